From an optimization exercise on the open Yosys and OpenROAD flow, aimed at small area; shortcuts taken in it are not production practice. At most, simulation tests tie the RTL to the original design; equivalence was not proved. Runs are listed by start time; runs that overlapped did not see each other's results, and the first one shown may already differ from the original design. Not every run is shown, and edits may drop behaviour that the tests do not exercise. Function not checked in runs 2 to 10, 12 to 14, 17, 18, 20, 22, 24, 35 and 41: the RTL went through the layout flow alone. Power and IR drop assume default switching activity.

==> design/flow/design.v <==
module mid_3x3(
	input			clk,
	input			reset_n,
	input			i_line_vaild,
	output			o_data_valid,
	input	[23:0]	i_line3_1,
	input	[23:0]	i_line3_2,
	input	[23:0]	i_line3_3,
	output	[7:0]	o_mid_data
);
reg		data_vaild;
always @(posedge clk or negedge reset_n)
	if(~reset_n)
		data_vaild	<=	1'b0;
	else
		data_vaild	<=	i_line_vaild;
reg		[7:0]	r1_1_d,r1_2_d,r1_3_d;
reg		[7:0]	r2_1_d,r2_2_d,r2_3_d;
reg		[7:0]	r3_1_d,r3_2_d,r3_3_d;
always @(*) begin
	{r1_1_d,r1_2_d,r1_3_d}		=i_line3_1;
	{r2_1_d,r2_2_d,r2_3_d}		=i_line3_2;
	{r3_1_d,r3_2_d,r3_3_d}		=i_line3_3;
end
reg		[7:0]	r1_1,r1_2,r1_3;
reg		[7:0]	r2_1,r2_2,r2_3;
reg		[7:0]	r3_1,r3_2,r3_3;
reg		[7:0]	r1_max,r1_mid,r1_min;
reg		[7:0]	r2_max,r2_mid,r2_min;
reg		[7:0]	r3_max,r3_mid,r3_min;
always @(posedge clk)
	{r1_1,r1_2,r1_3	}	<=	{i_line3_1};
always @(posedge clk)
	{r2_1,r2_2,r2_3	}	<=	{i_line3_2};
always @(posedge clk)
	{r3_1,r3_2,r3_3	}	<=	{i_line3_3};
wire	a_cmp1_12,a_cmp1_13,a_cmp1_23;
wire	a_cmp2_12,a_cmp2_13,a_cmp2_23;
wire	a_cmp3_12,a_cmp3_13,a_cmp3_23;
assign	a_cmp1_12	=	~(r1_1_d	>r1_2_d);
assign	a_cmp1_13	=	~(r1_1_d	>r1_3_d);
assign	a_cmp1_23	=	~(r1_2_d	>r1_3_d);
assign	a_cmp2_12	=	~(r2_1_d	>r2_2_d);
assign	a_cmp2_13	=	~(r2_1_d	>r2_3_d);
assign	a_cmp2_23	=	~(r2_2_d	>r2_3_d);
assign	a_cmp3_12	=	~(r3_1_d	>r3_2_d);
assign	a_cmp3_13	=	~(r3_1_d	>r3_3_d);
assign	a_cmp3_23	=	~(r3_2_d	>r3_3_d);
always @(posedge clk) begin
		case({a_cmp1_12,a_cmp1_13,a_cmp1_23})
			3'b000:	{r1_max,r1_mid,r1_min}	<=	{r1_1_d,r1_2_d,r1_3_d};
			3'b001:	{r1_max,r1_mid,r1_min}	<=	{r1_1_d,r1_3_d,r1_2_d};
			3'b011:	{r1_max,r1_mid,r1_min}	<=	{r1_3_d,r1_1_d,r1_2_d};
			3'b100:	{r1_max,r1_mid,r1_min}	<=	{r1_2_d,r1_1_d,r1_3_d};
			3'b110:	{r1_max,r1_mid,r1_min}	<=	{r1_2_d,r1_3_d,r1_1_d};
			3'b111:	{r1_max,r1_mid,r1_min}	<=	{r1_3_d,r1_2_d,r1_1_d};
			default:
					{r1_max,r1_mid,r1_min}	<=	0	;
		endcase
		case({a_cmp2_12,a_cmp2_13,a_cmp2_23})
			3'b000:	{r2_max,r2_mid,r2_min}	<=	{r2_1_d,r2_2_d,r2_3_d};
			3'b001:	{r2_max,r2_mid,r2_min}	<=	{r2_1_d,r2_3_d,r2_2_d};
			3'b011:	{r2_max,r2_mid,r2_min}	<=	{r2_3_d,r2_1_d,r2_2_d};
			3'b100:	{r2_max,r2_mid,r2_min}	<=	{r2_2_d,r2_1_d,r2_3_d};
			3'b110:	{r2_max,r2_mid,r2_min}	<=	{r2_2_d,r2_3_d,r2_1_d};
			3'b111:	{r2_max,r2_mid,r2_min}	<=	{r2_3_d,r2_2_d,r2_1_d};
			default:
					{r2_max,r2_mid,r2_min}	<=	0	;
		endcase
		case({a_cmp3_12,a_cmp3_13,a_cmp3_23})
			3'b000:	{r3_max,r3_mid,r3_min}	<=	{r3_1_d,r3_2_d,r3_3_d};
			3'b001:	{r3_max,r3_mid,r3_min}	<=	{r3_1_d,r3_3_d,r3_2_d};
			3'b011:	{r3_max,r3_mid,r3_min}	<=	{r3_3_d,r3_1_d,r3_2_d};
			3'b100:	{r3_max,r3_mid,r3_min}	<=	{r3_2_d,r3_1_d,r3_3_d};
			3'b110:	{r3_max,r3_mid,r3_min}	<=	{r3_2_d,r3_3_d,r3_1_d};
			3'b111:	{r3_max,r3_mid,r3_min}	<=	{r3_3_d,r3_2_d,r3_1_d};
			default:
					{r3_max,r3_mid,r3_min}	<=	0	;
		endcase
	end
reg		[7:0]	b1_max,b1_mid,b1_min;
reg		[7:0]	b2_max,b2_mid,b2_min;
reg		[7:0]	b3_max,b3_mid,b3_min;
wire	b_cmp1_12,b_cmp1_13,b_cmp1_23;
wire	b_cmp2_12,b_cmp2_13,b_cmp2_23;
wire	b_cmp3_12,b_cmp3_13,b_cmp3_23;
assign	b_cmp1_12	=	~(r1_max	>r2_max);
assign	b_cmp1_13	=	~(r1_max	>r3_max);
assign	b_cmp1_23	=	~(r2_max	>r3_max);
assign	b_cmp2_12	=	~(r1_mid	>r2_mid);
assign	b_cmp2_13	=	~(r1_mid	>r3_mid);
assign	b_cmp2_23	=	~(r2_mid	>r3_mid);
assign	b_cmp3_12	=	~(r1_min	>r2_min);
assign	b_cmp3_13	=	~(r1_min	>r3_min);
assign	b_cmp3_23	=	~(r2_min	>r3_min);
always @(posedge clk) begin
		case({b_cmp1_12,b_cmp1_13,b_cmp1_23})
			3'b000:	{b1_max,b1_mid,b1_min}	<=	{r1_max,r2_max,r3_max};
			3'b001:	{b1_max,b1_mid,b1_min}	<=	{r1_max,r3_max,r2_max};
			3'b011:	{b1_max,b1_mid,b1_min}	<=	{r3_max,r1_max,r2_max};
			3'b100:	{b1_max,b1_mid,b1_min}	<=	{r2_max,r1_max,r3_max};
			3'b110:	{b1_max,b1_mid,b1_min}	<=	{r2_max,r3_max,r1_max};
			3'b111:	{b1_max,b1_mid,b1_min}	<=	{r3_max,r2_max,r1_max};
			default:
					{b1_max,b1_mid,b1_min}	<=	0	;
		endcase
		case({b_cmp2_12,b_cmp2_13,b_cmp2_23})
			3'b000:	{b2_max,b2_mid,b2_min}	<=	{r1_mid,r2_mid,r3_mid};
			3'b001:	{b2_max,b2_mid,b2_min}	<=	{r1_mid,r3_mid,r2_mid};
			3'b011:	{b2_max,b2_mid,b2_min}	<=	{r3_mid,r1_mid,r2_mid};
			3'b100:	{b2_max,b2_mid,b2_min}	<=	{r2_mid,r1_mid,r3_mid};
			3'b110:	{b2_max,b2_mid,b2_min}	<=	{r2_mid,r3_mid,r1_mid};
			3'b111:	{b2_max,b2_mid,b2_min}	<=	{r3_mid,r2_mid,r1_mid};
			default:
					{b2_max,b2_mid,b2_min}	<=	0	;
		endcase
		case({b_cmp3_12,b_cmp3_13,b_cmp3_23})
			3'b000:	{b3_max,b3_mid,b3_min}	<=	{r1_min,r2_min,r3_min};
			3'b001:	{b3_max,b3_mid,b3_min}	<=	{r1_min,r3_min,r2_min};
			3'b011:	{b3_max,b3_mid,b3_min}	<=	{r3_min,r1_min,r2_min};
			3'b100:	{b3_max,b3_mid,b3_min}	<=	{r2_min,r1_min,r3_min};
			3'b110:	{b3_max,b3_mid,b3_min}	<=	{r2_min,r3_min,r1_min};
			3'b111:	{b3_max,b3_mid,b3_min}	<=	{r3_min,r2_min,r1_min};
			default:
					{b3_max,b3_mid,b3_min}	<=	0	;
		endcase
	end
reg		[7:0]	c1_max,c1_mid,c1_min;
wire	c_cmp1_12,c_cmp1_13,c_cmp1_23;
assign	c_cmp1_12	=	~(b1_min	>b2_mid);
assign	c_cmp1_13	=	~(b1_min	>b3_max);
assign	c_cmp1_23	=	~(b2_mid	>b3_max);
always @(posedge clk) begin
		case({c_cmp1_12,c_cmp1_13,c_cmp1_23})
			3'b000:	{c1_max,c1_mid,c1_min}	<=	{b1_min,b2_mid,b3_max};
			3'b001:	{c1_max,c1_mid,c1_min}	<=	{b1_min,b3_max,b2_mid};
			3'b011:	{c1_max,c1_mid,c1_min}	<=	{b3_max,b1_min,b2_mid};
			3'b100:	{c1_max,c1_mid,c1_min}	<=	{b2_mid,b1_min,b3_max};
			3'b110:	{c1_max,c1_mid,c1_min}	<=	{b2_mid,b3_max,b1_min};
			3'b111:	{c1_max,c1_mid,c1_min}	<=	{b3_max,b2_mid,b1_min};
			default:
					{c1_max,c1_mid,c1_min}	<=	0	;
		endcase
end
reg	[2:0]	data_vaild_r;
always @(posedge clk or negedge reset_n)
	if(~reset_n)
		data_vaild_r	<=	3'b000;
	else
		data_vaild_r	<=	{data_vaild_r[1:0],i_line_vaild};
assign	o_mid_data	=	c1_mid										;
assign	o_data_valid=	data_vaild_r[2]								;
endmodule
module	delta_3x3(
	input			clk,
	input			reset_n,
	input			i_line_vaild,
	output			o_line_valid,
	input	[23:0]	i_line3_1,
	input	[23:0]	i_line3_2,
	input	[23:0]	i_line3_3,
	output	[26:0]	o_line3_1,
	output	[26:0]	o_line3_2,
	output	[26:0]	o_line3_3
);
reg		[7:0]	r1_1,r1_2,r1_3;
reg		[7:0]	r2_1,r2_2,r2_3;
reg		[7:0]	r3_1,r3_2,r3_3;
reg		data_vaild;
always @(posedge clk or negedge reset_n)
	if(~reset_n)
		data_vaild	<=	1'b0;
	else
		data_vaild	<=	i_line_vaild;
always @(posedge clk)
	{r1_1,r1_2,r1_3	}	<=	{i_line3_1};
always @(posedge clk)
	{r2_1,r2_2,r2_3	}	<=	{i_line3_2};
always @(posedge clk)
	{r3_1,r3_2,r3_3	}	<=	{i_line3_3};
reg		[7:0]	r2_2_1,r2_2_2,r2_2_3;
always @(posedge clk)
	{r2_2_1,r2_2_2,r2_2_3}	<=	{3{i_line3_2[15:8]}	};
reg signed	[8:0]	o_dat1,o_dat2,o_dat3,o_dat4,o_dat5,o_dat6,o_dat7,o_dat8,o_dat9;
reg signed	[8:0]	o_dat1_r1,o_dat2_r1,o_dat3_r1,o_dat4_r1,o_dat5_r1,o_dat6_r1,o_dat7_r1,o_dat8_r1,o_dat9_r1;
always @(posedge clk)
	if(data_vaild) begin
		o_dat1	<=	r2_2	-	r1_1;
		o_dat2	<=	r2_2	-	r1_2;
		o_dat3	<=	r2_2_1	-	r1_3;
		o_dat4	<=	r2_2_1	-	r2_1;
		o_dat6	<=	r2_2_2	-	r2_3;
		o_dat7	<=	r2_2_2	-	r3_1;
		o_dat8	<=	r2_2_3	-	r3_2;
		o_dat9	<=	r2_2_3	-	r3_3;
	end
always @(posedge clk)
	{o_dat1_r1,o_dat2_r1,o_dat3_r1,o_dat4_r1,o_dat6_r1,o_dat7_r1,o_dat8_r1,o_dat9_r1}	<=	
	{o_dat1,o_dat2,o_dat3,o_dat4,o_dat6,o_dat7,o_dat8,o_dat9							};
reg	[2:0]	data_vaild_r;
always @(posedge clk or negedge reset_n)
	if(~reset_n)
		data_vaild_r	<=	3'b000;
	else
		data_vaild_r	<=	{data_vaild_r[1:0],i_line_vaild};
reg	[7:0]	r2_2_q0;
reg	[7:0]	r2_2_q1;
reg	[7:0]	r2_2_q2;
always @(posedge clk) begin
	r2_2_q0	<=	r2_2;
	r2_2_q1	<=	r2_2_q0;
	r2_2_q2	<=	r2_2_q1;
end
assign	o_line3_1	=	{o_dat1_r1,	o_dat2_r1,			o_dat3_r1}	;
assign	o_line3_2	=	{o_dat4_r1,	{1'b0,r2_2_q2},		o_dat6_r1}	;
assign	o_line3_3	=	{o_dat7_r1,	o_dat8_r1,			o_dat9_r1}	;
assign	o_line_valid=	data_vaild_r[2]								;
endmodule
module dpc_judge(
	input				clk,
	input				reset_n,
	input	[7:0]		i_dpc_threshold,
	input				i_line_vaild,
	input	[26:0]		i_line3_1,
	input	[26:0]		i_line3_2,
	input	[26:0]		i_line3_3,
	input	[7:0]		i_mid_num,
	output	[7:0]		o_judge_data,
	output				o_judge_vaild
);
reg			[8:0]		r1_0,r2_0,r3_0,r4_0,r5_0,r6_0,r7_0,r8_0,r9_0;
reg			[7:0]		thr1r0;
wire		[7:0]		sig_bit;
wire		comp_en;
always @(posedge clk )
	{r1_0,r2_0,r3_0,r4_0,r5_0,r6_0,r7_0,r8_0,r9_0	}	<=	{i_line3_1,i_line3_2,i_line3_3	};
always @(posedge clk or negedge reset_n)
	if(~reset_n)
		thr1r0	<=	0;
	else
		thr1r0	<=	i_dpc_threshold;
assign	sig_bit	=	{	r1_0[8],r2_0[8],r3_0[8],r4_0[8],
						r6_0[8],r7_0[8],r8_0[8],r9_0[8]	};
assign	comp_en	=	sig_bit	==4'h0 | sig_bit ==4'hf;
reg		comp_en_q;	
reg			[7:0]		r1_1,r2_1,r3_1,r4_1			,r6_1,r7_1,r8_1,r9_1;
reg			[7:0]		thrlr1,thr2r1,thr3r1,thr4r1,	thr6r1,thr7r1,thr8r1,thr9r1;
always @(posedge clk) begin
		{thrlr1,thr2r1,thr3r1,thr4r1,	thr6r1,thr7r1,thr8r1,thr9r1}	<=	{8{	thr1r0}};
		comp_en_q			<=	comp_en;
	end
always @(posedge clk)
	if(	r1_0[8])
		r1_1	<=	~r1_0[7:0]	;
	else
		r1_1	<=	r1_0[7:0]	;
always @(posedge clk)
	if(	r2_0[8])
		r2_1	<=	~r2_0[7:0]	;
	else
		r2_1	<=	r2_0[7:0]	;
always @(posedge clk)
	if(	r3_0[8])
		r3_1	<=	~r3_0[7:0]	;
	else
		r3_1	<=	r3_0[7:0]	;
always @(posedge clk)
	if(	r4_0[8])
		r4_1	<=	~r4_0[7:0]	;
	else
		r4_1	<=	r4_0[7:0]	;
always @(posedge clk)
	if(	r6_0[8])
		r6_1	<=	~r6_0[7:0]	;
	else
		r6_1	<=	r6_0[7:0]	;
always @(posedge clk)
	if(	r7_0[8])
		r7_1	<=	~r7_0[7:0]	;
	else
		r7_1	<=	r7_0[7:0]	;
always @(posedge clk)
	if(	r8_0[8])
		r8_1	<=	~r8_0[7:0]	;
	else
		r8_1	<=	r8_0[7:0]	;
always @(posedge clk)
	if(	r9_0[8])
		r9_1	<=	~r9_0[7:0]	;
	else
		r9_1	<=	r9_0[7:0]	;
wire	[7:0]	flg;
assign			flg[0]		=	r1_1	>	thrlr1;
assign			flg[1]		=	r2_1	>	thr2r1;
assign			flg[2]		=	r3_1	>	thr3r1;
assign			flg[3]		=	r4_1	>	thr4r1;
assign			flg[4]		=	r6_1	>	thr6r1;
assign			flg[5]		=	r7_1	>	thr7r1;
assign			flg[6]		=	r8_1	>	thr8r1;
assign			flg[7]		=	r9_1	>	thr9r1;
reg		[7:0]	new_data;
reg		[7:0]	r5_1;
reg		[7:0]	midr0,midr1	;
reg		[2:0]	vaild_r;
wire	judge_flag;
always @(posedge clk)
	r5_1			<=	r5_0;
always @(posedge clk)
	{midr1,midr0}	<=	{midr0,i_mid_num};
always @(posedge clk)
	vaild_r			<=	{vaild_r[1:0],i_line_vaild};
always @(posedge clk)
	if(judge_flag	==1'b1)
		new_data	<=	midr1;
	else
		new_data	<=	r5_1;
assign	judge_flag		=comp_en_q &(flg ==8'hff);
assign	o_judge_data	=new_data;
assign	o_judge_vaild	=vaild_r[2];
endmodule
module	dpc_5x5(
	input			clk,
	input			reset_n,
	input			bayer_format,
	input	[7:0]	i_dpc_threshold,
	input	[2:0]	i_video_syn,
	input	[7:0]	i_data_r0,
	input	[7:0]	i_data_r1,
	input	[7:0]	i_data_r2,
	input	[7:0]	i_data_r3,
	input	[7:0]	i_data_r4,
	output	[2:0]	o_video_sync,
	output	[7:0]	o_data
);
reg		[7:0]		r1_1,r1_2,r1_3,r1_4,r1_5;
reg		[7:0]		r2_1,r2_2,r2_3,r2_4,r2_5;
reg		[7:0]		r3_1,r3_2,r3_3,r3_4,r3_5;
reg		[7:0]		r4_1,r4_2,r4_3,r4_4,r4_5;
reg		[7:0]		r5_1,r5_2,r5_3,r5_4,r5_5;
always @(posedge clk or negedge reset_n)
	if(~reset_n)
		{r1_1,r1_2,r1_3,r1_4,r1_5	}	<=	0;
	else
		{r1_1,r1_2,r1_3,r1_4,r1_5	}	<=	{r1_2,r1_3,r1_4,r1_5,i_data_r0	};
always @(posedge clk or negedge reset_n)
	if(~reset_n)
		{r2_1,r2_2,r2_3,r2_4,r2_5	}	<=	0;
	else
		{r2_1,r2_2,r2_3,r2_4,r2_5	}	<=	{r2_2,r2_3,r2_4,r2_5,i_data_r1	};
always @(posedge clk or negedge reset_n)
	if(~reset_n)
		{r3_1,r3_2,r3_3,r3_4,r3_5	}	<=	0;
	else
		{r3_1,r3_2,r3_3,r3_4,r3_5	}	<=	{r3_2,r3_3,r3_4,r3_5,i_data_r2	};
always @(posedge clk or negedge reset_n)
	if(~reset_n)
		{r4_1,r4_2,r4_3,r4_4,r4_5	}	<=	0;
	else
		{r4_1,r4_2,r4_3,r4_4,r4_5	}	<=	{r4_2,r4_3,r4_4,r4_5,i_data_r3	};
always @(posedge clk or negedge reset_n)
	if(~reset_n)
		{r5_1,r5_2,r5_3,r5_4,r5_5	}	<=	0;
	else
		{r5_1,r5_2,r5_3,r5_4,r5_5	}	<=	{r5_2,r5_3,r5_4,r5_5,i_data_r4	};
reg		[11:0]		syn_v,syn_h,syn_d;
always @(posedge clk or negedge reset_n)
	if(~reset_n) begin
		syn_v	<=	0;
		syn_h	<=	0;
		syn_d	<=	0;
	end else begin
		syn_v	<=	{syn_v[10:0],	i_video_syn[2]};
		syn_d	<=	{syn_d[10:0],	i_video_syn[1]};
		syn_h	<=	{syn_h[10:0],	i_video_syn[0]};
	end
wire	syn_d_pos	=	(syn_d[4:3]	==	2'b01);
wire	syn_v_neg	=	(syn_v[4:3]	==	2'b10);
reg					odd_pixel,odd_line;
reg		[7:0]		r1_1r0,r1_3r0,r1_5r0;
reg		[7:0]		r3_1r0,r3_3r0,r3_5r0;
reg		[7:0]		r5_1r0,r5_3r0,r5_5r0;
always @(posedge clk or negedge reset_n)
	if(~reset_n)
		odd_pixel	<=	1'b0;
	else if(syn_d_pos)
		odd_pixel	<=	~bayer_format;
	else if(syn_d[4])
		odd_pixel	<=	~odd_pixel;
always @(posedge clk or negedge reset_n)
	if(~reset_n)
		odd_line	<=	1'b0;
	else if(syn_v_neg)
		odd_line	<=	1'b0;
	else if(syn_d_pos)
		odd_line	<=	~odd_line;
always @(posedge clk)
	if(odd_pixel	==	odd_line) begin
		{r1_1r0,r1_3r0,r1_5r0}	<=	{r1_1,r1_3,r1_5};
		{r3_1r0,r3_3r0,r3_5r0}	<=	{r3_1,r3_3,r3_5};
		{r5_1r0,r5_3r0,r5_5r0}	<=	{r5_1,r5_3,r5_5};
	end else begin
		{r1_3r0}				<=	{r1_3};
		{r1_1r0,r1_5r0}			<=	{r2_2,r2_4};
		{r3_1r0,r3_3r0,r3_5r0}	<=	{r3_1,r3_3,r3_5};
		{r5_1r0,r5_5r0}			<=	{r4_2,r4_4};
		{r5_3r0}				<=	{r5_3};
	end
wire	signed 	[8:0]		dlt1,dlt2,dlt3,dlt4,dlt5,dlt6,dlt7,dlt8,dlt9	;
wire			[7:0]		mid_num;
delta_3x3 u_delta_3x3(
	.clk				(clk					),
	.reset_n			(reset_n				),
	.i_line_vaild		(syn_d[5]				),
	.i_line3_1			({r1_1r0,r1_3r0,r1_5r0}	),
	.i_line3_2			({r3_1r0,r3_3r0,r3_5r0}	),
	.i_line3_3			({r5_1r0,r5_3r0,r5_5r0}	),
	.o_line3_1			({dlt1,dlt2,dlt3}		),
	.o_line3_2			({dlt4,dlt5,dlt6}		),
	.o_line3_3			({dlt7,dlt8,dlt9}		)
);
mid_3x3	u_mid_3x3(
	.clk				(clk					),
	.reset_n			(reset_n				),
	.i_line_vaild		(syn_d[5]				),
	.i_line3_1			({r1_1r0,r1_3r0,r1_5r0}	),
	.i_line3_2			({r3_1r0,r3_3r0,r3_5r0}	),
	.i_line3_3			({r5_1r0,r5_3r0,r5_5r0}	),
	.o_mid_data			(mid_num				)
);
dpc_judge	u_dpc_judge(
	.clk				(clk					),
	.reset_n			(reset_n				),
	.i_dpc_threshold	(i_dpc_threshold		),
	.i_line_vaild		(syn_d[8]				),
	.i_line3_1			({dlt1,dlt2,dlt3}		),
	.i_line3_2			({dlt4,dlt5,dlt6}		),
	.i_line3_3			({dlt7,dlt8,dlt9}		),
	.i_mid_num			(mid_num				),
	.o_judge_data		(o_data					),
	.o_judge_vaild		(						)
);
assign		o_video_sync	=	{syn_v[11],		syn_d[11],		syn_h[11]};
endmodule
==> design/flow/run.sh <==
#!/bin/bash
# synth_recipe.tcl (not shown) runs the flow's synth.tcl, then flattens the netlist and writes it again
# the make line also repeats each setting of config.mk as NAME=value (left out here)
make -C /OpenROAD-flow-scripts/flow DESIGN_CONFIG=/design/flow/config.mk WORK_HOME=/design/flow/orfs CLKGATE_MAP_FILE= SYNTH_SCRIPT=/design/flow/synth_recipe.tcl finish
==> design/flow/config.mk <==
export PLATFORM = sky130hd
export DESIGN_NAME = dpc_5x5
export DESIGN_NICKNAME = dpc_5x5
export VERILOG_FILES = /design/flow/design.v
export SDC_FILE = /design/flow/constraint.sdc
export NUM_CORES = 4
export LEC_CHECK = 0
export CAP_MARGIN = 20
export CORE_MARGIN = 2
export CORE_UTILIZATION = 40
export SLEW_MARGIN = 20
==> design/flow/constraint.sdc <==
create_clock -name core_clock -period 3.5 [get_ports {clk}]
set_input_delay 0.7000 -clock core_clock [delete_from_list [all_inputs] [get_ports {clk}]]
set_output_delay 0.7000 -clock core_clock [all_outputs]
set_load 0.01 [all_outputs]
==> results of run 1 <==
logic make-up after synthesis:
family	count (synthesis)
flops	831
compound gates	434
mux	49
buf+inv	292
simple gates	269
xor+xnor	107
fa+ha+maj	304
cells in the mapped netlist (all sizes together), types with 8 or more instances:
| cell type | count |
|---|---|
| and2 | 21 |
| dfrtp | 230 |
| a21o | 37 |
| nand3 | 29 |
| inv | 266 |
| nand2b | 23 |
| a21boi | 23 |
| xnor2 | 19 |
| ha | 296 |
| a221o | 57 |
| dfxtp | 529 |
| o211ai | 16 |
| xor2 | 88 |
| mux2 | 47 |
| clkbuf | 18 |
| nor2 | 38 |
| nor2b | 40 |
| edfxtp | 72 |
| o21ai | 75 |
| a21oi | 142 |
| nand4 | 44 |
| buf | 8 |
| fa | 8 |
| a222oi | 48 |
| nand2 | 51 |
placed cells by master, fill, tap and decap left out, drive strengths merged, types with 21 or more instances in the layout:
cell type      count
dfxtp            529
ha               296
inv              274
dfrtp            230
a21oi            142
clkbuf           119
xor2              88
o21ai             75
edfxtp            72
clkdlybuf4s50     63
a221o             57
nand2             51
a222oi            48
mux2              47
nand4             44
nor2b             40
nor2              38
a21o              37
nand3             29
nand2b            23
a21boi            23
and2              21
cell type report:
class                      count  share of cell area
clock inverter                34             0.00944
tap                          959              0.0352
timing repair buffer          72              0.0215
multi-input combinational   1163               0.289
sequential                   831               0.544
clock buffer                 119              0.0717
inverter                     266              0.0293
metrics by stage:
step / setup WS (ns) / power (mW) / instances / hold WS (ns)
finish: 0.691 / 28.2 / 3444 / 0.0438
global route: 0.544 / 30.0 / 3444 / 0.0861
CTS: 0.700 / 28.5 / 3444 / 0.0675
detailed placement: 0.731 / 19.6 / 3291 / 0.312
global placement: 0.764 / 19.4 / 3291 / 0.312
floorplan: 1.26 / 17.3 / 2286 / 0.310
worst register-to-register path: stages, from the launching register on:
cell,delay (ns)
dfxtp_1,0.53
inv_1,0.13
ha_1,0.32
nor2b_1,0.14
o211ai_1,0.17
a21oi_1,0.12
o21bai_1,0.38
nor2_1,0.25
a222oi_1,0.49
inv_1,0.13
worst paths after layout:
path                                    endpoint                startpoint  cells after the start
max                          u_mid_3x3.r2_max[5]                 r3_5r0[1]                      9
min                                      r1_5[3]                   reset_n                      1
max reg2reg                  u_mid_3x3.r2_max[5]                 r3_5r0[1]                      9
min reg2reg                  u_dpc_judge.r9_0[6]  u_delta_3x3.o_dat9_r1[6]                      0
max in group asynchronous  u_dpc_judge.thr1r0[0]                   reset_n                      2
min in group core_clock      u_dpc_judge.r9_0[6]  u_delta_3x3.o_dat9_r1[6]                      0
power groups by stage:
stage / combinational, mW / clock [mW] / sequential, mW
2_1_floorplan: 5.09 / 0 / 12.2
3_3_place_gp: 6.41 / 0 / 13.0
3_5_place_dp: 6.67 / 0 / 13.0
4_1_cts: 6.71 / 9.00 / 12.8
5_1_grt: 7.65 / 9.43 / 12.9
6_report: 6.70 / 8.73 / 12.7
layer usage:
layer / routed length (um) / vias up / track usage
li1: - / 8274 / -
met1: 26200 / 8013 / 0.209
met2: 29200 / 482 / 0.277
met3: 3350 / 124 / 0.0319
met4: 2050 / 0 / 0.0656
met5: 0 / - / 0
==> notes.md, run 1 <==
* Crit path top cell by count: inv_1
* Post-synth EDFFs at just over 70
* PortBufs at between 60 and 70
* Initial core utilization at 0.404
* CP Buf/Inv Count at 2
* Synth Area in Simple Gates at 0.0493
* Pre-antenna DRT Iters at 9
* Clock latency (worst-skew pair) at roughly 0.63 ns
* Post-cts resize count at 0
* Post-CTS Setup Bufs at 0
* P per Cell Area at between 800 and 900 mW/mm2
* Critical path's top delay family: compound AO/OA/AOI/OAI gates
* Clock power share at 0.310
* Core area at ~0.073 mm2
* Crit Path Category: reg -> reg
* Mapped Nets at ~2.6k
* Worst-Margin Slew at between 0.6 and 0.7 ns
* CTS H-tree lvls at 3
* CTS Root Buffer Type: clkbuf_16
* P&R area growth vs syn at 15.5%
* Rel. slew slack at 0.534
* CP Data Arrival Time at about 3.3 ns
* Clock skew at 0.0240 ns
* Max Fanout on Critical Path at 8
* Post-route cell area at ~0.034 mm2
* Largest regs: syn_d x12, syn_h x12, syn_v x12
* Mux contribution to synthesized area at 0.0188
* Reg clk slew, reported paths at 0.06 ns
* Via density at 4.91
* Max-cap violations at 0
* CP Launch Type: register
* Worst stage delay on the critical path at 0.53 ns
* Dpl cell area at approximately 0.031 mm2
* Placer Congestion at between 0.8 and 0.9
* Switching Power at between 8 and 9 mW
* Setup slack, reg-to-reg at just under 0.7 ns
* Bufs on Longest Clock Path at 3
* First-pass GRT wire length at around 96 mm
* Worst min-delay path class: in -> async
* Fmax achieved at roughly 360 MHz
* FF+latch area at about 0.019 mm2
* Leak pwr at 15.4 nW
* Final net count at around 2.8k
* FP Rows at 99
* Distinct cell type count after synthesis at 66
* DRC at 0
* Post-synth top flop: dfxtp_1
* Fin crit share at 0.803
* Total grt overflow at 0
* Crit-path slowest cell: dfxtp_1
* Routed Antenna Nets at 0
* Diode count at 0
* Mean cell area of the mapped netlist at between 10 and 15 um2
* Status: timing/DRC/antenna clean
* Synth top area cells: dfxtp_1 36%, dfrtp_1 20%, ha_1 13%
* Seq/Total Area, Yosys at 0.628
* Top cell type's share of synthesized area at 0.359
* DIE AREA at between 0.07 and 0.08 mm2
* Vias in the first global route at 17.8k
* Post-detail-place hpwl at 45.8 mm
* Post-route setup TNS at 0 ns
* Die X at 275 um
* RSZ-0062 raised after global routing: no
* Area fraction in compound gates after synthesis at 0.103
* Final Setup Violations at 0
* GRT Util Overall at 0.165
* P_int at 19.5 mW
* Top Ports at 65
* Antenna violations before repair at 0
* Synth area leader: dfxtp_1
* Power share of the combinational group at 0.238
* CTS tree: built
* Synth Area in Adders at 0.131
* Wirelength per Cell at around 18 um
* Sw Ratio at 0.307
* Die height at about 280 um
* Util after Layout at 0.467
* Minimum clock period at around 2.8 ns
* Share of cells above drive strength 1 at 0.0833
* DRT iter0 DRCs at 1210
* Vias at about 17k
* CTS Buf Count at between 80 and 90
* Number of max-slew violations in the final report at 0
* Synth Register Bits at 831
* CTS sink count at just over 800
* Largest net degree at the start of global routing at 86
* Post-Synth XOR/XNOR Area at 0.0318
* Cell Area, Synth at between 0.02 and 0.03 mm2
* Final hold vios at 0
* Cells after Synth at approximately 2.3k
* Critical Path Sink Type: register
* Multi-input logic area at approximately 0.0098 mm2
* Required time worst endpoint at between 3 and 4 ns
* Max IR drop VDD at 0.440 mV
* Seq pwr share at 0.452
* Ys async rst share at 0.277
* Hold_buf cts at 0
* Routed wire length at 60.8 mm
* Worst path cell trace: inv_1 -> ha_1 -> nor2b_1 -> o211ai_1 -> a21oi_1 -> o21bai_1 -> nor2_1 -> a222oi_1 -> inv_1
* Synthesis warning total at 4
* # fillers at 6350
* Largest family of logic cells by synthesized area: adder cells
==> run 2: changes to the inputs <==
==> design/flow/design.v (replaced) <==
module dpc_5x5(
	input			clk,
	input			reset_n,
	input			bayer_format,
	input	[7:0]	i_dpc_threshold,
	input	[2:0]	i_video_syn,
	input	[7:0]	i_data_r0,
	input	[7:0]	i_data_r1,
	input	[7:0]	i_data_r2,
	input	[7:0]	i_data_r3,
	input	[7:0]	i_data_r4,
	output	[2:0]	o_video_sync,
	output	[7:0]	o_data
);
reg		[11:0]	syn_v, syn_h, syn_d;
always @(posedge clk or negedge reset_n)
	if (~reset_n) begin
		syn_v <= 0;
		syn_h <= 0;
		syn_d <= 0;
	end else begin
		syn_v <= {syn_v[10:0], i_video_syn[2]};
		syn_d <= {syn_d[10:0], i_video_syn[1]};
		syn_h <= {syn_h[10:0], i_video_syn[0]};
	end
assign o_video_sync = {syn_v[11], syn_d[11], syn_h[11]};
wire	de_rise = syn_d[2] & ~syn_d[3];
wire	vs_fall = syn_v[3] & ~syn_v[2];
reg		odd_pixel;
reg		odd_line;
always @(posedge clk)
	if (de_rise)
		odd_pixel <= ~bayer_format;
	else if (syn_d[3])
		odd_pixel <= ~odd_pixel;
always @(posedge clk or negedge reset_n)
	if (~reset_n)
		odd_line <= 1'b0;
	else if (vs_fall)
		odd_line <= 1'b0;
	else if (de_rise)
		odd_line <= ~odd_line;
wire	g1 = odd_pixel ^ odd_line;		 
reg		[39:0]	s1, s2, s3, s4, s5, s6;
wire	[39:0]	s0 = {i_data_r4, i_data_r3, i_data_r2, i_data_r1, i_data_r0};
always @(posedge clk) begin
	s1 <= s0;
	s2 <= s1;
	s3 <= s2;
	s4 <= s3;
	s5 <= s4;
	s6 <= s5;
end
function [63:0] nbrs;		 
	input			g;
	input	[39:0]	c1, c2, c3, c4, c5;
	reg		[7:0]	n1, n2, n3, n4, n6, n7, n8, n9;
	begin
		n1 = g ? c2[8*(1) +: 8] : c1[8*(0) +: 8];
		n2 = c3[8*(0) +: 8];
		n3 = g ? c4[8*(1) +: 8] : c5[8*(0) +: 8];
		n4 = c1[8*(2) +: 8];
		n6 = c5[8*(2) +: 8];
		n7 = g ? c2[8*(3) +: 8] : c1[8*(4) +: 8];
		n8 = c3[8*(4) +: 8];
		n9 = g ? c4[8*(3) +: 8] : c5[8*(4) +: 8];
		nbrs = {n9, n8, n7, n6, n4, n3, n2, n1};
	end
endfunction
wire	[63:0]	w1 = nbrs(g1, s4, s3, s2, s1, s0);
wire	[7:0]	c_1 = s2[8*(2) +: 8];
wire	[7:0]	thr = i_dpc_threshold;
wire	[8:0]	u = {1'b0, c_1} - {1'b0, thr};			 
wire	[8:0]	v = {1'b0, c_1} + {1'b0, thr} + 9'd1;	 
reg		[7:0]	pos;		 
reg		[3:0]	neg;		 
integer	i;
always @(*) begin
	for (i = 0; i < 8; i = i + 1)
		pos[i] = ~u[8] & (u[7:0] > w1[8*i +: 8]);
	for (i = 0; i < 4; i = i + 1)
		neg[i] = ~v[8] & (w1[8*(i+4) +: 8] > v[7:0]);
end
wire	dec_a = &pos;
wire	dec_b = (&pos[3:0]) & (&neg);
function [16:0] mstep;		 
	input	[7:0]	t;
	input	[7:0]	a;
	input	[7:0]	x;
	reg		[7:0]	e;
	reg				m;
	integer			k;
	reg		[3:0]	cnt;
	begin
		e = (t & x) | (~t & a);
		cnt = 0;
		for (k = 0; k < 8; k = k + 1)
			cnt = cnt + e[k];
		m = (cnt >= 4);
		mstep = {m, t & ~(x ^ {8{m}}), e};
	end
endfunction
function [7:0] bitcol;
	input	[63:0]	w;
	input	integer	b;
	integer			k;
	begin
		for (k = 0; k < 8; k = k + 1)
			bitcol[k] = w[8*k + b];
	end
endfunction
reg		[7:0]	t1, a1;
reg		[7:6]	m1;
reg				a_1, b_1, g2;
reg		[16:0]	st7, st6;
always @(*) begin
	st7 = mstep(8'hff, 8'h00, bitcol(w1, 7));
	st6 = mstep(st7[15:8], st7[7:0], bitcol(w1, 6));
end
always @(posedge clk) begin
	t1  <= st6[15:8];
	a1  <= st6[7:0];
	m1  <= {st7[16], st6[16]};
	a_1 <= dec_a;
	b_1 <= dec_b;
	g2  <= g1;
end
wire	[63:0]	w2 = nbrs(g2, s5, s4, s3, s2, s1);
reg		[7:0]	t2, a2;
reg		[7:3]	m2;
reg				a_2, b_2, g3;
reg		[16:0]	st5, st4, st3;
always @(*) begin
	st5 = mstep(t1, a1, bitcol(w2, 5));
	st4 = mstep(st5[15:8], st5[7:0], bitcol(w2, 4));
	st3 = mstep(st4[15:8], st4[7:0], bitcol(w2, 3));
end
always @(posedge clk) begin
	t2  <= st3[15:8];
	a2  <= st3[7:0];
	m2  <= {m1, st5[16], st4[16], st3[16]};
	a_2 <= a_1;
	b_2 <= b_1;
	g3  <= g2;
end
wire	[63:0]	w3 = nbrs(g3, s6, s5, s4, s3, s2);
wire	[7:0]	c_3 = s4[8*(2) +: 8];		 
wire	[7:0]	p_3 = s5[8*(2) +: 8];		 
reg		[16:0]	st2, st1, st0;
always @(*) begin
	st2 = mstep(t2, a2, bitcol(w3, 2));
	st1 = mstep(st2[15:8], st2[7:0], bitcol(w3, 1));
	st0 = mstep(st1[15:8], st1[7:0], bitcol(w3, 0));
end
wire	[7:0]	med = {m2, st2[16], st1[16], st0[16]};
reg		[7:0]	d0, d1, d2, d3, d4, d5;
always @(posedge clk) begin
	d0 <= a_2 ? med : (b_2 ? c_3 : p_3);
	d1 <= d0;
	d2 <= d1;
	d3 <= d2;
	d4 <= d3;
	d5 <= d4;
end
assign o_data = d5;
endmodule
==> run 2 against run 1 <==
Effect of this change:
- the layout now fails its checks (setup timing)
- register-to-register slack lost 5.4 ns
- via count is 43% lower
- clock-buffer cell count is 76 lower
- cell count fell by 41%
- sequential share of layout area decreased by 19 points
- core utilization increased by 11 points
- critical path type unchanged
==> notes.md, run 2 <==
* Post-synth EDFFs at 1
* Post-detail-place hpwl at between 20 and 30 mm
* Synthesis warning total at 1
* Required time worst endpoint at roughly 4 ns
* Worst hold path endpoint: d2[7]
* Hold_sp: d1[7]
* DRC at 0
* Top cell type's share of synthesized area at 0.429
* CTS sink count at ~320
* CTS H-tree lvls at 2
* Mean cell area of the mapped netlist at roughly 11 um2
* Routed Antenna Nets at 0
* Hold Path Stages at 0
* Vias in the first global route at between 10k and 15k
* Setup slack after layout at -4.71 ns
* Placer Congestion at between 0.8 and 0.9
* Wirelength per Cell at between 15 and 20 um
* CP Launch Type: register
* CTS Root Buffer Type: clkbuf_16
* P&R area growth vs syn at 42.5%
* Top Ports at 65
* Rel. slew slack at 0.406
* Hold slack at around 0.32 ns
* Crit Path Category: reg -> reg
* Synth Register Bits at about 320
* Final hold vios at 0
* Distinct cell type count after synthesis at 80
* Core area at ~0.033 mm2
* Crit-path slowest cell: fa_1
* Minimum clock period at 8.21 ns
* CTS tree: built
* Post-synth top flop: dfxtp_1
* Hold_buf cts at 0
* Synth top cells by count: 284 x dfxtp_1, 128 x ha_1, 105 x inv_1, 60 x a21oi_1, 51 x mux2i_1
* Crit path top cell by count: fa_1
* Cell Area, Synth at 0.0132 mm2
* Capturing point of the worst reg2reg path: t2[5]
* Synth top area cells: dfxtp_1 43%, ha_1 12%, dfrtp_1 7.0%
* DRT iter0 DRCs at around 400
* Worst stage delay on the critical path at around 0.56 ns
* Max Fanout on Critical Path at 5
* Vias at 9669
* Most frequent cell after synthesis: dfxtp_1
* Status: finished with violations
* CP Data Arrival Time at about 8.6 ns
* Clock skew at between 0.015 and 0.02 ns
* Worst-Margin Slew at ~0.9 ns
* Fmax achieved at around 120 MHz
* First-pass GRT wire length at roughly 54 mm
* Most frequent cells in the layout: 279 x dfxtp_1, 277 x buf_4, 103 x ha_1
* Pre-antenna DRT Iters at 7
* Synth area leader: dfxtp_1
* Total grt overflow at 0
* Worst min-delay path class: reg -> reg
* Seq/Total Area, Yosys at 0.502
* Share of cells above drive strength 1 at 0.351
* GRT Util Overall at 0.204
* FP Rows at 66
* Setup slack, reg-to-reg at -4.71 ns
* Reg clk slew, reported paths at around 0.060 ns
* Via density at 4.78
* Final Setup Violations at 31
* Mapped Nets at roughly 1.4k
* Post-route insts no fill at ~2.0k
* Reg2reg start: g2
* Largest regs: s1 x40, s2 x40, s3 x40
* PortBufs at between 60 and 70
* Cells after Synth at roughly 1.2k
* Commonest non-fill, non-tap cell in the layout: dfxtp_1
* Initial core utilization at 0.407
* SO Viols: setup timing
* Max-cap violations at 0
* Fin crit share at 2.35
* Clock latency (worst-skew pair) at 0.52 ns
* CTS Buf Count at 35
* Number of max-slew violations in the final report at 0
* Antenna violations before repair at 2
* Largest net degree at the start of global routing at 38
* Die height at roughly 190 um
* Placed cells at 1927
* R2R cell count at 33
* Bufs on Longest Clock Path at 3
* Critical Path Sink Type: register
* Ys async rst share at 0.115
* RSZ-0062 raised after global routing: yes
* Routed wire length at around 34 mm
* DIE AREA at 0.0346 mm2
* Final net count at around 1.8k
* Die X at approximately 190 um
[run 2: stage by stage]
stage	setup slack (ns)	util	area [um2]	setup TNS (ns)
global route	-5.06	0.580	18900	-96.41
finish	-4.71	0.580	18900	-88.02
floorplan	-5.00	-	13600	-90.99
detailed placement	-4.89	0.510	16600	-104.64
CTS	-4.73	0.570	18500	-89.75
global placement	-4.67	0.510	16600	-100.98
[run 2: what timing repair did]
action / 4_1_cts / 5_1_grt
endpoints found under the setup margin: 33 / 31
buffers inserted: 27 / 11
pin swaps: 76 / 42
resized for setup: 115 / 54
cloned: 1 / 0
[run 2: metal layers]
layer	global-route usage	up-vias	wire, um
met1	0.262	4577	15300
met2	0.344	168	16200
met4	0.0800	0	1210
met5	0	-	0
met3	0.0321	61	1160
li1	-	4863	-
[run 2: layout make-up]
class / instances / area (um2)
antenna: 1 / 2.50
clock buffer: 43 / 967
clock inverter: 19 / 270
fill: 2835 / 13700
inverter: 107 / 420
multi-input combinational: 728 / 7010
sequential: 322 / 6650
tap: 442 / 553
timing repair buffer: 361 / 3000
[run 2: worst max path at each step]
stage,from,end,slack [ns],cells after the start
6_report,g2,t2[5],-4.71,33
5_1_grt,g2,t2[5],-5.06,33
4_1_cts,g2,t2[4],-4.73,35
3_5_place_dp,g2,t2[3],-4.89,34
3_3_place_gp,g2,t2[3],-4.67,34
2_1_floorplan,g2,t2[3],-5.00,38
[run 2: cells by family (layout without fill, tap and decap cells)]
family | after synthesis | in the layout | share of synthesized area
AO/OA/AOI/OAI | 220 | 221 | 0.113
XOR/XNOR | 46 | 46 | 0.0310
adder cells (fa/ha/maj) | 162 | 162 | 0.167
buffers and inverters | 131 | 530 | 0.0412
flip-flops | 322 | 322 | 0.502
multiplexers | 73 | 73 | 0.0580
other | 0 | 1 | 0
AND/OR/NAND/NOR | 226 | 226 | 0.0882
[run 2: worst max-delay path: cells and delay by family (launching register included)]
| kind | cells | cell delay [ns] |
|---|---|---|
| fa+ha+maj | 11 | 4.64 |
| simple gates | 9 | 1.25 |
| compound gates | 7 | 1.01 |
| mux | 2 | 0.47 |
| flops | 1 | 0.36 |
| buf+inv | 3 | 0.21 |
| xor+xnor | 1 | 0.18 |
Power of run 2 is left out: the tool's default activity adds up to more than one toggle a clock period on the data nets, which glitch-free logic cannot reach.
==> run 3: changes to the inputs <==
--- a/design/flow/design.v
+++ b/design/flow/design.v
@@ -85,17 +85,24 @@
 wire	dec_b = (&pos[3:0]) & (&neg);
+function [3:0] sort4;		 
+	input	[3:0]	x;
+	begin
+		sort4[0] = |x;
+		sort4[3] = &x;
+		sort4[1] = (x[0] & x[1]) | (x[2] & x[3]) | ((x[0] | x[1]) & (x[2] | x[3]));
+		sort4[2] = (x[0] & x[1] & (x[2] | x[3])) | (x[2] & x[3] & (x[0] | x[1]));
+	end
+endfunction
 function [16:0] mstep;		 
-	input	[7:0]	t;
-	input	[7:0]	a;
+	input	[7:0]	hi;
+	input	[7:0]	lo;
 	input	[7:0]	x;
 	reg		[7:0]	e;
+	reg		[3:0]	p, q;
 	reg				m;
-	integer			k;
-	reg		[3:0]	cnt;
 	begin
-		e = (t & x) | (~t & a);
-		cnt = 0;
-		for (k = 0; k < 8; k = k + 1)
-			cnt = cnt + e[k];
-		m = (cnt >= 4);
-		mstep = {m, t & ~(x ^ {8{m}}), e};
+		e = hi | (x & ~lo);
+		p = sort4(e[3:0]);
+		q = sort4(e[7:4]);
+		m = p[3] | q[3] | (p[0] & q[2]) | (p[1] & q[1]) | (p[2] & q[0]);
+		mstep = {m, hi | (e & {8{~m}}), lo | (~e & {8{m}})};
 	end
@@ -114,5 +121,6 @@
 reg				a_1, b_1, g2;
+reg		[5:0]	n1_2, n7_2;		 
 reg		[16:0]	st7, st6;
 always @(*) begin
-	st7 = mstep(8'hff, 8'h00, bitcol(w1, 7));
+	st7 = mstep(8'h00, 8'h00, bitcol(w1, 7));
 	st6 = mstep(st7[15:8], st7[7:0], bitcol(w1, 6));
@@ -126,4 +134,7 @@
 	g2  <= g1;
+	n1_2 <= w1[5:0];
+	n7_2 <= w1[45:40];
 end
-wire	[63:0]	w2 = nbrs(g2, s5, s4, s3, s2, s1);
+wire	[63:0]	w2x = nbrs(g2, s5, s4, s3, s2, s1);
+wire	[63:0]	w2 = {w2x[63:48], 2'b0, n7_2, w2x[39:8], 2'b0, n1_2};
 reg		[7:0]	t2, a2;
@@ -131,2 +142,3 @@
 reg				a_2, b_2, g3;
+reg		[2:0]	n1_3, n7_3;
 reg		[16:0]	st5, st4, st3;
@@ -144,4 +156,7 @@
 	g3  <= g2;
+	n1_3 <= n1_2[2:0];
+	n7_3 <= n7_2[2:0];
 end
-wire	[63:0]	w3 = nbrs(g3, s6, s5, s4, s3, s2);
+wire	[63:0]	w3x = nbrs(g3, s6, s5, s4, s3, s2);
+wire	[63:0]	w3 = {w3x[63:48], 5'b0, n7_3, w3x[39:8], 5'b0, n1_3};
 wire	[7:0]	c_3 = s4[8*(2) +: 8];		 
--- a/design/flow/config.mk
+++ b/design/flow/config.mk
@@ -7,2 +7,3 @@
 export LEC_CHECK = 0
+export ABC_AREA = 1
 export CAP_MARGIN = 20
==> run 3 against run 2 <==
Effect of this change:
- now clean on timing, DRC and antenna
- routed wire length grew 0.93%
- synthesized area down 4.9%
- core utilization down 1.7 points
- synthesized cell count rose by 23%
- first-iteration DRC count grew 23%
- via count rose by 7.3%
- worst setup slack better by 4.8 ns
- maximum frequency is 140% higher
- critical endpoint unchanged
==> notes.md, run 3 <==
* Status: timing/DRC/antenna clean
* Pre-antenna DRT Iters at 5
* Crit-path slowest cell: dfxtp_4
* Placer Congestion at between 0.9 and 1
* Synth area leader: dfxtp_1
* Critical Path Sink Type: register
* Routed Antenna Nets at 0
* Post-detail-place hpwl at roughly 26 mm
* Cell Area, Synth at 0.0126 mm2
* Synth Register Bits at between 300 and 400
* Final hold vios at 0
* Required time worst endpoint at 3.87 ns
* Antenna violations before repair at 3
* Core area at between 0.03 and 0.04 mm2
* Crit path top cell by count: nand2_2
* CP Data Arrival Time at ~3.8 ns
* Commonest non-fill, non-tap cell in the layout: dfxtp_1
* Util after Layout at 0.563
* CTS tree: built
* Worst min-delay path class: reg -> reg
* Max Fanout on Critical Path at 6
* R2R cell count at 31
* Number of max-slew violations in the final report at 0
* Clock skew at roughly 0.033 ns
* Worst-Margin Slew at around 0.82 ns
* Routed wire length at roughly 34 mm
* Setup slack after layout at slightly below 0.1 ns
* Ys async rst share at 0.122
* DRC at 0
* Setup slack, reg-to-reg at around 0.097 ns
* DIE AREA at between 0.03 and 0.04 mm2
* P&R area growth vs syn at 37.9%
* Final Setup Violations at 0
* Die height at about 180 um
* Mean cell area of the mapped netlist at between 8 and 9 um2
* Synth top area cells: dfxtp_1 42%, ha_1 11%, nand2_1 9.1%
* Distinct cell type count after synthesis at 54
* Vias in the first global route at roughly 9.9k
* Reg clk slew, reported paths at 0.06 ns
* Mapped Nets at approximately 1.6k
* Seq/Total Area, Yosys at 0.499
* Synth top cells by count: 304 x nand2_1, 266 x dfxtp_1, 220 x inv_1, 112 x ha_1, 90 x a21oi_1
* Hold_sp: s3[6]
* Fin crit share at 0.972
* Wirelength per Cell at approximately 16 um
* Largest regs: s1 x40, s2 x40, s3 x40
* Final net count at roughly 1.9k
* Initial core utilization at 0.409
* CTS H-tree lvls at 2
* Top Ports at between 60 and 70
* CTS Buf Count at 34
* Post-route insts no fill at between 2k and 2.5k
* CTS sink count at 304
* Largest net degree at the start of global routing at 32
* Synthesis warning total at 1
* Reg2reg start: g2
* Max-cap violations at 0
* Fmax achieved at between 200 and 300 MHz
* Share of cells above drive strength 1 at 0.302
* Worst hold path endpoint: s4[6]
* Placed cells at 2037
* Pre-CTS WS at -0.675 ns
* Clock latency (worst-skew pair) at between 0.5 and 0.6 ns
* Post-synth top flop: dfxtp_1
* DRT iter0 DRCs at 501
* Minimum clock period at about 3.4 ns
* Crit Path Category: reg -> reg
* Post-synth EDFFs at 1
* Vias at just over 10k
* Most frequent cells in the layout: 257 x dfxtp_1, 239 x nand2_1, 195 x inv_1
* Worst stage delay on the critical path at between 0.4 and 0.5 ns
* FP Rows at 64
* Bufs on Longest Clock Path at 3
* RSZ-0062 raised after global routing: yes
* Cells after Synth at between 1k and 1.5k
* Die X at 181 um
* CTS Root Buffer Type: clkbuf_16
* Total grt overflow at 0
* CP Buf/Inv Count at 5
* Via density at roughly 4.8
* Critical path's top delay family: simple AND/OR/NAND/NOR gates
* GRT Util Overall at 0.199
* Hold Path Stages at 0
* CP Launch Type: register
* Top cell type's share of synthesized area at 0.423
* Capturing point of the worst reg2reg path: t2[5]
* Most frequent cell after synthesis: nand2_1
* PortBufs at 64
* Rel. slew slack at 0.451
* First-pass GRT wire length at a little over 50 mm
run 3: cell count changes after synthesis, moves of 30 or more:
cell | previous run | this run
nand3_1 | 19 | 59
inv_1 | 105 | 220
nand2_1 | 47 | 304
mux2i_1 | 51 | 7
o21ai_0 | 42 | 72
a21oi_1 | 60 | 90
xnor2_1 | 38 | 1
run 3: stage by stage:
step | hold WS, ns | area (um2) | setup TNS [ns]
2_1_floorplan | 0.310 | 12600 | 0
3_3_place_gp | 0.310 | 14700 | -2.85
3_5_place_dp | 0.312 | 14700 | -4.59
4_1_cts | 0.323 | 16000 | 0
5_1_grt | 0.326 | 17400 | -1.84
6_report | 0.319 | 17400 | 0
run 3: logic make-up (layout without fill, tap and decap cells):
family                     Yosys count  in the layout  synth area share
AOI/OAI and AO/OA                  247            247             0.113
xor gates and xnor gates            12             12           0.00834
adders and majority gates          114            114             0.114
buffers and inverters              247            543            0.0760
DFF                                304            304             0.499
muxes                                7              7           0.00556
other                                0              1                 0
and+or+nand+nor                    516            523             0.184
run 3: how the worst max path moves through the flow:
stage | depth (start not counted) | end | from
2_1_floorplan | 19 | a_1 | i_dpc_threshold[2]
3_3_place_gp | 18 | b_1 | i_dpc_threshold[2]
3_5_place_dp | 20 | a_1 | i_dpc_threshold[2]
4_1_cts | 27 | t2[5] | g2
5_1_grt | 31 | t2[7] | a1[1]
6_report | 31 | t2[5] | g2
run 3: repair_timing:
item / 4_1_cts / 5_1_grt
resized for setup: 24 / 280
hold endpoints to repair: 0 / 0
buffers inserted: 4 / 37
setup endpoints to repair: 22 / 37
pin swaps: 11 / 101
hold buffers: 0 / 0
cloned: 0 / 8
run 3: final cells by class:
class	instances	area (um2)
Multi-Input combinational cell	903	6400
Clock buffer	42	932
Antenna cell	1	2.50
Fill cell	2698	13500
Sequential cell	304	6300
Inverter	233	902
Clock inverter	19	239
Timing Repair Buffer	249	2090
Tap cell	396	495
run 3: metal layers:
metal,share of wire,wire [um],GRT usage
met5,0,0,0
met4,0.031,1080,0.0663
met3,0.047,1610,0.0293
met2,0.48,16500,0.347
met1,0.44,15000,0.253
run 3: worst register-to-register path, delay by kind of cell (launching register included):
kind / cells / cell delay, ns
and+or+nand+nor: 25 / 2.28
AOI/OAI and AO/OA: 1 / 0.18
DFF: 1 / 0.42
buffers and inverters: 5 / 0.36
Power of run 3 is not shown: the default activity estimate is doubtful for this run.
==> run 4: changes to the inputs <==
--- a/design/flow/config.mk
+++ b/design/flow/config.mk
@@ -7,3 +7,2 @@
 export LEC_CHECK = 0
-export ABC_AREA = 1
 export CAP_MARGIN = 20
==> run 4 against run 3 <==
Effect of this change:
- the layout now fails its checks (setup timing)
- core utilization grew 2.3 points
- worst hold slack lost 0.068 ns
- design area grew 12%
- critical path depth shrank 10
- synthesized area grew 6.7%
- flip-flop and latch count is the same
- highest routed layer unchanged
- first-iteration DRC count grew 28%
- non-clock buffer count grew 151
- cell count grew 3.5%
- die area grew 6.6%
==> notes.md, run 4 <==
* Status: finished with violations
* SO Viols: setup timing
* Setup slack, reg-to-reg at -1.06 ns
* Crit path capture: a2[4]
* Minimum clock period at 4.56 ns
* Cells after Synth at 1340
* Vias in the first global route at 11.6k
* Synthesis warning total at 1
* Worst-Margin Slew at between 0.9 and 1 ns
* Initial core utilization at 0.404
* Worst path cell trace: mux2_4 -> a21oi_4 -> maj3_2 -> a2bb2oi_2 -> o221ai_4 -> buf_6 -> nor2_4 -> inv_2 -> o31a_1 -> maj3_2 -> a2bb2oi_2 -> o221ai_2 -> buf_12 -> o31a_1 -> nor4b_4 -> a221oi_2 -> nor3_4 -> o21ai_4 -> buf_6 -> o211ai_1 -> nand2b_1
* Crit Path Category: reg -> reg
* Worst Setup SP: g2
* CTS H-tree lvls at 2
* Synth Register Bits at roughly 300
* Ys async rst share at 0.122
* Final net count at about 1.9k
* Mean cell area of the mapped netlist at between 10 and 15 um2
* DRC at 0
* Capturing point of the worst reg2reg path: a2[4]
* Commonest non-fill, non-tap cell in the layout: buf_4
* Cell Area, Synth at between 0.01 and 0.015 mm2
* Routed wire length at between 40 and 50 mm
* Routed wire length on met2 at 19.9 mm
* Total grt overflow at 0
* DR top layer: met4
* Post-synth top flop: dfxtp_1
* Synth area leader: dfxtp_1
* FP Rows at 67
* Worst min-delay path class: in -> async
* Required time worst endpoint at 3.90 ns
* CTS sink count at approximately 300
* Critical path's top delay family: compound AO/OA/AOI/OAI gates
* Reg2reg start: g2
* Synth top area cells: dfxtp_1 40%, ha_1 10%, dfrtp_1 6.9%
* Vias at around 12k
* First-pass GRT wire length at between 60 and 70 mm
* Reg clk slew, reported paths at ~0.06 ns
* RSZ-0062 raised after global routing: yes
* CTS Root Buffer Type: clkbuf_16
* Mapped Nets at 1508
* Routed Antenna Nets at 0
* CP Data Arrival Time at ~5.0 ns
* CP Launch Type: register
* Wirelength per Cell at approximately 18 um
* Max-cap violations at 0
* Largest net degree at the start of global routing at 38
* Core area at around 0.033 mm2
* R2R cell count at 21
* Critical Path Sink Type: register
* Rel. slew slack at 0.386
* Post-synth EDFFs at 1
* Placer Congestion at between 0.8 and 0.9
* Fin crit share at 1.30
* Via density at 5.23
* Largest regs: s1 x40, s2 x40, s3 x40
* P&R area growth vs syn at 45.1%
* Most frequent cells in the layout: 310 x buf_4, 260 x dfxtp_1, 105 x ha_1
* Antenna violations before repair at 0
* Clock skew at 0.0146 ns
* Die height at between 150 and 200 um
* Crit-path slowest cell: maj3_2
* Number of max-slew violations in the final report at 0
* Post-detail-place hpwl at slightly above 30 mm
* Fmax achieved at 219 MHz
* Share of cells above drive strength 1 at 0.346
* CTS tree: built
* Most frequent cell after synthesis: dfxtp_1
* Seq/Total Area, Yosys at 0.467
* Met3 routed WL at 1.81 mm
* Distinct cell type count after synthesis at 100
* GRT Util Overall at 0.228
* Final Setup Violations at 37
* Bufs on Longest Clock Path at 3
* Pre-antenna DRT Iters at 5
* Clock latency (worst-skew pair) at around 0.52 ns
* Top cell type's share of synthesized area at 0.396
* Diode count at 0
* Final hold vios at 0
* Synth top cells by count: 266 x dfxtp_1, 112 x ha_1, 101 x nor2_1, 91 x inv_1, 90 x a21oi_1
* DRT iter0 DRCs at 643
* Worst path depth at 21
* CP Buf/Inv Count at 4
* Post-route setup TNS at -26.30 ns
* DIE AREA at around 0.035 mm2
* Max Fanout on Critical Path at 12
* Worst stage delay on the critical path at about 0.35 ns
* PortBufs at 64
* Setup slack after layout at -1.06 ns
* Met1 wire length at approximately 18 mm
* Top Ports at 65
* CTS Buf Count at 34
* Die X at around 190 um
run 4: cell count changes in the layout (fill, tap and decap cells not counted), sizes merged, moves of 17 or more:
cell    previous run  this run
maj3               0        24
nor2b              0        34
buf              184       337
nand3             63        20
nor2              76       104
nor3               5        26
a21o               2        21
mux2i              7        44
nand2            330        73
or2               25         5
inv              234        96
nand2b             0        25
a31oi              0        17
run 4: cells by family (layout without fill, tap and decap cells):
logic type	after synthesis	count (layout)	synth area share
mux	52	52	0.0400
compound gates	363	365	0.188
fa+ha+maj	138	138	0.125
xor+xnor	14	14	0.00968
buf+inv	126	558	0.0398
flops	304	304	0.467
simple gates	343	344	0.130
run 4: worst min-delay path by stage:
stage	start	end	slack, ns	cells past startpoint
after floorplan	a_1	a_2	0.31	0
after global placement	d1[2]	d2[2]	0.31	0
after detailed placement	s1[2]	s2[2]	0.31	0
after CTS	reset_n	syn_v[0]	0.26	1
after global routing	reset_n	syn_d[0]	0.32	1
final	reset_n	syn_h[0]	0.25	1
run 4: final cells by class:
cell class | instances | area (um2)
Sequential cell | 304 | 6290
Tap cell | 448 | 561
Timing Repair Buffer | 400 | 3290
Inverter | 97 | 375
Fill cell | 2869 | 13800
Multi-Input combinational cell | 913 | 7770
Clock buffer | 47 | 983
Clock inverter | 14 | 235
run 4: routing by layer:
| layer | up-vias | GRT usage |
|---|---|---|
| met5 | - | 0 |
| met4 | 0 | 0.0815 |
| met3 | 76 | 0.0356 |
| met2 | 288 | 0.401 |
| met1 | 5581 | 0.282 |
| li1 | 5679 | - |
run 4: stage by stage:
step	util	setup slack, ns	instance area [um2]	hold slack (ns)	instances
finish	0.586	-1.06	19500	0.251	2223
global route	0.586	-1.28	19500	0.325	2223
CTS	0.568	-0.989	18900	0.264	2211
detailed placement	0.508	-1.30	16900	0.312	2115
global placement	0.508	-1.20	16900	0.310	2115
floorplan	-	-0.715	13700	0.310	1340
run 4: repair_timing:
item                       4_1_cts  5_1_grt
setup endpoints to repair       39       39
buffers inserted                35       13
pin swaps                       79       54
hold buffers                     0        0
resized for setup              113      103
cloned                           3        0
Power of run 4 is not shown: the default activity estimate is doubtful for this run.
==> run 5: changes to the inputs <==
==> design/flow/design.v (replaced) <==
module dpc_5x5(
	input			clk,
	input			reset_n,
	input			bayer_format,
	input	[7:0]	i_dpc_threshold,
	input	[2:0]	i_video_syn,
	input	[7:0]	i_data_r0,
	input	[7:0]	i_data_r1,
	input	[7:0]	i_data_r2,
	input	[7:0]	i_data_r3,
	input	[7:0]	i_data_r4,
	output	[2:0]	o_video_sync,
	output	[7:0]	o_data
);
reg		[11:0]	syn_v, syn_h, syn_d;
always @(posedge clk or negedge reset_n)
	if (~reset_n) begin
		syn_v <= 0;
		syn_h <= 0;
		syn_d <= 0;
	end else begin
		syn_v <= {syn_v[10:0], i_video_syn[2]};
		syn_d <= {syn_d[10:0], i_video_syn[1]};
		syn_h <= {syn_h[10:0], i_video_syn[0]};
	end
assign o_video_sync = {syn_v[11], syn_d[11], syn_h[11]};
wire	de_rise = syn_d[2] & ~syn_d[3];
wire	vs_fall = syn_v[3] & ~syn_v[2];
reg		odd_pixel;
reg		odd_line;
always @(posedge clk)
	if (de_rise)
		odd_pixel <= ~bayer_format;
	else if (syn_d[3])
		odd_pixel <= ~odd_pixel;
always @(posedge clk or negedge reset_n)
	if (~reset_n)
		odd_line <= 1'b0;
	else if (vs_fall)
		odd_line <= 1'b0;
	else if (de_rise)
		odd_line <= ~odd_line;
wire	g1 = odd_pixel ^ odd_line;		 
wire	[39:0]	s0 = {i_data_r4, i_data_r3, i_data_r2, i_data_r1, i_data_r0};
reg		[39:0]	s1, s2, s3, s4, s5, s6;
always @(posedge clk) begin
	s1 <= s0;
	s2 <= s1;
	s3 <= s2;
	s4 <= s3;
	s5 <= s4;
	s6 <= s5;
end
function [63:0] nbrs;
	input			g;
	input	[39:0]	c1, c2, c3, c4, c5;
	reg		[7:0]	n1, n2, n3, n4, n6, n7, n8, n9;
	begin
		n1 = g ? c2[8*(1) +: 8] : c1[8*(0) +: 8];
		n2 = c3[8*(0) +: 8];
		n3 = g ? c4[8*(1) +: 8] : c5[8*(0) +: 8];
		n4 = c1[8*(2) +: 8];
		n6 = c5[8*(2) +: 8];
		n7 = g ? c2[8*(3) +: 8] : c1[8*(4) +: 8];
		n8 = c3[8*(4) +: 8];
		n9 = g ? c4[8*(3) +: 8] : c5[8*(4) +: 8];
		nbrs = {n9, n8, n7, n6, n4, n3, n2, n1};
	end
endfunction
function [7:0] bitcol;
	input	[63:0]	x;
	input	integer	b;
	integer			k;
	begin
		for (k = 0; k < 8; k = k + 1)
			bitcol[k] = x[8*k + b];
	end
endfunction
function gt8;
	input	[7:0]	a;
	input	[7:0]	b;
	integer			k;
	begin
		gt8 = 1'b0;
		for (k = 0; k < 8; k = k + 1)
			gt8 = (a[k] & ~b[k]) | ((a[k] | ~b[k]) & gt8);
	end
endfunction
function [8:0] add8;
	input	[7:0]	a;
	input	[7:0]	b;
	input			ci;
	integer			k;
	reg				cy;
	begin
		cy = ci;
		for (k = 0; k < 8; k = k + 1) begin
			add8[k] = a[k] ^ b[k] ^ cy;
			cy = (a[k] & b[k]) | (a[k] & cy) | (b[k] & cy);
		end
		add8[8] = cy;
	end
endfunction
function [3:0] sort4;		 
	input	[3:0]	x;
	begin
		sort4[0] = |x;
		sort4[3] = &x;
		sort4[1] = (x[0] & x[1]) | (x[2] & x[3]) | ((x[0] | x[1]) & (x[2] | x[3]));
		sort4[2] = (x[0] & x[1] & (x[2] | x[3])) | (x[2] & x[3] & (x[0] | x[1]));
	end
endfunction
function th4;				 
	input	[7:0]	e;
	reg		[3:0]	p, q;
	begin
		p = sort4(e[3:0]);
		q = sort4(e[7:4]);
		th4 = p[3] | q[3] | (p[0] & q[2]) | (p[1] & q[1]) | (p[2] & q[0]);
	end
endfunction
function [16:0] mstep;		 
	input	[7:0]	hi;
	input	[7:0]	lo;
	input	[7:0]	x;
	reg		[7:0]	e;
	reg				m;
	begin
		e = hi | (x & ~lo);
		m = th4(e);
		mstep = {m, hi | (e & {8{~m}}), lo | (~e & {8{m}})};
	end
endfunction
function [17:0] mstep2;	 
	input	[7:0]	hi;
	input	[7:0]	lo;
	input	[7:0]	x1;
	input	[7:0]	x0;
	reg		[7:0]	e, e0, e1, hia, loa;
	reg				m, ma, mb, mn;
	begin
		e = hi | (x1 & ~lo);
		m = th4(e);
		e0 = e | (x0 & ~lo);
		e1 = hi | (x0 & e);
		ma = th4(e0);
		mb = th4(e1);
		mn = m ? mb : ma;
		hia = hi | (e & {8{~m}});
		loa = lo | (~e & {8{m}});
		e = m ? e1 : e0;
		mstep2 = {m, mn, hia | (e & {8{~mn}}), loa | (~e & {8{mn}})};
	end
endfunction
wire	[63:0]	w1 = nbrs(g1, s4, s3, s2, s1, s0);
wire	[7:0]	c_1 = s2[8*(2) +: 8];
wire	[7:0]	thr = i_dpc_threshold;
wire	[8:0]	u_c = add8(c_1, ~thr, 1'b1);	 
wire	[8:0]	v = add8(c_1, thr, 1'b1);		 
reg		[7:0]	pos;		 
reg		[3:0]	neg;		 
integer	i;
always @(*) begin
	for (i = 0; i < 8; i = i + 1)
		pos[i] = u_c[8] & gt8(u_c[7:0], w1[8*i +: 8]);
	for (i = 0; i < 4; i = i + 1)
		neg[i] = ~v[8] & gt8(w1[8*(i+4) +: 8], v[7:0]);
end
wire	dec_a = &pos;
wire	dec_b = (&pos[3:0]) & (&neg);
wire	[16:0]	q1_7 = mstep(8'h00, 8'h00, bitcol(w1, 7));
wire	[16:0]	q1_6 = mstep(q1_7[15:8], q1_7[7:0], bitcol(w1, 6));
reg		[7:0]	hi2, lo2;
reg		[7:6]	m2;
reg				a_2, b_2, g2;
reg		[5:0]	n1_2, n7_2;
always @(posedge clk) begin
	hi2 <= q1_6[15:8];
	lo2 <= q1_6[7:0];
	m2 <= {q1_7[16], q1_6[16]};
	a_2 <= dec_a;
	b_2 <= dec_b;
	g2 <= g1;
	n1_2 <= w1[5:0];
	n7_2 <= w1[45:40];
end
wire	[63:0]	w2x = nbrs(g2, s5, s4, s3, s2, s1);
wire	[63:0]	w2 = {w2x[63:48], 2'b0, n7_2, w2x[39:8], 2'b0, n1_2};
wire	[16:0]	q2_5 = mstep(hi2, lo2, bitcol(w2, 5));
wire	[16:0]	q2_4 = mstep(q2_5[15:8], q2_5[7:0], bitcol(w2, 4));
wire	[16:0]	q2_3 = mstep(q2_4[15:8], q2_4[7:0], bitcol(w2, 3));
reg		[7:0]	hi3, lo3;
reg		[7:3]	m3;
reg				a_3, b_3, g3;
reg		[2:0]	n1_3, n7_3;
always @(posedge clk) begin
	hi3 <= q2_3[15:8];
	lo3 <= q2_3[7:0];
	m3 <= {m2, q2_5[16], q2_4[16], q2_3[16]};
	a_3 <= a_2;
	b_3 <= b_2;
	g3 <= g2;
	n1_3 <= n1_2[2:0];
	n7_3 <= n7_2[2:0];
end
wire	[63:0]	w3x = nbrs(g3, s6, s5, s4, s3, s2);
wire	[63:0]	w3 = {w3x[63:48], 5'b0, n7_3, w3x[39:8], 5'b0, n1_3};
wire	[16:0]	q3_2 = mstep(hi3, lo3, bitcol(w3, 2));
wire	[16:0]	q3_1 = mstep(q3_2[15:8], q3_2[7:0], bitcol(w3, 1));
wire	[16:0]	q3_0 = mstep(q3_1[15:8], q3_1[7:0], bitcol(w3, 0));
wire	[7:0]	med = {m3, q3_2[16], q3_1[16], q3_0[16]};
wire	[7:0]	c_f = s4[8*(2) +: 8];		 
wire	[7:0]	p_f = s5[8*(2) +: 8];		 
reg		[7:0]	d0, d1, d2, d3, d4, d5;
always @(posedge clk) begin
	d0 <= a_3 ? med : (b_3 ? c_f : p_f);
	d1 <= d0;
	d2 <= d1;
	d3 <= d2;
	d4 <= d3;
	d5 <= d4;
end
assign o_data = d5;
endmodule
--- a/design/flow/config.mk
+++ b/design/flow/config.mk
@@ -7,2 +7,3 @@
 export LEC_CHECK = 0
+export ABC_AREA = 1
 export CAP_MARGIN = 20
==> run 5 against run 4 <==
Effect of this change:
- clock skew grew 0.0085 ns
- worst hold slack improved by 0.071 ns
- largest cell class is now registers
- synthesized cell count fell by 3.0%
- via count down 23%
- worst setup slack gained 0.41 ns
- the layout still fails its checks (setup timing)
- global-route usage shrank 4.5 points
- critical path type unchanged
==> notes.md, run 5 <==
* Most frequent cell after synthesis: nand2_1
* Most frequent cells in the layout: 259 x nand2_1, 256 x dfxtp_1, 167 x inv_1
* Post-synth EDFFs at 1
* Antenna violations before repair at 1
* Post-Synth XOR/XNOR Area at 0
* Final hold vios at 0
* Post-detail-place hpwl at ~21 mm
* Total grt overflow at 0
* Seq/Total Area, Yosys at 0.552
* Largest family of logic cells by synthesized area: simple AND/OR/NAND/NOR gates
* Minimum clock period at roughly 4.2 ns
* Die X at around 170 um
* DRT iter0 DRCs at around 630
* DR top layer: met4
* CP Data Arrival Time at around 4.6 ns
* Final Setup Violations at 2
* Initial core utilization at 0.408
* CTS Buf Count at 31
* Routed Antenna Nets at 0
* Core area at 0.0279 mm2
* GRT Util Overall at 0.183
* Rel. slew slack at 0.601
* CTS H-tree lvls at 1
* Die height at 173 um
* Bufs on Longest Clock Path at 3
* RSZ-0062 raised after global routing: yes
* Crit Path Category: reg -> reg
* SO Viols: setup timing
* Top cell type's share of synthesized area at 0.468
* Fin crit share at 1.19
* Routed wire length on met2 at between 10 and 15 mm
* Final net count at approximately 1.6k
* Vias at roughly 9.0k
* First-pass GRT wire length at 43.9 mm
* Cell Area, Synth at 0.0114 mm2
* Hold_buf cts at 0
* Synth Area in Simple Gates at 0.197
* CTS tree: built
* Wirelength per Cell at 14.9 um
* Synthesis warning total at 1
* DRC at 0
* Mapped Nets at between 1k and 1.5k
* Mean cell area of the mapped netlist at approximately 8.7 um2
* Met1 wire length at around 14 mm
* Critical Path Sink Type: register
* Synth area leader: dfxtp_1
* R2R cell count at 16
* Worst Setup SP: s2[16]
* Fmax achieved at between 200 and 250 MHz
* Max-cap violations at 0
* Post-route cell area at 0.0149 mm2
* PortBufs at between 60 and 70
* Area fraction in compound gates after synthesis at 0.136
* Hold_sp: d2[0]
* Status: finished with violations
* Clock latency (worst-skew pair) at about 0.57 ns
* Distinct cell type count after synthesis at 46
* DIE AREA at between 0.02 and 0.03 mm2
* Via density at 4.75
* Worst-Margin Slew at about 0.58 ns
* Synth top cells by count: 296 x nand2_1, 266 x dfxtp_1, 184 x inv_1, 84 x o21ai_0, 71 x nor2_1
* Dpl cell area at 0.0131 mm2
* Share of cells above drive strength 1 at 0.263
* Required time worst endpoint at between 3 and 4 ns
* Max Fanout on Critical Path at 5
* Cells after Synth at between 1k and 1.5k
* CTS sink count at approximately 300
* Commonest non-fill, non-tap cell in the layout: nand2_1
* Largest regs: s1 x40, s2 x40, s3 x40
* Met3 routed WL at between 1 and 1.5 mm
* Worst min-delay path class: reg -> reg
* Util after Layout at 0.536
* Routed wire length at approximately 28 mm
* Vias in the first global route at between 8k and 9k
* Synth top area cells: dfxtp_1 47%, nand2_1 9.8%, dfrtp_1 8.1%
* FP Rows at 61
* Pre-antenna DRT Iters at 5
* Setup slack after layout at -0.652 ns
* CP Launch Type: register
* Post-synth top flop: dfxtp_1
* Clock skew at around 0.023 ns
* Synth Register Bits at a little over 300
* P&R area growth vs syn at 31.4%
* Mux contribution to synthesized area at 0.00440
* # fillers at 2557
* Reg clk slew, reported paths at approximately 0.060 ns
* Ys async rst share at 0.122
* Reg2reg start: s2[16]
* Hold Path Stages at 0
* Synth Area in Adders at 0.0321
* Top Ports at 65
* Post-route setup TNS at -1.28 ns
* CTS Root Buffer Type: clkbuf_16
* Placer Congestion at between 0.9 and 1
* Largest net degree at the start of global routing at 38
* Diode count at 0
* Number of max-slew violations in the final report at 0
[run 5: cell families after synthesis]
kind of cell | count (synthesis)
flip-flops | 304
AO/OA/AOI/OAI | 247
multiplexers | 5
AND/OR/NAND/NOR | 495
buffers and inverters | 227
adder cells (fa/ha/maj) | 22
[run 5: repair_timing]
action / in CTS / in global routing
endpoints found under the setup margin: 13 / 37
pin swaps: 2 / 43
cloned: 0 / 6
resized for setup: 12 / 156
buffers inserted: 4 / 13
[run 5: final timing paths]
kind	to	slack, ns
max reg2reg	a_2	-0.65
min	d3[0]	0.32
min in group asynchronous	syn_d[0]	0.53
max	a_2	-0.65
min reg2reg	d3[0]	0.32
max in group asynchronous	syn_v[7]	2.66
[run 5: final cells by class]
cell class	count	area (um2)	share of cell area
Multi-Input combinational cell	775	4800	0.321
Sequential cell	304	6300	0.421
Clock inverter	20	244	0.0163
Inverter	210	803	0.0538
Clock buffer	38	875	0.0585
Tap cell	378	473	0.0317
Timing Repair Buffer	167	1450	0.0971
[run 5: routing by layer]
metal,track usage,vias up
met5,0,-
met4,0.0427,0
met3,0.0244,44
met2,0.299,187
met1,0.259,4199
li1,-,4550
[run 5: critical path, cell delays in order (launching register included)]
cell     delay, ns
dfxtp_2       0.32
inv_2         0.07
ha_4          0.13
inv_2         0.03
fa_2          0.34
fa_2          0.36
fa_2          0.36
fa_2          0.36
fa_2          0.36
fa_2          0.35
fa_2          0.57
inv_4         0.05
o21ai_2       0.10
nand4_1       0.10
a21oi_1       0.11
o21ai_1       0.10
nor4_1        0.32
[run 5: through the flow]
stage	worst slack [ns]	hold slack [ns]	cells
finish	-0.652	0.322	1892
global placement	-1.48	0.310	1811
global route	-0.794	0.320	1892
CTS	-0.664	0.324	1873
floorplan	-0.690	0.310	1300
detailed placement	-1.51	0.312	1811
Power of run 5 is not shown: the default activity estimate is doubtful for this run.
==> run 6: changes to the inputs <==
--- a/design/flow/design.v
+++ b/design/flow/design.v
@@ -170,4 +170,3 @@
 wire	dec_b = (&pos[3:0]) & (&neg);
-wire	[16:0]	q1_7 = mstep(8'h00, 8'h00, bitcol(w1, 7));
-wire	[16:0]	q1_6 = mstep(q1_7[15:8], q1_7[7:0], bitcol(w1, 6));
+wire	[17:0]	q1_7 = mstep2(8'h00, 8'h00, bitcol(w1, 7), bitcol(w1, 6));
 reg		[7:0]	hi2, lo2;
@@ -177,5 +176,5 @@
 always @(posedge clk) begin
-	hi2 <= q1_6[15:8];
-	lo2 <= q1_6[7:0];
-	m2 <= {q1_7[16], q1_6[16]};
+	hi2 <= q1_7[15:8];
+	lo2 <= q1_7[7:0];
+	m2 <= {q1_7[17], q1_7[16]};
 	a_2 <= dec_a;
@@ -188,9 +187,8 @@
 wire	[63:0]	w2 = {w2x[63:48], 2'b0, n7_2, w2x[39:8], 2'b0, n1_2};
-wire	[16:0]	q2_5 = mstep(hi2, lo2, bitcol(w2, 5));
-wire	[16:0]	q2_4 = mstep(q2_5[15:8], q2_5[7:0], bitcol(w2, 4));
-wire	[16:0]	q2_3 = mstep(q2_4[15:8], q2_4[7:0], bitcol(w2, 3));
+wire	[17:0]	q2_5 = mstep2(hi2, lo2, bitcol(w2, 5), bitcol(w2, 4));
+wire	[17:0]	q2_3 = mstep2(q2_5[15:8], q2_5[7:0], bitcol(w2, 3), bitcol(w2, 2));
 reg		[7:0]	hi3, lo3;
-reg		[7:3]	m3;
+reg		[7:2]	m3;
 reg				a_3, b_3, g3;
-reg		[2:0]	n1_3, n7_3;
+reg		[1:0]	n1_3, n7_3;
 always @(posedge clk) begin
@@ -198,3 +196,3 @@
 	lo3 <= q2_3[7:0];
-	m3 <= {m2, q2_5[16], q2_4[16], q2_3[16]};
+	m3 <= {m2, q2_5[17], q2_5[16], q2_3[17], q2_3[16]};
 	a_3 <= a_2;
@@ -202,11 +200,9 @@
 	g3 <= g2;
-	n1_3 <= n1_2[2:0];
-	n7_3 <= n7_2[2:0];
+	n1_3 <= n1_2[1:0];
+	n7_3 <= n7_2[1:0];
 end
 wire	[63:0]	w3x = nbrs(g3, s6, s5, s4, s3, s2);
-wire	[63:0]	w3 = {w3x[63:48], 5'b0, n7_3, w3x[39:8], 5'b0, n1_3};
-wire	[16:0]	q3_2 = mstep(hi3, lo3, bitcol(w3, 2));
-wire	[16:0]	q3_1 = mstep(q3_2[15:8], q3_2[7:0], bitcol(w3, 1));
-wire	[16:0]	q3_0 = mstep(q3_1[15:8], q3_1[7:0], bitcol(w3, 0));
-wire	[7:0]	med = {m3, q3_2[16], q3_1[16], q3_0[16]};
+wire	[63:0]	w3 = {w3x[63:48], 6'b0, n7_3, w3x[39:8], 6'b0, n1_3};
+wire	[17:0]	q3_1 = mstep2(hi3, lo3, bitcol(w3, 1), bitcol(w3, 0));
+wire	[7:0]	med = {m3, q3_1[17], q3_1[16]};
 wire	[7:0]	c_f = s4[8*(2) +: 8];		 
==> run 6 against run 5 <==
Effect of this change:
- the layout still fails its checks (setup timing)
- die area is 5.8% higher
- worst hold slack got worse by 0.094 ns
- largest cell class unchanged
- clock skew fell by 0.011 ns
- design area is 0.18% higher
- core utilization shrank 3.1 points
- critical endpoint unchanged
- cell count increased by 8.2%
- register-to-register slack better by 0.21 ns
==> notes.md, run 6 <==
* CP Buf/Inv Count at 5
* Die X at 178 um
* Seq/Total Area, Yosys at 0.518
* DR top layer: met4
* Total grt overflow at 0
* Crit path top cell by count: fa_2
* Fmax achieved at approximately 250 MHz
* Synth area leader: dfxtp_1
* Vias in the first global route at ~9.5k
* Hold_buf cts at 0
* Setup slack after layout at -0.449 ns
* Top Ports at 65
* Final Setup Violations at 2
* Cells after Synth at around 1.5k
* Top cell type's share of synthesized area at 0.439
* CTS Root Buffer Type: clkbuf_16
* Vias at a little over 10k
* Number of max-slew violations in the final report at 0
* CTS tree: built
* SO Viols: setup timing
* CTS sink count at around 300
* Routed wire length on met2 at around 15 mm
* Cell Area, Synth at ~0.012 mm2
* Met3 routed WL at about 1.6 mm
* Post-route cell area at around 0.015 mm2
* CP Data Arrival Time at 4.45 ns
* GRT Util Overall at 0.209
* Worst path cell trace: clkdlybuf4s15_2 -> ha_4 -> inv_2 -> fa_2 -> fa_2 -> fa_2 -> fa_2 -> inv_2 -> fa_2 -> inv_2 -> fa_2 -> fa_2 -> clkinv_4 -> o22ai_2 -> o2111ai_2 -> nor2_1 -> nand2_1 -> nor2_1
* Share of cells above drive strength 1 at 0.162
* Ys async rst share at 0.123
* Post-synth top flop: dfxtp_1
* CP Launch Type: input port
* Worst min-delay path class: in -> async
* Diode count at 0
* Wirelength per Cell at 16.1 um
* Largest regs: s1 x40, s2 x40, s3 x40
* Core area at around 0.030 mm2
* CTS H-tree lvls at 1
* Bufs on Longest Clock Path at 3
* Mean cell area of the mapped netlist at a little over 8 um2
* Worst stage delay on the critical path at a little over 0.6 ns
* Post-route insts no fill at a little over 2k
* Status: finished with violations
* Final net count at ~1.7k
* Synth top area cells: dfxtp_1 44%, nand2_1 11%, dfrtp_1 7.7%
* Hold slack at ~0.23 ns
* Die height at between 150 and 200 um
* Antenna violations before repair at 0
* Critical Path Sink Type: register
* Most frequent cell after synthesis: nand2_1
* Synth top cells by count: 343 x nand2_1, 264 x dfxtp_1, 218 x inv_1, 95 x o21ai_0
* CTS Buf Count at 30
* Synth Register Bits at 302
* Crit-path slowest cell: fa_2
* Distinct cell type count after synthesis at slightly above 50
* Routed wire length at 32.9 mm
* Post-detail-place hpwl at approximately 26 mm
* Fin crit share at 1.13
* Initial core utilization at 0.406
* Required time worst endpoint at around 4.0 ns
* Rel. slew slack at 0.480
* Setup slack, reg-to-reg at -0.44 ns
* Post-synth EDFFs at 1
* Crit path capture: a_2
* Largest net degree at the start of global routing at 38
* Max-cap violations at 0
* FP Rows at 63
* P&R area growth vs syn at 24.3%
* Met1 wire length at 14.9 mm
* Reg2reg start: s2[16]
* Commonest non-fill, non-tap cell in the layout: nand2_1
* Pre-antenna DRT Iters at 5
* Max Fanout on Critical Path at 5
* Worst-Margin Slew at approximately 0.8 ns
* DIE AREA at 0.0315 mm2
* Worst Setup SP: i_dpc_threshold[0]
* DRC at 0
* Reg clk slew, reported paths at approximately 0.060 ns
* Mapped Nets at between 1.5k and 2k
* Dpl cell area at 0.0138 mm2
* Crit Path Category: in -> reg
* Placer Congestion at 0.916
* Final hold vios at 0
* DRT iter0 DRCs at roughly 760
* Minimum clock period at a little under 4 ns
* Placed cells at ~2k
* RSZ-0062 raised after global routing: yes
* Clock skew at 0.0123 ns
* First-pass GRT wire length at around 50 mm
* Synthesis warning total at 1
* Routed Antenna Nets at 0
* R2R cell count at 18
* # fillers at ~2.9k
* Capturing point of the worst reg2reg path: a_2
* Critical path's top delay family: adder cells
* Clock latency (worst-skew pair) at about 0.56 ns
* Worst path depth at 18
* Most frequent cells in the layout: 340 x nand2_1, 261 x dfxtp_1, 212 x inv_1
* PortBufs at 64
* Via density at around 5
* Pre-CTS WS at -1.49 ns
run 6: how the worst min path moves through the flow:
stage	from	end	cells past startpoint
after floorplan	a_2	a_3	0
final	reset_n	syn_h[0]	1
after CTS	reset_n	syn_h[0]	1
after detailed placement	d0[4]	d1[4]	0
after global routing	reset_n	syn_h[1]	1
after global placement	s3[21]	s4[21]	0
run 6: cell type report:
type	instances	area (um2)	area share
inverters	229	872	0.0583
clock buffers	42	847	0.0566
flip-flops and latches	302	6240	0.417
multi-input cells	909	4990	0.333
repair buffers	163	1400	0.0938
repair inverters	1	5.00	0.000334
well taps	390	488	0.0326
clock inverters	12	123	0.00819
run 6: timing repair:
action | CTS | global route
setup endpoints to repair | 4 | 23
gates resized for setup | 13 | 32
cloned | 1 | 3
buffers inserted | 2 | 3
pin swaps | 6 | 7
run 6: kinds of logic (layout without fill, tap and decap cells):
kind of cell	Yosys count	after routing	share of synthesized area
AO/OA/AOI/OAI	296	296	0.154
adder cells (fa/ha/maj)	19	19	0.0278
flip-flops	302	302	0.518
multiplexers	5	5	0.00415
AND/OR/NAND/NOR	586	589	0.214
buffers and inverters	249	447	0.0813
run 6: through the flow:
| step | setup TNS (ns) | util |
|---|---|---|
| after floorplan | -1.22 | - |
| after global placement | -2.84 | 0.466 |
| after detailed placement | -2.91 | 0.466 |
| after CTS | -0.854 | 0.501 |
| after global routing | -1.23 | 0.505 |
| final | -0.895 | 0.505 |
run 6: metal layers:
layer  vias up  GRT usage
met1      4566      0.280
met3        73     0.0274
li1       5118          -
met2       300      0.348
met5         -          0
met4         0     0.0707
Power of run 6 is not shown: the default activity estimate is doubtful for this run.
==> run 7: changes to the inputs <==
--- a/design/flow/design.v
+++ b/design/flow/design.v
@@ -156,3 +156,5 @@
 wire	[7:0]	c_1 = s2[8*(2) +: 8];
-wire	[7:0]	thr = i_dpc_threshold;
+reg		[7:0]	thr;
+always @(posedge clk)
+	thr <= i_dpc_threshold;
 wire	[8:0]	u_c = add8(c_1, ~thr, 1'b1);	 
==> run 7 against run 6 <==
Effect of this change:
- still fails the layout checks on setup timing
- critical path depth up 2
- die area up 2.7%
- first-iteration DRC count up 2.7%
- critical endpoint unchanged
- highest routed layer unchanged
==> notes.md, run 7 <==
* Status: finished with violations
* SO Viols: setup timing
* Vias at between 10k and 15k
* First-pass GRT wire length at roughly 52 mm
* Distinct cell type count after synthesis at between 40 and 50
* Max Fanout on Critical Path at 9
* Wirelength per Cell at ~16 um
* DRC at 0
* Cell Area, Synth at between 0.01 and 0.015 mm2
* Top Ports at between 60 and 70
* Share of cells above drive strength 1 at 0.146
* Largest net degree at the start of global routing at 38
* P&R area growth vs syn at 21.2%
* PortBufs at 64
* Synth Register Bits at just over 300
* DRT iter0 DRCs at about 790
* Reg clk slew, reported paths at around 0.070 ns
* Most frequent cells in the layout: 337 x nand2_1, 267 x dfxtp_1, 213 x inv_1
* CTS Buf Count at 31
* Clock latency (worst-skew pair) at 0.57 ns
* Top cell type's share of synthesized area at 0.440
* Largest regs: s1 x40, s2 x40, s3 x40
* Bufs on Longest Clock Path at 3
* Worst min-delay path class: in -> async
* Final hold vios at 0
* DIE AREA at 0.0324 mm2
* Diode count at 0
* Post-route setup TNS at -0.642 ns
* Synthesis warning total at 1
* Post-Synth XOR/XNOR Area at 0
* Synth Area in Simple Gates at 0.219
* CTS H-tree lvls at 1
* Post-synth EDFFs at 1
* CP Data Arrival Time at approximately 4.3 ns
* RSZ-0062 raised after global routing: yes
* Max-cap violations at 0
* Required time worst endpoint at around 4.0 ns
* Via density at about 5
* CTS tree: built
* Placer Congestion at slightly above 0.9
* Die height at around 180 um
* Ys async rst share at 0.119
* Vias in the first global route at a little under 10k
* Setup slack after layout at -0.331 ns
* Post-route cell area at between 0.015 and 0.02 mm2
* Antenna violations before repair at 0
* Commonest non-fill, non-tap cell in the layout: nand2_1
* GRT Util Overall at 0.202
* Synth Area in Adders at 0.0279
* Worst-Margin Slew at around 0.87 ns
* Synth top cells by count: 339 x nand2_1, 272 x dfxtp_1, 217 x inv_1, 108 x o21ai_0, 89 x nor2_1
* Clock skew at 0.0209 ns
* Mapped Nets at roughly 1.6k
* Seq/Total Area, Yosys at 0.517
* CTS sink count at 310
* Most frequent cell after synthesis: nand2_1
* Rel. slew slack at 0.420
* Pre-CTS WS at -0.413 ns
* Die X at roughly 180 um
* Routed Antenna Nets at 0
* Area fraction in compound gates after synthesis at 0.150
* Routed wire length at ~33 mm
* Mux contribution to synthesized area at 0.00323
* Post-detail-place hpwl at 25.8 mm
* CTS Root Buffer Type: clkbuf_16
* Final net count at 1672
* Core area at 0.0305 mm2
* Post-CTS Setup Bufs at 0
* Fin crit share at 1.09
* Dpl cell area at between 0.01 and 0.015 mm2
* Mean cell area of the mapped netlist at around 8.3 um2
* Synth area leader: dfxtp_1
* Fmax achieved at about 260 MHz
* Crit Path Category: reg -> reg
* Synth top area cells: dfxtp_1 44%, nand2_1 10%, dfrtp_1 7.5%
* CP Launch Type: register
* Minimum clock period at about 3.8 ns
* Post-synth top flop: dfxtp_1
* FP Rows at 64
* Largest family of logic cells by synthesized area: simple AND/OR/NAND/NOR gates
* Critical Path Sink Type: register
* Initial core utilization at 0.406
* Number of max-slew violations in the final report at 0
* Cells after Synth at 1487
* Final Setup Violations at 2
* Pre-antenna DRT Iters at 6
* Total grt overflow at 0
==> run 7: area by class of cell <==
class | instances | area (um2)
clock buffers | 43 | 871
clock inverters | 13 | 279
fillers | 2860 | 15500
inverters | 235 | 890
multi-input cells | 922 | 5110
flip-flops and latches | 310 | 6410
well taps | 396 | 495
repair buffers | 102 | 950
==> run 7: path summary, 6_finish.rpt <==
| kind | from | to | slack (ns) | cells after the start |
|---|---|---|---|---|
| max reg2reg | s2[16] | a_2 | -0.33 | 20 |
| min | reset_n | syn_v[0] | 0.25 | 1 |
| max | s2[16] | a_2 | -0.33 | 20 |
| max in group asynchronous | reset_n | syn_d[9] | 2.70 | 1 |
| min in group core_clock | s3[20] | s4[20] | 0.32 | 0 |
| min reg2reg | s3[20] | s4[20] | 0.32 | 0 |
==> run 7: timing repair <==
| action | 4_1_cts | 5_1_grt |
|---|---|---|
| endpoints found under the setup margin | 2 | 31 |
| gates cloned | 0 | 2 |
| pin swaps | 4 | 3 |
| hold buffers | 0 | 0 |
| resized for setup | 6 | 30 |
==> run 7: cell families after synthesis <==
family | after synthesis
flip-flops | 310
buffers and inverters | 257
AND/OR/NAND/NOR | 596
multiplexers | 4
AO/OA/AOI/OAI | 300
adder cells (fa/ha/maj) | 20
==> run 7: per-layer routing <==
metal	vias to the layer above	global-route usage	part of all wire
li1	5054	-	-
met1	4635	0.254	0.44
met2	299	0.353	0.48
met3	71	0.0310	0.052
met4	0	0.0654	0.033
met5	-	0	0
==> run 7: critical path, cell delays in order (launching register included) <==
cell	delay, ns
dfxtp_2	0.32
inv_2	0.06
ha_1	0.15
inv_1	0.05
fa_2	0.34
fa_2	0.37
fa_2	0.34
fa_2	0.35
inv_2	0.06
fa_1	0.16
inv_1	0.05
fa_2	0.33
fa_1	0.53
inv_2	0.10
nand2_1	0.07
o211ai_1	0.08
inv_1	0.07
nand4_1	0.09
nor2_1	0.12
nand2_1	0.06
nor2_1	0.07
==> run 7: through the flow <==
stage	hold slack, ns	util	instances
after floorplan	0.310	-	1487
after global placement	0.310	0.450	1963
after detailed placement	0.312	0.450	1963
after CTS	0.266	0.488	2019
after global routing	0.319	0.492	2021
final	0.249	0.492	2021
Power of run 7 is not shown: the default activity estimate is doubtful for this run.
==> run 8: changes to the inputs <==
--- a/design/flow/design.v
+++ b/design/flow/design.v
@@ -172,3 +172,4 @@
 wire	dec_b = (&pos[3:0]) & (&neg);
-wire	[17:0]	q1_7 = mstep2(8'h00, 8'h00, bitcol(w1, 7), bitcol(w1, 6));
+wire	[16:0]	q1_7 = mstep(8'h00, 8'h00, bitcol(w1, 7));
+wire	[16:0]	q1_6 = mstep(q1_7[15:8], q1_7[7:0], bitcol(w1, 6));
 reg		[7:0]	hi2, lo2;
@@ -178,5 +179,5 @@
 always @(posedge clk) begin
-	hi2 <= q1_7[15:8];
-	lo2 <= q1_7[7:0];
-	m2 <= {q1_7[17], q1_7[16]};
+	hi2 <= q1_6[15:8];
+	lo2 <= q1_6[7:0];
+	m2 <= {q1_7[16], q1_6[16]};
 	a_2 <= dec_a;
@@ -189,8 +190,9 @@
 wire	[63:0]	w2 = {w2x[63:48], 2'b0, n7_2, w2x[39:8], 2'b0, n1_2};
-wire	[17:0]	q2_5 = mstep2(hi2, lo2, bitcol(w2, 5), bitcol(w2, 4));
-wire	[17:0]	q2_3 = mstep2(q2_5[15:8], q2_5[7:0], bitcol(w2, 3), bitcol(w2, 2));
+wire	[16:0]	q2_5 = mstep(hi2, lo2, bitcol(w2, 5));
+wire	[16:0]	q2_4 = mstep(q2_5[15:8], q2_5[7:0], bitcol(w2, 4));
+wire	[16:0]	q2_3 = mstep(q2_4[15:8], q2_4[7:0], bitcol(w2, 3));
 reg		[7:0]	hi3, lo3;
-reg		[7:2]	m3;
+reg		[7:3]	m3;
 reg				a_3, b_3, g3;
-reg		[1:0]	n1_3, n7_3;
+reg		[2:0]	n1_3, n7_3;
 always @(posedge clk) begin
@@ -198,3 +200,3 @@
 	lo3 <= q2_3[7:0];
-	m3 <= {m2, q2_5[17], q2_5[16], q2_3[17], q2_3[16]};
+	m3 <= {m2, q2_5[16], q2_4[16], q2_3[16]};
 	a_3 <= a_2;
@@ -202,9 +204,11 @@
 	g3 <= g2;
-	n1_3 <= n1_2[1:0];
-	n7_3 <= n7_2[1:0];
+	n1_3 <= n1_2[2:0];
+	n7_3 <= n7_2[2:0];
 end
 wire	[63:0]	w3x = nbrs(g3, s6, s5, s4, s3, s2);
-wire	[63:0]	w3 = {w3x[63:48], 6'b0, n7_3, w3x[39:8], 6'b0, n1_3};
-wire	[17:0]	q3_1 = mstep2(hi3, lo3, bitcol(w3, 1), bitcol(w3, 0));
-wire	[7:0]	med = {m3, q3_1[17], q3_1[16]};
+wire	[63:0]	w3 = {w3x[63:48], 5'b0, n7_3, w3x[39:8], 5'b0, n1_3};
+wire	[16:0]	q3_2 = mstep(hi3, lo3, bitcol(w3, 2));
+wire	[16:0]	q3_1 = mstep(q3_2[15:8], q3_2[7:0], bitcol(w3, 1));
+wire	[16:0]	q3_0 = mstep(q3_1[15:8], q3_1[7:0], bitcol(w3, 0));
+wire	[7:0]	med = {m3, q3_2[16], q3_1[16], q3_0[16]};
 wire	[7:0]	c_f = s4[8*(2) +: 8];		 
==> run 8 against run 7 <==
Effect of this change:
- still fails the layout checks on setup timing
- routed wire length decreased by 18%
- via count fell by 11%
- clock skew fell by 0.0064 ns
- clock-buffer cell count grew 5
- worst setup slack lost 0.24 ns
- first-iteration DRC count decreased by 19%
- worst hold slack got worse by 0.026 ns
- flip-flop and latch count grew 2
- critical endpoint unchanged
- largest cell class unchanged
- highest routed layer unchanged
==> notes.md, run 8 <==
* Initial core utilization at 0.404
* CTS tree: built
* DIE AREA at a little over 0.03 mm2
* Cell Area, Synth at approximately 0.012 mm2
* Bufs on Longest Clock Path at 3
* DR top layer: met4
* Placer Congestion at just under 0.9
* Commonest non-fill, non-tap cell in the layout: dfxtp_1
* Post-synth top flop: dfxtp_1
* Distinct cell type count after synthesis at 46
* Ys async rst share at 0.119
* Number of max-slew violations in the final report at 0
* Synth top cells by count: 296 x nand2_1, 274 x dfxtp_1, 184 x inv_1, 84 x o21ai_0, 71 x nor2_1
* Fmax achieved at 246 MHz
* Share of cells above drive strength 1 at 0.239
* Synthesis warning total at 1
* PortBufs at 64
* Critical Path Sink Type: register
* Post-synth EDFFs at 1
* Worst stage delay on the critical path at approximately 0.58 ns
* Minimum clock period at 4.07 ns
* Required time worst endpoint at 3.96 ns
* CTS Root Buffer Type: clkbuf_16
* Util after Layout at 0.521
* CTS Buf Count at 30
* Synth area leader: dfxtp_1
* Vias at a little under 9k
* Met3 routed WL at around 1.1 mm
* Worst path cell trace: inv_2 -> ha_2 -> inv_1 -> fa_2 -> fa_2 -> fa_2 -> fa_2 -> fa_2 -> fa_2 -> fa_2 -> inv_4 -> o21ai_2 -> nand4_1 -> a21oi_2 -> o21ai_2 -> nor4_1
* First-pass GRT wire length at roughly 42 mm
* Diode count at 0
* Post-detail-place hpwl at about 20 mm
* RSZ-0062 raised after global routing: yes
* # fillers at about 2.7k
* CP Launch Type: register
* Largest regs: s1 x40, s2 x40, s3 x40
* Worst Setup SP: s2[16]
* Rel. slew slack at 0.490
* Max-cap violations at 0
* Routed wire length at roughly 27 mm
* Crit path top cell by count: fa_2
* FP Rows at 62
* Die height at 174 um
* Top cell type's share of synthesized area at 0.476
* Die X at between 150 and 200 um
* Most frequent cells in the layout: 268 x dfxtp_1, 263 x nand2_1, 175 x inv_1
* Clock latency (worst-skew pair) at approximately 0.56 ns
* Setup slack after layout at -0.567 ns
* Pre-CTS WS at -0.606 ns
* Most frequent cell after synthesis: nand2_1
* Routed wire length on met2 at about 12 mm
* CP Data Arrival Time at approximately 4.5 ns
* CTS H-tree lvls at 1
* Top Ports at 65
* Final hold vios at 0
* Hold_buf cts at 0
* Post-route insts no fill at 1884
* Pre-antenna DRT Iters at 5
* GRT Util Overall at 0.172
* Worst min-delay path class: in -> async
* Placed cells at 1806
* Reg2reg start: s2[16]
* Hold slack at 0.224 ns
* Seq/Total Area, Yosys at 0.558
* CTS sink count at between 300 and 400
* Via density at 4.74
* Final Setup Violations at 2
* Routed Antenna Nets at 0
* Crit Path Category: reg -> reg
* CP Buf/Inv Count at 3
* Met1 wire length at about 14 mm
* Vias in the first global route at roughly 8.3k
* Critical path's top delay family: adder cells
* Cells after Synth at ~1.3k
* Final net count at 1546
* Fin crit share at 1.16
* Mean cell area of the mapped netlist at around 8.8 um2
* Wirelength per Cell at 14.5 um
* Largest net degree at the start of global routing at 38
* DRC at 0
* Core area at around 0.029 mm2
* Mapped Nets at around 1.4k
* Synth Register Bits at 312
* P&R area growth vs syn at 28.9%
* Synth top area cells: dfxtp_1 48%, nand2_1 9.6%, dfrtp_1 8.0%
* Antenna violations before repair at 0
* Total grt overflow at 0
* Max Fanout on Critical Path at 5
* SO Viols: setup timing
* DRT iter0 DRCs at roughly 630
* Crit-path slowest cell: fa_2
* Clock skew at 0.0145 ns
* Worst-Margin Slew at about 0.77 ns
* Status: finished with violations
* Reg clk slew, reported paths at 0.06 ns
run 8: kinds of logic (layout without fill, tap and decap cells):
group	after synthesis	in the layout	synth area share
multiplexers	5	5	0.00434
AND/OR/NAND/NOR	495	502	0.194
flip-flops	312	312	0.558
adder cells (fa/ha/maj)	22	22	0.0317
AO/OA/AOI/OAI	247	247	0.134
buffers and inverters	227	412	0.0770
run 8: final timing paths:
kind | endpoint | slack [ns] | cells past startpoint
max in group asynchronous | syn_d[7] | 2.79 | 1
hold reg to reg | s2[1] | 0.32 | 0
hold / removal | syn_v[0] | 0.22 | 1
min in group core_clock | s2[1] | 0.32 | 0
setup / recovery | a_2 | -0.57 | 16
setup reg to reg | a_2 | -0.57 | 16
run 8: cell type report:
| type | instances | area (um2) | share of cell area |
|---|---|---|---|
| clock inverters | 8 | 126 | 0.00850 |
| repair buffers | 146 | 1280 | 0.0859 |
| flip-flops and latches | 312 | 6450 | 0.434 |
| multi-input cells | 776 | 4790 | 0.322 |
| inverters | 210 | 796 | 0.0535 |
| well taps | 384 | 480 | 0.0323 |
| clock buffers | 48 | 940 | 0.0632 |
run 8: per-stage QoR:
stage,cell area [um2],setup TNS (ns)
2_1_floorplan,11600,-0.688
3_3_place_gp,13100,-3.74
3_5_place_dp,13100,-4.33
4_1_cts,14200,-1.05
5_1_grt,14900,-4.95
6_report,14900,-1.06
run 8: what timing repair did:
action | in CTS | in global routing
buffers inserted | 0 | 14
gates resized for setup | 2 | 141
pin swaps | 1 | 51
endpoints found under the setup margin | 2 | 37
endpoints found under the hold margin | 0 | 0
gates cloned | 0 | 8
run 8: per-layer routing:
metal / up-vias / track usage
li1: 4538 / -
met1: 4157 / 0.245
met4: 0 / 0.0424
met2: 200 / 0.277
met5: - / 0
met3: 43 / 0.0243
Power of run 8 is not shown: the default activity estimate is doubtful for this run.
==> run 9: changes to the inputs <==
--- a/design/flow/design.v
+++ b/design/flow/design.v
@@ -155,3 +155,2 @@
 wire	[63:0]	w1 = nbrs(g1, s4, s3, s2, s1, s0);
-wire	[7:0]	c_1 = s2[8*(2) +: 8];
 reg		[7:0]	thr;
@@ -159,4 +158,7 @@
 	thr <= i_dpc_threshold;
-wire	[8:0]	u_c = add8(c_1, ~thr, 1'b1);	 
-wire	[8:0]	v = add8(c_1, thr, 1'b1);		 
+reg		[8:0]	u_c, v;
+always @(posedge clk) begin
+	u_c <= add8(s1[8*(2) +: 8], ~thr, 1'b1);
+	v   <= add8(s1[8*(2) +: 8], thr, 1'b1);
+end
 reg		[7:0]	pos;		 
--- a/design/flow/config.mk
+++ b/design/flow/config.mk
@@ -11,2 +11,4 @@
 export CORE_UTILIZATION = 40
+export CTS_BUF_LIST = sky130_fd_sc_hd__clkbuf_8
+export GPL_TIMING_DRIVEN = 0
 export SLEW_MARGIN = 20
==> run 9 against run 8 <==
Effect of this change:
- still fails the layout checks on setup timing
- cell count is 1.6% higher
- synthesized area is 1.7% higher
- worst setup slack better by 0.53 ns
- critical path depth is 16 higher
- critical path type unchanged
- clock skew is 0.018 ns higher
- worst hold slack worse by 0.21 ns
- global-route usage is 0.27 points higher
==> notes.md, run 9 <==
* Pre-CTS WS at -0.784 ns
* Core area at 0.0288 mm2
* Hold_buf cts at 0
* RSZ-0062 raised after global routing: yes
* Multi-input logic area at around 0.0047 mm2
* Fin crit share at 1.01
* Setup slack after layout at -0.0333 ns
* Ys async rst share at 0.112
* Cell Area, Synth at approximately 0.012 mm2
* Util after Layout at 0.528
* Synthesis warning total at 1
* Top cell type's share of synthesized area at 0.498
* Seq/Total Area, Yosys at 0.580
* Vias at 9198
* FF+latch area at ~0.007 mm2
* CTS H-tree lvls at 2
* DRT iter0 DRCs at around 610
* Mean cell area of the mapped netlist at 8.89 um2
* Crit path top cell by count: nand2_1
* Post-synth top flop: dfxtp_1
* Final Setup Violations at 9
* Share of cells above drive strength 1 at 0.239
* Via density at 4.81
* Largest regs: s1 x40, s2 x40, s3 x40
* Final hold vios at 0
* Synth area leader: dfxtp_1
* P&R area growth vs syn at 29.6%
* Crit Path Category: reg -> reg
* CP Data Arrival Time at 3.97 ns
* CTS sink count at 330
* CTS tree: built
* Bufs on Longest Clock Path at 3
* Dpl cell area at roughly 0.013 mm2
* Routed Antenna Nets at 0
* Synth top cells by count: 314 x nand2_1, 292 x dfxtp_1, 188 x inv_1, 71 x o21ai_0, 70 x nor2_1
* Max Fanout on Critical Path at 7
* Pre-antenna DRT Iters at 5
* Clock latency (worst-skew pair) at 0.59 ns
* DIE AREA at between 0.03 and 0.04 mm2
* Post-detail-place hpwl at ~20 mm
* Worst-Margin Slew at ~0.74 ns
* Synth Area in Adders at 0.0303
* Mapped Nets at around 1.4k
* First-pass GRT wire length at 42.6 mm
* Area fraction in compound gates after synthesis at 0.126
* Clock skew at 0.0326 ns
* Worst min-delay path class: in -> async
* Max-cap violations at 0
* CP Launch Type: register
* Total grt overflow at 0
* Minimum clock period at roughly 3.5 ns
* # fillers at between 2k and 3k
* Critical Path Sink Type: register
* Required time worst endpoint at 3.94 ns
* SO Viols: setup timing
* Most frequent cells in the layout: 290 x dfxtp_1, 259 x nand2_1, 187 x inv_1
* Most frequent cell after synthesis: nand2_1
* Fmax achieved at 283 MHz
* Vias in the first global route at about 8.5k
* Post-route cell area at between 0.015 and 0.02 mm2
* Diode count at 0
* Worst stage delay on the critical path at 0.39 ns
* Top Ports at 65
* Crit-path slowest cell: dfxtp_4
* Largest net degree at the start of global routing at 24
* Die X at approximately 180 um
* DRC at 0
* Status: finished with violations
* Rel. slew slack at 0.502
* Largest family of logic cells by synthesized area: simple AND/OR/NAND/NOR gates
* Antenna violations before repair at 0
* Placer Congestion at 0.923
* PortBufs at 64
* CTS Root Buffer Type: clkbuf_8
* GRT Util Overall at 0.175
* FP Rows at 62
* Mux contribution to synthesized area at 0.00693
* Final net count at 1556
* Post-synth EDFFs at 1
* Synth Register Bits at 330
* Commonest non-fill, non-tap cell in the layout: dfxtp_1
* Die height at around 180 um
* Synth top area cells: dfxtp_1 50%, nand2_1 10%, dfrtp_1 7.9%
* Distinct cell type count after synthesis at 47
* Cells after Synth at ~1.3k
* Post-Synth XOR/XNOR Area at 0
* Routed wire length at approximately 28 mm
* Synth Area in Simple Gates at 0.183
* Initial core utilization at 0.408
* Wirelength per Cell at 14.6 um
* Number of max-slew violations in the final report at 0
* CTS Buf Count at 53
* Reg clk slew, reported paths at roughly 0.06 ns
## run 9: final timing paths
kind | from | endpoint | slack, ns | depth (start not counted)
min | reset_n | syn_h[5] | 0.01 | 1
min reg2reg | d0[3] | d1[3] | 0.30 | 0
max | s1[21] | hi3[1] | -0.03 | 32
max in group asynchronous | reset_n | odd_line | 3.05 | 2
min in group core_clock | d0[3] | d1[3] | 0.30 | 0
max reg2reg | s1[21] | hi3[1] | -0.03 | 32
## run 9: area by class of cell
class | count | area share
repair buffers | 101 | 0.0637
clock inverters | 30 | 0.0222
well taps | 384 | 0.0316
inverters | 208 | 0.0526
flip-flops and latches | 330 | 0.448
clock buffers | 69 | 0.0624
plain buffers | 17 | 0.00773
multi-input cells | 775 | 0.312
## run 9: metrics by stage
stage               setup TNS, ns  cells  hold slack [ns]
floorplan                       0   1320            0.310
global placement            -7.86   1768            0.310
detailed placement          -9.09   1769            0.312
CTS                             0   1875         0.000816
global route                -4.80   1914          0.00357
finish                     -0.147   1914           0.0113
## run 9: timing repair
item,CTS,global route
resized for setup,38,189
pin swaps,6,65
endpoints found under the setup margin,39,39
gates cloned,3,8
setup buffers,4,31
## run 9: critical path, delay by kind of cell, from the launching register on
kind	cells	cell delay (ns)
AO/OA/AOI/OAI	2	0.37
flip-flops	1	0.39
buffers and inverters	6	0.52
AND/OR/NAND/NOR	24	2.09
## run 9: kinds of logic after synthesis
family,Yosys count
adder cells (fa/ha/maj),21
multiplexers,8
flip-flops,330
buffers and inverters,225
AO/OA/AOI/OAI,245
AND/OR/NAND/NOR,491
## run 9: routing by layer
| layer | GRT usage | share of wire | up-vias | wire [um] |
|---|---|---|---|---|
| li1 | - | - | 4587 | - |
| met1 | 0.251 | 0.48 | 4298 | 13400 |
| met2 | 0.268 | 0.44 | 267 | 12300 |
| met3 | 0.0340 | 0.062 | 46 | 1740 |
| met4 | 0.0500 | 0.017 | 0 | 465 |
| met5 | 0 | 0 | - | 0 |
Power of run 9 is not shown: the default activity estimate is doubtful for this run.
==> run 10: changes to the inputs <==
--- a/design/flow/design.v
+++ b/design/flow/design.v
@@ -44,3 +44,3 @@
 wire	[39:0]	s0 = {i_data_r4, i_data_r3, i_data_r2, i_data_r1, i_data_r0};
-reg		[39:0]	s1, s2, s3, s4, s5, s6;
+reg		[39:0]	s1, s2, s3, s4, s5, s6, s7;
 always @(posedge clk) begin
@@ -52,2 +52,3 @@
 	s6 <= s5;
+	s7 <= s6;
 end
@@ -194,11 +195,10 @@
 wire	[16:0]	q2_4 = mstep(q2_5[15:8], q2_5[7:0], bitcol(w2, 4));
-wire	[16:0]	q2_3 = mstep(q2_4[15:8], q2_4[7:0], bitcol(w2, 3));
 reg		[7:0]	hi3, lo3;
-reg		[7:3]	m3;
+reg		[7:4]	m3;
 reg				a_3, b_3, g3;
-reg		[2:0]	n1_3, n7_3;
-always @(posedge clk) begin
-	hi3 <= q2_3[15:8];
-	lo3 <= q2_3[7:0];
-	m3 <= {m2, q2_5[16], q2_4[16], q2_3[16]};
+reg		[3:0]	n1_3, n7_3;
+always @(posedge clk) begin
+	hi3 <= q2_4[15:8];
+	lo3 <= q2_4[7:0];
+	m3 <= {m2, q2_5[16], q2_4[16]};
 	a_3 <= a_2;
@@ -206,16 +206,33 @@
 	g3 <= g2;
-	n1_3 <= n1_2[2:0];
-	n7_3 <= n7_2[2:0];
+	n1_3 <= n1_2[3:0];
+	n7_3 <= n7_2[3:0];
 end
 wire	[63:0]	w3x = nbrs(g3, s6, s5, s4, s3, s2);
-wire	[63:0]	w3 = {w3x[63:48], 5'b0, n7_3, w3x[39:8], 5'b0, n1_3};
-wire	[16:0]	q3_2 = mstep(hi3, lo3, bitcol(w3, 2));
-wire	[16:0]	q3_1 = mstep(q3_2[15:8], q3_2[7:0], bitcol(w3, 1));
-wire	[16:0]	q3_0 = mstep(q3_1[15:8], q3_1[7:0], bitcol(w3, 0));
-wire	[7:0]	med = {m3, q3_2[16], q3_1[16], q3_0[16]};
-wire	[7:0]	c_f = s4[8*(2) +: 8];		 
-wire	[7:0]	p_f = s5[8*(2) +: 8];		 
-reg		[7:0]	d0, d1, d2, d3, d4, d5;
-always @(posedge clk) begin
-	d0 <= a_3 ? med : (b_3 ? c_f : p_f);
+wire	[63:0]	w3 = {w3x[63:48], 4'b0, n7_3, w3x[39:8], 4'b0, n1_3};
+wire	[16:0]	q3_3 = mstep(hi3, lo3, bitcol(w3, 3));
+wire	[16:0]	q3_2 = mstep(q3_3[15:8], q3_3[7:0], bitcol(w3, 2));
+reg		[7:0]	hi4, lo4;
+reg		[7:2]	m4;
+reg				a_4, b_4, g4;
+reg		[1:0]	n1_4, n7_4;
+always @(posedge clk) begin
+	hi4 <= q3_2[15:8];
+	lo4 <= q3_2[7:0];
+	m4 <= {m3, q3_3[16], q3_2[16]};
+	a_4 <= a_3;
+	b_4 <= b_3;
+	g4 <= g3;
+	n1_4 <= n1_3[1:0];
+	n7_4 <= n7_3[1:0];
+end
+wire	[63:0]	w4x = nbrs(g4, s7, s6, s5, s4, s3);
+wire	[63:0]	w4 = {w4x[63:48], 6'b0, n7_4, w4x[39:8], 6'b0, n1_4};
+wire	[16:0]	q4_1 = mstep(hi4, lo4, bitcol(w4, 1));
+wire	[16:0]	q4_0 = mstep(q4_1[15:8], q4_1[7:0], bitcol(w4, 0));
+wire	[7:0]	med = {m4, q4_1[16], q4_0[16]};
+wire	[7:0]	c_f = s5[8*(2) +: 8];		 
+wire	[7:0]	p_f = s6[8*(2) +: 8];		 
+reg		[7:0]	d0, d1, d2, d3, d4;
+always @(posedge clk) begin
+	d0 <= a_4 ? med : (b_4 ? c_f : p_f);
 	d1 <= d0;
@@ -224,5 +241,4 @@
 	d4 <= d3;
-	d5 <= d4;
-end
-assign o_data = d5;
+end
+assign o_data = d4;
 endmodule
--- a/design/flow/config.mk
+++ b/design/flow/config.mk
@@ -11,4 +11,2 @@
 export CORE_UTILIZATION = 40
-export CTS_BUF_LIST = sky130_fd_sc_hd__clkbuf_8
-export GPL_TIMING_DRIVEN = 0
 export SLEW_MARGIN = 20
==> run 10 against run 9 <==
Effect of this change:
- the run now finishes clean
- synthesized cell count rose by 12%
- sequential share of layout area rose by 4.8 points
- routed wire length up 3.5%
- synthesized area increased by 8.7%
- critical path depth down 22
- cell count is 4.9% higher
- worst setup slack improved by 0.15 ns
- global-route usage increased by 0.23 points
- critical endpoint is now u_c[7]
- largest cell class unchanged
- highest routed layer unchanged
==> notes.md, run 10 <==
* Seq/Total Area, Yosys at 0.591
* Util after Layout at 0.483
* Diode count at 0
* Antenna violations before repair at 0
* Top Ports at 65
* Sw Ratio at 0.371
* Bufs on Longest Clock Path at 3
* Leak pwr at between 7 and 8 nW
* Commonest non-fill, non-tap cell in the layout: nand2_1
* Synth Register Bits at approximately 370
* Worst path cell trace: inv_1 -> ha_1 -> fa_1 -> fa_2 -> fa_2 -> fa_2 -> fa_2 -> fa_1 -> inv_1 -> fa_1
* P per Cell Area at between 900 and 1000 mW/mm2
* Ys async rst share at 0.101
* CTS sink count at 367
* Worst stage delay on the critical path at approximately 0.40 ns
* Largest regs: s1 x40, s2 x40, s3 x40
* Worst-Margin Slew at slightly below 0.8 ns
* Max-cap violations at 0
* Critical Path Sink Type: register
* Pre-CTS WS at -0.0803 ns
* Most frequent cells in the layout: 437 x nand2_1, 329 x dfxtp_1, 213 x inv_1
* Share of cells above drive strength 1 at 0.0897
* Rel. slew slack at 0.470
* Post-detail-place hpwl at about 22 mm
* FP Rows at 65
* Final Setup Violations at 0
* Total Power at ~14 mW
* DRT iter0 DRCs at 553
* Synth top area cells: dfxtp_1 52%, nand2_1 13%, dfrtp_1 7.3%
* Synth top cells by count: 437 x nand2_1, 329 x dfxtp_1, 213 x inv_1, 79 x o21ai_0, 74 x a21oi_1
* Setup slack after layout at ~0.11 ns
* Reg clk slew, reported paths at around 0.060 ns
* DRC at 0
* CTS Buf Count at 39
* Crit Path Category: reg -> reg
* Post-Synth XOR/XNOR Area at 0
* CP Launch Type: register
* First-pass GRT wire length at between 40 and 50 mm
* Status: timing/DRC/antenna clean
* RSZ-0062 raised after global routing: no
* Hold slack at approximately 0.31 ns
* Clock latency (worst-skew pair) at around 0.53 ns
* CTS Root Buffer Type: clkbuf_16
* Critical path's top delay family: adder cells
* Die X at approximately 180 um
* Largest net degree at the start of global routing at 38
* Area fraction in compound gates after synthesis at 0.105
* Cell Area, Synth at 0.0128 mm2
* P_int at ~8.7 mW
* CP Data Arrival Time at around 3.8 ns
* P&R area growth vs syn at 19.3%
* Routed Antenna Nets at 0
* Post-synth top flop: dfxtp_1
* Die height at approximately 180 um
* Final net count at 1646
* Vias in the first global route at around 9k
* Worst min-delay path class: reg -> reg
* Max Fanout on Critical Path at 2
* Crit-path slowest cell: fa_1
* GRT Util Overall at 0.177
* Cells after Synth at about 1.5k
* Clock power share at 0.302
* Post-synth EDFFs at 1
* Mux contribution to synthesized area at 0.00314
* DIE AREA at approximately 0.033 mm2
* Power share of the combinational group at 0.327
* Max IR drop VDD at between 0.5 and 0.6 mV
* Top cell type's share of synthesized area at 0.516
* CTS tree: built
* Routed wire length at roughly 29 mm
* Fin crit share at 0.967
* Total grt overflow at 0
* Largest family of logic cells by synthesized area: simple AND/OR/NAND/NOR gates
* Initial core utilization at 0.405
* Mean cell area of the mapped netlist at 8.61 um2
* Synth area leader: dfxtp_1
* Final hold vios at 0
* CP Buf/Inv Count at 2
* Wirelength per Cell at 14.4 um
* PortBufs at 64
* Synth Area in Simple Gates at 0.200
* Minimum clock period at 3.39 ns
* CTS H-tree lvls at 2
* Fmax achieved at ~300 MHz
* Placer Congestion at between 0.8 and 0.9
* Most frequent cell after synthesis: nand2_1
* Mapped Nets at roughly 1.6k
* Distinct cell type count after synthesis at 42
* Seq pwr share at 0.371
* Required time worst endpoint at slightly below 4 ns
* Pre-antenna DRT Iters at 5
* Clock skew at 0.0265 ns
* Via density at 4.65
* Crit path top cell by count: fa_2
* Synthesis warning total at 1
* Core area at ~0.031 mm2
* Switching Power at a little over 5 mW
* Vias at roughly 9.3k
* Post-route setup TNS at 0 ns
* Number of max-slew violations in the final report at 0
* Synth Area in Adders at 0.0255
run 10: timing repair:
item                                    in CTS  in global routing
setup buffers                                0                  0
pin swaps                                    0                  0
hold buffers                                 0                  0
gates resized for setup                      5                  4
endpoints found under the setup margin       2                  2
run 10: layout make-up:
class | count | area [um2]
flip-flops and latches | 367 | 7540
clock inverters | 19 | 228
inverters | 230 | 863
clock buffers | 52 | 1100
fillers | 2907 | 16300
multi-input cells | 866 | 4270
repair buffers | 72 | 701
well taps | 402 | 503
run 10: power groups by stage:
stage | sequential (mW) | clock, mW | combinational, mW
final | 5.10 | 4.15 | 4.50
after global routing | 5.16 | 4.43 | 5.23
after CTS | 5.11 | 4.24 | 4.49
after detailed placement | 5.19 | 0 | 4.48
after global placement | 5.19 | 0 | 4.41
after floorplan | 5.03 | 0 | 3.45
run 10: per-stage QoR:
step | instances | cell area (um2)
final | 2008 | 15200
after global routing | 2008 | 15200
after CTS | 2008 | 15200
after detailed placement | 1937 | 13900
after global placement | 1937 | 13900
after floorplan | 1481 | 12800
run 10: path summary, 6_finish.rpt:
check / from / to / slack (ns) / cells past startpoint
max reg2reg: s1[16] / u_c[7] / 0.11 / 10
max in group asynchronous: reset_n / syn_h[10] / 2.62 / 2
min in group asynchronous: reset_n / syn_v[2] / 0.57 / 2
max: s1[16] / u_c[7] / 0.11 / 10
min: d3[4] / d4[4] / 0.31 / 0
min reg2reg: d3[4] / d4[4] / 0.31 / 0
run 10: worst reg2reg max path, stage by stage, from the launching register on:
cell and delay (ns):
dfxtp_1 0.33, inv_1 0.07, ha_1 0.21, fa_1 0.39, fa_2 0.36, fa_2 0.36
fa_2 0.35, fa_2 0.35, fa_1 0.38, inv_1 0.08, fa_1 0.40
run 10: logic make-up (layout without fill, tap and decap cells):
kind of cell | after synthesis | after routing
AO/OA/AOI/OAI | 234 | 234
multiplexers | 4 | 4
AND/OR/NAND/NOR | 610 | 610
buffers and inverters | 248 | 373
adder cells (fa/ha/maj) | 18 | 18
flip-flops | 367 | 367
run 10: routing by layer:
layer,GRT usage,wire length (um),vias up
li1,-,-,4847
met1,0.242,13700,4246
met4,0.0390,449,0
met3,0.0315,1430,37
met5,0,0,-
met2,0.294,13200,213
==> run 11: changes to the inputs <==
--- a/design/flow/design.v
+++ b/design/flow/design.v
@@ -44,3 +44,3 @@
 wire	[39:0]	s0 = {i_data_r4, i_data_r3, i_data_r2, i_data_r1, i_data_r0};
-reg		[39:0]	s1, s2, s3, s4, s5, s6, s7;
+reg		[39:0]	s1, s2, s3, s4, s5, s6;
 always @(posedge clk) begin
@@ -52,3 +52,2 @@
 	s6 <= s5;
-	s7 <= s6;
 end
@@ -175,4 +174,3 @@
 wire	dec_b = (&pos[3:0]) & (&neg);
-wire	[16:0]	q1_7 = mstep(8'h00, 8'h00, bitcol(w1, 7));
-wire	[16:0]	q1_6 = mstep(q1_7[15:8], q1_7[7:0], bitcol(w1, 6));
+wire	[17:0]	q1_7 = mstep2(8'h00, 8'h00, bitcol(w1, 7), bitcol(w1, 6));
 reg		[7:0]	hi2, lo2;
@@ -182,5 +180,5 @@
 always @(posedge clk) begin
-	hi2 <= q1_6[15:8];
-	lo2 <= q1_6[7:0];
-	m2 <= {q1_7[16], q1_6[16]};
+	hi2 <= q1_7[15:8];
+	lo2 <= q1_7[7:0];
+	m2 <= {q1_7[17], q1_7[16]};
 	a_2 <= dec_a;
@@ -193,12 +191,12 @@
 wire	[63:0]	w2 = {w2x[63:48], 2'b0, n7_2, w2x[39:8], 2'b0, n1_2};
-wire	[16:0]	q2_5 = mstep(hi2, lo2, bitcol(w2, 5));
-wire	[16:0]	q2_4 = mstep(q2_5[15:8], q2_5[7:0], bitcol(w2, 4));
+wire	[17:0]	q2_5 = mstep2(hi2, lo2, bitcol(w2, 5), bitcol(w2, 4));
+wire	[17:0]	q2_3 = mstep2(q2_5[15:8], q2_5[7:0], bitcol(w2, 3), bitcol(w2, 2));
 reg		[7:0]	hi3, lo3;
-reg		[7:4]	m3;
+reg		[7:2]	m3;
 reg				a_3, b_3, g3;
-reg		[3:0]	n1_3, n7_3;
-always @(posedge clk) begin
-	hi3 <= q2_4[15:8];
-	lo3 <= q2_4[7:0];
-	m3 <= {m2, q2_5[16], q2_4[16]};
+reg		[1:0]	n1_3, n7_3;
+always @(posedge clk) begin
+	hi3 <= q2_3[15:8];
+	lo3 <= q2_3[7:0];
+	m3 <= {m2, q2_5[17], q2_5[16], q2_3[17], q2_3[16]};
 	a_3 <= a_2;
@@ -206,33 +204,14 @@
 	g3 <= g2;
-	n1_3 <= n1_2[3:0];
-	n7_3 <= n7_2[3:0];
+	n1_3 <= n1_2[1:0];
+	n7_3 <= n7_2[1:0];
 end
 wire	[63:0]	w3x = nbrs(g3, s6, s5, s4, s3, s2);
-wire	[63:0]	w3 = {w3x[63:48], 4'b0, n7_3, w3x[39:8], 4'b0, n1_3};
-wire	[16:0]	q3_3 = mstep(hi3, lo3, bitcol(w3, 3));
-wire	[16:0]	q3_2 = mstep(q3_3[15:8], q3_3[7:0], bitcol(w3, 2));
-reg		[7:0]	hi4, lo4;
-reg		[7:2]	m4;
-reg				a_4, b_4, g4;
-reg		[1:0]	n1_4, n7_4;
-always @(posedge clk) begin
-	hi4 <= q3_2[15:8];
-	lo4 <= q3_2[7:0];
-	m4 <= {m3, q3_3[16], q3_2[16]};
-	a_4 <= a_3;
-	b_4 <= b_3;
-	g4 <= g3;
-	n1_4 <= n1_3[1:0];
-	n7_4 <= n7_3[1:0];
-end
-wire	[63:0]	w4x = nbrs(g4, s7, s6, s5, s4, s3);
-wire	[63:0]	w4 = {w4x[63:48], 6'b0, n7_4, w4x[39:8], 6'b0, n1_4};
-wire	[16:0]	q4_1 = mstep(hi4, lo4, bitcol(w4, 1));
-wire	[16:0]	q4_0 = mstep(q4_1[15:8], q4_1[7:0], bitcol(w4, 0));
-wire	[7:0]	med = {m4, q4_1[16], q4_0[16]};
-wire	[7:0]	c_f = s5[8*(2) +: 8];		 
-wire	[7:0]	p_f = s6[8*(2) +: 8];		 
-reg		[7:0]	d0, d1, d2, d3, d4;
-always @(posedge clk) begin
-	d0 <= a_4 ? med : (b_4 ? c_f : p_f);
+wire	[63:0]	w3 = {w3x[63:48], 6'b0, n7_3, w3x[39:8], 6'b0, n1_3};
+wire	[17:0]	q3_1 = mstep2(hi3, lo3, bitcol(w3, 1), bitcol(w3, 0));
+wire	[7:0]	med = {m3, q3_1[17], q3_1[16]};
+wire	[7:0]	c_f = s4[8*(2) +: 8];		 
+wire	[7:0]	p_f = s5[8*(2) +: 8];		 
+reg		[7:0]	d0, d1, d2, d3, d4, d5;
+always @(posedge clk) begin
+	d0 <= a_3 ? med : (b_3 ? c_f : p_f);
 	d1 <= d0;
@@ -241,4 +220,5 @@
 	d4 <= d3;
-end
-assign o_data = d4;
+	d5 <= d4;
+end
+assign o_data = d5;
 endmodule
==> run 11 against run 10 <==
Effect of this change:
- sequential share of layout area fell by 4.8 points
- critical endpoint is now v[7]
- synthesized cell count rose by 1.6%
- critical path depth rose by 2
- register-to-register slack improved by 0.07 ns
- synthesized area fell by 1.4%
- still clean
- cell count rose by 1.3%
- routed wire length rose by 11%
- highest routed layer unchanged
==> notes.md, run 11 <==
* Die X at 181 um
* Worst stage delay on the critical path at approximately 0.4 ns
* Post-route setup TNS at 0 ns
* Initial core utilization at 0.409
* Post-synth top flop: dfxtp_1
* Vias in the first global route at between 9k and 10k
* Worst min-delay path class: in -> async
* Worst path cell trace: inv_1 -> ha_1 -> inv_1 -> fa_2 -> fa_2 -> fa_2 -> fa_2 -> fa_2 -> fa_2 -> inv_1 -> fa_1 -> inv_1
* Synth top cells by count: 360 x nand2_1, 290 x dfxtp_1, 218 x inv_1, 104 x o21ai_0, 88 x nor2_1
* Routed wire length at between 30 and 40 mm
* Synth Register Bits at 328
* Synth top area cells: dfxtp_1 46%, nand2_1 11%, dfrtp_1 7.4%
* CTS Buf Count at 35
* CP Launch Type: register
* Critical Path Sink Type: register
* PortBufs at 64
* CP Data Arrival Time at ~3.8 ns
* Synthesis warning total at 1
* GRT Util Overall at 0.190
* Distinct cell type count after synthesis at just under 60
* Bufs on Longest Clock Path at 3
* First-pass GRT wire length at slightly below 50 mm
* Minimum clock period at 3.32 ns
* Ys async rst share at 0.113
* Commonest non-fill, non-tap cell in the layout: nand2_1
* Final Setup Violations at 0
* Cell Area, Synth at approximately 0.013 mm2
* Max Fanout on Critical Path at 2
* Clock latency (worst-skew pair) at 0.52 ns
* P&R area growth vs syn at 20.4%
* Total grt overflow at 0
* DRT iter0 DRCs at slightly below 800
* Largest net degree at the start of global routing at 38
* Vias at about 10k
* Most frequent cell after synthesis: nand2_1
* Diode count at 0
* Required time worst endpoint at ~4 ns
* Largest regs: s1 x40, s2 x40, s3 x40
* Fmax achieved at ~300 MHz
* Reg clk slew, reported paths at ~0.06 ns
* Top Ports at 65
* Via density at between 4 and 5
* Wirelength per Cell at approximately 16 um
* Fin crit share at 0.949
* CTS tree: built
* Placer Congestion at between 0.9 and 1
* CTS sink count at roughly 330
* CTS H-tree lvls at 2
* Antenna violations before repair at 0
* Crit-path slowest cell: fa_2
* Mapped Nets at 1574
* Max-cap violations at 0
* Final net count at between 1.5k and 2k
* Crit Path Category: reg -> reg
* Most frequent cells in the layout: 356 x nand2_1, 285 x dfxtp_1, 216 x inv_1
* Top cell type's share of synthesized area at 0.462
* Cells after Synth at roughly 1.5k
* Number of max-slew violations in the final report at 0
* Share of cells above drive strength 1 at 0.126
* Status: timing/DRC/antenna clean
* Mean cell area of the mapped netlist at 8.36 um2
* Pre-antenna DRT Iters at 5
* Rel. slew slack at 0.337
* Clock skew at around 0.023 ns
* DRC at 0
* Seq/Total Area, Yosys at 0.538
* Crit path top cell by count: fa_2
* DIE AREA at roughly 0.033 mm2
* Worst-Margin Slew at a little under 1 ns
* CTS Root Buffer Type: clkbuf_16
* Post-detail-place hpwl at around 24 mm
* Post-synth EDFFs at 1
* Synth area leader: dfxtp_1
* Routed Antenna Nets at 0
* Die height at about 180 um
* Final hold vios at 0
* FP Rows at 64
* Core area at 0.0307 mm2
[run 11: worst paths after layout]
path                              start  endpoint  slack, ns  depth (start not counted)
worst min register to register    m2[6]     m3[6]       0.32                          0
worst min-delay path            reset_n  syn_v[0]       0.25                          1
worst max-delay path             s1[16]      v[7]       0.18                         12
max in group asynchronous       reset_n  syn_h[2]       2.76                          1
min in group core_clock           m2[6]     m3[6]       0.32                          0
worst max register to register   s1[16]      v[7]       0.18                         12
[run 11: critical path: cells and delay by family (launching register included)]
family | cells | cell delay, ns
flops | 1 | 0.31
fa+ha+maj | 8 | 2.71
buf+inv | 4 | 0.25
[run 11: final cells by class]
type	instances	area (um2)
Sequential cell	328	6770
Timing Repair Buffer	95	901
Tap cell	396	495
Fill cell	3002	15600
Inverter	230	878
Clock inverter	13	138
Multi-Input combinational cell	924	4960
Clock buffer	48	996
Timing Repair inverter	1	5.00
[run 11: kinds of logic after synthesis]
group | synth area share
muxes | 0.00478
adders and majority gates | 0.0251
and+or+nand+nor | 0.208
DFF | 0.538
buffers and inverters | 0.0805
AOI/OAI and AO/OA | 0.144
[run 11: per-layer routing]
metal / part of all wire / global-route usage / wire [um] / vias to the layer above
met5: 0 / 0 / 0 / -
met4: 0.027 / 0.0595 / 872 / 0
met3: 0.059 / 0.0306 / 1900 / 60
met2: 0.44 / 0.301 / 14100 / 308
met1: 0.47 / 0.265 / 15100 / 4691
li1: - / - / - / 5109
[run 11: per-stage QoR]
stage	hold slack (ns)	cells	worst slack (ns)	cell area (um2)	utilization
CTS	0.265	2023	0.0305	14900	0.484
floorplan	0.310	1504	0.131	12600	-
global route	0.304	2035	-0.0201	15100	0.492
detailed placement	0.312	1962	-0.0681	13700	0.447
finish	0.246	2035	0.180	15100	0.492
global placement	0.310	1962	-0.0510	13700	0.447
[run 11: timing repair]
item                       4_1_cts  5_1_grt
setup endpoints to repair        2       36
cloned                           0        3
buffers inserted                 0        9
gates resized for setup          4       54
hold buffers                     0        0
pin swaps                        0        9
Power of run 11 is not shown: the default activity estimate is doubtful for this run.
==> run 12: changes to the inputs <==
--- a/design/flow/design.v
+++ b/design/flow/design.v
@@ -174,3 +174,4 @@
 wire	dec_b = (&pos[3:0]) & (&neg);
-wire	[17:0]	q1_7 = mstep2(8'h00, 8'h00, bitcol(w1, 7), bitcol(w1, 6));
+wire	[16:0]	q1_7 = mstep(8'h00, 8'h00, bitcol(w1, 7));
+wire	[16:0]	q1_6 = mstep(q1_7[15:8], q1_7[7:0], bitcol(w1, 6));
 reg		[7:0]	hi2, lo2;
@@ -180,5 +181,5 @@
 always @(posedge clk) begin
-	hi2 <= q1_7[15:8];
-	lo2 <= q1_7[7:0];
-	m2 <= {q1_7[17], q1_7[16]};
+	hi2 <= q1_6[15:8];
+	lo2 <= q1_6[7:0];
+	m2 <= {q1_7[16], q1_6[16]};
 	a_2 <= dec_a;
@@ -191,8 +192,9 @@
 wire	[63:0]	w2 = {w2x[63:48], 2'b0, n7_2, w2x[39:8], 2'b0, n1_2};
-wire	[17:0]	q2_5 = mstep2(hi2, lo2, bitcol(w2, 5), bitcol(w2, 4));
-wire	[17:0]	q2_3 = mstep2(q2_5[15:8], q2_5[7:0], bitcol(w2, 3), bitcol(w2, 2));
+wire	[16:0]	q2_5 = mstep(hi2, lo2, bitcol(w2, 5));
+wire	[16:0]	q2_4 = mstep(q2_5[15:8], q2_5[7:0], bitcol(w2, 4));
+wire	[16:0]	q2_3 = mstep(q2_4[15:8], q2_4[7:0], bitcol(w2, 3));
 reg		[7:0]	hi3, lo3;
-reg		[7:2]	m3;
+reg		[7:3]	m3;
 reg				a_3, b_3, g3;
-reg		[1:0]	n1_3, n7_3;
+reg		[2:0]	n1_3, n7_3;
 always @(posedge clk) begin
@@ -200,3 +202,3 @@
 	lo3 <= q2_3[7:0];
-	m3 <= {m2, q2_5[17], q2_5[16], q2_3[17], q2_3[16]};
+	m3 <= {m2, q2_5[16], q2_4[16], q2_3[16]};
 	a_3 <= a_2;
@@ -204,9 +206,11 @@
 	g3 <= g2;
-	n1_3 <= n1_2[1:0];
-	n7_3 <= n7_2[1:0];
+	n1_3 <= n1_2[2:0];
+	n7_3 <= n7_2[2:0];
 end
 wire	[63:0]	w3x = nbrs(g3, s6, s5, s4, s3, s2);
-wire	[63:0]	w3 = {w3x[63:48], 6'b0, n7_3, w3x[39:8], 6'b0, n1_3};
-wire	[17:0]	q3_1 = mstep2(hi3, lo3, bitcol(w3, 1), bitcol(w3, 0));
-wire	[7:0]	med = {m3, q3_1[17], q3_1[16]};
+wire	[63:0]	w3 = {w3x[63:48], 5'b0, n7_3, w3x[39:8], 5'b0, n1_3};
+wire	[16:0]	q3_2 = mstep(hi3, lo3, bitcol(w3, 2));
+wire	[16:0]	q3_1 = mstep(q3_2[15:8], q3_2[7:0], bitcol(w3, 1));
+wire	[16:0]	q3_0 = mstep(q3_1[15:8], q3_1[7:0], bitcol(w3, 0));
+wire	[7:0]	med = {m3, q3_2[16], q3_1[16], q3_0[16]};
 wire	[7:0]	c_f = s4[8*(2) +: 8];		 
==> design/flow/flow/run.sh (new file) <==
#!/bin/bash
# Layout flow: the standard synthesis, then the combinational logic of
# the synthesised netlist is mapped again for area (ABC amap); registers are
# left exactly as the standard synthesis made them. The rest is the standard
# layout (floorplan to finish). Each tool writes its own log here.
set -euo pipefail
R=orfs/results/${FLOW_PLATFORM}/dpc_5x5/base

# 1. standard synthesis
bash standard.sh synth > log_synth.txt 2>&1

# 2. map the combinational logic again
cp "$R/1_2_yosys.v" log_1_2_yosys_standard.v
yosys -c flow/remap.tcl > log_remap.txt 2>&1
cp remap_out.v "$R/1_2_yosys.v"
rm -f "$R/1_synth.odb" "$R/1_synth.sdc"

# 3. the rest of the standard layout
bash standard.sh > log_layout.txt 2>&1
==> design/flow/flow/amap.abc (new file) <==
strash
dch -f
amap
topo
==> design/flow/flow/remap.tcl (new file) <==
# Map the combinational part of the standard synthesis netlist again with an
# area-oriented ABC script. Flip-flops are kept as cells (same names and
# types); only the logic between them is replaced.
yosys -import
set lib $::env(FLOW_HOME)/platforms/$::env(FLOW_PLATFORM)/lib/sky130_fd_sc_hd__tt_025C_1v80.lib
set top $::env(FLOW_TOP)
set net orfs/results/$::env(FLOW_PLATFORM)/dpc_5x5/base/1_2_yosys.v

read_liberty -ignore_miss_func $lib
read_verilog $net
hierarchy -top $top
# keep every sequential cell as it is
setattr -mod -set keep_hierarchy 1 sky130_fd_sc_hd__df* sky130_fd_sc_hd__edf* sky130_fd_sc_hd__sdf* sky130_fd_sc_hd__dl* sky130_fd_sc_hd__sdl*
flatten
opt_clean
stat -liberty $lib

set dont_use {}
foreach c {probe_p_8 probec_p_8 lpflow_*} { lappend dont_use -dont_use sky130_fd_sc_hd__$c }
abc -script flow/amap.abc -liberty $lib {*}$dont_use
opt_clean -purge
stat -liberty $lib
select $top
write_verilog -noattr -noexpr -nohex -nodec -selected remap_out.v
==> design/flow/standard.sh (new file) <==
#!/bin/bash
# synth_recipe.tcl (not shown) runs the flow's synth.tcl, then flattens the netlist and writes it again
# the make line also repeats each setting of config.mk as NAME=value (left out here)
make -C /OpenROAD-flow-scripts/flow DESIGN_CONFIG=/design/flow/config.mk WORK_HOME=/design/flow/orfs CLKGATE_MAP_FILE= SYNTH_SCRIPT=/design/flow/synth_recipe.tcl "${@:-finish}"
removed: design/flow/run.sh
==> run 12 against run 11 <==
Effect of this change:
- now fails the layout checks on setup timing
- first-iteration DRC count down 34%
- clock skew is 0.0031 ns higher
- synthesized cell count decreased by 28%
- worst setup slack worse by 1.4 ns
- clock-buffer cell count up 4
- register-to-register slack got worse by 1.4 ns
- non-clock buffer count up 249
- flip-flop and latch count up 2
- sequential share of layout area shrank 2.7 points
- global-route usage increased by 2.4 points
- cell count shrank 10%
- routed wire length shrank 5.2%
- critical path type unchanged
==> notes.md, run 12 <==
* CTS Root Buffer Type: clkbuf_16
* Rel. slew slack at 0.661
* Routed Antenna Nets at 0
* Critical Path Sink Type: register
* Post-detail-place hpwl at between 20 and 25 mm
* Wirelength per Cell at 16.6 um
* DRT iter0 DRCs at around 510
* Reg clk slew, reported paths at 0.06 ns
* PortBufs at 64
* CP Data Arrival Time at between 5 and 6 ns
* RSZ-0062 raised after global routing: yes
* Synthesis warning total at 1
* Die height at approximately 170 um
* Final hold vios at 0
* Diode count at 0
* Cell Area, Synth at 0.0107 mm2
* Crit Path Category: reg -> reg
* Top Ports at 65
* Setup slack after layout at -1.20 ns
* Clock skew at about 0.026 ns
* Share of cells above drive strength 1 at 0.357
* Die X at 168 um
* Final net count at ~1.5k
* Minimum clock period at around 4.7 ns
* Cells after Synth at between 1k and 1.5k
* DRC at 0
* Largest net degree at the start of global routing at 38
* Core area at between 0.02 and 0.03 mm2
* P&R area growth vs syn at 51.1%
* Via density at ~5
* Status: finished with violations
* Pre-CTS WS at -1.57 ns
* DIE AREA at approximately 0.028 mm2
* First-pass GRT wire length at approximately 47 mm
* Vias at between 9k and 10k
* Util after Layout at 0.618
* Worst stage delay on the critical path at ~0.38 ns
* Largest regs: s1 x40, s2 x40, s3 x40
* Most frequent cells in the layout: 290 x dfxtp_1, 262 x buf_4, 113 x clkinv_1
* CTS Buf Count at 35
* Commonest non-fill, non-tap cell in the layout: dfxtp_1
* Clock latency (worst-skew pair) at 0.52 ns
* Pre-antenna DRT Iters at 5
* Antenna violations before repair at 0
* GRT Util Overall at 0.214
* Routed wire length at ~30 mm
* Total grt overflow at 0
* Worst-Margin Slew at slightly above 0.5 ns
* Number of max-slew violations in the final report at 0
* CP Launch Type: register
* Mean cell area of the mapped netlist at 9.85 um2
* Crit-path slowest cell: nor4_4
* Hold slack at 0.320 ns
* CTS sink count at 330
* Fin crit share at 1.34
* CTS H-tree lvls at 2
* Worst Setup SP: lo2[4]
* Fmax achieved at 213 MHz
* Bufs on Longest Clock Path at 3
* Placer Congestion at 0.932
* SO Viols: setup timing
* FP Rows at between 50 and 60
* Worst min-delay path class: reg -> reg
* Reg2reg start: lo2[4]
* Mapped Nets at ~1.1k
* CTS tree: built
* Initial core utilization at 0.409
* Hold_sp: s2[20]
* Max-cap violations at 0
* Required time worst endpoint at around 4 ns
* Final Setup Violations at 35
* Vias in the first global route at slightly above 9k
* Max Fanout on Critical Path at 8
==> run 12: critical path: cells and delay by family, from the launching register on <==
family / cells / cell delay [ns]
flip-flops: 1 / 0.32
AND/OR/NAND/NOR: 8 / 1.42
buffers and inverters: 11 / 1.50
AO/OA/AOI/OAI: 10 / 1.35
==> run 12: worst paths after layout <==
check	end	slack [ns]	cells after the start
hold reg to reg	s3[20]	0.32	0
min in group asynchronous	syn_h[0]	0.60	2
max in group asynchronous	syn_v[11]	2.58	2
setup reg to reg	hi3[6]	-1.20	29
setup / recovery	hi3[6]	-1.20	29
hold / removal	s3[20]	0.32	0
==> run 12: cell type report <==
type                            count  area (um2)
Clock buffer                       52        1020
Sequential cell                   330        6810
Inverter                          148         621
Timing Repair Buffer              344        2840
Multi-Input combinational cell    610        4390
Clock inverter                     11         101
Fill cell                        2190       10000
Tap cell                          335         419
==> run 12: layer usage <==
metal / GRT usage / part of all wire / vias up
met5: 0 / 0 / -
met3: 0.0378 / 0.050 / 38
li1: - / - / 4603
met2: 0.355 / 0.48 / 219
met1: 0.287 / 0.45 / 4491
met4: 0.0631 / 0.019 / 0
==> run 12: through the flow <==
step	cell area [um2]	instances	TNS (ns)
2_1_floorplan	11000	1088	-24.57
3_3_place_gp	13700	1696	-35.15
3_5_place_dp	13700	1696	-36.98
4_1_cts	15800	1820	-19.41
5_1_grt	16200	1830	-31.18
6_report	16200	1830	-24.10
==> run 12: repair_timing <==
action,CTS,global route
endpoints found under the setup margin,38,40
hold buffers,0,0
setup buffers,60,15
endpoints found under the hold margin,0,0
resized for setup,171,72
cloned,1,0
pin swaps,57,25
Power of run 12 is not shown: the default activity estimate is doubtful for this run.
==> run 13: changes to the inputs <==
==> design/flow/flow/abc.constr (new file) <==
set_driving_cell sky130_fd_sc_hd__buf_1
set_load 5
==> design/flow/flow/amap.abc (replaced) <==
strash
dch -f
amap
topo
stime -c
buffer -c
upsize -c
dnsize -c
--- a/design/flow/flow/remap.tcl
+++ b/design/flow/flow/remap.tcl
@@ -19,3 +19,3 @@
 foreach c {probe_p_8 probec_p_8 lpflow_*} { lappend dont_use -dont_use sky130_fd_sc_hd__$c }
-abc -script flow/amap.abc -liberty $lib {*}$dont_use
+abc -script flow/amap.abc -liberty $lib {*}$dont_use -constr flow/abc.constr -D [expr {int($::env(FLOW_PERIOD_NS) * 1000)}]
 opt_clean -purge
--- a/design/flow/config.mk
+++ b/design/flow/config.mk
@@ -7,3 +7,2 @@
 export LEC_CHECK = 0
-export ABC_AREA = 1
 export CAP_MARGIN = 20
==> run 13 against run 12 <==
Effect of this change:
- synthesized cell count is 15% higher
- flip-flop and latch count stayed put
- register-to-register slack worse by 0.43 ns
- global-route usage is 0.53 points higher
- maximum frequency is 8.3% lower
- design area is 11% higher
- die area is 8.7% higher
- worst setup slack worse by 0.43 ns
- the layout still fails its checks (setup timing)
==> notes.md, run 13 <==
* Crit path top cell by count: buf_4
* Worst stage delay on the critical path at 0.37 ns
* Reg clk slew, reported paths at 0.06 ns
* Dpl cell area at 0.0151 mm2
* CTS Root Buffer Type: clkbuf_16
* Synthesis warning total at 1
* SO Viols: setup timing
* Final Setup Violations at 36
* Rel. slew slack at 0.476
* Wirelength per Cell at around 17 um
* Die height at roughly 170 um
* Vias at 10.9k
* Final hold vios at 0
* Bufs on Longest Clock Path at 3
* Hold Path Stages at 0
* Fmax achieved at 195 MHz
* Core area at roughly 0.029 mm2
* Most frequent cells in the layout: 327 x buf_4, 288 x dfxtp_1, 142 x inv_1
* Status: finished with violations
* Fin crit share at 1.46
* Post-detail-place hpwl at between 20 and 25 mm
* Required time worst endpoint at a little under 4 ns
* Met3 usage at 0.0292
* FP Rows at 62
* CP Data Arrival Time at around 5.5 ns
* Met1 Usage GRT at 0.297
* DIE AREA at around 0.031 mm2
* Final net count at 1739
* DRC at 0
* RSZ-0062 raised after global routing: yes
* Antenna violations before repair at 1
* Share of cells above drive strength 1 at 0.375
* Clock latency (worst-skew pair) at between 0.5 and 0.6 ns
* Pre-antenna DRT Iters at 5
* Post-route setup TNS at -35.16 ns
* R2R cell count at 32
* CP Launch Type: register
* Largest regs: s1 x40, s2 x40, s3 x40
* Initial core utilization at 0.407
* Commonest non-fill, non-tap cell in the layout: buf_4
* GRT Util Overall at 0.219
* CTS Buf Count at 35
* Cell Area, Synth at between 0.01 and 0.015 mm2
* Worst min-delay path class: reg -> reg
* Routed Antenna Nets at 0
* Worst-Margin Slew at about 0.78 ns
* CTS sink count at between 300 and 400
* Number of max-slew violations in the final report at 0
* Total grt overflow at 0
* CTS H-tree lvls at 2
* Max-cap violations at 0
* Post-route cell area at approximately 0.018 mm2
* First-pass GRT wire length at between 50 and 60 mm
* Cells after Synth at between 1k and 1.5k
* CTS tree: built
* Diode count at 0
* Routing usage on met2 at 0.373
* Placer Congestion at just under 0.9
* Via density at around 5.2
* PortBufs at 64
* Clock skew at roughly 0.031 ns
* Minimum clock period at 5.13 ns
* Critical Path Sink Type: register
* P&R area growth vs syn at 53.5%
* Largest net degree at the start of global routing at 27
* Mapped Nets at about 1.3k
* Routed wire length at 34.9 mm
* GR peak layer: met2
* DRT iter0 DRCs at about 820
* Vias in the first global route at ~11k
* Max Fanout on Critical Path at 8
* Crit Path Category: reg -> reg
* Hold_buf cts at 0
* Top Ports at 65
* Post-route insts no fill at 2094
* Setup slack after layout at -1.63 ns
* Mean cell area of the mapped netlist at around 9.3 um2
* Die X at roughly 170 um
* Placed cells at 1948
* Crit-path slowest cell: dfxtp_4
==> run 13: final timing paths <==
| kind | startpoint | end | slack [ns] |
|---|---|---|---|
| worst max-delay path | g2 | hi3[5] | -1.63 |
| worst min-delay path | n1_2[0] | n1_3[0] | 0.31 |
| worst max register to register | g2 | hi3[5] | -1.63 |
| worst min register to register | n1_2[0] | n1_3[0] | 0.31 |
| max in group asynchronous | reset_n | syn_h[11] | 2.21 |
| min in group asynchronous | reset_n | syn_v[0] | 0.63 |
==> run 13: repair_timing <==
| item | CTS | global route |
|---|---|---|
| setup buffers | 50 | 41 |
| cloned | 1 | 0 |
| setup endpoints to repair | 39 | 40 |
| pin swaps | 30 | 86 |
| resized for setup | 126 | 142 |
| endpoints found under the hold margin | 0 | 0 |
==> run 13: worst max-delay path, delay by kind of cell, from the launching register on <==
| kind | cells | cell delay, ns |
|---|---|---|
| compound gates | 13 | 2.13 |
| buf+inv | 12 | 1.34 |
| flops | 1 | 0.37 |
| simple gates | 7 | 1.17 |
==> run 13: metal layers <==
metal / share of wire / wire length (um)
met4: 0.018 / 646
met1: 0.45 / 15700
met5: 0 / 0
met2: 0.48 / 16700
met3: 0.053 / 1850
==> run 13: area by class of cell <==
cell class,count,area (um2)
timing repair inverter,1,7.51
clock buffer,50,1010
inverter,164,633
clock inverter,12,143
tap,384,480
multi-input combinational,729,5310
fill,2345,10800
timing repair buffer,424,3510
sequential,330,6810
==> run 13: through the flow <==
| step | worst slack, ns | hold slack (ns) | utilization |
|---|---|---|---|
| CTS | -1.49 | 0.321 | 0.596 |
| finish | -1.63 | 0.315 | 0.624 |
| global placement | -1.54 | 0.310 | 0.525 |
| global route | -1.82 | 0.326 | 0.624 |
| detailed placement | -1.72 | 0.312 | 0.525 |
| floorplan | -1.33 | 0.310 | - |
Power of run 13 is not shown: the default activity estimate is doubtful for this run.
==> run 14: changes to the inputs <==
--- a/design/flow/design.v
+++ b/design/flow/design.v
@@ -174,4 +174,3 @@
 wire	dec_b = (&pos[3:0]) & (&neg);
-wire	[16:0]	q1_7 = mstep(8'h00, 8'h00, bitcol(w1, 7));
-wire	[16:0]	q1_6 = mstep(q1_7[15:8], q1_7[7:0], bitcol(w1, 6));
+wire	[17:0]	q1_7 = mstep2(8'h00, 8'h00, bitcol(w1, 7), bitcol(w1, 6));
 reg		[7:0]	hi2, lo2;
@@ -181,5 +180,5 @@
 always @(posedge clk) begin
-	hi2 <= q1_6[15:8];
-	lo2 <= q1_6[7:0];
-	m2 <= {q1_7[16], q1_6[16]};
+	hi2 <= q1_7[15:8];
+	lo2 <= q1_7[7:0];
+	m2 <= {q1_7[17], q1_7[16]};
 	a_2 <= dec_a;
@@ -192,13 +191,11 @@
 wire	[63:0]	w2 = {w2x[63:48], 2'b0, n7_2, w2x[39:8], 2'b0, n1_2};
-wire	[16:0]	q2_5 = mstep(hi2, lo2, bitcol(w2, 5));
-wire	[16:0]	q2_4 = mstep(q2_5[15:8], q2_5[7:0], bitcol(w2, 4));
-wire	[16:0]	q2_3 = mstep(q2_4[15:8], q2_4[7:0], bitcol(w2, 3));
+wire	[17:0]	q2_5 = mstep2(hi2, lo2, bitcol(w2, 5), bitcol(w2, 4));
 reg		[7:0]	hi3, lo3;
-reg		[7:3]	m3;
+reg		[7:4]	m3;
 reg				a_3, b_3, g3;
-reg		[2:0]	n1_3, n7_3;
-always @(posedge clk) begin
-	hi3 <= q2_3[15:8];
-	lo3 <= q2_3[7:0];
-	m3 <= {m2, q2_5[16], q2_4[16], q2_3[16]};
+reg		[3:0]	n1_3, n7_3;
+always @(posedge clk) begin
+	hi3 <= q2_5[15:8];
+	lo3 <= q2_5[7:0];
+	m3 <= {m2, q2_5[17], q2_5[16]};
 	a_3 <= a_2;
@@ -206,11 +203,10 @@
 	g3 <= g2;
-	n1_3 <= n1_2[2:0];
-	n7_3 <= n7_2[2:0];
+	n1_3 <= n1_2[3:0];
+	n7_3 <= n7_2[3:0];
 end
 wire	[63:0]	w3x = nbrs(g3, s6, s5, s4, s3, s2);
-wire	[63:0]	w3 = {w3x[63:48], 5'b0, n7_3, w3x[39:8], 5'b0, n1_3};
-wire	[16:0]	q3_2 = mstep(hi3, lo3, bitcol(w3, 2));
-wire	[16:0]	q3_1 = mstep(q3_2[15:8], q3_2[7:0], bitcol(w3, 1));
-wire	[16:0]	q3_0 = mstep(q3_1[15:8], q3_1[7:0], bitcol(w3, 0));
-wire	[7:0]	med = {m3, q3_2[16], q3_1[16], q3_0[16]};
+wire	[63:0]	w3 = {w3x[63:48], 4'b0, n7_3, w3x[39:8], 4'b0, n1_3};
+wire	[17:0]	q3_3 = mstep2(hi3, lo3, bitcol(w3, 3), bitcol(w3, 2));
+wire	[17:0]	q3_1 = mstep2(q3_3[15:8], q3_3[7:0], bitcol(w3, 1), bitcol(w3, 0));
+wire	[7:0]	med = {m3, q3_3[17], q3_3[16], q3_1[17], q3_1[16]};
 wire	[7:0]	c_f = s4[8*(2) +: 8];		 
==> run 14 against run 13 <==
Effect of this change:
- still fails the layout checks on setup timing
- core utilization decreased by 8.4 points
- first-iteration DRC count increased by 11%
- cell count decreased by 2.5%
- non-clock buffer count is 166 lower
- global-route usage rose by 0.18 points
- critical path depth decreased by 12
- flip-flop and latch count up 2
- routed wire length up 0.82%
- sequential share of layout area is 3.8 points higher
- worst hold slack better by 0.0070 ns
- highest routed layer unchanged
==> notes.md, run 14 <==
* Cells after Synth at between 1k and 1.5k
* Mapped Nets at between 1k and 1.5k
* Wirelength per Cell at between 15 and 20 um
* Final net count at approximately 1.7k
* Via density at ~5.2
* Worst-Margin Slew at just over 0.6 ns
* Clock skew at roughly 0.02 ns
* CP Launch Type: register
* Synthesis warning total at 1
* Bufs on Longest Clock Path at 3
* DIE AREA at 0.0320 mm2
* Fmax achieved at about 250 MHz
* Initial core utilization at 0.403
* Max Fanout on Critical Path at 8
* Core area at roughly 0.03 mm2
* CTS tree: built
* Placed cells at between 1.5k and 2k
* First-pass GRT wire length at approximately 54 mm
* Post-route cell area at roughly 0.016 mm2
* Share of cells above drive strength 1 at 0.237
* Pre-antenna DRT Iters at 9
* Total Power at roughly 18 mW
* P&R area growth vs syn at 34.0%
* Routed wire length at ~35 mm
* P per Cell Area at between 1000 and 1500 mW/mm2
* Largest regs: s1 x40, s2 x40, s3 x40
* Critical Path Sink Type: register
* Required time worst endpoint at a little under 4 ns
* Hold slack at around 0.32 ns
* PortBufs at 64
* Reg clk slew, reported paths at 0.06 ns
* Rel. slew slack at 0.598
* CP Data Arrival Time at roughly 4.4 ns
* Clock latency (worst-skew pair) at between 0.5 and 0.6 ns
* Vias at 10.6k
* CTS sink count at approximately 330
* Number of max-slew violations in the final report at 0
* Largest net degree at the start of global routing at 38
* Dpl cell area at 0.0146 mm2
* Minimum clock period at about 3.9 ns
* SO Viols: setup timing
* DRC at 0
* Vias in the first global route at roughly 10k
* GRT Util Overall at 0.221
* Worst min-delay path class: reg -> reg
* Hold_buf cts at 0
* Status: finished with violations
* Max IR drop VDD at around 0.64 mV
* CTS Buf Count at 34
* FP Rows at 64
* Post-route setup TNS at -0.797 ns
* Total grt overflow at 0
* Most frequent cells in the layout: 289 x dfxtp_1, 187 x buf_4, 165 x nor2_1
* Max-cap violations at 0
* RSZ-0062 raised after global routing: yes
* Routed Antenna Nets at 0
* Post-detail-place hpwl at 26.6 mm
* Mean cell area of the mapped netlist at ~9 um2
* Final hold vios at 0
* Fin crit share at 1.13
* Setup slack after layout at -0.450 ns
* Crit Path Category: reg -> reg
* Die height at 179 um
* DRT iter0 DRCs at around 910
* Cell Area, Synth at 0.0122 mm2
* Post-route insts no fill at ~2k
* CTS Root Buffer Type: clkbuf_16
* Die X at ~180 um
* Antenna violations before repair at 0
* CTS H-tree lvls at 2
* Leak pwr at 7.03 nW
* Placer Congestion at ~1
* Top Ports at 65
* Commonest non-fill, non-tap cell in the layout: dfxtp_1
* Final Setup Violations at 2
==> run 14: critical path, stage by stage, from the launching register on <==
cell and delay (ns):
dfxtp_1 0.32, inv_2 0.05, a21oi_4 0.20, nor2_2 0.10, o21a_1 0.24, buf_4 0.15, o21a_1 0.20, a311oi_2 0.30
nor2b_4 0.32, inv_4 0.11, a21oi_4 0.19, nor2_2 0.07, or4b_4 0.49, o21a_1 0.24, nand2_2 0.10, nor2_1 0.06
o21a_1 0.18, a221oi_2 0.23, nor3_1 0.09, o22a_1 0.17, nand2b_1 0.06
==> run 14: path summary, 6_finish.rpt <==
check                        start        to  slack, ns  depth (start not counted)
setup / recovery            lo3[4]     d0[0]      -0.45                         20
hold / removal               d0[3]     d1[3]       0.32                          0
setup reg to reg            lo3[4]     d0[0]      -0.45                         20
hold reg to reg              d0[3]     d1[3]       0.32                          0
max in group asynchronous  reset_n  syn_h[8]       2.58                          2
min in group asynchronous  reset_n  syn_v[2]       0.58                          2
==> run 14: layout make-up <==
| class | count | area, um2 |
|---|---|---|
| antenna | 1 | 2.50 |
| clock buffer | 50 | 992 |
| clock inverter | 10 | 101 |
| fill | 2694 | 14000 |
| inverter | 175 | 672 |
| multi-input combinational | 819 | 5150 |
| sequential | 332 | 6850 |
| tap | 396 | 495 |
| timing repair buffer | 258 | 2120 |
==> run 14: through the flow <==
step / setup WS (ns) / utilization
2_1_floorplan: -0.0411 / -
3_3_place_gp: -0.447 / 0.480
3_5_place_dp: -0.603 / 0.480
4_1_cts: -0.292 / 0.528
5_1_grt: -0.636 / 0.540
6_report: -0.450 / 0.540
==> run 14: power breakdown <==
group	internal [mW]	leakage, nW	switching [mW]
clock	2.06	0.541	1.44
sequential	4.22	2.92	0.298
combinational	4.33	3.57	5.34
==> run 14: repair_timing <==
item / CTS / global route
setup endpoints to repair: 11 / 31
resized for setup: 50 / 74
pin swaps: 19 / 23
buffers inserted: 13 / 13
cloned: 1 / 0
==> run 14: metal layers <==
layer	global-route usage	up-vias	wire [um]
met2	0.350	338	15800
li1	-	5299	-
met5	0	-	0
met1	0.306	4932	16500
met3	0.0382	68	2060
met4	0.0722	0	922
==> run 15: changes to the inputs <==
--- a/design/flow/design.v
+++ b/design/flow/design.v
@@ -192,10 +192,11 @@
 wire	[17:0]	q2_5 = mstep2(hi2, lo2, bitcol(w2, 5), bitcol(w2, 4));
+wire	[17:0]	q2_3 = mstep2(q2_5[15:8], q2_5[7:0], bitcol(w2, 3), bitcol(w2, 2));
 reg		[7:0]	hi3, lo3;
-reg		[7:4]	m3;
+reg		[7:2]	m3;
 reg				a_3, b_3, g3;
-reg		[3:0]	n1_3, n7_3;
-always @(posedge clk) begin
-	hi3 <= q2_5[15:8];
-	lo3 <= q2_5[7:0];
-	m3 <= {m2, q2_5[17], q2_5[16]};
+reg		[1:0]	n1_3, n7_3;
+always @(posedge clk) begin
+	hi3 <= q2_3[15:8];
+	lo3 <= q2_3[7:0];
+	m3 <= {m2, q2_5[17], q2_5[16], q2_3[17], q2_3[16]};
 	a_3 <= a_2;
@@ -203,10 +204,9 @@
 	g3 <= g2;
-	n1_3 <= n1_2[3:0];
-	n7_3 <= n7_2[3:0];
+	n1_3 <= n1_2[1:0];
+	n7_3 <= n7_2[1:0];
 end
 wire	[63:0]	w3x = nbrs(g3, s6, s5, s4, s3, s2);
-wire	[63:0]	w3 = {w3x[63:48], 4'b0, n7_3, w3x[39:8], 4'b0, n1_3};
-wire	[17:0]	q3_3 = mstep2(hi3, lo3, bitcol(w3, 3), bitcol(w3, 2));
-wire	[17:0]	q3_1 = mstep2(q3_3[15:8], q3_3[7:0], bitcol(w3, 1), bitcol(w3, 0));
-wire	[7:0]	med = {m3, q3_3[17], q3_3[16], q3_1[17], q3_1[16]};
+wire	[63:0]	w3 = {w3x[63:48], 6'b0, n7_3, w3x[39:8], 6'b0, n1_3};
+wire	[17:0]	q3_1 = mstep2(hi3, lo3, bitcol(w3, 1), bitcol(w3, 0));
+wire	[7:0]	med = {m3, q3_1[17], q3_1[16]};
 wire	[7:0]	c_f = s4[8*(2) +: 8];		 
==> design/flow/run.sh (new file) <==
#!/bin/bash
# synth_recipe.tcl (not shown) runs the flow's synth.tcl, then flattens the netlist and writes it again
# the make line also repeats each setting of config.mk as NAME=value (left out here)
make -C /OpenROAD-flow-scripts/flow DESIGN_CONFIG=/design/flow/config.mk WORK_HOME=/design/flow/orfs CLKGATE_MAP_FILE= SYNTH_SCRIPT=/design/flow/synth_recipe.tcl finish
--- a/design/flow/config.mk
+++ b/design/flow/config.mk
@@ -7,2 +7,3 @@
 export LEC_CHECK = 0
+export ABC_AREA = 1
 export CAP_MARGIN = 20
@@ -10,2 +11,4 @@
 export CORE_UTILIZATION = 40
+export CTS_CLUSTER_DIAMETER = 100
+export CTS_CLUSTER_SIZE = 30
 export SLEW_MARGIN = 20
removed: design/flow/flow/run.sh
removed: design/flow/flow/abc.constr
removed: design/flow/flow/amap.abc
removed: design/flow/flow/remap.tcl
removed: design/flow/standard.sh
==> run 15 against run 14 <==
Effect of this change:
- the run now finishes clean
- cell count is 2.1% lower
- register-to-register slack better by 0.62 ns
- critical path depth is 8 lower
- design area is 12% lower
- first-iteration DRC count is 16% lower
- clock skew is 0.0045 ns higher
- global-route usage is 3.6 points lower
- critical path type unchanged
==> notes.md, run 15 <==
* Largest regs: s1 x40, s2 x40, s3 x40
* Synth top cells by count: 360 x nand2_1, 290 x dfxtp_1, 218 x inv_1, 104 x o21ai_0, 88 x nor2_1
* CTS tree: built
* Fmax achieved at about 300 MHz
* # fillers at 3066
* Worst-Margin Slew at between 0.9 and 1 ns
* DR top layer: met4
* Fin crit share at 0.951
* Synth area leader: dfxtp_1
* Crit path top cell by count: fa_2
* DRC at 0
* Rel. slew slack at 0.355
* Die X at 181 um
* Max-cap violations at 0
* Placer Congestion at about 0.9
* Commonest non-fill, non-tap cell in the layout: nand2_1
* Worst min-delay path class: in -> async
* Core area at between 0.03 and 0.04 mm2
* Post-route setup TNS at 0 ns
* Antenna violations before repair at 0
* Placed cells at slightly below 2k
* CP Launch Type: register
* Mapped Nets at about 1.6k
* Synthesis warning total at 1
* Routed wire length at around 32 mm
* Reg clk slew, reported paths at approximately 0.11 ns
* Initial core utilization at 0.409
* Cells after Synth at between 1.5k and 2k
* Diode count at 0
* Status: timing/DRC/antenna clean
* Number of max-slew violations in the final report at 0
* Largest net degree at the start of global routing at 38
* PortBufs at between 60 and 70
* Required time worst endpoint at between 3 and 4 ns
* Ys async rst share at 0.113
* P&R area growth vs syn at 14.8%
* Synth Register Bits at around 330
* Minimum clock period at 3.33 ns
* Die height at 181 um
* CTS H-tree lvls at 1
* Clock latency (worst-skew pair) at roughly 0.52 ns
* Critical path's top delay family: adder cells
* Crit Path Category: reg -> reg
* Met3 routed WL at around 1.4 mm
* Distinct cell type count after synthesis at 58
* Top cell type's share of synthesized area at 0.462
* Final net count at between 1.5k and 2k
* Worst path cell trace: inv_1 -> ha_1 -> inv_1 -> fa_2 -> fa_2 -> fa_2 -> fa_2 -> fa_2 -> fa_2 -> inv_1 -> fa_1 -> inv_1
* CP Buf/Inv Count at 4
* Hold_buf cts at 0
* Final Setup Violations at 0
* Vias in the first global route at a little over 9k
* Dpl cell area at approximately 0.014 mm2
* Seq/Total Area, Yosys at 0.538
* Wirelength per Cell at between 15 and 20 um
* Synth top area cells: dfxtp_1 46%, nand2_1 11%, dfrtp_1 7.4%
* First-pass GRT wire length at around 48 mm
* DRT iter0 DRCs at around 760
* DIE AREA at around 0.033 mm2
* GRT Util Overall at 0.185
* Vias at around 10k
* Final hold vios at 0
* CP Data Arrival Time at 3.80 ns
* Post-synth EDFFs at 1
* Routed wire length on met2 at 13.8 mm
* Most frequent cell after synthesis: nand2_1
* Top Ports at 65
* Routed Antenna Nets at 0
* CTS sink count at approximately 330
* Post-route cell area at around 0.014 mm2
* Pre-antenna DRT Iters at 6
* Via density at 5.04
* Post-detail-place hpwl at ~24 mm
* Post-route insts no fill at 1998
* Total grt overflow at 0
* Share of cells above drive strength 1 at 0.107
* Critical Path Sink Type: register
* Reg2reg start: s1[16]
* Cell Area, Synth at about 0.013 mm2
* Clock skew at 0.0246 ns
* Capturing point of the worst reg2reg path: v[7]
* Mean cell area of the mapped netlist at 8.36 um2
* Post-synth top flop: dfxtp_1
* CTS Root Buffer Type: clkbuf_16
* Worst stage delay on the critical path at 0.40 ns
* Setup slack, reg-to-reg at between 0.15 and 0.2 ns
* Most frequent cells in the layout: 357 x nand2_1, 281 x dfxtp_1, 217 x inv_1
* FP Rows at between 60 and 70
* Hold slack at approximately 0.23 ns
* Max Fanout on Critical Path at 2
* Met1 wire length at 15.6 mm
* R2R cell count at 12
* Bufs on Longest Clock Path at 3
* CTS Buf Count at 15
* Crit-path slowest cell: fa_1
-- run 15: area by class of cell --
type / count / area (um2) / share of cell area
Timing Repair Buffer: 95 / 901 / 0.0624
Sequential cell: 328 / 6780 / 0.469
Timing Repair inverter: 1 / 5.00 / 0.000347
Inverter: 230 / 878 / 0.0608
Clock buffer: 19 / 390 / 0.0270
Multi-Input combinational cell: 925 / 4940 / 0.342
Clock inverter: 4 / 50.0 / 0.00347
Tap cell: 396 / 495 / 0.0343
-- run 15: how the worst max path moves through the flow --
stage	start	depth (start not counted)	end	slack, ns
after floorplan	s1[16]	10	u_c[7]	0.13
after global placement	s1[16]	10	u_c[7]	-0.05
after detailed placement	s1[16]	10	u_c[7]	-0.07
after CTS	s1[16]	10	u_c[7]	0.01
after global routing	lo2[6]	27	lo3[5]	-0.02
final	s1[16]	12	v[7]	0.17
-- run 15: metrics by stage --
stage | util | setup WS, ns
6_report | 0.470 | 0.170
5_1_grt | 0.470 | -0.0219
4_1_cts | 0.462 | 0.0123
3_5_place_dp | 0.447 | -0.0681
3_3_place_gp | 0.447 | -0.0510
2_1_floorplan | - | 0.131
-- run 15: layer usage --
layer	vias to the layer above	track usage
met2	257	0.293
met1	4708	0.268
li1	5053	-
met3	44	0.0196
met5	-	0
met4	0	0.0494
-- run 15: cell families after synthesis --
logic type | Yosys count | share of synthesized area
mux | 6 | 0.00478
compound gates | 302 | 0.144
fa+ha+maj | 17 | 0.0251
flops | 328 | 0.538
simple gates | 597 | 0.208
buf+inv | 254 | 0.0805
-- run 15: what timing repair did --
action | CTS | global route
setup buffers | 0 | 9
resized for setup | 4 | 52
cloned | 0 | 4
setup endpoints to repair | 2 | 36
pin swaps | 0 | 10
hold endpoints to repair | 0 | 0
Power of run 15 is not shown: the default activity estimate is doubtful for this run.
==> run 16: changes to the inputs <==
--- a/design/flow/config.mk
+++ b/design/flow/config.mk
@@ -13,2 +13,3 @@
 export CTS_CLUSTER_SIZE = 30
+export GPL_TIMING_DRIVEN = 0
 export SLEW_MARGIN = 20
==> run 16 against run 15 <==
Effect of this change:
- via count rose by 0.12%
- core utilization up 1.4 points
- sequential share of layout area decreased by 1.4 points
- flip-flop and latch count unchanged
==> notes.md, run 16 <==
* CTS tree: built
* P&R area growth vs syn at 18.2%
* Mapped Nets at approximately 1.6k
* Commonest non-fill, non-tap cell in the layout: nand2_1
* Max Fanout on Critical Path at 2
* DRC at 0
* CP Data Arrival Time at 3.83 ns
* Die height at 181 um
* Fmax achieved at 292 MHz
* Final net count at about 1.7k
* Top cell type's share of synthesized area at 0.462
* Max-cap violations at 0
* # fillers at ~3.0k
* R2R cell count at 10
* GR peak layer: met2
* Fin crit share at 0.978
* Met1 Usage GRT at 0.277
* Post-route cell area at 0.0149 mm2
* FP Rows at 64
* Hold_sp: s2[18]
* Worst-Margin Slew at approximately 0.90 ns
* Largest net degree at the start of global routing at 35
* Synth area leader: dfxtp_1
* Ys async rst share at 0.113
* Synth Register Bits at approximately 330
* Rel. slew slack at 0.387
* Critical Path Sink Type: register
* Routed Antenna Nets at 0
* Core area at 0.0307 mm2
* CP Buf/Inv Count at 2
* Hold Path Stages at 0
* Reg2reg start: s1[16]
* Wirelength per Cell at 16.0 um
* Top Ports at 65
* Met3 usage at 0.0298
* Post-detail-place hpwl at ~24 mm
* Required time worst endpoint at 3.91 ns
* Dpl cell area at ~0.014 mm2
* Crit path top cell by count: fa_2
* CTS sink count at 328
* Clock latency (worst-skew pair) at ~0.53 ns
* Largest regs: s1 x40, s2 x40, s3 x40
* RSZ-0062 raised after global routing: yes
* Synthesis warning total at 1
* PortBufs at 64
* Share of cells above drive strength 1 at 0.138
* Cells after Synth at roughly 1.5k
* Critical path's top delay family: adder cells
* Placer Congestion at around 0.9
* Most frequent cells in the layout: 348 x nand2_1, 280 x dfxtp_1, 214 x inv_1
* Distinct cell type count after synthesis at 58
* Antenna violations before repair at 1
* Most frequent cell after synthesis: nand2_1
* Post-synth EDFFs at 1
* CTS H-tree lvls at 1
* Pre-antenna DRT Iters at 6
* Die X at 181 um
* Post-synth top flop: dfxtp_1
* Total grt overflow at 0
* Setup slack, reg-to-reg at approximately 0.076 ns
* Clock skew at 0.0315 ns
* Util after Layout at 0.483
* Worst min-delay path class: reg -> reg
* Cell Area, Synth at ~0.013 mm2
* Final hold vios at 0
* Crit Path Category: reg -> reg
* Minimum clock period at 3.42 ns
* Worst hold path endpoint: s3[18]
* Bufs on Longest Clock Path at 3
* GRT Util Overall at 0.193
* Synth top area cells: dfxtp_1 46%, nand2_1 11%, dfrtp_1 7.4%
* CTS Root Buffer Type: clkbuf_16
* Worst path cell trace: inv_1 -> ha_1 -> fa_2 -> fa_2 -> fa_2 -> fa_2 -> fa_2 -> fa_2 -> inv_2 -> fa_1
* DIE AREA at 0.0329 mm2
* Reg clk slew, reported paths at between 0.1 and 0.15 ns
* Crit-path slowest cell: fa_2
* Capturing point of the worst reg2reg path: u_c[7]
* First-pass GRT wire length at roughly 50 mm
* Routed wire length at ~32 mm
* Initial core utilization at 0.409
* CP Launch Type: register
* CTS Buf Count at 15
* Number of max-slew violations in the final report at 0
* Worst stage delay on the critical path at approximately 0.43 ns
* DRT iter0 DRCs at 846
* Status: timing/DRC/antenna clean
* Synth top cells by count: 360 x nand2_1, 290 x dfxtp_1, 218 x inv_1, 104 x o21ai_0, 88 x nor2_1
* Routing usage on met2 at 0.303
* Mean cell area of the mapped netlist at 8.36 um2
* Vias at between 10k and 15k
* Via density at between 5 and 6
* Vias in the first global route at between 9k and 10k
* Final Setup Violations at 0
* Seq/Total Area, Yosys at 0.538
-- run 16: cell counts after synthesis --
Identical to the previous run, type by type.
-- run 16: kinds of logic (layout without fill, tap and decap cells) --
| logic type | Yosys count | in the layout | share of synthesized area |
|---|---|---|---|
| and+or+nand+nor | 597 | 600 | 0.208 |
| DFF | 328 | 328 | 0.538 |
| AOI/OAI and AO/OA | 302 | 302 | 0.144 |
| buffers and inverters | 254 | 364 | 0.0805 |
| adders and majority gates | 17 | 17 | 0.0251 |
| muxes | 6 | 6 | 0.00478 |
| other | 0 | 1 | 0 |
-- run 16: timing repair --
item	CTS	global route
endpoints found under the setup margin	37	39
pin swaps	5	25
endpoints found under the hold margin	3	0
hold buffers	1	0
gates resized for setup	29	121
setup buffers	3	18
cloned	0	5
-- run 16: worst max-delay path by stage --
stage                     startpoint      to  slack (ns)  depth (start not counted)
after floorplan               s1[16]  u_c[7]        0.13                         10
after CTS                   odd_line  lo2[6]       0.008                         21
after global placement     odd_pixel     a_2       -0.48                         15
after global routing              g2  hi3[0]       -0.03                         26
final                         s1[16]  u_c[7]        0.08                         10
after detailed placement    odd_line     a_2       -0.45                         15
-- run 16: layout make-up --
class / count / area [um2] / area share
tap: 396 / 495 / 0.0333
clock buffer: 17 / 383 / 0.0258
inverter: 230 / 871 / 0.0586
antenna: 1 / 2.50 / 0.000168
timing repair buffer: 89 / 843 / 0.0567
sequential: 328 / 6780 / 0.456
buffer: 24 / 174 / 0.0117
clock inverter: 4 / 67.6 / 0.00454
multi-input combinational: 925 / 5250 / 0.353
-- run 16: metal layers --
layer,up-vias,wire [um],share of wire
met5,-,0,0
met4,0,782,0.024
met2,260,14100,0.44
li1,5081,-,-
met1,4698,15500,0.48
met3,35,1840,0.057
-- run 16: stage by stage --
stage                     setup WS [ns]  instances  hold WS [ns]  setup TNS (ns)
final                            0.0762       2014         0.331               0
after global routing            -0.0303       2013         0.334         -0.0774
after CTS                       0.00787       1990         0.318               0
after detailed placement         -0.445       1965         0.312           -6.05
after global placement           -0.475       1964         0.310           -6.03
after floorplan                   0.131       1504         0.310               0
-- run 16: worst register-to-register path, delay by kind of cell (launching register included) --
family | cells | cell delay, ns
flip-flops | 1 | 0.34
adder cells (fa/ha/maj) | 8 | 2.85
buffers and inverters | 2 | 0.11
Power of run 16 is not shown: the default activity estimate is doubtful for this run.
==> run 17: changes to the inputs <==
--- a/design/flow/design.v
+++ b/design/flow/design.v
@@ -158,7 +158,4 @@
 	thr <= i_dpc_threshold;
-reg		[8:0]	u_c, v;
-always @(posedge clk) begin
-	u_c <= add8(s1[8*(2) +: 8], ~thr, 1'b1);
-	v   <= add8(s1[8*(2) +: 8], thr, 1'b1);
-end
+wire	[8:0]	u_c = {1'b0, s2[8*(2) +: 8]} + {1'b0, ~thr} + 9'd1;
+wire	[8:0]	v = {1'b0, s2[8*(2) +: 8]} + {1'b0, thr} + 9'd1;
 reg		[7:0]	pos;		 
@@ -174,3 +171,4 @@
 wire	dec_b = (&pos[3:0]) & (&neg);
-wire	[17:0]	q1_7 = mstep2(8'h00, 8'h00, bitcol(w1, 7), bitcol(w1, 6));
+wire	[16:0]	q1_7 = mstep(8'h00, 8'h00, bitcol(w1, 7));
+wire	[16:0]	q1_6 = mstep(q1_7[15:8], q1_7[7:0], bitcol(w1, 6));
 reg		[7:0]	hi2, lo2;
@@ -180,5 +178,5 @@
 always @(posedge clk) begin
-	hi2 <= q1_7[15:8];
-	lo2 <= q1_7[7:0];
-	m2 <= {q1_7[17], q1_7[16]};
+	hi2 <= q1_6[15:8];
+	lo2 <= q1_6[7:0];
+	m2 <= {q1_7[16], q1_6[16]};
 	a_2 <= dec_a;
@@ -191,8 +189,9 @@
 wire	[63:0]	w2 = {w2x[63:48], 2'b0, n7_2, w2x[39:8], 2'b0, n1_2};
-wire	[17:0]	q2_5 = mstep2(hi2, lo2, bitcol(w2, 5), bitcol(w2, 4));
-wire	[17:0]	q2_3 = mstep2(q2_5[15:8], q2_5[7:0], bitcol(w2, 3), bitcol(w2, 2));
+wire	[16:0]	q2_5 = mstep(hi2, lo2, bitcol(w2, 5));
+wire	[16:0]	q2_4 = mstep(q2_5[15:8], q2_5[7:0], bitcol(w2, 4));
+wire	[16:0]	q2_3 = mstep(q2_4[15:8], q2_4[7:0], bitcol(w2, 3));
 reg		[7:0]	hi3, lo3;
-reg		[7:2]	m3;
+reg		[7:3]	m3;
 reg				a_3, b_3, g3;
-reg		[1:0]	n1_3, n7_3;
+reg		[2:0]	n1_3, n7_3;
 always @(posedge clk) begin
@@ -200,3 +199,3 @@
 	lo3 <= q2_3[7:0];
-	m3 <= {m2, q2_5[17], q2_5[16], q2_3[17], q2_3[16]};
+	m3 <= {m2, q2_5[16], q2_4[16], q2_3[16]};
 	a_3 <= a_2;
@@ -204,9 +203,11 @@
 	g3 <= g2;
-	n1_3 <= n1_2[1:0];
-	n7_3 <= n7_2[1:0];
+	n1_3 <= n1_2[2:0];
+	n7_3 <= n7_2[2:0];
 end
 wire	[63:0]	w3x = nbrs(g3, s6, s5, s4, s3, s2);
-wire	[63:0]	w3 = {w3x[63:48], 6'b0, n7_3, w3x[39:8], 6'b0, n1_3};
-wire	[17:0]	q3_1 = mstep2(hi3, lo3, bitcol(w3, 1), bitcol(w3, 0));
-wire	[7:0]	med = {m3, q3_1[17], q3_1[16]};
+wire	[63:0]	w3 = {w3x[63:48], 5'b0, n7_3, w3x[39:8], 5'b0, n1_3};
+wire	[16:0]	q3_2 = mstep(hi3, lo3, bitcol(w3, 2));
+wire	[16:0]	q3_1 = mstep(q3_2[15:8], q3_2[7:0], bitcol(w3, 1));
+wire	[16:0]	q3_0 = mstep(q3_1[15:8], q3_1[7:0], bitcol(w3, 0));
+wire	[7:0]	med = {m3, q3_2[16], q3_1[16], q3_0[16]};
 wire	[7:0]	c_f = s4[8*(2) +: 8];		 
--- a/design/flow/config.mk
+++ b/design/flow/config.mk
@@ -13,3 +13,2 @@
 export CTS_CLUSTER_SIZE = 30
-export GPL_TIMING_DRIVEN = 0
 export SLEW_MARGIN = 20
==> run 17 against run 16 <==
Effect of this change:
- sequential share of layout area down 1.8 points
- critical path depth up 19
- cell count down 3.4%
- clock-buffer cell count up 2
- worst hold slack worse by 0.0087 ns
- clock skew down 0.0013 ns
- worst setup slack better by 0.064 ns
- design area down 0.74%
- first-iteration DRC count down 36%
- largest cell class unchanged
==> notes.md, run 17 <==
* Status: timing/DRC/antenna clean
* Total grt overflow at 0
* Post-route setup TNS at 0 ns
* Hold slack at between 0.3 and 0.4 ns
* Vias at around 9.3k
* Via density at between 4 and 5
* Worst stage delay on the critical path at just under 0.4 ns
* Antenna violations before repair at 1
* Wirelength per Cell at approximately 15 um
* Hold_buf cts at 0
* CP Launch Type: register
* Post-route cell area at 0.0148 mm2
* DRT iter0 DRCs at 538
* Largest net degree at the start of global routing at 38
* DIE AREA at slightly above 0.03 mm2
* Fin crit share at 0.960
* Crit path top cell by count: nand2_2
* Synth top area cells: dfxtp_1 47%, nand2_1 12%, dfrtp_1 7.9%
* Die height at 175 um
* Bufs on Longest Clock Path at 3
* Pre-CTS WS at -0.213 ns
* Diode count at 0
* Post-synth EDFFs at 1
* Share of cells above drive strength 1 at 0.242
* Most frequent cells in the layout: 302 x nand2_1, 261 x dfxtp_1, 160 x inv_1
* Crit-path slowest cell: dfxtp_4
* R2R cell count at 29
* Pre-antenna DRT Iters at 5
* Core area at 0.0287 mm2
* Minimum clock period at roughly 3.4 ns
* # fillers at roughly 2.7k
* Mapped Nets at around 1.5k
* Dpl cell area at 0.0133 mm2
* Crit Path Category: reg -> reg
* Setup slack, reg-to-reg at roughly 0.14 ns
* Synthesis warning total at 1
* Worst-Margin Slew at roughly 0.64 ns
* Initial core utilization at 0.407
* Hold_sp: d0[2]
* Routed wire length at a little under 30 mm
* Final hold vios at 0
* P&R area growth vs syn at 26.4%
* Max-cap violations at 0
* Multi-input logic area at a little over 0.005 mm2
* Most frequent cell after synthesis: nand2_1
* Largest regs: s1 x40, s2 x40, s3 x40
* Die X at 175 um
* CP Data Arrival Time at 3.76 ns
* CTS sink count at 312
* Final net count at ~1.6k
* Final Setup Violations at 0
* Rel. slew slack at 0.570
* Synth Register Bits at about 310
* Required time worst endpoint at between 3 and 4 ns
* Commonest non-fill, non-tap cell in the layout: nand2_1
* Synth top cells by count: 365 x nand2_1, 274 x dfxtp_1, 180 x inv_1, 97 x o21ai_0, 76 x nor2_1
* Placer Congestion at about 0.92
* Number of max-slew violations in the final report at 0
* Reg clk slew, reported paths at ~0.11 ns
* CTS Buf Count at 14
* Mean cell area of the mapped netlist at between 8 and 9 um2
* FF+latch area at around 0.0065 mm2
* Seq/Total Area, Yosys at 0.552
* Reg2reg start: g2
* Vias in the first global route at 8562
* CTS tree: built
* PortBufs at 64
* Max Fanout on Critical Path at 8
* Cell Area, Synth at about 0.012 mm2
* CTS Root Buffer Type: clkbuf_16
* RSZ-0062 raised after global routing: yes
* Capturing point of the worst reg2reg path: hi3[1]
* Fmax achieved at a little under 300 MHz
* Synth area leader: dfxtp_1
* Clock skew at between 0.03 and 0.04 ns
* Distinct cell type count after synthesis at between 50 and 60
* Hold Path Stages at 0
* Clock latency (worst-skew pair) at slightly above 0.5 ns
* Worst hold path endpoint: d1[2]
* GRT Util Overall at 0.181
* DRC at 0
* Critical Path Sink Type: register
* Ys async rst share at 0.119
* Top cell type's share of synthesized area at 0.470
* Setup slack after layout at between 0.1 and 0.15 ns
* Worst min-delay path class: reg -> reg
* Top Ports at 65
* First-pass GRT wire length at 43.8 mm
* Post-synth top flop: dfxtp_1
* CTS H-tree lvls at 1
* Post-detail-place hpwl at 21.7 mm
* FP Rows at 62
* Routed Antenna Nets at 0
* Cells after Synth at approximately 1.4k
## run 17: logic make-up after synthesis
logic type      synth area share
simple gates               0.215
buf+inv                   0.0730
fa+ha+maj                 0.0257
compound gates             0.130
flops                      0.552
xor+xnor                 0.00150
mux                      0.00343
## run 17: cell type report
class,instances,share of cell area
multi-input combinational,868,0.352
clock inverter,2,0.00136
timing repair buffer,159,0.0968
tap,384,0.0326
inverter,202,0.0519
clock buffer,19,0.0271
sequential,312,0.438
## run 17: how the worst max path moves through the flow
stage / startpoint / to / slack, ns / depth (start not counted)
after CTS: lo2[0] / hi3[1] / 0.005 / 28
after detailed placement: i_data_r4[7] / lo2[5] / -0.21 / 20
after floorplan: i_data_r4[7] / hi2[4] / 0.51 / 18
final: g2 / hi3[1] / 0.14 / 29
after global placement: i_data_r4[7] / lo2[0] / -0.13 / 20
after global routing: g2 / hi3[1] / -0.10 / 31
## run 17: per-stage QoR
step	utilization	instances
2_1_floorplan	-	1390
3_3_place_gp	0.462	1892
3_5_place_dp	0.462	1892
4_1_cts	0.477	1914
5_1_grt	0.514	1946
6_report	0.514	1946
## run 17: timing repair
item	in CTS	in global routing
setup buffers	0	23
pin swaps	1	67
gates cloned	1	9
endpoints found under the setup margin	10	37
gates resized for setup	5	244
## run 17: metal layers
metal / GRT usage / vias up / wire length [um]
met2: 0.290 / 174 / 13000
met3: 0.0211 / 36 / 1230
li1: - / 4790 / -
met5: 0 / - / 0
met4: 0.0382 / 0 / 487
met1: 0.263 / 4308 / 14300
## run 17: worst max-delay path, delay by kind of cell (launching register included)
family,cells,cell delay (ns)
compound gates,1,0.17
buf+inv,3,0.23
simple gates,25,2.46
flops,1,0.39
Power of run 17 is not shown: the default activity estimate is doubtful for this run.
==> run 18: changes to the inputs <==
==> design/flow/flow/run.sh (new file) <==
#!/bin/bash
# Layout flow: the standard synthesis, then the combinational logic of
# the synthesised netlist is mapped again; registers are
# left exactly as the standard synthesis made them. The rest is the standard
# layout (floorplan to finish). Each tool writes its own log here.
set -euo pipefail
R=orfs/results/${FLOW_PLATFORM}/dpc_5x5/base

# 1. standard synthesis
bash standard.sh synth > log_synth.txt 2>&1

# 2. map the combinational logic again
cp "$R/1_2_yosys.v" log_1_2_yosys_standard.v
yosys -c flow/remap.tcl > log_remap.txt 2>&1
cp remap_out.v "$R/1_2_yosys.v"
rm -f "$R/1_synth.odb" "$R/1_synth.sdc"

# 3. the rest of the standard layout
bash standard.sh > log_layout.txt 2>&1
==> design/flow/flow/abc.constr (new file) <==
set_driving_cell sky130_fd_sc_hd__buf_1
set_load 5
==> design/flow/flow/remap.abc (new file) <==
strash
dch
map -B 0.9
topo
stime -c
buffer -c
upsize -c
dnsize -c
==> design/flow/flow/remap.tcl (new file) <==
# Map the combinational part of the standard synthesis netlist again: the
# adder cells that synthesis extracted are dissolved into plain logic and
# ABC maps all logic between the registers again, with the same ABC script,
# delay target and constraints as the standard synthesis. Flip-flops are
# kept as cells (same names and types); only the logic between them changes.
yosys -import
set lib $::env(FLOW_HOME)/platforms/$::env(FLOW_PLATFORM)/lib/sky130_fd_sc_hd__tt_025C_1v80.lib
set top $::env(FLOW_TOP)
set net orfs/results/$::env(FLOW_PLATFORM)/dpc_5x5/base/1_2_yosys.v

read_liberty -ignore_miss_func $lib
read_verilog $net
hierarchy -top $top
# keep every sequential cell as it is
setattr -mod -set keep_hierarchy 1 sky130_fd_sc_hd__df* sky130_fd_sc_hd__edf* sky130_fd_sc_hd__sdf* sky130_fd_sc_hd__dl* sky130_fd_sc_hd__sdl*
flatten
opt_clean
stat -liberty $lib

set dont_use {}
foreach c {probe_p_8 probec_p_8 lpflow_*} { lappend dont_use -dont_use sky130_fd_sc_hd__$c }
abc -script flow/remap.abc -liberty $lib {*}$dont_use -constr flow/abc.constr -D [expr {int($::env(FLOW_PERIOD_NS) * 1000)}]
opt_clean -purge
stat -liberty $lib
select $top
write_verilog -noattr -noexpr -nohex -nodec -selected remap_out.v
==> design/flow/standard.sh (new file) <==
#!/bin/bash
# synth_recipe.tcl (not shown) runs the flow's synth.tcl, then flattens the netlist and writes it again
# the make line also repeats each setting of config.mk as NAME=value (left out here)
make -C /OpenROAD-flow-scripts/flow DESIGN_CONFIG=/design/flow/config.mk WORK_HOME=/design/flow/orfs CLKGATE_MAP_FILE= SYNTH_SCRIPT=/design/flow/synth_recipe.tcl "${@:-finish}"
removed: design/flow/run.sh
==> run 18 against run 17 <==
Effect of this change:
- die area shrank 2.5%
- clock-buffer cell count shrank 1
- critical path depth is the same
- core utilization shrank 1.3 points
- clock skew shrank 0.0058 ns
- flip-flop and latch count is the same
- register-to-register slack gained 0.03 ns
- highest routed layer unchanged
==> notes.md, run 18 <==
* Critical Path Sink Type: register
* Share of cells above drive strength 1 at 0.173
* First-pass GRT wire length at around 42 mm
* Reg clk slew, reported paths at 0.11 ns
* RSZ-0062 raised after global routing: yes
* Diode count at 0
* Vias in the first global route at roughly 8.3k
* Post-route insts no fill at ~1.9k
* Final hold vios at 0
* CTS tree: built
* Routed wire length at around 28 mm
* GRT Util Overall at 0.175
* CTS sink count at 312
* Commonest non-fill, non-tap cell in the layout: nand2_1
* Fmax achieved at 300 MHz
* Placed cells at 1868
* CTS Buf Count at 15
* Cell Area, Synth at roughly 0.011 mm2
* P&R area growth vs syn at 22.7%
* Crit path capture: hi3[2]
* Pre-antenna DRT Iters at 6
* Post-detail-place hpwl at roughly 21 mm
* Mean cell area of the mapped netlist at between 8 and 9 um2
* Mapped Nets at about 1.4k
* DRC at 0
* Crit Path Category: reg -> reg
* CTS Root Buffer Type: clkbuf_16
* Antenna violations before repair at 0
* Top Ports at 65
* Max Fanout on Critical Path at 6
* Minimum clock period at ~3.3 ns
* Worst stage delay on the critical path at 0.35 ns
* Number of max-slew violations in the final report at 0
* CP Launch Type: register
* Crit path top cell by count: nand2_2
* Required time worst endpoint at about 4 ns
* Clock skew at 0.0244 ns
* Cells after Synth at roughly 1.4k
* Synthesis warning total at 1
* Largest net degree at the start of global routing at 41
* DRT iter0 DRCs at 677
* Total grt overflow at 0
* R2R cell count at 29
* Capturing point of the worst reg2reg path: hi3[2]
* Max-cap violations at 0
* Setup slack, reg-to-reg at roughly 0.17 ns
* Reg2reg start: lo2[4]
* Worst Setup SP: lo2[4]
* Largest regs: s1 x40, s2 x40, s3 x40
* Crit-path slowest cell: dfxtp_2
* Initial core utilization at 0.408
* Worst min-delay path class: in -> async
* Placer Congestion at 0.939
* Bufs on Longest Clock Path at 3
* Final Setup Violations at 0
* Wirelength per Cell at 14.5 um
* CP Data Arrival Time at 3.80 ns
* Worst-Margin Slew at between 0.8 and 0.9 ns
* Status: timing/DRC/antenna clean
* Routed Antenna Nets at 0
* Clock latency (worst-skew pair) at around 0.52 ns
* Most frequent cells in the layout: 335 x nand2_1, 269 x dfxtp_1, 185 x inv_1
* FP Rows at between 60 and 70
* Vias at 9214
* Die height at approximately 170 um
* PortBufs at 64
* Core area at 0.0279 mm2
* Die X at 173 um
* CTS H-tree lvls at 1
* DIE AREA at 0.0298 mm2
* Rel. slew slack at 0.429
* Via density at between 4 and 5
* Fin crit share at 0.952
* Final net count at about 1.6k
* Hold_buf cts at 0
## run 18: routing by layer
layer  up-vias  part of all wire  track usage
met5         -                 0            0
met4         0             0.016       0.0410
met3        28             0.055       0.0233
met2       217              0.45        0.279
met1      4261              0.48        0.254
li1       4708                 -            -
## run 18: what timing repair did
| item | in CTS | in global routing |
|---|---|---|
| gates cloned | 0 | 4 |
| setup buffers | 0 | 17 |
| gates resized for setup | 4 | 156 |
| setup endpoints to repair | 17 | 37 |
| pin swaps | 0 | 44 |
## run 18: stage by stage
stage | TNS, ns | area (um2) | setup slack (ns) | hold slack (ns) | util
finish | 0 | 14000 | 0.168 | 0.274 | 0.501
global route | -0.491 | 14000 | -0.0513 | 0.320 | 0.501
CTS | 0 | 13300 | 0.00587 | 0.289 | 0.479
detailed placement | -1.87 | 12900 | -0.152 | 0.312 | 0.461
global placement | 0 | 12900 | 0.0130 | 0.310 | 0.461
floorplan | 0 | 11400 | 0.542 | 0.310 | -
## run 18: layout make-up
cell class	instances	area [um2]
Clock inverter	5	83.8
Tap cell	378	473
Fill cell	2667	13900
Inverter	206	779
Multi-Input combinational cell	851	4510
Clock buffer	18	397
Sequential cell	312	6450
Timing Repair Buffer	142	1260
## run 18: critical path, delay by kind of cell, from the launching register on
kind | cells | cell delay (ns)
simple gates | 24 | 2.41
compound gates | 1 | 0.22
flops | 1 | 0.35
buf+inv | 4 | 0.30
## run 18: how the worst min path moves through the flow
stage,depth (start not counted),slack [ns],start,endpoint
6_report,1,0.27,reset_n,syn_h[10]
5_1_grt,0,0.32,d3[0],d4[0]
4_1_cts,1,0.29,reset_n,syn_h[8]
3_5_place_dp,0,0.31,d3[6],d4[6]
3_3_place_gp,0,0.31,s2[31],s3[31]
2_1_floorplan,0,0.31,a_2,a_3
Power of run 18 is not shown: the default activity estimate is doubtful for this run.
==> run 19: changes to the inputs <==
--- a/design/flow/design.v
+++ b/design/flow/design.v
@@ -171,4 +171,3 @@
 wire	dec_b = (&pos[3:0]) & (&neg);
-wire	[16:0]	q1_7 = mstep(8'h00, 8'h00, bitcol(w1, 7));
-wire	[16:0]	q1_6 = mstep(q1_7[15:8], q1_7[7:0], bitcol(w1, 6));
+wire	[17:0]	q1_7 = mstep2(8'h00, 8'h00, bitcol(w1, 7), bitcol(w1, 6));
 reg		[7:0]	hi2, lo2;
@@ -178,5 +177,5 @@
 always @(posedge clk) begin
-	hi2 <= q1_6[15:8];
-	lo2 <= q1_6[7:0];
-	m2 <= {q1_7[16], q1_6[16]};
+	hi2 <= q1_7[15:8];
+	lo2 <= q1_7[7:0];
+	m2 <= {q1_7[17], q1_7[16]};
 	a_2 <= dec_a;
@@ -189,9 +188,8 @@
 wire	[63:0]	w2 = {w2x[63:48], 2'b0, n7_2, w2x[39:8], 2'b0, n1_2};
-wire	[16:0]	q2_5 = mstep(hi2, lo2, bitcol(w2, 5));
-wire	[16:0]	q2_4 = mstep(q2_5[15:8], q2_5[7:0], bitcol(w2, 4));
-wire	[16:0]	q2_3 = mstep(q2_4[15:8], q2_4[7:0], bitcol(w2, 3));
+wire	[17:0]	q2_5 = mstep2(hi2, lo2, bitcol(w2, 5), bitcol(w2, 4));
+wire	[17:0]	q2_3 = mstep2(q2_5[15:8], q2_5[7:0], bitcol(w2, 3), bitcol(w2, 2));
 reg		[7:0]	hi3, lo3;
-reg		[7:3]	m3;
+reg		[7:2]	m3;
 reg				a_3, b_3, g3;
-reg		[2:0]	n1_3, n7_3;
+reg		[1:0]	n1_3, n7_3;
 always @(posedge clk) begin
@@ -199,3 +197,3 @@
 	lo3 <= q2_3[7:0];
-	m3 <= {m2, q2_5[16], q2_4[16], q2_3[16]};
+	m3 <= {m2, q2_5[17], q2_5[16], q2_3[17], q2_3[16]};
 	a_3 <= a_2;
@@ -203,11 +201,9 @@
 	g3 <= g2;
-	n1_3 <= n1_2[2:0];
-	n7_3 <= n7_2[2:0];
+	n1_3 <= n1_2[1:0];
+	n7_3 <= n7_2[1:0];
 end
 wire	[63:0]	w3x = nbrs(g3, s6, s5, s4, s3, s2);
-wire	[63:0]	w3 = {w3x[63:48], 5'b0, n7_3, w3x[39:8], 5'b0, n1_3};
-wire	[16:0]	q3_2 = mstep(hi3, lo3, bitcol(w3, 2));
-wire	[16:0]	q3_1 = mstep(q3_2[15:8], q3_2[7:0], bitcol(w3, 1));
-wire	[16:0]	q3_0 = mstep(q3_1[15:8], q3_1[7:0], bitcol(w3, 0));
-wire	[7:0]	med = {m3, q3_2[16], q3_1[16], q3_0[16]};
+wire	[63:0]	w3 = {w3x[63:48], 6'b0, n7_3, w3x[39:8], 6'b0, n1_3};
+wire	[17:0]	q3_1 = mstep2(hi3, lo3, bitcol(w3, 1), bitcol(w3, 0));
+wire	[7:0]	med = {m3, q3_1[17], q3_1[16]};
 wire	[7:0]	c_f = s4[8*(2) +: 8];		 
==> run 19 against run 18 <==
Effect of this change:
- largest cell class unchanged
- global-route usage is 2.6 points higher
- core utilization is 3.6 points lower
- die area increased by 8.0%
- critical path depth down 5
- routed wire length rose by 15%
- non-clock buffer count is 53 lower
- critical path type unchanged
- flip-flop and latch count decreased by 2
- critical endpoint is now hi3[0]
- sequential share of layout area is 0.90 points lower
- register-to-register slack improved by 0.06 ns
- synthesized area rose by 8.2%
- worst hold slack gained 0.044 ns
==> notes.md, run 19 <==
* Clock skew at around 0.024 ns
* Total grt overflow at 0
* Worst-Margin Slew at between 0.7 and 0.8 ns
* Rel. slew slack at 0.470
* Required time worst endpoint at about 4 ns
* Met1 wire length at about 16 mm
* Antenna violations before repair at 0
* Wirelength per Cell at around 16 um
* Vias at 10.1k
* Post-detail-place hpwl at 25.1 mm
* Worst path cell trace: inv_2 -> nand2_1 -> nand2_1 -> inv_1 -> nand2_1 -> or2_1 -> nand2_2 -> nand2_4 -> inv_4 -> nand2_4 -> a21oi_2 -> nand3_1 -> nand2_2 -> nand2_1 -> nand2_2 -> inv_2 -> nand2_1 -> nand2_2 -> nand2_4 -> nor2_8 -> buf_8 -> o21ai_0 -> nand2_1 -> nand2_1
* Top Ports at 65
* Multi-input logic area at 0.00508 mm2
* R2R cell count at 24
* Post-route setup TNS at 0 ns
* CTS Buf Count at 15
* Pre-CTS WS at -0.0652 ns
* Hold Path Stages at 0
* CP Data Arrival Time at 3.73 ns
* Crit path top cell by count: nand2_1
* Final hold vios at 0
* GRT Util Overall at 0.202
* Cell Area, Synth at ~0.012 mm2
* PortBufs at 64
* Clock latency (worst-skew pair) at 0.52 ns
* Hold_sp: d3[4]
* CP Launch Type: register
* CTS Root Buffer Type: clkbuf_16
* Fmax achieved at approximately 310 MHz
* Met3 routed WL at between 1 and 1.5 mm
* Die X at 179 um
* Routed wire length at 32.0 mm
* Largest regs: s1 x40, s2 x40, s3 x40
* Die height at between 150 and 200 um
* Number of max-slew violations in the final report at 0
* Mapped Nets at about 1.6k
* Mean cell area of the mapped netlist at 7.87 um2
* DRT iter0 DRCs at approximately 780
* Diode count at 0
* Largest net degree at the start of global routing at 38
* Final Setup Violations at 0
* Bufs on Longest Clock Path at 3
* CTS H-tree lvls at 1
* Reg clk slew, reported paths at approximately 0.11 ns
* Hold slack at approximately 0.32 ns
* Worst stage delay on the critical path at between 0.3 and 0.4 ns
* First-pass GRT wire length at a little over 50 mm
* Worst hold path endpoint: d4[4]
* Routed Antenna Nets at 0
* FF+latch area at around 0.0064 mm2
* Pre-antenna DRT Iters at 5
* Placer Congestion at about 0.92
* Reg2reg start: lo2[0]
* Routed wire length on met2 at 14.3 mm
* Via density at approximately 5
* Max Fanout on Critical Path at 22
* Max-cap violations at 0
* Vias in the first global route at approximately 9.4k
* Setup slack, reg-to-reg at 0.23 ns
* Initial core utilization at 0.404
* DRC at 0
* # fillers at slightly above 3k
* Crit Path Category: reg -> reg
* FP Rows at between 60 and 70
* Cells after Synth at between 1.5k and 2k
* CTS sink count at 310
* Capturing point of the worst reg2reg path: hi3[0]
* Share of cells above drive strength 1 at 0.106
* Synthesis warning total at 1
* Hold_buf cts at 0
* Core area at between 0.03 and 0.04 mm2
* Fin crit share at 0.934
* Final net count at 1705
* CTS tree: built
* Critical Path Sink Type: register
* P&R area growth vs syn at 14.9%
* Minimum clock period at 3.27 ns
* Setup slack after layout at roughly 0.23 ns
* Crit-path slowest cell: dfxtp_2
* Most frequent cells in the layout: 419 x nand2_1, 269 x dfxtp_1, 202 x inv_1
* Commonest non-fill, non-tap cell in the layout: nand2_1
* DIE AREA at 0.0322 mm2
* Worst min-delay path class: reg -> reg
* DR top layer: met4
* Status: timing/DRC/antenna clean
[run 19: worst max-delay path by stage]
stage | from | end | cells past startpoint | slack [ns]
2_1_floorplan | g2 | lo3[4] | 25 | 0.75
3_3_place_gp | g2 | hi3[0] | 24 | -0.08
3_5_place_dp | g2 | hi3[0] | 26 | -0.07
4_1_cts | lo2[1] | hi3[0] | 25 | 0.002
5_1_grt | lo2[5] | hi3[0] | 25 | -0.02
6_report | lo2[0] | hi3[0] | 24 | 0.23
[run 19: metrics by stage]
stage	util	instances	cell area, um2
2_1_floorplan	-	1563	12300
3_3_place_gp	0.443	2024	13500
3_5_place_dp	0.443	2024	13500
4_1_cts	0.458	2047	13900
5_1_grt	0.465	2053	14100
6_report	0.465	2053	14100
[run 19: final cells by class]
class                           instances  share of cell area
Multi-Input combinational cell       1008               0.360
Clock buffer                           17              0.0271
Clock inverter                          6             0.00460
Inverter                              227              0.0612
Tap cell                              396              0.0351
Timing Repair Buffer                   89              0.0591
Sequential cell                       310               0.453
[run 19: repair_timing]
action                     4_1_cts  5_1_grt
buffers inserted                 0        4
pin swaps                        0        4
cloned                           0        2
setup endpoints to repair       15       19
gates resized for setup          2       41
[run 19: critical path, delay by kind of cell (launching register included)]
kind	cells	cell delay, ns
buffers and inverters	5	0.45
and+or+nand+nor	17	1.75
AOI/OAI and AO/OA	2	0.62
DFF	1	0.36
[run 19: routing by layer]
layer  GRT usage  vias up
met3      0.0205       31
met5           0        -
met2       0.325      227
met4      0.0370        0
li1            -     5186
met1       0.296     4665
Power of run 19 is not shown: the default activity estimate is doubtful for this run.
==> run 20: changes to the inputs <==
--- a/design/flow/design.v
+++ b/design/flow/design.v
@@ -171,3 +171,4 @@
 wire	dec_b = (&pos[3:0]) & (&neg);
-wire	[17:0]	q1_7 = mstep2(8'h00, 8'h00, bitcol(w1, 7), bitcol(w1, 6));
+wire	[16:0]	q1_7 = mstep(8'h00, 8'h00, bitcol(w1, 7));
+wire	[16:0]	q1_6 = mstep(q1_7[15:8], q1_7[7:0], bitcol(w1, 6));
 reg		[7:0]	hi2, lo2;
@@ -177,5 +178,5 @@
 always @(posedge clk) begin
-	hi2 <= q1_7[15:8];
-	lo2 <= q1_7[7:0];
-	m2 <= {q1_7[17], q1_7[16]};
+	hi2 <= q1_6[15:8];
+	lo2 <= q1_6[7:0];
+	m2 <= {q1_7[16], q1_6[16]};
 	a_2 <= dec_a;
@@ -188,8 +189,9 @@
 wire	[63:0]	w2 = {w2x[63:48], 2'b0, n7_2, w2x[39:8], 2'b0, n1_2};
-wire	[17:0]	q2_5 = mstep2(hi2, lo2, bitcol(w2, 5), bitcol(w2, 4));
-wire	[17:0]	q2_3 = mstep2(q2_5[15:8], q2_5[7:0], bitcol(w2, 3), bitcol(w2, 2));
+wire	[16:0]	q2_5 = mstep(hi2, lo2, bitcol(w2, 5));
+wire	[16:0]	q2_4 = mstep(q2_5[15:8], q2_5[7:0], bitcol(w2, 4));
+wire	[16:0]	q2_3 = mstep(q2_4[15:8], q2_4[7:0], bitcol(w2, 3));
 reg		[7:0]	hi3, lo3;
-reg		[7:2]	m3;
+reg		[7:3]	m3;
 reg				a_3, b_3, g3;
-reg		[1:0]	n1_3, n7_3;
+reg		[2:0]	n1_3, n7_3;
 always @(posedge clk) begin
@@ -197,3 +199,3 @@
 	lo3 <= q2_3[7:0];
-	m3 <= {m2, q2_5[17], q2_5[16], q2_3[17], q2_3[16]};
+	m3 <= {m2, q2_5[16], q2_4[16], q2_3[16]};
 	a_3 <= a_2;
@@ -201,9 +203,11 @@
 	g3 <= g2;
-	n1_3 <= n1_2[1:0];
-	n7_3 <= n7_2[1:0];
+	n1_3 <= n1_2[2:0];
+	n7_3 <= n7_2[2:0];
 end
 wire	[63:0]	w3x = nbrs(g3, s6, s5, s4, s3, s2);
-wire	[63:0]	w3 = {w3x[63:48], 6'b0, n7_3, w3x[39:8], 6'b0, n1_3};
-wire	[17:0]	q3_1 = mstep2(hi3, lo3, bitcol(w3, 1), bitcol(w3, 0));
-wire	[7:0]	med = {m3, q3_1[17], q3_1[16]};
+wire	[63:0]	w3 = {w3x[63:48], 5'b0, n7_3, w3x[39:8], 5'b0, n1_3};
+wire	[16:0]	q3_2 = mstep(hi3, lo3, bitcol(w3, 2));
+wire	[16:0]	q3_1 = mstep(q3_2[15:8], q3_2[7:0], bitcol(w3, 1));
+wire	[16:0]	q3_0 = mstep(q3_1[15:8], q3_1[7:0], bitcol(w3, 0));
+wire	[7:0]	med = {m3, q3_2[16], q3_1[16], q3_0[16]};
 wire	[7:0]	c_f = s4[8*(2) +: 8];		 
==> design/flow/flow/remap.abc (replaced) <==
strash
dch
map -D 2400
topo
stime -c
buffer -c
upsize -c
dnsize -c
--- a/design/flow/flow/remap.tcl
+++ b/design/flow/flow/remap.tcl
@@ -2,4 +2,4 @@
 # adder cells that synthesis extracted are dissolved into plain logic and
-# ABC maps all logic between the registers again, with the same ABC script,
-# delay target and constraints as the standard synthesis. Flip-flops are
+# ABC maps all logic between the registers again, with an ABC script that maps for area under a required time,
+# and the constraints of the standard synthesis. Flip-flops are
 # kept as cells (same names and types); only the logic between them changes.
==> run 20 against run 19 <==
Effect of this change:
- sequential share of layout area fell by 2.4 points
- synthesized area down 11%
- worst hold slack better by 0.0051 ns
- now fails the layout checks on setup timing
- critical path type unchanged
==> notes.md, run 20 <==
* Setup slack after layout at -0.334 ns
* Post-detail-place hpwl at roughly 21 mm
* CTS H-tree lvls at 1
* Crit Path Category: reg -> reg
* Core area at roughly 0.027 mm2
* Die X at 170 um
* Final Setup Violations at 18
* Worst-Margin Slew at between 0.8 and 0.9 ns
* Max Fanout on Critical Path at 6
* Mapped Nets at 1274
* Cell Area, Synth at around 0.011 mm2
* Synthesis warning total at 1
* CP Buf/Inv Count at 4
* Die height at ~170 um
* Mean cell area of the mapped netlist at about 9.0 um2
* Routed wire length on met2 at roughly 13 mm
* Wirelength per Cell at 15.5 um
* Minimum clock period at between 3 and 4 ns
* Pre-antenna DRT Iters at 5
* Antenna violations before repair at 0
* CTS sink count at 312
* CP Launch Type: register
* Status: finished with violations
* Initial core utilization at 0.407
* RSZ-0062 raised after global routing: yes
* Vias in the first global route at between 8k and 9k
* Reg clk slew, reported paths at between 0.1 and 0.15 ns
* DRT iter0 DRCs at ~570
* Final hold vios at 0
* DRC at 0
* GRT Util Overall at 0.194
* Met3 routed WL at between 800 and 900 um
* Max-cap violations at 0
* CTS Buf Count at 14
* Worst stage delay on the critical path at 0.41 ns
* Clock latency (worst-skew pair) at 0.51 ns
* Required time worst endpoint at 3.90 ns
* Worst min-delay path class: reg -> reg
* Hold slack at approximately 0.32 ns
* Largest regs: s1 x40, s2 x40, s3 x40
* Met1 wire length at 14.1 mm
* Cells after Synth at between 1k and 1.5k
* FP Rows at 60
* Fin crit share at 1.10
* DIE AREA at about 0.029 mm2
* Commonest non-fill, non-tap cell in the layout: dfxtp_1
* Fmax achieved at approximately 260 MHz
* Largest net degree at the start of global routing at 38
* Placer Congestion at between 0.8 and 0.9
* Crit-path slowest cell: dfxtp_4
* Hold_buf cts at 0
* Bufs on Longest Clock Path at 3
* Rel. slew slack at 0.429
* Clock skew at approximately 0.032 ns
* Most frequent cells in the layout: 268 x dfxtp_1, 191 x buf_4, 169 x nand2_1
* CP Data Arrival Time at between 4 and 5 ns
* Routed wire length at approximately 29 mm
* Total grt overflow at 0
* SO Viols: setup timing
* CTS tree: built
* CTS Root Buffer Type: clkbuf_16
* Critical Path Sink Type: register
* Share of cells above drive strength 1 at 0.322
* P&R area growth vs syn at 37.0%
* Number of max-slew violations in the final report at 0
* Vias at 9106
* Via density at 4.95
* DR top layer: met4
* First-pass GRT wire length at 44.0 mm
* Routed Antenna Nets at 0
* Crit path top cell by count: nand2_2
* Final net count at about 1.5k
* Critical path's top delay family: compound AO/OA/AOI/OAI gates
* Top Ports at 65
* PortBufs at between 60 and 70
## run 20: final cells by class
| class | count | area (um2) |
|---|---|---|
| Clock inverter | 3 | 37.5 |
| Timing Repair Buffer | 278 | 2350 |
| Sequential cell | 312 | 6450 |
| Multi-Input combinational cell | 728 | 4790 |
| Fill cell | 2326 | 11900 |
| Antenna cell | 1 | 2.50 |
| Clock buffer | 18 | 365 |
| Tap cell | 341 | 427 |
| Inverter | 158 | 609 |
## run 20: per-stage QoR
stage	setup slack (ns)	instance area [um2]	setup TNS, ns	std cells	utilization
finish	-0.334	15000	-5.12	1839	0.558
CTS	-0.263	14300	-3.79	1820	0.529
floorplan	0.0537	11000	0	1220	-
global route	-0.552	15000	-10.96	1838	0.558
global placement	-0.443	13300	-12.49	1783	0.494
detailed placement	-0.582	13300	-16.06	1783	0.494
## run 20: timing repair
item	CTS	global route
setup endpoints to repair	35	37
cloned	2	0
setup buffers	14	19
resized for setup	123	180
pin swaps	32	57
## run 20: worst register-to-register path: cells and delay by family, from the launching register on
family,cells,cell delay (ns)
simple gates,12,1.23
buf+inv,4,0.60
flops,1,0.41
compound gates,9,1.49
## run 20: per-layer routing
metal / vias up / GRT usage
li1: 4633 / -
met1: 4285 / 0.284
met2: 159 / 0.312
met3: 29 / 0.0212
met4: 0 / 0.0383
met5: - / 0
## run 20: path summary, 6_finish.rpt
check | from | cells past startpoint | slack [ns] | end
hold reg to reg | d2[1] | 0 | 0.32 | d3[1]
hold / removal | d2[1] | 0 | 0.32 | d3[1]
setup / recovery | g2 | 25 | -0.33 | lo3[0]
max in group asynchronous | reset_n | 2 | 2.61 | syn_h[10]
min in group asynchronous | reset_n | 2 | 0.59 | syn_d[3]
setup reg to reg | g2 | 25 | -0.33 | lo3[0]
Power of run 20 is not shown: the default activity estimate is doubtful for this run.
==> run 21: changes to the inputs <==
--- a/design/flow/design.v
+++ b/design/flow/design.v
@@ -171,4 +171,3 @@
 wire	dec_b = (&pos[3:0]) & (&neg);
-wire	[16:0]	q1_7 = mstep(8'h00, 8'h00, bitcol(w1, 7));
-wire	[16:0]	q1_6 = mstep(q1_7[15:8], q1_7[7:0], bitcol(w1, 6));
+wire	[17:0]	q1_7 = mstep2(8'h00, 8'h00, bitcol(w1, 7), bitcol(w1, 6));
 reg		[7:0]	hi2, lo2;
@@ -178,5 +177,5 @@
 always @(posedge clk) begin
-	hi2 <= q1_6[15:8];
-	lo2 <= q1_6[7:0];
-	m2 <= {q1_7[16], q1_6[16]};
+	hi2 <= q1_7[15:8];
+	lo2 <= q1_7[7:0];
+	m2 <= {q1_7[17], q1_7[16]};
 	a_2 <= dec_a;
@@ -189,9 +188,8 @@
 wire	[63:0]	w2 = {w2x[63:48], 2'b0, n7_2, w2x[39:8], 2'b0, n1_2};
-wire	[16:0]	q2_5 = mstep(hi2, lo2, bitcol(w2, 5));
-wire	[16:0]	q2_4 = mstep(q2_5[15:8], q2_5[7:0], bitcol(w2, 4));
-wire	[16:0]	q2_3 = mstep(q2_4[15:8], q2_4[7:0], bitcol(w2, 3));
+wire	[17:0]	q2_5 = mstep2(hi2, lo2, bitcol(w2, 5), bitcol(w2, 4));
+wire	[17:0]	q2_3 = mstep2(q2_5[15:8], q2_5[7:0], bitcol(w2, 3), bitcol(w2, 2));
 reg		[7:0]	hi3, lo3;
-reg		[7:3]	m3;
+reg		[7:2]	m3;
 reg				a_3, b_3, g3;
-reg		[2:0]	n1_3, n7_3;
+reg		[1:0]	n1_3, n7_3;
 always @(posedge clk) begin
@@ -199,3 +197,3 @@
 	lo3 <= q2_3[7:0];
-	m3 <= {m2, q2_5[16], q2_4[16], q2_3[16]};
+	m3 <= {m2, q2_5[17], q2_5[16], q2_3[17], q2_3[16]};
 	a_3 <= a_2;
@@ -203,11 +201,9 @@
 	g3 <= g2;
-	n1_3 <= n1_2[2:0];
-	n7_3 <= n7_2[2:0];
+	n1_3 <= n1_2[1:0];
+	n7_3 <= n7_2[1:0];
 end
 wire	[63:0]	w3x = nbrs(g3, s6, s5, s4, s3, s2);
-wire	[63:0]	w3 = {w3x[63:48], 5'b0, n7_3, w3x[39:8], 5'b0, n1_3};
-wire	[16:0]	q3_2 = mstep(hi3, lo3, bitcol(w3, 2));
-wire	[16:0]	q3_1 = mstep(q3_2[15:8], q3_2[7:0], bitcol(w3, 1));
-wire	[16:0]	q3_0 = mstep(q3_1[15:8], q3_1[7:0], bitcol(w3, 0));
-wire	[7:0]	med = {m3, q3_2[16], q3_1[16], q3_0[16]};
+wire	[63:0]	w3 = {w3x[63:48], 6'b0, n7_3, w3x[39:8], 6'b0, n1_3};
+wire	[17:0]	q3_1 = mstep2(hi3, lo3, bitcol(w3, 1), bitcol(w3, 0));
+wire	[7:0]	med = {m3, q3_1[17], q3_1[16]};
 wire	[7:0]	c_f = s4[8*(2) +: 8];		 
==> design/flow/flow/remap.abc (replaced) <==
strash
dch
map -D 3000
topo
stime -c
buffer -c
upsize -c
dnsize -c
==> run 21 against run 20 <==
Effect of this change:
- the layout still fails its checks (setup timing)
- routed wire length increased by 7.1%
- cell count increased by 2.9%
- critical path depth decreased by 1
- maximum frequency increased by 3.8%
- largest cell class unchanged
- sequential share of layout area increased by 1.5 points
- worst setup slack improved by 0.14 ns
- die area increased by 3.2%
- via count increased by 4.9%
- register-to-register slack improved by 0.14 ns
- clock-buffer cell count unchanged
==> notes.md, run 21 <==
* Status: finished with violations
* SO Viols: setup timing
* Mean cell area of the mapped netlist at between 8 and 9 um2
* Setup slack after layout at -0.193 ns
* Worst path cell trace: inv_1 -> nand2_1 -> nand2_1 -> nor2_1 -> nand3_1 -> a31oi_2 -> nand3_2 -> buf_6 -> nand4_4 -> nand2_4 -> buf_6 -> o221ai_4 -> inv_2 -> nand2_2 -> nand2_2 -> inv_2 -> nor2_4 -> nor2_4 -> a22oi_2 -> a221oi_2 -> nand3_4 -> nand2_1 -> o21ai_4 -> a221o_1
* Largest regs: s1 x40, s2 x40, s3 x40
* CTS Buf Count at 14
* Final hold vios at 0
* Fmax achieved at around 270 MHz
* Post-detail-place hpwl at approximately 24 mm
* Post-route setup TNS at -2.07 ns
* Fin crit share at 1.06
* Max-cap violations at 0
* Commonest non-fill, non-tap cell in the layout: dfxtp_1
* Routed Antenna Nets at 0
* Worst min-delay path class: reg -> reg
* CP Data Arrival Time at approximately 4 ns
* Clock latency (worst-skew pair) at between 0.5 and 0.6 ns
* First-pass GRT wire length at about 47 mm
* Vias at roughly 9.6k
* Die X at 172 um
* Required time worst endpoint at approximately 3.9 ns
* Antenna violations before repair at 1
* Multi-input logic area at about 0.0046 mm2
* PortBufs at between 60 and 70
* Cells after Synth at approximately 1.3k
* Core area at around 0.028 mm2
* Diode count at 0
* Share of cells above drive strength 1 at 0.204
* RSZ-0062 raised after global routing: yes
* Synthesis warning total at 1
* Wirelength per Cell at around 16 um
* FP Rows at 61
* Crit-path slowest cell: dfxtp_1
* Final Setup Violations at 17
* Max Fanout on Critical Path at 8
* Routed wire length at 30.6 mm
* CTS H-tree lvls at 1
* Worst stage delay on the critical path at between 0.3 and 0.4 ns
* CTS Root Buffer Type: clkbuf_16
* Crit path top cell by count: nand2_1
* DRC at 0
* Worst-Margin Slew at 0.792 ns
* Reg clk slew, reported paths at 0.11 ns
* Crit Path Category: reg -> reg
* Pre-antenna DRT Iters at 5
* Most frequent cells in the layout: 271 x dfxtp_1, 198 x nand2_1, 166 x inv_1
* Largest net degree at the start of global routing at 38
* CTS sink count at 310
* Die height at 172 um
* Final net count at around 1.6k
* Top Ports at 65
* CP Launch Type: register
* Setup slack, reg-to-reg at -0.19 ns
* Initial core utilization at 0.407
* DRT iter0 DRCs at ~660
* Critical Path Sink Type: register
* Mapped Nets at between 1k and 1.5k
* Total grt overflow at 0
* P&R area growth vs syn at 27.3%
* Via density at ~5.0
* DIE AREA at between 0.02 and 0.03 mm2
* Bufs on Longest Clock Path at 3
* Minimum clock period at roughly 3.7 ns
* # fillers at ~2.6k
* Clock skew at approximately 0.016 ns
* Placer Congestion at about 0.9
* CTS tree: built
* Cell Area, Synth at 0.0113 mm2
* Vias in the first global route at a little over 9k
* Number of max-slew violations in the final report at 0
* FF+latch area at between 0.006 and 0.007 mm2
* Rel. slew slack at 0.466
* GRT Util Overall at 0.204
-- run 21: cell count changes in the layout (fill, tap and decap cells not counted), moves of 10 or more --
cell,delta
buf_4,-66
nor2_1,+42
a21oi_1,+32
inv_1,+30
nand2_1,+29
o22ai_1,+22
o21ai_2,-21
nand2_2,-16
nor2_2,-16
a31oi_1,+11
o21ai_1,-10
-- run 21: final timing paths --
path,depth (start not counted),endpoint,startpoint
setup / recovery,24,hi3[5],lo2[1]
hold / removal,0,d5[3],d4[3]
setup reg to reg,24,hi3[5],lo2[1]
hold reg to reg,0,d5[3],d4[3]
max in group asynchronous,2,syn_h[11],reset_n
min in group asynchronous,2,syn_v[0],reset_n
-- run 21: repair_timing --
item,4_1_cts,5_1_grt
endpoints found under the setup margin,17,21
pin swaps,10,22
buffers inserted,9,8
gates cloned,4,1
gates resized for setup,60,98
hold buffers,0,0
-- run 21: worst max-delay path: cells and delay by family, from the launching register on --
| family | cells | cell delay (ns) |
|---|---|---|
| AO/OA/AOI/OAI | 6 | 1.09 |
| AND/OR/NAND/NOR | 13 | 1.65 |
| flip-flops | 1 | 0.33 |
| buffers and inverters | 5 | 0.54 |
-- run 21: metal layers --
metal  routed length, um  global-route usage  vias up
met3                1600              0.0266       45
met4                 657              0.0537        0
met1               14400               0.281     4492
met2               13900               0.340      227
li1                    -                   -     4786
met5                   0                   0        -
-- run 21: final cells by class --
cell class	instances	area share
multi-input combinational	790	0.322
tap	378	0.0328
sequential	310	0.444
clock inverter	2	0.00321
timing repair buffer	204	0.121
timing repair inverter	2	0.000954
clock buffer	18	0.0268
inverter	189	0.0501
-- run 21: per-stage QoR --
step / worst slack (ns) / utilization / hold WS, ns / area [um2] / cells
final: -0.193 / 0.518 / 0.332 / 14400 / 1893
after global routing: -0.459 / 0.518 / 0.330 / 14400 / 1893
after CTS: -0.0393 / 0.503 / 0.335 / 14000 / 1884
after detailed placement: -0.342 / 0.475 / 0.312 / 13200 / 1851
after global placement: -0.239 / 0.475 / 0.310 / 13200 / 1851
after floorplan: 0.235 / - / 0.310 / 11300 / 1308
Power of run 21 is not shown: the default activity estimate is doubtful for this run.
==> run 22: changes to the inputs <==
--- a/design/flow/design.v
+++ b/design/flow/design.v
@@ -171,3 +171,4 @@
 wire	dec_b = (&pos[3:0]) & (&neg);
-wire	[17:0]	q1_7 = mstep2(8'h00, 8'h00, bitcol(w1, 7), bitcol(w1, 6));
+wire	[16:0]	q1_7 = mstep(8'h00, 8'h00, bitcol(w1, 7));
+wire	[16:0]	q1_6 = mstep(q1_7[15:8], q1_7[7:0], bitcol(w1, 6));
 reg		[7:0]	hi2, lo2;
@@ -177,5 +178,5 @@
 always @(posedge clk) begin
-	hi2 <= q1_7[15:8];
-	lo2 <= q1_7[7:0];
-	m2 <= {q1_7[17], q1_7[16]};
+	hi2 <= q1_6[15:8];
+	lo2 <= q1_6[7:0];
+	m2 <= {q1_7[16], q1_6[16]};
 	a_2 <= dec_a;
@@ -188,8 +189,9 @@
 wire	[63:0]	w2 = {w2x[63:48], 2'b0, n7_2, w2x[39:8], 2'b0, n1_2};
-wire	[17:0]	q2_5 = mstep2(hi2, lo2, bitcol(w2, 5), bitcol(w2, 4));
-wire	[17:0]	q2_3 = mstep2(q2_5[15:8], q2_5[7:0], bitcol(w2, 3), bitcol(w2, 2));
+wire	[16:0]	q2_5 = mstep(hi2, lo2, bitcol(w2, 5));
+wire	[16:0]	q2_4 = mstep(q2_5[15:8], q2_5[7:0], bitcol(w2, 4));
+wire	[16:0]	q2_3 = mstep(q2_4[15:8], q2_4[7:0], bitcol(w2, 3));
 reg		[7:0]	hi3, lo3;
-reg		[7:2]	m3;
+reg		[7:3]	m3;
 reg				a_3, b_3, g3;
-reg		[1:0]	n1_3, n7_3;
+reg		[2:0]	n1_3, n7_3;
 always @(posedge clk) begin
@@ -197,3 +199,3 @@
 	lo3 <= q2_3[7:0];
-	m3 <= {m2, q2_5[17], q2_5[16], q2_3[17], q2_3[16]};
+	m3 <= {m2, q2_5[16], q2_4[16], q2_3[16]};
 	a_3 <= a_2;
@@ -201,9 +203,11 @@
 	g3 <= g2;
-	n1_3 <= n1_2[1:0];
-	n7_3 <= n7_2[1:0];
+	n1_3 <= n1_2[2:0];
+	n7_3 <= n7_2[2:0];
 end
 wire	[63:0]	w3x = nbrs(g3, s6, s5, s4, s3, s2);
-wire	[63:0]	w3 = {w3x[63:48], 6'b0, n7_3, w3x[39:8], 6'b0, n1_3};
-wire	[17:0]	q3_1 = mstep2(hi3, lo3, bitcol(w3, 1), bitcol(w3, 0));
-wire	[7:0]	med = {m3, q3_1[17], q3_1[16]};
+wire	[63:0]	w3 = {w3x[63:48], 5'b0, n7_3, w3x[39:8], 5'b0, n1_3};
+wire	[16:0]	q3_2 = mstep(hi3, lo3, bitcol(w3, 2));
+wire	[16:0]	q3_1 = mstep(q3_2[15:8], q3_2[7:0], bitcol(w3, 1));
+wire	[16:0]	q3_0 = mstep(q3_1[15:8], q3_1[7:0], bitcol(w3, 0));
+wire	[7:0]	med = {m3, q3_2[16], q3_1[16], q3_0[16]};
 wire	[7:0]	c_f = s4[8*(2) +: 8];		 
--- a/design/flow/flow/run.sh
+++ b/design/flow/flow/run.sh
@@ -2,5 +2,6 @@
 # Layout flow: the standard synthesis, then the combinational logic of
-# the synthesised netlist is mapped again; registers are
+# the synthesised netlist is mapped again (see remap.tcl); registers are
 # left exactly as the standard synthesis made them. The rest is the standard
-# layout (floorplan to finish). Each tool writes its own log here.
+# layout (floorplan to finish), with the port buffers made of the smallest
+# buffer cell. Each tool writes its own log here.
 set -euo pipefail
@@ -18,2 +19,2 @@
 # 3. the rest of the standard layout
-bash standard.sh > log_layout.txt 2>&1
+bash standard.sh "BUFFER_PORTS_ARGS=-buffer_cell sky130_fd_sc_hd__buf_1" finish > log_layout.txt 2>&1
==> design/flow/flow/remap.abc (replaced) <==
strash
dch
map -B 0.9
topo
stime -c
buffer -c
upsize -c
dnsize -c
--- a/design/flow/flow/remap.tcl
+++ b/design/flow/flow/remap.tcl
@@ -2,4 +2,4 @@
 # adder cells that synthesis extracted are dissolved into plain logic and
-# ABC maps all logic between the registers again, with an ABC script that maps for area under a required time,
-# and the constraints of the standard synthesis. Flip-flops are
+# ABC maps all logic between the registers again, with the same ABC script,
+# delay target and constraints as the standard synthesis. Flip-flops are
 # kept as cells (same names and types); only the logic between them changes.
==> run 22 against run 21 <==
Effect of this change:
- the run now finishes clean
- global-route usage down 3.1 points
- via count down 4.4%
- critical path type unchanged
- clock skew up 0.014 ns
- cell count up 0.32%
==> notes.md, run 22 <==
* Final net count at ~1.6k
* Pre-antenna DRT Iters at 5
* CP Launch Type: register
* Routed wire length at between 20 and 30 mm
* Setup slack after layout at ~0.076 ns
* R2R cell count at 25
* Pre-CTS WS at -0.0214 ns
* Diode count at 0
* Hold_sp: i_data_r3[3]
* Status: timing/DRC/antenna clean
* # fillers at between 2k and 3k
* Mapped Nets at around 1.4k
* Top Ports at 65
* Share of cells above drive strength 1 at 0.183
* CP Buf/Inv Count at 3
* GRT Util Overall at 0.173
* Bufs on Longest Clock Path at 3
* Met3 usage at 0.0231
* Minimum clock period at 3.42 ns
* Crit Path Category: reg -> reg
* Final Setup Violations at 0
* Dpl cell area at between 0.01 and 0.015 mm2
* DRT iter0 DRCs at roughly 580
* GR peak layer: met2
* Clock skew at 0.0299 ns
* CTS sink count at around 310
* Post-detail-place hpwl at between 20 and 25 mm
* Final hold vios at 0
* Die height at around 170 um
* Placer Congestion at 0.927
* Cell Area, Synth at ~0.011 mm2
* Routing usage on met2 at 0.280
* Wirelength per Cell at approximately 15 um
* Vias at approximately 9.1k
* First-pass GRT wire length at just over 40 mm
* Hold Path Stages at 1
* Most frequent cells in the layout: 322 x nand2_1, 268 x dfxtp_1, 182 x inv_1
* Util after Layout at 0.491
* Max Fanout on Critical Path at 8
* DIE AREA at roughly 0.030 mm2
* Total grt overflow at 0
* CTS H-tree lvls at 1
* Number of max-slew violations in the final report at 0
* FP Rows at 61
* Setup slack, reg-to-reg at roughly 0.076 ns
* Crit-path slowest cell: dfxtp_2
* RSZ-0062 raised after global routing: yes
* CP Data Arrival Time at between 3 and 4 ns
* Required time worst endpoint at ~4 ns
* Mean cell area of the mapped netlist at about 8.2 um2
* Reg2reg start: lo2[0]
* CTS Buf Count at 15
* Met1 Usage GRT at 0.248
* Cells after Synth at roughly 1.4k
* Vias in the first global route at approximately 8.2k
* PortBufs at 64
* Post-route cell area at approximately 0.014 mm2
* Routed Antenna Nets at 0
* Synthesis warning total at 1
* Capturing point of the worst reg2reg path: hi3[2]
* Critical Path Sink Type: register
* Fmax achieved at 292 MHz
* Die X at between 150 and 200 um
* Via density at approximately 4.8
* DRC at 0
* Largest regs: s1 x40, s2 x40, s3 x40
* Worst-Margin Slew at between 0.8 and 0.9 ns
* Rel. slew slack at 0.430
* Commonest non-fill, non-tap cell in the layout: nand2_1
* Max-cap violations at 0
* Worst min-delay path class: in -> reg
* Post-route setup TNS at 0 ns
* Antenna violations before repair at 0
* P&R area growth vs syn at 20.3%
* Largest net degree at the start of global routing at 41
* Fin crit share at 0.978
* CTS tree: built
* Reg clk slew, reported paths at around 0.12 ns
* Core area at 0.0279 mm2
* CTS Root Buffer Type: clkbuf_16
* Worst hold path endpoint: s1[27]
* Worst stage delay on the critical path at 0.34 ns
* Clock latency (worst-skew pair) at 0.53 ns
* Initial core utilization at 0.408
* Critical path's top delay family: simple AND/OR/NAND/NOR gates
run 22: cell types whose count changed in the layout (fill, tap and decap cells not counted), moves of 26 or more:
cell / delta
buf_1: +63
o22ai_1: -27
buf_4: -65
o21ai_0: +28
nor2_1: -49
nand2_1: +124
clkdlybuf4s50_1: -64
nand3_1: +26
a21oi_1: -50
run 22: final cells by class:
class	instances	area, um2	share of cell area
Clock buffer	18	387	0.0283
Timing Repair Buffer	130	786	0.0574
Inverter	206	782	0.0572
Multi-Input combinational cell	851	4730	0.346
Sequential cell	312	6450	0.472
Tap cell	378	473	0.0346
Clock inverter	4	67.6	0.00494
run 22: stage by stage:
step | hold slack (ns) | cells
after floorplan | 0.310 | 1383
after global placement | 0.310 | 1842
after detailed placement | 0.312 | 1842
after CTS | 0.239 | 1864
after global routing | 0.245 | 1899
final | 0.253 | 1899
run 22: metal layers:
metal / part of all wire / vias to the layer above
li1: - / 4662
met1: 0.48 / 4239
met3: 0.048 / 37
met4: 0.016 / 0
met5: 0 / -
met2: 0.46 / 191
run 22: what timing repair did:
item	in CTS	in global routing
endpoints found under the setup margin	8	37
buffers inserted	0	31
cloned	0	4
hold buffers	0	0
gates resized for setup	1	212
pin swaps	0	64
run 22: worst reg2reg max path, cell delays in order (launching register included):
cell     delay, ns
dfxtp_2       0.34
inv_2         0.04
a21o_1        0.23
inv_2         0.08
nand2_1       0.06
or2_1         0.25
nand2_2       0.13
nand2_4       0.10
buf_12        0.15
o21ai_4       0.14
nand3_2       0.12
nand2_4       0.12
nor2_2        0.06
nor2_1        0.11
nand3_2       0.14
nand4_4       0.22
nand2_2       0.08
nand2_2       0.11
nand2_4       0.08
nor2_2        0.15
nand2_1       0.10
nand3_2       0.15
nand2_4       0.10
nor2_4        0.18
nand2_1       0.07
nand2_1       0.05
run 22: worst max-delay path by stage:
| stage | startpoint | end | cells after the start |
|---|---|---|---|
| floorplan | odd_pixel | lo2[5] | 22 |
| global placement | g2 | hi3[7] | 27 |
| detailed placement | g2 | hi3[2] | 29 |
| CTS | g3 | d0[0] | 26 |
| global route | odd_pixel | hi2[3] | 24 |
| finish | lo2[0] | hi3[2] | 25 |
Power of run 22 is not shown: the default activity estimate is doubtful for this run.
==> run 23: changes to the inputs <==
--- a/design/flow/design.v
+++ b/design/flow/design.v
@@ -171,4 +171,3 @@
 wire	dec_b = (&pos[3:0]) & (&neg);
-wire	[16:0]	q1_7 = mstep(8'h00, 8'h00, bitcol(w1, 7));
-wire	[16:0]	q1_6 = mstep(q1_7[15:8], q1_7[7:0], bitcol(w1, 6));
+wire	[17:0]	q1_7 = mstep2(8'h00, 8'h00, bitcol(w1, 7), bitcol(w1, 6));
 reg		[7:0]	hi2, lo2;
@@ -178,5 +177,5 @@
 always @(posedge clk) begin
-	hi2 <= q1_6[15:8];
-	lo2 <= q1_6[7:0];
-	m2 <= {q1_7[16], q1_6[16]};
+	hi2 <= q1_7[15:8];
+	lo2 <= q1_7[7:0];
+	m2 <= {q1_7[17], q1_7[16]};
 	a_2 <= dec_a;
@@ -189,9 +188,8 @@
 wire	[63:0]	w2 = {w2x[63:48], 2'b0, n7_2, w2x[39:8], 2'b0, n1_2};
-wire	[16:0]	q2_5 = mstep(hi2, lo2, bitcol(w2, 5));
-wire	[16:0]	q2_4 = mstep(q2_5[15:8], q2_5[7:0], bitcol(w2, 4));
-wire	[16:0]	q2_3 = mstep(q2_4[15:8], q2_4[7:0], bitcol(w2, 3));
+wire	[17:0]	q2_5 = mstep2(hi2, lo2, bitcol(w2, 5), bitcol(w2, 4));
+wire	[17:0]	q2_3 = mstep2(q2_5[15:8], q2_5[7:0], bitcol(w2, 3), bitcol(w2, 2));
 reg		[7:0]	hi3, lo3;
-reg		[7:3]	m3;
+reg		[7:2]	m3;
 reg				a_3, b_3, g3;
-reg		[2:0]	n1_3, n7_3;
+reg		[1:0]	n1_3, n7_3;
 always @(posedge clk) begin
@@ -199,3 +197,3 @@
 	lo3 <= q2_3[7:0];
-	m3 <= {m2, q2_5[16], q2_4[16], q2_3[16]};
+	m3 <= {m2, q2_5[17], q2_5[16], q2_3[17], q2_3[16]};
 	a_3 <= a_2;
@@ -203,11 +201,9 @@
 	g3 <= g2;
-	n1_3 <= n1_2[2:0];
-	n7_3 <= n7_2[2:0];
+	n1_3 <= n1_2[1:0];
+	n7_3 <= n7_2[1:0];
 end
 wire	[63:0]	w3x = nbrs(g3, s6, s5, s4, s3, s2);
-wire	[63:0]	w3 = {w3x[63:48], 5'b0, n7_3, w3x[39:8], 5'b0, n1_3};
-wire	[16:0]	q3_2 = mstep(hi3, lo3, bitcol(w3, 2));
-wire	[16:0]	q3_1 = mstep(q3_2[15:8], q3_2[7:0], bitcol(w3, 1));
-wire	[16:0]	q3_0 = mstep(q3_1[15:8], q3_1[7:0], bitcol(w3, 0));
-wire	[7:0]	med = {m3, q3_2[16], q3_1[16], q3_0[16]};
+wire	[63:0]	w3 = {w3x[63:48], 6'b0, n7_3, w3x[39:8], 6'b0, n1_3};
+wire	[17:0]	q3_1 = mstep2(hi3, lo3, bitcol(w3, 1), bitcol(w3, 0));
+wire	[7:0]	med = {m3, q3_1[17], q3_1[16]};
 wire	[7:0]	c_f = s4[8*(2) +: 8];		 
==> run 23 against run 22 <==
Effect of this change:
- via count increased by 10%
- die area increased by 8.0%
- synthesized area increased by 8.2%
- global-route usage increased by 2.5 points
- routed wire length increased by 14%
- design area increased by 0.55%
- worst setup slack improved by 0.19 ns
- largest cell class unchanged
- highest routed layer unchanged
==> notes.md, run 23 <==
* Status: timing/DRC/antenna clean
* Crit-path slowest cell: dfxtp_1
* Reg clk slew, reported paths at between 0.1 and 0.15 ns
* CTS H-tree lvls at 1
* DRT iter0 DRCs at 821
* Total grt overflow at 0
* PortBufs at 64
* Capturing point of the worst reg2reg path: hi3[1]
* Dpl cell area at 0.0131 mm2
* DRC at 0
* Fin crit share at 0.924
* Cells after Synth at about 1.6k
* Synthesis warning total at 1
* Minimum clock period at 3.23 ns
* Commonest non-fill, non-tap cell in the layout: nand2_1
* Top Ports at 65
* Die height at 179 um
* Post-route insts no fill at between 2k and 2.5k
* Final Setup Violations at 0
* Routed Antenna Nets at 0
* Hold_buf cts at 0
* GRT Util Overall at 0.198
* Crit Path Category: reg -> reg
* Share of cells above drive strength 1 at 0.107
* Final net count at approximately 1.7k
* Pre-antenna DRT Iters at 6
* Placer Congestion at approximately 0.9
* CTS tree: built
* Met1 Usage GRT at 0.276
* Routed wire length at approximately 31 mm
* Bufs on Longest Clock Path at 3
* Fmax achieved at about 310 MHz
* Vias in the first global route at approximately 9.4k
* Crit path capture: hi3[1]
* Vias at approximately 10k
* Mapped Nets at roughly 1.6k
* Routing usage on met2 at 0.323
* Worst-Margin Slew at ~0.85 ns
* Most frequent cells in the layout: 418 x nand2_1, 268 x dfxtp_1, 202 x inv_1
* Post-route cell area at 0.0138 mm2
* Final hold vios at 0
* Number of max-slew violations in the final report at 0
* Worst Setup SP: lo2[0]
* Max-cap violations at 0
* Wirelength per Cell at ~15 um
* Critical Path Sink Type: register
* Reg2reg start: lo2[0]
* CP Launch Type: register
* GR peak layer: met2
* DIE AREA at around 0.032 mm2
* P&R area growth vs syn at 11.8%
* Required time worst endpoint at between 3 and 4 ns
* Clock latency (worst-skew pair) at a little over 0.5 ns
* Hold slack at about 0.27 ns
* Placed cells at 2024
* Mean cell area of the mapped netlist at roughly 7.9 um2
* CTS sink count at a little over 300
* Setup slack, reg-to-reg at between 0.2 and 0.3 ns
* Antenna violations before repair at 0
* R2R cell count at 24
* # fillers at between 3k and 4k
* CTS Root Buffer Type: clkbuf_16
* Diode count at 0
* Largest net degree at the start of global routing at 38
* Worst path cell trace: inv_2 -> nand2_1 -> nand2_1 -> inv_1 -> nand2_1 -> or2_1 -> nand2_2 -> nand2_8 -> nor2_8 -> nand2_1 -> nand2_1 -> inv_1 -> a21oi_4 -> nand2_2 -> nor2_2 -> nand2_1 -> nand3_2 -> nand2_4 -> nor2_8 -> inv_6 -> nand2_8 -> nand2_4 -> nand2_1 -> nand2_1
* Rel. slew slack at 0.436
* Cell Area, Synth at around 0.012 mm2
* Die X at roughly 180 um
* First-pass GRT wire length at between 40 and 50 mm
* Via density at a little under 5
* Max Fanout on Critical Path at 18
* Clock skew at between 0.01 and 0.015 ns
* CP Data Arrival Time at roughly 3.7 ns
* Post-detail-place hpwl at 24.6 mm
* CTS Buf Count at 14
* Initial core utilization at 0.404
* Largest regs: s1 x40, s2 x40, s3 x40
* Crit path top cell by count: nand2_1
* FP Rows at between 60 and 70
* Met3 usage at 0.0293
* Worst stage delay on the critical path at 0.37 ns
* Worst min-delay path class: in -> reg
* Core area at ~0.03 mm2
==> run 23: cell types whose count changed in the layout (fill, tap and decap cells not counted), moves of 18 or more <==
cell / delta
o22ai_1: +21
buf_4: -35
nand3_1: +28
nor2_1: +48
o21ai_0: +25
nand2_1: +96
nand2_4: -18
inv_1: +20
==> run 23: per-layer routing <==
| metal | up-vias | wire length (um) | part of all wire |
|---|---|---|---|
| met4 | 0 | 731 | 0.023 |
| met2 | 272 | 14200 | 0.45 |
| met5 | - | 0 | 0 |
| met3 | 41 | 1740 | 0.055 |
| met1 | 4589 | 14800 | 0.47 |
| li1 | 5183 | - | - |
==> run 23: critical path: cells and delay by family, from the launching register on <==
family	cells	cell delay, ns
DFF	1	0.37
AOI/OAI and AO/OA	1	0.18
and+or+nand+nor	19	2.21
buffers and inverters	4	0.34
==> run 23: layout make-up <==
type	count	area [um2]	share of cell area
clock inverter	3	51.3	0.00373
multi-input combinational	1008	5080	0.369
clock buffer	18	387	0.0281
sequential	310	6410	0.466
timing repair buffer	91	460	0.0335
inverter	227	871	0.0633
tap	396	495	0.0360
==> run 23: how the worst min path moves through the flow <==
stage | start | endpoint | slack, ns | cells after the start
3_3_place_gp | s1[7] | s2[7] | 0.31 | 0
6_report | i_dpc_threshold[4] | thr[4] | 0.27 | 1
3_5_place_dp | d1[7] | d2[7] | 0.31 | 0
2_1_floorplan | a_2 | a_3 | 0.31 | 0
5_1_grt | i_data_r3[5] | s1[29] | 0.25 | 1
4_1_cts | i_data_r1[4] | s1[12] | 0.25 | 1
==> run 23: repair_timing <==
item | in CTS | in global routing
buffers inserted | 0 | 6
gates resized for setup | 0 | 46
endpoints found under the hold margin | 0 | 0
setup endpoints to repair | 0 | 27
==> run 23: through the flow <==
step           setup TNS, ns  setup WS, ns  utilization
3_3_place_gp               0        0.0696        0.429
2_1_floorplan              0         0.754            -
3_5_place_dp               0        0.0766        0.429
4_1_cts                    0        0.0170        0.444
5_1_grt              -0.0285       -0.0227        0.452
6_report                   0         0.266        0.452
Power of run 23 is not shown: the default activity estimate is doubtful for this run.
==> run 24: changes to the inputs <==
--- a/design/flow/design.v
+++ b/design/flow/design.v
@@ -171,3 +171,4 @@
 wire	dec_b = (&pos[3:0]) & (&neg);
-wire	[17:0]	q1_7 = mstep2(8'h00, 8'h00, bitcol(w1, 7), bitcol(w1, 6));
+wire	[16:0]	q1_7 = mstep(8'h00, 8'h00, bitcol(w1, 7));
+wire	[16:0]	q1_6 = mstep(q1_7[15:8], q1_7[7:0], bitcol(w1, 6));
 reg		[7:0]	hi2, lo2;
@@ -177,5 +178,5 @@
 always @(posedge clk) begin
-	hi2 <= q1_7[15:8];
-	lo2 <= q1_7[7:0];
-	m2 <= {q1_7[17], q1_7[16]};
+	hi2 <= q1_6[15:8];
+	lo2 <= q1_6[7:0];
+	m2 <= {q1_7[16], q1_6[16]};
 	a_2 <= dec_a;
@@ -188,8 +189,9 @@
 wire	[63:0]	w2 = {w2x[63:48], 2'b0, n7_2, w2x[39:8], 2'b0, n1_2};
-wire	[17:0]	q2_5 = mstep2(hi2, lo2, bitcol(w2, 5), bitcol(w2, 4));
-wire	[17:0]	q2_3 = mstep2(q2_5[15:8], q2_5[7:0], bitcol(w2, 3), bitcol(w2, 2));
+wire	[16:0]	q2_5 = mstep(hi2, lo2, bitcol(w2, 5));
+wire	[16:0]	q2_4 = mstep(q2_5[15:8], q2_5[7:0], bitcol(w2, 4));
+wire	[16:0]	q2_3 = mstep(q2_4[15:8], q2_4[7:0], bitcol(w2, 3));
 reg		[7:0]	hi3, lo3;
-reg		[7:2]	m3;
+reg		[7:3]	m3;
 reg				a_3, b_3, g3;
-reg		[1:0]	n1_3, n7_3;
+reg		[2:0]	n1_3, n7_3;
 always @(posedge clk) begin
@@ -197,3 +199,3 @@
 	lo3 <= q2_3[7:0];
-	m3 <= {m2, q2_5[17], q2_5[16], q2_3[17], q2_3[16]};
+	m3 <= {m2, q2_5[16], q2_4[16], q2_3[16]};
 	a_3 <= a_2;
@@ -201,9 +203,11 @@
 	g3 <= g2;
-	n1_3 <= n1_2[1:0];
-	n7_3 <= n7_2[1:0];
+	n1_3 <= n1_2[2:0];
+	n7_3 <= n7_2[2:0];
 end
 wire	[63:0]	w3x = nbrs(g3, s6, s5, s4, s3, s2);
-wire	[63:0]	w3 = {w3x[63:48], 6'b0, n7_3, w3x[39:8], 6'b0, n1_3};
-wire	[17:0]	q3_1 = mstep2(hi3, lo3, bitcol(w3, 1), bitcol(w3, 0));
-wire	[7:0]	med = {m3, q3_1[17], q3_1[16]};
+wire	[63:0]	w3 = {w3x[63:48], 5'b0, n7_3, w3x[39:8], 5'b0, n1_3};
+wire	[16:0]	q3_2 = mstep(hi3, lo3, bitcol(w3, 2));
+wire	[16:0]	q3_1 = mstep(q3_2[15:8], q3_2[7:0], bitcol(w3, 1));
+wire	[16:0]	q3_0 = mstep(q3_1[15:8], q3_1[7:0], bitcol(w3, 0));
+wire	[7:0]	med = {m3, q3_2[16], q3_1[16], q3_0[16]};
 wire	[7:0]	c_f = s4[8*(2) +: 8];		 
==> design/flow/flow/run.sh (replaced) <==
#!/bin/bash
# Layout flow: the standard synthesis, then the combinational logic of
# the synthesised netlist is mapped again (remap.tcl); registers are left
# exactly as the standard synthesis made them. The re-mapped netlist is used
# only if Yosys proves it equivalent to the standard one (check.tcl). The
# rest is the standard layout (floorplan to finish), with the port buffers
# made of the smallest buffer cell. Each tool writes its own log here.
set -euo pipefail
R=orfs/results/${FLOW_PLATFORM}/dpc_5x5/base

# 1. standard synthesis
bash standard.sh synth > log_synth.txt 2>&1

# 2. map the combinational logic again, keep it if proven equivalent
cp "$R/1_2_yosys.v" log_1_2_yosys_standard.v
if yosys -c flow/remap.tcl > log_remap.txt 2>&1 && yosys -c flow/check.tcl > log_check.txt 2>&1; then
	echo "re-mapped netlist proven equivalent; using it" > log_choice.txt
	cp remap_out.v "$R/1_2_yosys.v"
	rm -f "$R/1_synth.odb" "$R/1_synth.sdc"
else
	echo "re-mapped netlist not used; keeping the standard netlist" > log_choice.txt
fi

# 3. the rest of the standard layout
bash standard.sh "BUFFER_PORTS_ARGS=-buffer_cell sky130_fd_sc_hd__buf_1" finish > log_layout.txt 2>&1
==> design/flow/flow/check.tcl (new file) <==
# Prove that the re-mapped netlist (remap_out.v) does what the standard
# synthesis netlist does: registers and ports are paired by name, internal
# nets are not, and equiv_status fails if any pair is not proven.
yosys -import
set lib $::env(FLOW_HOME)/platforms/$::env(FLOW_PLATFORM)/lib/sky130_fd_sc_hd__tt_025C_1v80.lib
set top $::env(FLOW_TOP)

foreach {name file} [list gold log_1_2_yosys_standard.v gate remap_out.v] {
	design -reset
	read_liberty -ignore_miss_func $lib
	read_verilog $file
	hierarchy -top $top
	flatten
	async2sync
	yosys rename -hide w:_*
	opt_clean
	yosys rename $top $name
	design -stash $name
}
design -reset
design -copy-from gold -as gold gold
design -copy-from gate -as gate gate
equiv_make gold gate equiv
hierarchy -top equiv
equiv_simple -seq 2
equiv_induct -seq 2
equiv_status -assert
==> design/flow/flow/remap.abc (replaced) <==
strash
dc2
dch
map -B 0.9
topo
stime -c
buffer -c
upsize -c
dnsize -c
--- a/design/flow/flow/remap.tcl
+++ b/design/flow/flow/remap.tcl
@@ -2,4 +2,5 @@
 # adder cells that synthesis extracted are dissolved into plain logic and
-# ABC maps all logic between the registers again, with the same ABC script,
-# delay target and constraints as the standard synthesis. Flip-flops are
+# ABC maps all logic between the registers again (a dc2 rewrite, then the
+# same mapping script as the standard synthesis),
+# with its delay target and constraints. Flip-flops are
 # kept as cells (same names and types); only the logic between them changes.
==> run 24 against run 23 <==
Effect of this change:
- the layout now fails its checks (setup timing)
- worst setup slack lost 0.28 ns
- via count down 9.8%
- global-route usage shrank 1.1 points
- clock-buffer cell count is 2 lower
- cell count is 9.4% lower
- critical path type unchanged
- highest routed layer unchanged
==> notes.md, run 24 <==
* Status: finished with violations
* SO Viols: setup timing
* Commonest non-fill, non-tap cell in the layout: nand2_1
* Final net count at around 1.5k
* CTS Buf Count at 14
* Max-cap violations at 0
* CP Launch Type: register
* Post-detail-place hpwl at around 22 mm
* Fin crit share at 1.00
* Fmax achieved at roughly 280 MHz
* Worst hold path endpoint: s1[14]
* Util after Layout at 0.490
* Number of max-slew violations in the final report at 0
* Wirelength per Cell at ~15 um
* Routed Antenna Nets at 0
* Reg clk slew, reported paths at around 0.11 ns
* Largest regs: s1 x40, s2 x40, s3 x40
* Mapped Nets at 1394
* Largest net degree at the start of global routing at 38
* Rel. slew slack at 0.419
* Top Ports at between 60 and 70
* Share of cells above drive strength 1 at 0.208
* Final hold vios at 0
* CTS H-tree lvls at 1
* Die height at 172 um
* Total grt overflow at 0
* Mean cell area of the mapped netlist at 8.42 um2
* P&R area growth vs syn at 20.7%
* Via density at around 5
* Synthesis warning total at 1
* Setup slack, reg-to-reg at -0.02 ns
* Critical path's top delay family: simple AND/OR/NAND/NOR gates
* Worst stage delay on the critical path at approximately 0.34 ns
* Antenna violations before repair at 0
* Setup slack after layout at -0.0159 ns
* Worst-Margin Slew at around 0.87 ns
* Capturing point of the worst reg2reg path: hi3[0]
* CP Data Arrival Time at between 3 and 4 ns
* Critical Path Sink Type: register
* Pre-CTS WS at -0.132 ns
* Cells after Synth at around 1.3k
* CTS Root Buffer Type: clkbuf_16
* CTS tree: built
* Crit path top cell by count: nand2_4
* Most frequent cells in the layout: 285 x nand2_1, 261 x dfxtp_1, 169 x inv_1
* Vias at between 9k and 10k
* R2R cell count at 29
* DRT iter0 DRCs at ~500
* GRT Util Overall at 0.186
* # fillers at about 2.7k
* Max Fanout on Critical Path at 5
* Hold_sp: i_data_r1[6]
* Pre-antenna DRT Iters at 5
* Routed wire length at approximately 29 mm
* DRC at 0
* CP Buf/Inv Count at 5
* Vias in the first global route at around 8.5k
* Reg2reg start: lo2[3]
* Die X at between 150 and 200 um
* Worst min-delay path class: in -> reg
* RSZ-0062 raised after global routing: yes
* Final Setup Violations at 2
* Bufs on Longest Clock Path at 3
* CTS sink count at 312
* Initial core utilization at 0.406
* PortBufs at 64
* Placer Congestion at between 0.9 and 1
* Hold Path Stages at 1
* FP Rows at 61
* Crit-path slowest cell: dfxtp_2
* Required time worst endpoint at roughly 4.0 ns
* Diode count at 0
* Clock latency (worst-skew pair) at approximately 0.52 ns
* Clock skew at approximately 0.03 ns
* Minimum clock period at about 3.5 ns
* DIE AREA at between 0.02 and 0.03 mm2
* First-pass GRT wire length at between 40 and 50 mm
* Cell Area, Synth at between 0.01 and 0.015 mm2
* Crit Path Category: reg -> reg
* Core area at ~0.028 mm2
run 24: cell count changes in the layout (fill, tap and decap cells not counted), moves of 13 or more:
cell | previous run | this run
o221ai_1 | 17 | 33
inv_1 | 202 | 169
a21oi_2 | 16 | 3
nand3_1 | 74 | 44
nand2_2 | 24 | 50
o22ai_1 | 41 | 21
o21ai_2 | 1 | 14
o21ai_0 | 110 | 80
nand2_4 | 10 | 26
nand2_1 | 418 | 285
nor2_1 | 134 | 58
o21ai_1 | 9 | 24
buf_4 | 25 | 62
run 24: worst max-delay path by stage:
stage               from      to  cells after the start
2_1_floorplan  odd_pixel  hi2[6]                     25
3_3_place_gp          g2  hi3[4]                     27
3_5_place_dp          g2  hi3[4]                     27
4_1_cts               g2  hi3[3]                     27
5_1_grt           lo2[1]  lo3[4]                     29
6_report          lo2[3]  hi3[0]                     29
run 24: layout make-up:
type,instances,area (um2),share of cell area
repair buffers,134,817,0.0600
repair inverters,1,7.51,0.000551
clock inverters,3,62.6,0.00459
well taps,378,473,0.0347
flip-flops and latches,312,6460,0.474
inverters,195,742,0.0545
multi-input cells,822,4700,0.345
clock buffers,16,358,0.0263
run 24: repair_timing:
item	4_1_cts	5_1_grt
buffers inserted	0	43
gates resized for setup	3	221
pin swaps	0	50
cloned	0	6
hold buffers	0	0
setup endpoints to repair	17	37
run 24: worst reg2reg max path: cells and delay by family (launching register included):
kind                   cells  cell delay [ns]
and+or+nand+nor           22             2.32
buffers and inverters      5             0.61
DFF                        1             0.34
AOI/OAI and AO/OA          2             0.18
run 24: metal layers:
layer  vias to the layer above  global-route usage  share of wire
met3                        64              0.0227          0.037
li1                       4608                   -              -
met1                      4234               0.235           0.44
met5                         -                   0              0
met4                         0              0.0614          0.034
met2                       193               0.332           0.49
run 24: metrics by stage:
stage	instance area [um2]	TNS, ns	hold slack, ns	std cells
CTS	12600	0	0.250	1812
detailed placement	12100	-1.10	0.312	1793
global route	13600	-2.43	0.243	1861
global placement	12100	-0.980	0.310	1793
floorplan	11300	0	0.310	1340
finish	13600	-0.0233	0.266	1861
Power of run 24 is not shown: the default activity estimate is doubtful for this run.
==> run 25: changes to the inputs <==
--- a/design/flow/design.v
+++ b/design/flow/design.v
@@ -171,4 +171,3 @@
 wire	dec_b = (&pos[3:0]) & (&neg);
-wire	[16:0]	q1_7 = mstep(8'h00, 8'h00, bitcol(w1, 7));
-wire	[16:0]	q1_6 = mstep(q1_7[15:8], q1_7[7:0], bitcol(w1, 6));
+wire	[17:0]	q1_7 = mstep2(8'h00, 8'h00, bitcol(w1, 7), bitcol(w1, 6));
 reg		[7:0]	hi2, lo2;
@@ -178,5 +177,5 @@
 always @(posedge clk) begin
-	hi2 <= q1_6[15:8];
-	lo2 <= q1_6[7:0];
-	m2 <= {q1_7[16], q1_6[16]};
+	hi2 <= q1_7[15:8];
+	lo2 <= q1_7[7:0];
+	m2 <= {q1_7[17], q1_7[16]};
 	a_2 <= dec_a;
@@ -189,9 +188,8 @@
 wire	[63:0]	w2 = {w2x[63:48], 2'b0, n7_2, w2x[39:8], 2'b0, n1_2};
-wire	[16:0]	q2_5 = mstep(hi2, lo2, bitcol(w2, 5));
-wire	[16:0]	q2_4 = mstep(q2_5[15:8], q2_5[7:0], bitcol(w2, 4));
-wire	[16:0]	q2_3 = mstep(q2_4[15:8], q2_4[7:0], bitcol(w2, 3));
+wire	[17:0]	q2_5 = mstep2(hi2, lo2, bitcol(w2, 5), bitcol(w2, 4));
+wire	[17:0]	q2_3 = mstep2(q2_5[15:8], q2_5[7:0], bitcol(w2, 3), bitcol(w2, 2));
 reg		[7:0]	hi3, lo3;
-reg		[7:3]	m3;
+reg		[7:2]	m3;
 reg				a_3, b_3, g3;
-reg		[2:0]	n1_3, n7_3;
+reg		[1:0]	n1_3, n7_3;
 always @(posedge clk) begin
@@ -199,3 +197,3 @@
 	lo3 <= q2_3[7:0];
-	m3 <= {m2, q2_5[16], q2_4[16], q2_3[16]};
+	m3 <= {m2, q2_5[17], q2_5[16], q2_3[17], q2_3[16]};
 	a_3 <= a_2;
@@ -203,11 +201,9 @@
 	g3 <= g2;
-	n1_3 <= n1_2[2:0];
-	n7_3 <= n7_2[2:0];
+	n1_3 <= n1_2[1:0];
+	n7_3 <= n7_2[1:0];
 end
 wire	[63:0]	w3x = nbrs(g3, s6, s5, s4, s3, s2);
-wire	[63:0]	w3 = {w3x[63:48], 5'b0, n7_3, w3x[39:8], 5'b0, n1_3};
-wire	[16:0]	q3_2 = mstep(hi3, lo3, bitcol(w3, 2));
-wire	[16:0]	q3_1 = mstep(q3_2[15:8], q3_2[7:0], bitcol(w3, 1));
-wire	[16:0]	q3_0 = mstep(q3_1[15:8], q3_1[7:0], bitcol(w3, 0));
-wire	[7:0]	med = {m3, q3_2[16], q3_1[16], q3_0[16]};
+wire	[63:0]	w3 = {w3x[63:48], 6'b0, n7_3, w3x[39:8], 6'b0, n1_3};
+wire	[17:0]	q3_1 = mstep2(hi3, lo3, bitcol(w3, 1), bitcol(w3, 0));
+wire	[7:0]	med = {m3, q3_1[17], q3_1[16]};
 wire	[7:0]	c_f = s4[8*(2) +: 8];		 
==> run 25 against run 24 <==
Effect of this change:
- now clean on timing, DRC and antenna
- maximum frequency grew 10%
- non-clock buffer count shrank 49
- register-to-register slack gained 0.32 ns
- first-iteration DRC count grew 68%
- core utilization shrank 3.9 points
- sequential share of layout area shrank 0.58 points
- via count grew 10%
- synthesized cell count grew 17%
- flip-flop and latch count shrank 2
- synthesized area grew 8.6%
- critical endpoint is now hi3[3]
==> notes.md, run 25 <==
* DIE AREA at about 0.032 mm2
* Core area at between 0.03 and 0.04 mm2
* Synthesis warning total at 1
* Routed wire length at 31.1 mm
* Cell Area, Synth at about 0.012 mm2
* Crit Path Category: reg -> reg
* Cells after Synth at around 1.6k
* Largest net degree at the start of global routing at 38
* DRC at 0
* Fmax achieved at about 310 MHz
* Rel. slew slack at 0.425
* Max-cap violations at 0
* Crit-path slowest cell: dfxtp_4
* CTS Root Buffer Type: clkbuf_16
* Crit path top cell by count: nand2_1
* # fillers at between 3k and 4k
* Routed Antenna Nets at 0
* CTS sink count at 310
* Status: timing/DRC/antenna clean
* Wirelength per Cell at ~15 um
* Final hold vios at 0
* Final net count at approximately 1.7k
* Die X at ~180 um
* First-pass GRT wire length at 48.7 mm
* Met3 usage at 0.0244
* Post-detail-place hpwl at roughly 25 mm
* DRT iter0 DRCs at roughly 840
* CTS H-tree lvls at 1
* Diode count at 0
* Number of max-slew violations in the final report at 0
* Total grt overflow at 0
* CP Launch Type: register
* RSZ-0062 raised after global routing: yes
* Met1 Usage GRT at 0.259
* Hold_buf cts at 0
* Mapped Nets at roughly 1.6k
* Share of cells above drive strength 1 at 0.105
* Worst-Margin Slew at 0.863 ns
* P&R area growth vs syn at 11.7%
* Routing usage on met2 at 0.336
* GRT Util Overall at 0.196
* Top Ports at 65
* GR peak layer: met2
* CTS Buf Count at 14
* Reg clk slew, reported paths at roughly 0.11 ns
* CP Data Arrival Time at 3.59 ns
* Pre-antenna DRT Iters at 10
* Critical Path Sink Type: register
* Die height at around 180 um
* Largest regs: s1 x40, s2 x40, s3 x40
* Fin crit share at 0.913
* Bufs on Longest Clock Path at 3
* Worst stage delay on the critical path at between 0.4 and 0.5 ns
* FP Rows at 64
* Placer Congestion at about 0.97
* Via density at 4.90
* CTS tree: built
* Final Setup Violations at 0
* Setup slack, reg-to-reg at ~0.31 ns
* Vias in the first global route at slightly above 9k
* Most frequent cells in the layout: 423 x nand2_1, 265 x dfxtp_1, 213 x inv_1
* Hold slack at 0.279 ns
* Clock latency (worst-skew pair) at around 0.5 ns
* Initial core utilization at 0.404
* Mean cell area of the mapped netlist at 7.84 um2
* Worst path cell trace: inv_4 -> nand2_1 -> nand2_1 -> nand2_2 -> nand3_1 -> nand2_1 -> nand3_1 -> nand2_2 -> nand4_4 -> buf_6 -> a21oi_2 -> nand3_1 -> nand2_1 -> clkinv_1 -> nand2_1 -> nand2_1 -> nand2_1 -> nand2_2 -> nand4_4 -> buf_4 -> nand2_1 -> nand2_1 -> nand2_1
* PortBufs at 64
* Worst min-delay path class: in -> reg
* Required time worst endpoint at about 3.9 ns
* Antenna violations before repair at 0
* Minimum clock period at 3.19 ns
* Max Fanout on Critical Path at 11
* Commonest non-fill, non-tap cell in the layout: nand2_1
* Clock skew at roughly 0.017 ns
* Vias at ~10k
-- run 25: worst paths after layout --
kind,depth (start not counted),end,from
setup reg to reg,23,hi3[3],g2
setup / recovery,23,hi3[3],g2
hold / removal,1,s1[31],i_data_r3[7]
max in group asynchronous,1,syn_v[9],reset_n
min in group asynchronous,1,syn_h[0],reset_n
hold reg to reg,0,d1[6],d0[6]
-- run 25: layout make-up --
| cell class | instances | area (um2) | share of cell area |
|---|---|---|---|
| clock inverter | 1 | 20.0 | 0.00146 |
| tap | 396 | 495 | 0.0362 |
| multi-input combinational | 994 | 5060 | 0.370 |
| inverter | 241 | 907 | 0.0662 |
| timing repair buffer | 85 | 403 | 0.0294 |
| sequential | 310 | 6420 | 0.469 |
| clock buffer | 18 | 387 | 0.0282 |
-- run 25: critical path, delay by kind of cell, from the launching register on --
family	cells	cell delay (ns)
AND/OR/NAND/NOR	18	1.81
buffers and inverters	4	0.59
flip-flops	1	0.41
AO/OA/AOI/OAI	1	0.23
-- run 25: through the flow --
step	util	worst slack [ns]	cells	cell area, um2	setup TNS (ns)
floorplan	-	0.888	1563	12300	0
global placement	0.429	0.161	2017	13000	0
detailed placement	0.429	0.143	2017	13000	0
CTS	0.442	0.104	2036	13400	0
global route	0.451	-0.0146	2045	13700	-0.0146
finish	0.451	0.306	2045	13700	0
-- run 25: repair_timing --
action | CTS | global route
gates resized for setup | 0 | 59
setup endpoints to repair | 0 | 25
buffers inserted | 0 | 8
-- run 25: metal layers --
| layer | vias to the layer above | share of wire |
|---|---|---|
| met5 | - | 0 |
| met4 | 0 | 0.027 |
| met3 | 42 | 0.052 |
| met2 | 293 | 0.47 |
| met1 | 4505 | 0.45 |
| li1 | 5186 | - |
Power of run 25 is not shown: the default activity estimate is doubtful for this run.
==> run 26: changes to the inputs <==
--- a/design/flow/design.v
+++ b/design/flow/design.v
@@ -171,3 +171,4 @@
 wire	dec_b = (&pos[3:0]) & (&neg);
-wire	[17:0]	q1_7 = mstep2(8'h00, 8'h00, bitcol(w1, 7), bitcol(w1, 6));
+wire	[16:0]	q1_7 = mstep(8'h00, 8'h00, bitcol(w1, 7));
+wire	[16:0]	q1_6 = mstep(q1_7[15:8], q1_7[7:0], bitcol(w1, 6));
 reg		[7:0]	hi2, lo2;
@@ -177,5 +178,5 @@
 always @(posedge clk) begin
-	hi2 <= q1_7[15:8];
-	lo2 <= q1_7[7:0];
-	m2 <= {q1_7[17], q1_7[16]};
+	hi2 <= q1_6[15:8];
+	lo2 <= q1_6[7:0];
+	m2 <= {q1_7[16], q1_6[16]};
 	a_2 <= dec_a;
@@ -189,7 +190,7 @@
 wire	[17:0]	q2_5 = mstep2(hi2, lo2, bitcol(w2, 5), bitcol(w2, 4));
-wire	[17:0]	q2_3 = mstep2(q2_5[15:8], q2_5[7:0], bitcol(w2, 3), bitcol(w2, 2));
+wire	[16:0]	q2_3 = mstep(q2_5[15:8], q2_5[7:0], bitcol(w2, 3));
 reg		[7:0]	hi3, lo3;
-reg		[7:2]	m3;
+reg		[7:3]	m3;
 reg				a_3, b_3, g3;
-reg		[1:0]	n1_3, n7_3;
+reg		[2:0]	n1_3, n7_3;
 always @(posedge clk) begin
@@ -197,3 +198,3 @@
 	lo3 <= q2_3[7:0];
-	m3 <= {m2, q2_5[17], q2_5[16], q2_3[17], q2_3[16]};
+	m3 <= {m2, q2_5[17], q2_5[16], q2_3[16]};
 	a_3 <= a_2;
@@ -201,9 +202,11 @@
 	g3 <= g2;
-	n1_3 <= n1_2[1:0];
-	n7_3 <= n7_2[1:0];
+	n1_3 <= n1_2[2:0];
+	n7_3 <= n7_2[2:0];
 end
 wire	[63:0]	w3x = nbrs(g3, s6, s5, s4, s3, s2);
-wire	[63:0]	w3 = {w3x[63:48], 6'b0, n7_3, w3x[39:8], 6'b0, n1_3};
-wire	[17:0]	q3_1 = mstep2(hi3, lo3, bitcol(w3, 1), bitcol(w3, 0));
-wire	[7:0]	med = {m3, q3_1[17], q3_1[16]};
+wire	[63:0]	w3 = {w3x[63:48], 5'b0, n7_3, w3x[39:8], 5'b0, n1_3};
+wire	[16:0]	q3_2 = mstep(hi3, lo3, bitcol(w3, 2));
+wire	[16:0]	q3_1 = mstep(q3_2[15:8], q3_2[7:0], bitcol(w3, 1));
+wire	[16:0]	q3_0 = mstep(q3_1[15:8], q3_1[7:0], bitcol(w3, 0));
+wire	[7:0]	med = {m3, q3_2[16], q3_1[16], q3_0[16]};
 wire	[7:0]	c_f = s4[8*(2) +: 8];		 
==> run 26 against run 25 <==
Effect of this change:
- routed wire length shrank 11%
- register-to-register slack worse by 0.08 ns
- flip-flop and latch count grew 2
- worst hold slack worse by 0.013 ns
- clock-buffer cell count did not move
- cell count is 8.8% lower
- worst setup slack got worse by 0.078 ns
- critical path type unchanged
==> notes.md, run 26 <==
* PortBufs at 64
* Top Ports at between 60 and 70
* CTS tree: built
* CTS sink count at around 310
* Pre-antenna DRT Iters at 5
* Crit Path Category: reg -> reg
* CTS Buf Count at 15
* Bufs on Longest Clock Path at 3
* Clock latency (worst-skew pair) at about 0.52 ns
* Cells after Synth at 1385
* Reg clk slew, reported paths at roughly 0.11 ns
* Fmax achieved at 306 MHz
* Critical path's top delay family: simple AND/OR/NAND/NOR gates
* Met3 usage at 0.0228
* CP Data Arrival Time at 3.67 ns
* Mean cell area of the mapped netlist at about 8.3 um2
* Status: timing/DRC/antenna clean
* Routing usage on met2 at 0.292
* CTS Root Buffer Type: clkbuf_16
* Routed wire length at between 20 and 30 mm
* Share of cells above drive strength 1 at 0.0985
* CP Launch Type: register
* Vias at 8944
* Max-cap violations at 0
* Initial core utilization at 0.403
* CTS H-tree lvls at 1
* DRT iter0 DRCs at slightly below 600
* DIE AREA at ~0.03 mm2
* Placer Congestion at between 0.9 and 1
* Post-detail-place hpwl at 21.2 mm
* First-pass GRT wire length at ~43 mm
* Final net count at approximately 1.5k
* Wirelength per Cell at approximately 15 um
* FP Rows at just over 60
* GRT Util Overall at 0.181
* Final Setup Violations at 0
* Worst stage delay on the critical path at 0.40 ns
* Diode count at 0
* Vias in the first global route at 8297
* Met1 Usage GRT at 0.260
* Worst-Margin Slew at around 0.87 ns
* Minimum clock period at between 3 and 4 ns
* Number of max-slew violations in the final report at 0
* Clock skew at ~0.035 ns
* P&R area growth vs syn at 12.3%
* Worst min-delay path class: in -> reg
* Via density at 4.79
* CP Buf/Inv Count at 6
* Critical Path Sink Type: register
* Worst path cell trace: inv_1 -> nand2_1 -> nand2_2 -> buf_4 -> o21ai_0 -> buf_4 -> nor2_1 -> a21oi_1 -> nand2_1 -> o22ai_1 -> nand2_1 -> nor2_4 -> buf_4 -> buf_4 -> o21ai_1 -> nand2_1 -> nor2_1 -> nand2_1 -> nand3_1 -> o221ai_1 -> nor2_4 -> buf_4 -> o22ai_1
* Rel. slew slack at 0.419
* Die X at between 150 and 200 um
* Fin crit share at 0.935
* Core area at 0.0285 mm2
* DRC at 0
* Required time worst endpoint at approximately 4 ns
* Synthesis warning total at 1
* Commonest non-fill, non-tap cell in the layout: nand2_1
* Hold_buf cts at 0
* Die height at about 170 um
* Max Fanout on Critical Path at 8
* Crit-path slowest cell: edfxtp_1
* Mapped Nets at 1439
* Largest net degree at the start of global routing at 38
* GR peak layer: met2
* Pre-CTS WS at -0.0337 ns
* Antenna violations before repair at 0
* Cell Area, Synth at about 0.011 mm2
* Total grt overflow at 0
* Largest regs: s1 x40, s2 x40, s3 x40
* Most frequent cells in the layout: 350 x nand2_1, 267 x dfxtp_1, 189 x inv_1
* Final hold vios at 0
* Routed Antenna Nets at 0
* Setup slack after layout at between 0.2 and 0.25 ns
## run 26: changes by cell type in the layout (fill, tap and decap cells not counted), moves of 9 or more
cell / delta
a21oi_4: -9
inv_1: -24
inv_2: -13
nand2_1: -73
nand3_1: -28
nand3_2: -15
o21ai_0: -18
o21bai_1: +9
## run 26: final cells by class
type | count | area, um2
Clock inverter | 4 | 66.3
Fill cell | 2894 | 15600
Inverter | 202 | 763
Clock buffer | 18 | 387
Tap cell | 384 | 480
Sequential cell | 312 | 6450
Multi-Input combinational cell | 854 | 4280
Timing Repair Buffer | 92 | 452
## run 26: path summary, 6_finish.rpt
check / start / to / slack, ns / depth (start not counted)
worst min register to register: b_2 / b_3 / 0.31 / 0
worst max register to register: odd_pixel / lo2[6] / 0.23 / 23
min in group asynchronous: reset_n / syn_v[7] / 0.28 / 1
max in group asynchronous: reset_n / syn_v[0] / 2.68 / 1
worst min-delay path: i_data_r3[3] / s1[27] / 0.27 / 1
worst max-delay path: odd_pixel / lo2[6] / 0.23 / 23
## run 26: timing repair
action                     CTS  global route
gates resized for setup      2            50
setup buffers                0            20
setup endpoints to repair   15            37
pin swaps                    0            11
gates cloned                 0             2
## run 26: stage by stage
step | hold slack, ns | TNS, ns | cells | instance area (um2) | utilization
finish | 0.266 | 0 | 1866 | 12900 | 0.453
floorplan | 0.310 | 0 | 1385 | 11500 | -
global route | 0.246 | -0.0145 | 1866 | 12900 | 0.453
global placement | 0.310 | 0 | 1822 | 12200 | 0.427
CTS | 0.249 | 0 | 1844 | 12600 | 0.443
detailed placement | 0.312 | -0.182 | 1822 | 12200 | 0.427
## run 26: worst register-to-register path: cells and delay by family (launching register included)
| kind | cells | cell delay, ns |
|---|---|---|
| AND/OR/NAND/NOR | 11 | 1.27 |
| AO/OA/AOI/OAI | 6 | 0.61 |
| buffers and inverters | 6 | 0.91 |
| flip-flops | 1 | 0.40 |
## run 26: layer usage
metal | vias to the layer above | part of all wire
met4 | 0 | 0.015
met1 | 4125 | 0.49
li1 | 4626 | -
met3 | 27 | 0.040
met5 | - | 0
met2 | 166 | 0.45
Power of run 26 is not shown: the default activity estimate is doubtful for this run.
==> run 27: changes to the inputs <==
--- a/design/flow/design.v
+++ b/design/flow/design.v
@@ -155,5 +155,3 @@
 wire	[63:0]	w1 = nbrs(g1, s4, s3, s2, s1, s0);
-reg		[7:0]	thr;
-always @(posedge clk)
-	thr <= i_dpc_threshold;
+wire	[7:0]	thr = i_dpc_threshold;
 wire	[8:0]	u_c = {1'b0, s2[8*(2) +: 8]} + {1'b0, ~thr} + 9'd1;
==> run 27 against run 26 <==
Effect of this change:
- clock skew decreased by 0.0042 ns
- global-route usage grew 0.34 points
- highest routed layer unchanged
- synthesized cell count decreased by 5.8%
- maximum frequency up 1.7%
- via count decreased by 4.4%
- register-to-register slack better by 0.06 ns
- die area decreased by 2.6%
- routed wire length is 3.0% lower
- critical endpoint is now hi2[0]
- critical path depth unchanged
- cell count fell by 4.6%
==> notes.md, run 27 <==
* Required time worst endpoint at 3.88 ns
* Commonest non-fill, non-tap cell in the layout: nand2_1
* Largest net degree at the start of global routing at 38
* P&R area growth vs syn at 11.6%
* Critical Path Sink Type: register
* Cells after Synth at ~1.3k
* CTS tree: built
* Worst path cell trace: inv_1 -> nand2_1 -> nand2_2 -> inv_2 -> or2_1 -> o21ai_2 -> nand2_2 -> a21oi_1 -> o21ai_0 -> nand2_1 -> nand3_2 -> buf_4 -> nor2_2 -> nor2_1 -> a21oi_2 -> nor2_1 -> nor2_1 -> nand3_1 -> nand2_1 -> nor2_2 -> buf_4 -> inv_2 -> o21ai_0
* Clock power share at 0.160
* CTS H-tree lvls at 1
* Vias in the first global route at roughly 8k
* Worst-Margin Slew at between 0.8 and 0.9 ns
* Mapped Nets at between 1k and 1.5k
* Reg clk slew, reported paths at 0.11 ns
* Largest regs: s1 x40, s2 x40, s3 x40
* Leak pwr at roughly 5.8 nW
* Initial core utilization at 0.404
* Sw Ratio at 0.440
* Worst stage delay on the critical path at 0.40 ns
* Core area at between 0.02 and 0.03 mm2
* Bufs on Longest Clock Path at 3
* Wirelength per Cell at around 15 um
* Placed cells at about 1.8k
* Max IR drop VDD at about 0.51 mV
* Final Setup Violations at 0
* Worst min-delay path class: in -> reg
* RSZ-0062 raised after global routing: yes
* Rel. slew slack at 0.402
* Power share of the combinational group at 0.486
* DRC at 0
* P_int at around 6.4 mW
* Share of cells above drive strength 1 at 0.107
* GRT Util Overall at 0.184
* Post-route cell area at approximately 0.012 mm2
* DRT iter0 DRCs at 516
* Mean cell area of the mapped netlist at between 8 and 9 um2
* FP Rows at 61
* Routed Antenna Nets at 0
* CTS Buf Count at 14
* Routed wire length at roughly 27 mm
* Switching Power at 5.07 mW
* Fin crit share at 0.919
* Post-route insts no fill at ~1.8k
* CTS sink count at a little over 300
* Final net count at ~1.5k
* Util after Layout at 0.451
* First-pass GRT wire length at 42.0 mm
* Clock skew at slightly above 0.03 ns
* CTS Root Buffer Type: clkbuf_16
* Setup slack after layout at 0.284 ns
* P per Cell Area at 922 mW/mm2
* Pre-antenna DRT Iters at 6
* Minimum clock period at 3.22 ns
* PortBufs at between 60 and 70
* Final hold vios at 0
* Number of max-slew violations in the final report at 0
* # fillers at around 2.8k
* Seq pwr share at 0.354
* Hold slack at 0.269 ns
* Max Fanout on Critical Path at 6
* Die X at 171 um
* Antenna violations before repair at 0
* Dpl cell area at ~0.012 mm2
* Crit-path slowest cell: dfrtp_1
* Most frequent cells in the layout: 277 x nand2_1, 263 x dfxtp_1, 181 x inv_1
* Fmax achieved at 311 MHz
* Clock latency (worst-skew pair) at 0.51 ns
* DIE AREA at approximately 0.029 mm2
* Status: timing/DRC/antenna clean
* Synthesis warning total at 1
* Pre-CTS WS at ~0.019 ns
* Cell Area, Synth at between 0.01 and 0.015 mm2
* Vias at about 8.6k
* Max-cap violations at 0
* Post-detail-place hpwl at 21.4 mm
* Via density at approximately 4.8
* Total grt overflow at 0
* CP Launch Type: register
* Crit Path Category: reg -> reg
* Diode count at 0
* Top Ports at 65
* Placer Congestion at roughly 0.91
* CP Data Arrival Time at 3.60 ns
* Die height at 171 um
-- run 27: path summary, 6_finish.rpt --
kind | from | endpoint | slack, ns | cells after the start
max in group asynchronous | reset_n | syn_v[9] | 2.65 | 1
hold / removal | i_data_r3[3] | s1[27] | 0.27 | 1
min in group asynchronous | reset_n | syn_h[2] | 0.28 | 1
setup reg to reg | odd_line | hi2[0] | 0.28 | 23
hold reg to reg | d4[6] | d5[6] | 0.33 | 0
setup / recovery | odd_line | hi2[0] | 0.28 | 23
-- run 27: worst max-delay path: cells and delay by family, from the launching register on --
family	cells	cell delay, ns
AOI/OAI and AO/OA	5	0.68
buffers and inverters	5	0.61
DFF	1	0.40
and+or+nand+nor	13	1.40
-- run 27: area by class of cell --
cell class | instances | area (um2) | area share
clock buffer | 18 | 365 | 0.0293
inverter | 195 | 732 | 0.0587
timing repair buffer | 94 | 467 | 0.0374
tap | 378 | 473 | 0.0379
clock inverter | 4 | 51.3 | 0.00411
multi-input combinational | 787 | 4100 | 0.329
sequential | 304 | 6280 | 0.504
-- run 27: power by group through the flow --
stage | Combinational, mW | Sequential, mW | Clock, mW
global route | 6.26 | 4.12 | 2.04
floorplan | 4.23 | 4.07 | 0
finish | 5.59 | 4.07 | 1.84
global placement | 5.31 | 4.15 | 0
CTS | 5.40 | 4.08 | 1.92
detailed placement | 5.38 | 4.16 | 0
-- run 27: repair_timing --
item | 4_1_cts | 5_1_grt
hold buffers | 0 | 0
buffers inserted | 0 | 3
resized for setup | 0 | 22
setup endpoints to repair | 0 | 31
-- run 27: layer usage --
metal / vias to the layer above / global-route usage / share of wire
li1: 4438 / - / -
met1: 3937 / 0.244 / 0.46
met2: 144 / 0.319 / 0.48
met3: 35 / 0.0206 / 0.035
met4: 0 / 0.0497 / 0.024
met5: - / 0 / 0
-- run 27: metrics by stage --
step                setup TNS, ns  power [mW]
CTS                             0        11.4
detailed placement              0        9.54
global route              -0.0103        12.4
finish                          0        11.5
global placement                0        9.46
floorplan                       0        8.31
==> run 28: changes to the inputs <==
--- a/design/flow/config.mk
+++ b/design/flow/config.mk
@@ -11,2 +11,3 @@
 export CORE_UTILIZATION = 40
+export CTS_BUF_LIST = sky130_fd_sc_hd__clkbuf_8 sky130_fd_sc_hd__clkbuf_16
 export CTS_CLUSTER_DIAMETER = 100
==> run 28 against run 27 <==
Effect of this change:
- still clean
- design area unchanged
- worst setup slack improved by 0.0034 ns
- maximum frequency is 0.10% higher
- sequential share of layout area stayed put
- core utilization stayed put
- synthesized area unchanged
- flip-flop and latch count is the same
- register-to-register slack is essentially flat
- routed wire length barely moved
- total power down 0.15%
- critical path depth unchanged
- clock power barely moved
- largest cell class unchanged
==> notes.md, run 28 <==
* Largest net degree at the start of global routing at 38
* DRT iter0 DRCs at about 490
* R2R cell count at 23
* Wirelength per Cell at ~15 um
* Share of cells above drive strength 1 at 0.107
* Hold_buf cts at 0
* Cell Area, Synth at 0.0112 mm2
* Rel. slew slack at 0.405
* PortBufs at 64
* CTS tree: built
* Clock skew at around 0.03 ns
* DIE AREA at about 0.029 mm2
* Setup slack after layout at ~0.29 ns
* Commonest non-fill, non-tap cell in the layout: nand2_1
* Clock latency (worst-skew pair) at between 0.5 and 0.6 ns
* Via density at 4.83
* Top Ports at 65
* Leak pwr at 5.80 nW
* Die height at ~170 um
* CTS Root Buffer Type: clkbuf_16
* CP Data Arrival Time at around 3.6 ns
* Fmax achieved at between 300 and 400 MHz
* Fin crit share at 0.918
* Hold_sp: i_data_r3[3]
* Hold slack at ~0.27 ns
* Placer Congestion at between 0.9 and 1
* Vias at 8593
* Antenna violations before repair at 0
* Status: timing/DRC/antenna clean
* Capturing point of the worst reg2reg path: hi2[0]
* Pre-antenna DRT Iters at 6
* Die X at about 170 um
* Hold Path Stages at 1
* Total Power at between 10 and 15 mW
* Largest regs: s1 x40, s2 x40, s3 x40
* Final Setup Violations at 0
* Pre-CTS WS at between 0.015 and 0.02 ns
* Synthesis warning total at 1
* Most frequent cells in the layout: 277 x nand2_1, 263 x dfxtp_1, 185 x inv_1
* Final hold vios at 0
* Mapped Nets at ~1.4k
* Vias in the first global route at between 8k and 9k
* CTS sink count at 304
* Crit Path Category: reg -> reg
* Max Fanout on Critical Path at 6
* Post-route cell area at between 0.01 and 0.015 mm2
* Worst hold path endpoint: s1[27]
* Routed Antenna Nets at 0
* Routed wire length at around 27 mm
* CP Launch Type: register
* CTS H-tree lvls at 1
* Reg2reg start: odd_line
* Mean cell area of the mapped netlist at around 8.6 um2
* RSZ-0062 raised after global routing: yes
* Max IR drop VDD at about 0.5 mV
* Diode count at 0
* Core area at between 0.02 and 0.03 mm2
* Cells after Synth at 1305
* CTS Buf Count at 14
* Number of max-slew violations in the final report at 0
* Required time worst endpoint at ~3.9 ns
* Initial core utilization at 0.404
* Reg clk slew, reported paths at about 0.11 ns
* Post-route setup TNS at 0 ns
* Post-detail-place hpwl at ~21 mm
* Critical Path Sink Type: register
* Setup slack, reg-to-reg at around 0.29 ns
* P&R area growth vs syn at 11.6%
* Bufs on Longest Clock Path at 3
* P per Cell Area at between 900 and 1000 mW/mm2
* Minimum clock period at 3.21 ns
* Worst min-delay path class: in -> reg
* Worst-Margin Slew at 0.893 ns
* GRT Util Overall at 0.184
* First-pass GRT wire length at 42.1 mm
* Max-cap violations at 0
* Dpl cell area at about 0.012 mm2
* DRC at 0
* FP Rows at 61
* Total grt overflow at 0
* Final net count at roughly 1.5k
[run 28: critical path, cell delays in order (launching register included)]
cell and delay, ns:
dfrtp_1 0.40, inv_1 0.10, nand2_1 0.07, nand2_2 0.11
inv_2 0.08, or2_1 0.22, o21ai_2 0.14, nand2_2 0.13
a21oi_1 0.17, o21ai_0 0.10, nand2_1 0.09, nand3_2 0.15
buf_4 0.20, nor2_2 0.09, nor2_1 0.06, a21oi_2 0.18
nor2_1 0.08, nor2_1 0.15, nand3_1 0.09, nand2_1 0.10
nor2_2 0.05, buf_4 0.15, inv_2 0.08, o21ai_0 0.09
[run 28: how the worst max path moves through the flow]
stage / startpoint / endpoint / slack (ns) / cells past startpoint
after CTS: odd_pixel / hi2[0] / 0.24 / 23
final: odd_line / hi2[0] / 0.29 / 23
after global placement: i_dpc_threshold[0] / a_2 / 0.08 / 19
after global routing: g3 / d0[0] / -0.007 / 26
after detailed placement: i_dpc_threshold[0] / a_2 / 0.02 / 20
after floorplan: i_dpc_threshold[0] / a_2 / 0.71 / 18
[run 28: per-layer routing]
metal / wire (um) / global-route usage / share of wire
met5: 0 / 0 / 0
met4: 656 / 0.0497 / 0.024
met3: 1040 / 0.0206 / 0.039
met2: 12800 / 0.319 / 0.48
met1: 12300 / 0.244 / 0.46
[run 28: final cells by class]
cell class,count,area (um2)
Tap cell,378,473
Clock buffer,14,350
Multi-Input combinational cell,787,4100
Inverter,195,732
Clock inverter,8,66.3
Sequential cell,304,6280
Fill cell,2772,15200
Timing Repair Buffer,94,467
[run 28: timing repair]
item,in CTS,in global routing
resized for setup,0,22
endpoints found under the setup margin,0,31
setup buffers,0,3
[run 28: stage by stage]
step | std cells | utilization
after CTS | 1776 | 0.448
after global placement | 1754 | 0.433
final | 1780 | 0.451
after global routing | 1780 | 0.451
after detailed placement | 1754 | 0.433
after floorplan | 1305 | -
[run 28: report_power, final]
group / internal (mW) / leakage (nW) / switching, mW
Clock: 0.762 / 0.214 / 1.07
Combinational: 1.78 / 2.91 / 3.80
Sequential: 3.88 / 2.68 / 0.189
==> run 29: changes to the inputs <==
--- a/design/flow/config.mk
+++ b/design/flow/config.mk
@@ -10,4 +10,3 @@
 export CORE_MARGIN = 2
-export CORE_UTILIZATION = 40
-export CTS_BUF_LIST = sky130_fd_sc_hd__clkbuf_8 sky130_fd_sc_hd__clkbuf_16
+export CORE_UTILIZATION = 55
 export CTS_CLUSTER_DIAMETER = 100
==> run 29 against run 28 <==
Effect of this change:
- clock-buffer cell count grew 5
- non-clock buffer count fell by 4
- core utilization rose by 16 points
- first-iteration DRC count decreased by 9.1%
- total power shrank 0.91%
- worst setup slack improved by 0.0094 ns
- routed wire length decreased by 1.6%
- highest routed layer unchanged
- sequential share of layout area is 0.84 points higher
- clock power barely moved
- critical path type unchanged
- clock skew increased by 0.0047 ns
- register-to-register slack hardly changed
- worst hold slack better by 0.020 ns
- critical endpoint is now lo3[7]
==> notes.md, run 29 <==
* FP Rows at 52
* Multi-input logic area at 0.00406 mm2
* Share of cells above drive strength 1 at 0.0925
* DRC at 0
* GRT Util Overall at 0.243
* Cell Area, Synth at 0.0112 mm2
* Diode count at 0
* Hold slack at approximately 0.29 ns
* Max IR drop VDD at 0.748 mV
* Routed wire length at ~26 mm
* Max Fanout on Critical Path at 17
* PortBufs at 64
* Dpl cell area at ~0.012 mm2
* # fillers at 1801
* Largest net degree at the start of global routing at 38
* Required time worst endpoint at ~4 ns
* Initial core utilization at 0.556
* Final net count at between 1k and 1.5k
* Reg clk slew, reported paths at 0.11 ns
* Reg2reg start: s5[21]
* Bufs on Longest Clock Path at 3
* Cells after Synth at 1305
* Leak pwr at just under 6 nW
* Post-route cell area at 0.0123 mm2
* Setup slack after layout at 0.297 ns
* CP Launch Type: register
* Placed cells at roughly 1.6k
* Status: timing/DRC/antenna clean
* RSZ-0062 raised after global routing: no
* FF+latch area at between 0.006 and 0.007 mm2
* Post-route insts no fill at ~1.7k
* CP Data Arrival Time at approximately 3.6 ns
* P per Cell Area at slightly above 900 mW/mm2
* Mean cell area of the mapped netlist at ~8.6 um2
* Vias at ~8.6k
* Final hold vios at 0
* Fmax achieved at approximately 310 MHz
* Core area at 0.0201 mm2
* Minimum clock period at 3.20 ns
* Final Setup Violations at 0
* Wirelength per Cell at ~16 um
* CTS tree: built
* Die X at roughly 150 um
* Post-cts resize count at 0
* Pre-antenna DRT Iters at 5
* Synthesis warning total at 1
* CTS H-tree lvls at 1
* Routed Antenna Nets at 0
* Clock latency (worst-skew pair) at 0.50 ns
* Pre-CTS WS at -0.0240 ns
* DIE AREA at about 0.021 mm2
* Die height at about 150 um
* CTS Buf Count at 14
* Number of max-slew violations in the final report at 0
* P&R area growth vs syn at 9.79%
* Largest regs: s1 x40, s2 x40, s3 x40
* Clock skew at between 0.03 and 0.04 ns
* Placer Congestion at 0.940
* Post-CTS Setup Bufs at 0
* Max-cap violations at 0
* Worst min-delay path class: in -> async
* Hold_buf cts at 0
* Post-detail-place hpwl at ~21 mm
* Most frequent cells in the layout: 280 x nand2_1, 264 x dfxtp_1, 181 x inv_1
* Total grt overflow at 0
* Critical Path Sink Type: register
* Vias in the first global route at roughly 8.0k
* CTS Root Buffer Type: clkbuf_16
* Antenna violations before repair at 0
* Post-route setup TNS at 0 ns
* Mapped Nets at between 1k and 1.5k
* Setup slack, reg-to-reg at 0.30 ns
* CTS sink count at between 300 and 400
* R2R cell count at 22
* Rel. slew slack at 0.440
* Top Ports at 65
* Util after Layout at 0.610
* Commonest non-fill, non-tap cell in the layout: nand2_1
* Fin crit share at 0.915
* DRT iter0 DRCs at ~450
* Via density at around 5.1
* First-pass GRT wire length at just over 40 mm
* Crit Path Category: reg -> reg
* Capturing point of the worst reg2reg path: lo3[7]
* Worst-Margin Slew at between 0.8 and 0.9 ns
* Total Power at between 10 and 15 mW
-- run 29: worst max-delay path by stage --
stage                       start      to  slack, ns  cells after the start
2_1_floorplan  i_dpc_threshold[0]     a_2       0.71                     18
3_3_place_gp   i_dpc_threshold[0]     a_2      -0.03                     20
3_5_place_dp   i_dpc_threshold[0]     a_2      -0.02                     20
4_1_cts                        g2  lo3[7]       0.20                     23
5_1_grt                    s2[17]     b_2      0.006                     20
6_report                   s5[21]  lo3[7]       0.30                     22
-- run 29: report_power, final --
group / internal, mW / switching (mW)
sequential: 3.88 / 0.200
clock: 0.807 / 1.04
combinational: 1.70 / 3.75
total: 6.40 / 4.99
-- run 29: layout make-up --
class,instances,area share
clock buffers,19,0.0318
clock inverters,1,0.00245
well taps,270,0.0275
flip-flops and latches,304,0.512
repair buffers,90,0.0356
inverters,195,0.0597
multi-input cells,786,0.331
-- run 29: critical path: stages, from the launching register on --
cell      delay (ns)
dfxtp_1         0.43
nand2_1         0.11
nand2_1         0.15
inv_1           0.11
o21ai_0         0.14
inv_1           0.12
nand2_1         0.09
and2_1          0.16
nor2_1          0.05
nand2_1         0.05
nand2_1         0.04
nand4_1         0.11
nand2_4         0.16
o21ai_2         0.22
nor2_1          0.06
o21ai_0         0.11
nand2_1         0.16
nor2_1          0.17
nand2_1         0.08
nand3_1         0.16
nand2_2         0.11
nor2_8          0.22
o21bai_2        0.08
-- run 29: routing by layer --
layer / share of wire / track usage / vias up
met3: 0.035 / 0.0219 / 33
met2: 0.48 / 0.428 / 183
met4: 0.024 / 0.0587 / 0
met5: 0 / 0 / -
met1: 0.46 / 0.325 / 3918
li1: - / - / 4420
==> run 30: changes to the inputs <==
--- a/design/flow/flow/run.sh
+++ b/design/flow/flow/run.sh
@@ -6,3 +6,4 @@
 # rest is the standard layout (floorplan to finish), with the port buffers
-# made of the smallest buffer cell. Each tool writes its own log here.
+# made of the smallest buffer cell and a clock tree without dummy loads.
+# Each tool writes its own log here.
 set -euo pipefail
@@ -24,2 +25,2 @@
 # 3. the rest of the standard layout
-bash standard.sh "BUFFER_PORTS_ARGS=-buffer_cell sky130_fd_sc_hd__buf_1" finish > log_layout.txt 2>&1
+bash standard.sh "BUFFER_PORTS_ARGS=-buffer_cell sky130_fd_sc_hd__buf_1" "CTS_ARGS=-sink_clustering_enable -repair_clock_nets -sink_clustering_size 30 -sink_clustering_max_diameter 100 -dont_use_dummy_load" finish > log_layout.txt 2>&1
--- a/design/flow/config.mk
+++ b/design/flow/config.mk
@@ -10,3 +10,3 @@
 export CORE_MARGIN = 2
-export CORE_UTILIZATION = 55
+export CORE_UTILIZATION = 40
 export CTS_CLUSTER_DIAMETER = 100
==> run 30 against run 29 <==
Effect of this change:
- die area is 36% higher
- still clean on timing, DRC and antenna
- non-clock buffer count is 4 higher
- routed wire length is 1.5% higher
- highest routed layer unchanged
==> notes.md, run 30 <==
* Routed Antenna Nets at 0
* CTS tree: built
* Setup slack, reg-to-reg at approximately 0.25 ns
* Largest net degree at the start of global routing at 38
* PortBufs at 64
* Critical Path Sink Type: register
* Pre-antenna DRT Iters at 5
* P per Cell Area at 915 mW/mm2
* Minimum clock period at around 3.2 ns
* Capturing point of the worst reg2reg path: hi2[0]
* Die X at between 150 and 200 um
* Fin crit share at 0.927
* Critical path's top delay family: simple AND/OR/NAND/NOR gates
* CP Data Arrival Time at between 3 and 4 ns
* Initial core utilization at 0.404
* Largest regs: s1 x40, s2 x40, s3 x40
* Cells after Synth at 1305
* Worst path cell trace: inv_1 -> nand2_1 -> nand2_2 -> inv_2 -> or2_1 -> o21ai_2 -> nand2_2 -> a21oi_1 -> o21ai_0 -> nand2_1 -> nand3_2 -> buf_4 -> nor2_2 -> nor2_1 -> a21oi_2 -> nor2_1 -> nor2_1 -> nand3_1 -> nand2_1 -> nor2_2 -> buf_4 -> inv_2 -> o21ai_0
* Leak pwr at 5.76 nW
* Top Ports at 65
* Placer Congestion at 0.914
* Clock skew at approximately 0.066 ns
* DRC at 0
* Mapped Nets at between 1k and 1.5k
* Setup slack after layout at between 0.2 and 0.3 ns
* Antenna violations before repair at 0
* # fillers at roughly 2.8k
* Hold_sp: i_data_r3[0]
* GRT Util Overall at 0.184
* Routed wire length on met2 at 12.6 mm
* Rel. slew slack at 0.407
* Worst hold path endpoint: s1[24]
* Placed cells at 1754
* CP Buf/Inv Count at 5
* Synthesis warning total at 1
* CTS Buf Count at 14
* Core area at about 0.028 mm2
* Vias in the first global route at about 8.0k
* CTS H-tree lvls at 1
* Worst min-delay path class: in -> reg
* Worst-Margin Slew at between 0.8 and 0.9 ns
* DRT iter0 DRCs at roughly 520
* Vias at about 8.6k
* Reg clk slew, reported paths at approximately 0.10 ns
* R2R cell count at 23
* RSZ-0062 raised after global routing: yes
* Crit-path slowest cell: dfrtp_1
* Post-route insts no fill at 1772
* Via density at roughly 4.8
* Total grt overflow at 0
* Post-detail-place hpwl at ~21 mm
* Reg2reg start: odd_line
* Worst stage delay on the critical path at ~0.4 ns
* DR top layer: met4
* Number of max-slew violations in the final report at 0
* Cell Area, Synth at around 0.011 mm2
* Met3 routed WL at just over 1 mm
* Commonest non-fill, non-tap cell in the layout: nand2_1
* Bufs on Longest Clock Path at 3
* CTS Root Buffer Type: clkbuf_16
* Wirelength per Cell at approximately 15 um
* Die height at 171 um
* Dpl cell area at 0.0120 mm2
* Fmax achieved at around 310 MHz
* Status: timing/DRC/antenna clean
* Pre-CTS WS at 0.0189 ns
* Final Setup Violations at 0
* CTS sink count at approximately 300
* DIE AREA at roughly 0.029 mm2
* Max Fanout on Critical Path at 6
* Mean cell area of the mapped netlist at 8.56 um2
* Max-cap violations at 0
* FP Rows at 61
* Final net count at roughly 1.5k
* P&R area growth vs syn at 11.0%
* Diode count at 0
* Hold Path Stages at 1
* Post-route cell area at ~0.012 mm2
* FF+latch area at 0.00628 mm2
* Max IR drop VDD at ~0.50 mV
* Share of cells above drive strength 1 at 0.103
* Met1 wire length at approximately 12 mm
* Multi-input logic area at ~0.0041 mm2
* Most frequent cells in the layout: 277 x nand2_1, 263 x dfxtp_1, 181 x inv_1
* Clock latency (worst-skew pair) at roughly 0.51 ns
* First-pass GRT wire length at approximately 42 mm
* Routed wire length at between 20 and 30 mm
* CP Launch Type: register
* Required time worst endpoint at about 3.9 ns
* Final hold vios at 0
* Crit Path Category: reg -> reg
-- run 30: worst max path at each step --
stage / cells past startpoint / from / end
final: 23 / odd_line / hi2[0]
after global routing: 21 / g2 / hi3[7]
after global placement: 19 / i_dpc_threshold[0] / a_2
after detailed placement: 20 / i_dpc_threshold[0] / a_2
after floorplan: 18 / i_dpc_threshold[0] / a_2
after CTS: 23 / odd_pixel / hi2[0]
-- run 30: power by group --
group          leakage (nW)  internal [mW]  switching [mW]  total [mW]
Clock                 0.173          0.723           0.986        1.71
Combinational          2.91           1.77            3.79        5.56
Sequential             2.68           3.88           0.187        4.07
Total                  5.76           6.38            4.96        11.3
-- run 30: per-layer routing --
| layer | vias to the layer above | GRT usage |
|---|---|---|
| li1 | 4424 | - |
| met1 | 3938 | 0.243 |
| met2 | 158 | 0.319 |
| met3 | 40 | 0.0206 |
| met4 | 0 | 0.0508 |
| met5 | - | 0 |
-- run 30: worst reg2reg max path, delay by kind of cell, from the launching register on --
family,cells,cell delay (ns)
buf+inv,5,0.61
simple gates,13,1.40
flops,1,0.40
compound gates,5,0.68
-- run 30: repair_timing --
item	in CTS	in global routing
setup endpoints to repair	0	33
setup buffers	0	3
hold buffers	0	0
resized for setup	0	19
-- run 30: area by class of cell --
| type | count | share of cell area |
|---|---|---|
| clock buffer | 14 | 0.0283 |
| inverter | 195 | 0.0590 |
| multi-input combinational | 787 | 0.330 |
| sequential | 304 | 0.507 |
| tap | 378 | 0.0381 |
| timing repair buffer | 94 | 0.0376 |
-- run 30: stage by stage --
stage / setup TNS, ns / power, mW / hold slack [ns] / utilization
after detailed placement: 0 / 9.54 / 0.312 / 0.433
after floorplan: 0 / 8.31 / 0.310 / -
after global routing: -0.0144 / 12.3 / 0.255 / 0.449
final: 0 / 11.3 / 0.273 / 0.449
after global placement: 0 / 9.46 / 0.310 / 0.433
after CTS: 0 / 11.3 / 0.251 / 0.446
==> run 31: changes to the inputs <==
--- a/design/flow/design.v
+++ b/design/flow/design.v
@@ -187,12 +187,12 @@
 wire	[63:0]	w2 = {w2x[63:48], 2'b0, n7_2, w2x[39:8], 2'b0, n1_2};
-wire	[17:0]	q2_5 = mstep2(hi2, lo2, bitcol(w2, 5), bitcol(w2, 4));
-wire	[16:0]	q2_3 = mstep(q2_5[15:8], q2_5[7:0], bitcol(w2, 3));
+wire	[16:0]	q2_5 = mstep(hi2, lo2, bitcol(w2, 5));
+wire	[16:0]	q2_4 = mstep(q2_5[15:8], q2_5[7:0], bitcol(w2, 4));
 reg		[7:0]	hi3, lo3;
-reg		[7:3]	m3;
+reg		[7:4]	m3;
 reg				a_3, b_3, g3;
-reg		[2:0]	n1_3, n7_3;
-always @(posedge clk) begin
-	hi3 <= q2_3[15:8];
-	lo3 <= q2_3[7:0];
-	m3 <= {m2, q2_5[17], q2_5[16], q2_3[16]};
+reg		[3:0]	n1_3, n7_3;
+always @(posedge clk) begin
+	hi3 <= q2_4[15:8];
+	lo3 <= q2_4[7:0];
+	m3 <= {m2, q2_5[16], q2_4[16]};
 	a_3 <= a_2;
@@ -200,11 +200,10 @@
 	g3 <= g2;
-	n1_3 <= n1_2[2:0];
-	n7_3 <= n7_2[2:0];
+	n1_3 <= n1_2[3:0];
+	n7_3 <= n7_2[3:0];
 end
 wire	[63:0]	w3x = nbrs(g3, s6, s5, s4, s3, s2);
-wire	[63:0]	w3 = {w3x[63:48], 5'b0, n7_3, w3x[39:8], 5'b0, n1_3};
-wire	[16:0]	q3_2 = mstep(hi3, lo3, bitcol(w3, 2));
-wire	[16:0]	q3_1 = mstep(q3_2[15:8], q3_2[7:0], bitcol(w3, 1));
-wire	[16:0]	q3_0 = mstep(q3_1[15:8], q3_1[7:0], bitcol(w3, 0));
-wire	[7:0]	med = {m3, q3_2[16], q3_1[16], q3_0[16]};
+wire	[63:0]	w3 = {w3x[63:48], 4'b0, n7_3, w3x[39:8], 4'b0, n1_3};
+wire	[17:0]	q3_3 = mstep2(hi3, lo3, bitcol(w3, 3), bitcol(w3, 2));
+wire	[17:0]	q3_1 = mstep2(q3_3[15:8], q3_3[7:0], bitcol(w3, 1), bitcol(w3, 0));
+wire	[7:0]	med = {m3, q3_3[17], q3_3[16], q3_1[17], q3_1[16]};
 wire	[7:0]	c_f = s4[8*(2) +: 8];		 
==> design/flow/flow/remap.abc (replaced) <==
strash
dc2
dch
map -D 2100
topo
stime -c
buffer -c
upsize -c
dnsize -c
--- a/design/flow/flow/remap.tcl
+++ b/design/flow/flow/remap.tcl
@@ -2,4 +2,5 @@
 # adder cells that synthesis extracted are dissolved into plain logic and
-# ABC maps all logic between the registers again (a dc2 rewrite, then the
-# same mapping script as the standard synthesis),
+# ABC maps all logic between the registers again (a dc2 rewrite, then a
+# mapping for area under a 2.1 ns required time, then the sizing steps of
+# the standard synthesis script),
 # with its delay target and constraints. Flip-flops are
--- a/design/flow/config.mk
+++ b/design/flow/config.mk
@@ -10,3 +10,3 @@
 export CORE_MARGIN = 2
-export CORE_UTILIZATION = 40
+export CORE_UTILIZATION = 55
 export CTS_CLUSTER_DIAMETER = 100
==> run 31 against run 30 <==
Effect of this change:
- synthesized area decreased by 2.4%
- register-to-register slack got worse by 0.06 ns
- still clean
- critical path depth shrank 3
- sequential share of layout area increased by 1.6 points
- combinational power rose by about 10%
- global-route usage is 5.8 points higher
- worst hold slack got worse by 0.015 ns
- via count decreased by 1.8%
- largest power group unchanged
==> notes.md, run 31 <==
* Status: timing/DRC/antenna clean
* Post-route insts no fill at between 1.5k and 2k
* Placer Congestion at approximately 0.92
* Setup slack after layout at between 0.15 and 0.2 ns
* Required time worst endpoint at between 3 and 4 ns
* Mean cell area of the mapped netlist at 8.88 um2
* Vias at ~8.4k
* Max-cap violations at 0
* Diode count at 0
* PortBufs at between 60 and 70
* CTS H-tree lvls at 1
* Worst min-delay path class: in -> async
* CTS Buf Count at 14
* Synthesis warning total at 1
* Routed wire length at roughly 25 mm
* Final hold vios at 0
* Hold slack at ~0.26 ns
* GRT Util Overall at 0.242
* Antenna violations before repair at 0
* CTS Root Buffer Type: clkbuf_16
* Post-route cell area at ~0.012 mm2
* Crit Path Category: reg -> reg
* Wirelength per Cell at between 15 and 20 um
* Core area at a little under 0.02 mm2
* # fillers at roughly 1.7k
* Capturing point of the worst reg2reg path: d0[0]
* Dpl cell area at roughly 0.012 mm2
* Max IR drop VDD at ~0.55 mV
* Initial core utilization at 0.561
* Clock latency (worst-skew pair) at around 0.52 ns
* Fmax achieved at ~300 MHz
* Largest regs: s1 x40, s2 x40, s3 x40
* Fin crit share at 0.943
* Mapped Nets at approximately 1.3k
* Total grt overflow at 0
* CP Launch Type: register
* Largest net degree at the start of global routing at 38
* FF+latch area at 0.00632 mm2
* Final Setup Violations at 0
* First-pass GRT wire length at around 40 mm
* Worst-Margin Slew at between 0.8 and 0.9 ns
* Vias in the first global route at approximately 7.7k
* Die height at between 100 and 150 um
* Pre-CTS WS at approximately 0.010 ns
* Die X at roughly 140 um
* Bufs on Longest Clock Path at 3
* Setup slack, reg-to-reg at slightly below 0.2 ns
* Cells after Synth at between 1k and 1.5k
* CP Data Arrival Time at between 3 and 4 ns
* Critical Path Sink Type: register
* Minimum clock period at about 3.3 ns
* Multi-input logic area at 0.00401 mm2
* Via density at between 5 and 6
* CTS sink count at 306
* DRT iter0 DRCs at about 550
* Reg2reg start: g3
* Clock skew at around 0.064 ns
* R2R cell count at 20
* Cell Area, Synth at approximately 0.011 mm2
* P per Cell Area at between 900 and 1000 mW/mm2
* Commonest non-fill, non-tap cell in the layout: dfxtp_1
* CTS tree: built
* Share of cells above drive strength 1 at 0.0877
* DIE AREA at roughly 0.021 mm2
* FP Rows at 51
* Reg clk slew, reported paths at between 0.1 and 0.15 ns
* DRC at 0
* Placed cells at between 1.5k and 2k
* Most frequent cells in the layout: 266 x dfxtp_1, 213 x nand2_1, 140 x inv_1
* Leak pwr at 5.42 nW
* Post-detail-place hpwl at 19.9 mm
* Number of max-slew violations in the final report at 0
* Pre-antenna DRT Iters at 5
* Rel. slew slack at 0.420
* Top Ports at between 60 and 70
* P&R area growth vs syn at 10.8%
* Final net count at approximately 1.4k
* Routed Antenna Nets at 0
* Max Fanout on Critical Path at 8
run 31: timing repair:
| action | in CTS | in global routing |
|---|---|---|
| hold buffers | 0 | 0 |
| setup endpoints to repair | 0 | 32 |
| gates resized for setup | 0 | 28 |
| setup buffers | 0 | 4 |
run 31: power by group:
part           internal [mW]  switching, mW
Clock                  0.723          0.999
Combinational           2.25           3.88
Sequential              3.94          0.230
Total                   6.91           5.11
run 31: final cells by class:
type | instances | share of cell area
tap | 265 | 0.0274
inverter | 148 | 0.0462
clock buffer | 14 | 0.0290
multi-input combinational | 755 | 0.332
timing repair buffer | 100 | 0.0426
sequential | 306 | 0.523
run 31: worst max path at each step:
stage,start,end,slack [ns],cells after the start
floorplan,i_dpc_threshold[2],a_2,0.46,18
global placement,i_dpc_threshold[0],a_2,0.07,20
detailed placement,i_dpc_threshold[0],a_2,0.01,20
CTS,g3,d0[0],0.17,15
global route,g3,d0[0],-0.02,19
finish,g3,d0[0],0.20,20
run 31: metrics by stage:
step,power (mW),utilization,TNS (ns)
after floorplan,8.51,-,0
after global placement,9.91,0.597,0
after detailed placement,9.98,0.597,0
after CTS,11.7,0.615,0
after global routing,13.0,0.621,-0.0211
final,12.0,0.621,0
run 31: worst max-delay path, stage by stage (launching register included):
cell      delay, ns
dfxtp_2        0.38
o21ai_1        0.17
a21oi_2        0.08
or2_1          0.25
nand2_1        0.10
o22ai_1        0.07
a31oi_1        0.18
nand3_2        0.21
buf_4          0.20
inv_2          0.10
nand2_1        0.06
o21ai_1        0.10
nor2_1         0.08
a211oi_2       0.33
nand2_1        0.13
nor2_1         0.14
nor2_1         0.08
o22ai_1        0.11
nand4_1        0.10
a21oi_1        0.18
o22ai_2        0.10
run 31: metal layers:
metal	global-route usage	up-vias	wire length [um]
met3	0.0286	29	1090
met5	0	-	0
li1	-	4312	-
met1	0.355	3873	12500
met4	0.0485	0	473
met2	0.389	195	11400
==> run 32: changes to the inputs <==
--- a/design/flow/design.v
+++ b/design/flow/design.v
@@ -187,12 +187,12 @@
 wire	[63:0]	w2 = {w2x[63:48], 2'b0, n7_2, w2x[39:8], 2'b0, n1_2};
-wire	[16:0]	q2_5 = mstep(hi2, lo2, bitcol(w2, 5));
-wire	[16:0]	q2_4 = mstep(q2_5[15:8], q2_5[7:0], bitcol(w2, 4));
+wire	[17:0]	q2_5 = mstep2(hi2, lo2, bitcol(w2, 5), bitcol(w2, 4));
+wire	[16:0]	q2_3 = mstep(q2_5[15:8], q2_5[7:0], bitcol(w2, 3));
 reg		[7:0]	hi3, lo3;
-reg		[7:4]	m3;
+reg		[7:3]	m3;
 reg				a_3, b_3, g3;
-reg		[3:0]	n1_3, n7_3;
-always @(posedge clk) begin
-	hi3 <= q2_4[15:8];
-	lo3 <= q2_4[7:0];
-	m3 <= {m2, q2_5[16], q2_4[16]};
+reg		[2:0]	n1_3, n7_3;
+always @(posedge clk) begin
+	hi3 <= q2_3[15:8];
+	lo3 <= q2_3[7:0];
+	m3 <= {m2, q2_5[17], q2_5[16], q2_3[16]};
 	a_3 <= a_2;
@@ -200,10 +200,11 @@
 	g3 <= g2;
-	n1_3 <= n1_2[3:0];
-	n7_3 <= n7_2[3:0];
+	n1_3 <= n1_2[2:0];
+	n7_3 <= n7_2[2:0];
 end
 wire	[63:0]	w3x = nbrs(g3, s6, s5, s4, s3, s2);
-wire	[63:0]	w3 = {w3x[63:48], 4'b0, n7_3, w3x[39:8], 4'b0, n1_3};
-wire	[17:0]	q3_3 = mstep2(hi3, lo3, bitcol(w3, 3), bitcol(w3, 2));
-wire	[17:0]	q3_1 = mstep2(q3_3[15:8], q3_3[7:0], bitcol(w3, 1), bitcol(w3, 0));
-wire	[7:0]	med = {m3, q3_3[17], q3_3[16], q3_1[17], q3_1[16]};
+wire	[63:0]	w3 = {w3x[63:48], 5'b0, n7_3, w3x[39:8], 5'b0, n1_3};
+wire	[16:0]	q3_2 = mstep(hi3, lo3, bitcol(w3, 2));
+wire	[16:0]	q3_1 = mstep(q3_2[15:8], q3_2[7:0], bitcol(w3, 1));
+wire	[16:0]	q3_0 = mstep(q3_1[15:8], q3_1[7:0], bitcol(w3, 0));
+wire	[7:0]	med = {m3, q3_2[16], q3_1[16], q3_0[16]};
 wire	[7:0]	c_f = s4[8*(2) +: 8];		 
==> design/flow/flow/remap.abc (replaced) <==
strash
dc2
dch
map -B 0.9
topo
stime -c
buffer -c
upsize -c
dnsize -c
--- a/design/flow/flow/remap.tcl
+++ b/design/flow/flow/remap.tcl
@@ -2,5 +2,4 @@
 # adder cells that synthesis extracted are dissolved into plain logic and
-# ABC maps all logic between the registers again (a dc2 rewrite, then a
-# mapping for area under a 2.1 ns required time, then the sizing steps of
-# the standard synthesis script),
+# ABC maps all logic between the registers again (a dc2 rewrite, then the
+# same mapping script as the standard synthesis),
 # with its delay target and constraints. Flip-flops are
==> run 32 against run 31 <==
Effect of this change:
- still clean
- flip-flop and latch count is 2 lower
- global-route usage hardly changed
- cell count is 4.5% higher
- clock skew is 0.0086 ns higher
- non-clock buffer count is 10 lower
- routed wire length is 2.8% higher
- synthesized cell count is 6.3% higher
- clock-buffer cell count stayed put
- highest routed layer unchanged
==> notes.md, run 32 <==
* Bufs on Longest Clock Path at 3
* Initial core utilization at 0.556
* RSZ-0062 raised after global routing: no
* Dpl cell area at 0.0118 mm2
* Pre-CTS WS at -0.0240 ns
* Core area at slightly above 0.02 mm2
* Post-detail-place hpwl at about 21 mm
* Cells after Synth at ~1.3k
* Fin crit share at 0.912
* Critical path's top delay family: simple AND/OR/NAND/NOR gates
* Fmax achieved at around 310 MHz
* Worst stage delay on the critical path at around 0.43 ns
* Leak pwr at between 5 and 6 nW
* Reg clk slew, reported paths at about 0.11 ns
* R2R cell count at 22
* Largest net degree at the start of global routing at 38
* P per Cell Area at approximately 920 mW/mm2
* Status: timing/DRC/antenna clean
* CP Buf/Inv Count at 2
* Share of cells above drive strength 1 at 0.0922
* CTS Root Buffer Type: clkbuf_16
* Max IR drop VDD at between 0.7 and 0.8 mV
* Placer Congestion at around 0.94
* Routed wire length at 26.2 mm
* Largest regs: s1 x40, s2 x40, s3 x40
* P&R area growth vs syn at 9.18%
* Total grt overflow at 0
* Wirelength per Cell at approximately 16 um
* Post-CTS Setup Bufs at 0
* Mapped Nets at approximately 1.4k
* Worst min-delay path class: in -> reg
* Minimum clock period at roughly 3.2 ns
* PortBufs at 64
* Worst path cell trace: nand2_1 -> nand2_1 -> inv_1 -> o21ai_0 -> inv_1 -> nand2_1 -> and2_1 -> nor2_1 -> nand2_1 -> nand2_1 -> nand4_1 -> nand2_4 -> o21ai_2 -> nor2_1 -> o21ai_0 -> nand2_1 -> nor2_1 -> nand2_1 -> nand3_1 -> nand2_2 -> nor2_8 -> o21bai_2
* Diode count at 0
* Mean cell area of the mapped netlist at approximately 8.6 um2
* Routed Antenna Nets at 0
* Crit-path slowest cell: dfxtp_1
* Rel. slew slack at 0.436
* Die height at roughly 150 um
* Hold Path Stages at 1
* Max Fanout on Critical Path at 17
* Number of max-slew violations in the final report at 0
* Most frequent cells in the layout: 279 x nand2_1, 264 x dfxtp_1, 181 x inv_1
* DIE AREA at 0.0215 mm2
* Final hold vios at 0
* Commonest non-fill, non-tap cell in the layout: nand2_1
* Hold_sp: i_data_r1[2]
* Top Ports at 65
* Vias in the first global route at between 7k and 8k
* CTS H-tree lvls at 1
* Capturing point of the worst reg2reg path: lo3[7]
* Setup slack after layout at a little over 0.3 ns
* Setup slack, reg-to-reg at around 0.31 ns
* CTS sink count at just over 300
* Critical Path Sink Type: register
* DRT iter0 DRCs at roughly 470
* FP Rows at 52
* CP Data Arrival Time at about 3.6 ns
* Crit Path Category: reg -> reg
* Worst hold path endpoint: s1[10]
* Clock latency (worst-skew pair) at 0.49 ns
* Via density at 5.14
* Vias at between 8k and 9k
* Post-route cell area at 0.0122 mm2
* Required time worst endpoint at about 3.9 ns
* GRT Util Overall at 0.243
* Pre-antenna DRT Iters at 5
* DRC at 0
* Crit path top cell by count: nand2_1
* Die X at roughly 150 um
* Antenna violations before repair at 0
* Clock skew at roughly 0.072 ns
* Final Setup Violations at 0
* Worst-Margin Slew at 0.846 ns
* Final net count at between 1k and 1.5k
* Synthesis warning total at 1
* CP Launch Type: register
* Hold slack at around 0.29 ns
* CTS tree: built
* Reg2reg start: s5[21]
* First-pass GRT wire length at between 40 and 50 mm
* CTS Buf Count at 14
* Max-cap violations at 0
* Cell Area, Synth at 0.0112 mm2
run 32: cell types whose count changed in the layout (fill, tap and decap cells not counted), moves of 12 or more:
cell,previous run,this run
a21oi_1,72,45
o21ai_1,23,35
o221ai_1,21,47
nor2_1,106,87
nand2_1,213,279
o22ai_1,29,14
inv_1,140,181
run 32: where the power goes:
part	total [mW]	switching, mW	internal (mW)
registers	4.09	0.200	3.89
clock network	1.70	0.976	0.723
logic	5.44	3.74	1.70
run 32: layout make-up:
class                   count  area [um2]
fillers                  1805        7910
flip-flops and latches    304        6280
inverters                 195         732
well taps                 270         338
clock buffers              14         350
multi-input cells         786        4060
repair buffers             90         437
run 32: how the worst max path moves through the flow:
stage          slack, ns          startpoint  endpoint  cells past startpoint
2_1_floorplan       0.71  i_dpc_threshold[0]       a_2                     18
3_3_place_gp       -0.03  i_dpc_threshold[0]       a_2                     20
3_5_place_dp       -0.02  i_dpc_threshold[0]       a_2                     20
4_1_cts             0.21                  g2    lo3[7]                     23
5_1_grt            0.001            odd_line    hi2[3]                     21
6_report            0.31              s5[21]    lo3[7]                     22
run 32: timing repair:
action                     in CTS  in global routing
gates resized for setup         0                  7
hold buffers                    0                  0
setup endpoints to repair       0                 33
run 32: layer usage:
metal | vias up | wire length [um] | track usage
li1 | 4421 | - | -
met2 | 193 | 12500 | 0.425
met3 | 29 | 1080 | 0.0250
met1 | 3889 | 12000 | 0.325
met5 | - | 0 | 0
met4 | 0 | 618 | 0.0568
run 32: through the flow:
stage                     power [mW]  TNS (ns)  utilization  std cells
after detailed placement        9.55   -0.0240        0.588       1645
after CTS                       11.3         0        0.606       1659
after global placement          9.50   -0.0310        0.588       1645
final                           11.2         0        0.607       1659
after global routing            12.1         0        0.607       1659
after floorplan                 8.31         0            -       1305
run 32: worst register-to-register path, delay by kind of cell (launching register included):
kind | cells | cell delay [ns]
AO/OA/AOI/OAI | 4 | 0.55
AND/OR/NAND/NOR | 16 | 1.88
flip-flops | 1 | 0.43
buffers and inverters | 2 | 0.22
==> run 33: changes to the inputs <==
--- a/design/flow/design.v
+++ b/design/flow/design.v
@@ -187,12 +187,12 @@
 wire	[63:0]	w2 = {w2x[63:48], 2'b0, n7_2, w2x[39:8], 2'b0, n1_2};
-wire	[17:0]	q2_5 = mstep2(hi2, lo2, bitcol(w2, 5), bitcol(w2, 4));
-wire	[16:0]	q2_3 = mstep(q2_5[15:8], q2_5[7:0], bitcol(w2, 3));
+wire	[16:0]	q2_5 = mstep(hi2, lo2, bitcol(w2, 5));
+wire	[16:0]	q2_4 = mstep(q2_5[15:8], q2_5[7:0], bitcol(w2, 4));
 reg		[7:0]	hi3, lo3;
-reg		[7:3]	m3;
+reg		[7:4]	m3;
 reg				a_3, b_3, g3;
-reg		[2:0]	n1_3, n7_3;
-always @(posedge clk) begin
-	hi3 <= q2_3[15:8];
-	lo3 <= q2_3[7:0];
-	m3 <= {m2, q2_5[17], q2_5[16], q2_3[16]};
+reg		[3:0]	n1_3, n7_3;
+always @(posedge clk) begin
+	hi3 <= q2_4[15:8];
+	lo3 <= q2_4[7:0];
+	m3 <= {m2, q2_5[16], q2_4[16]};
 	a_3 <= a_2;
@@ -200,11 +200,10 @@
 	g3 <= g2;
-	n1_3 <= n1_2[2:0];
-	n7_3 <= n7_2[2:0];
+	n1_3 <= n1_2[3:0];
+	n7_3 <= n7_2[3:0];
 end
 wire	[63:0]	w3x = nbrs(g3, s6, s5, s4, s3, s2);
-wire	[63:0]	w3 = {w3x[63:48], 5'b0, n7_3, w3x[39:8], 5'b0, n1_3};
-wire	[16:0]	q3_2 = mstep(hi3, lo3, bitcol(w3, 2));
-wire	[16:0]	q3_1 = mstep(q3_2[15:8], q3_2[7:0], bitcol(w3, 1));
-wire	[16:0]	q3_0 = mstep(q3_1[15:8], q3_1[7:0], bitcol(w3, 0));
-wire	[7:0]	med = {m3, q3_2[16], q3_1[16], q3_0[16]};
+wire	[63:0]	w3 = {w3x[63:48], 4'b0, n7_3, w3x[39:8], 4'b0, n1_3};
+wire	[17:0]	q3_3 = mstep2(hi3, lo3, bitcol(w3, 3), bitcol(w3, 2));
+wire	[17:0]	q3_1 = mstep2(q3_3[15:8], q3_3[7:0], bitcol(w3, 1), bitcol(w3, 0));
+wire	[7:0]	med = {m3, q3_3[17], q3_3[16], q3_1[17], q3_1[16]};
 wire	[7:0]	c_f = s4[8*(2) +: 8];		 
==> design/flow/flow/remap.abc (replaced) <==
strash
dc2
dch
map -D 2100
topo
stime -c
buffer -c
upsize -c
dnsize -c
--- a/design/flow/flow/remap.tcl
+++ b/design/flow/flow/remap.tcl
@@ -2,4 +2,5 @@
 # adder cells that synthesis extracted are dissolved into plain logic and
-# ABC maps all logic between the registers again (a dc2 rewrite, then the
-# same mapping script as the standard synthesis),
+# ABC maps all logic between the registers again (a dc2 rewrite, then a
+# mapping for area under a 2.1 ns required time, then the sizing steps of
+# the standard synthesis script),
 # with its delay target and constraints. Flip-flops are
--- a/design/flow/config.mk
+++ b/design/flow/config.mk
@@ -10,3 +10,3 @@
 export CORE_MARGIN = 2
-export CORE_UTILIZATION = 55
+export CORE_UTILIZATION = 65
 export CTS_CLUSTER_DIAMETER = 100
==> run 33 against run 32 <==
Effect of this change:
- core utilization rose by 12 points
- largest cell class unchanged
- worst hold slack got worse by 0.0054 ns
- die area down 17%
- highest routed layer unchanged
- critical path depth shrank 4
- routed wire length fell by 0.77%
- still clean
- synthesized area fell by 2.4%
- cell count decreased by 7.4%
- non-clock buffer count up 2
- first-iteration DRC count rose by 93%
- flip-flop and latch count rose by 2
- register-to-register slack lost 0.20 ns
==> notes.md, run 33 <==
* Total grt overflow at 0
* Clock latency (worst-skew pair) at around 0.5 ns
* Synthesis warning total at 1
* Dpl cell area at ~0.011 mm2
* Pre-antenna DRT Iters at 5
* Post-detail-place hpwl at between 15 and 20 mm
* Vias at approximately 8.7k
* Worst-Margin Slew at 0.862 ns
* DIE AREA at between 0.015 and 0.02 mm2
* Mean cell area of the mapped netlist at ~8.9 um2
* Max Fanout on Critical Path at 7
* CP Data Arrival Time at 3.77 ns
* Hold slack at approximately 0.29 ns
* CTS Root Buffer Type: clkbuf_16
* Placed cells at between 1.5k and 2k
* CTS tree: built
* Most frequent cells in the layout: 266 x dfxtp_1, 215 x nand2_1, 138 x inv_1
* # fillers at 1278
* Routed Antenna Nets at 0
* Cell Area, Synth at between 0.01 and 0.015 mm2
* Core area at roughly 0.017 mm2
* Via density at 5.67
* CTS Buf Count at 14
* Cells after Synth at ~1.2k
* Initial core utilization at 0.660
* Clock skew at 0.0247 ns
* Post-route insts no fill at ~1.5k
* Die X at approximately 130 um
* Worst min-delay path class: in -> async
* Largest net degree at the start of global routing at 38
* Number of max-slew violations in the final report at 0
* Bufs on Longest Clock Path at 3
* CTS sink count at 306
* Fmax achieved at ~290 MHz
* DR top layer: met4
* PortBufs at 64
* Placer Congestion at roughly 0.92
* P&R area growth vs syn at 10.5%
* Largest regs: s1 x40, s2 x40, s3 x40
* Met1 wire length at between 10 and 15 mm
* Minimum clock period at about 3.4 ns
* Vias in the first global route at a little over 8k
* Met3 routed WL at 1.66 mm
* Post-route cell area at about 0.012 mm2
* Commonest non-fill, non-tap cell in the layout: dfxtp_1
* Antenna violations before repair at 0
* Share of cells above drive strength 1 at 0.0904
* Routed wire length on met2 at 11.9 mm
* DRT iter0 DRCs at ~900
* Setup slack after layout at 0.103 ns
* GRT Util Overall at 0.290
* Routed wire length at 26.0 mm
* Top Ports at 65
* Required time worst endpoint at a little under 4 ns
* Final hold vios at 0
* Rel. slew slack at 0.425
* Wirelength per Cell at around 17 um
* Reg clk slew, reported paths at around 0.1 ns
* CTS H-tree lvls at 1
* DRC at 0
* Hold_buf cts at 0
* Mapped Nets at between 1k and 1.5k
* Final net count at 1373
* Fin crit share at 0.971
* Pre-CTS WS at approximately 0.0085 ns
* Status: timing/DRC/antenna clean
* Critical Path Sink Type: register
* CP Launch Type: register
* Final Setup Violations at 0
* Die height at approximately 130 um
* Diode count at 0
* Crit Path Category: reg -> reg
* Max-cap violations at 0
* FP Rows at 47
* First-pass GRT wire length at around 41 mm
-- run 33: layer usage --
metal	up-vias	global-route usage
li1	4300	-
met1	4054	0.416
met2	308	0.464
met3	53	0.0384
met4	0	0.0833
met5	-	0
-- run 33: per-stage QoR --
| stage | setup TNS, ns | utilization |
|---|---|---|
| 5_1_grt | -0.178 | 0.729 |
| 3_5_place_dp | 0 | 0.696 |
| 3_3_place_gp | 0 | 0.696 |
| 4_1_cts | 0 | 0.717 |
| 2_1_floorplan | 0 | - |
| 6_report | 0 | 0.729 |
-- run 33: final cells by class --
class | instances | area [um2] | area share
flip-flops and latches | 306 | 6330 | 0.525
multi-input cells | 757 | 4080 | 0.339
well taps | 220 | 275 | 0.0228
clock buffers | 14 | 350 | 0.0291
repair buffers | 92 | 459 | 0.0381
inverters | 148 | 562 | 0.0466
-- run 33: timing repair --
item                       4_1_cts  5_1_grt
buffers inserted                 0        5
gates resized for setup          0       47
setup endpoints to repair        0       33
-- run 33: path summary, 6_finish.rpt --
kind                        endpoint  cells past startpoint    startpoint  slack (ns)
hold reg to reg               s2[18]                      0        s1[18]        0.31
setup reg to reg               d0[1]                     18        s2[19]        0.10
max in group asynchronous  syn_d[10]                      1       reset_n        2.64
hold / removal              syn_d[1]                      1       reset_n        0.29
min in group core_clock        s1[9]                      1  i_data_r1[1]        0.29
setup / recovery               d0[1]                     18        s2[19]        0.10
-- run 33: worst max-delay path, cell delays in order (launching register included) --
cell	delay (ns)
dfxtp_1	0.44
nand2_1	0.13
o21ai_0	0.34
nor2_1	0.12
a21oi_1	0.26
o41ai_2	0.12
a22o_1	0.19
nand4_1	0.17
and2_4	0.26
nor2_1	0.07
a211oi_2	0.20
buf_4	0.17
nand2_2	0.08
o22ai_4	0.14
nand3_1	0.12
a22oi_2	0.27
nand2_1	0.08
nand2_1	0.06
o21ai_1	0.06
Power of run 33 is not shown: the default activity estimate is doubtful for this run.
==> run 34: changes to the inputs <==
==> design/flow/flow/remap.abc (replaced) <==
strash
dc2
dch
map -D 1800
topo
stime -c
buffer -c
upsize -c
dnsize -c
--- a/design/flow/flow/remap.tcl
+++ b/design/flow/flow/remap.tcl
@@ -3,3 +3,3 @@
 # ABC maps all logic between the registers again (a dc2 rewrite, then a
-# mapping for area under a 2.1 ns required time, then the sizing steps of
+# mapping for area under a 1.8 ns required time, then the sizing steps of
 # the standard synthesis script),
--- a/design/flow/config.mk
+++ b/design/flow/config.mk
@@ -10,3 +10,3 @@
 export CORE_MARGIN = 2
-export CORE_UTILIZATION = 65
+export CORE_UTILIZATION = 55
 export CTS_CLUSTER_DIAMETER = 100
==> run 34 against run 33 <==
Effect of this change:
- non-clock buffer count shrank 6
- design area grew 2.6%
- via count grew 0.72%
- still clean on timing, DRC and antenna
- maximum frequency grew 1.6%
==> notes.md, run 34 <==
* Largest net degree at the start of global routing at 38
* Mapped Nets at 1314
* CTS tree: built
* Vias at a little under 9k
* Routing usage on met2 at 0.406
* CTS sink count at a little over 300
* Cells after Synth at approximately 1.3k
* Reg clk slew, reported paths at between 0.1 and 0.15 ns
* Vias in the first global route at ~8.4k
* Bufs on Longest Clock Path at 3
* Die height at between 100 and 150 um
* Share of cells above drive strength 1 at 0.0885
* Post-detail-place hpwl at about 21 mm
* Required time worst endpoint at between 3 and 4 ns
* Pre-antenna DRT Iters at 5
* Commonest non-fill, non-tap cell in the layout: dfxtp_1
* DRC at 0
* Fin crit share at 0.956
* Top Ports at 65
* Clock latency (worst-skew pair) at 0.52 ns
* Met3 usage at 0.0264
* Diode count at 0
* Routed Antenna Nets at 0
* Status: timing/DRC/antenna clean
* P&R area growth vs syn at 10.4%
* Dpl cell area at between 0.01 and 0.015 mm2
* Final Setup Violations at 0
* First-pass GRT wire length at between 40 and 50 mm
* Hold_buf cts at 0
* CP Data Arrival Time at about 3.6 ns
* Wirelength per Cell at roughly 17 um
* Worst min-delay path class: in -> reg
* Met1 Usage GRT at 0.351
* Worst-Margin Slew at 0.850 ns
* Routed wire length at between 20 and 30 mm
* Hold slack at between 0.2 and 0.3 ns
* Fmax achieved at between 200 and 300 MHz
* Final hold vios at 0
* Crit Path Category: reg -> reg
* Largest regs: s1 x40, s2 x40, s3 x40
* Max-cap violations at 0
* GR peak layer: met2
* Initial core utilization at 0.557
* Final net count at ~1.4k
* CTS Root Buffer Type: clkbuf_16
* Mean cell area of the mapped netlist at roughly 8.9 um2
* Crit-path slowest cell: dfxtp_1
* RSZ-0062 raised after global routing: yes
* Minimum clock period at roughly 3.3 ns
* GRT Util Overall at 0.247
* FF+latch area at approximately 0.0063 mm2
* Rel. slew slack at 0.433
* Worst stage delay on the critical path at between 0.4 and 0.5 ns
* Max Fanout on Critical Path at 9
* FP Rows at 52
* Cell Area, Synth at ~0.011 mm2
* Crit path top cell by count: nand2_1
* Post-route insts no fill at 1614
* DIE AREA at 0.0215 mm2
* Critical Path Sink Type: register
* Die X at between 100 and 150 um
* CTS H-tree lvls at 1
* Antenna violations before repair at 0
* DRT iter0 DRCs at between 500 and 600
* Post-route cell area at 0.0124 mm2
* Total grt overflow at 0
* Most frequent cells in the layout: 268 x dfxtp_1, 246 x nand2_1, 143 x inv_1
* Multi-input logic area at around 0.0044 mm2
* PortBufs at 64
* Via density at ~5.4
* Core area at a little over 0.02 mm2
* Post-route setup TNS at 0 ns
* Placed cells at 1592
* CP Launch Type: register
* Worst path cell trace: inv_2 -> o21bai_1 -> nand2_1 -> nor2_1 -> nor2_2 -> a31oi_4 -> nand3_4 -> nand4_4 -> nand2_8 -> a2bb2oi_2 -> nand2_1 -> o22ai_1 -> nand3_1 -> o21ai_1 -> nand4_1 -> a21oi_1 -> o22ai_2
* Number of max-slew violations in the final report at 0
* Placer Congestion at between 0.9 and 1
* # fillers at around 1.8k
* Synthesis warning total at 1
* Clock skew at 0.104 ns
* CTS Buf Count at 14
run 34: stage by stage:
| step | util | setup WS, ns |
|---|---|---|
| CTS | 0.605 | 0.0319 |
| global route | 0.615 | -0.116 |
| finish | 0.615 | 0.155 |
| floorplan | - | 0.737 |
| detailed placement | 0.586 | 0.0747 |
| global placement | 0.586 | 0.0353 |
run 34: critical path: cells and delay by family, from the launching register on:
| kind | cells | cell delay [ns] |
|---|---|---|
| flops | 1 | 0.43 |
| simple gates | 9 | 1.33 |
| compound gates | 7 | 1.23 |
| buf+inv | 1 | 0.10 |
run 34: metal layers:
metal  routed length [um]  share of wire
met3                 1070          0.040
met4                  722          0.027
met2                12100           0.45
met5                    0              0
met1                12900           0.48
run 34: layout make-up:
type / instances / area share
Clock buffer: 14 / 0.0283
Inverter: 148 / 0.0449
Multi-Input combinational cell: 790 / 0.354
Sequential cell: 306 / 0.511
Tap cell: 270 / 0.0273
Timing Repair Buffer: 86 / 0.0339
run 34: path summary, 6_finish.rpt:
check / startpoint / to / slack (ns) / cells after the start
min in group asynchronous: reset_n / syn_v[0] / 0.27 / 1
setup reg to reg: g3 / d0[0] / 0.16 / 17
hold reg to reg: d4[0] / d5[0] / 0.28 / 0
setup / recovery: g3 / d0[0] / 0.16 / 17
hold / removal: i_data_r1[5] / s1[13] / 0.26 / 1
max in group asynchronous: reset_n / syn_d[10] / 2.68 / 1
run 34: timing repair:
action	4_1_cts	5_1_grt
buffers inserted	0	6
setup endpoints to repair	2	25
cloned	1	1
pin swaps	1	5
resized for setup	1	27
Power of run 34 is not shown: the default activity estimate is doubtful for this run.
==> run 35: changes to the inputs <==
--- a/design/flow/design.v
+++ b/design/flow/design.v
@@ -155,3 +155,5 @@
 wire	[63:0]	w1 = nbrs(g1, s4, s3, s2, s1, s0);
-wire	[7:0]	thr = i_dpc_threshold;
+reg		[7:0]	thr;
+always @(posedge clk)
+	thr <= i_dpc_threshold;
 wire	[8:0]	u_c = {1'b0, s2[8*(2) +: 8]} + {1'b0, ~thr} + 9'd1;
==> design/flow/flow/remap.abc (replaced) <==
strash
dc2
dch
map -D 2700
topo
stime -c
buffer -c
upsize -c
dnsize -c
--- a/design/flow/flow/remap.tcl
+++ b/design/flow/flow/remap.tcl
@@ -3,3 +3,3 @@
 # ABC maps all logic between the registers again (a dc2 rewrite, then a
-# mapping for area under a 1.8 ns required time, then the sizing steps of
+# mapping for area under a 2.7 ns required time, then the sizing steps of
 # the standard synthesis script),
==> run 35 against run 34 <==
Effect of this change:
- sequential share of layout area shrank 0.51 points
- via count down 0.66%
- largest cell class unchanged
- worst hold slack improved by 0.017 ns
- clock skew shrank 0.070 ns
- routed wire length is 0.29% lower
- still clean on timing, DRC and antenna
- synthesized area decreased by 3.2%
- cell count up 0.31%
- non-clock buffer count rose by 63
- synthesized cell count down 4.0%
==> notes.md, run 35 <==
* Pre-CTS WS at -0.266 ns
* Crit Path Category: reg -> reg
* Hold Path Stages at 1
* Worst path depth at 18
* CTS sink count at around 310
* Routed Antenna Nets at 0
* Critical path's top delay family: compound AO/OA/AOI/OAI gates
* DRT iter0 DRCs at between 500 and 600
* Fin crit share at 0.978
* Top Ports at 65
* Placer Congestion at slightly above 0.9
* Commonest non-fill, non-tap cell in the layout: dfxtp_1
* Worst path cell trace: buf_6 -> a211oi_2 -> inv_1 -> or2_1 -> nand2_2 -> inv_2 -> o22ai_2 -> o311ai_1 -> nand4_1 -> o21a_4 -> nor2_1 -> a211oi_2 -> buf_4 -> nand2_1 -> or4_1 -> a31oi_1 -> o2111ai_2 -> o311ai_1
* PortBufs at 64
* Number of max-slew violations in the final report at 0
* Most frequent cells in the layout: 270 x dfxtp_1, 192 x nand2_1, 138 x inv_1
* Cell Area, Synth at 0.0108 mm2
* RSZ-0062 raised after global routing: yes
* Rel. slew slack at 0.414
* # fillers at between 1.5k and 2k
* GRT Util Overall at 0.251
* Leak pwr at between 5 and 6 nW
* CTS Root Buffer Type: clkbuf_16
* Worst min-delay path class: in -> reg
* First-pass GRT wire length at between 40 and 50 mm
* Crit-path slowest cell: or4_1
* Reg clk slew, reported paths at between 0.1 and 0.15 ns
* DIE AREA at about 0.021 mm2
* Critical Path Sink Type: register
* Post-route setup TNS at 0 ns
* Initial core utilization at 0.559
* Max-cap violations at 0
* Largest net degree at the start of global routing at 38
* Max IR drop VDD at about 0.55 mV
* Placed cells at approximately 1.6k
* Max Fanout on Critical Path at 6
* CP Buf/Inv Count at 4
* Final net count at 1410
* DRC at 0
* Core area at approximately 0.019 mm2
* Total grt overflow at 0
* Cells after Synth at between 1k and 1.5k
* Final Setup Violations at 0
* P per Cell Area at ~1000 mW/mm2
* Via density at about 5.4
* Vias in the first global route at approximately 7.9k
* Mean cell area of the mapped netlist at 8.96 um2
* Status: timing/DRC/antenna clean
* Die X at around 140 um
* P&R area growth vs syn at 18.3%
* Post-route insts no fill at 1619
* Pre-antenna DRT Iters at 5
* Antenna violations before repair at 0
* Clock latency (worst-skew pair) at between 0.5 and 0.6 ns
* Post-detail-place hpwl at around 20 mm
* Wirelength per Cell at approximately 16 um
* Fmax achieved at between 200 and 300 MHz
* Routed wire length at between 20 and 30 mm
* Minimum clock period at 3.42 ns
* CP Data Arrival Time at ~3.8 ns
* CTS H-tree lvls at 1
* CP Launch Type: register
* Mapped Nets at around 1.3k
* Setup slack after layout at between 0.07 and 0.08 ns
* Worst-Margin Slew at approximately 0.88 ns
* Share of cells above drive strength 1 at 0.176
* Required time worst endpoint at 3.90 ns
* Clock skew at 0.0342 ns
* Total Power at 12.8 mW
* FP Rows at 51
* R2R cell count at 18
* CTS Buf Count at 14
* Final hold vios at 0
* Bufs on Longest Clock Path at 3
* Vias at 8720
* Synthesis warning total at 1
* CTS tree: built
* Diode count at 0
* Largest regs: s1 x40, s2 x40, s3 x40
* Die height at around 140 um
* Worst stage delay on the critical path at approximately 0.43 ns
-- run 35: timing repair --
action                                  4_1_cts  5_1_grt
endpoints found under the setup margin        6       38
hold buffers                                  0        0
cloned                                        0        1
resized for setup                             7      145
pin swaps                                     0       27
setup buffers                                 0       11
-- run 35: per-stage QoR --
stage / hold slack (ns) / utilization / cell area [um2]
2_1_floorplan: 0.310 / - / 10800
3_3_place_gp: 0.310 / 0.614 / 11900
3_5_place_dp: 0.312 / 0.614 / 11900
4_1_cts: 0.272 / 0.633 / 12300
5_1_grt: 0.270 / 0.661 / 12800
6_report: 0.280 / 0.661 / 12800
-- run 35: final timing paths --
check,start,slack (ns),to
setup reg to reg,g3,0.08,d0[0]
setup / recovery,g3,0.08,d0[0]
max in group asynchronous,reset_n,2.64,syn_h[11]
hold reg to reg,s1[18],0.32,s2[18]
hold / removal,i_dpc_threshold[6],0.28,thr[6]
min in group asynchronous,reset_n,0.30,syn_d[1]
-- run 35: power by group --
group / leakage, nW / internal (mW) / switching (mW)
Combinational: 2.73 / 2.64 / 4.07
Clock: 0.173 / 0.725 / 1.03
Sequential: 2.77 / 4.03 / 0.276
Total: 5.67 / 7.40 / 5.38
-- run 35: layout make-up --
type,count,area [um2],area share
Clock buffer,14,350,0.0273
Inverter,146,552,0.0430
Multi-Input combinational cell,731,4150,0.323
Sequential cell,314,6490,0.506
Tap cell,265,332,0.0258
Timing Repair Buffer,149,953,0.0743
-- run 35: routing by layer --
layer,track usage,wire [um],vias up
li1,-,-,4351
met4,0.0634,718,0
met3,0.0262,1280,48
met1,0.361,12500,4060
met5,0,0,-
met2,0.409,12200,261
==> run 36: changes to the inputs <==
--- a/design/flow/design.v
+++ b/design/flow/design.v
@@ -155,5 +155,3 @@
 wire	[63:0]	w1 = nbrs(g1, s4, s3, s2, s1, s0);
-reg		[7:0]	thr;
-always @(posedge clk)
-	thr <= i_dpc_threshold;
+wire	[7:0]	thr = i_dpc_threshold;
 wire	[8:0]	u_c = {1'b0, s2[8*(2) +: 8]} + {1'b0, ~thr} + 9'd1;
--- a/design/flow/flow/run.sh
+++ b/design/flow/flow/run.sh
@@ -25,2 +25,2 @@
 # 3. the rest of the standard layout
-bash standard.sh "BUFFER_PORTS_ARGS=-buffer_cell sky130_fd_sc_hd__buf_1" "CTS_ARGS=-sink_clustering_enable -repair_clock_nets -sink_clustering_size 30 -sink_clustering_max_diameter 100 -dont_use_dummy_load" finish > log_layout.txt 2>&1
+bash standard.sh "BUFFER_PORTS_ARGS=-buffer_cell sky130_fd_sc_hd__buf_1" "CTS_ARGS=-sink_clustering_enable -repair_clock_nets -sink_clustering_size 18 -sink_clustering_max_diameter 80 -dont_use_dummy_load -buf_list sky130_fd_sc_hd__clkbuf_8" finish > log_layout.txt 2>&1
==> design/flow/flow/remap.abc (replaced) <==
strash
dc2
dch
map -D 2100
topo
stime -c
buffer -c
upsize -c
dnsize -c
--- a/design/flow/flow/remap.tcl
+++ b/design/flow/flow/remap.tcl
@@ -3,3 +3,3 @@
 # ABC maps all logic between the registers again (a dc2 rewrite, then a
-# mapping for area under a 2.7 ns required time, then the sizing steps of
+# mapping for area under a 2.1 ns required time, then the sizing steps of
 # the standard synthesis script),
==> run 36 against run 35 <==
Effect of this change:
- maximum frequency grew 3.2%
- design area shrank 6.6%
- die area grew 0.64%
- critical path depth shrank 3
- sequential power shrank 3%
==> notes.md, run 36 <==
* Reg2reg start: s2[19]
* Final hold vios at 0
* Capturing point of the worst reg2reg path: d0[0]
* Crit-path slowest cell: dfxtp_1
* Max-cap violations at 0
* FP Rows at 51
* Top Ports at 65
* Number of max-slew violations in the final report at 0
* Core area at around 0.019 mm2
* CP Launch Type: register
* PortBufs at 64
* Required time worst endpoint at ~4 ns
* Initial core utilization at 0.561
* Die height at approximately 140 um
* Worst stage delay on the critical path at between 0.4 and 0.5 ns
* First-pass GRT wire length at around 39 mm
* Mean cell area of the mapped netlist at ~8.9 um2
* Die X at between 100 and 150 um
* Reg clk slew, reported paths at 0.12 ns
* Wirelength per Cell at between 15 and 20 um
* Vias in the first global route at approximately 7.8k
* Final Setup Violations at 0
* Vias at ~8.5k
* CTS H-tree lvls at 1
* Cell Area, Synth at 0.0109 mm2
* DRT iter0 DRCs at ~580
* GRT Util Overall at 0.245
* Setup slack, reg-to-reg at 0.18 ns
* P&R area growth vs syn at 9.77%
* Bufs on Longest Clock Path at 3
* Worst Setup SP: s2[19]
* Fin crit share at 0.948
* P per Cell Area at between 900 and 1000 mW/mm2
* CTS Root Buffer Type: clkbuf_8
* Commonest non-fill, non-tap cell in the layout: dfxtp_1
* Largest regs: s1 x40, s2 x40, s3 x40
* Post-route insts no fill at approximately 1.6k
* Max IR drop VDD at 0.449 mV
* DIE AREA at approximately 0.021 mm2
* Synthesis warning total at 1
* Max Fanout on Critical Path at 14
* Largest net degree at the start of global routing at 38
* Worst min-delay path class: in -> async
* R2R cell count at 15
* CTS sink count at 306
* Critical path's top delay family: compound AO/OA/AOI/OAI gates
* CTS Buf Count at 20
* Worst path cell trace: nand2_1 -> o21ai_0 -> nor2_1 -> a21oi_1 -> o41ai_2 -> a22o_1 -> nand4_1 -> and2_4 -> o221a_2 -> o21ai_0 -> or2_1 -> o211ai_1 -> nand4_1 -> a21oi_1 -> o22ai_2
* Clock skew at 0.0207 ns
* Post-route setup TNS at 0 ns
* Minimum clock period at roughly 3.3 ns
* Post-detail-place hpwl at roughly 20 mm
* Clock latency (worst-skew pair) at 0.55 ns
* Mapped Nets at 1282
* Leak pwr at approximately 5.4 nW
* Total grt overflow at 0
* Most frequent cells in the layout: 266 x dfxtp_1, 213 x nand2_1, 140 x inv_1
* Status: timing/DRC/antenna clean
* Antenna violations before repair at 0
* Routed wire length at about 25 mm
* Cells after Synth at approximately 1.2k
* Placer Congestion at 0.921
* Rel. slew slack at 0.426
* Worst-Margin Slew at between 0.8 and 0.9 ns
* Pre-antenna DRT Iters at 5
* Final net count at 1384
* CP Data Arrival Time at between 3 and 4 ns
* Critical Path Sink Type: register
* Routed Antenna Nets at 0
* Hold slack at 0.237 ns
* Hold_buf cts at 0
* CTS tree: built
* Via density at approximately 5.3
* Share of cells above drive strength 1 at 0.0881
* Fmax achieved at around 300 MHz
* Placed cells at 1569
* CP Buf/Inv Count at 0
* DRC at 0
* Total Power at about 12 mW
* Crit Path Category: reg -> reg
* Diode count at 0
[run 36: layout make-up]
| type | instances | area (um2) |
|---|---|---|
| inverters | 148 | 558 |
| repair buffers | 100 | 515 |
| flip-flops and latches | 306 | 6320 |
| fillers | 1708 | 7490 |
| clock buffers | 20 | 275 |
| multi-input cells | 754 | 3970 |
| well taps | 265 | 332 |
[run 36: repair_timing]
| action | in CTS | in global routing |
|---|---|---|
| resized for setup | 0 | 19 |
| buffers inserted | 0 | 4 |
| endpoints found under the setup margin | 0 | 30 |
[run 36: layer usage]
metal	vias up	routed length, um	share of wire	track usage
met2	215	11400	0.45	0.391
li1	4325	-	-	-
met1	3882	12200	0.48	0.356
met5	-	0	0	0
met3	28	1350	0.053	0.0306
met4	0	493	0.019	0.0583
[run 36: power by group]
group	total (mW)	internal (mW)	switching [mW]
clock	1.51	0.518	0.989
sequential	4.16	3.93	0.229
combinational	5.97	2.17	3.80
[run 36: metrics by stage]
step	setup WS (ns)	utilization	area, um2
6_report	0.183	0.615	12000
5_1_grt	-0.0271	0.615	12000
4_1_cts	0.206	0.611	11900
3_5_place_dp	0.0101	0.597	11600
3_3_place_gp	0.0662	0.597	11600
2_1_floorplan	0.463	-	10900
[run 36: worst max path at each step]
| stage | to | slack (ns) | depth (start not counted) |
|---|---|---|---|
| after floorplan | a_2 | 0.46 | 18 |
| after global placement | a_2 | 0.07 | 20 |
| after detailed placement | a_2 | 0.01 | 20 |
| after CTS | d0[0] | 0.21 | 15 |
| after global routing | d0[1] | -0.03 | 18 |
| final | d0[0] | 0.18 | 15 |
==> run 37: changes to the inputs <==
--- a/design/flow/flow/run.sh
+++ b/design/flow/flow/run.sh
@@ -6,3 +6,4 @@
 # rest is the standard layout (floorplan to finish), with the port buffers
-# made of the smallest buffer cell and a clock tree without dummy loads.
+# made of the smallest buffer cell and a clock tree of clkbuf_8 cells in
+# clusters of up to 18 sinks, without dummy loads.
 # Each tool writes its own log here.
==> run 37 against run 36 <==
Effect of this change:
- combinational power is essentially flat
- sequential power is essentially flat
- cell count is the same
- global-route usage is the same
- synthesized area is the same
- synthesized cell count is the same
- first-iteration DRC count is the same
- clock power is essentially flat
- sequential share of layout area is the same
- design area is the same
- routed wire length is the same
- clock-buffer cell count is the same
==> notes.md, run 37 <==
* Status: timing/DRC/antenna clean
* Fin crit share at 0.948
* P per Cell Area at between 900 and 1000 mW/mm2
* Worst path cell trace: nand2_1 -> o21ai_0 -> nor2_1 -> a21oi_1 -> o41ai_2 -> a22o_1 -> nand4_1 -> and2_4 -> o221a_2 -> o21ai_0 -> or2_1 -> o211ai_1 -> nand4_1 -> a21oi_1 -> o22ai_2
* Minimum clock period at between 3 and 4 ns
* Via density at between 5 and 6
* CTS sink count at ~300
* Util after Layout at 0.615
* Total grt overflow at 0
* CP Buf/Inv Count at 0
* FP Rows at just over 50
* Vias at about 8.5k
* Final hold vios at 0
* Reg2reg start: s2[19]
* Max Fanout on Critical Path at 14
* Largest net degree at the start of global routing at 38
* Fmax achieved at between 300 and 400 MHz
* Largest regs: s1 x40, s2 x40, s3 x40
* Initial core utilization at 0.561
* GRT Util Overall at 0.245
* Placed cells at around 1.6k
* Reg clk slew, reported paths at 0.12 ns
* CP Launch Type: register
* Die height at about 140 um
* Setup slack, reg-to-reg at ~0.18 ns
* Worst min-delay path class: in -> async
* Post-route cell area at 0.0120 mm2
* Required time worst endpoint at 3.93 ns
* Worst-Margin Slew at roughly 0.86 ns
* P&R area growth vs syn at 9.77%
* Post-route setup TNS at 0 ns
* Leak pwr at ~5.4 nW
* Capturing point of the worst reg2reg path: d0[0]
* Commonest non-fill, non-tap cell in the layout: dfxtp_1
* Worst stage delay on the critical path at about 0.44 ns
* Share of cells above drive strength 1 at 0.0881
* Hold slack at roughly 0.24 ns
* Vias in the first global route at just under 8k
* Max-cap violations at 0
* Post-route insts no fill at about 1.6k
* Routed Antenna Nets at 0
* Crit Path Category: reg -> reg
* Max IR drop VDD at approximately 0.45 mV
* Core area at between 0.015 and 0.02 mm2
* Antenna violations before repair at 0
* Synthesis warning total at 1
* Post-detail-place hpwl at 19.9 mm
* Top Ports at 65
* Mapped Nets at approximately 1.3k
* Pre-antenna DRT Iters at 5
* CP Data Arrival Time at about 3.7 ns
* Critical Path Sink Type: register
* Setup slack after layout at approximately 0.18 ns
* Crit-path slowest cell: dfxtp_1
* First-pass GRT wire length at 39.4 mm
* CTS Buf Count at 20
* Diode count at 0
* Final Setup Violations at 0
* Number of max-slew violations in the final report at 0
* PortBufs at 64
* CTS Root Buffer Type: clkbuf_8
* DRC at 0
* Placer Congestion at just over 0.9
* Rel. slew slack at 0.426
* Clock skew at 0.0207 ns
* Cells after Synth at 1228
* Cell Area, Synth at 0.0109 mm2
* Dpl cell area at about 0.012 mm2
* Wirelength per Cell at ~16 um
* Die X at between 100 and 150 um
* DRT iter0 DRCs at a little under 600
* Pre-CTS WS at roughly 0.010 ns
* Routed wire length at ~25 mm
* R2R cell count at 15
* Bufs on Longest Clock Path at 3
* Most frequent cells in the layout: 266 x dfxtp_1, 213 x nand2_1, 140 x inv_1
* Total Power at approximately 12 mW
* Critical path's top delay family: compound AO/OA/AOI/OAI gates
* CTS H-tree lvls at 1
* Final net count at between 1k and 1.5k
* # fillers at ~1.7k
* CTS tree: built
* Clock latency (worst-skew pair) at between 0.5 and 0.6 ns
* Mean cell area of the mapped netlist at between 8 and 9 um2
* DIE AREA at 0.0210 mm2
-- run 37: how the worst max path moves through the flow --
| stage | start | to | slack (ns) | cells after the start |
|---|---|---|---|---|
| global route | g3 | d0[1] | -0.03 | 18 |
| CTS | g3 | d0[0] | 0.21 | 15 |
| detailed placement | i_dpc_threshold[0] | a_2 | 0.01 | 20 |
| global placement | i_dpc_threshold[0] | a_2 | 0.07 | 20 |
| finish | s2[19] | d0[0] | 0.18 | 15 |
| floorplan | i_dpc_threshold[2] | a_2 | 0.46 | 18 |
-- run 37: layout make-up --
cell class,instances,area (um2),area share
multi-input cells,754,3970,0.332
inverters,148,558,0.0466
clock buffers,20,275,0.0230
repair buffers,100,515,0.0430
flip-flops and latches,306,6320,0.528
well taps,265,332,0.0277
-- run 37: where the power goes --
group | internal (mW) | switching (mW) | leakage, nW
Combinational | 2.17 | 3.80 | 2.54
Sequential | 3.93 | 0.229 | 2.70
Clock | 0.518 | 0.989 | 0.144
-- run 37: per-layer routing --
layer	track usage	vias up	share of wire
met3	0.0306	28	0.053
met2	0.391	215	0.45
li1	-	4325	-
met1	0.356	3882	0.48
met5	0	-	0
met4	0.0583	0	0.019
-- run 37: what timing repair did --
action,in CTS,in global routing
hold buffers,0,0
setup buffers,0,4
setup endpoints to repair,0,30
resized for setup,0,19
==> run 38: changes to the inputs <==
--- a/design/flow/config.mk
+++ b/design/flow/config.mk
@@ -11,4 +11,3 @@
 export CORE_UTILIZATION = 55
-export CTS_CLUSTER_DIAMETER = 100
-export CTS_CLUSTER_SIZE = 30
+export GPL_TIMING_DRIVEN = 0
 export SLEW_MARGIN = 20
==> run 38 against run 37 <==
Effect of this change:
- routed wire length rose by 1.2%
- synthesized cell count did not move
- worst hold slack improved by 0.0012 ns
- non-clock buffer count fell by 9
- core utilization rose by 0.37 points
- critical endpoint is now d0[1]
- largest cell class unchanged
==> notes.md, run 38 <==
* Via density at 5.36
* Most frequent cells in the layout: 264 x dfxtp_1, 215 x nand2_1, 137 x inv_1
* Post-route insts no fill at roughly 1.6k
* Fmax achieved at around 300 MHz
* Bufs on Longest Clock Path at 3
* Max-cap violations at 0
* Initial core utilization at 0.561
* Number of max-slew violations in the final report at 0
* Reg2reg start: g3
* DIE AREA at 0.0210 mm2
* Total grt overflow at 0
* Final hold vios at 0
* Post-detail-place hpwl at 19.8 mm
* Multi-input logic area at around 0.0041 mm2
* FF+latch area at ~0.0063 mm2
* Worst min-delay path class: in -> reg
* RSZ-0062 raised after global routing: yes
* Crit Path Category: reg -> reg
* # fillers at approximately 1.7k
* Crit path capture: d0[1]
* Reg clk slew, reported paths at between 0.1 and 0.15 ns
* Post-route cell area at 0.0120 mm2
* FP Rows at 51
* Die height at between 100 and 150 um
* Die X at 145 um
* Largest regs: s1 x40, s2 x40, s3 x40
* Routed Antenna Nets at 0
* Final Setup Violations at 0
* Placed cells at between 1.5k and 2k
* CP Data Arrival Time at approximately 3.7 ns
* Status: timing/DRC/antenna clean
* Capturing point of the worst reg2reg path: d0[1]
* Commonest non-fill, non-tap cell in the layout: dfxtp_1
* Mapped Nets at ~1.3k
* Clock latency (worst-skew pair) at 0.55 ns
* Minimum clock period at 3.28 ns
* CP Launch Type: register
* Fin crit share at 0.937
* Top Ports at 65
* Setup slack after layout at between 0.2 and 0.25 ns
* Max Fanout on Critical Path at 10
* Synthesis warning total at 1
* Worst-Margin Slew at roughly 0.65 ns
* Pre-antenna DRT Iters at 5
* CTS sink count at approximately 300
* Critical Path Sink Type: register
* Final net count at roughly 1.4k
* PortBufs at 64
* Cells after Synth at approximately 1.2k
* Antenna violations before repair at 0
* P&R area growth vs syn at 10.4%
* Dpl cell area at around 0.012 mm2
* CTS Root Buffer Type: clkbuf_8
* DRT iter0 DRCs at just over 600
* Rel. slew slack at 0.570
* R2R cell count at 20
* Wirelength per Cell at approximately 16 um
* Mean cell area of the mapped netlist at ~8.9 um2
* Largest net degree at the start of global routing at 35
* Setup slack, reg-to-reg at about 0.22 ns
* Cell Area, Synth at 0.0109 mm2
* Core area at approximately 0.02 mm2
* CTS tree: built
* First-pass GRT wire length at 40.1 mm
* DRC at 0
* Required time worst endpoint at roughly 3.9 ns
* CTS H-tree lvls at 1
* Share of cells above drive strength 1 at 0.0963
* Vias at around 8.5k
* Diode count at 0
* Routed wire length at between 20 and 30 mm
* Clock skew at about 0.028 ns
* Placer Congestion at 0.979
* Pre-CTS WS at -0.482 ns
* CTS Buf Count at 20
* GRT Util Overall at 0.250
* Worst Setup SP: g3
* Vias in the first global route at between 7k and 8k
==> run 38: worst min path at each step <==
stage | startpoint | end | cells after the start
after floorplan | a_2 | a_3 | 0
after global placement | s3[21] | s4[21] | 0
after detailed placement | b_2 | b_3 | 0
after CTS | i_data_r3[7] | s1[31] | 1
after global routing | i_data_r1[6] | s1[14] | 1
final | i_data_r3[7] | s1[31] | 1
==> run 38: repair_timing <==
| item | CTS | global route |
|---|---|---|
| buffers inserted | 0 | 5 |
| hold endpoints to repair | 3 | 0 |
| gates resized for setup | 3 | 75 |
| hold buffers | 1 | 0 |
| setup endpoints to repair | 2 | 33 |
| pin swaps | 0 | 15 |
==> run 38: final cells by class <==
class | count | area share
Timing Repair Buffer | 71 | 0.0257
Sequential cell | 306 | 0.525
Inverter | 148 | 0.0461
Multi-Input combinational cell | 754 | 0.341
Tap cell | 265 | 0.0275
Clock buffer | 20 | 0.0228
Buffer | 20 | 0.0111
==> run 38: worst max-delay path: stages (launching register included) <==
cell      delay [ns]
dfxtp_4         0.41
o21ai_4         0.18
a21oi_4         0.06
or2_1           0.24
nand2_1         0.09
o22ai_1         0.07
a31oi_1         0.18
nand3_2         0.16
nand4_1         0.14
and2_4          0.20
buf_6           0.15
nor2_1          0.06
a211oi_2        0.29
buf_4           0.17
nand2_2         0.08
o22ai_4         0.12
nand3_1         0.11
a22oi_2         0.24
nand2_1         0.07
nand2_1         0.06
o21ai_1         0.06
==> run 38: stage by stage <==
| stage | TNS [ns] | hold WS, ns | utilization |
|---|---|---|---|
| finish | 0 | 0.238 | 0.619 |
| global route | -0.188 | 0.216 | 0.619 |
| CTS | 0 | 0.218 | 0.606 |
| detailed placement | -0.930 | 0.312 | 0.591 |
| global placement | -0.894 | 0.309 | 0.590 |
| floorplan | 0 | 0.310 | - |
==> run 38: layer usage <==
layer	part of all wire	track usage
met1	0.47	0.353
met2	0.44	0.399
met3	0.063	0.0428
met4	0.026	0.0639
met5	0	0
Power of run 38 is not shown: the default activity estimate is doubtful for this run.
==> run 39: changes to the inputs <==
--- a/design/flow/config.mk
+++ b/design/flow/config.mk
@@ -10,4 +10,3 @@
 export CORE_MARGIN = 2
-export CORE_UTILIZATION = 55
-export GPL_TIMING_DRIVEN = 0
+export CORE_UTILIZATION = 48
 export SLEW_MARGIN = 20
==> run 39 against run 38 <==
Effect of this change:
- core utilization down 8.2 points
- sequential share of layout area down 0.20 points
- synthesized area unchanged
- design area up 0.30%
- worst hold slack worse by 0.026 ns
- clock skew up 0.018 ns
- critical path depth down 1
==> notes.md, run 39 <==
* Status: timing/DRC/antenna clean
* P&R area growth vs syn at 10.8%
* Placer Congestion at between 0.9 and 1
* Critical path's top delay family: simple AND/OR/NAND/NOR gates
* Top Ports at 65
* Via density at 5.25
* Post-route insts no fill at approximately 1.6k
* Total Power at 11.8 mW
* Max-cap violations at 0
* Hold slack at 0.212 ns
* Cell Area, Synth at 0.0109 mm2
* Crit path top cell by count: nand2_1
* FP Rows at 55
* P per Cell Area at 975 mW/mm2
* Clock skew at 0.0461 ns
* Critical Path Sink Type: register
* Minimum clock period at about 3.3 ns
* Largest regs: s1 x40, s2 x40, s3 x40
* First-pass GRT wire length at a little over 40 mm
* Clock latency (worst-skew pair) at between 0.5 and 0.6 ns
* Vias at 8484
* Worst-Margin Slew at slightly below 0.9 ns
* Routed Antenna Nets at 0
* Share of cells above drive strength 1 at 0.0939
* CTS sink count at between 300 and 400
* Core area at around 0.023 mm2
* Final hold vios at 0
* Number of max-slew violations in the final report at 0
* Die X at 155 um
* CP Buf/Inv Count at 1
* Max Fanout on Critical Path at 14
* Vias in the first global route at 7916
* Largest net degree at the start of global routing at 38
* Worst stage delay on the critical path at around 0.39 ns
* Rel. slew slack at 0.423
* Fin crit share at 0.945
* Crit Path Category: reg -> reg
* Dpl cell area at 0.0116 mm2
* Routed wire length at 26.0 mm
* Cells after Synth at roughly 1.2k
* Worst min-delay path class: in -> reg
* Reg clk slew, reported paths at between 0.1 and 0.15 ns
* Initial core utilization at 0.485
* Wirelength per Cell at about 16 um
* Die height at approximately 150 um
* Fmax achieved at 302 MHz
* Placed cells at roughly 1.6k
* Pre-antenna DRT Iters at 5
* CP Launch Type: register
* Crit-path slowest cell: dfxtp_2
* Final net count at 1387
* Max IR drop VDD at 0.452 mV
* Bufs on Longest Clock Path at 3
* CP Data Arrival Time at roughly 3.7 ns
* GRT Util Overall at 0.214
* CTS tree: built
* Total grt overflow at 0
* DRT iter0 DRCs at between 600 and 700
* Final Setup Violations at 0
* CTS Root Buffer Type: clkbuf_8
* Most frequent cells in the layout: 266 x dfxtp_1, 215 x nand2_1, 140 x inv_1
* Diode count at 0
* Leak pwr at 5.42 nW
* Mapped Nets at around 1.3k
* Post-detail-place hpwl at between 20 and 25 mm
* Commonest non-fill, non-tap cell in the layout: dfxtp_1
* CTS H-tree lvls at 1
* CTS Buf Count at 21
* DIE AREA at around 0.024 mm2
* Mean cell area of the mapped netlist at roughly 9 um2
* Post-route cell area at 0.0121 mm2
* Synthesis warning total at 1
* PortBufs at 64
* Worst path cell trace: o21ai_1 -> a21oi_2 -> or2_1 -> nand2_1 -> o22ai_1 -> a31oi_2 -> nand3_2 -> nand4_1 -> and2_4 -> nor2_1 -> a211oi_2 -> buf_4 -> nand2_2 -> o22ai_2 -> nand3_1 -> a22oi_1 -> nand2_1 -> nand2_1 -> o21ai_1
* DRC at 0
* Util after Layout at 0.537
* Required time worst endpoint at 3.93 ns
* Antenna violations before repair at 1
run 39: cell count changes in the layout (fill, tap and decap cells not counted), moves of 3 or more:
cell	before	now
nor2_4	4	1
inv_2	10	6
nor2_1	102	108
o21ai_1	24	21
inv_1	137	140
buf_2	5	0
a21oi_1	66	72
buf_4	8	36
nor2_2	9	6
clkbuf_4	4	0
o21ai_0	84	90
clkbuf_1	5	0
a21oi_2	8	4
run 39: path summary, 6_finish.rpt:
kind	from	cells past startpoint	to	slack (ns)
setup reg to reg	g3	19	d0[1]	0.19
hold reg to reg	syn_h[5]	0	syn_h[6]	0.30
max in group asynchronous	reset_n	1	syn_h[5]	2.65
setup / recovery	g3	19	d0[1]	0.19
min in group asynchronous	reset_n	1	syn_h[3]	0.25
hold / removal	i_data_r1[4]	1	s1[12]	0.21
run 39: final cells by class:
class                   count  area, um2
flip-flops and latches    306       6320
repair buffers            100        512
multi-input cells         756       4050
inverters                 148        558
fillers                  2137      10400
well taps                 285        357
clock buffers              21        289
run 39: worst reg2reg max path, stage by stage (launching register included):
cell and delay (ns):
dfxtp_2 0.39, o21ai_1 0.17, a21oi_2 0.09, or2_1 0.24
nand2_1 0.08, o22ai_1 0.08, a31oi_2 0.23, nand3_2 0.21
nand4_1 0.17, and2_4 0.26, nor2_1 0.08, a211oi_2 0.29
buf_4 0.17, nand2_2 0.07, o22ai_2 0.14, nand3_1 0.09
a22oi_1 0.23, nand2_1 0.09, nand2_1 0.07, o21ai_1 0.06
run 39: report_power, final:
part / internal [mW] / switching [mW]
clock: 0.540 / 1.01
sequential: 3.93 / 0.228
combinational: 2.17 / 3.91
run 39: metal layers:
| metal | part of all wire | global-route usage | vias to the layer above |
|---|---|---|---|
| met5 | 0 | 0 | - |
| met4 | 0.017 | 0.0520 | 0 |
| met3 | 0.051 | 0.0286 | 38 |
| met2 | 0.44 | 0.341 | 203 |
| met1 | 0.49 | 0.310 | 3916 |
| li1 | - | - | 4327 |
run 39: what timing repair did:
item | in CTS | in global routing
hold buffers | 0 | 0
endpoints found under the setup margin | 0 | 35
resized for setup | 0 | 26
setup buffers | 0 | 4
run 39: through the flow:
step / TNS [ns] / setup slack, ns
floorplan: 0 / 0.463
global placement: 0 / 0.0396
detailed placement: 0 / 0.0338
CTS: 0 / 0.125
global route: -0.134 / -0.0372
finish: 0 / 0.192
==> run 40: changes to the inputs <==
--- a/design/flow/config.mk
+++ b/design/flow/config.mk
@@ -8,5 +8,5 @@
 export ABC_AREA = 1
-export CAP_MARGIN = 20
+export CAP_MARGIN = 0
 export CORE_MARGIN = 2
-export CORE_UTILIZATION = 48
-export SLEW_MARGIN = 20
+export CORE_UTILIZATION = 55
+export SLEW_MARGIN = 0
==> run 40 against run 39 <==
Effect of this change:
- still clean on timing, DRC and antenna
- critical path depth fell by 4
- non-clock buffer count stayed put
- worst setup slack lost 0.0090 ns
- largest cell class unchanged
- combinational power down 2%
- total power shrank 1.3%
- maximum frequency shrank 0.27%
- routed wire length decreased by 2.1%
- highest routed layer unchanged
- sequential power barely moved
- register-to-register slack about the same
- synthesized area did not move
- design area down 0.89%
==> notes.md, run 40 <==
* Worst-Margin Slew at between 0.8 and 0.9 ns
* Reg2reg start: s2[19]
* Largest regs: s1 x40, s2 x40, s3 x40
* Placed cells at between 1.5k and 2k
* Synthesis warning total at 1
* Cell Area, Synth at ~0.011 mm2
* Post-detail-place hpwl at 19.9 mm
* Worst min-delay path class: in -> async
* First-pass GRT wire length at between 30 and 40 mm
* Crit path capture: d0[0]
* Most frequent cells in the layout: 266 x dfxtp_1, 213 x nand2_1, 140 x inv_1
* Bufs on Longest Clock Path at 3
* Final Setup Violations at 0
* Diode count at 0
* FF+latch area at about 0.0063 mm2
* DIE AREA at 0.0210 mm2
* P&R area growth vs syn at 9.77%
* Fmax achieved at roughly 300 MHz
* Largest net degree at the start of global routing at 38
* Pre-antenna DRT Iters at 5
* Fin crit share at 0.948
* R2R cell count at 15
* Wirelength per Cell at ~16 um
* Rel. slew slack at 0.426
* Hold slack at about 0.24 ns
* CTS Root Buffer Type: clkbuf_8
* # fillers at between 1.5k and 2k
* Routed wire length at roughly 25 mm
* Share of cells above drive strength 1 at 0.0881
* CP Launch Type: register
* Commonest non-fill, non-tap cell in the layout: dfxtp_1
* Critical Path Sink Type: register
* Setup slack, reg-to-reg at 0.18 ns
* Die X at about 140 um
* Reg clk slew, reported paths at roughly 0.12 ns
* Clock skew at around 0.021 ns
* Mapped Nets at 1282
* Leak pwr at 5.38 nW
* Top Ports at 65
* P per Cell Area at roughly 970 mW/mm2
* FP Rows at 51
* CTS H-tree lvls at 1
* CP Data Arrival Time at 3.74 ns
* Multi-input logic area at roughly 0.0040 mm2
* Routed Antenna Nets at 0
* Total grt overflow at 0
* Vias in the first global route at between 7k and 8k
* Antenna violations before repair at 0
* Initial core utilization at 0.561
* PortBufs at between 60 and 70
* Cells after Synth at around 1.2k
* CTS tree: built
* Clock latency (worst-skew pair) at 0.55 ns
* Worst stage delay on the critical path at ~0.44 ns
* Status: timing/DRC/antenna clean
* Worst path cell trace: nand2_1 -> o21ai_0 -> nor2_1 -> a21oi_1 -> o41ai_2 -> a22o_1 -> nand4_1 -> and2_4 -> o221a_2 -> o21ai_0 -> or2_1 -> o211ai_1 -> nand4_1 -> a21oi_1 -> o22ai_2
* Minimum clock period at about 3.3 ns
* GRT Util Overall at 0.245
* Crit Path Category: reg -> reg
* DRT iter0 DRCs at just under 600
* DRC at 0
* Max Fanout on Critical Path at 14
* CTS Buf Count at 20
* Number of max-slew violations in the final report at 0
* Mean cell area of the mapped netlist at 8.88 um2
* Max IR drop VDD at ~0.45 mV
* Required time worst endpoint at roughly 3.9 ns
* Placer Congestion at 0.921
* Worst Setup SP: s2[19]
* Vias at between 8k and 9k
* Final net count at 1384
* Capturing point of the worst reg2reg path: d0[0]
* Crit-path slowest cell: dfxtp_1
* Final hold vios at 0
* Via density at about 5.3
* Core area at approximately 0.019 mm2
* Die height at ~140 um
* CTS sink count at a little over 300
* Post-route insts no fill at roughly 1.6k
* Max-cap violations at 0
[run 40: through the flow]
stage	instance area, um2	power [mW]	util	setup slack, ns	TNS (ns)
floorplan	10900	8.51	-	0.463	0
global placement	11600	9.91	0.597	0.0662	0
detailed placement	11600	9.98	0.597	0.0101	0
CTS	11900	11.5	0.611	0.206	0
global route	12000	12.6	0.615	-0.0271	-0.0396
finish	12000	11.6	0.615	0.183	0
[run 40: where the power goes]
group / leakage (nW) / internal, mW / total (mW) / switching [mW]
Clock: 0.144 / 0.518 / 1.51 / 0.989
Sequential: 2.70 / 3.93 / 4.16 / 0.229
Combinational: 2.54 / 2.17 / 5.97 / 3.80
Total: 5.38 / 6.62 / 11.6 / 5.01
[run 40: what timing repair did]
item                       4_1_cts  5_1_grt
buffers inserted                 0        4
hold buffers                     0        0
setup endpoints to repair        0       30
gates resized for setup          0       19
[run 40: how the worst min path moves through the flow]
stage                     endpoint  slack (ns)  cells past startpoint
final                     syn_v[2]        0.24                      1
after global routing        s1[11]        0.21                      1
after CTS                   s1[12]        0.19                      1
after detailed placement     d1[1]        0.31                      0
after global placement       d3[0]        0.31                      0
after floorplan                a_3        0.31                      0
[run 40: layout make-up]
type,count,share of cell area
Clock buffer,20,0.0230
Inverter,148,0.0466
Multi-Input combinational cell,754,0.332
Sequential cell,306,0.528
Tap cell,265,0.0277
Timing Repair Buffer,100,0.0430
[run 40: routing by layer]
layer  part of all wire  global-route usage  routed length (um)  up-vias
met2               0.45               0.391               11400      215
met5                  0                   0                   0        -
met4              0.019              0.0583                 493        0
met1               0.48               0.356               12200     3882
met3              0.053              0.0306                1350       28
li1                   -                   -                   -     4325
[run 40: critical path, delay by kind of cell (launching register included)]
family             cells  cell delay, ns
and+or+nand+nor        6            0.97
DFF                    1            0.44
AOI/OAI and AO/OA      9            1.78
==> run 41: changes to the inputs <==
--- a/design/flow/design.v
+++ b/design/flow/design.v
@@ -155,3 +155,5 @@
 wire	[63:0]	w1 = nbrs(g1, s4, s3, s2, s1, s0);
-wire	[7:0]	thr = i_dpc_threshold;
+reg		[7:0]	thr;
+always @(posedge clk)
+	thr <= i_dpc_threshold;
 wire	[8:0]	u_c = {1'b0, s2[8*(2) +: 8]} + {1'b0, ~thr} + 9'd1;
--- a/design/flow/config.mk
+++ b/design/flow/config.mk
@@ -8,5 +8,7 @@
 export ABC_AREA = 1
-export CAP_MARGIN = 0
+export CAP_MARGIN = 20
 export CORE_MARGIN = 2
 export CORE_UTILIZATION = 55
-export SLEW_MARGIN = 0
+export CTS_CLUSTER_DIAMETER = 100
+export CTS_CLUSTER_SIZE = 30
+export SLEW_MARGIN = 20
==> run 41 against run 40 <==
Effect of this change:
- cell count is 0.25% lower
- still clean
- worst setup slack better by 0.015 ns
- flip-flop and latch count is 8 higher
- design area is 2.8% higher
- non-clock buffer count is 2 higher
- maximum frequency is 0.45% higher
- worst hold slack better by 0.0071 ns
- global-route usage is 0.20 points lower
==> notes.md, run 41 <==
* Antenna violations before repair at 0
* Rel. slew slack at 0.422
* Vias at 8614
* Initial core utilization at 0.564
* Minimum clock period at approximately 3.3 ns
* Largest net degree at the start of global routing at 39
* CTS sink count at about 310
* Bufs on Longest Clock Path at 3
* Via density at 5.42
* Mapped Nets at ~1.3k
* Vias in the first global route at 7923
* PortBufs at 64
* Placer Congestion at around 0.95
* Share of cells above drive strength 1 at 0.113
* Cell Area, Synth at ~0.011 mm2
* Hold_buf cts at 0
* Util after Layout at 0.628
* DRC at 0
* Fmax achieved at around 300 MHz
* Cells after Synth at 1220
* CP Launch Type: register
* Commonest non-fill, non-tap cell in the layout: dfxtp_1
* FP Rows at a little over 50
* Final Setup Violations at 0
* Most frequent cells in the layout: 271 x dfxtp_1, 206 x nand2_1, 116 x inv_1
* Diode count at 0
* Total grt overflow at 0
* Clock latency (worst-skew pair) at 0.54 ns
* Clock skew at 0.0443 ns
* Number of max-slew violations in the final report at 0
* Reg clk slew, reported paths at ~0.1 ns
* Largest regs: s1 x40, s2 x40, s3 x40
* Wirelength per Cell at approximately 17 um
* Required time worst endpoint at between 3 and 4 ns
* Final net count at about 1.4k
* Max Fanout on Critical Path at 10
* DRT iter0 DRCs at just over 600
* First-pass GRT wire length at slightly above 40 mm
* CP Data Arrival Time at 3.75 ns
* Final hold vios at 0
* Status: timing/DRC/antenna clean
* Fin crit share at 0.943
* FF+latch area at 0.00649 mm2
* Worst min-delay path class: in -> reg
* Routed wire length at approximately 26 mm
* P&R area growth vs syn at 11.5%
* CTS Buf Count at 21
* Die X at roughly 150 um
* CTS Root Buffer Type: clkbuf_8
* CTS H-tree lvls at 1
* Top Ports at 65
* Pre-antenna DRT Iters at 5
* Mean cell area of the mapped netlist at roughly 9.1 um2
* Post-detail-place hpwl at approximately 20 mm
* RSZ-0062 raised after global routing: yes
* Multi-input logic area at ~0.0042 mm2
* # fillers at approximately 1.8k
* Max-cap violations at 0
* Synthesis warning total at 1
* GRT Util Overall at 0.243
* Critical Path Sink Type: register
* Crit Path Category: reg -> reg
* DIE AREA at between 0.02 and 0.025 mm2
* Worst-Margin Slew at 0.867 ns
* Post-route setup TNS at 0 ns
* Core area at about 0.02 mm2
* Die height at between 100 and 150 um
* Routed Antenna Nets at 0
* CTS tree: built
## run 41: area by class of cell
cell class              instances  share of cell area
flip-flops and latches        314               0.527
inverters                     126              0.0386
multi-input cells             760               0.339
well taps                     265              0.0269
repair inverters                1            0.000610
repair buffers                102              0.0439
clock buffers                  21              0.0235
## run 41: stage by stage
stage | instance area [um2] | cells | hold slack (ns) | worst slack (ns)
CTS | 12000 | 1574 | 0.213 | 0.00451
finish | 12300 | 1589 | 0.244 | 0.198
global placement | 11700 | 1553 | 0.309 | -0.393
floorplan | 11000 | 1220 | 0.310 | 0.645
detailed placement | 11700 | 1553 | 0.312 | -0.377
global route | 12300 | 1589 | 0.213 | -0.0851
## run 41: metal layers
metal	GRT usage	part of all wire	up-vias
met5	0	0	-
met4	0.0569	0.021	0
met3	0.0332	0.047	31
met2	0.373	0.43	228
met1	0.365	0.50	4026
li1	-	-	4329
## run 41: path summary, 6_finish.rpt
kind,startpoint,cells past startpoint,slack (ns),end
setup / recovery,odd_pixel,18,0.20,lo2[3]
hold / removal,i_data_r1[0],1,0.24,s1[8]
setup reg to reg,odd_pixel,18,0.20,lo2[3]
hold reg to reg,s1[19],0,0.32,s2[19]
max in group asynchronous,reset_n,1,2.70,syn_d[6]
min in group asynchronous,reset_n,1,0.26,syn_h[9]
## run 41: repair_timing
item                                    in CTS  in global routing
setup buffers                                0                 14
resized for setup                            6                 51
pin swaps                                    1                 14
cloned                                       0                  1
endpoints found under the setup margin       4                 32
## run 41: worst max-delay path, stage by stage, from the launching register on
cell,delay [ns]
edfxtp_1,0.40
inv_1,0.09
nand2_1,0.05
and2_1,0.13
buf_4,0.16
nand2_1,0.15
nand2_1,0.16
nor2_1,0.19
o21ai_1,0.10
a21oi_1,0.24
nand3_4,0.20
buf_12,0.19
o21ai_0,0.31
nand2_1,0.12
o21ai_0,0.22
a31oi_2,0.08
nand3_4,0.18
inv_4,0.08
a21oi_1,0.15
Power of run 41 is not shown: the default activity estimate is doubtful for this run.
==> run 42: changes to the inputs <==
--- a/design/flow/design.v
+++ b/design/flow/design.v
@@ -155,5 +155,3 @@
 wire	[63:0]	w1 = nbrs(g1, s4, s3, s2, s1, s0);
-reg		[7:0]	thr;
-always @(posedge clk)
-	thr <= i_dpc_threshold;
+wire	[7:0]	thr = i_dpc_threshold;
 wire	[8:0]	u_c = {1'b0, s2[8*(2) +: 8]} + {1'b0, ~thr} + 9'd1;
==> design/flow/flow/remap.abc (replaced) <==
strash
dc2
dch
map -D 2000
topo
stime -c
buffer -c
upsize -c
dnsize -c
--- a/design/flow/flow/remap.tcl
+++ b/design/flow/flow/remap.tcl
@@ -3,3 +3,3 @@
 # ABC maps all logic between the registers again (a dc2 rewrite, then a
-# mapping for area under a 2.1 ns required time, then the sizing steps of
+# mapping for area under a 2.0 ns required time, then the sizing steps of
 # the standard synthesis script),
==> run 42 against run 41 <==
Effect of this change:
- synthesized cell count increased by 1.4%
- worst setup slack better by 0.093 ns
- global-route usage decreased by 0.38 points
- clock-buffer cell count unchanged
- critical path depth shrank 2
- critical endpoint is now d0[0]
- synthesized area down 0.26%
- via count shrank 1.3%
- routed wire length is 2.3% lower
- sequential share of layout area is 0.11 points higher
- die area fell by 0.25%
==> notes.md, run 42 <==
* Status: timing/DRC/antenna clean
* DRC at 0
* Capturing point of the worst reg2reg path: d0[0]
* Mapped Nets at approximately 1.3k
* Crit path capture: d0[0]
* Mean cell area of the mapped netlist at between 8 and 9 um2
* Post-route setup TNS at 0 ns
* Met3 usage at 0.0345
* Minimum clock period at approximately 3.2 ns
* CP Launch Type: register
* Pre-antenna DRT Iters at 5
* Cells after Synth at between 1k and 1.5k
* CP Data Arrival Time at ~3.6 ns
* Number of max-slew violations in the final report at 0
* First-pass GRT wire length at between 40 and 50 mm
* Core area at approximately 0.020 mm2
* Bufs on Longest Clock Path at 3
* Worst path cell trace: inv_1 -> nand2_1 -> o21ai_0 -> inv_1 -> a22oi_1 -> nor2_1 -> a22o_1 -> nand4_2 -> nand2_4 -> o211ai_1 -> o21ai_1 -> o22a_1 -> o22ai_1 -> nand4_1 -> a21oi_1 -> o22ai_1
* CTS Buf Count at 21
* Max Fanout on Critical Path at 16
* Commonest non-fill, non-tap cell in the layout: dfxtp_1
* Via density at 5.35
* Fmax achieved at around 310 MHz
* # fillers at 1734
* Routed wire length at around 26 mm
* Top Ports at 65
* P&R area growth vs syn at 8.74%
* CTS tree: built
* Final Setup Violations at 0
* CTS Root Buffer Type: clkbuf_8
* Fin crit share at 0.917
* Dpl cell area at roughly 0.012 mm2
* Antenna violations before repair at 0
* Die X at 146 um
* Worst stage delay on the critical path at ~0.38 ns
* DRT iter0 DRCs at roughly 540
* R2R cell count at 16
* Wirelength per Cell at between 15 and 20 um
* Post-detail-place hpwl at approximately 20 mm
* Clock skew at around 0.046 ns
* Final hold vios at 0
* Cell Area, Synth at 0.0110 mm2
* Critical Path Sink Type: register
* Synthesis warning total at 1
* Post-route insts no fill at around 1.6k
* CTS H-tree lvls at 1
* Max-cap violations at 0
* PortBufs at between 60 and 70
* Placed cells at approximately 1.6k
* RSZ-0062 raised after global routing: yes
* Total grt overflow at 0
* Worst-Margin Slew at roughly 0.85 ns
* Final net count at roughly 1.4k
* Routed Antenna Nets at 0
* Crit-path slowest cell: o21ai_0
* GR peak layer: met1
* GRT Util Overall at 0.239
* Vias at ~8.5k
* Worst Setup SP: lo3[3]
* Share of cells above drive strength 1 at 0.0899
* Largest regs: s1 x40, s2 x40, s3 x40
* CTS sink count at 306
* Clock latency (worst-skew pair) at around 0.54 ns
* Worst min-delay path class: in -> reg
* Most frequent cells in the layout: 266 x dfxtp_1, 237 x nand2_1, 138 x inv_1
* Initial core utilization at 0.564
* Post-route cell area at 0.0120 mm2
* Largest net degree at the start of global routing at 38
* Required time worst endpoint at between 3 and 4 ns
* FF+latch area at 0.00633 mm2
* Reg clk slew, reported paths at ~0.10 ns
* FP Rows at 51
* Diode count at 0
* Placer Congestion at between 0.9 and 1
* Reg2reg start: lo3[3]
* Met1 Usage GRT at 0.366
* Rel. slew slack at 0.430
* DIE AREA at ~0.021 mm2
* Die height at between 100 and 150 um
* Crit Path Category: reg -> reg
* Setup slack, reg-to-reg at around 0.29 ns
* Multi-input logic area at 0.00407 mm2
* Vias in the first global route at just under 8k
* Routing usage on met2 at 0.361
[run 42: critical path: cells and delay by family (launching register included)]
kind                   cells  cell delay, ns
AO/OA/AOI/OAI              9            2.00
buffers and inverters      2            0.21
flip-flops                 1            0.34
AND/OR/NAND/NOR            5            0.53
[run 42: through the flow]
| stage | worst slack, ns | hold slack [ns] | util |
|---|---|---|---|
| 6_report | 0.291 | 0.238 | 0.613 |
| 3_3_place_gp | 0.0440 | 0.310 | 0.596 |
| 2_1_floorplan | 0.578 | 0.310 | - |
| 5_1_grt | -0.0258 | 0.215 | 0.613 |
| 4_1_cts | 0.155 | 0.214 | 0.610 |
| 3_5_place_dp | 0.0356 | 0.312 | 0.596 |
[run 42: metal layers]
layer / vias to the layer above / wire length (um)
li1: 4327 / -
met1: 3926 / 13100
met2: 223 / 11000
met3: 26 / 1410
met4: 0 / 361
met5: - / 0
[run 42: repair_timing]
item,4_1_cts,5_1_grt
endpoints found under the setup margin,0,22
gates resized for setup,0,18
setup buffers,0,0
hold buffers,0,0
[run 42: how the worst min path moves through the flow]
stage                       startpoint  cells after the start     end
after global placement             b_2                      0     b_3
after floorplan                    a_2                      0     a_3
after detailed placement         d0[4]                      0   d1[4]
after CTS                 i_data_r1[5]                      1  s1[13]
after global routing      i_data_r3[7]                      1  s1[31]
final                     i_data_r3[4]                      1  s1[28]
[run 42: layout make-up]
| class | count | area share |
|---|---|---|
| well taps | 265 | 0.0277 |
| multi-input cells | 763 | 0.339 |
| repair buffers | 85 | 0.0333 |
| flip-flops and latches | 306 | 0.528 |
| clock buffers | 21 | 0.0241 |
| inverters | 149 | 0.0471 |
Power of run 42 is not shown: the default activity estimate is doubtful for this run.

-- separate check: timing with driven ports --
How much do the figures lean on ideal ports? The routed layouts below were timed once more, with nothing changed but the port constraints. Step 1, drivers: a clkbuf_16 drives clk and a buf_2 each remaining input, both assumed. Step 2 adds t to the input delays and takes it off the output delays; t is the mean of the earliest and latest rising clock arrival at the registers after step 1. Input paths then give back, and output paths get back, about the clock's delay inside the block. Slacks: ideal / step 1 / step 2; pairs: ideal / step 1.
run | t, ns | slack for setup (ns) | hold WS [ns] | clock arrival spread, ns | slew at the worst register clock pin (ns) | worst slew at a driven data input, ns
run 1 | 0.674 | 0.691 / 0.691 / 0.691 | 0.044 / 0.040 / 0.322 | 0.026 / 0.027 | 0.07 / 0.07 | 0.06
run 2 | 0.558 | -4.711 / -4.711 / -4.711 | 0.324 / 0.324 / 0.324 | 0.017 / 0.017 | 0.06 / 0.06 | 0.04
run 3 | 0.555 | 0.097 / 0.097 / -0.399 | 0.319 / 0.319 / 0.319 | 0.034 / 0.034 | 0.06 / 0.06 | 0.04
run 4 | 0.565 | -1.060 / -1.060 / -1.060 | 0.251 / 0.224 / 0.319 | 0.016 / 0.016 | 0.07 / 0.07 | 0.04
run 5 | 0.609 | -0.652 / -0.652 / -1.230 | 0.322 / 0.322 / 0.322 | 0.023 / 0.024 | 0.07 / 0.07 | 0.05
run 6 | 0.601 | -0.449 / -0.444 / -1.029 | 0.227 / 0.200 / 0.321 | 0.014 / 0.013 | 0.06 / 0.06 | 0.04
run 7 | 0.606 | -0.331 / -0.331 / -0.331 | 0.249 / 0.222 / 0.316 | 0.024 / 0.024 | 0.07 / 0.07 | 0.03
run 8 | 0.595 | -0.567 / -0.567 / -0.567 | 0.224 / 0.201 / 0.324 | 0.015 / 0.015 | 0.06 / 0.06 | 0.04
run 9 | 0.624 | -0.033 / -0.033 / -0.255 | 0.011 / -0.016 / 0.299 | 0.038 / 0.038 | 0.06 / 0.06 | 0.05
run 10 | 0.569 | 0.114 / 0.114 / 0.114 | 0.312 / 0.312 / 0.312 | 0.031 / 0.032 | 0.07 / 0.07 | 0.05
run 11 | 0.561 | 0.180 / 0.180 / 0.180 | 0.246 / 0.220 / 0.323 | 0.023 / 0.023 | 0.06 / 0.06 | 0.04
run 12 | 0.557 | -1.199 / -1.199 / -1.199 | 0.320 / 0.320 / 0.320 | 0.027 / 0.027 | 0.06 / 0.06 | 0.06
run 13 | 0.561 | -1.626 / -1.626 / -1.626 | 0.315 / 0.315 / 0.315 | 0.034 / 0.035 | 0.07 / 0.07 | 0.04
run 14 | 0.561 | -0.450 / -0.450 / -0.450 | 0.322 / 0.322 / 0.322 | 0.022 / 0.022 | 0.06 / 0.06 | 0.06
run 15 | 0.561 | 0.170 / 0.170 / 0.170 | 0.228 / 0.202 / 0.326 | 0.026 / 0.026 | 0.11 / 0.11 | 0.04
run 16 | 0.567 | 0.076 / 0.076 / 0.076 | 0.331 / 0.331 / 0.331 | 0.032 / 0.032 | 0.11 / 0.11 | 0.04
run 17 | 0.553 | 0.140 / 0.140 / -0.161 | 0.322 / 0.322 / 0.322 | 0.035 / 0.035 | 0.12 / 0.12 | 0.04
run 18 | 0.558 | 0.168 / 0.168 / -0.040 | 0.274 / 0.244 / 0.325 | 0.029 / 0.029 | 0.11 / 0.11 | 0.04
run 19 | 0.552 | 0.230 / 0.230 / 0.230 | 0.318 / 0.318 / 0.318 | 0.026 / 0.026 | 0.11 / 0.11 | 0.05
run 20 | 0.546 | -0.334 / -0.334 / -0.334 | 0.323 / 0.323 / 0.323 | 0.038 / 0.039 | 0.11 / 0.11 | 0.04
run 21 | 0.550 | -0.193 / -0.193 / -0.193 | 0.332 / 0.332 / 0.332 | 0.019 / 0.019 | 0.11 / 0.11 | 0.07
run 22 | 0.562 | 0.076 / 0.076 / 0.076 | 0.253 / 0.226 / 0.331 | 0.035 / 0.035 | 0.12 / 0.12 | 0.04
run 23 | 0.546 | 0.266 / 0.266 / 0.266 | 0.275 / 0.250 / 0.326 | 0.017 / 0.017 | 0.11 / 0.11 | 0.04
run 24 | 0.551 | -0.016 / -0.016 / -0.016 | 0.266 / 0.240 / 0.321 | 0.031 / 0.031 | 0.11 / 0.11 | 0.05
run 25 | 0.546 | 0.306 / 0.306 / 0.306 | 0.279 / 0.249 / 0.331 | 0.019 / 0.019 | 0.11 / 0.11 | 0.05
run 26 | 0.557 | 0.228 / 0.228 / 0.183 | 0.266 / 0.237 / 0.314 | 0.035 / 0.035 | 0.11 / 0.11 | 0.04
run 27 | 0.549 | 0.284 / 0.284 / -0.029 | 0.269 / 0.243 / 0.333 | 0.032 / 0.032 | 0.11 / 0.11 | 0.05
run 28 | 0.550 | 0.287 / 0.287 / -0.018 | 0.266 / 0.240 / 0.332 | 0.031 / 0.031 | 0.11 / 0.11 | 0.05
run 29 | 0.526 | 0.297 / 0.297 / -0.038 | 0.286 / 0.263 / 0.324 | 0.035 / 0.035 | 0.11 / 0.11 | 0.05
run 30 | 0.530 | 0.255 / 0.255 / -0.028 | 0.273 / 0.249 / 0.328 | 0.067 / 0.066 | 0.11 / 0.11 | 0.05
run 31 | 0.537 | 0.199 / 0.199 / 0.019 | 0.258 / 0.237 / 0.264 | 0.066 / 0.066 | 0.11 / 0.11 | 0.04
run 32 | 0.499 | 0.308 / 0.308 / 0.000 | 0.292 / 0.270 / 0.322 | 0.072 / 0.072 | 0.11 / 0.11 | 0.05
run 33 | 0.531 | 0.103 / 0.103 / -0.065 | 0.286 / 0.261 / 0.307 | 0.026 / 0.026 | 0.11 / 0.11 | 0.05
run 34 | 0.514 | 0.155 / 0.155 / 0.155 | 0.263 / 0.236 / 0.283 | 0.106 / 0.106 | 0.11 / 0.11 | 0.04
run 35 | 0.535 | 0.078 / 0.078 / 0.078 | 0.280 / 0.254 / 0.318 | 0.034 / 0.034 | 0.11 / 0.11 | 0.04
run 36 | 0.582 | 0.183 / 0.183 / 0.009 | 0.237 / 0.218 / 0.316 | 0.022 / 0.022 | 0.12 / 0.12 | 0.04
run 37 | 0.582 | 0.183 / 0.183 / 0.009 | 0.237 / 0.218 / 0.316 | 0.022 / 0.022 | 0.12 / 0.12 | 0.04
run 38 | 0.574 | 0.219 / 0.219 / -0.084 | 0.238 / 0.221 / 0.326 | 0.034 / 0.034 | 0.11 / 0.11 | 0.04
run 39 | 0.575 | 0.192 / 0.192 / 0.023 | 0.212 / 0.194 / 0.295 | 0.074 / 0.074 | 0.12 / 0.12 | 0.05
run 40 | 0.582 | 0.183 / 0.183 / 0.009 | 0.237 / 0.218 / 0.316 | 0.022 / 0.022 | 0.12 / 0.12 | 0.04
run 41 | 0.561 | 0.198 / 0.198 / 0.198 | 0.244 / 0.224 / 0.320 | 0.045 / 0.045 | 0.11 / 0.11 | 0.04
run 42 | 0.564 | 0.291 / 0.291 / 0.039 | 0.238 / 0.218 / 0.299 | 0.046 / 0.046 | 0.11 / 0.11 | 0.03
Met with ideal ports but missed after step 2: setup timing in 9 of these runs. For run 6, which loses most, drivers alone change the setup slack by +0.005 ns; drivers and shift together by -0.580 ns.
